What follows belongs to an exercise in optimizing a design on an open flow for small area and a short achievable clock period; a production flow would make more cautious choices. RTL that was checked went through simulation tests only; none was proved equivalent to the original. Order is by start time. A run may have started before the one above it ended, and the first run may already hold edits. The series may have gaps, and a smaller design here may also do less where the tests do not look. Function not checked in runs 2, 3, 8, 12, 13, 15 to 17, 21 to 31, 33 and 34: the RTL went through the layout flow alone. No activity file was given, so power comes from the tool's default toggle rates.

--- run.sh ---
#!/bin/bash
# synth_recipe.tcl (not shown) runs the flow's synth.tcl, then flattens the netlist and writes it again
# the make line also repeats each setting of config.mk as NAME=value (left out here)
make -C /OpenROAD-flow-scripts/flow DESIGN_CONFIG=/design/flow/config.mk WORK_HOME=/design/flow/orfs CLKGATE_MAP_FILE= SYNTH_SCRIPT=/design/flow/synth_recipe.tcl finish
--- config.mk ---
export PLATFORM = sky130hd
export DESIGN_NAME = mult16_top
export DESIGN_NICKNAME = mult16_top
export VERILOG_FILES = /design/flow/design.v
export SDC_FILE = /design/flow/constraint.sdc
export NUM_CORES = 4
export LEC_CHECK = 0
export CAP_MARGIN = 20
export CORE_MARGIN = 2
export CORE_UTILIZATION = 40
export SLEW_MARGIN = 20
--- constraint.sdc ---
create_clock -name core_clock -period 15.0 [get_ports {clk}]
set_input_delay 3.0000 -clock core_clock [delete_from_list [all_inputs] [get_ports {clk}]]
set_output_delay 3.0000 -clock core_clock [all_outputs]
set_load 0.01 [all_outputs]
--- design.v ---
module mult16_top (
  input         clk,
  input  [15:0] a,
  input  [15:0] b,
  output [31:0] p
);
  reg  [15:0] a_r, b_r;
  reg  [31:0] p_r;
  wire [31:0] o;
  multiplier_16bit u_mul (.a(a_r), .b(b_r), .o(o));
  always @(posedge clk) begin
    a_r <= a;
    b_r <= b;
    p_r <= o;
  end
  assign p = p_r;
endmodule

module ha(input a, b, output sum, cout);
  assign {cout, sum} = a + b;
endmodule
module fa(input a, b, cin, output sum, cout);
  assign {cout, sum} = a + b + cin;
endmodule
module multiplier_16bit(input [15:0] a, b, output [31:0] o);
  wire [254:0] c;
  wire [209:0] s;
  assign o[0] = a[0] & b[0];
  ha ha1(.a(a[1]&b[0]), .b(a[0]&b[1]), .sum(o[1]), .cout(c[0]));
  ha ha2(.a(a[2]&b[0]), .b(a[1]&b[1]), .sum(s[0]), .cout(c[1]));
  ha ha3(.a(a[3]&b[0]), .b(a[2]&b[1]), .sum(s[1]), .cout(c[2]));
  ha ha4(.a(a[4]&b[0]), .b(a[3]&b[1]), .sum(s[2]), .cout(c[3]));
  ha ha5(.a(a[5]&b[0]), .b(a[4]&b[1]), .sum(s[3]), .cout(c[4]));
  ha ha6(.a(a[6]&b[0]), .b(a[5]&b[1]), .sum(s[4]), .cout(c[5]));
  ha ha7(.a(a[7]&b[0]), .b(a[6]&b[1]), .sum(s[5]), .cout(c[6]));
  ha ha8(.a(a[8]&b[0]), .b(a[7]&b[1]), .sum(s[6]), .cout(c[7]));
  ha ha9(.a(a[9]&b[0]), .b(a[8]&b[1]), .sum(s[7]), .cout(c[8]));
  ha ha10(.a(a[10]&b[0]), .b(a[9]&b[1]), .sum(s[8]), .cout(c[9]));
  ha ha11(.a(a[11]&b[0]), .b(a[10]&b[1]), .sum(s[9]), .cout(c[10]));
  ha ha12(.a(a[12]&b[0]), .b(a[11]&b[1]), .sum(s[10]), .cout(c[11]));
  ha ha13(.a(a[13]&b[0]), .b(a[12]&b[1]), .sum(s[11]), .cout(c[12]));
  ha ha14(.a(a[14]&b[0]), .b(a[13]&b[1]), .sum(s[12]), .cout(c[13]));
  ha ha15(.a(a[15]&b[0]), .b(a[14]&b[1]), .sum(s[13]), .cout(c[14]));
  fa fa1(.a(a[0]&b[2]), .b(s[0]), .cin(c[0]), .sum(o[2]), .cout(c[15]));
  fa fa2(.a(a[1]&b[2]), .b(s[1]), .cin(c[1]), .sum(s[14]), .cout(c[16]));
  fa fa3(.a(a[2]&b[2]), .b(s[2]), .cin(c[2]), .sum(s[15]), .cout(c[17]));
  fa fa4(.a(a[3]&b[2]), .b(s[3]), .cin(c[3]), .sum(s[16]), .cout(c[18]));
  fa fa5(.a(a[4]&b[2]), .b(s[4]), .cin(c[4]), .sum(s[17]), .cout(c[19]));
  fa fa6(.a(a[5]&b[2]), .b(s[5]), .cin(c[5]), .sum(s[18]), .cout(c[20]));
  fa fa7(.a(a[6]&b[2]), .b(s[6]), .cin(c[6]), .sum(s[19]), .cout(c[21]));
  fa fa8(.a(a[7]&b[2]), .b(s[7]), .cin(c[7]), .sum(s[20]), .cout(c[22]));
  fa fa9(.a(a[8]&b[2]), .b(s[8]), .cin(c[8]), .sum(s[21]), .cout(c[23]));
  fa fa10(.a(a[9]&b[2]), .b(s[9]), .cin(c[9]), .sum(s[22]), .cout(c[24]));
  fa fa11(.a(a[10]&b[2]), .b(s[10]), .cin(c[10]), .sum(s[23]), .cout(c[25]));
  fa fa12(.a(a[11]&b[2]), .b(s[11]), .cin(c[11]), .sum(s[24]), .cout(c[26]));
  fa fa13(.a(a[12]&b[2]), .b(s[12]), .cin(c[12]), .sum(s[25]), .cout(c[27]));
  fa fa14(.a(a[13]&b[2]), .b(s[13]), .cin(c[13]), .sum(s[26]), .cout(c[28]));
  fa fa15(.a(a[14]&b[2]), .b(a[15]&b[1]), .cin(c[14]), .sum(s[27]), .cout(c[29]));
  fa fa16(.a(a[0]&b[3]), .b(s[14]), .cin(c[15]), .sum(o[3]), .cout(c[30]));
  fa fa17(.a(a[1]&b[3]), .b(s[15]), .cin(c[16]), .sum(s[28]), .cout(c[31]));
  fa fa18(.a(a[2]&b[3]), .b(s[16]), .cin(c[17]), .sum(s[29]), .cout(c[32]));
  fa fa19(.a(a[3]&b[3]), .b(s[17]), .cin(c[18]), .sum(s[30]), .cout(c[33]));
  fa fa20(.a(a[4]&b[3]), .b(s[18]), .cin(c[19]), .sum(s[31]), .cout(c[34]));
  fa fa21(.a(a[5]&b[3]), .b(s[19]), .cin(c[20]), .sum(s[32]), .cout(c[35]));
  fa fa22(.a(a[6]&b[3]), .b(s[20]), .cin(c[21]), .sum(s[33]), .cout(c[36]));
  fa fa23(.a(a[7]&b[3]), .b(s[21]), .cin(c[22]), .sum(s[34]), .cout(c[37]));
  fa fa24(.a(a[8]&b[3]), .b(s[22]), .cin(c[23]), .sum(s[35]), .cout(c[38]));
  fa fa25(.a(a[9]&b[3]), .b(s[23]), .cin(c[24]), .sum(s[36]), .cout(c[39]));
  fa fa26(.a(a[10]&b[3]), .b(s[24]), .cin(c[25]), .sum(s[37]), .cout(c[40]));
  fa fa27(.a(a[11]&b[3]), .b(s[25]), .cin(c[26]), .sum(s[38]), .cout(c[41]));
  fa fa28(.a(a[12]&b[3]), .b(s[26]), .cin(c[27]), .sum(s[39]), .cout(c[42]));
  fa fa29(.a(a[13]&b[3]), .b(s[27]), .cin(c[28]), .sum(s[40]), .cout(c[43]));
  fa fa30(.a(a[14]&b[3]), .b(a[15]&b[2]), .cin(c[29]), .sum(s[41]), .cout(c[44]));
  fa fa31(.a(a[0]&b[4]), .b(s[28]), .cin(c[30]), .sum(o[4]), .cout(c[45]));
  fa fa32(.a(a[1]&b[4]), .b(s[29]), .cin(c[31]), .sum(s[42]), .cout(c[46]));
  fa fa33(.a(a[2]&b[4]), .b(s[30]), .cin(c[32]), .sum(s[43]), .cout(c[47]));
  fa fa34(.a(a[3]&b[4]), .b(s[31]), .cin(c[33]), .sum(s[44]), .cout(c[48]));
  fa fa35(.a(a[4]&b[4]), .b(s[32]), .cin(c[34]), .sum(s[45]), .cout(c[49]));
  fa fa36(.a(a[5]&b[4]), .b(s[33]), .cin(c[35]), .sum(s[46]), .cout(c[50]));
  fa fa37(.a(a[6]&b[4]), .b(s[34]), .cin(c[36]), .sum(s[47]), .cout(c[51]));
  fa fa38(.a(a[7]&b[4]), .b(s[35]), .cin(c[37]), .sum(s[48]), .cout(c[52]));
  fa fa39(.a(a[8]&b[4]), .b(s[36]), .cin(c[38]), .sum(s[49]), .cout(c[53]));
  fa fa40(.a(a[9]&b[4]), .b(s[37]), .cin(c[39]), .sum(s[50]), .cout(c[54]));
  fa fa41(.a(a[10]&b[4]), .b(s[38]), .cin(c[40]), .sum(s[51]), .cout(c[55]));
  fa fa42(.a(a[11]&b[4]), .b(s[39]), .cin(c[41]), .sum(s[52]), .cout(c[56]));
  fa fa43(.a(a[12]&b[4]), .b(s[40]), .cin(c[42]), .sum(s[53]), .cout(c[57]));
  fa fa44(.a(a[13]&b[4]), .b(s[41]), .cin(c[43]), .sum(s[54]), .cout(c[58]));
  fa fa45(.a(a[14]&b[4]), .b(a[15]&b[3]), .cin(c[44]), .sum(s[55]), .cout(c[59]));
  fa fa46(.a(a[0]&b[5]), .b(s[42]), .cin(c[45]), .sum(o[5]), .cout(c[60]));
  fa fa47(.a(a[1]&b[5]), .b(s[43]), .cin(c[46]), .sum(s[56]), .cout(c[61]));
  fa fa48(.a(a[2]&b[5]), .b(s[44]), .cin(c[47]), .sum(s[57]), .cout(c[62]));
  fa fa49(.a(a[3]&b[5]), .b(s[45]), .cin(c[48]), .sum(s[58]), .cout(c[63]));
  fa fa50(.a(a[4]&b[5]), .b(s[46]), .cin(c[49]), .sum(s[59]), .cout(c[64]));
  fa fa51(.a(a[5]&b[5]), .b(s[47]), .cin(c[50]), .sum(s[60]), .cout(c[65]));
  fa fa52(.a(a[6]&b[5]), .b(s[48]), .cin(c[51]), .sum(s[61]), .cout(c[66]));
  fa fa53(.a(a[7]&b[5]), .b(s[49]), .cin(c[52]), .sum(s[62]), .cout(c[67]));
  fa fa54(.a(a[8]&b[5]), .b(s[50]), .cin(c[53]), .sum(s[63]), .cout(c[68]));
  fa fa55(.a(a[9]&b[5]), .b(s[51]), .cin(c[54]), .sum(s[64]), .cout(c[69]));
  fa fa56(.a(a[10]&b[5]), .b(s[52]), .cin(c[55]), .sum(s[65]), .cout(c[70]));
  fa fa57(.a(a[11]&b[5]), .b(s[53]), .cin(c[56]), .sum(s[66]), .cout(c[71]));
  fa fa58(.a(a[12]&b[5]), .b(s[54]), .cin(c[57]), .sum(s[67]), .cout(c[72]));
  fa fa59(.a(a[13]&b[5]), .b(s[55]), .cin(c[58]), .sum(s[68]), .cout(c[73]));
  fa fa60(.a(a[14]&b[5]), .b(a[15]&b[4]), .cin(c[59]), .sum(s[69]), .cout(c[74]));
  fa fa61(.a(a[0]&b[6]), .b(s[56]), .cin(c[60]), .sum(o[6]), .cout(c[75]));
  fa fa62(.a(a[1]&b[6]), .b(s[57]), .cin(c[61]), .sum(s[70]), .cout(c[76]));
  fa fa63(.a(a[2]&b[6]), .b(s[58]), .cin(c[62]), .sum(s[71]), .cout(c[77]));
  fa fa64(.a(a[3]&b[6]), .b(s[59]), .cin(c[63]), .sum(s[72]), .cout(c[78]));
  fa fa65(.a(a[4]&b[6]), .b(s[60]), .cin(c[64]), .sum(s[73]), .cout(c[79]));
  fa fa66(.a(a[5]&b[6]), .b(s[61]), .cin(c[65]), .sum(s[74]), .cout(c[80]));
  fa fa67(.a(a[6]&b[6]), .b(s[62]), .cin(c[66]), .sum(s[75]), .cout(c[81]));
  fa fa68(.a(a[7]&b[6]), .b(s[63]), .cin(c[67]), .sum(s[76]), .cout(c[82]));
  fa fa69(.a(a[8]&b[6]), .b(s[64]), .cin(c[68]), .sum(s[77]), .cout(c[83]));
  fa fa70(.a(a[9]&b[6]), .b(s[65]), .cin(c[69]), .sum(s[78]), .cout(c[84]));
  fa fa71(.a(a[10]&b[6]), .b(s[66]), .cin(c[70]), .sum(s[79]), .cout(c[85]));
  fa fa72(.a(a[11]&b[6]), .b(s[67]), .cin(c[71]), .sum(s[80]), .cout(c[86]));
  fa fa73(.a(a[12]&b[6]), .b(s[68]), .cin(c[72]), .sum(s[81]), .cout(c[87]));
  fa fa74(.a(a[13]&b[6]), .b(s[69]), .cin(c[73]), .sum(s[82]), .cout(c[88]));
  fa fa75(.a(a[14]&b[6]), .b(a[15]&b[5]), .cin(c[74]), .sum(s[83]), .cout(c[89]));
  fa fa76(.a(a[0]&b[7]), .b(s[70]), .cin(c[75]), .sum(o[7]), .cout(c[90]));
  fa fa77(.a(a[1]&b[7]), .b(s[71]), .cin(c[76]), .sum(s[84]), .cout(c[91]));
  fa fa78(.a(a[2]&b[7]), .b(s[72]), .cin(c[77]), .sum(s[85]), .cout(c[92]));
  fa fa79(.a(a[3]&b[7]), .b(s[73]), .cin(c[78]), .sum(s[86]), .cout(c[93]));
  fa fa80(.a(a[4]&b[7]), .b(s[74]), .cin(c[79]), .sum(s[87]), .cout(c[94]));
  fa fa81(.a(a[5]&b[7]), .b(s[75]), .cin(c[80]), .sum(s[88]), .cout(c[95]));
  fa fa82(.a(a[6]&b[7]), .b(s[76]), .cin(c[81]), .sum(s[89]), .cout(c[96]));
  fa fa83(.a(a[7]&b[7]), .b(s[77]), .cin(c[82]), .sum(s[90]), .cout(c[97]));
  fa fa84(.a(a[8]&b[7]), .b(s[78]), .cin(c[83]), .sum(s[91]), .cout(c[98]));
  fa fa85(.a(a[9]&b[7]), .b(s[79]), .cin(c[84]), .sum(s[92]), .cout(c[99]));
  fa fa86(.a(a[10]&b[7]), .b(s[80]), .cin(c[85]), .sum(s[93]), .cout(c[100]));
  fa fa87(.a(a[11]&b[7]), .b(s[81]), .cin(c[86]), .sum(s[94]), .cout(c[101]));
  fa fa88(.a(a[12]&b[7]), .b(s[82]), .cin(c[87]), .sum(s[95]), .cout(c[102]));
  fa fa89(.a(a[13]&b[7]), .b(s[83]), .cin(c[88]), .sum(s[96]), .cout(c[103]));
  fa fa90(.a(a[14]&b[7]), .b(a[15]&b[6]), .cin(c[89]), .sum(s[97]), .cout(c[104]));
  fa fa91(.a(a[0]&b[8]), .b(s[84]), .cin(c[90]), .sum(o[8]), .cout(c[105]));
  fa fa92(.a(a[1]&b[8]), .b(s[85]), .cin(c[91]), .sum(s[98]), .cout(c[106]));
  fa fa93(.a(a[2]&b[8]), .b(s[86]), .cin(c[92]), .sum(s[99]), .cout(c[107]));
  fa fa94(.a(a[3]&b[8]), .b(s[87]), .cin(c[93]), .sum(s[100]), .cout(c[108]));
  fa fa95(.a(a[4]&b[8]), .b(s[88]), .cin(c[94]), .sum(s[101]), .cout(c[109]));
  fa fa96(.a(a[5]&b[8]), .b(s[89]), .cin(c[95]), .sum(s[102]), .cout(c[110]));
  fa fa97(.a(a[6]&b[8]), .b(s[90]), .cin(c[96]), .sum(s[103]), .cout(c[111]));
  fa fa98(.a(a[7]&b[8]), .b(s[91]), .cin(c[97]), .sum(s[104]), .cout(c[112]));
  fa fa99(.a(a[8]&b[8]), .b(s[92]), .cin(c[98]), .sum(s[105]), .cout(c[113]));
  fa fa100(.a(a[9]&b[8]), .b(s[93]), .cin(c[99]), .sum(s[106]), .cout(c[114]));
  fa fa101(.a(a[10]&b[8]), .b(s[94]), .cin(c[100]), .sum(s[107]), .cout(c[115]));
  fa fa102(.a(a[11]&b[8]), .b(s[95]), .cin(c[101]), .sum(s[108]), .cout(c[116]));
  fa fa103(.a(a[12]&b[8]), .b(s[96]), .cin(c[102]), .sum(s[109]), .cout(c[117]));
  fa fa104(.a(a[13]&b[8]), .b(s[97]), .cin(c[103]), .sum(s[110]), .cout(c[118]));
  fa fa105(.a(a[14]&b[8]), .b(a[15]&b[7]), .cin(c[104]), .sum(s[111]), .cout(c[119]));
  fa fa106(.a(a[0]&b[9]), .b(s[98]), .cin(c[105]), .sum(o[9]), .cout(c[120]));
  fa fa107(.a(a[1]&b[9]), .b(s[99]), .cin(c[106]), .sum(s[112]), .cout(c[121]));
  fa fa108(.a(a[2]&b[9]), .b(s[100]), .cin(c[107]), .sum(s[113]), .cout(c[122]));
  fa fa109(.a(a[3]&b[9]), .b(s[101]), .cin(c[108]), .sum(s[114]), .cout(c[123]));
  fa fa110(.a(a[4]&b[9]), .b(s[102]), .cin(c[109]), .sum(s[115]), .cout(c[124]));
  fa fa111(.a(a[5]&b[9]), .b(s[103]), .cin(c[110]), .sum(s[116]), .cout(c[125]));
  fa fa112(.a(a[6]&b[9]), .b(s[104]), .cin(c[111]), .sum(s[117]), .cout(c[126]));
  fa fa113(.a(a[7]&b[9]), .b(s[105]), .cin(c[112]), .sum(s[118]), .cout(c[127]));
  fa fa114(.a(a[8]&b[9]), .b(s[106]), .cin(c[113]), .sum(s[119]), .cout(c[128]));
  fa fa115(.a(a[9]&b[9]), .b(s[107]), .cin(c[114]), .sum(s[120]), .cout(c[129]));
  fa fa116(.a(a[10]&b[9]), .b(s[108]), .cin(c[115]), .sum(s[121]), .cout(c[130]));
  fa fa117(.a(a[11]&b[9]), .b(s[109]), .cin(c[116]), .sum(s[122]), .cout(c[131]));
  fa fa118(.a(a[12]&b[9]), .b(s[110]), .cin(c[117]), .sum(s[123]), .cout(c[132]));
  fa fa119(.a(a[13]&b[9]), .b(s[111]), .cin(c[118]), .sum(s[124]), .cout(c[133]));
  fa fa120(.a(a[14]&b[9]), .b(a[15]&b[8]), .cin(c[119]), .sum(s[125]), .cout(c[134]));
  fa fa121(.a(a[0]&b[10]), .b(s[112]), .cin(c[120]), .sum(o[10]), .cout(c[135]));
  fa fa122(.a(a[1]&b[10]), .b(s[113]), .cin(c[121]), .sum(s[126]), .cout(c[136]));
  fa fa123(.a(a[2]&b[10]), .b(s[114]), .cin(c[122]), .sum(s[127]), .cout(c[137]));
  fa fa124(.a(a[3]&b[10]), .b(s[115]), .cin(c[123]), .sum(s[128]), .cout(c[138]));
  fa fa125(.a(a[4]&b[10]), .b(s[116]), .cin(c[124]), .sum(s[129]), .cout(c[139]));
  fa fa126(.a(a[5]&b[10]), .b(s[117]), .cin(c[125]), .sum(s[130]), .cout(c[140]));
  fa fa127(.a(a[6]&b[10]), .b(s[118]), .cin(c[126]), .sum(s[131]), .cout(c[141]));
  fa fa128(.a(a[7]&b[10]), .b(s[119]), .cin(c[127]), .sum(s[132]), .cout(c[142]));
  fa fa129(.a(a[8]&b[10]), .b(s[120]), .cin(c[128]), .sum(s[133]), .cout(c[143]));
  fa fa130(.a(a[9]&b[10]), .b(s[121]), .cin(c[129]), .sum(s[134]), .cout(c[144]));
  fa fa131(.a(a[10]&b[10]), .b(s[122]), .cin(c[130]), .sum(s[135]), .cout(c[145]));
  fa fa132(.a(a[11]&b[10]), .b(s[123]), .cin(c[131]), .sum(s[136]), .cout(c[146]));
  fa fa133(.a(a[12]&b[10]), .b(s[124]), .cin(c[132]), .sum(s[137]), .cout(c[147]));
  fa fa134(.a(a[13]&b[10]), .b(s[125]), .cin(c[133]), .sum(s[138]), .cout(c[148]));
  fa fa135(.a(a[14]&b[10]), .b(a[15]&b[9]), .cin(c[134]), .sum(s[139]), .cout(c[149]));
  fa fa136(.a(a[0]&b[11]), .b(s[126]), .cin(c[135]), .sum(o[11]), .cout(c[150]));
  fa fa137(.a(a[1]&b[11]), .b(s[127]), .cin(c[136]), .sum(s[140]), .cout(c[151]));
  fa fa138(.a(a[2]&b[11]), .b(s[128]), .cin(c[137]), .sum(s[141]), .cout(c[152]));
  fa fa139(.a(a[3]&b[11]), .b(s[129]), .cin(c[138]), .sum(s[142]), .cout(c[153]));
  fa fa140(.a(a[4]&b[11]), .b(s[130]), .cin(c[139]), .sum(s[143]), .cout(c[154]));
  fa fa141(.a(a[5]&b[11]), .b(s[131]), .cin(c[140]), .sum(s[144]), .cout(c[155]));
  fa fa142(.a(a[6]&b[11]), .b(s[132]), .cin(c[141]), .sum(s[145]), .cout(c[156]));
  fa fa143(.a(a[7]&b[11]), .b(s[133]), .cin(c[142]), .sum(s[146]), .cout(c[157]));
  fa fa144(.a(a[8]&b[11]), .b(s[134]), .cin(c[143]), .sum(s[147]), .cout(c[158]));
  fa fa145(.a(a[9]&b[11]), .b(s[135]), .cin(c[144]), .sum(s[148]), .cout(c[159]));
  fa fa146(.a(a[10]&b[11]), .b(s[136]), .cin(c[145]), .sum(s[149]), .cout(c[160]));
  fa fa147(.a(a[11]&b[11]), .b(s[137]), .cin(c[146]), .sum(s[150]), .cout(c[161]));
  fa fa148(.a(a[12]&b[11]), .b(s[138]), .cin(c[147]), .sum(s[151]), .cout(c[162]));
  fa fa149(.a(a[13]&b[11]), .b(s[139]), .cin(c[148]), .sum(s[152]), .cout(c[163]));
  fa fa150(.a(a[14]&b[11]), .b(a[15]&b[10]), .cin(c[149]), .sum(s[153]), .cout(c[164]));
  fa fa151(.a(a[0]&b[12]), .b(s[140]), .cin(c[150]), .sum(o[12]), .cout(c[165]));
  fa fa152(.a(a[1]&b[12]), .b(s[141]), .cin(c[151]), .sum(s[154]), .cout(c[166]));
  fa fa153(.a(a[2]&b[12]), .b(s[142]), .cin(c[152]), .sum(s[155]), .cout(c[167]));
  fa fa154(.a(a[3]&b[12]), .b(s[143]), .cin(c[153]), .sum(s[156]), .cout(c[168]));
  fa fa155(.a(a[4]&b[12]), .b(s[144]), .cin(c[154]), .sum(s[157]), .cout(c[169]));
  fa fa156(.a(a[5]&b[12]), .b(s[145]), .cin(c[155]), .sum(s[158]), .cout(c[170]));
  fa fa157(.a(a[6]&b[12]), .b(s[146]), .cin(c[156]), .sum(s[159]), .cout(c[171]));
  fa fa158(.a(a[7]&b[12]), .b(s[147]), .cin(c[157]), .sum(s[160]), .cout(c[172]));
  fa fa159(.a(a[8]&b[12]), .b(s[148]), .cin(c[158]), .sum(s[161]), .cout(c[173]));
  fa fa160(.a(a[9]&b[12]), .b(s[149]), .cin(c[159]), .sum(s[162]), .cout(c[174]));
  fa fa161(.a(a[10]&b[12]), .b(s[150]), .cin(c[160]), .sum(s[163]), .cout(c[175]));
  fa fa162(.a(a[11]&b[12]), .b(s[151]), .cin(c[161]), .sum(s[164]), .cout(c[176]));
  fa fa163(.a(a[12]&b[12]), .b(s[152]), .cin(c[162]), .sum(s[165]), .cout(c[177]));
  fa fa164(.a(a[13]&b[12]), .b(s[153]), .cin(c[163]), .sum(s[166]), .cout(c[178]));
  fa fa165(.a(a[14]&b[12]), .b(a[15]&b[11]), .cin(c[164]), .sum(s[167]), .cout(c[179]));
  fa fa166(.a(a[0]&b[13]), .b(s[154]), .cin(c[165]), .sum(o[13]), .cout(c[180]));
  fa fa167(.a(a[1]&b[13]), .b(s[155]), .cin(c[166]), .sum(s[168]), .cout(c[181]));
  fa fa168(.a(a[2]&b[13]), .b(s[156]), .cin(c[167]), .sum(s[169]), .cout(c[182]));
  fa fa169(.a(a[3]&b[13]), .b(s[157]), .cin(c[168]), .sum(s[170]), .cout(c[183]));
  fa fa170(.a(a[4]&b[13]), .b(s[158]), .cin(c[169]), .sum(s[171]), .cout(c[184]));
  fa fa171(.a(a[5]&b[13]), .b(s[159]), .cin(c[170]), .sum(s[172]), .cout(c[185]));
  fa fa172(.a(a[6]&b[13]), .b(s[160]), .cin(c[171]), .sum(s[173]), .cout(c[186]));
  fa fa173(.a(a[7]&b[13]), .b(s[161]), .cin(c[172]), .sum(s[174]), .cout(c[187]));
  fa fa174(.a(a[8]&b[13]), .b(s[162]), .cin(c[173]), .sum(s[175]), .cout(c[188]));
  fa fa175(.a(a[9]&b[13]), .b(s[163]), .cin(c[174]), .sum(s[176]), .cout(c[189]));
  fa fa176(.a(a[10]&b[13]), .b(s[164]), .cin(c[175]), .sum(s[177]), .cout(c[190]));
  fa fa177(.a(a[11]&b[13]), .b(s[165]), .cin(c[176]), .sum(s[178]), .cout(c[191]));
  fa fa178(.a(a[12]&b[13]), .b(s[166]), .cin(c[177]), .sum(s[179]), .cout(c[192]));
  fa fa179(.a(a[13]&b[13]), .b(s[167]), .cin(c[178]), .sum(s[180]), .cout(c[193]));
  fa fa180(.a(a[14]&b[13]), .b(a[15]&b[12]), .cin(c[179]), .sum(s[181]), .cout(c[194]));
  fa fa181(.a(a[0]&b[14]), .b(s[168]), .cin(c[180]), .sum(o[14]), .cout(c[195]));
  fa fa182(.a(a[1]&b[14]), .b(s[169]), .cin(c[181]), .sum(s[182]), .cout(c[196]));
  fa fa183(.a(a[2]&b[14]), .b(s[170]), .cin(c[182]), .sum(s[183]), .cout(c[197]));
  fa fa184(.a(a[3]&b[14]), .b(s[171]), .cin(c[183]), .sum(s[184]), .cout(c[198]));
  fa fa185(.a(a[4]&b[14]), .b(s[172]), .cin(c[184]), .sum(s[185]), .cout(c[199]));
  fa fa186(.a(a[5]&b[14]), .b(s[173]), .cin(c[185]), .sum(s[186]), .cout(c[200]));
  fa fa187(.a(a[6]&b[14]), .b(s[174]), .cin(c[186]), .sum(s[187]), .cout(c[201]));
  fa fa188(.a(a[7]&b[14]), .b(s[175]), .cin(c[187]), .sum(s[188]), .cout(c[202]));
  fa fa189(.a(a[8]&b[14]), .b(s[176]), .cin(c[188]), .sum(s[189]), .cout(c[203]));
  fa fa190(.a(a[9]&b[14]), .b(s[177]), .cin(c[189]), .sum(s[190]), .cout(c[204]));
  fa fa191(.a(a[10]&b[14]), .b(s[178]), .cin(c[190]), .sum(s[191]), .cout(c[205]));
  fa fa192(.a(a[11]&b[14]), .b(s[179]), .cin(c[191]), .sum(s[192]), .cout(c[206]));
  fa fa193(.a(a[12]&b[14]), .b(s[180]), .cin(c[192]), .sum(s[193]), .cout(c[207]));
  fa fa194(.a(a[13]&b[14]), .b(s[181]), .cin(c[193]), .sum(s[194]), .cout(c[208]));
  fa fa195(.a(a[14]&b[14]), .b(a[15]&b[13]), .cin(c[194]), .sum(s[195]), .cout(c[209]));
  fa fa196(.a(a[0]&b[15]), .b(s[182]), .cin(c[195]), .sum(o[15]), .cout(c[210]));
  fa fa197(.a(a[1]&b[15]), .b(s[183]), .cin(c[196]), .sum(s[196]), .cout(c[211]));
  fa fa198(.a(a[2]&b[15]), .b(s[184]), .cin(c[197]), .sum(s[197]), .cout(c[212]));
  fa fa199(.a(a[3]&b[15]), .b(s[185]), .cin(c[198]), .sum(s[198]), .cout(c[213]));
  fa fa200(.a(a[4]&b[15]), .b(s[186]), .cin(c[199]), .sum(s[199]), .cout(c[214]));
  fa fa201(.a(a[5]&b[15]), .b(s[187]), .cin(c[200]), .sum(s[200]), .cout(c[215]));
  fa fa202(.a(a[6]&b[15]), .b(s[188]), .cin(c[201]), .sum(s[201]), .cout(c[216]));
  fa fa203(.a(a[7]&b[15]), .b(s[189]), .cin(c[202]), .sum(s[202]), .cout(c[217]));
  fa fa204(.a(a[8]&b[15]), .b(s[190]), .cin(c[203]), .sum(s[203]), .cout(c[218]));
  fa fa205(.a(a[9]&b[15]), .b(s[191]), .cin(c[204]), .sum(s[204]), .cout(c[219]));
  fa fa206(.a(a[10]&b[15]), .b(s[192]), .cin(c[205]), .sum(s[205]), .cout(c[220]));
  fa fa207(.a(a[11]&b[15]), .b(s[193]), .cin(c[206]), .sum(s[206]), .cout(c[221]));
  fa fa208(.a(a[12]&b[15]), .b(s[194]), .cin(c[207]), .sum(s[207]), .cout(c[222]));
  fa fa209(.a(a[13]&b[15]), .b(s[195]), .cin(c[208]), .sum(s[208]), .cout(c[223]));
  fa fa210(.a(a[14]&b[15]), .b(a[15]&b[14]), .cin(c[209]), .sum(s[209]), .cout(c[224]));
  ha ha16(.a(c[210]), .b(s[196]), .sum(o[16]), .cout(c[225]));
  fa fa211(.a(c[211]), .b(s[197]), .cin(c[225]), .sum(o[17]), .cout(c[226]));
  fa fa212(.a(c[212]), .b(s[198]), .cin(c[226]), .sum(o[18]), .cout(c[227]));
  fa fa213(.a(c[213]), .b(s[199]), .cin(c[227]), .sum(o[19]), .cout(c[228]));
  fa fa214(.a(c[214]), .b(s[200]), .cin(c[228]), .sum(o[20]), .cout(c[229]));
  fa fa215(.a(c[215]), .b(s[201]), .cin(c[229]), .sum(o[21]), .cout(c[230]));
  fa fa216(.a(c[216]), .b(s[202]), .cin(c[230]), .sum(o[22]), .cout(c[231]));
  fa fa217(.a(c[217]), .b(s[203]), .cin(c[231]), .sum(o[23]), .cout(c[232]));
  fa fa218(.a(c[218]), .b(s[204]), .cin(c[232]), .sum(o[24]), .cout(c[233]));
  fa fa219(.a(c[219]), .b(s[205]), .cin(c[233]), .sum(o[25]), .cout(c[234]));
  fa fa220(.a(c[220]), .b(s[206]), .cin(c[234]), .sum(o[26]), .cout(c[235]));
  fa fa221(.a(c[221]), .b(s[207]), .cin(c[235]), .sum(o[27]), .cout(c[236]));
  fa fa222(.a(c[222]), .b(s[208]), .cin(c[236]), .sum(o[28]), .cout(c[237]));
  fa fa223(.a(c[223]), .b(s[209]), .cin(c[237]), .sum(o[29]), .cout(c[238]));
  fa fa224(.a(c[224]), .b(a[15]&b[15]), .cin(c[238]), .sum(o[30]), .cout(o[31]));
endmodule
==> flow_summary.json, run 1 <==
{
  "outcome": "no timing/DRC/antenna violations",
  "nets": 979,
  "io_buffers": 64,
  "netlist_top_cells_area": "fa_1 58%, dfxtp_1 17%, nand2_1 11%, buf_6 4.2%, inv_1 3.5%",
  "post-cts-setup-buffer-count": 0,
  "syn_avg_cell_area_um2": 11.4,
  "critPathKind": "register to register",
  "rsz0062_at_grt": "false",
  "synth_top_area_share": 0.582,
  "grt_overflow": 0,
  "yosys.cell_types.count": 10,
  "required_ns": 15.22,
  "pin_count": 65,
  "finalCoreUtilization": 0.455,
  "grt_pass1_vias": 4992,
  "numCtsBuffers": 9,
  "crit_top_cell": "fa_1",
  "slew-limit-headroom": 0.581,
  "track_usage": 0.131,
  "cp_max_fo": 16,
  "dieArea_mm2": 0.0204,
  "drt-vias-per-instance": 4.58,
  "dr.pass1.iters": 4,
  "finalWorstSetupSlack_ns": 0.940,
  "cts_root_buffer": "clkbuf_16",
  "cts_tree": "yes",
  "routed_wl_um": 11700,
  "cp_slowest_cell": "dfxtp_1",
  "fin_crit_ns": 14.06,
  "synth_area_leader_cell": "fa_1",
  "hold_class": "register to register",
  "hpwl_um": 10100,
  "synth-seq-area-share": 0.166,
  "layout_common_cells": "224 x fa_1, 218 x nand2_1, 71 x inv_1",
  "setup.worst_path.end_class": "register",
  "maxCapViolations": 0,
  "drtAntennaViolNets": 0,
  "drt_iter0_markers": 135,
  "cts_resized": 0,
  "start_util": 0.409,
  "cts.path.max_buffers": 2,
  "max_freq_mhz": 71.1,
  "core_mm2": 0.0188,
  "grt_pass1_wl_um": 21600,
  "syn2layout_area_growth_pct": 11.2,
  "worst_path_largest_cell_delay_ns": 0.66,
  "tns_ns": 0,
  "avgRoutedWirePerCell_um": 12.1,
  "synth_cells": 674,
  "htree_levels": 3,
  "drv_slew": 0,
  "clk_latency_ns": 0.34,
  "antenna_found_initial": 0,
  "drive_gt1_frac": 0.0338,
  "num_antenna_cells": 0,
  "path_clk_slew_ns": 0.06,
  "netlist_area_mm2": 0.00771,
  "gp_congestion": 0.752,
  "cp.arrival_ns": 14.28,
  "cts_num_sinks": 64,
  "synth_seq_cells": 64,
  "layout_commonest_cell": "fa_1",
  "fp-row-count": 50,
  "setup_viol": 0,
  "startpoint_type": "register",
  "tightest_slew_ns": 0.628,
  "grt_start_max_net_pins": 17,
  "die_w_um": 143,
  "synth_warnings": 1,
  "post-place-ws_ns": 0.877,
  "timing.final.crit_share": 0.937,
  "holdBufCountCts": 0,
  "drcViolationCount": 0,
  "fin_skew_ns": 0.00788,
  "hold_viol_final": 0,
  "syn_nets": 947,
  "chipHeight_um": 143,
  "vias": 4445
}
[metrics by stage]
stage	std cells	hold slack, ns	area [µm²]
finish	970	0.709	8570
floorplan	674	0.521	7710
global route	970	0.748	8570
CTS	970	0.691	8570
detailed placement	955	0.684	8270
global placement	955	0.655	8270
[logic make-up after synthesis]
logic type | synth area share
simple gates | 0.139
fa+ha+maj | 0.608
buf+inv | 0.0870
flops | 0.166
[registers in the layout (all words and copies together), names as in the netlist]
name  cells
p_r      32
b_r      16
a_r      16
[worst max-delay path: cells and delay by family (launching register included)]
kind                     cells  cell delay, ns
buffers and inverters        4            0.28
flip-flops                   1            0.66
adder cells (fa/ha/maj)     30           12.78
AND/OR/NAND/NOR              1            0.25
[path summary, 6_finish.rpt]
path	from	end	slack, ns	depth (start not counted)
hold reg to reg	b_r[0]	p_r[0]	0.71	1
setup reg to reg	a_r[13]	p_r[30]	0.94	35
setup / recovery	a_r[13]	p_r[30]	0.94	35
hold / removal	b_r[0]	p_r[0]	0.71	1
[synthesized netlist by cell type]
cell,count
dfxtp_1,64
inv_1,71
ha_1,16
nand2_1,218
and2_1,27
and2_2,11
buf_2,11
buf_6,29
fa_1,224
buf_4,3
[metal layers]
| layer | GRT usage | vias to the layer above | share of wire |
|---|---|---|---|
| met4 | 0.0396 | 0 | 0.016 |
| met2 | 0.235 | 65 | 0.54 |
| met3 | 0.0298 | 15 | 0.031 |
| met1 | 0.158 | 2374 | 0.41 |
| li1 | - | 1991 | - |
| met5 | 0 | - | 0 |
[area by class of cell]
cell class	instances	area, µm²
tap	260	325
clock inverter	4	70.1
fill	1790	10300
inverter	71	267
sequential	64	1280
multi-input combinational	496	5750
timing repair buffer	64	641
clock buffer	11	233
Power of run 1 is left out: the tool's default activity adds up to more than one toggle a clock period on the data nets, which glitch-free logic cannot reach.
==> run 2, diff against run 1 <==
==> design.v (replaced) <==
module mult16_top (
  input         clk,
  input  [15:0] a,
  input  [15:0] b,
  output [31:0] p
);
  reg  [15:0] a_r, b_r;
  reg  [31:0] p_r;
  wire [31:0] o;
  multiplier_16bit u_mul (.a(a_r), .b(b_r), .o(o));
  always @(posedge clk) begin
    a_r <= a;
    b_r <= b;
    p_r <= o;
  end
  assign p = p_r;
endmodule

module ha(input a, b, output sum, cout);
  assign {cout, sum} = a + b;
endmodule
module fa(input a, b, cin, output sum, cout);
  assign {cout, sum} = a + b + cin;
endmodule
module multiplier_16bit(input [15:0] a, b, output [31:0] o);
  wire pp_0_0;
  wire pp_0_1;
  wire pp_0_2;
  wire pp_0_3;
  wire pp_0_4;
  wire pp_0_5;
  wire pp_0_6;
  wire pp_0_7;
  wire pp_0_8;
  wire pp_0_9;
  wire pp_0_10;
  wire pp_0_11;
  wire pp_0_12;
  wire pp_0_13;
  wire pp_0_14;
  wire pp_0_15;
  wire pp_1_0;
  wire pp_1_1;
  wire pp_1_2;
  wire pp_1_3;
  wire pp_1_4;
  wire pp_1_5;
  wire pp_1_6;
  wire pp_1_7;
  wire pp_1_8;
  wire pp_1_9;
  wire pp_1_10;
  wire pp_1_11;
  wire pp_1_12;
  wire pp_1_13;
  wire pp_1_14;
  wire pp_1_15;
  wire pp_2_0;
  wire pp_2_1;
  wire pp_2_2;
  wire pp_2_3;
  wire pp_2_4;
  wire pp_2_5;
  wire pp_2_6;
  wire pp_2_7;
  wire pp_2_8;
  wire pp_2_9;
  wire pp_2_10;
  wire pp_2_11;
  wire pp_2_12;
  wire pp_2_13;
  wire pp_2_14;
  wire pp_2_15;
  wire pp_3_0;
  wire pp_3_1;
  wire pp_3_2;
  wire pp_3_3;
  wire pp_3_4;
  wire pp_3_5;
  wire pp_3_6;
  wire pp_3_7;
  wire pp_3_8;
  wire pp_3_9;
  wire pp_3_10;
  wire pp_3_11;
  wire pp_3_12;
  wire pp_3_13;
  wire pp_3_14;
  wire pp_3_15;
  wire pp_4_0;
  wire pp_4_1;
  wire pp_4_2;
  wire pp_4_3;
  wire pp_4_4;
  wire pp_4_5;
  wire pp_4_6;
  wire pp_4_7;
  wire pp_4_8;
  wire pp_4_9;
  wire pp_4_10;
  wire pp_4_11;
  wire pp_4_12;
  wire pp_4_13;
  wire pp_4_14;
  wire pp_4_15;
  wire pp_5_0;
  wire pp_5_1;
  wire pp_5_2;
  wire pp_5_3;
  wire pp_5_4;
  wire pp_5_5;
  wire pp_5_6;
  wire pp_5_7;
  wire pp_5_8;
  wire pp_5_9;
  wire pp_5_10;
  wire pp_5_11;
  wire pp_5_12;
  wire pp_5_13;
  wire pp_5_14;
  wire pp_5_15;
  wire pp_6_0;
  wire pp_6_1;
  wire pp_6_2;
  wire pp_6_3;
  wire pp_6_4;
  wire pp_6_5;
  wire pp_6_6;
  wire pp_6_7;
  wire pp_6_8;
  wire pp_6_9;
  wire pp_6_10;
  wire pp_6_11;
  wire pp_6_12;
  wire pp_6_13;
  wire pp_6_14;
  wire pp_6_15;
  wire pp_7_0;
  wire pp_7_1;
  wire pp_7_2;
  wire pp_7_3;
  wire pp_7_4;
  wire pp_7_5;
  wire pp_7_6;
  wire pp_7_7;
  wire pp_7_8;
  wire pp_7_9;
  wire pp_7_10;
  wire pp_7_11;
  wire pp_7_12;
  wire pp_7_13;
  wire pp_7_14;
  wire pp_7_15;
  wire pp_8_0;
  wire pp_8_1;
  wire pp_8_2;
  wire pp_8_3;
  wire pp_8_4;
  wire pp_8_5;
  wire pp_8_6;
  wire pp_8_7;
  wire pp_8_8;
  wire pp_8_9;
  wire pp_8_10;
  wire pp_8_11;
  wire pp_8_12;
  wire pp_8_13;
  wire pp_8_14;
  wire pp_8_15;
  wire pp_9_0;
  wire pp_9_1;
  wire pp_9_2;
  wire pp_9_3;
  wire pp_9_4;
  wire pp_9_5;
  wire pp_9_6;
  wire pp_9_7;
  wire pp_9_8;
  wire pp_9_9;
  wire pp_9_10;
  wire pp_9_11;
  wire pp_9_12;
  wire pp_9_13;
  wire pp_9_14;
  wire pp_9_15;
  wire pp_10_0;
  wire pp_10_1;
  wire pp_10_2;
  wire pp_10_3;
  wire pp_10_4;
  wire pp_10_5;
  wire pp_10_6;
  wire pp_10_7;
  wire pp_10_8;
  wire pp_10_9;
  wire pp_10_10;
  wire pp_10_11;
  wire pp_10_12;
  wire pp_10_13;
  wire pp_10_14;
  wire pp_10_15;
  wire pp_11_0;
  wire pp_11_1;
  wire pp_11_2;
  wire pp_11_3;
  wire pp_11_4;
  wire pp_11_5;
  wire pp_11_6;
  wire pp_11_7;
  wire pp_11_8;
  wire pp_11_9;
  wire pp_11_10;
  wire pp_11_11;
  wire pp_11_12;
  wire pp_11_13;
  wire pp_11_14;
  wire pp_11_15;
  wire pp_12_0;
  wire pp_12_1;
  wire pp_12_2;
  wire pp_12_3;
  wire pp_12_4;
  wire pp_12_5;
  wire pp_12_6;
  wire pp_12_7;
  wire pp_12_8;
  wire pp_12_9;
  wire pp_12_10;
  wire pp_12_11;
  wire pp_12_12;
  wire pp_12_13;
  wire pp_12_14;
  wire pp_12_15;
  wire pp_13_0;
  wire pp_13_1;
  wire pp_13_2;
  wire pp_13_3;
  wire pp_13_4;
  wire pp_13_5;
  wire pp_13_6;
  wire pp_13_7;
  wire pp_13_8;
  wire pp_13_9;
  wire pp_13_10;
  wire pp_13_11;
  wire pp_13_12;
  wire pp_13_13;
  wire pp_13_14;
  wire pp_13_15;
  wire pp_14_0;
  wire pp_14_1;
  wire pp_14_2;
  wire pp_14_3;
  wire pp_14_4;
  wire pp_14_5;
  wire pp_14_6;
  wire pp_14_7;
  wire pp_14_8;
  wire pp_14_9;
  wire pp_14_10;
  wire pp_14_11;
  wire pp_14_12;
  wire pp_14_13;
  wire pp_14_14;
  wire pp_14_15;
  wire pp_15_0;
  wire pp_15_1;
  wire pp_15_2;
  wire pp_15_3;
  wire pp_15_4;
  wire pp_15_5;
  wire pp_15_6;
  wire pp_15_7;
  wire pp_15_8;
  wire pp_15_9;
  wire pp_15_10;
  wire pp_15_11;
  wire pp_15_12;
  wire pp_15_13;
  wire pp_15_14;
  wire pp_15_15;
  wire s1;
  wire c2;
  wire s3;
  wire c4;
  wire s5;
  wire c6;
  wire s7;
  wire c8;
  wire s9;
  wire c10;
  wire s11;
  wire c12;
  wire s13;
  wire c14;
  wire s15;
  wire c16;
  wire s17;
  wire c18;
  wire s19;
  wire c20;
  wire s21;
  wire c22;
  wire s23;
  wire c24;
  wire s25;
  wire c26;
  wire s27;
  wire c28;
  wire s29;
  wire c30;
  wire s31;
  wire c32;
  wire s33;
  wire c34;
  wire s35;
  wire c36;
  wire s37;
  wire c38;
  wire s39;
  wire c40;
  wire s41;
  wire c42;
  wire s43;
  wire c44;
  wire s45;
  wire c46;
  wire s47;
  wire c48;
  wire s49;
  wire c50;
  wire s51;
  wire c52;
  wire s53;
  wire c54;
  wire s55;
  wire c56;
  wire s57;
  wire c58;
  wire s59;
  wire c60;
  wire s61;
  wire c62;
  wire s63;
  wire c64;
  wire s65;
  wire c66;
  wire s67;
  wire c68;
  wire s69;
  wire c70;
  wire s71;
  wire c72;
  wire s73;
  wire c74;
  wire s75;
  wire c76;
  wire s77;
  wire c78;
  wire s79;
  wire c80;
  wire s81;
  wire c82;
  wire s83;
  wire c84;
  wire s85;
  wire c86;
  wire s87;
  wire c88;
  wire s89;
  wire c90;
  wire s91;
  wire c92;
  wire s93;
  wire c94;
  wire s95;
  wire c96;
  wire s97;
  wire c98;
  wire s99;
  wire c100;
  wire s101;
  wire c102;
  wire s103;
  wire c104;
  wire s105;
  wire c106;
  wire s107;
  wire c108;
  wire s109;
  wire c110;
  wire s111;
  wire c112;
  wire s113;
  wire c114;
  wire s115;
  wire c116;
  wire s117;
  wire c118;
  wire s119;
  wire c120;
  wire s121;
  wire c122;
  wire s123;
  wire c124;
  wire s125;
  wire c126;
  wire s127;
  wire c128;
  wire s129;
  wire c130;
  wire s131;
  wire c132;
  wire s133;
  wire c134;
  wire s135;
  wire c136;
  wire s137;
  wire c138;
  wire s139;
  wire c140;
  wire s141;
  wire c142;
  wire s143;
  wire c144;
  wire s145;
  wire c146;
  wire s147;
  wire c148;
  wire s149;
  wire c150;
  wire s151;
  wire c152;
  wire s153;
  wire c154;
  wire s155;
  wire c156;
  wire s157;
  wire c158;
  wire s159;
  wire c160;
  wire s161;
  wire c162;
  wire s163;
  wire c164;
  wire s165;
  wire c166;
  wire s167;
  wire c168;
  wire s169;
  wire c170;
  wire s171;
  wire c172;
  wire s173;
  wire c174;
  wire s175;
  wire c176;
  wire s177;
  wire c178;
  wire s179;
  wire c180;
  wire s181;
  wire c182;
  wire s183;
  wire c184;
  wire s185;
  wire c186;
  wire s187;
  wire c188;
  wire s189;
  wire c190;
  wire s191;
  wire c192;
  wire s193;
  wire c194;
  wire s195;
  wire c196;
  wire s197;
  wire c198;
  wire s199;
  wire c200;
  wire s201;
  wire c202;
  wire s203;
  wire c204;
  wire s205;
  wire c206;
  wire s207;
  wire c208;
  wire s209;
  wire c210;
  wire s211;
  wire c212;
  wire s213;
  wire c214;
  wire s215;
  wire c216;
  wire s217;
  wire c218;
  wire s219;
  wire c220;
  wire s221;
  wire c222;
  wire s223;
  wire c224;
  wire s225;
  wire c226;
  wire s227;
  wire c228;
  wire s229;
  wire c230;
  wire s231;
  wire c232;
  wire s233;
  wire c234;
  wire s235;
  wire c236;
  wire s237;
  wire c238;
  wire s239;
  wire c240;
  wire s241;
  wire c242;
  wire s243;
  wire c244;
  wire s245;
  wire c246;
  wire s247;
  wire c248;
  wire s249;
  wire c250;
  wire s251;
  wire c252;
  wire s253;
  wire c254;
  wire s255;
  wire c256;
  wire s257;
  wire c258;
  wire s259;
  wire c260;
  wire s261;
  wire c262;
  wire s263;
  wire c264;
  wire s265;
  wire c266;
  wire s267;
  wire c268;
  wire s269;
  wire c270;
  wire s271;
  wire c272;
  wire s273;
  wire c274;
  wire s275;
  wire c276;
  wire s277;
  wire c278;
  wire s279;
  wire c280;
  wire s281;
  wire c282;
  wire s283;
  wire c284;
  wire s285;
  wire c286;
  wire s287;
  wire c288;
  wire s289;
  wire c290;
  wire s291;
  wire c292;
  wire s293;
  wire c294;
  wire s295;
  wire c296;
  wire s297;
  wire c298;
  wire s299;
  wire c300;
  wire s301;
  wire c302;
  wire s303;
  wire c304;
  wire s305;
  wire c306;
  wire s307;
  wire c308;
  wire s309;
  wire c310;
  wire s311;
  wire c312;
  wire s313;
  wire c314;
  wire s315;
  wire c316;
  wire s317;
  wire c318;
  wire s319;
  wire c320;
  wire s321;
  wire c322;
  wire s323;
  wire c324;
  wire s325;
  wire c326;
  wire s327;
  wire c328;
  wire s329;
  wire c330;
  wire s331;
  wire c332;
  wire s333;
  wire c334;
  wire s335;
  wire c336;
  wire s337;
  wire c338;
  wire s339;
  wire c340;
  wire s341;
  wire c342;
  wire s343;
  wire c344;
  wire s345;
  wire c346;
  wire s347;
  wire c348;
  wire s349;
  wire c350;
  wire s351;
  wire c352;
  wire s353;
  wire c354;
  wire s355;
  wire c356;
  wire s357;
  wire c358;
  wire s359;
  wire c360;
  wire s361;
  wire c362;
  wire s363;
  wire c364;
  wire s365;
  wire c366;
  wire s367;
  wire c368;
  wire s369;
  wire c370;
  wire s371;
  wire c372;
  wire s373;
  wire c374;
  wire s375;
  wire c376;
  wire s377;
  wire c378;
  wire s379;
  wire c380;
  wire s381;
  wire c382;
  wire s383;
  wire c384;
  wire s385;
  wire c386;
  wire s387;
  wire c388;
  wire s389;
  wire c390;
  wire s391;
  wire c392;
  wire s393;
  wire c394;
  wire s395;
  wire c396;
  wire s397;
  wire c398;
  wire s399;
  wire c400;
  wire s401;
  wire c402;
  wire s403;
  wire c404;
  wire s405;
  wire c406;
  wire s407;
  wire c408;
  wire s409;
  wire c410;
  wire s411;
  wire c412;
  wire s413;
  wire c414;
  wire s415;
  wire c416;
  wire s417;
  wire c418;
  wire s419;
  wire c420;
  assign pp_0_0 = a[0] & b[0];
  assign pp_0_1 = a[0] & b[1];
  assign pp_0_2 = a[0] & b[2];
  assign pp_0_3 = a[0] & b[3];
  assign pp_0_4 = a[0] & b[4];
  assign pp_0_5 = a[0] & b[5];
  assign pp_0_6 = a[0] & b[6];
  assign pp_0_7 = a[0] & b[7];
  assign pp_0_8 = a[0] & b[8];
  assign pp_0_9 = a[0] & b[9];
  assign pp_0_10 = a[0] & b[10];
  assign pp_0_11 = a[0] & b[11];
  assign pp_0_12 = a[0] & b[12];
  assign pp_0_13 = a[0] & b[13];
  assign pp_0_14 = a[0] & b[14];
  assign pp_0_15 = a[0] & b[15];
  assign pp_1_0 = a[1] & b[0];
  assign pp_1_1 = a[1] & b[1];
  assign pp_1_2 = a[1] & b[2];
  assign pp_1_3 = a[1] & b[3];
  assign pp_1_4 = a[1] & b[4];
  assign pp_1_5 = a[1] & b[5];
  assign pp_1_6 = a[1] & b[6];
  assign pp_1_7 = a[1] & b[7];
  assign pp_1_8 = a[1] & b[8];
  assign pp_1_9 = a[1] & b[9];
  assign pp_1_10 = a[1] & b[10];
  assign pp_1_11 = a[1] & b[11];
  assign pp_1_12 = a[1] & b[12];
  assign pp_1_13 = a[1] & b[13];
  assign pp_1_14 = a[1] & b[14];
  assign pp_1_15 = a[1] & b[15];
  assign pp_2_0 = a[2] & b[0];
  assign pp_2_1 = a[2] & b[1];
  assign pp_2_2 = a[2] & b[2];
  assign pp_2_3 = a[2] & b[3];
  assign pp_2_4 = a[2] & b[4];
  assign pp_2_5 = a[2] & b[5];
  assign pp_2_6 = a[2] & b[6];
  assign pp_2_7 = a[2] & b[7];
  assign pp_2_8 = a[2] & b[8];
  assign pp_2_9 = a[2] & b[9];
  assign pp_2_10 = a[2] & b[10];
  assign pp_2_11 = a[2] & b[11];
  assign pp_2_12 = a[2] & b[12];
  assign pp_2_13 = a[2] & b[13];
  assign pp_2_14 = a[2] & b[14];
  assign pp_2_15 = a[2] & b[15];
  assign pp_3_0 = a[3] & b[0];
  assign pp_3_1 = a[3] & b[1];
  assign pp_3_2 = a[3] & b[2];
  assign pp_3_3 = a[3] & b[3];
  assign pp_3_4 = a[3] & b[4];
  assign pp_3_5 = a[3] & b[5];
  assign pp_3_6 = a[3] & b[6];
  assign pp_3_7 = a[3] & b[7];
  assign pp_3_8 = a[3] & b[8];
  assign pp_3_9 = a[3] & b[9];
  assign pp_3_10 = a[3] & b[10];
  assign pp_3_11 = a[3] & b[11];
  assign pp_3_12 = a[3] & b[12];
  assign pp_3_13 = a[3] & b[13];
  assign pp_3_14 = a[3] & b[14];
  assign pp_3_15 = a[3] & b[15];
  assign pp_4_0 = a[4] & b[0];
  assign pp_4_1 = a[4] & b[1];
  assign pp_4_2 = a[4] & b[2];
  assign pp_4_3 = a[4] & b[3];
  assign pp_4_4 = a[4] & b[4];
  assign pp_4_5 = a[4] & b[5];
  assign pp_4_6 = a[4] & b[6];
  assign pp_4_7 = a[4] & b[7];
  assign pp_4_8 = a[4] & b[8];
  assign pp_4_9 = a[4] & b[9];
  assign pp_4_10 = a[4] & b[10];
  assign pp_4_11 = a[4] & b[11];
  assign pp_4_12 = a[4] & b[12];
  assign pp_4_13 = a[4] & b[13];
  assign pp_4_14 = a[4] & b[14];
  assign pp_4_15 = a[4] & b[15];
  assign pp_5_0 = a[5] & b[0];
  assign pp_5_1 = a[5] & b[1];
  assign pp_5_2 = a[5] & b[2];
  assign pp_5_3 = a[5] & b[3];
  assign pp_5_4 = a[5] & b[4];
  assign pp_5_5 = a[5] & b[5];
  assign pp_5_6 = a[5] & b[6];
  assign pp_5_7 = a[5] & b[7];
  assign pp_5_8 = a[5] & b[8];
  assign pp_5_9 = a[5] & b[9];
  assign pp_5_10 = a[5] & b[10];
  assign pp_5_11 = a[5] & b[11];
  assign pp_5_12 = a[5] & b[12];
  assign pp_5_13 = a[5] & b[13];
  assign pp_5_14 = a[5] & b[14];
  assign pp_5_15 = a[5] & b[15];
  assign pp_6_0 = a[6] & b[0];
  assign pp_6_1 = a[6] & b[1];
  assign pp_6_2 = a[6] & b[2];
  assign pp_6_3 = a[6] & b[3];
  assign pp_6_4 = a[6] & b[4];
  assign pp_6_5 = a[6] & b[5];
  assign pp_6_6 = a[6] & b[6];
  assign pp_6_7 = a[6] & b[7];
  assign pp_6_8 = a[6] & b[8];
  assign pp_6_9 = a[6] & b[9];
  assign pp_6_10 = a[6] & b[10];
  assign pp_6_11 = a[6] & b[11];
  assign pp_6_12 = a[6] & b[12];
  assign pp_6_13 = a[6] & b[13];
  assign pp_6_14 = a[6] & b[14];
  assign pp_6_15 = a[6] & b[15];
  assign pp_7_0 = a[7] & b[0];
  assign pp_7_1 = a[7] & b[1];
  assign pp_7_2 = a[7] & b[2];
  assign pp_7_3 = a[7] & b[3];
  assign pp_7_4 = a[7] & b[4];
  assign pp_7_5 = a[7] & b[5];
  assign pp_7_6 = a[7] & b[6];
  assign pp_7_7 = a[7] & b[7];
  assign pp_7_8 = a[7] & b[8];
  assign pp_7_9 = a[7] & b[9];
  assign pp_7_10 = a[7] & b[10];
  assign pp_7_11 = a[7] & b[11];
  assign pp_7_12 = a[7] & b[12];
  assign pp_7_13 = a[7] & b[13];
  assign pp_7_14 = a[7] & b[14];
  assign pp_7_15 = a[7] & b[15];
  assign pp_8_0 = a[8] & b[0];
  assign pp_8_1 = a[8] & b[1];
  assign pp_8_2 = a[8] & b[2];
  assign pp_8_3 = a[8] & b[3];
  assign pp_8_4 = a[8] & b[4];
  assign pp_8_5 = a[8] & b[5];
  assign pp_8_6 = a[8] & b[6];
  assign pp_8_7 = a[8] & b[7];
  assign pp_8_8 = a[8] & b[8];
  assign pp_8_9 = a[8] & b[9];
  assign pp_8_10 = a[8] & b[10];
  assign pp_8_11 = a[8] & b[11];
  assign pp_8_12 = a[8] & b[12];
  assign pp_8_13 = a[8] & b[13];
  assign pp_8_14 = a[8] & b[14];
  assign pp_8_15 = a[8] & b[15];
  assign pp_9_0 = a[9] & b[0];
  assign pp_9_1 = a[9] & b[1];
  assign pp_9_2 = a[9] & b[2];
  assign pp_9_3 = a[9] & b[3];
  assign pp_9_4 = a[9] & b[4];
  assign pp_9_5 = a[9] & b[5];
  assign pp_9_6 = a[9] & b[6];
  assign pp_9_7 = a[9] & b[7];
  assign pp_9_8 = a[9] & b[8];
  assign pp_9_9 = a[9] & b[9];
  assign pp_9_10 = a[9] & b[10];
  assign pp_9_11 = a[9] & b[11];
  assign pp_9_12 = a[9] & b[12];
  assign pp_9_13 = a[9] & b[13];
  assign pp_9_14 = a[9] & b[14];
  assign pp_9_15 = a[9] & b[15];
  assign pp_10_0 = a[10] & b[0];
  assign pp_10_1 = a[10] & b[1];
  assign pp_10_2 = a[10] & b[2];
  assign pp_10_3 = a[10] & b[3];
  assign pp_10_4 = a[10] & b[4];
  assign pp_10_5 = a[10] & b[5];
  assign pp_10_6 = a[10] & b[6];
  assign pp_10_7 = a[10] & b[7];
  assign pp_10_8 = a[10] & b[8];
  assign pp_10_9 = a[10] & b[9];
  assign pp_10_10 = a[10] & b[10];
  assign pp_10_11 = a[10] & b[11];
  assign pp_10_12 = a[10] & b[12];
  assign pp_10_13 = a[10] & b[13];
  assign pp_10_14 = a[10] & b[14];
  assign pp_10_15 = a[10] & b[15];
  assign pp_11_0 = a[11] & b[0];
  assign pp_11_1 = a[11] & b[1];
  assign pp_11_2 = a[11] & b[2];
  assign pp_11_3 = a[11] & b[3];
  assign pp_11_4 = a[11] & b[4];
  assign pp_11_5 = a[11] & b[5];
  assign pp_11_6 = a[11] & b[6];
  assign pp_11_7 = a[11] & b[7];
  assign pp_11_8 = a[11] & b[8];
  assign pp_11_9 = a[11] & b[9];
  assign pp_11_10 = a[11] & b[10];
  assign pp_11_11 = a[11] & b[11];
  assign pp_11_12 = a[11] & b[12];
  assign pp_11_13 = a[11] & b[13];
  assign pp_11_14 = a[11] & b[14];
  assign pp_11_15 = a[11] & b[15];
  assign pp_12_0 = a[12] & b[0];
  assign pp_12_1 = a[12] & b[1];
  assign pp_12_2 = a[12] & b[2];
  assign pp_12_3 = a[12] & b[3];
  assign pp_12_4 = a[12] & b[4];
  assign pp_12_5 = a[12] & b[5];
  assign pp_12_6 = a[12] & b[6];
  assign pp_12_7 = a[12] & b[7];
  assign pp_12_8 = a[12] & b[8];
  assign pp_12_9 = a[12] & b[9];
  assign pp_12_10 = a[12] & b[10];
  assign pp_12_11 = a[12] & b[11];
  assign pp_12_12 = a[12] & b[12];
  assign pp_12_13 = a[12] & b[13];
  assign pp_12_14 = a[12] & b[14];
  assign pp_12_15 = a[12] & b[15];
  assign pp_13_0 = a[13] & b[0];
  assign pp_13_1 = a[13] & b[1];
  assign pp_13_2 = a[13] & b[2];
  assign pp_13_3 = a[13] & b[3];
  assign pp_13_4 = a[13] & b[4];
  assign pp_13_5 = a[13] & b[5];
  assign pp_13_6 = a[13] & b[6];
  assign pp_13_7 = a[13] & b[7];
  assign pp_13_8 = a[13] & b[8];
  assign pp_13_9 = a[13] & b[9];
  assign pp_13_10 = a[13] & b[10];
  assign pp_13_11 = a[13] & b[11];
  assign pp_13_12 = a[13] & b[12];
  assign pp_13_13 = a[13] & b[13];
  assign pp_13_14 = a[13] & b[14];
  assign pp_13_15 = a[13] & b[15];
  assign pp_14_0 = a[14] & b[0];
  assign pp_14_1 = a[14] & b[1];
  assign pp_14_2 = a[14] & b[2];
  assign pp_14_3 = a[14] & b[3];
  assign pp_14_4 = a[14] & b[4];
  assign pp_14_5 = a[14] & b[5];
  assign pp_14_6 = a[14] & b[6];
  assign pp_14_7 = a[14] & b[7];
  assign pp_14_8 = a[14] & b[8];
  assign pp_14_9 = a[14] & b[9];
  assign pp_14_10 = a[14] & b[10];
  assign pp_14_11 = a[14] & b[11];
  assign pp_14_12 = a[14] & b[12];
  assign pp_14_13 = a[14] & b[13];
  assign pp_14_14 = a[14] & b[14];
  assign pp_14_15 = a[14] & b[15];
  assign pp_15_0 = a[15] & b[0];
  assign pp_15_1 = a[15] & b[1];
  assign pp_15_2 = a[15] & b[2];
  assign pp_15_3 = a[15] & b[3];
  assign pp_15_4 = a[15] & b[4];
  assign pp_15_5 = a[15] & b[5];
  assign pp_15_6 = a[15] & b[6];
  assign pp_15_7 = a[15] & b[7];
  assign pp_15_8 = a[15] & b[8];
  assign pp_15_9 = a[15] & b[9];
  assign pp_15_10 = a[15] & b[10];
  assign pp_15_11 = a[15] & b[11];
  assign pp_15_12 = a[15] & b[12];
  assign pp_15_13 = a[15] & b[13];
  assign pp_15_14 = a[15] & b[14];
  assign pp_15_15 = a[15] & b[15];
  ha u_ha1 (.a(pp_0_13), .b(pp_10_3), .sum(s1), .cout(c2));
  fa u_fa1 (.a(pp_0_14), .b(pp_10_4), .cin(pp_11_3), .sum(s3), .cout(c4));
  ha u_ha2 (.a(pp_12_2), .b(pp_13_1), .sum(s5), .cout(c6));
  fa u_fa2 (.a(pp_0_15), .b(pp_10_5), .cin(pp_11_4), .sum(s7), .cout(c8));
  fa u_fa3 (.a(pp_12_3), .b(pp_13_2), .cin(pp_14_1), .sum(s9), .cout(c10));
  ha u_ha3 (.a(pp_15_0), .b(pp_1_14), .sum(s11), .cout(c12));
  fa u_fa4 (.a(pp_10_6), .b(pp_11_5), .cin(pp_12_4), .sum(s13), .cout(c14));
  fa u_fa5 (.a(pp_13_3), .b(pp_14_2), .cin(pp_15_1), .sum(s15), .cout(c16));
  ha u_ha4 (.a(pp_1_15), .b(pp_2_14), .sum(s17), .cout(c18));
  fa u_fa6 (.a(pp_10_7), .b(pp_11_6), .cin(pp_12_5), .sum(s19), .cout(c20));
  fa u_fa7 (.a(pp_13_4), .b(pp_14_3), .cin(pp_15_2), .sum(s21), .cout(c22));
  fa u_fa8 (.a(pp_10_8), .b(pp_11_7), .cin(pp_12_6), .sum(s23), .cout(c24));
  ha u_ha5 (.a(pp_0_9), .b(pp_1_8), .sum(s25), .cout(c26));
  fa u_fa9 (.a(pp_0_10), .b(pp_10_0), .cin(pp_1_9), .sum(s27), .cout(c28));
  ha u_ha6 (.a(pp_2_8), .b(pp_3_7), .sum(s29), .cout(c30));
  fa u_fa10 (.a(pp_0_11), .b(pp_10_1), .cin(pp_11_0), .sum(s31), .cout(c32));
  fa u_fa11 (.a(pp_1_10), .b(pp_2_9), .cin(pp_3_8), .sum(s33), .cout(c34));
  ha u_ha7 (.a(pp_4_7), .b(pp_5_6), .sum(s35), .cout(c36));
  fa u_fa12 (.a(pp_0_12), .b(pp_10_2), .cin(pp_11_1), .sum(s37), .cout(c38));
  fa u_fa13 (.a(pp_12_0), .b(pp_1_11), .cin(pp_2_10), .sum(s39), .cout(c40));
  fa u_fa14 (.a(pp_3_9), .b(pp_4_8), .cin(pp_5_7), .sum(s41), .cout(c42));
  ha u_ha8 (.a(pp_6_6), .b(pp_7_5), .sum(s43), .cout(c44));
  fa u_fa15 (.a(pp_11_2), .b(pp_12_1), .cin(pp_13_0), .sum(s45), .cout(c46));
  fa u_fa16 (.a(pp_1_12), .b(pp_2_11), .cin(pp_3_10), .sum(s47), .cout(c48));
  fa u_fa17 (.a(pp_4_9), .b(pp_5_8), .cin(pp_6_7), .sum(s49), .cout(c50));
  fa u_fa18 (.a(pp_7_6), .b(pp_8_5), .cin(pp_9_4), .sum(s51), .cout(c52));
  fa u_fa19 (.a(pp_14_0), .b(pp_1_13), .cin(pp_2_12), .sum(s53), .cout(c54));
  fa u_fa20 (.a(pp_3_11), .b(pp_4_10), .cin(pp_5_9), .sum(s55), .cout(c56));
  fa u_fa21 (.a(pp_6_8), .b(pp_7_7), .cin(pp_8_6), .sum(s57), .cout(c58));
  fa u_fa22 (.a(pp_9_5), .b(c2), .cin(s5), .sum(s59), .cout(c60));
  fa u_fa23 (.a(pp_2_13), .b(pp_3_12), .cin(pp_4_11), .sum(s61), .cout(c62));
  fa u_fa24 (.a(pp_5_10), .b(pp_6_9), .cin(pp_7_8), .sum(s63), .cout(c64));
  fa u_fa25 (.a(pp_8_7), .b(pp_9_6), .cin(c6), .sum(s65), .cout(c66));
  fa u_fa26 (.a(s11), .b(c4), .cin(s7), .sum(s67), .cout(c68));
  fa u_fa27 (.a(pp_3_13), .b(pp_4_12), .cin(pp_5_11), .sum(s69), .cout(c70));
  fa u_fa28 (.a(pp_6_10), .b(pp_7_9), .cin(pp_8_8), .sum(s71), .cout(c72));
  fa u_fa29 (.a(pp_9_7), .b(c12), .cin(s17), .sum(s73), .cout(c74));
  fa u_fa30 (.a(c10), .b(c8), .cin(s13), .sum(s75), .cout(c76));
  fa u_fa31 (.a(pp_2_15), .b(pp_3_14), .cin(pp_4_13), .sum(s77), .cout(c78));
  fa u_fa32 (.a(pp_5_12), .b(pp_6_11), .cin(pp_7_10), .sum(s79), .cout(c80));
  fa u_fa33 (.a(pp_8_9), .b(pp_9_8), .cin(c18), .sum(s81), .cout(c82));
  fa u_fa34 (.a(c14), .b(c16), .cin(s19), .sum(s83), .cout(c84));
  fa u_fa35 (.a(pp_13_5), .b(pp_14_4), .cin(pp_15_3), .sum(s85), .cout(c86));
  fa u_fa36 (.a(pp_3_15), .b(pp_4_14), .cin(pp_5_13), .sum(s87), .cout(c88));
  fa u_fa37 (.a(pp_6_12), .b(pp_7_11), .cin(pp_8_10), .sum(s89), .cout(c90));
  fa u_fa38 (.a(pp_9_9), .b(c20), .cin(c22), .sum(s91), .cout(c92));
  fa u_fa39 (.a(pp_10_9), .b(pp_11_8), .cin(pp_12_7), .sum(s93), .cout(c94));
  fa u_fa40 (.a(pp_13_6), .b(pp_14_5), .cin(pp_15_4), .sum(s95), .cout(c96));
  fa u_fa41 (.a(pp_4_15), .b(pp_5_14), .cin(pp_6_13), .sum(s97), .cout(c98));
  fa u_fa42 (.a(pp_7_12), .b(pp_8_11), .cin(pp_9_10), .sum(s99), .cout(c100));
  fa u_fa43 (.a(pp_10_10), .b(pp_11_9), .cin(pp_12_8), .sum(s101), .cout(c102));
  fa u_fa44 (.a(pp_13_7), .b(pp_14_6), .cin(pp_15_5), .sum(s103), .cout(c104));
  fa u_fa45 (.a(pp_5_15), .b(pp_6_14), .cin(pp_7_13), .sum(s105), .cout(c106));
  fa u_fa46 (.a(pp_10_11), .b(pp_11_10), .cin(pp_12_9), .sum(s107), .cout(c108));
  fa u_fa47 (.a(pp_13_8), .b(pp_14_7), .cin(pp_15_6), .sum(s109), .cout(c110));
  fa u_fa48 (.a(pp_10_12), .b(pp_11_11), .cin(pp_12_10), .sum(s111), .cout(c112));
  ha u_ha9 (.a(pp_0_6), .b(pp_1_5), .sum(s113), .cout(c114));
  fa u_fa49 (.a(pp_0_7), .b(pp_1_6), .cin(pp_2_5), .sum(s115), .cout(c116));
  ha u_ha10 (.a(pp_3_4), .b(pp_4_3), .sum(s117), .cout(c118));
  fa u_fa50 (.a(pp_0_8), .b(pp_1_7), .cin(pp_2_6), .sum(s119), .cout(c120));
  fa u_fa51 (.a(pp_3_5), .b(pp_4_4), .cin(pp_5_3), .sum(s121), .cout(c122));
  ha u_ha11 (.a(pp_6_2), .b(pp_7_1), .sum(s123), .cout(c124));
  fa u_fa52 (.a(pp_2_7), .b(pp_3_6), .cin(pp_4_5), .sum(s125), .cout(c126));
  fa u_fa53 (.a(pp_5_4), .b(pp_6_3), .cin(pp_7_2), .sum(s127), .cout(c128));
  fa u_fa54 (.a(pp_8_1), .b(pp_9_0), .cin(s25), .sum(s129), .cout(c130));
  fa u_fa55 (.a(pp_4_6), .b(pp_5_5), .cin(pp_6_4), .sum(s131), .cout(c132));
  fa u_fa56 (.a(pp_7_3), .b(pp_8_2), .cin(pp_9_1), .sum(s133), .cout(c134));
  fa u_fa57 (.a(c26), .b(s29), .cin(s27), .sum(s135), .cout(c136));
  fa u_fa58 (.a(pp_6_5), .b(pp_7_4), .cin(pp_8_3), .sum(s137), .cout(c138));
  fa u_fa59 (.a(pp_9_2), .b(c30), .cin(s35), .sum(s139), .cout(c140));
  fa u_fa60 (.a(c28), .b(s31), .cin(s33), .sum(s141), .cout(c142));
  fa u_fa61 (.a(pp_8_4), .b(pp_9_3), .cin(c36), .sum(s143), .cout(c144));
  fa u_fa62 (.a(s43), .b(c32), .cin(c34), .sum(s145), .cout(c146));
  fa u_fa63 (.a(s37), .b(s39), .cin(s41), .sum(s147), .cout(c148));
  fa u_fa64 (.a(c44), .b(s1), .cin(c38), .sum(s149), .cout(c150));
  fa u_fa65 (.a(c40), .b(c42), .cin(s45), .sum(s151), .cout(c152));
  fa u_fa66 (.a(s47), .b(s49), .cin(s51), .sum(s153), .cout(c154));
  fa u_fa67 (.a(c46), .b(c48), .cin(c50), .sum(s155), .cout(c156));
  fa u_fa68 (.a(c52), .b(s3), .cin(s53), .sum(s157), .cout(c158));
  fa u_fa69 (.a(s55), .b(s57), .cin(s59), .sum(s159), .cout(c160));
  fa u_fa70 (.a(c54), .b(c56), .cin(c58), .sum(s161), .cout(c162));
  fa u_fa71 (.a(s61), .b(s63), .cin(s9), .sum(s163), .cout(c164));
  fa u_fa72 (.a(s65), .b(c60), .cin(s67), .sum(s165), .cout(c166));
  fa u_fa73 (.a(c62), .b(c64), .cin(s15), .sum(s167), .cout(c168));
  fa u_fa74 (.a(s69), .b(s71), .cin(c66), .sum(s169), .cout(c170));
  fa u_fa75 (.a(s73), .b(c68), .cin(s75), .sum(s171), .cout(c172));
  fa u_fa76 (.a(c70), .b(c72), .cin(s21), .sum(s173), .cout(c174));
  fa u_fa77 (.a(s77), .b(s79), .cin(s81), .sum(s175), .cout(c176));
  fa u_fa78 (.a(c74), .b(c76), .cin(s83), .sum(s177), .cout(c178));
  fa u_fa79 (.a(c78), .b(c80), .cin(s23), .sum(s179), .cout(c180));
  fa u_fa80 (.a(s85), .b(s87), .cin(s89), .sum(s181), .cout(c182));
  fa u_fa81 (.a(c82), .b(c84), .cin(s91), .sum(s183), .cout(c184));
  fa u_fa82 (.a(c24), .b(c86), .cin(c88), .sum(s185), .cout(c186));
  fa u_fa83 (.a(c90), .b(s93), .cin(s95), .sum(s187), .cout(c188));
  fa u_fa84 (.a(s97), .b(s99), .cin(c92), .sum(s189), .cout(c190));
  fa u_fa85 (.a(pp_8_12), .b(pp_9_11), .cin(c100), .sum(s191), .cout(c192));
  fa u_fa86 (.a(c94), .b(c96), .cin(c98), .sum(s193), .cout(c194));
  fa u_fa87 (.a(s101), .b(s103), .cin(s105), .sum(s195), .cout(c196));
  fa u_fa88 (.a(pp_6_15), .b(pp_7_14), .cin(pp_8_13), .sum(s197), .cout(c198));
  fa u_fa89 (.a(pp_9_12), .b(c102), .cin(c104), .sum(s199), .cout(c200));
  fa u_fa90 (.a(c106), .b(s107), .cin(s109), .sum(s201), .cout(c202));
  fa u_fa91 (.a(pp_13_9), .b(pp_14_8), .cin(pp_15_7), .sum(s203), .cout(c204));
  fa u_fa92 (.a(pp_7_15), .b(pp_8_14), .cin(pp_9_13), .sum(s205), .cout(c206));
  fa u_fa93 (.a(c108), .b(c110), .cin(s111), .sum(s207), .cout(c208));
  fa u_fa94 (.a(pp_10_13), .b(pp_11_12), .cin(pp_12_11), .sum(s209), .cout(c210));
  fa u_fa95 (.a(pp_13_10), .b(pp_14_9), .cin(pp_15_8), .sum(s211), .cout(c212));
  fa u_fa96 (.a(pp_8_15), .b(pp_9_14), .cin(c112), .sum(s213), .cout(c214));
  fa u_fa97 (.a(pp_10_14), .b(pp_11_13), .cin(pp_12_12), .sum(s215), .cout(c216));
  fa u_fa98 (.a(pp_13_11), .b(pp_14_10), .cin(pp_15_9), .sum(s217), .cout(c218));
  fa u_fa99 (.a(pp_10_15), .b(pp_11_14), .cin(pp_12_13), .sum(s219), .cout(c220));
  ha u_ha12 (.a(pp_0_4), .b(pp_1_3), .sum(s221), .cout(c222));
  fa u_fa100 (.a(pp_0_5), .b(pp_1_4), .cin(pp_2_3), .sum(s223), .cout(c224));
  ha u_ha13 (.a(pp_3_2), .b(pp_4_1), .sum(s225), .cout(c226));
  fa u_fa101 (.a(pp_2_4), .b(pp_3_3), .cin(pp_4_2), .sum(s227), .cout(c228));
  fa u_fa102 (.a(pp_5_1), .b(pp_6_0), .cin(s113), .sum(s229), .cout(c230));
  fa u_fa103 (.a(pp_5_2), .b(pp_6_1), .cin(pp_7_0), .sum(s231), .cout(c232));
  fa u_fa104 (.a(c114), .b(s117), .cin(s115), .sum(s233), .cout(c234));
  fa u_fa105 (.a(pp_8_0), .b(c118), .cin(s123), .sum(s235), .cout(c236));
  fa u_fa106 (.a(c116), .b(s119), .cin(s121), .sum(s237), .cout(c238));
  fa u_fa107 (.a(c124), .b(c120), .cin(c122), .sum(s239), .cout(c240));
  fa u_fa108 (.a(s125), .b(s127), .cin(s129), .sum(s241), .cout(c242));
  fa u_fa109 (.a(c126), .b(c128), .cin(s131), .sum(s243), .cout(c244));
  fa u_fa110 (.a(s133), .b(c130), .cin(s135), .sum(s245), .cout(c246));
  fa u_fa111 (.a(c132), .b(c134), .cin(s137), .sum(s247), .cout(c248));
  fa u_fa112 (.a(s139), .b(c136), .cin(s141), .sum(s249), .cout(c250));
  fa u_fa113 (.a(c138), .b(s143), .cin(c140), .sum(s251), .cout(c252));
  fa u_fa114 (.a(c142), .b(s145), .cin(s147), .sum(s253), .cout(c254));
  fa u_fa115 (.a(c144), .b(s149), .cin(c146), .sum(s255), .cout(c256));
  fa u_fa116 (.a(c148), .b(s151), .cin(s153), .sum(s257), .cout(c258));
  fa u_fa117 (.a(c150), .b(c152), .cin(c154), .sum(s259), .cout(c260));
  fa u_fa118 (.a(s155), .b(s157), .cin(s159), .sum(s261), .cout(c262));
  fa u_fa119 (.a(c156), .b(c158), .cin(s161), .sum(s263), .cout(c264));
  fa u_fa120 (.a(s163), .b(c160), .cin(s165), .sum(s265), .cout(c266));
  fa u_fa121 (.a(c162), .b(c164), .cin(s167), .sum(s267), .cout(c268));
  fa u_fa122 (.a(s169), .b(c166), .cin(s171), .sum(s269), .cout(c270));
  fa u_fa123 (.a(c168), .b(s173), .cin(c170), .sum(s271), .cout(c272));
  fa u_fa124 (.a(s175), .b(c172), .cin(s177), .sum(s273), .cout(c274));
  fa u_fa125 (.a(c174), .b(s179), .cin(s181), .sum(s275), .cout(c276));
  fa u_fa126 (.a(c176), .b(c178), .cin(s183), .sum(s277), .cout(c278));
  fa u_fa127 (.a(c180), .b(c182), .cin(s185), .sum(s279), .cout(c280));
  fa u_fa128 (.a(s187), .b(s189), .cin(c184), .sum(s281), .cout(c282));
  fa u_fa129 (.a(s191), .b(c186), .cin(c188), .sum(s283), .cout(c284));
  fa u_fa130 (.a(s193), .b(s195), .cin(c190), .sum(s285), .cout(c286));
  fa u_fa131 (.a(s197), .b(c192), .cin(c194), .sum(s287), .cout(c288));
  fa u_fa132 (.a(c196), .b(s199), .cin(s201), .sum(s289), .cout(c290));
  fa u_fa133 (.a(c198), .b(s203), .cin(s205), .sum(s291), .cout(c292));
  fa u_fa134 (.a(c200), .b(c202), .cin(s207), .sum(s293), .cout(c294));
  fa u_fa135 (.a(c204), .b(c206), .cin(s209), .sum(s295), .cout(c296));
  fa u_fa136 (.a(s211), .b(s213), .cin(c208), .sum(s297), .cout(c298));
  fa u_fa137 (.a(pp_9_15), .b(c210), .cin(c212), .sum(s299), .cout(c300));
  fa u_fa138 (.a(s215), .b(s217), .cin(c214), .sum(s301), .cout(c302));
  fa u_fa139 (.a(pp_13_12), .b(pp_14_11), .cin(pp_15_10), .sum(s303), .cout(c304));
  fa u_fa140 (.a(c216), .b(c218), .cin(s219), .sum(s305), .cout(c306));
  fa u_fa141 (.a(pp_11_15), .b(pp_12_14), .cin(pp_13_13), .sum(s307), .cout(c308));
  fa u_fa142 (.a(pp_14_12), .b(pp_15_11), .cin(c220), .sum(s309), .cout(c310));
  fa u_fa143 (.a(pp_12_15), .b(pp_13_14), .cin(pp_14_13), .sum(s311), .cout(c312));
  ha u_ha14 (.a(pp_0_3), .b(pp_1_2), .sum(s313), .cout(c314));
  fa u_fa144 (.a(pp_2_2), .b(pp_3_1), .cin(pp_4_0), .sum(s315), .cout(c316));
  fa u_fa145 (.a(pp_5_0), .b(c222), .cin(s225), .sum(s317), .cout(c318));
  fa u_fa146 (.a(c226), .b(c224), .cin(s227), .sum(s319), .cout(c320));
  fa u_fa147 (.a(c228), .b(s231), .cin(c230), .sum(s321), .cout(c322));
  fa u_fa148 (.a(c232), .b(s235), .cin(c234), .sum(s323), .cout(c324));
  fa u_fa149 (.a(c236), .b(c238), .cin(s239), .sum(s325), .cout(c326));
  fa u_fa150 (.a(c240), .b(s243), .cin(c242), .sum(s327), .cout(c328));
  fa u_fa151 (.a(c244), .b(s247), .cin(c246), .sum(s329), .cout(c330));
  fa u_fa152 (.a(c248), .b(s251), .cin(c250), .sum(s331), .cout(c332));
  fa u_fa153 (.a(c252), .b(s255), .cin(c254), .sum(s333), .cout(c334));
  fa u_fa154 (.a(c256), .b(c258), .cin(s259), .sum(s335), .cout(c336));
  fa u_fa155 (.a(c260), .b(s263), .cin(c262), .sum(s337), .cout(c338));
  fa u_fa156 (.a(c264), .b(s267), .cin(c266), .sum(s339), .cout(c340));
  fa u_fa157 (.a(c268), .b(s271), .cin(c270), .sum(s341), .cout(c342));
  fa u_fa158 (.a(c272), .b(s275), .cin(c274), .sum(s343), .cout(c344));
  fa u_fa159 (.a(c276), .b(s279), .cin(c278), .sum(s345), .cout(c346));
  fa u_fa160 (.a(c280), .b(s283), .cin(s285), .sum(s347), .cout(c348));
  fa u_fa161 (.a(s287), .b(c284), .cin(s289), .sum(s349), .cout(c350));
  fa u_fa162 (.a(s291), .b(c288), .cin(c290), .sum(s351), .cout(c352));
  fa u_fa163 (.a(c292), .b(s295), .cin(s297), .sum(s353), .cout(c354));
  fa u_fa164 (.a(c296), .b(s299), .cin(s301), .sum(s355), .cout(c356));
  fa u_fa165 (.a(s303), .b(c300), .cin(s305), .sum(s357), .cout(c358));
  fa u_fa166 (.a(c304), .b(s307), .cin(s309), .sum(s359), .cout(c360));
  fa u_fa167 (.a(pp_15_12), .b(c308), .cin(s311), .sum(s361), .cout(c362));
  fa u_fa168 (.a(pp_13_15), .b(pp_14_14), .cin(pp_15_13), .sum(s363), .cout(c364));
  ha u_ha15 (.a(pp_0_2), .b(pp_1_1), .sum(s365), .cout(c366));
  fa u_fa169 (.a(pp_2_1), .b(pp_3_0), .cin(s313), .sum(s367), .cout(c368));
  fa u_fa170 (.a(c314), .b(s221), .cin(s315), .sum(s369), .cout(c370));
  fa u_fa171 (.a(c316), .b(s223), .cin(s317), .sum(s371), .cout(c372));
  fa u_fa172 (.a(c318), .b(s229), .cin(s319), .sum(s373), .cout(c374));
  fa u_fa173 (.a(c320), .b(s233), .cin(s321), .sum(s375), .cout(c376));
  fa u_fa174 (.a(s237), .b(c322), .cin(s323), .sum(s377), .cout(c378));
  fa u_fa175 (.a(s241), .b(c324), .cin(s325), .sum(s379), .cout(c380));
  fa u_fa176 (.a(s245), .b(c326), .cin(s327), .sum(s381), .cout(c382));
  fa u_fa177 (.a(s249), .b(c328), .cin(s329), .sum(s383), .cout(c384));
  fa u_fa178 (.a(s253), .b(c330), .cin(s331), .sum(s385), .cout(c386));
  fa u_fa179 (.a(s257), .b(c332), .cin(s333), .sum(s387), .cout(c388));
  fa u_fa180 (.a(s261), .b(c334), .cin(s335), .sum(s389), .cout(c390));
  fa u_fa181 (.a(s265), .b(c336), .cin(s337), .sum(s391), .cout(c392));
  fa u_fa182 (.a(s269), .b(c338), .cin(s339), .sum(s393), .cout(c394));
  fa u_fa183 (.a(s273), .b(c340), .cin(s341), .sum(s395), .cout(c396));
  fa u_fa184 (.a(s277), .b(c342), .cin(s343), .sum(s397), .cout(c398));
  fa u_fa185 (.a(s281), .b(c344), .cin(s345), .sum(s399), .cout(c400));
  fa u_fa186 (.a(c282), .b(s347), .cin(c346), .sum(s401), .cout(c402));
  fa u_fa187 (.a(c286), .b(s349), .cin(c348), .sum(s403), .cout(c404));
  fa u_fa188 (.a(s293), .b(c350), .cin(s351), .sum(s405), .cout(c406));
  fa u_fa189 (.a(c294), .b(c352), .cin(s353), .sum(s407), .cout(c408));
  fa u_fa190 (.a(c298), .b(s355), .cin(c354), .sum(s409), .cout(c410));
  fa u_fa191 (.a(c302), .b(s357), .cin(c356), .sum(s411), .cout(c412));
  fa u_fa192 (.a(c306), .b(s359), .cin(c358), .sum(s413), .cout(c414));
  fa u_fa193 (.a(c310), .b(s361), .cin(c360), .sum(s415), .cout(c416));
  fa u_fa194 (.a(c312), .b(s363), .cin(c362), .sum(s417), .cout(c418));
  fa u_fa195 (.a(pp_14_15), .b(pp_15_14), .cin(c364), .sum(s419), .cout(c420));
  assign o[0] = pp_0_0;
  wire [30:0] fx = {1'b0, pp_15_15, s419, s417, s415, s413, s411, s409, c406, s405, s403, s401, c398, c396, c394, c392, c390, c388, c386, c384, c382, c380, c378, c376, c374, c372, c370, c368, c366, pp_2_0, pp_0_1};
  wire [30:0] fy = {1'b0, c420, c418, c416, c414, c412, c410, c408, s407, c404, c402, c400, s399, s397, s395, s393, s391, s389, s387, s385, s383, s381, s379, s377, s375, s373, s371, s369, s367, s365, pp_1_0};
  wire [30:0] g0 = fx & fy;
  wire [30:0] p0 = fx ^ fy;
  wire G1_1 = g0[1] | (p0[1] & g0[0]);
  wire P1_1 = p0[1] & p0[0];
  wire G1_3 = g0[3] | (p0[3] & g0[2]);
  wire P1_3 = p0[3] & p0[2];
  wire G1_5 = g0[5] | (p0[5] & g0[4]);
  wire P1_5 = p0[5] & p0[4];
  wire G1_7 = g0[7] | (p0[7] & g0[6]);
  wire P1_7 = p0[7] & p0[6];
  wire G1_9 = g0[9] | (p0[9] & g0[8]);
  wire P1_9 = p0[9] & p0[8];
  wire G1_11 = g0[11] | (p0[11] & g0[10]);
  wire P1_11 = p0[11] & p0[10];
  wire G1_13 = g0[13] | (p0[13] & g0[12]);
  wire P1_13 = p0[13] & p0[12];
  wire G1_15 = g0[15] | (p0[15] & g0[14]);
  wire P1_15 = p0[15] & p0[14];
  wire G1_17 = g0[17] | (p0[17] & g0[16]);
  wire P1_17 = p0[17] & p0[16];
  wire G1_19 = g0[19] | (p0[19] & g0[18]);
  wire P1_19 = p0[19] & p0[18];
  wire G1_21 = g0[21] | (p0[21] & g0[20]);
  wire P1_21 = p0[21] & p0[20];
  wire G1_23 = g0[23] | (p0[23] & g0[22]);
  wire P1_23 = p0[23] & p0[22];
  wire G1_25 = g0[25] | (p0[25] & g0[24]);
  wire P1_25 = p0[25] & p0[24];
  wire G1_27 = g0[27] | (p0[27] & g0[26]);
  wire P1_27 = p0[27] & p0[26];
  wire G1_29 = g0[29] | (p0[29] & g0[28]);
  wire P1_29 = p0[29] & p0[28];
  wire G2_2 = g0[2] | (p0[2] & G1_1);
  wire P2_2 = p0[2] & P1_1;
  wire G2_3 = G1_3 | (P1_3 & G1_1);
  wire P2_3 = P1_3 & P1_1;
  wire G2_6 = g0[6] | (p0[6] & G1_5);
  wire P2_6 = p0[6] & P1_5;
  wire G2_7 = G1_7 | (P1_7 & G1_5);
  wire P2_7 = P1_7 & P1_5;
  wire G2_10 = g0[10] | (p0[10] & G1_9);
  wire P2_10 = p0[10] & P1_9;
  wire G2_11 = G1_11 | (P1_11 & G1_9);
  wire P2_11 = P1_11 & P1_9;
  wire G2_14 = g0[14] | (p0[14] & G1_13);
  wire P2_14 = p0[14] & P1_13;
  wire G2_15 = G1_15 | (P1_15 & G1_13);
  wire P2_15 = P1_15 & P1_13;
  wire G2_18 = g0[18] | (p0[18] & G1_17);
  wire P2_18 = p0[18] & P1_17;
  wire G2_19 = G1_19 | (P1_19 & G1_17);
  wire P2_19 = P1_19 & P1_17;
  wire G2_22 = g0[22] | (p0[22] & G1_21);
  wire P2_22 = p0[22] & P1_21;
  wire G2_23 = G1_23 | (P1_23 & G1_21);
  wire P2_23 = P1_23 & P1_21;
  wire G2_26 = g0[26] | (p0[26] & G1_25);
  wire P2_26 = p0[26] & P1_25;
  wire G2_27 = G1_27 | (P1_27 & G1_25);
  wire P2_27 = P1_27 & P1_25;
  wire G2_30 = g0[30] | (p0[30] & G1_29);
  wire P2_30 = p0[30] & P1_29;
  wire G3_4 = g0[4] | (p0[4] & G2_3);
  wire P3_4 = p0[4] & P2_3;
  wire G3_5 = G1_5 | (P1_5 & G2_3);
  wire P3_5 = P1_5 & P2_3;
  wire G3_6 = G2_6 | (P2_6 & G2_3);
  wire P3_6 = P2_6 & P2_3;
  wire G3_7 = G2_7 | (P2_7 & G2_3);
  wire P3_7 = P2_7 & P2_3;
  wire G3_12 = g0[12] | (p0[12] & G2_11);
  wire P3_12 = p0[12] & P2_11;
  wire G3_13 = G1_13 | (P1_13 & G2_11);
  wire P3_13 = P1_13 & P2_11;
  wire G3_14 = G2_14 | (P2_14 & G2_11);
  wire P3_14 = P2_14 & P2_11;
  wire G3_15 = G2_15 | (P2_15 & G2_11);
  wire P3_15 = P2_15 & P2_11;
  wire G3_20 = g0[20] | (p0[20] & G2_19);
  wire P3_20 = p0[20] & P2_19;
  wire G3_21 = G1_21 | (P1_21 & G2_19);
  wire P3_21 = P1_21 & P2_19;
  wire G3_22 = G2_22 | (P2_22 & G2_19);
  wire P3_22 = P2_22 & P2_19;
  wire G3_23 = G2_23 | (P2_23 & G2_19);
  wire P3_23 = P2_23 & P2_19;
  wire G3_28 = g0[28] | (p0[28] & G2_27);
  wire P3_28 = p0[28] & P2_27;
  wire G3_29 = G1_29 | (P1_29 & G2_27);
  wire P3_29 = P1_29 & P2_27;
  wire G3_30 = G2_30 | (P2_30 & G2_27);
  wire P3_30 = P2_30 & P2_27;
  wire G4_8 = g0[8] | (p0[8] & G3_7);
  wire P4_8 = p0[8] & P3_7;
  wire G4_9 = G1_9 | (P1_9 & G3_7);
  wire P4_9 = P1_9 & P3_7;
  wire G4_10 = G2_10 | (P2_10 & G3_7);
  wire P4_10 = P2_10 & P3_7;
  wire G4_11 = G2_11 | (P2_11 & G3_7);
  wire P4_11 = P2_11 & P3_7;
  wire G4_12 = G3_12 | (P3_12 & G3_7);
  wire P4_12 = P3_12 & P3_7;
  wire G4_13 = G3_13 | (P3_13 & G3_7);
  wire P4_13 = P3_13 & P3_7;
  wire G4_14 = G3_14 | (P3_14 & G3_7);
  wire P4_14 = P3_14 & P3_7;
  wire G4_15 = G3_15 | (P3_15 & G3_7);
  wire P4_15 = P3_15 & P3_7;
  wire G4_24 = g0[24] | (p0[24] & G3_23);
  wire P4_24 = p0[24] & P3_23;
  wire G4_25 = G1_25 | (P1_25 & G3_23);
  wire P4_25 = P1_25 & P3_23;
  wire G4_26 = G2_26 | (P2_26 & G3_23);
  wire P4_26 = P2_26 & P3_23;
  wire G4_27 = G2_27 | (P2_27 & G3_23);
  wire P4_27 = P2_27 & P3_23;
  wire G4_28 = G3_28 | (P3_28 & G3_23);
  wire P4_28 = P3_28 & P3_23;
  wire G4_29 = G3_29 | (P3_29 & G3_23);
  wire P4_29 = P3_29 & P3_23;
  wire G4_30 = G3_30 | (P3_30 & G3_23);
  wire P4_30 = P3_30 & P3_23;
  wire G5_16 = g0[16] | (p0[16] & G4_15);
  wire P5_16 = p0[16] & P4_15;
  wire G5_17 = G1_17 | (P1_17 & G4_15);
  wire P5_17 = P1_17 & P4_15;
  wire G5_18 = G2_18 | (P2_18 & G4_15);
  wire P5_18 = P2_18 & P4_15;
  wire G5_19 = G2_19 | (P2_19 & G4_15);
  wire P5_19 = P2_19 & P4_15;
  wire G5_20 = G3_20 | (P3_20 & G4_15);
  wire P5_20 = P3_20 & P4_15;
  wire G5_21 = G3_21 | (P3_21 & G4_15);
  wire P5_21 = P3_21 & P4_15;
  wire G5_22 = G3_22 | (P3_22 & G4_15);
  wire P5_22 = P3_22 & P4_15;
  wire G5_23 = G3_23 | (P3_23 & G4_15);
  wire P5_23 = P3_23 & P4_15;
  wire G5_24 = G4_24 | (P4_24 & G4_15);
  wire P5_24 = P4_24 & P4_15;
  wire G5_25 = G4_25 | (P4_25 & G4_15);
  wire P5_25 = P4_25 & P4_15;
  wire G5_26 = G4_26 | (P4_26 & G4_15);
  wire P5_26 = P4_26 & P4_15;
  wire G5_27 = G4_27 | (P4_27 & G4_15);
  wire P5_27 = P4_27 & P4_15;
  wire G5_28 = G4_28 | (P4_28 & G4_15);
  wire P5_28 = P4_28 & P4_15;
  wire G5_29 = G4_29 | (P4_29 & G4_15);
  wire P5_29 = P4_29 & P4_15;
  wire G5_30 = G4_30 | (P4_30 & G4_15);
  wire P5_30 = P4_30 & P4_15;
  assign o[1] = p0[0] ^ 1'b0;
  assign o[2] = p0[1] ^ g0[0];
  assign o[3] = p0[2] ^ G1_1;
  assign o[4] = p0[3] ^ G2_2;
  assign o[5] = p0[4] ^ G2_3;
  assign o[6] = p0[5] ^ G3_4;
  assign o[7] = p0[6] ^ G3_5;
  assign o[8] = p0[7] ^ G3_6;
  assign o[9] = p0[8] ^ G3_7;
  assign o[10] = p0[9] ^ G4_8;
  assign o[11] = p0[10] ^ G4_9;
  assign o[12] = p0[11] ^ G4_10;
  assign o[13] = p0[12] ^ G4_11;
  assign o[14] = p0[13] ^ G4_12;
  assign o[15] = p0[14] ^ G4_13;
  assign o[16] = p0[15] ^ G4_14;
  assign o[17] = p0[16] ^ G4_15;
  assign o[18] = p0[17] ^ G5_16;
  assign o[19] = p0[18] ^ G5_17;
  assign o[20] = p0[19] ^ G5_18;
  assign o[21] = p0[20] ^ G5_19;
  assign o[22] = p0[21] ^ G5_20;
  assign o[23] = p0[22] ^ G5_21;
  assign o[24] = p0[23] ^ G5_22;
  assign o[25] = p0[24] ^ G5_23;
  assign o[26] = p0[25] ^ G5_24;
  assign o[27] = p0[26] ^ G5_25;
  assign o[28] = p0[27] ^ G5_26;
  assign o[29] = p0[28] ^ G5_27;
  assign o[30] = p0[29] ^ G5_28;
  assign o[31] = p0[30] ^ G5_29;
endmodule
==> flow_summary.json, run 2 <==
{
  "grt_pass1_wl_um": 34800,
  "tightest_slew_ns": 0.795,
  "syn2layout_area_growth_pct": 13.9,
  "async_flop_share": 0,
  "syn_nets": 1163,
  "synth_area_leader_cell": "fa_1",
  "cp_slowest_cell": "dfxtp_1",
  "nets": 1209,
  "p_leak_uw": 0.00439,
  "max_freq_mhz": 169,
  "startpoint_type": "register",
  "fill_cells": 2104,
  "holdBufCountCts": 0,
  "power_density_mw_per_mm2": 203,
  "gp_congestion": 0.812,
  "synth_xor_area_frac": 0.0210,
  "grt_start_max_net_pins": 17,
  "netlist_area_mm2": 0.00875,
  "post-cts-setup-buffer-count": 0,
  "clk_latency_ns": 0.36,
  "synthSimpleGateAreaFrac": 0.179,
  "synth_cells": 886,
  "synth_most_common_cell": "fa_1",
  "setup.worst_path.end_class": "register",
  "rsz0062_at_grt": "false",
  "core_mm2": 0.0216,
  "layout_common_cells": "200 x fa_1, 189 x inv_1, 181 x and2_1",
  "synthAdderAreaFrac": 0.520,
  "synth_top_area_share": 0.457,
  "cts_num_sinks": 64,
  "dr.pass1.iters": 4,
  "outcome": "no timing/DRC/antenna violations",
  "fin_skew_ns": 0.0163,
  "ir_drop_v": 0.000137,
  "synth_compound_area_frac": 0.0389,
  "maxCapViolations": 0,
  "antenna_found_initial": 0,
  "netlist_top_cells_area": "fa_1 46%, dfxtp_1 15%, and2_1 13%, inv_1 8.1%, ha_1 6.3%",
  "cts_tree": "yes",
  "yosys-top-cells-count": "200 x fa_1, 189 x inv_1, 181 x and2_1",
  "setup_viol": 0,
  "synth-seq-area-share": 0.146,
  "hold_viol_final": 0,
  "required_ns": 15.28,
  "instances_no_fill": 1217,
  "critPathKind": "register to register",
  "drt-vias-per-instance": 4.79,
  "timing.final.crit_share": 0.394,
  "synth_seq_cells": 64,
  "slew-limit-headroom": 0.469,
  "path_clk_slew_ns": 0.07,
  "syn_avg_cell_area_um2": 9.88,
  "worst-path-buf-inv": 2,
  "synth_top_family_by_area": "adder cells",
  "hpwl_um": 15900,
  "drive_gt1_frac": 0.0288,
  "regMostFlops": "p_r",
  "drcViolationCount": 0,
  "synth_mux_area_frac": 0,
  "grt_overflow": 0,
  "track_usage": 0.194,
  "fin_crit_ns": 5.91,
  "fp-row-count": 54,
  "pin_count": 65,
  "yosys_most_used_dff": "dfxtp_1",
  "chipHeight_um": 152,
  "cp.arrival_ns": 6.19,
  "yosys.cell_types.count": 36,
  "io_buffers": 64,
  "crit_family": "adder cells",
  "placed_cells": 1201,
  "crit_chain": "and2_1 -> fa_1 -> inv_1 -> fa_1 -> fa_1 -> fa_1 -> fa_1 -> fa_1 -> inv_1 -> ha_1 -> nand3_1 -> a2111oi_2 -> o2111ai_1 -> o211a_2 -> o21ai_2 -> a221o_1 -> xor2_1",
  "worst_path_largest_cell_delay_ns": 0.66,
  "num_antenna_cells": 0,
  "drtAntennaViolNets": 0,
  "tns_ns": 0,
  "start_util": 0.405,
  "hold_class": "register to register",
  "reg_top3": "p_r: 32 flops, a_r: 16 flops, b_r: 16 flops",
  "htree_levels": 3,
  "cts.path.max_buffers": 2,
  "crit_top_cell": "fa_1",
  "die_w_um": 152,
  "drt_iter0_markers": 234,
  "cts_resized": 0,
  "drv_slew": 0,
  "cp_max_fo": 16,
  "numCtsBuffers": 9,
  "avgRoutedWirePerCell_um": 16.9,
  "layout_commonest_cell": "fa_1",
  "largest_reg_flops": 32,
  "synth-edff-count": 0,
  "routed_wl_um": 20600,
  "vias": 5826,
  "grt_pass1_vias": 6441,
  "synth_warnings": 1,
  "cts_root_buffer": "clkbuf_16",
  "dieArea_mm2": 0.0231
}
[run 2: cell type report]
cell class,count,area (µm²),area share
multi-input combinational,601,6640,0.666
clock inverter,7,101,0.0102
timing repair buffer,67,663,0.0665
tap,280,350,0.0351
inverter,189,709,0.0711
clock buffer,9,225,0.0226
sequential,64,1280,0.128
[run 2: worst paths after layout]
path	from	endpoint	slack (ns)	depth (start not counted)
hold / removal	a_r[0]	p_r[0]	0.77	1
setup / recovery	a_r[0]	p_r[30]	9.09	17
hold reg to reg	a_r[0]	p_r[0]	0.77	1
setup reg to reg	a_r[0]	p_r[30]	9.09	17
[run 2: report_power, final]
group	switching (µW)	total [µW]	internal, µW
clock network	93.8	241	147
registers	31.7	277	245
logic	808	1510	698
total	933	2020	1090
[run 2: per-stage QoR]
step	total power (µW)	hold slack, ns	setup WS, ns	util	instance area, µm²
floorplan	1440	0.495	9.58	-	8750
global placement	1800	0.750	9.19	0.446	9650
detailed placement	1820	0.758	9.03	0.446	9650
CTS	2070	0.768	9.02	0.461	9970
global route	2300	0.825	8.71	0.461	9970
finish	2020	0.769	9.09	0.461	9970
[run 2: cells by family after synthesis]
kind of cell,after synthesis
simple gates,287
compound gates,49
fa+ha+maj,244
flops,64
buf+inv,221
xor+xnor,21
[run 2: per-layer routing]
layer | global-route usage | share of wire
met1 | 0.257 | 0.44
met3 | 0.0337 | 0.059
met2 | 0.327 | 0.48
met5 | 0 | 0
met4 | 0.0619 | 0.020
==> run 3, diff against run 2 <==
--- a/design.v
+++ b/design.v
@@ -1170,185 +1170,3 @@
   wire [30:0] fy = {1'b0, c420, c418, c416, c414, c412, c410, c408, s407, c404, c402, c400, s399, s397, s395, s393, s391, s389, s387, s385, s383, s381, s379, s377, s375, s373, s371, s369, s367, s365, pp_1_0};
-  wire [30:0] g0 = fx & fy;
-  wire [30:0] p0 = fx ^ fy;
-  wire G1_1 = g0[1] | (p0[1] & g0[0]);
-  wire P1_1 = p0[1] & p0[0];
-  wire G1_3 = g0[3] | (p0[3] & g0[2]);
-  wire P1_3 = p0[3] & p0[2];
-  wire G1_5 = g0[5] | (p0[5] & g0[4]);
-  wire P1_5 = p0[5] & p0[4];
-  wire G1_7 = g0[7] | (p0[7] & g0[6]);
-  wire P1_7 = p0[7] & p0[6];
-  wire G1_9 = g0[9] | (p0[9] & g0[8]);
-  wire P1_9 = p0[9] & p0[8];
-  wire G1_11 = g0[11] | (p0[11] & g0[10]);
-  wire P1_11 = p0[11] & p0[10];
-  wire G1_13 = g0[13] | (p0[13] & g0[12]);
-  wire P1_13 = p0[13] & p0[12];
-  wire G1_15 = g0[15] | (p0[15] & g0[14]);
-  wire P1_15 = p0[15] & p0[14];
-  wire G1_17 = g0[17] | (p0[17] & g0[16]);
-  wire P1_17 = p0[17] & p0[16];
-  wire G1_19 = g0[19] | (p0[19] & g0[18]);
-  wire P1_19 = p0[19] & p0[18];
-  wire G1_21 = g0[21] | (p0[21] & g0[20]);
-  wire P1_21 = p0[21] & p0[20];
-  wire G1_23 = g0[23] | (p0[23] & g0[22]);
-  wire P1_23 = p0[23] & p0[22];
-  wire G1_25 = g0[25] | (p0[25] & g0[24]);
-  wire P1_25 = p0[25] & p0[24];
-  wire G1_27 = g0[27] | (p0[27] & g0[26]);
-  wire P1_27 = p0[27] & p0[26];
-  wire G1_29 = g0[29] | (p0[29] & g0[28]);
-  wire P1_29 = p0[29] & p0[28];
-  wire G2_2 = g0[2] | (p0[2] & G1_1);
-  wire P2_2 = p0[2] & P1_1;
-  wire G2_3 = G1_3 | (P1_3 & G1_1);
-  wire P2_3 = P1_3 & P1_1;
-  wire G2_6 = g0[6] | (p0[6] & G1_5);
-  wire P2_6 = p0[6] & P1_5;
-  wire G2_7 = G1_7 | (P1_7 & G1_5);
-  wire P2_7 = P1_7 & P1_5;
-  wire G2_10 = g0[10] | (p0[10] & G1_9);
-  wire P2_10 = p0[10] & P1_9;
-  wire G2_11 = G1_11 | (P1_11 & G1_9);
-  wire P2_11 = P1_11 & P1_9;
-  wire G2_14 = g0[14] | (p0[14] & G1_13);
-  wire P2_14 = p0[14] & P1_13;
-  wire G2_15 = G1_15 | (P1_15 & G1_13);
-  wire P2_15 = P1_15 & P1_13;
-  wire G2_18 = g0[18] | (p0[18] & G1_17);
-  wire P2_18 = p0[18] & P1_17;
-  wire G2_19 = G1_19 | (P1_19 & G1_17);
-  wire P2_19 = P1_19 & P1_17;
-  wire G2_22 = g0[22] | (p0[22] & G1_21);
-  wire P2_22 = p0[22] & P1_21;
-  wire G2_23 = G1_23 | (P1_23 & G1_21);
-  wire P2_23 = P1_23 & P1_21;
-  wire G2_26 = g0[26] | (p0[26] & G1_25);
-  wire P2_26 = p0[26] & P1_25;
-  wire G2_27 = G1_27 | (P1_27 & G1_25);
-  wire P2_27 = P1_27 & P1_25;
-  wire G2_30 = g0[30] | (p0[30] & G1_29);
-  wire P2_30 = p0[30] & P1_29;
-  wire G3_4 = g0[4] | (p0[4] & G2_3);
-  wire P3_4 = p0[4] & P2_3;
-  wire G3_5 = G1_5 | (P1_5 & G2_3);
-  wire P3_5 = P1_5 & P2_3;
-  wire G3_6 = G2_6 | (P2_6 & G2_3);
-  wire P3_6 = P2_6 & P2_3;
-  wire G3_7 = G2_7 | (P2_7 & G2_3);
-  wire P3_7 = P2_7 & P2_3;
-  wire G3_12 = g0[12] | (p0[12] & G2_11);
-  wire P3_12 = p0[12] & P2_11;
-  wire G3_13 = G1_13 | (P1_13 & G2_11);
-  wire P3_13 = P1_13 & P2_11;
-  wire G3_14 = G2_14 | (P2_14 & G2_11);
-  wire P3_14 = P2_14 & P2_11;
-  wire G3_15 = G2_15 | (P2_15 & G2_11);
-  wire P3_15 = P2_15 & P2_11;
-  wire G3_20 = g0[20] | (p0[20] & G2_19);
-  wire P3_20 = p0[20] & P2_19;
-  wire G3_21 = G1_21 | (P1_21 & G2_19);
-  wire P3_21 = P1_21 & P2_19;
-  wire G3_22 = G2_22 | (P2_22 & G2_19);
-  wire P3_22 = P2_22 & P2_19;
-  wire G3_23 = G2_23 | (P2_23 & G2_19);
-  wire P3_23 = P2_23 & P2_19;
-  wire G3_28 = g0[28] | (p0[28] & G2_27);
-  wire P3_28 = p0[28] & P2_27;
-  wire G3_29 = G1_29 | (P1_29 & G2_27);
-  wire P3_29 = P1_29 & P2_27;
-  wire G3_30 = G2_30 | (P2_30 & G2_27);
-  wire P3_30 = P2_30 & P2_27;
-  wire G4_8 = g0[8] | (p0[8] & G3_7);
-  wire P4_8 = p0[8] & P3_7;
-  wire G4_9 = G1_9 | (P1_9 & G3_7);
-  wire P4_9 = P1_9 & P3_7;
-  wire G4_10 = G2_10 | (P2_10 & G3_7);
-  wire P4_10 = P2_10 & P3_7;
-  wire G4_11 = G2_11 | (P2_11 & G3_7);
-  wire P4_11 = P2_11 & P3_7;
-  wire G4_12 = G3_12 | (P3_12 & G3_7);
-  wire P4_12 = P3_12 & P3_7;
-  wire G4_13 = G3_13 | (P3_13 & G3_7);
-  wire P4_13 = P3_13 & P3_7;
-  wire G4_14 = G3_14 | (P3_14 & G3_7);
-  wire P4_14 = P3_14 & P3_7;
-  wire G4_15 = G3_15 | (P3_15 & G3_7);
-  wire P4_15 = P3_15 & P3_7;
-  wire G4_24 = g0[24] | (p0[24] & G3_23);
-  wire P4_24 = p0[24] & P3_23;
-  wire G4_25 = G1_25 | (P1_25 & G3_23);
-  wire P4_25 = P1_25 & P3_23;
-  wire G4_26 = G2_26 | (P2_26 & G3_23);
-  wire P4_26 = P2_26 & P3_23;
-  wire G4_27 = G2_27 | (P2_27 & G3_23);
-  wire P4_27 = P2_27 & P3_23;
-  wire G4_28 = G3_28 | (P3_28 & G3_23);
-  wire P4_28 = P3_28 & P3_23;
-  wire G4_29 = G3_29 | (P3_29 & G3_23);
-  wire P4_29 = P3_29 & P3_23;
-  wire G4_30 = G3_30 | (P3_30 & G3_23);
-  wire P4_30 = P3_30 & P3_23;
-  wire G5_16 = g0[16] | (p0[16] & G4_15);
-  wire P5_16 = p0[16] & P4_15;
-  wire G5_17 = G1_17 | (P1_17 & G4_15);
-  wire P5_17 = P1_17 & P4_15;
-  wire G5_18 = G2_18 | (P2_18 & G4_15);
-  wire P5_18 = P2_18 & P4_15;
-  wire G5_19 = G2_19 | (P2_19 & G4_15);
-  wire P5_19 = P2_19 & P4_15;
-  wire G5_20 = G3_20 | (P3_20 & G4_15);
-  wire P5_20 = P3_20 & P4_15;
-  wire G5_21 = G3_21 | (P3_21 & G4_15);
-  wire P5_21 = P3_21 & P4_15;
-  wire G5_22 = G3_22 | (P3_22 & G4_15);
-  wire P5_22 = P3_22 & P4_15;
-  wire G5_23 = G3_23 | (P3_23 & G4_15);
-  wire P5_23 = P3_23 & P4_15;
-  wire G5_24 = G4_24 | (P4_24 & G4_15);
-  wire P5_24 = P4_24 & P4_15;
-  wire G5_25 = G4_25 | (P4_25 & G4_15);
-  wire P5_25 = P4_25 & P4_15;
-  wire G5_26 = G4_26 | (P4_26 & G4_15);
-  wire P5_26 = P4_26 & P4_15;
-  wire G5_27 = G4_27 | (P4_27 & G4_15);
-  wire P5_27 = P4_27 & P4_15;
-  wire G5_28 = G4_28 | (P4_28 & G4_15);
-  wire P5_28 = P4_28 & P4_15;
-  wire G5_29 = G4_29 | (P4_29 & G4_15);
-  wire P5_29 = P4_29 & P4_15;
-  wire G5_30 = G4_30 | (P4_30 & G4_15);
-  wire P5_30 = P4_30 & P4_15;
-  assign o[1] = p0[0] ^ 1'b0;
-  assign o[2] = p0[1] ^ g0[0];
-  assign o[3] = p0[2] ^ G1_1;
-  assign o[4] = p0[3] ^ G2_2;
-  assign o[5] = p0[4] ^ G2_3;
-  assign o[6] = p0[5] ^ G3_4;
-  assign o[7] = p0[6] ^ G3_5;
-  assign o[8] = p0[7] ^ G3_6;
-  assign o[9] = p0[8] ^ G3_7;
-  assign o[10] = p0[9] ^ G4_8;
-  assign o[11] = p0[10] ^ G4_9;
-  assign o[12] = p0[11] ^ G4_10;
-  assign o[13] = p0[12] ^ G4_11;
-  assign o[14] = p0[13] ^ G4_12;
-  assign o[15] = p0[14] ^ G4_13;
-  assign o[16] = p0[15] ^ G4_14;
-  assign o[17] = p0[16] ^ G4_15;
-  assign o[18] = p0[17] ^ G5_16;
-  assign o[19] = p0[18] ^ G5_17;
-  assign o[20] = p0[19] ^ G5_18;
-  assign o[21] = p0[20] ^ G5_19;
-  assign o[22] = p0[21] ^ G5_20;
-  assign o[23] = p0[22] ^ G5_21;
-  assign o[24] = p0[23] ^ G5_22;
-  assign o[25] = p0[24] ^ G5_23;
-  assign o[26] = p0[25] ^ G5_24;
-  assign o[27] = p0[26] ^ G5_25;
-  assign o[28] = p0[27] ^ G5_26;
-  assign o[29] = p0[28] ^ G5_27;
-  assign o[30] = p0[29] ^ G5_28;
-  assign o[31] = p0[30] ^ G5_29;
+  assign o[31:1] = fx + fy;
 endmodule
==> flow_summary.json, run 3 <==
{
  "syn2layout_area_growth_pct": 13.0,
  "core_mm2": 0.0224,
  "regMostFlops": "p_r",
  "dieArea_mm2": 0.0239,
  "outcome": "no timing/DRC/antenna violations",
  "chipHeight_um": 155,
  "cp_max_fo": 16,
  "cp.arrival_ns": 6.17,
  "layout_common_cells": "196 x fa_1, 167 x inv_1, 162 x and2_1",
  "antenna_found_initial": 0,
  "syn_nets": 1223,
  "slew-limit-headroom": 0.455,
  "clk_latency_ns": 0.36,
  "drv_slew": 0,
  "drt_iter0_markers": 280,
  "hold_viol_final": 0,
  "synth_warnings": 1,
  "hpwl_um": 17100,
  "holdBufCountCts": 0,
  "synth-edff-count": 0,
  "synth_cells": 949,
  "start_util": 0.405,
  "grt_overflow": 0,
  "yosys_most_used_dff": "dfxtp_1",
  "numCtsBuffers": 9,
  "cts_num_sinks": 64,
  "cts_tree": "yes",
  "synth_most_common_cell": "fa_1",
  "pin_count": 65,
  "drcViolationCount": 0,
  "reg_top3": "p_r: 32 flops, a_r: 16 flops, b_r: 16 flops",
  "required_ns": 15.22,
  "synth_top_area_share": 0.432,
  "place_area_mm2": 0.00995,
  "yosys.cell_types.count": 49,
  "drt-vias-per-instance": 5.03,
  "fill_cells": 2146,
  "tightest_slew_ns": 0.817,
  "path_clk_slew_ns": 0.06,
  "fin_skew_ns": 0.0155,
  "cts.path.max_buffers": 2,
  "largest_reg_flops": 32,
  "timing.final.crit_share": 0.396,
  "track_usage": 0.205,
  "routed_wl_um": 22500,
  "seq_area_mm2": 0.00128,
  "cts_root_buffer": "clkbuf_16",
  "grt_start_max_net_pins": 17,
  "setup_viol": 0,
  "synth_area_leader_cell": "fa_1",
  "instances_no_fill": 1279,
  "layout_commonest_cell": "fa_1",
  "yosys-top-cells-count": "196 x fa_1, 167 x inv_1, 162 x and2_1",
  "drive_gt1_frac": 0.0332,
  "hold_class": "register to register",
  "netlist_area_mm2": 0.00908,
  "synth_seq_cells": 64,
  "placed_cells": 1263,
  "max_freq_mhz": 168,
  "crit_chain": "and2_1 -> fa_1 -> inv_1 -> fa_1 -> fa_1 -> fa_1 -> fa_1 -> fa_1 -> inv_1 -> ha_1 -> a21oi_1 -> o21ai_0 -> a221oi_2 -> o31ai_2 -> and3_4 -> a221oi_4 -> o221ai_1",
  "design_area_mm2": 0.0103,
  "fin_hold_ws_ns": 0.781,
  "multi_input_area_mm2": 0.00702,
  "cts_resized": 0,
  "tns_ns": 0,
  "cp_slowest_cell": "dfxtp_1",
  "nets": 1263,
  "dr.pass1.iters": 4,
  "vias": 6439,
  "htree_levels": 3,
  "syn_avg_cell_area_um2": 9.57,
  "netlist_top_cells_area": "fa_1 43%, dfxtp_1 14%, and2_1 11%, inv_1 6.9%, ha_1 6.2%",
  "drtAntennaViolNets": 0,
  "maxCapViolations": 0,
  "worst_path_largest_cell_delay_ns": 0.73,
  "num_antenna_cells": 0,
  "crit_top_cell": "fa_1",
  "gp_congestion": 0.845,
  "grt_pass1_wl_um": 37200,
  "rsz0062_at_grt": "false",
  "fp-row-count": 55,
  "synth-seq-area-share": 0.141,
  "setup.worst_path.end_class": "register",
  "io_buffers": 64,
  "die_w_um": 155,
  "grt_pass1_vias": 7109,
  "async_flop_share": 0,
  "post-cts-setup-buffer-count": 0,
  "startpoint_type": "register",
  "fin_crit_ns": 5.95,
  "avgRoutedWirePerCell_um": 17.6,
  "critPathKind": "register to register"
}
[run 3: changes by cell type in the layout (fill, tap and decap cells not counted), sizes merged, moves of 4 or more]
cell,previous run,this run
nand2,86,116
inv,192,168
and2,182,162
a21oi,19,33
nor2,7,19
o21ai,7,17
nand4,1,9
fa,200,196
nand2b,5,1
o21a,1,5
[run 3: area by class of cell]
class | count | share of cell area
multi-input combinational | 680 | 0.685
inverter | 167 | 0.0611
tap | 285 | 0.0348
timing repair buffer | 67 | 0.0647
clock inverter | 6 | 0.00659
clock buffer | 10 | 0.0233
sequential | 64 | 0.125
[run 3: cell families after synthesis]
family | share of synthesized area
AND/OR/NAND/NOR | 0.190
adder cells (fa/ha/maj) | 0.494
XOR/XNOR | 0.0232
AO/OA/AOI/OAI | 0.0653
buffers and inverters | 0.0853
multiplexers | 0.00110
flip-flops | 0.141
[run 3: layer usage]
| metal | vias up | GRT usage | wire length (µm) |
|---|---|---|---|
| li1 | 2937 | - | - |
| met3 | 48 | 0.0434 | 1300 |
| met4 | 0 | 0.0935 | 826 |
| met2 | 182 | 0.352 | 11100 |
| met1 | 3272 | 0.249 | 9270 |
| met5 | - | 0 | 0 |
[run 3: critical path, delay by kind of cell (launching register included)]
family                     cells  cell delay, ns
adders and majority gates      7            3.32
buffers and inverters          2            0.12
and+or+nand+nor                2            0.48
DFF                            1            0.73
AOI/OAI and AO/OA              6            1.16
[run 3: path summary, 6_finish.rpt]
kind	startpoint	slack, ns	cells after the start	to
setup / recovery	b_r[7]	9.05	17	p_r[31]
hold / removal	a_r[0]	0.78	1	p_r[0]
setup reg to reg	b_r[7]	9.05	17	p_r[31]
hold reg to reg	a_r[0]	0.78	1	p_r[0]
[run 3: stage by stage]
step	utilization	worst slack, ns
finish	0.457	9.05
floorplan	-	9.63
CTS	0.457	9.03
detailed placement	0.444	9.04
global route	0.457	8.67
global placement	0.444	9.09
Power of run 3 is not shown: the default activity estimate is doubtful for this run.
==> run 4, diff against run 3 <==
--- a/design.v
+++ b/design.v
@@ -19,6 +19,8 @@
 module ha(input a, b, output sum, cout);
-  assign {cout, sum} = a + b;
+  assign sum = a ^ b;
+  assign cout = a & b;
 endmodule
 module fa(input a, b, cin, output sum, cout);
-  assign {cout, sum} = a + b + cin;
+  assign sum = a ^ b ^ cin;
+  assign cout = (a & b) | (a & cin) | (b & cin);
 endmodule
@@ -1170,3 +1172,283 @@
   wire [30:0] fy = {1'b0, c420, c418, c416, c414, c412, c410, c408, s407, c404, c402, c400, s399, s397, s395, s393, s391, s389, s387, s385, s383, s381, s379, s377, s375, s373, s371, s369, s367, s365, pp_1_0};
-  assign o[31:1] = fx + fy;
+  wire [30:0] g0 = fx & fy;
+  wire [30:0] p0 = fx ^ fy;
+  wire G1_1 = g0[1] | (p0[1] & g0[0]);
+  wire P1_1 = p0[1] & p0[0];
+  wire G1_2 = g0[2] | (p0[2] & g0[1]);
+  wire P1_2 = p0[2] & p0[1];
+  wire G1_3 = g0[3] | (p0[3] & g0[2]);
+  wire P1_3 = p0[3] & p0[2];
+  wire G1_4 = g0[4] | (p0[4] & g0[3]);
+  wire P1_4 = p0[4] & p0[3];
+  wire G1_5 = g0[5] | (p0[5] & g0[4]);
+  wire P1_5 = p0[5] & p0[4];
+  wire G1_6 = g0[6] | (p0[6] & g0[5]);
+  wire P1_6 = p0[6] & p0[5];
+  wire G1_7 = g0[7] | (p0[7] & g0[6]);
+  wire P1_7 = p0[7] & p0[6];
+  wire G1_8 = g0[8] | (p0[8] & g0[7]);
+  wire P1_8 = p0[8] & p0[7];
+  wire G1_9 = g0[9] | (p0[9] & g0[8]);
+  wire P1_9 = p0[9] & p0[8];
+  wire G1_10 = g0[10] | (p0[10] & g0[9]);
+  wire P1_10 = p0[10] & p0[9];
+  wire G1_11 = g0[11] | (p0[11] & g0[10]);
+  wire P1_11 = p0[11] & p0[10];
+  wire G1_12 = g0[12] | (p0[12] & g0[11]);
+  wire P1_12 = p0[12] & p0[11];
+  wire G1_13 = g0[13] | (p0[13] & g0[12]);
+  wire P1_13 = p0[13] & p0[12];
+  wire G1_14 = g0[14] | (p0[14] & g0[13]);
+  wire P1_14 = p0[14] & p0[13];
+  wire G1_15 = g0[15] | (p0[15] & g0[14]);
+  wire P1_15 = p0[15] & p0[14];
+  wire G1_16 = g0[16] | (p0[16] & g0[15]);
+  wire P1_16 = p0[16] & p0[15];
+  wire G1_17 = g0[17] | (p0[17] & g0[16]);
+  wire P1_17 = p0[17] & p0[16];
+  wire G1_18 = g0[18] | (p0[18] & g0[17]);
+  wire P1_18 = p0[18] & p0[17];
+  wire G1_19 = g0[19] | (p0[19] & g0[18]);
+  wire P1_19 = p0[19] & p0[18];
+  wire G1_20 = g0[20] | (p0[20] & g0[19]);
+  wire P1_20 = p0[20] & p0[19];
+  wire G1_21 = g0[21] | (p0[21] & g0[20]);
+  wire P1_21 = p0[21] & p0[20];
+  wire G1_22 = g0[22] | (p0[22] & g0[21]);
+  wire P1_22 = p0[22] & p0[21];
+  wire G1_23 = g0[23] | (p0[23] & g0[22]);
+  wire P1_23 = p0[23] & p0[22];
+  wire G1_24 = g0[24] | (p0[24] & g0[23]);
+  wire P1_24 = p0[24] & p0[23];
+  wire G1_25 = g0[25] | (p0[25] & g0[24]);
+  wire P1_25 = p0[25] & p0[24];
+  wire G1_26 = g0[26] | (p0[26] & g0[25]);
+  wire P1_26 = p0[26] & p0[25];
+  wire G1_27 = g0[27] | (p0[27] & g0[26]);
+  wire P1_27 = p0[27] & p0[26];
+  wire G1_28 = g0[28] | (p0[28] & g0[27]);
+  wire P1_28 = p0[28] & p0[27];
+  wire G1_29 = g0[29] | (p0[29] & g0[28]);
+  wire P1_29 = p0[29] & p0[28];
+  wire G1_30 = g0[30] | (p0[30] & g0[29]);
+  wire P1_30 = p0[30] & p0[29];
+  wire G2_2 = G1_2 | (P1_2 & g0[0]);
+  wire P2_2 = P1_2 & p0[0];
+  wire G2_3 = G1_3 | (P1_3 & G1_1);
+  wire P2_3 = P1_3 & P1_1;
+  wire G2_4 = G1_4 | (P1_4 & G1_2);
+  wire P2_4 = P1_4 & P1_2;
+  wire G2_5 = G1_5 | (P1_5 & G1_3);
+  wire P2_5 = P1_5 & P1_3;
+  wire G2_6 = G1_6 | (P1_6 & G1_4);
+  wire P2_6 = P1_6 & P1_4;
+  wire G2_7 = G1_7 | (P1_7 & G1_5);
+  wire P2_7 = P1_7 & P1_5;
+  wire G2_8 = G1_8 | (P1_8 & G1_6);
+  wire P2_8 = P1_8 & P1_6;
+  wire G2_9 = G1_9 | (P1_9 & G1_7);
+  wire P2_9 = P1_9 & P1_7;
+  wire G2_10 = G1_10 | (P1_10 & G1_8);
+  wire P2_10 = P1_10 & P1_8;
+  wire G2_11 = G1_11 | (P1_11 & G1_9);
+  wire P2_11 = P1_11 & P1_9;
+  wire G2_12 = G1_12 | (P1_12 & G1_10);
+  wire P2_12 = P1_12 & P1_10;
+  wire G2_13 = G1_13 | (P1_13 & G1_11);
+  wire P2_13 = P1_13 & P1_11;
+  wire G2_14 = G1_14 | (P1_14 & G1_12);
+  wire P2_14 = P1_14 & P1_12;
+  wire G2_15 = G1_15 | (P1_15 & G1_13);
+  wire P2_15 = P1_15 & P1_13;
+  wire G2_16 = G1_16 | (P1_16 & G1_14);
+  wire P2_16 = P1_16 & P1_14;
+  wire G2_17 = G1_17 | (P1_17 & G1_15);
+  wire P2_17 = P1_17 & P1_15;
+  wire G2_18 = G1_18 | (P1_18 & G1_16);
+  wire P2_18 = P1_18 & P1_16;
+  wire G2_19 = G1_19 | (P1_19 & G1_17);
+  wire P2_19 = P1_19 & P1_17;
+  wire G2_20 = G1_20 | (P1_20 & G1_18);
+  wire P2_20 = P1_20 & P1_18;
+  wire G2_21 = G1_21 | (P1_21 & G1_19);
+  wire P2_21 = P1_21 & P1_19;
+  wire G2_22 = G1_22 | (P1_22 & G1_20);
+  wire P2_22 = P1_22 & P1_20;
+  wire G2_23 = G1_23 | (P1_23 & G1_21);
+  wire P2_23 = P1_23 & P1_21;
+  wire G2_24 = G1_24 | (P1_24 & G1_22);
+  wire P2_24 = P1_24 & P1_22;
+  wire G2_25 = G1_25 | (P1_25 & G1_23);
+  wire P2_25 = P1_25 & P1_23;
+  wire G2_26 = G1_26 | (P1_26 & G1_24);
+  wire P2_26 = P1_26 & P1_24;
+  wire G2_27 = G1_27 | (P1_27 & G1_25);
+  wire P2_27 = P1_27 & P1_25;
+  wire G2_28 = G1_28 | (P1_28 & G1_26);
+  wire P2_28 = P1_28 & P1_26;
+  wire G2_29 = G1_29 | (P1_29 & G1_27);
+  wire P2_29 = P1_29 & P1_27;
+  wire G2_30 = G1_30 | (P1_30 & G1_28);
+  wire P2_30 = P1_30 & P1_28;
+  wire G3_4 = G2_4 | (P2_4 & g0[0]);
+  wire P3_4 = P2_4 & p0[0];
+  wire G3_5 = G2_5 | (P2_5 & G1_1);
+  wire P3_5 = P2_5 & P1_1;
+  wire G3_6 = G2_6 | (P2_6 & G2_2);
+  wire P3_6 = P2_6 & P2_2;
+  wire G3_7 = G2_7 | (P2_7 & G2_3);
+  wire P3_7 = P2_7 & P2_3;
+  wire G3_8 = G2_8 | (P2_8 & G2_4);
+  wire P3_8 = P2_8 & P2_4;
+  wire G3_9 = G2_9 | (P2_9 & G2_5);
+  wire P3_9 = P2_9 & P2_5;
+  wire G3_10 = G2_10 | (P2_10 & G2_6);
+  wire P3_10 = P2_10 & P2_6;
+  wire G3_11 = G2_11 | (P2_11 & G2_7);
+  wire P3_11 = P2_11 & P2_7;
+  wire G3_12 = G2_12 | (P2_12 & G2_8);
+  wire P3_12 = P2_12 & P2_8;
+  wire G3_13 = G2_13 | (P2_13 & G2_9);
+  wire P3_13 = P2_13 & P2_9;
+  wire G3_14 = G2_14 | (P2_14 & G2_10);
+  wire P3_14 = P2_14 & P2_10;
+  wire G3_15 = G2_15 | (P2_15 & G2_11);
+  wire P3_15 = P2_15 & P2_11;
+  wire G3_16 = G2_16 | (P2_16 & G2_12);
+  wire P3_16 = P2_16 & P2_12;
+  wire G3_17 = G2_17 | (P2_17 & G2_13);
+  wire P3_17 = P2_17 & P2_13;
+  wire G3_18 = G2_18 | (P2_18 & G2_14);
+  wire P3_18 = P2_18 & P2_14;
+  wire G3_19 = G2_19 | (P2_19 & G2_15);
+  wire P3_19 = P2_19 & P2_15;
+  wire G3_20 = G2_20 | (P2_20 & G2_16);
+  wire P3_20 = P2_20 & P2_16;
+  wire G3_21 = G2_21 | (P2_21 & G2_17);
+  wire P3_21 = P2_21 & P2_17;
+  wire G3_22 = G2_22 | (P2_22 & G2_18);
+  wire P3_22 = P2_22 & P2_18;
+  wire G3_23 = G2_23 | (P2_23 & G2_19);
+  wire P3_23 = P2_23 & P2_19;
+  wire G3_24 = G2_24 | (P2_24 & G2_20);
+  wire P3_24 = P2_24 & P2_20;
+  wire G3_25 = G2_25 | (P2_25 & G2_21);
+  wire P3_25 = P2_25 & P2_21;
+  wire G3_26 = G2_26 | (P2_26 & G2_22);
+  wire P3_26 = P2_26 & P2_22;
+  wire G3_27 = G2_27 | (P2_27 & G2_23);
+  wire P3_27 = P2_27 & P2_23;
+  wire G3_28 = G2_28 | (P2_28 & G2_24);
+  wire P3_28 = P2_28 & P2_24;
+  wire G3_29 = G2_29 | (P2_29 & G2_25);
+  wire P3_29 = P2_29 & P2_25;
+  wire G3_30 = G2_30 | (P2_30 & G2_26);
+  wire P3_30 = P2_30 & P2_26;
+  wire G4_8 = G3_8 | (P3_8 & g0[0]);
+  wire P4_8 = P3_8 & p0[0];
+  wire G4_9 = G3_9 | (P3_9 & G1_1);
+  wire P4_9 = P3_9 & P1_1;
+  wire G4_10 = G3_10 | (P3_10 & G2_2);
+  wire P4_10 = P3_10 & P2_2;
+  wire G4_11 = G3_11 | (P3_11 & G2_3);
+  wire P4_11 = P3_11 & P2_3;
+  wire G4_12 = G3_12 | (P3_12 & G3_4);
+  wire P4_12 = P3_12 & P3_4;
+  wire G4_13 = G3_13 | (P3_13 & G3_5);
+  wire P4_13 = P3_13 & P3_5;
+  wire G4_14 = G3_14 | (P3_14 & G3_6);
+  wire P4_14 = P3_14 & P3_6;
+  wire G4_15 = G3_15 | (P3_15 & G3_7);
+  wire P4_15 = P3_15 & P3_7;
+  wire G4_16 = G3_16 | (P3_16 & G3_8);
+  wire P4_16 = P3_16 & P3_8;
+  wire G4_17 = G3_17 | (P3_17 & G3_9);
+  wire P4_17 = P3_17 & P3_9;
+  wire G4_18 = G3_18 | (P3_18 & G3_10);
+  wire P4_18 = P3_18 & P3_10;
+  wire G4_19 = G3_19 | (P3_19 & G3_11);
+  wire P4_19 = P3_19 & P3_11;
+  wire G4_20 = G3_20 | (P3_20 & G3_12);
+  wire P4_20 = P3_20 & P3_12;
+  wire G4_21 = G3_21 | (P3_21 & G3_13);
+  wire P4_21 = P3_21 & P3_13;
+  wire G4_22 = G3_22 | (P3_22 & G3_14);
+  wire P4_22 = P3_22 & P3_14;
+  wire G4_23 = G3_23 | (P3_23 & G3_15);
+  wire P4_23 = P3_23 & P3_15;
+  wire G4_24 = G3_24 | (P3_24 & G3_16);
+  wire P4_24 = P3_24 & P3_16;
+  wire G4_25 = G3_25 | (P3_25 & G3_17);
+  wire P4_25 = P3_25 & P3_17;
+  wire G4_26 = G3_26 | (P3_26 & G3_18);
+  wire P4_26 = P3_26 & P3_18;
+  wire G4_27 = G3_27 | (P3_27 & G3_19);
+  wire P4_27 = P3_27 & P3_19;
+  wire G4_28 = G3_28 | (P3_28 & G3_20);
+  wire P4_28 = P3_28 & P3_20;
+  wire G4_29 = G3_29 | (P3_29 & G3_21);
+  wire P4_29 = P3_29 & P3_21;
+  wire G4_30 = G3_30 | (P3_30 & G3_22);
+  wire P4_30 = P3_30 & P3_22;
+  wire G5_16 = G4_16 | (P4_16 & g0[0]);
+  wire P5_16 = P4_16 & p0[0];
+  wire G5_17 = G4_17 | (P4_17 & G1_1);
+  wire P5_17 = P4_17 & P1_1;
+  wire G5_18 = G4_18 | (P4_18 & G2_2);
+  wire P5_18 = P4_18 & P2_2;
+  wire G5_19 = G4_19 | (P4_19 & G2_3);
+  wire P5_19 = P4_19 & P2_3;
+  wire G5_20 = G4_20 | (P4_20 & G3_4);
+  wire P5_20 = P4_20 & P3_4;
+  wire G5_21 = G4_21 | (P4_21 & G3_5);
+  wire P5_21 = P4_21 & P3_5;
+  wire G5_22 = G4_22 | (P4_22 & G3_6);
+  wire P5_22 = P4_22 & P3_6;
+  wire G5_23 = G4_23 | (P4_23 & G3_7);
+  wire P5_23 = P4_23 & P3_7;
+  wire G5_24 = G4_24 | (P4_24 & G4_8);
+  wire P5_24 = P4_24 & P4_8;
+  wire G5_25 = G4_25 | (P4_25 & G4_9);
+  wire P5_25 = P4_25 & P4_9;
+  wire G5_26 = G4_26 | (P4_26 & G4_10);
+  wire P5_26 = P4_26 & P4_10;
+  wire G5_27 = G4_27 | (P4_27 & G4_11);
+  wire P5_27 = P4_27 & P4_11;
+  wire G5_28 = G4_28 | (P4_28 & G4_12);
+  wire P5_28 = P4_28 & P4_12;
+  wire G5_29 = G4_29 | (P4_29 & G4_13);
+  wire P5_29 = P4_29 & P4_13;
+  wire G5_30 = G4_30 | (P4_30 & G4_14);
+  wire P5_30 = P4_30 & P4_14;
+  assign o[1] = p0[0] ^ 1'b0;
+  assign o[2] = p0[1] ^ g0[0];
+  assign o[3] = p0[2] ^ G1_1;
+  assign o[4] = p0[3] ^ G2_2;
+  assign o[5] = p0[4] ^ G2_3;
+  assign o[6] = p0[5] ^ G3_4;
+  assign o[7] = p0[6] ^ G3_5;
+  assign o[8] = p0[7] ^ G3_6;
+  assign o[9] = p0[8] ^ G3_7;
+  assign o[10] = p0[9] ^ G4_8;
+  assign o[11] = p0[10] ^ G4_9;
+  assign o[12] = p0[11] ^ G4_10;
+  assign o[13] = p0[12] ^ G4_11;
+  assign o[14] = p0[13] ^ G4_12;
+  assign o[15] = p0[14] ^ G4_13;
+  assign o[16] = p0[15] ^ G4_14;
+  assign o[17] = p0[16] ^ G4_15;
+  assign o[18] = p0[17] ^ G5_16;
+  assign o[19] = p0[18] ^ G5_17;
+  assign o[20] = p0[19] ^ G5_18;
+  assign o[21] = p0[20] ^ G5_19;
+  assign o[22] = p0[21] ^ G5_20;
+  assign o[23] = p0[22] ^ G5_21;
+  assign o[24] = p0[23] ^ G5_22;
+  assign o[25] = p0[24] ^ G5_23;
+  assign o[26] = p0[25] ^ G5_24;
+  assign o[27] = p0[26] ^ G5_25;
+  assign o[28] = p0[27] ^ G5_26;
+  assign o[29] = p0[28] ^ G5_27;
+  assign o[30] = p0[29] ^ G5_28;
+  assign o[31] = p0[30] ^ G5_29;
 endmodule
--- a/config.mk
+++ b/config.mk
@@ -9,3 +9,5 @@
 export CORE_MARGIN = 2
-export CORE_UTILIZATION = 40
+export CORE_UTILIZATION = 65
 export SLEW_MARGIN = 20
+export SYNTH_HIERARCHICAL = 1
+export SYNTH_MINIMUM_KEEP_SIZE = 0
==> flow_summary.json, run 4 <==
{
  "track_usage": 0.354,
  "layout_common_cells": "257 x and2_1, 196 x fa_1, 64 x dfxtp_1, 64 x clkdlybuf4s50_1, 45 x ha_1",
  "netlist_top_cells_area": "fa_1 44%, and2_1 18%, dfxtp_1 14%, ha_1 6.3%, a21oi_1 1.7%",
  "post-place-ws_ns": 9.51,
  "nets": 1120,
  "grt_overflow": 0,
  "rrSetupSlack_ns": 9.44,
  "synth_most_common_cell": "and2_1",
  "avgRoutedWirePerCell_um": 23.2,
  "drive_gt1_frac": 0.0270,
  "maxCapViolations": 0,
  "netlist_area_mm2": 0.00887,
  "grt_start_max_net_pins": 17,
  "chipHeight_um": 121,
  "outcome": "no timing/DRC/antenna violations",
  "synth_top_area_share": 0.442,
  "dr.pass1.iters": 5,
  "post-cts-setup-buffer-count": 0,
  "num_antenna_cells": 0,
  "holdBufCountCts": 0,
  "max_freq_mhz": 180,
  "cp_max_fo": 16,
  "fill_cells": 912,
  "synth_area_leader_cell": "fa_1",
  "path_clk_slew_ns": 0.06,
  "pin_count": 65,
  "regMostFlops": "p_r",
  "setup_viol": 0,
  "grt_pass1_vias": 7112,
  "required_ns": 15.24,
  "async_flop_share": 0,
  "core_mm2": 0.0133,
  "drt-vias-per-instance": 6.27,
  "grt_pass1_wl_um": 38100,
  "hold_class": "register to register",
  "gp_congestion": 0.927,
  "setup.worst_path.end_class": "register",
  "hpwl_um": 18200,
  "io_buffers": 64,
  "routed_wl_um": 23800,
  "yosys.cell_types.count": 53,
  "cts_num_sinks": 64,
  "layout_commonest_cell": "and2_1",
  "fin_skew_ns": 0.0102,
  "largest_reg_flops": 32,
  "synth-seq-area-share": 0.144,
  "htree_levels": 3,
  "tightest_slew_ns": 0.730,
  "rsz0062_at_grt": "false",
  "syn2layout_area_growth_pct": 10.9,
  "cts_root_buffer": "clkbuf_16",
  "antenna_found_initial": 0,
  "cts.path.max_buffers": 2,
  "synth_cells": 816,
  "reg_top3": "p_r: 32 flops, a_r: 16 flops, b_r: 16 flops",
  "syn_nets": 1090,
  "cts_resized": 0,
  "synth-edff-count": 0,
  "drcViolationCount": 0,
  "cp.arrival_ns": 5.79,
  "synth_warnings": 7,
  "fp-row-count": 42,
  "clk_latency_ns": 0.35,
  "tns_ns": 0,
  "finalWorstSetupSlack_ns": 9.44,
  "instances_no_fill": 1027,
  "cts_tree": "yes",
  "syn_avg_cell_area_um2": 10.9,
  "slew-limit-headroom": 0.512,
  "yosys_most_used_dff": "dfxtp_1",
  "drtAntennaViolNets": 0,
  "yosys-top-cells-count": "257 x and2_1, 196 x fa_1, 64 x dfxtp_1",
  "timing.final.crit_share": 0.371,
  "vias": 6437,
  "die_w_um": 121,
  "hold_viol_final": 0,
  "numCtsBuffers": 9,
  "synth_seq_cells": 64,
  "startpoint_type": "register",
  "dieArea_mm2": 0.0146,
  "placed_cells": 1011,
  "drv_slew": 0,
  "critPathKind": "register to register",
  "drt_iter0_markers": 539,
  "fin_crit_ns": 5.56,
  "start_util": 0.667
}
==> run 4: cell count changes after synthesis, sizes merged, moves of 3 or more <==
| cell | change |
|---|---|
| o41ai | +3 |
| nand4 | -5 |
| o211ai | +10 |
| and2 | +95 |
| buf | +6 |
| nand2 | -94 |
| inv | -156 |
==> run 4: path summary, 6_finish.rpt <==
check | startpoint | end | depth (start not counted)
worst max-delay path | b_r[15] | p_r[31] | 14
worst min-delay path | a_r[0] | p_r[0] | 1
worst max register to register | b_r[15] | p_r[31] | 14
worst min register to register | a_r[0] | p_r[0] | 1
==> run 4: per-module statistics from Yosys, one instance, submodules excluded <==
| module | cells inside | flops+latches | cell area (µm²) |
|---|---|---|---|
| multiplier_16bit | 542 | 0 | 3500 |
| mult16_top | 64 | 64 | 1280 |
| fa | 1 | 0 | 20.0 |
| ha | 1 | 0 | 12.5 |
==> run 4: layout make-up <==
cell class / instances / area (µm²) / share of cell area
clock inverter: 5 / 63.8 / 0.00649
multi-input combinational: 696 / 7350 / 0.747
clock buffer: 11 / 243 / 0.0247
timing repair buffer: 64 / 641 / 0.0651
sequential: 64 / 1280 / 0.130
tap: 176 / 220 / 0.0224
inverter: 11 / 41.3 / 0.00420
==> run 4: cell families after synthesis <==
kind of cell | Yosys count | share of synthesized area
compound gates | 102 | 0.0787
xor+xnor | 24 | 0.0237
fa+ha+maj | 241 | 0.506
buf+inv | 56 | 0.0272
flops | 64 | 0.144
simple gates | 329 | 0.220
==> run 4: per-stage QoR <==
step	hold WS, ns	area [µm²]	utilization
6_report	0.766	9840	0.740
2_1_floorplan	0.592	8870	-
5_1_grt	0.801	9840	0.740
3_5_place_dp	0.759	9530	0.717
3_3_place_gp	0.729	9530	0.717
4_1_cts	0.757	9840	0.740
==> run 4: layer usage <==
metal,up-vias,track usage,share of wire
met1,3278,0.451,0.39
met3,95,0.0590,0.061
met5,-,0,0
met4,0,0.211,0.063
li1,2710,-,-
met2,354,0.570,0.49
==> run 4: critical path: stages (launching register included) <==
cell       delay [ns]
dfxtp_1          0.70
and2_1           0.24
fa_1             0.41
fa_1             0.51
fa_1             0.45
fa_1             0.39
fa_1             0.52
fa_1             0.42
ha_1             0.37
a21oi_1          0.21
o21ai_0          0.18
or3_1            0.40
o21a_2           0.25
a2111oi_2        0.30
nor2_1           0.08
Power of run 4 is not shown: the default activity estimate is doubtful for this run.
==> run 5, diff against run 4 <==
--- a/config.mk
+++ b/config.mk
@@ -9,3 +9,3 @@
 export CORE_MARGIN = 2
-export CORE_UTILIZATION = 65
+export CORE_UTILIZATION = 40
 export SLEW_MARGIN = 20
==> flow_summary.json, run 5 <==
{
  "syn_avg_cell_area_um2": 10.9,
  "grt_start_max_net_pins": 17,
  "grt_overflow": 0,
  "grt_pass1_wl_um": 37800,
  "crit_start": "a_r[11]",
  "tightest_slew_ns": 0.762,
  "hold_depth": 1,
  "required_ns": 15.23,
  "routed_wl_um": 23800,
  "die_w_um": 153,
  "tns_ns": 0,
  "chipHeight_um": 153,
  "dieArea_mm2": 0.0234,
  "cp.arrival_ns": 5.85,
  "drive_gt1_frac": 0.0259,
  "fin_hold_ws_ns": 0.797,
  "critPathKind": "register to register",
  "yosys.cell_types.count": 53,
  "synth_seq_cells": 64,
  "netlist_top_cells_area": "fa_1 44%, and2_1 18%, dfxtp_1 14%, ha_1 6.3%, a21oi_1 1.7%",
  "track_usage": 0.210,
  "timing.final.crit_share": 0.375,
  "setup_viol": 0,
  "place_area_mm2": 0.00966,
  "rsz0062_at_grt": "false",
  "reg2reg_depth": 14,
  "post-cts-setup-buffer-count": 0,
  "synth_most_common_cell": "and2_1",
  "reg_top3": "p_r: 32 flops, a_r: 16 flops, b_r: 16 flops",
  "cp_max_fo": 16,
  "cts_num_sinks": 64,
  "cts.path.max_buffers": 2,
  "outcome": "no timing/DRC/antenna violations",
  "finalWorstSetupSlack_ns": 9.38,
  "io_buffers": 64,
  "synth_top_area_share": 0.442,
  "htree_levels": 3,
  "drv_slew": 0,
  "min_from": "a_r[0]",
  "drt-vias-per-instance": 5.34,
  "netlist_area_mm2": 0.00887,
  "yosys_most_used_dff": "dfxtp_1",
  "drtAntennaViolNets": 0,
  "core_mm2": 0.0218,
  "layout_common_cells": "257 x and2_1, 196 x fa_1, 64 x dfxtp_1, 64 x clkdlybuf4s50_1, 45 x ha_1",
  "setup.worst_path.end_class": "register",
  "syn_nets": 1090,
  "syn2layout_area_growth_pct": 11.9,
  "path_clk_slew_ns": 0.06,
  "fin_skew_ns": 0.0118,
  "cts_resized": 0,
  "yosys-top-cells-count": "257 x and2_1, 196 x fa_1, 64 x dfxtp_1",
  "dr.pass1.iters": 5,
  "fill_cells": 2060,
  "synth-edff-count": 0,
  "startpoint_type": "register",
  "max_freq_mhz": 178,
  "avgRoutedWirePerCell_um": 21.1,
  "largest_reg_flops": 32,
  "synth_area_leader_cell": "fa_1",
  "fin_crit_ns": 5.62,
  "async_flop_share": 0,
  "fp-row-count": 54,
  "start_util": 0.406,
  "clk_latency_ns": 0.35,
  "pin_count": 65,
  "cts_root_buffer": "clkbuf_16",
  "hold_viol_final": 0,
  "hpwl_um": 17800,
  "slew-limit-headroom": 0.491,
  "synth-seq-area-share": 0.144,
  "numCtsBuffers": 9,
  "vias": 6030,
  "layout_commonest_cell": "and2_1",
  "gp_congestion": 0.871,
  "antenna_found_initial": 0,
  "seq_area_mm2": 0.00128,
  "drt_iter0_markers": 275,
  "grt_pass1_vias": 6493,
  "hold_class": "register to register",
  "nets": 1120,
  "design_area_mm2": 0.00992,
  "num_antenna_cells": 0,
  "synth_warnings": 7,
  "holdBufCountCts": 0,
  "maxCapViolations": 0,
  "r2r-start": "a_r[11]",
  "drcViolationCount": 0,
  "regMostFlops": "p_r",
  "cts_tree": "yes",
  "multi_input_area_mm2": 0.00735,
  "post-place-ws_ns": 9.42,
  "synth_cells": 816
}
## run 5: cell counts after synthesis
No cell type changed its count.
## run 5: final timing paths
check	endpoint	slack [ns]
setup / recovery	p_r[31]	9.38
hold / removal	p_r[0]	0.80
setup reg to reg	p_r[31]	9.38
hold reg to reg	p_r[0]	0.80
## run 5: per-module statistics from Yosys, one instance, submodules excluded
module / cells inside / cell area [µm²]
fa: 1 / 20.0
ha: 1 / 12.5
mult16_top: 64 / 1280
multiplier_16bit: 542 / 3500
## run 5: per-layer routing
metal	share of wire	global-route usage	vias to the layer above
met4	0.011	0.0441	0
met3	0.072	0.0539	17
met1	0.47	0.305	3107
li1	-	-	2705
met5	0	0	-
met2	0.44	0.319	201
## run 5: cell families after synthesis
family	count (synthesis)	share of synthesized area
AO/OA/AOI/OAI	102	0.0787
flip-flops	64	0.144
adder cells (fa/ha/maj)	241	0.506
buffers and inverters	56	0.0272
AND/OR/NAND/NOR	329	0.220
XOR/XNOR	24	0.0237
## run 5: layout make-up
class | count | share of cell area
clock inverter | 4 | 0.00227
tap | 280 | 0.0353
inverter | 11 | 0.00416
clock buffer | 10 | 0.0241
multi-input combinational | 696 | 0.741
sequential | 64 | 0.129
timing repair buffer | 64 | 0.0646
## run 5: critical path, cell delays in order (launching register included)
cell,delay [ns]
dfxtp_1,0.76
and2_1,0.24
fa_1,0.43
fa_1,0.51
fa_1,0.43
fa_1,0.39
fa_1,0.53
fa_1,0.44
ha_1,0.39
a21oi_1,0.20
o21ai_0,0.17
or3_1,0.39
o21a_2,0.25
a2111oi_2,0.30
nor2_1,0.08
## run 5: stage by stage
| stage | cells | util |
|---|---|---|
| after floorplan | 816 | - |
| after global placement | 1115 | 0.443 |
| after detailed placement | 1115 | 0.443 |
| after CTS | 1129 | 0.455 |
| after global routing | 1129 | 0.455 |
| final | 1129 | 0.455 |
Power of run 5 is not shown: the default activity estimate is doubtful for this run.
==> run 6, diff against run 5 <==
==> flow/run.sh (new file) <==
#!/bin/bash
# Standard layout, with the port buffers made from buf_2 cells.
set -e
cp standard.sh standard_sh_copy.log
export BUFFER_PORTS_ARGS="-buffer_cell sky130_fd_sc_hd__buf_2"
bash standard.sh > standard.log 2>&1
==> standard.sh (new file) <==
#!/bin/bash
# synth_recipe.tcl (not shown) runs the flow's synth.tcl, then flattens the netlist and writes it again
# the make line also repeats each setting of config.mk as NAME=value (left out here)
make -C /OpenROAD-flow-scripts/flow DESIGN_CONFIG=/design/flow/config.mk WORK_HOME=/design/flow/orfs CLKGATE_MAP_FILE= SYNTH_SCRIPT=/design/flow/synth_recipe.tcl "${@:-finish}"
removed: run.sh
==> flow_summary.json, run 6 <==
{
  "outcome": "no timing/DRC/antenna violations",
  "cts_num_sinks": 64,
  "hpwl_um": 17800,
  "antenna_found_initial": 0,
  "yosys.cell_types.count": 53,
  "fp-row-count": 54,
  "cts.path.max_buffers": 2,
  "required_ns": 15.23,
  "grt_pass1_vias": 6451,
  "drive_gt1_frac": 0.101,
  "slew-limit-headroom": 0.461,
  "cp_max_fo": 16,
  "layout_common_cells": "257 x and2_1, 196 x fa_1, 64 x dfxtp_1, 64 x buf_2, 45 x ha_1",
  "io_buffers": 64,
  "setup_viol": 0,
  "dieArea_mm2": 0.0234,
  "gp_congestion": 0.859,
  "netlist_top_cells_area": "fa_1 44%, and2_1 18%, dfxtp_1 14%, ha_1 6.3%, a21oi_1 1.7%",
  "synth-seq-area-share": 0.144,
  "tns_ns": 0,
  "track_usage": 0.212,
  "timing.final.crit_share": 0.377,
  "synth_top_area_share": 0.442,
  "syn_nets": 1090,
  "critPathKind": "register to register",
  "synth-edff-count": 0,
  "path_clk_slew_ns": 0.06,
  "yosys_most_used_dff": "dfxtp_1",
  "avgRoutedWirePerCell_um": 21.4,
  "core_mm2": 0.0218,
  "largest_reg_flops": 32,
  "fin_skew_ns": 0.0153,
  "cp.arrival_ns": 5.88,
  "synthSimpleGateAreaFrac": 0.220,
  "synth_top_family_by_area": "adder cells",
  "grt_pass1_wl_um": 37900,
  "synth_most_common_cell": "and2_1",
  "reg_top3": "p_r: 32 flops, a_r: 16 flops, b_r: 16 flops",
  "syn_avg_cell_area_um2": 10.9,
  "cts_root_buffer": "clkbuf_16",
  "rrSetupSlack_ns": 9.35,
  "drv_slew": 0,
  "synthAdderAreaFrac": 0.506,
  "yosys-top-cells-count": "257 x and2_1, 196 x fa_1, 64 x dfxtp_1",
  "clk_latency_ns": 0.35,
  "tightest_slew_ns": 0.808,
  "drt-vias-per-instance": 5.42,
  "htree_levels": 3,
  "hold_viol_final": 0,
  "grt_start_max_net_pins": 17,
  "regMostFlops": "p_r",
  "num_antenna_cells": 0,
  "numCtsBuffers": 9,
  "max_freq_mhz": 177,
  "drt_iter0_markers": 308,
  "synth_compound_area_frac": 0.0787,
  "synth_mux_area_frac": 0,
  "vias": 6121,
  "synth_cells": 816,
  "maxCapViolations": 0,
  "synth_warnings": 7,
  "pin_count": 65,
  "start_util": 0.406,
  "layout_commonest_cell": "and2_1",
  "cts_resized": 0,
  "chipHeight_um": 153,
  "synth_area_leader_cell": "fa_1",
  "setup.worst_path.end_class": "register",
  "routed_wl_um": 24200,
  "synth_seq_cells": 64,
  "async_flop_share": 0,
  "dr.pass1.iters": 4,
  "drtAntennaViolNets": 0,
  "rsz0062_at_grt": "false",
  "syn2layout_area_growth_pct": 8.39,
  "die_w_um": 153,
  "post-cts-setup-buffer-count": 0,
  "nets": 1120,
  "grt_overflow": 0,
  "startpoint_type": "register",
  "netlist_area_mm2": 0.00887,
  "hold_class": "register to register",
  "fin_crit_ns": 5.65,
  "holdBufCountCts": 0,
  "cts_tree": "yes",
  "drcViolationCount": 0,
  "synth_xor_area_frac": 0.0237
}
==> run 6: logic make-up after synthesis <==
logic type | after synthesis
xor+xnor | 24
flops | 64
fa+ha+maj | 241
compound gates | 102
simple gates | 329
buf+inv | 56
==> run 6: final timing paths <==
check,from,to,cells after the start
worst max-delay path,b_r[7],p_r[31],14
worst min register to register,a_r[0],p_r[0],1
worst max register to register,b_r[7],p_r[31],14
worst min-delay path,a_r[0],p_r[0],1
==> run 6: layer usage <==
metal / global-route usage / routed length, µm / vias up
li1: - / - / 2705
met1: 0.315 / 11500 / 3193
met2: 0.328 / 10900 / 204
met3: 0.0397 / 1520 / 19
met4: 0.0414 / 247 / 0
met5: 0 / 0 / -
==> run 6: final cells by class <==
type	count	area [µm²]
fill	2101	12200
multi-input combinational	696	7350
sequential	64	1280
tap	280	350
timing repair buffer	64	320
clock buffer	12	256
inverter	11	41.3
clock inverter	3	17.5
==> run 6: Yosys stat by module (local to each module, per instance) <==
module            cell area, µm²  flip-flops and latches
ha                          12.5                       0
fa                          20.0                       0
mult16_top                  1280                      64
multiplier_16bit            3500                       0
==> run 6: through the flow <==
| step | instance area [µm²] | util | hold slack, ns | cells | worst slack (ns) |
|---|---|---|---|---|---|
| 6_report | 9620 | 0.441 | 0.809 | 1130 | 9.35 |
| 5_1_grt | 9620 | 0.441 | 0.851 | 1130 | 9.04 |
| 4_1_cts | 9620 | 0.441 | 0.809 | 1130 | 9.35 |
| 3_5_place_dp | 9340 | 0.428 | 0.800 | 1115 | 9.37 |
| 3_3_place_gp | 9340 | 0.428 | 0.819 | 1115 | 9.41 |
| 2_1_floorplan | 8870 | - | 0.592 | 816 | 9.77 |
==> run 6: critical path: stages (launching register included) <==
cell and delay, ns:
dfxtp_1 0.79, and2_1 0.26, fa_1 0.41, fa_1 0.52
fa_1 0.44, fa_1 0.39, fa_1 0.52, fa_1 0.44
ha_1 0.39, a21oi_1 0.20, o21ai_0 0.16, or3_1 0.39
o21a_2 0.25, a2111oi_2 0.30, nor2_1 0.08
Power of run 6 is not shown: the default activity estimate is doubtful for this run.
==> run 7, diff against run 6 <==
--- a/flow/run.sh
+++ b/flow/run.sh
@@ -5,2 +5,3 @@
 export BUFFER_PORTS_ARGS="-buffer_cell sky130_fd_sc_hd__buf_2"
+export SETUP_SLACK_MARGIN=11
 bash standard.sh > standard.log 2>&1
==> flow_summary.json, run 7 <==
{
  "antenna_found_initial": 0,
  "routed_wl_um": 26000,
  "gp_congestion": 0.857,
  "io_buffers": 64,
  "synth_seq_cells": 64,
  "track_usage": 0.225,
  "crit_top_cell": "fa_1",
  "crit_start": "a_r[0]",
  "rsz0062_at_grt": "true",
  "layout_commonest_cell": "and2_1",
  "worst_path_largest_cell_delay_ns": 0.62,
  "pin_count": 65,
  "critPathKind": "register to register",
  "required_ns": 15.23,
  "core_mm2": 0.0218,
  "r2r-start": "a_r[0]",
  "chipHeight_um": 153,
  "crit_cells": 14,
  "synth_area_leader_cell": "fa_1",
  "drcViolationCount": 0,
  "yosys-top-cells-count": "257 x and2_1, 196 x fa_1, 64 x dfxtp_1",
  "rrSetupSlack_ns": 10.03,
  "synth_warnings": 7,
  "crit_family": "adder cells",
  "cts.path.max_buffers": 2,
  "synth-edff-count": 0,
  "drive_gt1_frac": 0.326,
  "drt_iter0_markers": 327,
  "setup.worst_path.end_class": "register",
  "numCtsBuffers": 9,
  "dieArea_mm2": 0.0234,
  "fin_skew_ns": 0.0103,
  "fin_crit_ns": 4.97,
  "drtAntennaViolNets": 0,
  "netlist_area_mm2": 0.00887,
  "outcome": "no timing/DRC/antenna violations",
  "path_clk_slew_ns": 0.06,
  "timing.final.crit_share": 0.331,
  "dr.pass1.iters": 7,
  "start_util": 0.406,
  "startpoint_type": "register",
  "max_freq_mhz": 201,
  "grt_pass1_wl_um": 40300,
  "cp-endpoint": "p_r[31]",
  "async_flop_share": 0,
  "grt_overflow": 0,
  "cp.arrival_ns": 5.20,
  "largest_reg_flops": 32,
  "synth-seq-area-share": 0.144,
  "reg_top3": "p_r: 32 flops, a_r: 16 flops, b_r: 16 flops",
  "layout_common_cells": "246 x and2_1, 164 x fa_1, 66 x buf_2",
  "syn_nets": 1090,
  "cts_root_buffer": "clkbuf_16",
  "worst-path-buf-inv": 1,
  "syn_avg_cell_area_um2": 10.9,
  "syn2layout_area_growth_pct": 24.7,
  "tns_ns": 0,
  "regMostFlops": "p_r",
  "fp-row-count": 54,
  "cp_slowest_cell": "fa_1",
  "cts_tree": "yes",
  "design_area_mm2": 0.0111,
  "cts_num_sinks": 64,
  "hold_viol_final": 0,
  "tightest_slew_ns": 0.651,
  "crit_chain": "buf_4 -> and2_1 -> fa_1 -> fa_1 -> fa_1 -> fa_1 -> fa_1 -> ha_4 -> a21oi_1 -> o221ai_1 -> or3_1 -> o21a_4 -> a2111oi_4 -> nor2_1",
  "avgRoutedWirePerCell_um": 21.6,
  "yosys_most_used_dff": "dfxtp_1",
  "drt-vias-per-instance": 5.39,
  "synth_cells": 816,
  "synth_most_common_cell": "and2_1",
  "yosys.cell_types.count": 53,
  "maxCapViolations": 0,
  "die_w_um": 153,
  "synth_top_area_share": 0.442,
  "reg2reg_depth": 14,
  "nets": 1193,
  "netlist_top_cells_area": "fa_1 44%, and2_1 18%, dfxtp_1 14%, ha_1 6.3%, a21oi_1 1.7%",
  "htree_levels": 3,
  "place_area_mm2": 0.00949,
  "clk_latency_ns": 0.34,
  "grt_pass1_vias": 6932,
  "grt_util_met1": 0.317,
  "timing.rr.end": "p_r[31]",
  "grt_start_max_net_pins": 17,
  "cp_max_fo": 7,
  "hpwl_um": 18000,
  "vias": 6485,
  "top_usage_layer": "met2",
  "hold_class": "register to register",
  "setup_viol": 0,
  "use_met3": 0.0519,
  "slew-limit-headroom": 0.563,
  "use_met2": 0.359,
  "drv_slew": 0,
  "num_antenna_cells": 0
}
-- run 7: cells by family after synthesis --
group,synth area share
simple gates,0.220
fa+ha+maj,0.506
compound gates,0.0787
flops,0.144
buf+inv,0.0272
xor+xnor,0.0237
-- run 7: how the worst min path moves through the flow --
| stage | startpoint | to | slack, ns | cells past startpoint |
|---|---|---|---|---|
| after floorplan | b_r[0] | p_r[0] | 0.59 | 2 |
| after global placement | a_r[0] | p_r[0] | 0.82 | 1 |
| after detailed placement | b_r[0] | p_r[0] | 0.82 | 1 |
| after CTS | b_r[0] | p_r[0] | 0.63 | 1 |
| after global routing | b_r[0] | p_r[0] | 0.66 | 1 |
| final | b_r[0] | p_r[0] | 0.64 | 1 |
-- run 7: timing repair --
action                     CTS  global route
setup endpoints to repair   23            22
hold buffers                 0             0
resized for setup          144            38
pin swaps                   46            49
buffers inserted            49            24
-- run 7: layer usage --
layer | part of all wire | up-vias | wire length [µm]
li1 | - | 2856 | -
met1 | 0.44 | 3356 | 11500
met2 | 0.47 | 244 | 12300
met3 | 0.066 | 29 | 1710
met4 | 0.015 | 0 | 399
met5 | 0 | - | 0
-- run 7: worst register-to-register path: stages, from the launching register on --
cell	delay, ns
dfxtp_4	0.36
buf_4	0.16
and2_1	0.17
fa_1	0.57
fa_1	0.43
fa_1	0.41
fa_1	0.41
fa_1	0.62
ha_4	0.27
a21oi_1	0.27
o221ai_1	0.22
or3_1	0.36
o21a_4	0.23
a2111oi_4	0.28
nor2_1	0.08
-- run 7: stage by stage --
stage	cells	setup WS [ns]	util	hold WS, ns
after floorplan	816	9.91	-	0.593
after global placement	1115	9.46	0.435	0.822
after detailed placement	1115	9.45	0.435	0.817
after CTS	1180	10.06	0.492	0.628
after global routing	1204	9.92	0.507	0.661
final	1204	10.03	0.507	0.641
-- run 7: cell type report --
type                            instances  area, µm²
Clock buffer                           10        229
Clock inverter                          6       60.1
Fill cell                            1947      10800
Inverter                               11       41.3
Multi-Input combinational cell        696       8050
Sequential cell                        64       1400
Tap cell                              280        350
Timing Repair Buffer                  137        931
-- run 7: modules after synthesis, one instance, submodules excluded --
module            cells  cell area (µm²)  times used
multiplier_16bit    542             3500           1
mult16_top           64             1280           1
fa                    1             20.0         195
ha                    1             12.5          15
Power of run 7 is not shown: default switching activity piles up to over one toggle a cycle in this logic, so the estimate is an artifact.
--- run 8: outline of the changes from run 7 ---
design.v: 1454 -> 1297 lines; modules unchanged: 1
  mul_fa: new, 4 lines, not shown
  mul_inv: new, 3 lines
  mul_mux2i: new, 3 lines, not shown
  mul_nand2: new, 3 lines
  mul_nor2: new, 3 lines
  mul_o22ai: new, 3 lines, not shown
  mul_xnor2: new, 3 lines
  mul_xor2: new, 3 lines
  multiplier_16bit: edited, 1428 -> 1254 lines, shown in part
  removed: ha, fa
==> module mul_inv as of run 8 <==
module mul_inv(input a, output y);
  assign y = ~a;
endmodule
==> module mul_nand2 as of run 8 <==
module mul_nand2(input a, b, output y);
  assign y = ~(a & b);
endmodule
==> module mul_nor2 as of run 8 <==
module mul_nor2(input a, b, output y);
  assign y = ~(a | b);
endmodule
==> module mul_xnor2 as of run 8 <==
module mul_xnor2(input a, b, output y);
  assign y = ~(a ^ b);
endmodule
==> module mul_xor2 as of run 8 <==
module mul_xor2(input a, b, output y);
  assign y = a ^ b;
endmodule
==> module multiplier_16bit as of run 8, first 43 of 1254 lines <==
module multiplier_16bit(input [15:0] a, b, output [31:0] o);
  wire n1;
  wire n2;
  wire n3;
  wire n4;
  wire n5;
  wire n6;
  wire n7;
  wire n8;
  wire n9;
  wire n10;
  wire n11;
  wire n12;
  wire n13;
  wire n14;
  wire n15;
  wire n16;
  wire n17;
  wire n18;
  wire n19;
  wire n20;
  wire n21;
  wire n22;
  wire n23;
  wire n24;
  wire n25;
  wire n26;
  wire n27;
  wire n28;
  wire n29;
  wire n30;
  wire n31;
  wire n32;
  wire n33;
  wire n34;
  wire n35;
  wire n36;
  wire n37;
  wire n38;
  wire n39;
  wire n40;
  wire n41;
  wire n42;
--- a/flow/run.sh
+++ b/flow/run.sh
@@ -5,3 +5,2 @@
 export BUFFER_PORTS_ARGS="-buffer_cell sky130_fd_sc_hd__buf_2"
-export SETUP_SLACK_MARGIN=11
 bash standard.sh > standard.log 2>&1
==> flow_summary.json, run 8 <==
{
  "outcome": "no timing/DRC/antenna violations",
  "tightest_slew_ns": 0.956,
  "cts.path.max_buffers": 2,
  "setup.worst_path.end_class": "register",
  "grt_start_max_net_pins": 18,
  "required_ns": 15.26,
  "synth_most_common_cell": "xnor2_1",
  "crit_chain": "xnor2_1 -> nand2_1 -> o22ai_1 -> xnor2_1 -> fa_1 -> fa_1 -> fa_1 -> nand2_1 -> xnor2_1 -> mux2i_1 -> mux2i_1 -> ha_1 -> and3_1 -> nand3_1 -> nor3_2 -> nand3_2 -> and4b_1 -> a311oi_2",
  "multi_input_area_mm2": 0.00631,
  "nets": 1066,
  "hpwl_um": 16400,
  "fin_crit_ns": 5.99,
  "layout_common_cells": "194 x xnor2_1, 120 x o22ai_1, 113 x fa_1",
  "cp_max_fo": 10,
  "cts_root_buffer": "clkbuf_16",
  "cts_resized": 0,
  "chipHeight_um": 145,
  "synthAdderAreaFrac": 0.321,
  "synth_warnings": 7,
  "fin_skew_ns": 0.00859,
  "path_clk_slew_ns": 0.06,
  "drv_slew": 0,
  "tns_ns": 0,
  "grt_pass1_vias": 6083,
  "clk_latency_ns": 0.34,
  "synth_mux_area_frac": 0.0102,
  "cp_slowest_cell": "xnor2_1",
  "timing.final.crit_share": 0.400,
  "dieArea_mm2": 0.0210,
  "drcViolationCount": 0,
  "track_usage": 0.207,
  "start_util": 0.408,
  "core_mm2": 0.0195,
  "numCtsBuffers": 9,
  "holdBufCountCts": 0,
  "num_antenna_cells": 0,
  "drtAntennaViolNets": 0,
  "synthSimpleGateAreaFrac": 0.0743,
  "slew-limit-headroom": 0.358,
  "fp-row-count": 51,
  "startpoint_type": "register",
  "avgRoutedWirePerCell_um": 18.0,
  "netlist_top_cells_area": "fa_1 29%, xnor2_1 21%, dfxtp_1 16%, o22ai_1 9.5%, inv_1 4.1%",
  "io_buffers": 64,
  "max_freq_mhz": 167,
  "synth_top_family_by_area": "adder cells",
  "synth_seq_cells": 64,
  "async_flop_share": 0,
  "synth_compound_area_frac": 0.153,
  "cts_num_sinks": 64,
  "yosys.cell_types.count": 53,
  "maxCapViolations": 0,
  "synth-edff-count": 0,
  "die_w_um": 145,
  "layout_commonest_cell": "xnor2_1",
  "syn_nets": 993,
  "synth-seq-area-share": 0.161,
  "critPathKind": "register to register",
  "syn2layout_area_growth_pct": 12.1,
  "yosys-top-cells-count": "194 x xnor2_1, 120 x o22ai_1, 113 x fa_1",
  "drive_gt1_frac": 0.110,
  "grt_pass1_wl_um": 32700,
  "gp_congestion": 0.896,
  "drt_iter0_markers": 563,
  "largest_reg_flops": 32,
  "synth_cells": 824,
  "dr.pass1.iters": 5,
  "seq_area_mm2": 0.00128,
  "setup_viol": 0,
  "cp.arrival_ns": 6.26,
  "synth_xor_area_frac": 0.237,
  "regMostFlops": "p_r",
  "grt_overflow": 0,
  "synth_top_area_share": 0.285,
  "reg_top3": "p_r: 32 flops, a_r: 16 flops, b_r: 16 flops",
  "crit_family": "adder cells",
  "pin_count": 65,
  "worst_path_largest_cell_delay_ns": 0.82,
  "synth_area_leader_cell": "fa_1",
  "netlist_area_mm2": 0.00794,
  "antenna_found_initial": 0,
  "vias": 6233,
  "rsz0062_at_grt": "false",
  "cts_tree": "yes",
  "syn_avg_cell_area_um2": 9.63,
  "yosys_most_used_dff": "dfxtp_1",
  "routed_wl_um": 21000,
  "fill_cells": 1874,
  "worst-path-buf-inv": 0,
  "post-cts-setup-buffer-count": 0,
  "drt-vias-per-instance": 5.35,
  "htree_levels": 3,
  "hold_class": "register to register",
  "hold_viol_final": 0
}
run 8: cell types whose count changed after synthesis, moves of 13 or more:
cell      change
nor2_1       +29
xnor2_1     +178
ha_1         -22
xor2_1       +13
inv_1        +76
fa_1         -83
nand2_1      +17
clkbuf_1     -34
and2_1      -254
a21oi_1      -13
o22ai_1     +120
run 8: through the flow:
step	std cells	util	hold slack [ns]	setup WS, ns	cell area, µm²
2_1_floorplan	824	-	0.658	9.99	7940
3_3_place_gp	1151	0.441	0.782	9.18	8570
3_5_place_dp	1151	0.441	0.796	9.11	8570
4_1_cts	1166	0.457	0.810	9.10	8900
5_1_grt	1166	0.457	0.835	8.71	8900
6_report	1166	0.457	0.810	9.01	8900
run 8: final timing paths:
path              to  slack, ns    from  cells past startpoint
max          p_r[27]       9.01  b_r[7]                     18
min           p_r[0]       0.81  b_r[1]                      1
max reg2reg  p_r[27]       9.01  b_r[7]                     18
min reg2reg   p_r[0]       0.81  b_r[1]                      1
run 8: logic make-up after synthesis:
group / after synthesis
flip-flops: 64
AND/OR/NAND/NOR: 126
AO/OA/AOI/OAI: 186
XOR/XNOR: 215
multiplexers: 8
adder cells (fa/ha/maj): 136
buffers and inverters: 89
run 8: worst register-to-register path: stages (launching register included):
cell      delay [ns]
dfxtp_1         0.42
xnor2_1         0.82
nand2_1         0.46
o22ai_1         0.28
xnor2_1         0.17
fa_1            0.49
fa_1            0.46
fa_1            0.53
nand2_1         0.07
xnor2_1         0.26
mux2i_1         0.31
mux2i_1         0.11
ha_1            0.34
and3_1          0.22
nand3_1         0.16
nor3_2          0.17
nand3_2         0.16
and4b_1         0.25
a311oi_2        0.22
run 8: layout make-up:
| cell class | count | area share |
|---|---|---|
| clock buffers | 12 | 0.0288 |
| clock inverters | 3 | 0.00731 |
| inverters | 87 | 0.0367 |
| multi-input cells | 671 | 0.710 |
| flip-flops and latches | 64 | 0.144 |
| well taps | 265 | 0.0373 |
| repair buffers | 64 | 0.0360 |
run 8: metal layers:
layer  wire [µm]  vias to the layer above  global-route usage  share of wire
li1            -                     2965                   -              -
met1        9820                     2941               0.300           0.47
met2        9100                      294               0.314           0.43
met3        1470                       33              0.0240          0.070
met4         561                        0              0.0848          0.027
met5           0                        -                   0              0
run 8: Yosys stat by module, one instance, submodules excluded, a selection:
module            times used  flops+latches  cell area, µm²
multiplier_16bit           1              0            1440
mult16_top                 1             64            1280
mul_fa                   113              0            20.0
mul_xnor2                170              0            8.76
mul_xor2                  16              0            8.76
mul_o22ai                120              0            6.26
mul_inv                   81              0            3.75
mul_nand2                 21              0            3.75
mul_nor2                  33              0            3.75
Power of run 8 is left out for the same reason.
--- run 9: outline of the changes from run 8 ---
design.v: 1297 -> 1528 lines; modules unchanged: 7
  multiplier_16bit: edited, 1254 -> 1491 lines, shown in part
  removed: mul_o22ai, mul_xor2
==> module multiplier_16bit, changes in run 9, first 101 of 1384 lines <==
@@ -394,2 +394,10 @@
   wire n393;
+  wire n394;
+  wire n395;
+  wire n396;
+  wire n397;
+  wire n398;
+  wire n399;
+  wire n400;
+  wire n401;
   wire n402;
@@ -682,573 +690,802 @@
   wire n689;
+  wire n690;
+  wire n691;
+  wire n692;
+  wire n693;
+  wire n694;
+  wire n695;
+  wire n696;
+  wire n697;
+  wire n698;
+  wire n699;
+  wire n700;
+  wire n701;
+  wire n702;
+  wire n703;
+  wire n704;
+  wire n705;
+  wire n706;
+  wire n707;
+  wire n708;
+  wire n709;
+  wire n710;
+  wire n711;
+  wire n712;
+  wire n713;
+  wire n714;
+  wire n715;
+  wire n716;
+  wire n717;
+  wire n718;
+  wire n719;
+  wire n720;
+  wire n721;
+  wire n722;
+  wire n723;
+  wire n724;
+  wire n725;
+  wire n726;
+  wire n727;
+  wire n728;
+  wire n729;
+  wire n730;
+  wire n731;
+  wire n732;
+  wire n733;
+  wire n734;
+  wire n735;
+  wire n736;
+  wire n737;
+  wire n738;
+  wire n739;
+  wire n740;
+  wire n741;
+  wire n742;
+  wire n743;
+  wire n744;
+  wire n745;
+  wire n746;
+  wire n747;
+  wire n748;
+  wire n749;
+  wire n750;
+  wire n751;
+  wire n752;
+  wire n753;
+  wire n754;
+  wire n755;
+  wire n756;
+  wire n757;
+  wire n758;
+  wire n759;
+  wire n760;
+  wire n761;
+  wire n762;
+  wire n763;
+  wire n764;
+  wire n765;
+  wire n766;
+  wire n767;
+  wire n768;
+  wire n769;
+  wire n770;
+  wire n771;
+  wire n772;
+  wire n773;
+  wire n774;
+  wire n775;
+  wire n776;
+  wire n777;
==> flow_summary.json, run 9 <==
{
  "worst_path_largest_cell_delay_ns": 0.49,
  "fin_skew_ns": 0.0175,
  "path_clk_slew_ns": 0.07,
  "setup_viol": 0,
  "grt_overflow": 0,
  "syn_avg_cell_area_um2": 9.34,
  "layout_common_cells": "269 x nor2_1, 157 x fa_1, 115 x xnor2_1",
  "netlist_area_mm2": 0.00833,
  "finalCoreUtilization": 0.456,
  "async_flop_share": 0,
  "fin_crit_ns": 5.26,
  "cts_num_sinks": 64,
  "grt_start_max_net_pins": 14,
  "dr.pass1.iters": 5,
  "synth_warnings": 7,
  "drive_gt1_frac": 0.0960,
  "largest_reg_flops": 32,
  "maxCapViolations": 0,
  "io_buffers": 64,
  "tns_ns": 0,
  "netlist_top_cells_area": "fa_1 38%, dfxtp_1 15%, nor2_1 12%, xnor2_1 12%, mux2i_1 5.5%",
  "reg_top3": "p_r: 32 flops, a_r: 16 flops, b_r: 16 flops",
  "drtAntennaViolNets": 0,
  "htree_levels": 3,
  "outcome": "no timing/DRC/antenna violations",
  "fill_cells": 2004,
  "crit_chain": "inv_1 -> nor2_1 -> fa_1 -> fa_1 -> fa_1 -> mux2i_1 -> xnor2_1 -> xnor2_1 -> xnor2_1 -> xnor2_1 -> xnor2_1 -> mux2i_1 -> inv_1 -> ha_1 -> nand2_1 -> nor4_4 -> a22oi_1 -> o221ai_2 -> a31oi_1 -> xnor2_1",
  "synth-seq-area-share": 0.154,
  "syn_nets": 1105,
  "die_w_um": 148,
  "post-cts-setup-buffer-count": 0,
  "synth_area_leader_cell": "fa_1",
  "timing.final.crit_share": 0.351,
  "placed_cells": 1223,
  "core_mm2": 0.0204,
  "synth-edff-count": 0,
  "setup.worst_path.end_class": "register",
  "synth_cells": 892,
  "drcViolationCount": 0,
  "cts.path.max_buffers": 2,
  "synth_top_area_share": 0.377,
  "nets": 1177,
  "cts_resized": 0,
  "holdBufCountCts": 0,
  "seq_area_mm2": 0.00128,
  "hold_viol_final": 0,
  "drt_iter0_markers": 367,
  "max_freq_mhz": 190,
  "cts_tree": "yes",
  "cp_slowest_cell": "fa_1",
  "layout_commonest_cell": "nor2_1",
  "cp_max_fo": 8,
  "tightest_slew_ns": 0.582,
  "num_antenna_cells": 0,
  "yosys-top-cells-count": "269 x nor2_1, 157 x fa_1, 115 x xnor2_1",
  "drt-vias-per-instance": 5.04,
  "yosys.cell_types.count": 41,
  "dieArea_mm2": 0.0220,
  "rsz0062_at_grt": "false",
  "multi_input_area_mm2": 0.00665,
  "pin_count": 65,
  "required_ns": 15.23,
  "critPathKind": "register to register",
  "hpwl_um": 16600,
  "routed_wl_um": 19700,
  "syn2layout_area_growth_pct": 11.4,
  "grt_pass1_vias": 6683,
  "antenna_found_initial": 0,
  "synth_most_common_cell": "nor2_1",
  "numCtsBuffers": 9,
  "cts_root_buffer": "clkbuf_16",
  "vias": 6246,
  "hold_class": "register to register",
  "clk_latency_ns": 0.36,
  "gp_congestion": 0.895,
  "drv_slew": 0,
  "grt_pass1_wl_um": 33300,
  "instances_no_fill": 1239,
  "cp.arrival_ns": 5.49,
  "avgRoutedWirePerCell_um": 15.9,
  "slew-limit-headroom": 0.611,
  "regMostFlops": "p_r",
  "track_usage": 0.196,
  "startpoint_type": "register",
  "fp-row-count": 52,
  "crit_top_cell": "xnor2_1",
  "synth_seq_cells": 64,
  "yosys_most_used_dff": "dfxtp_1",
  "start_util": 0.409,
  "chipHeight_um": 148
}
==> run 9: per-module statistics from Yosys, one instance, submodules excluded <==
module | copies in the design | area, µm² | flops+latches
mult16_top | 1 | 1280 | 64
mul_mux2i | 46 | 10.0 | 0
mul_nor2 | 259 | 3.75 | 0
mul_xnor2 | 99 | 8.76 | 0
multiplier_16bit | 1 | 1220 | 0
mul_fa | 157 | 20.0 | 0
mul_inv | 99 | 3.75 | 0
mul_nand2 | 4 | 3.75 | 0
==> run 9: layer usage <==
layer  share of wire  track usage  routed length [µm]
met4           0.044        0.101                 864
met5               0            0                   0
met1            0.39        0.223                7600
met2            0.53        0.356               10400
met3           0.042       0.0301                 833
==> run 9: logic make-up after synthesis <==
group                    Yosys count  synth area share
AND/OR/NAND/NOR                  318             0.153
adder cells (fa/ha/maj)          180             0.412
XOR/XNOR                         127             0.134
buffers and inverters            106            0.0482
flip-flops                        64             0.154
AO/OA/AOI/OAI                     51            0.0445
multiplexers                      46            0.0553
==> run 9: path summary, 6_finish.rpt <==
path | slack [ns] | start | endpoint | cells past startpoint
worst max-delay path | 9.74 | b_r[10] | p_r[27] | 20
worst min register to register | 0.58 | a_r[0] | p_r[0] | 2
worst min-delay path | 0.58 | a_r[0] | p_r[0] | 2
worst max register to register | 9.74 | b_r[10] | p_r[27] | 20
==> run 9: area by class of cell <==
cell class,count,share of cell area
clock buffers,9,0.0243
clock inverters,7,0.00876
inverters,102,0.0412
multi-input cells,722,0.716
flip-flops and latches,64,0.138
well taps,270,0.0364
repair buffers,65,0.0353
==> run 9: per-stage QoR <==
| step | instance area [µm²] | hold WS [ns] | setup slack, ns |
|---|---|---|---|
| after detailed placement | 8980 | 0.579 | 9.76 |
| after floorplan | 8330 | 0.612 | 10.34 |
| after CTS | 9280 | 0.588 | 9.71 |
| after global routing | 9280 | 0.656 | 9.29 |
| after global placement | 8980 | 0.589 | 9.74 |
| final | 9280 | 0.577 | 9.74 |
==> run 9: worst max-delay path, delay by kind of cell (launching register included) <==
family / cells / cell delay (ns)
mux: 2 / 0.43
simple gates: 3 / 0.61
buf+inv: 2 / 0.29
xor+xnor: 6 / 1.17
compound gates: 3 / 0.63
flops: 1 / 0.32
fa+ha+maj: 4 / 1.69
Power of run 9 is left out for the same reason.
==> run 10, diff against run 9 <==
==> flow/run.sh (replaced) <==
#!/bin/bash
# The standard layout (standard.sh), except that the input and output
# port buffers are buf_2 cells. All of the flow's output goes to standard.log.
set -e
export BUFFER_PORTS_ARGS="-buffer_cell sky130_fd_sc_hd__buf_2"
bash standard.sh > standard.log 2>&1
==> flow_summary.json, run 10 <==
{
  "hold_class": "register to register",
  "synth-seq-area-share": 0.154,
  "fin_crit_ns": 5.26,
  "path_clk_slew_ns": 0.07,
  "maxCapViolations": 0,
  "fill_cells": 2004,
  "num_antenna_cells": 0,
  "post-cts-setup-buffer-count": 0,
  "async_flop_share": 0,
  "hpwl_um": 16600,
  "required_ns": 15.23,
  "drt-vias-per-instance": 5.04,
  "htree_levels": 3,
  "synth_area_leader_cell": "fa_1",
  "slew-limit-headroom": 0.611,
  "drcViolationCount": 0,
  "cp.arrival_ns": 5.49,
  "synth-edff-count": 0,
  "reg_top3": "p_r: 32 flops, a_r: 16 flops, b_r: 16 flops",
  "layout_commonest_cell": "nor2_1",
  "max_freq_mhz": 190,
  "cts_num_sinks": 64,
  "netlist_area_mm2": 0.00833,
  "dr.pass1.iters": 5,
  "core_mm2": 0.0204,
  "numCtsBuffers": 9,
  "multi_input_area_mm2": 0.00665,
  "rsz0062_at_grt": "false",
  "grt_pass1_vias": 6683,
  "start_util": 0.409,
  "worst_path_largest_cell_delay_ns": 0.49,
  "avgRoutedWirePerCell_um": 15.9,
  "syn_avg_cell_area_um2": 9.34,
  "clk_latency_ns": 0.36,
  "critPathKind": "register to register",
  "setup_viol": 0,
  "yosys_most_used_dff": "dfxtp_1",
  "nets": 1177,
  "netlist_top_cells_area": "fa_1 38%, dfxtp_1 15%, nor2_1 12%, xnor2_1 12%, mux2i_1 5.5%",
  "crit_top_cell": "xnor2_1",
  "tns_ns": 0,
  "hold_viol_final": 0,
  "outcome": "no timing/DRC/antenna violations",
  "reg2reg_depth": 20,
  "pin_count": 65,
  "crit_chain": "inv_1 -> nor2_1 -> fa_1 -> fa_1 -> fa_1 -> mux2i_1 -> xnor2_1 -> xnor2_1 -> xnor2_1 -> xnor2_1 -> xnor2_1 -> mux2i_1 -> inv_1 -> ha_1 -> nand2_1 -> nor4_4 -> a22oi_1 -> o221ai_2 -> a31oi_1 -> xnor2_1",
  "fin_hold_ws_ns": 0.577,
  "regMostFlops": "p_r",
  "fin_skew_ns": 0.0175,
  "vias": 6246,
  "cts_tree": "yes",
  "die_w_um": 148,
  "largest_reg_flops": 32,
  "startpoint_type": "register",
  "cts_resized": 0,
  "syn_nets": 1105,
  "cts_root_buffer": "clkbuf_16",
  "grt_overflow": 0,
  "drt_iter0_markers": 367,
  "drtAntennaViolNets": 0,
  "grt_pass1_wl_um": 33300,
  "grt_start_max_net_pins": 14,
  "antenna_found_initial": 0,
  "seq_area_mm2": 0.00128,
  "drv_slew": 0,
  "setup.worst_path.end_class": "register",
  "synth_cells": 892,
  "syn2layout_area_growth_pct": 11.4,
  "holdBufCountCts": 0,
  "cts.path.max_buffers": 2,
  "layout_common_cells": "269 x nor2_1, 157 x fa_1, 115 x xnor2_1",
  "gp_congestion": 0.895,
  "cp_max_fo": 8,
  "dieArea_mm2": 0.0220,
  "synth_most_common_cell": "nor2_1",
  "drive_gt1_frac": 0.0960,
  "timing.final.crit_share": 0.351,
  "tightest_slew_ns": 0.582,
  "yosys-top-cells-count": "269 x nor2_1, 157 x fa_1, 115 x xnor2_1",
  "io_buffers": 64,
  "yosys.cell_types.count": 41,
  "cp_slowest_cell": "fa_1",
  "track_usage": 0.196,
  "synth_top_area_share": 0.377,
  "chipHeight_um": 148,
  "synth_seq_cells": 64,
  "hold_depth": 2,
  "routed_wl_um": 19700,
  "synth_warnings": 7,
  "fp-row-count": 52
}
[run 10: path summary, 6_finish.rpt]
path,start,endpoint,slack (ns)
worst max-delay path,b_r[10],p_r[27],9.74
worst min-delay path,a_r[0],p_r[0],0.58
worst max register to register,b_r[10],p_r[27],9.74
worst min register to register,a_r[0],p_r[0],0.58
[run 10: critical path: cells and delay by family, from the launching register on]
kind | cells | cell delay, ns
adders and majority gates | 4 | 1.69
xor gates and xnor gates | 6 | 1.17
AOI/OAI and AO/OA | 3 | 0.63
and+or+nand+nor | 3 | 0.61
muxes | 2 | 0.43
DFF | 1 | 0.32
buffers and inverters | 2 | 0.29
[run 10: per-stage QoR]
step | cells | utilization | cell area [µm²] | worst slack (ns)
CTS | 1239 | 0.456 | 9280 | 9.71
global route | 1239 | 0.456 | 9280 | 9.29
detailed placement | 1223 | 0.441 | 8980 | 9.76
global placement | 1223 | 0.441 | 8980 | 9.74
floorplan | 892 | - | 8330 | 10.34
finish | 1239 | 0.456 | 9280 | 9.74
[run 10: final cells by class]
cell class,count,share of cell area
Multi-Input combinational cell,722,0.716
Sequential cell,64,0.138
Clock inverter,7,0.00876
Clock buffer,9,0.0243
Tap cell,270,0.0364
Inverter,102,0.0412
Timing Repair Buffer,65,0.0353
[run 10: per-layer routing]
layer | global-route usage | part of all wire
met5 | 0 | 0
met4 | 0.101 | 0.044
met3 | 0.0301 | 0.042
met2 | 0.356 | 0.53
met1 | 0.223 | 0.39
[run 10: modules after synthesis (local to each module, per instance)]
module	copies in the design	cell area [µm²]
mul_inv	99	3.75
mul_xnor2	99	8.76
mul_nor2	259	3.75
mul_fa	157	20.0
mul_nand2	4	3.75
mult16_top	1	1280
multiplier_16bit	1	1220
mul_mux2i	46	10.0
[run 10: cell families (layout without fill, tap and decap cells)]
logic type	after synthesis	in the layout	synth area share
flip-flops	64	64	0.154
buffers and inverters	106	183	0.0482
AND/OR/NAND/NOR	318	318	0.153
AO/OA/AOI/OAI	51	51	0.0445
adder cells (fa/ha/maj)	180	180	0.412
multiplexers	46	46	0.0553
XOR/XNOR	127	127	0.134
Power of run 10 is left out for the same reason.
==> run 11, diff against run 10 <==
--- a/flow/run.sh
+++ b/flow/run.sh
@@ -5,2 +5,3 @@
 export BUFFER_PORTS_ARGS="-buffer_cell sky130_fd_sc_hd__buf_2"
+export SETUP_SLACK_MARGIN=10.2
 bash standard.sh > standard.log 2>&1
==> flow_summary.json, run 11 <==
{
  "gp_congestion": 0.895,
  "startpoint_type": "register",
  "setup.worst_path.end_class": "register",
  "yosys-top-cells-count": "269 x nor2_1, 157 x fa_1, 115 x xnor2_1",
  "avgRoutedWirePerCell_um": 16.5,
  "pin_count": 65,
  "core_mm2": 0.0204,
  "io_buffers": 64,
  "routed_wl_um": 21100,
  "tns_ns": 0,
  "cts_tree": "yes",
  "yosys_most_used_dff": "dfxtp_1",
  "crit_family": "adder cells",
  "crit_top_cell": "mux2i_1",
  "hpwl_um": 16600,
  "instances_no_fill": 1278,
  "largest_reg_flops": 32,
  "setup_viol": 0,
  "drive_gt1_frac": 0.314,
  "synth_xor_area_frac": 0.134,
  "hold_viol_final": 0,
  "synth_most_common_cell": "nor2_1",
  "synth_warnings": 7,
  "vias": 6460,
  "synthSimpleGateAreaFrac": 0.153,
  "seq_area_mm2": 0.00132,
  "crit_start": "b_r[12]",
  "synth_top_family_by_area": "adder cells",
  "drt-vias-per-instance": 5.05,
  "required_ns": 15.26,
  "nets": 1216,
  "grt_pass1_vias": 6835,
  "worst_path_largest_cell_delay_ns": 0.52,
  "track_usage": 0.200,
  "syn_nets": 1105,
  "r2r-start": "b_r[12]",
  "slew-limit-headroom": 0.572,
  "synth_cells": 892,
  "start_util": 0.409,
  "grt_start_max_net_pins": 14,
  "num_antenna_cells": 0,
  "synth-edff-count": 0,
  "min_from": "a_r[0]",
  "grt_pass1_wl_um": 34000,
  "layout_common_cells": "235 x nor2_1, 134 x fa_1, 84 x xnor2_1",
  "synth_compound_area_frac": 0.0445,
  "numCtsBuffers": 9,
  "tightest_slew_ns": 0.641,
  "yosys.cell_types.count": 41,
  "syn_avg_cell_area_um2": 9.34,
  "post-place-ws_ns": 9.76,
  "regMostFlops": "p_r",
  "crit_chain": "clkinv_4 -> nor2_4 -> fa_2 -> fa_1 -> fa_2 -> xnor2_2 -> mux2i_1 -> xnor2_1 -> mux2i_1 -> xnor2_2 -> mux2i_1 -> inv_1 -> ha_4 -> nand2_4 -> nor4_4 -> buf_4 -> a41oi_4 -> o41ai_2 -> xor2_1",
  "synth-seq-area-share": 0.154,
  "fin_crit_ns": 4.86,
  "cts_num_sinks": 64,
  "fin_skew_ns": 0.0159,
  "grt_overflow": 0,
  "fin_hold_ws_ns": 0.614,
  "cp.arrival_ns": 5.12,
  "fill_cells": 1888,
  "cp_slowest_cell": "fa_1",
  "fp-row-count": 52,
  "antenna_found_initial": 0,
  "cts_root_buffer": "clkbuf_16",
  "maxCapViolations": 0,
  "synth_top_area_share": 0.377,
  "synth_mux_area_frac": 0.0553,
  "syn2layout_area_growth_pct": 24.6,
  "reg_top3": "p_r: 32 flops, a_r: 16 flops, b_r: 16 flops",
  "critPathKind": "register to register",
  "netlist_top_cells_area": "fa_1 38%, dfxtp_1 15%, nor2_1 12%, xnor2_1 12%, mux2i_1 5.5%",
  "drv_slew": 0,
  "synth_seq_cells": 64,
  "drtAntennaViolNets": 0,
  "multi_input_area_mm2": 0.00731,
  "hold_class": "register to register",
  "htree_levels": 3,
  "rsz0062_at_grt": "true",
  "layout_commonest_cell": "nor2_1",
  "dieArea_mm2": 0.0220,
  "path_clk_slew_ns": 0.07,
  "netlist_area_mm2": 0.00833,
  "cts.path.max_buffers": 2,
  "max_freq_mhz": 206,
  "async_flop_share": 0,
  "drt_iter0_markers": 312,
  "placed_cells": 1223,
  "die_w_um": 148,
  "clk_latency_ns": 0.36,
  "cp_max_fo": 8,
  "worst-path-buf-inv": 3,
  "synth_area_leader_cell": "fa_1",
  "synthAdderAreaFrac": 0.412,
  "outcome": "no timing/DRC/antenna violations",
  "drcViolationCount": 0,
  "dr.pass1.iters": 5,
  "chipHeight_um": 148,
  "finalWorstSetupSlack_ns": 10.14,
  "timing.final.crit_share": 0.324
}
==> run 11: final timing paths <==
| check | to | slack (ns) | cells after the start |
|---|---|---|---|
| max reg2reg | p_r[28] | 10.14 | 19 |
| min reg2reg | p_r[0] | 0.61 | 2 |
| max | p_r[28] | 10.14 | 19 |
| min | p_r[0] | 0.61 | 2 |
==> run 11: worst register-to-register path, cell delays in order (launching register included) <==
cell and delay (ns):
dfxtp_2 0.34, clkinv_4 0.10, nor2_4 0.05, fa_2 0.41, fa_1 0.52, fa_2 0.43
xnor2_2 0.20, mux2i_1 0.23, xnor2_1 0.19, mux2i_1 0.32, xnor2_2 0.17, mux2i_1 0.20
inv_1 0.09, ha_4 0.29, nand2_4 0.06, nor4_4 0.35, buf_4 0.18, a41oi_4 0.11
o41ai_2 0.29, xor2_1 0.22
==> run 11: area by class of cell <==
type,instances,share of cell area
inverter,102,0.0456
timing repair buffer,104,0.0614
tap,270,0.0325
sequential,64,0.127
clock buffer,9,0.0217
clock inverter,7,0.00784
multi-input combinational,722,0.704
==> run 11: logic make-up (layout without fill, tap and decap cells) <==
kind of cell             Yosys count  count (layout)
flip-flops                        64              64
buffers and inverters            106             222
multiplexers                      46              46
AND/OR/NAND/NOR                  318             318
XOR/XNOR                         127             127
AO/OA/AOI/OAI                     51              51
adder cells (fa/ha/maj)          180             180
==> run 11: stage by stage <==
| step | util | instance area, µm² |
|---|---|---|
| after floorplan | - | 8330 |
| after global placement | 0.441 | 8980 |
| after detailed placement | 0.441 | 8980 |
| after CTS | 0.474 | 9660 |
| after global routing | 0.510 | 10400 |
| final | 0.510 | 10400 |
==> run 11: Yosys stat by module, one instance, submodules excluded <==
| module | times used | cells | flops+latches | area, µm² |
|---|---|---|---|---|
| mult16_top | 1 | 64 | 64 | 1280 |
| mul_nor2 | 259 | 1 | 0 | 3.75 |
| mul_nand2 | 4 | 1 | 0 | 3.75 |
| mul_xnor2 | 99 | 1 | 0 | 8.76 |
| multiplier_16bit | 1 | 164 | 0 | 1220 |
| mul_inv | 99 | 1 | 0 | 3.75 |
| mul_mux2i | 46 | 1 | 0 | 10.0 |
| mul_fa | 157 | 1 | 0 | 20.0 |
==> run 11: layer usage <==
metal  GRT usage  routed length, µm  up-vias
li1            -                  -     2997
met1       0.226               8010     3236
met4      0.0990                931        0
met2       0.369              11400      172
met5           0                  0        -
met3      0.0298                737       55
==> run 11: timing repair <==
| item | 4_1_cts | 5_1_grt |
|---|---|---|
| gates resized for setup | 70 | 173 |
| setup endpoints to repair | 13 | 15 |
| pin swaps | 17 | 48 |
| buffers inserted | 21 | 18 |
| cloned | 0 | 0 |
| hold buffers | 0 | 0 |
| hold endpoints to repair | 0 | 0 |
Power of run 11 is left out for the same reason.
==> run 12: too many edits to list; what changed since run 11 <==
design.v: 1528 -> 2127 lines; modules unchanged: 7
  mul_aoi21: new, 3 lines
  mul_oai21: new, 3 lines
  mul_xor2: new, 3 lines
  multiplier_16bit: edited, 1491 -> 2081 lines, shown in part
==> module mul_aoi21 as of run 12 <==
module mul_aoi21(input a1, a2, b1, output y);
  assign y = ~((a1 & a2) | b1);
endmodule
==> module mul_oai21 as of run 12 <==
module mul_oai21(input a1, a2, b1, output y);
  assign y = ~((a1 | a2) & b1);
endmodule
==> module mul_xor2 as of run 12 <==
module mul_xor2(input a, b, output y);
  assign y = a ^ b;
endmodule
==> module multiplier_16bit, changes in run 12, first 60 of 774 lines <==
@@ -822,65 +822,346 @@
   wire n821;
+  wire n822;
+  wire n823;
+  wire n824;
+  wire n825;
+  wire n826;
+  wire n827;
+  wire n828;
+  wire n829;
+  wire n830;
+  wire n831;
+  wire n832;
+  wire n833;
+  wire n834;
+  wire n835;
+  wire n836;
+  wire n837;
+  wire n838;
+  wire n839;
+  wire n840;
+  wire n841;
+  wire n842;
+  wire n843;
+  wire n844;
+  wire n845;
+  wire n846;
+  wire n847;
+  wire n848;
+  wire n849;
+  wire n850;
+  wire n851;
+  wire n852;
+  wire n853;
+  wire n854;
+  wire n855;
+  wire n856;
+  wire n857;
+  wire n858;
+  wire n859;
+  wire n860;
+  wire n861;
+  wire n862;
+  wire n863;
+  wire n864;
+  wire n865;
+  wire n866;
+  wire n867;
+  wire n868;
+  wire n869;
+  wire n870;
+  wire n871;
+  wire n872;
+  wire n873;
+  wire n874;
+  wire n875;
+  wire n876;
+  wire n877;
+  wire n878;
+  wire n879;
--- a/flow/run.sh
+++ b/flow/run.sh
@@ -5,3 +5,2 @@
 export BUFFER_PORTS_ARGS="-buffer_cell sky130_fd_sc_hd__buf_2"
-export SETUP_SLACK_MARGIN=10.2
 bash standard.sh > standard.log 2>&1
==> flow_summary.json, run 12 <==
{
  "outcome": "no timing/DRC/antenna violations",
  "syn_avg_cell_area_um2": 8.55,
  "chipHeight_um": 153,
  "netlist_area_mm2": 0.00890,
  "yosys-top-cells-count": "299 x nor2_1, 171 x inv_1, 157 x fa_1",
  "drt-vias-per-instance": 4.79,
  "max_freq_mhz": 191,
  "synth_area_leader_cell": "fa_1",
  "drive_gt1_frac": 0.111,
  "clk_latency_ns": 0.35,
  "synth_seq_cells": 64,
  "synth_cells": 1041,
  "rsz0062_at_grt": "false",
  "fin_crit_ns": 5.22,
  "slew-limit-headroom": 0.473,
  "synth-edff-count": 0,
  "avgRoutedWirePerCell_um": 14.8,
  "grt_pass1_vias": 7127,
  "pin_count": 65,
  "seq_area_mm2": 0.00128,
  "cts_num_sinks": 64,
  "setup.worst_path.end_class": "register",
  "drcViolationCount": 0,
  "routed_wl_um": 20200,
  "grt_pass1_wl_um": 34400,
  "cp_max_fo": 8,
  "cp.arrival_ns": 5.44,
  "fp-row-count": 54,
  "reg_top3": "p_r: 32 flops, a_r: 16 flops, b_r: 16 flops",
  "cts_resized": 0,
  "num_antenna_cells": 0,
  "regMostFlops": "p_r",
  "critPathKind": "register to register",
  "gp_congestion": 0.867,
  "holdBufCountCts": 0,
  "cts_tree": "yes",
  "synth_warnings": 7,
  "dr.pass1.iters": 5,
  "hpwl_um": 16600,
  "hold_depth": 2,
  "hold_class": "register to register",
  "nets": 1275,
  "synth_most_common_cell": "nor2_1",
  "path_clk_slew_ns": 0.06,
  "drt_iter0_markers": 323,
  "track_usage": 0.185,
  "maxCapViolations": 0,
  "required_ns": 15.22,
  "fill_cells": 2180,
  "r2r-start": "a_r[3]",
  "reg2reg_depth": 16,
  "tns_ns": 0,
  "drtAntennaViolNets": 0,
  "core_mm2": 0.0218,
  "syn_nets": 1231,
  "grt_start_max_net_pins": 14,
  "largest_reg_flops": 32,
  "tightest_slew_ns": 0.786,
  "post-cts-setup-buffer-count": 0,
  "start_util": 0.408,
  "netlist_top_cells_area": "fa_1 35%, dfxtp_1 14%, nor2_1 13%, xnor2_1 12%, inv_1 7.2%",
  "layout_common_cells": "299 x nor2_1, 171 x inv_1, 157 x fa_1",
  "timing.final.crit_share": 0.348,
  "multi_input_area_mm2": 0.00674,
  "min_from": "a_r[0]",
  "antenna_found_initial": 0,
  "hold_viol_final": 0,
  "drv_slew": 0,
  "layout_commonest_cell": "nor2_1",
  "grt_overflow": 0,
  "yosys_most_used_dff": "dfxtp_1",
  "htree_levels": 3,
  "cts.path.max_buffers": 2,
  "yosys.cell_types.count": 11,
  "die_w_um": 153,
  "async_flop_share": 0,
  "cts_root_buffer": "clkbuf_16",
  "dieArea_mm2": 0.0235,
  "crit_start": "a_r[3]",
  "synth-seq-area-share": 0.144,
  "startpoint_type": "register",
  "io_buffers": 64,
  "numCtsBuffers": 9,
  "synth_top_area_share": 0.353,
  "setup_viol": 0,
  "vias": 6556,
  "fin_skew_ns": 0.00613,
  "syn2layout_area_growth_pct": 8.33
}
## run 12: cell count changes after synthesis, sizes merged, moves of 6 or more
cell / previous run / this run
nand4: 7 / 0
a21oi: 13 / 40
o21ai: 10 / 34
ha: 23 / 0
a31oi: 7 / 0
nand3: 6 / 0
nor2: 269 / 299
xnor2: 115 / 126
buf: 1 / 32
xor2: 12 / 24
inv: 102 / 171
nand2: 24 / 48
## run 12: layer usage
| metal | routed length [µm] | share of wire | up-vias | GRT usage |
|---|---|---|---|---|
| li1 | - | - | 3154 | - |
| met1 | 7760 | 0.38 | 3179 | 0.204 |
| met2 | 10800 | 0.53 | 177 | 0.349 |
| met3 | 967 | 0.048 | 46 | 0.0301 |
| met4 | 671 | 0.033 | 0 | 0.0772 |
| met5 | 0 | 0 | - | 0 |
## run 12: area by class of cell
cell class | count | area share
well taps | 280 | 0.0363
repair buffers | 65 | 0.0340
clock inverters | 7 | 0.00817
flip-flops and latches | 64 | 0.133
clock buffers | 9 | 0.0233
multi-input cells | 774 | 0.699
inverters | 171 | 0.0665
## run 12: worst max-delay path, stage by stage, from the launching register on
cell	delay, ns
dfxtp_1	0.31
inv_1	0.29
nor2_1	0.12
fa_1	0.48
fa_1	0.51
fa_1	0.43
xnor2_1	0.27
mux2i_1	0.26
xnor2_1	0.20
mux2i_1	0.28
xnor2_1	0.20
mux2i_1	0.29
xor2_1	0.40
nand2_1	0.10
o21ai_1	0.63
a21oi_2	0.14
xor2_1	0.18
## run 12: cell families after synthesis
group / Yosys count / share of synthesized area
flip-flops: 64 / 0.144
AO/OA/AOI/OAI: 74 / 0.0585
XOR/XNOR: 150 / 0.148
multiplexers: 46 / 0.0517
adder cells (fa/ha/maj): 157 / 0.353
AND/OR/NAND/NOR: 347 / 0.146
buffers and inverters: 203 / 0.0991
## run 12: path summary, 6_finish.rpt
path,endpoint,slack (ns)
setup / recovery,p_r[29],9.78
hold / removal,p_r[0],0.63
setup reg to reg,p_r[29],9.78
hold reg to reg,p_r[0],0.63
## run 12: modules after synthesis (local to each module, per instance), excerpt
module            times used  area (µm²)  cells
mult16_top                 1        1280     64
multiplier_16bit           1         240     32
mul_mux2i                 46        10.0      1
mul_aoi21                 40        8.76      1
mul_xnor2                126        8.76      1
mul_inv                  171        3.75      1
mul_nand2                 48        3.75      1
## run 12: metrics by stage
stage / setup WS [ns] / hold WS (ns) / instance area (µm²) / util / std cells
global placement: 9.83 / 0.617 / 9330 / 0.428 / 1353
CTS: 9.70 / 0.631 / 9640 / 0.442 / 1369
detailed placement: 9.74 / 0.610 / 9330 / 0.428 / 1353
finish: 9.78 / 0.635 / 9650 / 0.442 / 1370
floorplan: 10.33 / 0.612 / 8900 / - / 1041
global route: 9.40 / 0.678 / 9650 / 0.442 / 1370
Power of run 12 is left out for the same reason.
--- run 13: outline of the changes from run 12 ---
design.v: 2127 -> 2042 lines; modules unchanged: 10
  multiplier_16bit: edited, 2081 -> 1996 lines, shown in part
==> module multiplier_16bit as of run 13, first 115 of 1996 lines <==
module multiplier_16bit(input [15:0] a, b, output [31:0] o);
  wire n1;
  wire n2;
  wire n3;
  wire n4;
  wire n5;
  wire n6;
  wire n7;
  wire n8;
  wire n9;
  wire n10;
  wire n11;
  wire n12;
  wire n13;
  wire n14;
  wire n15;
  wire n16;
  wire n17;
  wire n18;
  wire n19;
  wire n20;
  wire n21;
  wire n22;
  wire n23;
  wire n24;
  wire n25;
  wire n26;
  wire n27;
  wire n28;
  wire n29;
  wire n30;
  wire n31;
  wire n32;
  wire n33;
  wire n34;
  wire n35;
  wire n36;
  wire n37;
  wire n38;
  wire n39;
  wire n40;
  wire n41;
  wire n42;
  wire n43;
  wire n44;
  wire n45;
  wire n46;
  wire n47;
  wire n48;
  wire n49;
  wire n50;
  wire n51;
  wire n52;
  wire n53;
  wire n54;
  wire n55;
  wire n56;
  wire n57;
  wire n58;
  wire n59;
  wire n60;
  wire n61;
  wire n62;
  wire n63;
  wire n64;
  wire n65;
  wire n66;
  wire n67;
  wire n68;
  wire n69;
  wire n70;
  wire n71;
  wire n72;
  wire n73;
  wire n74;
  wire n75;
  wire n76;
  wire n77;
  wire n78;
  wire n79;
  wire n80;
  wire n81;
  wire n82;
  wire n83;
  wire n84;
  wire n85;
  wire n86;
  wire n87;
  wire n88;
  wire n89;
  wire n90;
  wire n91;
  wire n92;
  wire n93;
  wire n94;
  wire n95;
  wire n96;
  wire n97;
  wire n98;
  wire n99;
  wire n100;
  wire n101;
  wire n102;
  wire n103;
  wire n104;
  wire n105;
  wire n106;
  wire n107;
  wire n108;
  wire n109;
  wire n110;
  wire n111;
  wire n112;
  wire n113;
  wire n114;
==> flow_summary.json, run 13 <==
{
  "outcome": "no timing/DRC/antenna violations",
  "required_ns": 15.22,
  "track_usage": 0.192,
  "wl_met3_um": 887,
  "post-place-ws_ns": 10.04,
  "netlist_top_cells_area": "fa_1 41%, dfxtp_1 15%, nor2_1 13%, xnor2_1 9.2%, inv_1 6.9%",
  "drv_slew": 0,
  "cp.arrival_ns": 5.16,
  "routed_wl_um": 19800,
  "synth_warnings": 7,
  "synth_area_leader_cell": "fa_1",
  "slew-limit-headroom": 0.596,
  "worst_path_largest_cell_delay_ns": 0.48,
  "rsz0062_at_grt": "false",
  "die_w_um": 151,
  "largest_reg_flops": 32,
  "nets": 1242,
  "async_flop_share": 0,
  "io_buffers": 64,
  "timing.final.crit_share": 0.330,
  "rrSetupSlack_ns": 10.06,
  "holdBufCountCts": 0,
  "crit_chain": "inv_1 -> nor2_1 -> fa_1 -> fa_1 -> fa_1 -> fa_1 -> xnor2_1 -> xnor2_1 -> nand2_1 -> xnor2_1 -> mux2i_1 -> xor2_1 -> nand2_1 -> o21ai_1 -> a21oi_2 -> o21ai_1 -> xnor2_1",
  "post-cts-setup-buffer-count": 0,
  "start_util": 0.410,
  "r2r-start": "b_r[8]",
  "cp_max_fo": 8,
  "setup_viol": 0,
  "grt_overflow": 0,
  "vias": 6354,
  "setup.worst_path.end_class": "register",
  "tightest_slew_ns": 0.604,
  "cts.path.max_buffers": 2,
  "fp-row-count": 53,
  "gp_congestion": 0.856,
  "drt_iter0_markers": 313,
  "yosys_most_used_dff": "dfxtp_1",
  "crit_cells": 17,
  "cts_tree": "yes",
  "cts_root_buffer": "clkbuf_16",
  "chipHeight_um": 151,
  "worst-path-buf-inv": 1,
  "hpwl_um": 16400,
  "crit_family": "adder cells",
  "grt_pass1_wl_um": 33500,
  "synth-edff-count": 0,
  "dr.pass1.iters": 4,
  "timing.rr.end": "p_r[27]",
  "reg2reg_depth": 17,
  "fin_skew_ns": 0.00978,
  "wl_met2_um": 10200,
  "regMostFlops": "p_r",
  "syn_avg_cell_area_um2": 8.78,
  "tns_ns": 0,
  "hold_viol_final": 0,
  "drtAntennaViolNets": 0,
  "hold_class": "register to register",
  "pin_count": 65,
  "synth_cells": 988,
  "drive_gt1_frac": 0.111,
  "grt_pass1_vias": 6864,
  "cp_slowest_cell": "fa_1",
  "max_freq_mhz": 202,
  "syn2layout_area_growth_pct": 8.31,
  "drt-met1-wl_um": 7870,
  "numCtsBuffers": 9,
  "drt-vias-per-instance": 4.85,
  "dieArea_mm2": 0.0229,
  "reg_top3": "p_r: 32 flops, a_r: 16 flops, b_r: 16 flops",
  "antenna_found_initial": 0,
  "layout_commonest_cell": "nor2_1",
  "clk_latency_ns": 0.35,
  "fin_crit_ns": 4.94,
  "path_clk_slew_ns": 0.06,
  "critPathKind": "register to register",
  "yosys.cell_types.count": 11,
  "drcViolationCount": 0,
  "synth_seq_cells": 64,
  "core_mm2": 0.0212,
  "min_from": "a_r[0]",
  "hold_depth": 2,
  "grt_start_max_net_pins": 13,
  "synth_top_area_share": 0.411,
  "yosys-top-cells-count": "296 x nor2_1, 178 x fa_1, 160 x inv_1",
  "avgRoutedWirePerCell_um": 15.1,
  "maxCapViolations": 0,
  "synth-seq-area-share": 0.148,
  "cts_resized": 0,
  "synth_most_common_cell": "nor2_1",
  "layout_common_cells": "296 x nor2_1, 178 x fa_1, 160 x inv_1",
  "startpoint_type": "register",
  "num_antenna_cells": 0,
  "htree_levels": 3,
  "cts_num_sinks": 64,
  "holdPathEnd": "p_r[0]",
  "highest_layer": "met4",
  "netlist_area_mm2": 0.00867,
  "finalWorstSetupSlack_ns": 10.06,
  "syn_nets": 1199
}
-- run 13: cells by family after synthesis --
kind of cell             share of synthesized area
adder cells (fa/ha/maj)                      0.411
flip-flops                                   0.148
AO/OA/AOI/OAI                               0.0584
multiplexers                                0.0265
AND/OR/NAND/NOR                              0.151
buffers and inverters                       0.0969
XOR/XNOR                                     0.109
-- run 13: Yosys stat by module (local to each module, per instance) --
| module | flops+latches | cells | copies in the design |
|---|---|---|---|
| mult16_top | 64 | 64 | 1 |
| multiplier_16bit | 0 | 32 | 1 |
| mul_fa | 0 | 1 | 178 |
| mul_mux2i | 0 | 1 | 23 |
| mul_aoi21 | 0 | 1 | 35 |
| mul_xnor2 | 0 | 1 | 91 |
| mul_xor2 | 0 | 1 | 17 |
| mul_oai21 | 0 | 1 | 40 |
| mul_inv | 0 | 1 | 160 |
| mul_nand2 | 0 | 1 | 52 |
| mul_nor2 | 0 | 1 | 296 |
-- run 13: routing by layer --
metal	global-route usage	vias up
li1	-	2979
met1	0.222	3139
met2	0.345	176
met3	0.0340	60
met4	0.0879	0
met5	0	-
-- run 13: cell type report --
class	instances	area (µm²)
Multi-Input combinational cell	732	6550
Clock buffer	9	225
Inverter	160	601
Timing Repair Buffer	64	320
Tap cell	275	344
Sequential cell	64	1280
Fill cell	2088	11800
Clock inverter	7	71.3
-- run 13: through the flow --
step / std cells / util / instance area (µm²) / hold WS, ns
2_1_floorplan: 988 / - / 8670 / 0.612
3_3_place_gp: 1295 / 0.430 / 9100 / 0.605
3_5_place_dp: 1295 / 0.430 / 9100 / 0.634
4_1_cts: 1311 / 0.444 / 9400 / 0.647
5_1_grt: 1311 / 0.444 / 9400 / 0.692
6_report: 1311 / 0.444 / 9400 / 0.634
-- run 13: how the worst max path moves through the flow --
stage,start,endpoint,slack (ns)
6_report,b_r[8],p_r[27],10.06
5_1_grt,a_r[0],p_r[29],9.66
4_1_cts,b_r[8],p_r[30],10.00
3_5_place_dp,a_r[0],p_r[30],10.04
3_3_place_gp,a_r[0],p_r[27],10.15
2_1_floorplan,b_r[8],p_r[27],10.48
-- run 13: worst register-to-register path: stages (launching register included) --
cell     delay (ns)
dfxtp_1        0.31
inv_1          0.20
nor2_1         0.12
fa_1           0.48
fa_1           0.46
fa_1           0.39
fa_1           0.40
xnor2_1        0.27
xnor2_1        0.20
nand2_1        0.10
xnor2_1        0.27
mux2i_1        0.30
xor2_1         0.35
nand2_1        0.09
o21ai_1        0.38
a21oi_2        0.21
o21ai_1        0.21
xnor2_1        0.08
Power of run 13 is left out for the same reason.
==> run 14, diff against run 13 <==
--- a/design.v
+++ b/design.v
@@ -1065,54 +1065,2 @@
   wire n1018;
-  wire n1019;
-  wire n1020;
-  wire n1021;
-  wire n1022;
-  wire n1023;
-  wire n1024;
-  wire n1025;
-  wire n1026;
-  wire n1027;
-  wire n1028;
-  wire n1029;
-  wire n1030;
-  wire n1031;
-  wire n1032;
-  wire n1033;
-  wire n1034;
-  wire n1035;
-  wire n1036;
-  wire n1037;
-  wire n1038;
-  wire n1039;
-  wire n1040;
-  wire n1041;
-  wire n1042;
-  wire n1043;
-  wire n1044;
-  wire n1045;
-  wire n1046;
-  wire n1047;
-  wire n1048;
-  wire n1049;
-  wire n1050;
-  wire n1051;
-  wire n1052;
-  wire n1053;
-  wire n1054;
-  wire n1055;
-  wire n1056;
-  wire n1057;
-  wire n1058;
-  wire n1059;
-  wire n1060;
-  wire n1061;
-  wire n1062;
-  wire n1063;
-  wire n1064;
-  wire n1065;
-  wire n1066;
-  wire n1067;
-  wire n1068;
-  wire n1069;
-  wire n1070;
   mul_inv u0 (.a(a[0]), .y(n1));
@@ -1794,249 +1742,197 @@
   mul_aoi21 u676 (.a1(n854), .a2(n852), .b1(n853), .y(n855));
-  mul_oai21 u677 (.a1(n794), .a2(n792), .b1(n795), .y(n856));
-  mul_nor2 u678 (.a(n794), .b(n791), .y(n857));
-  mul_aoi21 u679 (.a1(n857), .a2(n852), .b1(n856), .y(n858));
-  mul_nor2 u680 (.a(n435), .b(n795), .y(n859));
-  mul_nor2 u681 (.a(n435), .b(n794), .y(n860));
-  mul_inv u682 (.a(n859), .y(n861));
-  mul_inv u683 (.a(n860), .y(n862));
-  mul_oai21 u684 (.a1(n862), .a2(n855), .b1(n861), .y(n863));
-  mul_inv u685 (.a(n798), .y(n864));
-  mul_inv u686 (.a(n797), .y(n865));
-  mul_aoi21 u687 (.a1(n865), .a2(n863), .b1(n864), .y(n866));
+  mul_oai21 u677 (.a1(n794), .a2(n855), .b1(n795), .y(n856));
+  mul_nor2 u678 (.a(n435), .b(n795), .y(n857));
+  mul_nor2 u679 (.a(n435), .b(n794), .y(n858));
+  mul_inv u680 (.a(n857), .y(n859));
+  mul_inv u681 (.a(n858), .y(n860));
+  mul_oai21 u682 (.a1(n860), .a2(n855), .b1(n859), .y(n861));
+  mul_inv u683 (.a(n798), .y(n862));
+  mul_inv u684 (.a(n797), .y(n863));
+  mul_aoi21 u685 (.a1(n863), .a2(n861), .b1(n862), .y(n864));
+  mul_inv u686 (.a(n486), .y(n865));
+  mul_nor2 u687 (.a(n865), .b(n798), .y(n866));
   mul_inv u688 (.a(n486), .y(n867));
-  mul_nor2 u689 (.a(n867), .b(n798), .y(n868));
-  mul_inv u690 (.a(n486), .y(n869));
-  mul_nor2 u691 (.a(n869), .b(n797), .y(n870));
-  mul_aoi21 u692 (.a1(n870), .a2(n863), .b1(n868), .y(n871));
-  mul_aoi21 u693 (.a1(n799), .a2(n868), .b1(n800), .y(n872));
-  mul_nand2 u694 (.a(n799), .b(n870), .y(n873));
-  mul_inv u695 (.a(n863), .y(n874));
-  mul_oai21 u696 (.a1(n873), .a2(n874), .b1(n872), .y(n875));
-  mul_nand2 u697 (.a(n545), .b(n800), .y(n876));
-  mul_nand2 u698 (.a(n545), .b(n799), .y(n877));
-  mul_oai21 u699 (.a1(n877), .a2(n871), .b1(n876), .y(n878));
-  mul_inv u700 (.a(n545), .y(n879));
-  mul_nor2 u701 (.a(n802), .b(n879), .y(n880));
-  mul_inv u702 (.a(n803), .y(n881));
-  mul_aoi21 u703 (.a1(n880), .a2(n875), .b1(n881), .y(n882));
-  mul_oai21 u704 (.a1(n804), .a2(n803), .b1(n805), .y(n883));
-  mul_nor2 u705 (.a(n804), .b(n802), .y(n884));
-  mul_aoi21 u706 (.a1(n884), .a2(n878), .b1(n883), .y(n885));
-  mul_inv u707 (.a(n807), .y(n886));
-  mul_inv u708 (.a(n806), .y(n887));
-  mul_aoi21 u709 (.a1(n887), .a2(n883), .b1(n886), .y(n888));
-  mul_nand2 u710 (.a(n887), .b(n884), .y(n889));
-  mul_inv u711 (.a(n878), .y(n890));
-  mul_oai21 u712 (.a1(n889), .a2(n890), .b1(n888), .y(n891));
-  mul_inv u713 (.a(n807), .y(n892));
-  mul_aoi21 u714 (.a1(n808), .a2(n892), .b1(n809), .y(n893));
-  mul_inv u715 (.a(n808), .y(n894));
-  mul_nor2 u716 (.a(n894), .b(n806), .y(n895));
-  mul_inv u717 (.a(n895), .y(n896));
-  mul_inv u718 (.a(n883), .y(n897));
-  mul_oai21 u719 (.a1(n896), .a2(n897), .b1(n893), .y(n898));
-  mul_inv u720 (.a(n884), .y(n899));
-  mul_nor2 u721 (.a(n896), .b(n899), .y(n900));
-  mul_aoi21 u722 (.a1(n900), .a2(n878), .b1(n898), .y(n901));
-  mul_inv u723 (.a(n812), .y(n902));
-  mul_inv u724 (.a(n811), .y(n903));
-  mul_aoi21 u725 (.a1(n903), .a2(n809), .b1(n902), .y(n904));
-  mul_nand2 u726 (.a(n903), .b(n808), .y(n905));
-  mul_oai21 u727 (.a1(n806), .a2(n805), .b1(n807), .y(n906));
-  mul_nor2 u728 (.a(n806), .b(n804), .y(n907));
-  mul_inv u729 (.a(n904), .y(n908));
-  mul_inv u730 (.a(n905), .y(n909));
-  mul_aoi21 u731 (.a1(n909), .a2(n906), .b1(n908), .y(n910));
-  mul_nand2 u732 (.a(n909), .b(n907), .y(n911));
-  mul_oai21 u733 (.a1(n911), .a2(n882), .b1(n910), .y(n912));
-  mul_oai21 u734 (.a1(n814), .a2(n812), .b1(n815), .y(n913));
-  mul_nor2 u735 (.a(n814), .b(n811), .y(n914));
-  mul_aoi21 u736 (.a1(n914), .a2(n809), .b1(n913), .y(n915));
-  mul_nand2 u737 (.a(n914), .b(n808), .y(n916));
-  mul_inv u738 (.a(n906), .y(n917));
-  mul_oai21 u739 (.a1(n916), .a2(n917), .b1(n915), .y(n918));
-  mul_inv u740 (.a(n916), .y(n919));
-  mul_nand2 u741 (.a(n919), .b(n907), .y(n920));
-  mul_inv u742 (.a(n920), .y(n921));
-  mul_inv u743 (.a(n918), .y(n922));
-  mul_inv u744 (.a(n921), .y(n923));
-  mul_oai21 u745 (.a1(n923), .a2(n882), .b1(n922), .y(n924));
-  mul_oai21 u746 (.a1(n817), .a2(n815), .b1(n818), .y(n925));
-  mul_nor2 u747 (.a(n817), .b(n814), .y(n926));
-  mul_inv u748 (.a(n925), .y(n927));
-  mul_inv u749 (.a(n926), .y(n928));
-  mul_oai21 u750 (.a1(n928), .a2(n904), .b1(n927), .y(n929));
-  mul_nor2 u751 (.a(n928), .b(n905), .y(n930));
-  mul_aoi21 u752 (.a1(n930), .a2(n906), .b1(n929), .y(n931));
-  mul_nand2 u753 (.a(n930), .b(n907), .y(n932));
-  mul_oai21 u754 (.a1(n932), .a2(n882), .b1(n931), .y(n933));
-  mul_aoi21 u755 (.a1(n820), .a2(n925), .b1(n821), .y(n934));
-  mul_nand2 u756 (.a(n820), .b(n926), .y(n935));
-  mul_oai21 u757 (.a1(n935), .a2(n910), .b1(n934), .y(n936));
-  mul_nor2 u758 (.a(n935), .b(n911), .y(n937));
-  mul_inv u759 (.a(n882), .y(n938));
-  mul_aoi21 u760 (.a1(n937), .a2(n938), .b1(n936), .y(n939));
-  mul_aoi21 u761 (.a1(n823), .a2(n821), .b1(n824), .y(n940));
-  mul_nand2 u762 (.a(n823), .b(n820), .y(n941));
-  mul_inv u763 (.a(n940), .y(n942));
-  mul_inv u764 (.a(n941), .y(n943));
-  mul_aoi21 u765 (.a1(n943), .a2(n925), .b1(n942), .y(n944));
-  mul_nand2 u766 (.a(n943), .b(n926), .y(n945));
-  mul_oai21 u767 (.a1(n945), .a2(n910), .b1(n944), .y(n946));
-  mul_nor2 u768 (.a(n945), .b(n911), .y(n947));
-  mul_inv u769 (.a(n882), .y(n948));
-  mul_aoi21 u770 (.a1(n947), .a2(n948), .b1(n946), .y(n949));
-  mul_aoi21 u771 (.a1(n826), .a2(n824), .b1(n827), .y(n950));
-  mul_nand2 u772 (.a(n826), .b(n823), .y(n951));
-  mul_inv u773 (.a(n821), .y(n952));
-  mul_oai21 u774 (.a1(n951), .a2(n952), .b1(n950), .y(n953));
-  mul_inv u775 (.a(n951), .y(n954));
-  mul_nand2 u776 (.a(n954), .b(n820), .y(n955));
-  mul_inv u777 (.a(n955), .y(n956));
-  mul_aoi21 u778 (.a1(n956), .a2(n925), .b1(n953), .y(n957));
-  mul_nand2 u779 (.a(n956), .b(n926), .y(n958));
-  mul_oai21 u780 (.a1(n958), .a2(n910), .b1(n957), .y(n959));
-  mul_nor2 u781 (.a(n958), .b(n911), .y(n960));
-  mul_inv u782 (.a(n882), .y(n961));
+  mul_nor2 u689 (.a(n867), .b(n797), .y(n868));
+  mul_aoi21 u690 (.a1(n868), .a2(n861), .b1(n866), .y(n869));
+  mul_inv u691 (.a(n800), .y(n870));
+  mul_inv u692 (.a(n799), .y(n871));
+  mul_oai21 u693 (.a1(n871), .a2(n869), .b1(n870), .y(n872));
+  mul_nand2 u694 (.a(n545), .b(n800), .y(n873));
+  mul_nand2 u695 (.a(n545), .b(n799), .y(n874));
+  mul_oai21 u696 (.a1(n874), .a2(n869), .b1(n873), .y(n875));
+  mul_oai21 u697 (.a1(n802), .a2(n873), .b1(n803), .y(n876));
+  mul_nor2 u698 (.a(n802), .b(n874), .y(n877));
+  mul_inv u699 (.a(n869), .y(n878));
+  mul_aoi21 u700 (.a1(n877), .a2(n878), .b1(n876), .y(n879));
+  mul_oai21 u701 (.a1(n804), .a2(n879), .b1(n805), .y(n880));
+  mul_oai21 u702 (.a1(n806), .a2(n805), .b1(n807), .y(n881));
+  mul_nor2 u703 (.a(n806), .b(n804), .y(n882));
+  mul_inv u704 (.a(n881), .y(n883));
+  mul_inv u705 (.a(n882), .y(n884));
+  mul_oai21 u706 (.a1(n884), .a2(n879), .b1(n883), .y(n885));
+  mul_aoi21 u707 (.a1(n808), .a2(n881), .b1(n809), .y(n886));
+  mul_nand2 u708 (.a(n808), .b(n882), .y(n887));
+  mul_oai21 u709 (.a1(n887), .a2(n879), .b1(n886), .y(n888));
+  mul_inv u710 (.a(n812), .y(n889));
+  mul_inv u711 (.a(n811), .y(n890));
+  mul_aoi21 u712 (.a1(n890), .a2(n809), .b1(n889), .y(n891));
+  mul_nand2 u713 (.a(n890), .b(n808), .y(n892));
+  mul_inv u714 (.a(n891), .y(n893));
+  mul_inv u715 (.a(n892), .y(n894));
+  mul_aoi21 u716 (.a1(n894), .a2(n881), .b1(n893), .y(n895));
+  mul_nand2 u717 (.a(n894), .b(n882), .y(n896));
+  mul_oai21 u718 (.a1(n896), .a2(n879), .b1(n895), .y(n897));
+  mul_oai21 u719 (.a1(n814), .a2(n812), .b1(n815), .y(n898));
+  mul_nor2 u720 (.a(n814), .b(n811), .y(n899));
+  mul_inv u721 (.a(n898), .y(n900));
+  mul_inv u722 (.a(n899), .y(n901));
+  mul_oai21 u723 (.a1(n901), .a2(n886), .b1(n900), .y(n902));
+  mul_nor2 u724 (.a(n901), .b(n887), .y(n903));
+  mul_inv u725 (.a(n879), .y(n904));
+  mul_aoi21 u726 (.a1(n903), .a2(n904), .b1(n902), .y(n905));
+  mul_inv u727 (.a(n818), .y(n906));
+  mul_inv u728 (.a(n817), .y(n907));
+  mul_aoi21 u729 (.a1(n907), .a2(n898), .b1(n906), .y(n908));
+  mul_nand2 u730 (.a(n907), .b(n899), .y(n909));
+  mul_oai21 u731 (.a1(n909), .a2(n886), .b1(n908), .y(n910));
+  mul_nor2 u732 (.a(n909), .b(n887), .y(n911));
+  mul_inv u733 (.a(n879), .y(n912));
+  mul_aoi21 u734 (.a1(n911), .a2(n912), .b1(n910), .y(n913));
+  mul_oai21 u735 (.a1(n817), .a2(n815), .b1(n818), .y(n914));
+  mul_nor2 u736 (.a(n817), .b(n814), .y(n915));
+  mul_aoi21 u737 (.a1(n820), .a2(n914), .b1(n821), .y(n916));
+  mul_nand2 u738 (.a(n820), .b(n915), .y(n917));
+  mul_oai21 u739 (.a1(n917), .a2(n895), .b1(n916), .y(n918));
+  mul_nor2 u740 (.a(n917), .b(n896), .y(n919));
+  mul_inv u741 (.a(n879), .y(n920));
+  mul_aoi21 u742 (.a1(n919), .a2(n920), .b1(n918), .y(n921));
+  mul_aoi21 u743 (.a1(n823), .a2(n821), .b1(n824), .y(n922));
+  mul_nand2 u744 (.a(n823), .b(n820), .y(n923));
+  mul_inv u745 (.a(n922), .y(n924));
+  mul_inv u746 (.a(n923), .y(n925));
+  mul_aoi21 u747 (.a1(n925), .a2(n914), .b1(n924), .y(n926));
+  mul_nand2 u748 (.a(n925), .b(n915), .y(n927));
+  mul_oai21 u749 (.a1(n927), .a2(n895), .b1(n926), .y(n928));
+  mul_nor2 u750 (.a(n927), .b(n896), .y(n929));
+  mul_inv u751 (.a(n879), .y(n930));
+  mul_aoi21 u752 (.a1(n929), .a2(n930), .b1(n928), .y(n931));
+  mul_aoi21 u753 (.a1(n826), .a2(n824), .b1(n827), .y(n932));
+  mul_nand2 u754 (.a(n826), .b(n823), .y(n933));
+  mul_inv u755 (.a(n821), .y(n934));
+  mul_oai21 u756 (.a1(n933), .a2(n934), .b1(n932), .y(n935));
+  mul_inv u757 (.a(n933), .y(n936));
+  mul_nand2 u758 (.a(n936), .b(n820), .y(n937));
+  mul_inv u759 (.a(n937), .y(n938));
+  mul_aoi21 u760 (.a1(n938), .a2(n914), .b1(n935), .y(n939));
+  mul_nand2 u761 (.a(n938), .b(n915), .y(n940));
+  mul_oai21 u762 (.a1(n940), .a2(n895), .b1(n939), .y(n941));
+  mul_nor2 u763 (.a(n940), .b(n896), .y(n942));
+  mul_inv u764 (.a(n879), .y(n943));
+  mul_aoi21 u765 (.a1(n942), .a2(n943), .b1(n941), .y(n944));
+  mul_oai21 u766 (.a1(n829), .a2(n932), .b1(n830), .y(n945));
+  mul_nor2 u767 (.a(n829), .b(n933), .y(n946));
+  mul_inv u768 (.a(n945), .y(n947));
+  mul_inv u769 (.a(n946), .y(n948));
+  mul_oai21 u770 (.a1(n948), .a2(n916), .b1(n947), .y(n949));
+  mul_nor2 u771 (.a(n948), .b(n917), .y(n950));
+  mul_aoi21 u772 (.a1(n950), .a2(n897), .b1(n949), .y(n951));
+  mul_oai21 u773 (.a1(n831), .a2(n830), .b1(n832), .y(n952));
+  mul_nor2 u774 (.a(n831), .b(n829), .y(n953));
+  mul_aoi21 u775 (.a1(n953), .a2(n827), .b1(n952), .y(n954));
+  mul_nand2 u776 (.a(n953), .b(n826), .y(n955));
+  mul_oai21 u777 (.a1(n955), .a2(n926), .b1(n954), .y(n956));
+  mul_nor2 u778 (.a(n955), .b(n927), .y(n957));
+  mul_aoi21 u779 (.a1(n957), .a2(n897), .b1(n956), .y(n958));
+  mul_oai21 u780 (.a1(n833), .a2(n832), .b1(n834), .y(n959));
+  mul_nor2 u781 (.a(n833), .b(n831), .y(n960));
+  mul_inv u782 (.a(n830), .y(n961));
   mul_aoi21 u783 (.a1(n960), .a2(n961), .b1(n959), .y(n962));
-  mul_inv u784 (.a(n830), .y(n963));
-  mul_inv u785 (.a(n829), .y(n964));
-  mul_aoi21 u786 (.a1(n964), .a2(n827), .b1(n963), .y(n965));
-  mul_nand2 u787 (.a(n964), .b(n826), .y(n966));
-  mul_inv u788 (.a(n824), .y(n967));
-  mul_oai21 u789 (.a1(n966), .a2(n967), .b1(n965), .y(n968));
-  mul_inv u790 (.a(n823), .y(n969));
-  mul_nor2 u791 (.a(n966), .b(n969), .y(n970));
-  mul_inv u792 (.a(n818), .y(n971));
-  mul_aoi21 u793 (.a1(n820), .a2(n971), .b1(n821), .y(n972));
-  mul_inv u794 (.a(n817), .y(n973));
-  mul_nand2 u795 (.a(n820), .b(n973), .y(n974));
-  mul_inv u796 (.a(n913), .y(n975));
-  mul_oai21 u797 (.a1(n974), .a2(n975), .b1(n972), .y(n976));
-  mul_inv u798 (.a(n914), .y(n977));
-  mul_nor2 u799 (.a(n974), .b(n977), .y(n978));
-  mul_aoi21 u800 (.a1(n970), .a2(n976), .b1(n968), .y(n979));
-  mul_nand2 u801 (.a(n970), .b(n978), .y(n980));
-  mul_oai21 u802 (.a1(n980), .a2(n901), .b1(n979), .y(n981));
-  mul_oai21 u803 (.a1(n831), .a2(n830), .b1(n832), .y(n982));
-  mul_nor2 u804 (.a(n831), .b(n829), .y(n983));
-  mul_aoi21 u805 (.a1(n983), .a2(n827), .b1(n982), .y(n984));
-  mul_nand2 u806 (.a(n983), .b(n826), .y(n985));
-  mul_inv u807 (.a(n824), .y(n986));
-  mul_oai21 u808 (.a1(n985), .a2(n986), .b1(n984), .y(n987));
-  mul_inv u809 (.a(n823), .y(n988));
-  mul_nor2 u810 (.a(n985), .b(n988), .y(n989));
-  mul_aoi21 u811 (.a1(n989), .a2(n976), .b1(n987), .y(n990));
-  mul_nand2 u812 (.a(n989), .b(n978), .y(n991));
-  mul_oai21 u813 (.a1(n991), .a2(n901), .b1(n990), .y(n992));
-  mul_oai21 u814 (.a1(n833), .a2(n832), .b1(n834), .y(n993));
-  mul_nor2 u815 (.a(n833), .b(n831), .y(n994));
-  mul_inv u816 (.a(n830), .y(n995));
-  mul_aoi21 u817 (.a1(n994), .a2(n995), .b1(n993), .y(n996));
-  mul_inv u818 (.a(n994), .y(n997));
-  mul_nor2 u819 (.a(n997), .b(n829), .y(n998));
-  mul_inv u820 (.a(n998), .y(n999));
-  mul_oai21 u821 (.a1(n999), .a2(n950), .b1(n996), .y(n1000));
-  mul_nor2 u822 (.a(n999), .b(n951), .y(n1001));
-  mul_aoi21 u823 (.a1(n1001), .a2(n976), .b1(n1000), .y(n1002));
-  mul_nand2 u824 (.a(n1001), .b(n978), .y(n1003));
-  mul_oai21 u825 (.a1(n1003), .a2(n901), .b1(n1002), .y(n1004));
-  mul_oai21 u826 (.a1(n835), .a2(n834), .b1(n836), .y(n1005));
-  mul_nor2 u827 (.a(n835), .b(n833), .y(n1006));
-  mul_inv u828 (.a(n832), .y(n1007));
-  mul_aoi21 u829 (.a1(n1006), .a2(n1007), .b1(n1005), .y(n1008));
-  mul_inv u830 (.a(n1006), .y(n1009));
-  mul_nor2 u831 (.a(n1009), .b(n831), .y(n1010));
-  mul_inv u832 (.a(n1010), .y(n1011));
-  mul_oai21 u833 (.a1(n1011), .a2(n830), .b1(n1008), .y(n1012));
-  mul_nor2 u834 (.a(n1011), .b(n829), .y(n1013));
-  mul_inv u835 (.a(n1012), .y(n1014));
-  mul_inv u836 (.a(n1013), .y(n1015));
-  mul_oai21 u837 (.a1(n1015), .a2(n950), .b1(n1014), .y(n1016));
-  mul_nor2 u838 (.a(n1015), .b(n951), .y(n1017));
-  mul_aoi21 u839 (.a1(n1017), .a2(n976), .b1(n1016), .y(n1018));
-  mul_nand2 u840 (.a(n1017), .b(n978), .y(n1019));
-  mul_oai21 u841 (.a1(n1019), .a2(n901), .b1(n1018), .y(n1020));
-  mul_oai21 u842 (.a1(n837), .a2(n836), .b1(n838), .y(n1021));
-  mul_nor2 u843 (.a(n837), .b(n835), .y(n1022));
-  mul_inv u844 (.a(n1021), .y(n1023));
-  mul_inv u845 (.a(n1022), .y(n1024));
-  mul_oai21 u846 (.a1(n1024), .a2(n834), .b1(n1023), .y(n1025));
-  mul_nor2 u847 (.a(n1024), .b(n833), .y(n1026));
-  mul_inv u848 (.a(n832), .y(n1027));
-  mul_aoi21 u849 (.a1(n1026), .a2(n1027), .b1(n1025), .y(n1028));
-  mul_inv u850 (.a(n1026), .y(n1029));
-  mul_nor2 u851 (.a(n1029), .b(n831), .y(n1030));
-  mul_inv u852 (.a(n1030), .y(n1031));
-  mul_oai21 u853 (.a1(n1031), .a2(n830), .b1(n1028), .y(n1032));
-  mul_nor2 u854 (.a(n1031), .b(n829), .y(n1033));
-  mul_inv u855 (.a(n1032), .y(n1034));
-  mul_inv u856 (.a(n1033), .y(n1035));
-  mul_oai21 u857 (.a1(n1035), .a2(n950), .b1(n1034), .y(n1036));
-  mul_nor2 u858 (.a(n1035), .b(n951), .y(n1037));
-  mul_aoi21 u859 (.a1(n1037), .a2(n976), .b1(n1036), .y(n1038));
-  mul_nand2 u860 (.a(n1037), .b(n978), .y(n1039));
-  mul_oai21 u861 (.a1(n1039), .a2(n901), .b1(n1038), .y(n1040));
-  mul_inv u862 (.a(n776), .y(n1041));
-  mul_xnor2 u863 (.a(n777), .b(n321), .y(n1042));
-  mul_xnor2 u864 (.a(n840), .b(n325), .y(n1043));
-  mul_xnor2 u865 (.a(n842), .b(n331), .y(n1044));
-  mul_xor2 u866 (.a(n844), .b(n779), .y(n1045));
-  mul_xnor2 u867 (.a(n845), .b(n782), .y(n1046));
-  mul_xor2 u868 (.a(n848), .b(n785), .y(n1047));
-  mul_xor2 u869 (.a(n851), .b(n788), .y(n1048));
-  mul_xnor2 u870 (.a(n852), .b(n791), .y(n1049));
-  mul_xor2 u871 (.a(n855), .b(n794), .y(n1050));
-  mul_xor2 u872 (.a(n858), .b(n435), .y(n1051));
-  mul_xnor2 u873 (.a(n863), .b(n797), .y(n1052));
-  mul_xnor2 u874 (.a(n866), .b(n486), .y(n1053));
-  mul_xnor2 u875 (.a(n871), .b(n799), .y(n1054));
-  mul_xor2 u876 (.a(n875), .b(n545), .y(n1055));
-  mul_xnor2 u877 (.a(n878), .b(n802), .y(n1056));
-  mul_xor2 u878 (.a(n882), .b(n804), .y(n1057));
-  mul_xor2 u879 (.a(n885), .b(n806), .y(n1058));
-  mul_xor2 u880 (.a(n891), .b(n808), .y(n1059));
-  mul_xor2 u881 (.a(n901), .b(n811), .y(n1060));
-  mul_xnor2 u882 (.a(n912), .b(n814), .y(n1061));
-  mul_xnor2 u883 (.a(n924), .b(n817), .y(n1062));
-  mul_xor2 u884 (.a(n933), .b(n820), .y(n1063));
-  mul_xnor2 u885 (.a(n939), .b(n823), .y(n1064));
-  mul_xnor2 u886 (.a(n949), .b(n826), .y(n1065));
-  mul_xor2 u887 (.a(n962), .b(n829), .y(n1066));
-  mul_xnor2 u888 (.a(n981), .b(n831), .y(n1067));
-  mul_xnor2 u889 (.a(n992), .b(n833), .y(n1068));
-  mul_xnor2 u890 (.a(n1004), .b(n835), .y(n1069));
-  mul_xnor2 u891 (.a(n1020), .b(n837), .y(n1070));
+  mul_inv u784 (.a(n960), .y(n963));
+  mul_nor2 u785 (.a(n963), .b(n829), .y(n964));
+  mul_inv u786 (.a(n964), .y(n965));
+  mul_inv u787 (.a(n827), .y(n966));
+  mul_oai21 u788 (.a1(n965), .a2(n966), .b1(n962), .y(n967));
+  mul_inv u789 (.a(n826), .y(n968));
+  mul_nor2 u790 (.a(n965), .b(n968), .y(n969));
+  mul_inv u791 (.a(n967), .y(n970));
+  mul_inv u792 (.a(n969), .y(n971));
+  mul_oai21 u793 (.a1(n971), .a2(n926), .b1(n970), .y(n972));
+  mul_nor2 u794 (.a(n971), .b(n927), .y(n973));
+  mul_aoi21 u795 (.a1(n973), .a2(n897), .b1(n972), .y(n974));
+  mul_oai21 u796 (.a1(n835), .a2(n834), .b1(n836), .y(n975));
+  mul_nor2 u797 (.a(n835), .b(n833), .y(n976));
+  mul_aoi21 u798 (.a1(n976), .a2(n952), .b1(n975), .y(n977));
+  mul_nand2 u799 (.a(n976), .b(n953), .y(n978));
+  mul_oai21 u800 (.a1(n978), .a2(n944), .b1(n977), .y(n979));
+  mul_oai21 u801 (.a1(n837), .a2(n836), .b1(n838), .y(n980));
+  mul_nor2 u802 (.a(n837), .b(n835), .y(n981));
+  mul_inv u803 (.a(n980), .y(n982));
+  mul_inv u804 (.a(n981), .y(n983));
+  mul_oai21 u805 (.a1(n983), .a2(n834), .b1(n982), .y(n984));
+  mul_nor2 u806 (.a(n983), .b(n833), .y(n985));
+  mul_aoi21 u807 (.a1(n985), .a2(n952), .b1(n984), .y(n986));
+  mul_nand2 u808 (.a(n985), .b(n953), .y(n987));
+  mul_oai21 u809 (.a1(n987), .a2(n944), .b1(n986), .y(n988));
+  mul_inv u810 (.a(n776), .y(n989));
+  mul_xnor2 u811 (.a(n777), .b(n321), .y(n990));
+  mul_xnor2 u812 (.a(n840), .b(n325), .y(n991));
+  mul_xnor2 u813 (.a(n842), .b(n331), .y(n992));
+  mul_xor2 u814 (.a(n844), .b(n779), .y(n993));
+  mul_xnor2 u815 (.a(n845), .b(n782), .y(n994));
+  mul_xor2 u816 (.a(n848), .b(n785), .y(n995));
+  mul_xor2 u817 (.a(n851), .b(n788), .y(n996));
+  mul_xnor2 u818 (.a(n852), .b(n791), .y(n997));
+  mul_xor2 u819 (.a(n855), .b(n794), .y(n998));
+  mul_xnor2 u820 (.a(n856), .b(n435), .y(n999));
+  mul_xnor2 u821 (.a(n861), .b(n797), .y(n1000));
+  mul_xnor2 u822 (.a(n864), .b(n486), .y(n1001));
+  mul_xnor2 u823 (.a(n869), .b(n799), .y(n1002));
+  mul_xor2 u824 (.a(n872), .b(n545), .y(n1003));
+  mul_xnor2 u825 (.a(n875), .b(n802), .y(n1004));
+  mul_xor2 u826 (.a(n879), .b(n804), .y(n1005));
+  mul_xnor2 u827 (.a(n880), .b(n806), .y(n1006));
+  mul_xor2 u828 (.a(n885), .b(n808), .y(n1007));
+  mul_xnor2 u829 (.a(n888), .b(n811), .y(n1008));
+  mul_xnor2 u830 (.a(n897), .b(n814), .y(n1009));
+  mul_xor2 u831 (.a(n905), .b(n817), .y(n1010));
+  mul_xnor2 u832 (.a(n913), .b(n820), .y(n1011));
+  mul_xnor2 u833 (.a(n921), .b(n823), .y(n1012));
+  mul_xnor2 u834 (.a(n931), .b(n826), .y(n1013));
+  mul_xor2 u835 (.a(n944), .b(n829), .y(n1014));
+  mul_xor2 u836 (.a(n951), .b(n831), .y(n1015));
+  mul_xor2 u837 (.a(n958), .b(n833), .y(n1016));
+  mul_xor2 u838 (.a(n974), .b(n835), .y(n1017));
+  mul_xnor2 u839 (.a(n979), .b(n837), .y(n1018));
   assign o[0] = n65;
-  assign o[1] = n1041;
-  assign o[2] = n1042;
-  assign o[3] = n1043;
-  assign o[4] = n1044;
-  assign o[5] = n1045;
-  assign o[6] = n1046;
-  assign o[7] = n1047;
-  assign o[8] = n1048;
-  assign o[9] = n1049;
-  assign o[10] = n1050;
-  assign o[11] = n1051;
-  assign o[12] = n1052;
-  assign o[13] = n1053;
-  assign o[14] = n1054;
-  assign o[15] = n1055;
-  assign o[16] = n1056;
-  assign o[17] = n1057;
-  assign o[18] = n1058;
-  assign o[19] = n1059;
-  assign o[20] = n1060;
-  assign o[21] = n1061;
-  assign o[22] = n1062;
-  assign o[23] = n1063;
-  assign o[24] = n1064;
-  assign o[25] = n1065;
-  assign o[26] = n1066;
-  assign o[27] = n1067;
-  assign o[28] = n1068;
-  assign o[29] = n1069;
-  assign o[30] = n1070;
-  assign o[31] = n1040;
+  assign o[1] = n989;
+  assign o[2] = n990;
+  assign o[3] = n991;
+  assign o[4] = n992;
+  assign o[5] = n993;
+  assign o[6] = n994;
+  assign o[7] = n995;
+  assign o[8] = n996;
+  assign o[9] = n997;
+  assign o[10] = n998;
+  assign o[11] = n999;
+  assign o[12] = n1000;
+  assign o[13] = n1001;
+  assign o[14] = n1002;
+  assign o[15] = n1003;
+  assign o[16] = n1004;
+  assign o[17] = n1005;
+  assign o[18] = n1006;
+  assign o[19] = n1007;
+  assign o[20] = n1008;
+  assign o[21] = n1009;
+  assign o[22] = n1010;
+  assign o[23] = n1011;
+  assign o[24] = n1012;
+  assign o[25] = n1013;
+  assign o[26] = n1014;
+  assign o[27] = n1015;
+  assign o[28] = n1016;
+  assign o[29] = n1017;
+  assign o[30] = n1018;
+  assign o[31] = n988;
 endmodule
==> flow_summary.json, run 14 <==
{
  "grt_start_max_net_pins": 14,
  "drcViolationCount": 0,
  "chipHeight_um": 149,
  "layout_common_cells": "288 x nor2_1, 178 x fa_1, 139 x inv_1",
  "synth_warnings": 7,
  "synth_top_family_by_area": "adder cells",
  "regMostFlops": "p_r",
  "crit_chain": "inv_1 -> nor2_1 -> fa_1 -> fa_1 -> fa_1 -> fa_1 -> xnor2_1 -> xnor2_1 -> nand2_1 -> xnor2_1 -> mux2i_1 -> xor2_1 -> nand2_1 -> nor2_1 -> a21oi_2 -> o21ai_1 -> a21oi_2 -> xor2_1",
  "synthAdderAreaFrac": 0.423,
  "post-cts-setup-buffer-count": 0,
  "tightest_slew_ns": 0.495,
  "fin_skew_ns": 0.0185,
  "critPathKind": "register to register",
  "reg_top3": "p_r: 32 flops, a_r: 16 flops, b_r: 16 flops",
  "setup_viol": 0,
  "drt-vias-per-instance": 4.84,
  "grt_pass1_wl_um": 33800,
  "max_freq_mhz": 199,
  "drv_slew": 0,
  "outcome": "no timing/DRC/antenna violations",
  "htree_levels": 3,
  "holdBufCountCts": 0,
  "cts.path.max_buffers": 2,
  "yosys_most_used_dff": "dfxtp_1",
  "dieArea_mm2": 0.0223,
  "grt_pass1_vias": 6784,
  "synth_xor_area_frac": 0.112,
  "cp.arrival_ns": 5.23,
  "grt_overflow": 0,
  "core_mm2": 0.0208,
  "cts_root_buffer": "clkbuf_16",
  "yosys-top-cells-count": "288 x nor2_1, 178 x fa_1, 139 x inv_1",
  "tns_ns": 0,
  "cts_num_sinks": 64,
  "drt_iter0_markers": 284,
  "netlist_top_cells_area": "fa_1 42%, dfxtp_1 15%, nor2_1 13%, xnor2_1 9.5%, inv_1 6.2%",
  "path_clk_slew_ns": 0.06,
  "slew-limit-headroom": 0.670,
  "async_flop_share": 0,
  "hold_viol_final": 0,
  "drtAntennaViolNets": 0,
  "routed_wl_um": 19800,
  "hpwl_um": 16300,
  "nets": 1190,
  "synth_seq_cells": 64,
  "synth_cells": 936,
  "start_util": 0.405,
  "drive_gt1_frac": 0.109,
  "rrSetupSlack_ns": 9.98,
  "worst_path_largest_cell_delay_ns": 0.44,
  "numCtsBuffers": 9,
  "cts_tree": "yes",
  "synthSimpleGateAreaFrac": 0.148,
  "dr.pass1.iters": 5,
  "synth_mux_area_frac": 0.0273,
  "die_w_um": 149,
  "pin_count": 65,
  "timing.final.crit_share": 0.334,
  "cts_resized": 0,
  "layout_commonest_cell": "nor2_1",
  "setup.worst_path.end_class": "register",
  "fin_crit_ns": 5.02,
  "clk_latency_ns": 0.36,
  "synth_top_area_share": 0.423,
  "io_buffers": 64,
  "syn_avg_cell_area_um2": 9.01,
  "synth_most_common_cell": "nor2_1",
  "maxCapViolations": 0,
  "syn_nets": 1147,
  "netlist_area_mm2": 0.00843,
  "synth_compound_area_frac": 0.0476,
  "avgRoutedWirePerCell_um": 15.8,
  "startpoint_type": "register",
  "synth-seq-area-share": 0.152,
  "fp-row-count": 53,
  "cp_slowest_cell": "fa_1",
  "antenna_found_initial": 0,
  "fill_cells": 2115,
  "vias": 6098,
  "synth_area_leader_cell": "fa_1",
  "largest_reg_flops": 32,
  "crit_top_cell": "fa_1",
  "yosys.cell_types.count": 11,
  "hold_class": "register to register",
  "required_ns": 15.22,
  "syn2layout_area_growth_pct": 9.19,
  "gp_congestion": 0.849,
  "track_usage": 0.198,
  "num_antenna_cells": 0,
  "rsz0062_at_grt": "false",
  "synth-edff-count": 0,
  "cp_max_fo": 10
}
==> run 14: changes by cell type after synthesis, sizes merged <==
cell   before  now
nand2      52   44
inv       160  139
a21oi      35   27
nor2      296  288
o21ai      40   33
==> run 14: stage by stage <==
step                      cell area (µm²)   util  setup WS, ns  hold WS (ns)  instances
after floorplan                      8430      -         10.38         0.612        936
after global placement               8850  0.425         10.04         0.608       1243
after detailed placement             8850  0.425          9.91         0.615       1243
after CTS                            9210  0.442          9.90         0.630       1259
after global routing                 9210  0.442          9.51         0.672       1259
final                                9210  0.442          9.98         0.635       1259
==> run 14: cell type report <==
class,count,area (µm²),area share
clock inverter,7,125,0.0136
multi-input combinational,701,6390,0.694
timing repair buffer,64,320,0.0348
tap,275,344,0.0374
sequential,64,1280,0.139
inverter,139,522,0.0567
clock buffer,9,225,0.0245
==> run 14: Yosys stat by module, one instance, submodules excluded, excerpt <==
module	area, µm²	cells inside	flops+latches	times used
mult16_top	1280	64	64	1
mul_fa	20.0	1	0	178
mul_mux2i	10.0	1	0	23
mul_aoi21	8.76	1	0	27
mul_xor2	8.76	1	0	17
mul_xnor2	8.76	1	0	91
mul_oai21	5.00	1	0	33
mul_nor2	3.75	1	0	288
mul_inv	3.75	1	0	139
mul_nand2	3.75	1	0	44
==> run 14: worst paths after layout <==
kind,start,to,cells past startpoint
max reg2reg,b_r[7],p_r[29],18
min,a_r[0],p_r[0],2
min reg2reg,a_r[0],p_r[0],2
max,b_r[7],p_r[29],18
==> run 14: worst max-delay path: cells and delay by family, from the launching register on <==
| kind | cells | cell delay [ns] |
|---|---|---|
| adder cells (fa/ha/maj) | 4 | 1.66 |
| multiplexers | 1 | 0.29 |
| buffers and inverters | 1 | 0.27 |
| AO/OA/AOI/OAI | 3 | 0.70 |
| XOR/XNOR | 5 | 1.16 |
| AND/OR/NAND/NOR | 4 | 0.48 |
| flip-flops | 1 | 0.32 |
==> run 14: kinds of logic (layout without fill, tap and decap cells) <==
| family | count (synthesis) | count (layout) |
|---|---|---|
| simple gates | 332 | 332 |
| fa+ha+maj | 178 | 178 |
| xor+xnor | 108 | 108 |
| mux | 23 | 23 |
| compound gates | 60 | 60 |
| buf+inv | 171 | 219 |
| flops | 64 | 64 |
==> run 14: per-layer routing <==
metal,track usage,vias up,routed length (µm)
li1,-,2831,-
met1,0.236,3024,7640
met2,0.360,194,10600
met3,0.0278,49,916
met4,0.0810,0,728
met5,0,-,0
Power of run 14 is not shown: the default activity estimate is doubtful for this run.
==> run 15: too many edits to list; what changed since run 14 <==
design.v: 1938 -> 2088 lines; modules unchanged: 10
  multiplier_16bit: edited, 1892 -> 2042 lines, shown in part
==> module multiplier_16bit, changes in run 15, first 84 of 1133 lines <==
@@ -1019,2 +1019,79 @@
   wire n1018;
+  wire n1019;
+  wire n1020;
+  wire n1021;
+  wire n1022;
+  wire n1023;
+  wire n1024;
+  wire n1025;
+  wire n1026;
+  wire n1027;
+  wire n1028;
+  wire n1029;
+  wire n1030;
+  wire n1031;
+  wire n1032;
+  wire n1033;
+  wire n1034;
+  wire n1035;
+  wire n1036;
+  wire n1037;
+  wire n1038;
+  wire n1039;
+  wire n1040;
+  wire n1041;
+  wire n1042;
+  wire n1043;
+  wire n1044;
+  wire n1045;
+  wire n1046;
+  wire n1047;
+  wire n1048;
+  wire n1049;
+  wire n1050;
+  wire n1051;
+  wire n1052;
+  wire n1053;
+  wire n1054;
+  wire n1055;
+  wire n1056;
+  wire n1057;
+  wire n1058;
+  wire n1059;
+  wire n1060;
+  wire n1061;
+  wire n1062;
+  wire n1063;
+  wire n1064;
+  wire n1065;
+  wire n1066;
+  wire n1067;
+  wire n1068;
+  wire n1069;
+  wire n1070;
+  wire n1071;
+  wire n1072;
+  wire n1073;
+  wire n1074;
+  wire n1075;
+  wire n1076;
+  wire n1077;
+  wire n1078;
+  wire n1079;
+  wire n1080;
+  wire n1081;
+  wire n1082;
+  wire n1083;
+  wire n1084;
+  wire n1085;
+  wire n1086;
+  wire n1087;
+  wire n1088;
+  wire n1089;
+  wire n1090;
+  wire n1091;
+  wire n1092;
+  wire n1093;
+  wire n1094;
+  wire n1095;
   mul_inv u0 (.a(a[0]), .y(n1));
@@ -1402,491 +1479,564 @@
   mul_fa u382 (.a(n423), .b(n425), .cin(n407), .sum(n429), .cout(n430));
-  mul_xnor2 u383 (.a(n409), .b(n427), .y(n431));
-  mul_xnor2 u384 (.a(n431), .b(n429), .y(n432));
==> flow_summary.json, run 15 <==
{
  "fin_skew_ns": 0.00874,
  "largest_reg_flops": 32,
  "crit_top_cell": "fa_1",
  "hold_class": "register to register",
  "syn_avg_cell_area_um2": 8.66,
  "fp-row-count": 54,
  "pin_count": 65,
  "slew-limit-headroom": 0.457,
  "numCtsBuffers": 9,
  "clk_latency_ns": 0.35,
  "grt_overflow": 0,
  "nets": 1267,
  "avgRoutedWirePerCell_um": 15.6,
  "maxCapViolations": 0,
  "grt_pass1_vias": 6919,
  "layout_common_cells": "307 x nor2_1, 182 x inv_1, 182 x fa_1",
  "cts_tree": "yes",
  "grt_pass1_wl_um": 35100,
  "synth_top_area_share": 0.417,
  "vias": 6450,
  "netlist_area_mm2": 0.00874,
  "post-cts-setup-buffer-count": 0,
  "cts_resized": 0,
  "timing.final.crit_share": 0.340,
  "core_mm2": 0.0216,
  "syn2layout_area_growth_pct": 8.69,
  "synth-edff-count": 0,
  "track_usage": 0.192,
  "drt-vias-per-instance": 4.82,
  "synth_cells": 1009,
  "cp_slowest_cell": "fa_1",
  "dr.pass1.iters": 5,
  "drv_slew": 0,
  "crit_family": "adder cells",
  "outcome": "no timing/DRC/antenna violations",
  "timing.rr.end": "p_r[24]",
  "synth_most_common_cell": "nor2_1",
  "drt_iter0_markers": 338,
  "htree_levels": 3,
  "cts_num_sinks": 64,
  "yosys_most_used_dff": "dfxtp_1",
  "r2r-start": "b_r[10]",
  "tightest_slew_ns": 0.809,
  "worst-path-buf-inv": 1,
  "holdPathEnd": "p_r[0]",
  "hold_depth": 2,
  "die_w_um": 152,
  "grt_start_max_net_pins": 14,
  "reg2reg_depth": 16,
  "cts.path.max_buffers": 2,
  "synth_warnings": 7,
  "cts_root_buffer": "clkbuf_16",
  "yosys-top-cells-count": "307 x nor2_1, 182 x fa_1, 182 x inv_1",
  "setup_viol": 0,
  "max_freq_mhz": 196,
  "crit_chain": "inv_1 -> nor2_1 -> fa_1 -> fa_1 -> fa_1 -> fa_1 -> xnor2_1 -> mux2i_1 -> nor2_1 -> xnor2_1 -> mux2i_1 -> xnor2_1 -> nor2_1 -> a21oi_2 -> o21ai_1 -> xor2_1",
  "io_buffers": 64,
  "start_util": 0.404,
  "rrSetupSlack_ns": 9.90,
  "dieArea_mm2": 0.0230,
  "hpwl_um": 16900,
  "fin_crit_ns": 5.10,
  "drive_gt1_frac": 0.104,
  "startpoint_type": "register",
  "hold_viol_final": 0,
  "min_from": "a_r[0]",
  "antenna_found_initial": 0,
  "chipHeight_um": 152,
  "synth_seq_cells": 64,
  "tns_ns": 0,
  "netlist_top_cells_area": "fa_1 42%, dfxtp_1 15%, nor2_1 13%, xnor2_1 7.9%, inv_1 7.8%",
  "path_clk_slew_ns": 0.06,
  "rsz0062_at_grt": "false",
  "critPathKind": "register to register",
  "reg_top3": "p_r: 32 flops, a_r: 16 flops, b_r: 16 flops",
  "gp_congestion": 0.893,
  "cp_max_fo": 9,
  "holdBufCountCts": 0,
  "async_flop_share": 0,
  "layout_commonest_cell": "nor2_1",
  "setup.worst_path.end_class": "register",
  "routed_wl_um": 20800,
  "worst_path_largest_cell_delay_ns": 0.49,
  "cp.arrival_ns": 5.31,
  "yosys.cell_types.count": 11,
  "drcViolationCount": 0,
  "required_ns": 15.21,
  "synth-seq-area-share": 0.147,
  "num_antenna_cells": 0,
  "regMostFlops": "p_r",
  "synth_area_leader_cell": "fa_1",
  "syn_nets": 1224,
  "drtAntennaViolNets": 0
}
==> run 15: cell count changes after synthesis, moves of 12 or more <==
cell / change
inv_1: +43
nor2_1: +19
o21ai_1: +16
xnor2_1: -12
==> run 15: worst max path at each step <==
stage	from	endpoint	slack, ns	cells past startpoint
after CTS	b_r[11]	p_r[24]	9.90	16
final	b_r[10]	p_r[24]	9.90	16
after floorplan	b_r[10]	p_r[24]	10.44	17
after global routing	b_r[8]	p_r[24]	9.56	15
after detailed placement	b_r[11]	p_r[24]	9.92	16
after global placement	b_r[8]	p_r[20]	9.93	15
==> run 15: Yosys stat by module (local to each module, per instance), excerpt <==
| module | cell area, µm² | cells inside |
|---|---|---|
| mul_aoi21 | 8.76 | 1 |
| mul_fa | 20.0 | 1 |
| mul_inv | 3.75 | 1 |
| mul_mux2i | 10.0 | 1 |
| mul_nand2 | 3.75 | 1 |
| mul_nor2 | 3.75 | 1 |
| mul_oai21 | 5.00 | 1 |
| mul_xor2 | 8.76 | 1 |
| mult16_top | 1280 | 64 |
==> run 15: metal layers <==
layer  global-route usage  wire length (µm)
met5                    0                 0
met4               0.0708               615
met3               0.0299               925
met2                0.340             10800
met1                0.237              8500
==> run 15: tightest hold or removal path, delay by kind of cell, from the launching register on <==
kind,cells,cell delay [ns]
buffers and inverters,1,0.14
AND/OR/NAND/NOR,1,0.11
flip-flops,1,0.33
==> run 15: logic make-up after synthesis <==
kind of cell,Yosys count,synth area share
xor gates and xnor gates,100,0.100
adders and majority gates,182,0.417
DFF,64,0.147
muxes,19,0.0218
buffers and inverters,214,0.106
AOI/OAI and AO/OA,79,0.0581
and+or+nand+nor,351,0.151
==> run 15: cell type report <==
| cell class | instances | area (µm²) |
|---|---|---|
| Tap cell | 280 | 350 |
| Sequential cell | 64 | 1280 |
| Fill cell | 2189 | 12100 |
| Timing Repair Buffer | 64 | 320 |
| Clock buffer | 9 | 225 |
| Clock inverter | 7 | 104 |
| Multi-Input combinational cell | 731 | 6540 |
| Inverter | 182 | 683 |
==> run 15: metrics by stage <==
stage / area [µm²] / utilization / instances / hold slack [ns] / setup WS [ns]
2_1_floorplan: 8740 / - / 1009 / 0.612 / 10.44
3_3_place_gp: 9170 / 0.424 / 1321 / 0.604 / 9.93
3_5_place_dp: 9170 / 0.424 / 1321 / 0.604 / 9.92
4_1_cts: 9500 / 0.439 / 1337 / 0.620 / 9.90
5_1_grt: 9500 / 0.439 / 1337 / 0.662 / 9.56
6_report: 9500 / 0.439 / 1337 / 0.619 / 9.90
Power of run 15 is not shown: default switching activity piles up to over one toggle a cycle in this logic, so the estimate is an artifact.
==> run 16: too many edits to list; what changed since run 15 <==
design.v: 2088 -> 2066 lines; modules unchanged: 10
  multiplier_16bit: edited, 2042 -> 2020 lines, shown in part
==> module multiplier_16bit as of run 16, first 115 of 2020 lines <==
module multiplier_16bit(input [15:0] a, b, output [31:0] o);
  wire n1;
  wire n2;
  wire n3;
  wire n4;
  wire n5;
  wire n6;
  wire n7;
  wire n8;
  wire n9;
  wire n10;
  wire n11;
  wire n12;
  wire n13;
  wire n14;
  wire n15;
  wire n16;
  wire n17;
  wire n18;
  wire n19;
  wire n20;
  wire n21;
  wire n22;
  wire n23;
  wire n24;
  wire n25;
  wire n26;
  wire n27;
  wire n28;
  wire n29;
  wire n30;
  wire n31;
  wire n32;
  wire n33;
  wire n34;
  wire n35;
  wire n36;
  wire n37;
  wire n38;
  wire n39;
  wire n40;
  wire n41;
  wire n42;
  wire n43;
  wire n44;
  wire n45;
  wire n46;
  wire n47;
  wire n48;
  wire n49;
  wire n50;
  wire n51;
  wire n52;
  wire n53;
  wire n54;
  wire n55;
  wire n56;
  wire n57;
  wire n58;
  wire n59;
  wire n60;
  wire n61;
  wire n62;
  wire n63;
  wire n64;
  wire n65;
  wire n66;
  wire n67;
  wire n68;
  wire n69;
  wire n70;
  wire n71;
  wire n72;
  wire n73;
  wire n74;
  wire n75;
  wire n76;
  wire n77;
  wire n78;
  wire n79;
  wire n80;
  wire n81;
  wire n82;
  wire n83;
  wire n84;
  wire n85;
  wire n86;
  wire n87;
  wire n88;
  wire n89;
  wire n90;
  wire n91;
  wire n92;
  wire n93;
  wire n94;
  wire n95;
  wire n96;
  wire n97;
  wire n98;
  wire n99;
  wire n100;
  wire n101;
  wire n102;
  wire n103;
  wire n104;
  wire n105;
  wire n106;
  wire n107;
  wire n108;
  wire n109;
  wire n110;
  wire n111;
  wire n112;
  wire n113;
  wire n114;
==> flow_summary.json, run 16 <==
{
  "post-cts-setup-buffer-count": 0,
  "slew-limit-headroom": 0.543,
  "syn2layout_area_growth_pct": 8.38,
  "numCtsBuffers": 9,
  "yosys_most_used_dff": "dfxtp_1",
  "reg2reg_depth": 19,
  "grt_overflow": 0,
  "outcome": "no timing/DRC/antenna violations",
  "grt_pass1_vias": 7130,
  "track_usage": 0.193,
  "synth_most_common_cell": "nor2_1",
  "synth-edff-count": 0,
  "tightest_slew_ns": 0.683,
  "cp.arrival_ns": 5.31,
  "max_freq_mhz": 196,
  "holdPathEnd": "p_r[0]",
  "setup_viol": 0,
  "io_buffers": 64,
  "drtAntennaViolNets": 0,
  "grt_start_max_net_pins": 15,
  "layout_commonest_cell": "nor2_1",
  "htree_levels": 3,
  "largest_reg_flops": 32,
  "holdBufCountCts": 0,
  "hpwl_um": 16800,
  "yosys.cell_types.count": 11,
  "nets": 1250,
  "start_util": 0.405,
  "synth_area_leader_cell": "fa_1",
  "drcViolationCount": 0,
  "cts_root_buffer": "clkbuf_16",
  "chipHeight_um": 152,
  "path_clk_slew_ns": 0.06,
  "startpoint_type": "register",
  "setup.worst_path.end_class": "register",
  "tns_ns": 0,
  "fp-row-count": 54,
  "pin_count": 65,
  "grt_pass1_wl_um": 35600,
  "crit_chain": "inv_1 -> nor2_1 -> fa_1 -> fa_1 -> fa_1 -> xnor2_1 -> mux2i_1 -> mux2i_1 -> xnor2_1 -> mux2i_1 -> xor2_1 -> nand2_1 -> o21ai_1 -> inv_1 -> o21ai_1 -> buf_4 -> inv_1 -> o21ai_1 -> xor2_1",
  "cts_num_sinks": 64,
  "drv_slew": 0,
  "netlist_top_cells_area": "fa_1 38%, dfxtp_1 15%, nor2_1 13%, xnor2_1 10%, inv_1 7.2%",
  "num_antenna_cells": 0,
  "required_ns": 15.20,
  "synth_seq_cells": 64,
  "synth_warnings": 7,
  "synth_cells": 1005,
  "cts_tree": "yes",
  "syn_avg_cell_area_um2": 8.71,
  "routed_wl_um": 20800,
  "hold_depth": 2,
  "worst_path_largest_cell_delay_ns": 0.45,
  "async_flop_share": 0,
  "drt-vias-per-instance": 4.82,
  "regMostFlops": "p_r",
  "gp_congestion": 0.890,
  "clk_latency_ns": 0.35,
  "timing.final.crit_share": 0.341,
  "hold_class": "register to register",
  "r2r-start": "b_r[4]",
  "die_w_um": 152,
  "fin_crit_ns": 5.11,
  "fin_skew_ns": 0.0100,
  "reg_top3": "p_r: 32 flops, a_r: 16 flops, b_r: 16 flops",
  "vias": 6426,
  "synth-seq-area-share": 0.146,
  "hold_viol_final": 0,
  "dieArea_mm2": 0.0231,
  "syn_nets": 1206,
  "cp_max_fo": 14,
  "yosys-top-cells-count": "296 x nor2_1, 168 x fa_1, 168 x inv_1",
  "min_from": "a_r[0]",
  "worst-path-buf-inv": 4,
  "timing.rr.end": "p_r[26]",
  "netlist_area_mm2": 0.00875,
  "core_mm2": 0.0216,
  "drive_gt1_frac": 0.112,
  "layout_common_cells": "296 x nor2_1, 168 x inv_1, 168 x fa_1",
  "dr.pass1.iters": 4,
  "antenna_found_initial": 0,
  "synth_top_area_share": 0.384,
  "cts.path.max_buffers": 2,
  "cp_slowest_cell": "fa_1",
  "crit_start": "b_r[4]",
  "rsz0062_at_grt": "false",
  "cts_resized": 0,
  "drt_iter0_markers": 316,
  "critPathKind": "register to register",
  "maxCapViolations": 0,
  "rrSetupSlack_ns": 9.89,
  "avgRoutedWirePerCell_um": 15.6,
  "fill_cells": 2162,
  "crit_family": "adder cells"
}
## run 16: changes by cell type in the layout (fill, tap and decap cells not counted), moves of 11 or more
cell / previous run / this run
fa_1: 182 / 168
inv_1: 182 / 168
mux2i_1: 19 / 35
nor2_1: 307 / 296
o21ai_1: 49 / 31
xnor2_1: 79 / 104
## run 16: worst max-delay path by stage
stage	slack [ns]	end	cells after the start
CTS	9.86	p_r[26]	19
finish	9.89	p_r[26]	19
floorplan	9.80	p_r[26]	20
global placement	9.98	p_r[26]	20
global route	9.41	p_r[26]	20
detailed placement	9.90	p_r[26]	19
## run 16: per-stage QoR
stage | std cells | setup slack, ns | util | area (µm²) | hold WS (ns)
after floorplan | 1005 | 9.80 | - | 8750 | 0.612
after global placement | 1318 | 9.98 | 0.425 | 9190 | 0.631
after detailed placement | 1318 | 9.90 | 0.425 | 9190 | 0.653
after CTS | 1333 | 9.86 | 0.439 | 9490 | 0.668
after global routing | 1333 | 9.41 | 0.439 | 9490 | 0.714
final | 1333 | 9.89 | 0.439 | 9490 | 0.659
## run 16: worst reg2reg max path, delay by kind of cell (launching register included)
| kind | cells | cell delay, ns |
|---|---|---|
| mux | 3 | 0.82 |
| flops | 1 | 0.31 |
| fa+ha+maj | 3 | 1.34 |
| compound gates | 3 | 0.73 |
| buf+inv | 4 | 0.66 |
| simple gates | 2 | 0.21 |
| xor+xnor | 4 | 0.91 |
## run 16: cell type report
class                      count  area, µm²  share of cell area
clock buffer                   9        225              0.0237
clock inverter                 6       70.1             0.00738
inverter                     168        631              0.0665
multi-input combinational    741       6600               0.696
sequential                    64       1280               0.135
tap                          280        350              0.0369
timing repair buffer          65        328              0.0346
## run 16: kinds of logic after synthesis
group	share of synthesized area
AND/OR/NAND/NOR	0.146
buffers and inverters	0.0995
adder cells (fa/ha/maj)	0.384
XOR/XNOR	0.128
AO/OA/AOI/OAI	0.0557
flip-flops	0.146
multiplexers	0.0400
## run 16: per-layer routing
| metal | share of wire | global-route usage | vias to the layer above |
|---|---|---|---|
| met4 | 0.032 | 0.0748 | 0 |
| met3 | 0.046 | 0.0325 | 41 |
| li1 | - | - | 3028 |
| met5 | 0 | 0 | - |
| met1 | 0.40 | 0.229 | 3188 |
| met2 | 0.52 | 0.350 | 169 |
## run 16: per-module statistics from Yosys, one instance, submodules excluded, excerpt
module,cells inside,times used
mul_nor2,1,296
mul_xor2,1,24
mul_mux2i,1,35
multiplier_16bit,32,1
mul_aoi21,1,38
mul_inv,1,168
mul_fa,1,168
mul_xnor2,1,104
Power of run 16 is left out for the same reason.
==> run 17: too many edits to list; what changed since run 16 <==
design.v: 2066 -> 1997 lines; modules unchanged: 10
  multiplier_16bit: edited, 2020 -> 1951 lines, shown in part
==> module multiplier_16bit as of run 17, first 115 of 1951 lines <==
module multiplier_16bit(input [15:0] a, b, output [31:0] o);
  wire n1;
  wire n2;
  wire n3;
  wire n4;
  wire n5;
  wire n6;
  wire n7;
  wire n8;
  wire n9;
  wire n10;
  wire n11;
  wire n12;
  wire n13;
  wire n14;
  wire n15;
  wire n16;
  wire n17;
  wire n18;
  wire n19;
  wire n20;
  wire n21;
  wire n22;
  wire n23;
  wire n24;
  wire n25;
  wire n26;
  wire n27;
  wire n28;
  wire n29;
  wire n30;
  wire n31;
  wire n32;
  wire n33;
  wire n34;
  wire n35;
  wire n36;
  wire n37;
  wire n38;
  wire n39;
  wire n40;
  wire n41;
  wire n42;
  wire n43;
  wire n44;
  wire n45;
  wire n46;
  wire n47;
  wire n48;
  wire n49;
  wire n50;
  wire n51;
  wire n52;
  wire n53;
  wire n54;
  wire n55;
  wire n56;
  wire n57;
  wire n58;
  wire n59;
  wire n60;
  wire n61;
  wire n62;
  wire n63;
  wire n64;
  wire n65;
  wire n66;
  wire n67;
  wire n68;
  wire n69;
  wire n70;
  wire n71;
  wire n72;
  wire n73;
  wire n74;
  wire n75;
  wire n76;
  wire n77;
  wire n78;
  wire n79;
  wire n80;
  wire n81;
  wire n82;
  wire n83;
  wire n84;
  wire n85;
  wire n86;
  wire n87;
  wire n88;
  wire n89;
  wire n90;
  wire n91;
  wire n92;
  wire n93;
  wire n94;
  wire n95;
  wire n96;
  wire n97;
  wire n98;
  wire n99;
  wire n100;
  wire n101;
  wire n102;
  wire n103;
  wire n104;
  wire n105;
  wire n106;
  wire n107;
  wire n108;
  wire n109;
  wire n110;
  wire n111;
  wire n112;
  wire n113;
  wire n114;
==> flow_summary.json, run 17 <==
{
  "fill_cells": 2078,
  "synth_seq_cells": 64,
  "fin_crit_ns": 5.43,
  "nets": 1228,
  "hold_class": "register to register",
  "grt_util_met1": 0.245,
  "cts_num_sinks": 64,
  "synth_most_common_cell": "nor2_1",
  "dr.pass1.iters": 5,
  "track_usage": 0.203,
  "reg2reg_depth": 16,
  "syn_nets": 1184,
  "antenna_found_initial": 0,
  "fp-row-count": 53,
  "cts_resized": 0,
  "async_flop_share": 0,
  "synth_area_leader_cell": "fa_1",
  "required_ns": 15.21,
  "timing.final.crit_share": 0.362,
  "max_freq_mhz": 184,
  "die_w_um": 150,
  "tns_ns": 0,
  "crit_cells": 16,
  "path_clk_slew_ns": 0.06,
  "layout_common_cells": "289 x nor2_1, 193 x fa_1, 163 x inv_1",
  "rsz0062_at_grt": "false",
  "grt_pass1_wl_um": 34600,
  "largest_reg_flops": 32,
  "worst-path-buf-inv": 2,
  "drtAntennaViolNets": 0,
  "hold_depth": 2,
  "synth_xor_area_frac": 0.0797,
  "cts.path.max_buffers": 2,
  "netlist_top_cells_area": "fa_1 45%, dfxtp_1 15%, nor2_1 13%, inv_1 7.1%, xnor2_1 5.4%",
  "worst_path_largest_cell_delay_ns": 0.87,
  "start_util": 0.408,
  "drt_iter0_markers": 325,
  "holdBufCountCts": 0,
  "netlist_area_mm2": 0.00858,
  "cp_max_fo": 9,
  "htree_levels": 3,
  "synth-edff-count": 0,
  "fin_skew_ns": 0.00967,
  "drive_gt1_frac": 0.119,
  "multi_input_area_mm2": 0.00644,
  "critPathKind": "register to register",
  "synthAdderAreaFrac": 0.451,
  "use_met2": 0.367,
  "reg_top3": "p_r: 32 flops, a_r: 16 flops, b_r: 16 flops",
  "grt_start_max_net_pins": 14,
  "synth_top_area_share": 0.451,
  "dieArea_mm2": 0.0226,
  "core_mm2": 0.0210,
  "crit_chain": "inv_1 -> nor2_1 -> fa_1 -> fa_1 -> fa_1 -> fa_1 -> fa_1 -> xnor2_1 -> mux2i_1 -> xor2_1 -> nand2_1 -> o21ai_1 -> a21oi_2 -> inv_1 -> a21oi_2 -> xor2_1",
  "cts_tree": "yes",
  "pin_count": 65,
  "hpwl_um": 16900,
  "synth_warnings": 7,
  "crit_top_cell": "fa_1",
  "synth_top_family_by_area": "adder cells",
  "synth_compound_area_frac": 0.0603,
  "io_buffers": 64,
  "drt-vias-per-instance": 4.75,
  "slew-limit-headroom": 0.256,
  "drcViolationCount": 0,
  "layout_commonest_cell": "nor2_1",
  "cts_root_buffer": "clkbuf_16",
  "routed_wl_um": 20500,
  "avgRoutedWirePerCell_um": 16.0,
  "syn2layout_area_growth_pct": 8.58,
  "gp_congestion": 0.856,
  "synth-seq-area-share": 0.149,
  "outcome": "no timing/DRC/antenna violations",
  "seq_area_mm2": 0.00128,
  "vias": 6089,
  "crit_family": "adder cells",
  "grt_pass1_vias": 6774,
  "numCtsBuffers": 9,
  "synth_cells": 958,
  "setup.worst_path.end_class": "register",
  "setup_viol": 0,
  "synth_mux_area_frac": 0.00934,
  "use_met3": 0.0252,
  "yosys_most_used_dff": "dfxtp_1",
  "hold_viol_final": 0,
  "grt_overflow": 0,
  "post-cts-setup-buffer-count": 0,
  "drv_slew": 0,
  "startpoint_type": "register",
  "synthSimpleGateAreaFrac": 0.151,
  "num_antenna_cells": 0,
  "tightest_slew_ns": 1.11,
  "clk_latency_ns": 0.35,
  "regMostFlops": "p_r",
  "cp_slowest_cell": "o21ai_1",
  "cp.arrival_ns": 5.65,
  "syn_avg_cell_area_um2": 8.95,
  "yosys.cell_types.count": 11,
  "yosys-top-cells-count": "289 x nor2_1, 193 x fa_1, 163 x inv_1",
  "chipHeight_um": 150,
  "maxCapViolations": 0,
  "top_usage_layer": "met2"
}
==> run 17: worst paths after layout <==
path	endpoint	from	slack, ns
worst min-delay path	p_r[0]	a_r[0]	0.63
worst max register to register	p_r[25]	b_r[12]	9.57
worst max-delay path	p_r[25]	b_r[12]	9.57
worst min register to register	p_r[0]	a_r[0]	0.63
==> run 17: logic make-up after synthesis <==
| group | count (synthesis) |
|---|---|
| AO/OA/AOI/OAI | 74 |
| XOR/XNOR | 78 |
| adder cells (fa/ha/maj) | 193 |
| buffers and inverters | 195 |
| flip-flops | 64 |
| multiplexers | 8 |
| AND/OR/NAND/NOR | 346 |
==> run 17: per-stage QoR <==
| stage | cells | hold WS (ns) | setup slack (ns) | util | instance area [µm²] |
|---|---|---|---|---|---|
| final | 1282 | 0.632 | 9.57 | 0.443 | 9310 |
| after global routing | 1282 | 0.688 | 9.18 | 0.443 | 9310 |
| after CTS | 1282 | 0.620 | 9.55 | 0.443 | 9310 |
| after detailed placement | 1266 | 0.591 | 9.57 | 0.428 | 9010 |
| after global placement | 1266 | 0.601 | 9.65 | 0.428 | 9010 |
| after floorplan | 958 | 0.612 | 9.92 | - | 8580 |
==> run 17: worst min-delay path, stage by stage, from the launching register on <==
cell	delay, ns
dfxtp_1	0.32
inv_1	0.13
nor2_1	0.14
==> run 17: cell type report <==
class	instances	area share
flip-flops and latches	64	0.138
multi-input cells	699	0.692
repair buffers	65	0.0352
clock inverters	7	0.00847
inverters	163	0.0657
clock buffers	9	0.0242
well taps	275	0.0370
==> run 17: routing by layer <==
layer  part of all wire  routed length [µm]  vias to the layer above
met4              0.030                 606                        0
met3              0.035                 715                       33
met1               0.40                8280                     3055
li1                   -                   -                     2857
met2               0.53               10900                      144
met5                  0                   0                        -
==> run 17: per-module statistics from Yosys, one instance, submodules excluded <==
module	copies in the design	cells	cell area (µm²)	flops+latches
mult16_top	1	64	1280	64
multiplier_16bit	1	32	240	0
mul_fa	193	1	20.0	0
mul_mux2i	8	1	10.0	0
mul_aoi21	39	1	8.76	0
mul_xnor2	53	1	8.76	0
mul_xor2	25	1	8.76	0
mul_oai21	35	1	5.00	0
mul_inv	163	1	3.75	0
mul_nand2	57	1	3.75	0
mul_nor2	289	1	3.75	0
Power of run 17 is not shown: the default activity estimate is doubtful for this run.
==> run 18, diff against run 17 <==
==> design.v: back to that of run 14 <==
--- a/config.mk
+++ b/config.mk
@@ -10,2 +10,5 @@
 export CORE_UTILIZATION = 40
+export CTS_BUF_LIST = sky130_fd_sc_hd__clkbuf_8
+export CTS_CLUSTER_DIAMETER = 300
+export CTS_CLUSTER_SIZE = 64
 export SLEW_MARGIN = 20
==> flow_summary.json, run 18 <==
{
  "place_area_mm2": 0.00885,
  "yosys.cell_types.count": 11,
  "startpoint_type": "register",
  "critPathKind": "register to register",
  "antenna_found_initial": 0,
  "synth_warnings": 7,
  "htree_levels": 3,
  "layout_commonest_cell": "nor2_1",
  "cp.arrival_ns": 5.33,
  "track_usage": 0.199,
  "synth_cells": 936,
  "clk_latency_ns": 0.39,
  "syn2layout_area_growth_pct": 7.98,
  "gp_congestion": 0.849,
  "path_clk_slew_ns": 0.11,
  "synth-edff-count": 0,
  "post-cts-setup-buffer-count": 0,
  "cts_num_sinks": 64,
  "cts_root_buffer": "clkbuf_8",
  "cp_max_fo": 10,
  "drive_gt1_frac": 0.109,
  "hold_depth": 2,
  "yosys_most_used_dff": "dfxtp_1",
  "required_ns": 15.30,
  "pin_count": 65,
  "num_antenna_cells": 0,
  "largest_reg_flops": 32,
  "grt_overflow": 0,
  "async_flop_share": 0,
  "drt_iter0_markers": 278,
  "start_util": 0.405,
  "rsz0062_at_grt": "false",
  "cts.path.max_buffers": 2,
  "outcome": "no timing/DRC/antenna violations",
  "yosys-top-cells-count": "288 x nor2_1, 178 x fa_1, 139 x inv_1",
  "layout_common_cells": "288 x nor2_1, 178 x fa_1, 139 x inv_1",
  "hpwl_um": 16300,
  "vias": 6047,
  "holdBufCountCts": 0,
  "grt_pass1_vias": 6780,
  "drt-vias-per-instance": 4.80,
  "grt_pass1_wl_um": 33800,
  "fill_cells": 2129,
  "die_w_um": 149,
  "nets": 1190,
  "cts_resized": 0,
  "reg2reg_depth": 16,
  "regMostFlops": "p_r",
  "tightest_slew_ns": 0.496,
  "core_mm2": 0.0208,
  "fin_skew_ns": 0.0233,
  "io_buffers": 64,
  "fin_crit_ns": 5.03,
  "dieArea_mm2": 0.0223,
  "syn_nets": 1147,
  "drv_slew": 0,
  "drcViolationCount": 0,
  "grt_start_max_net_pins": 14,
  "hold_class": "register to register",
  "synth_seq_cells": 64,
  "fp-row-count": 53,
  "hold_viol_final": 0,
  "setup_viol": 0,
  "timing.final.crit_share": 0.335,
  "crit_start": "b_r[11]",
  "r2r-start": "b_r[11]",
  "netlist_top_cells_area": "fa_1 42%, dfxtp_1 15%, nor2_1 13%, xnor2_1 9.5%, inv_1 6.2%",
  "synth_top_area_share": 0.423,
  "max_freq_mhz": 199,
  "routed_wl_um": 19900,
  "reg_top3": "p_r: 32 flops, a_r: 16 flops, b_r: 16 flops",
  "tns_ns": 0,
  "dr.pass1.iters": 5,
  "netlist_area_mm2": 0.00843,
  "syn_avg_cell_area_um2": 9.01,
  "numCtsBuffers": 9,
  "synth_most_common_cell": "nor2_1",
  "setup.worst_path.end_class": "register",
  "holdPathEnd": "p_r[0]",
  "drtAntennaViolNets": 0,
  "maxCapViolations": 0,
  "chipHeight_um": 149,
  "synth_area_leader_cell": "fa_1",
  "avgRoutedWirePerCell_um": 15.8,
  "rrSetupSlack_ns": 9.97,
  "timing.rr.end": "p_r[29]",
  "cts_tree": "yes",
  "min_from": "a_r[0]",
  "synth-seq-area-share": 0.152,
  "slew-limit-headroom": 0.670,
  "design_area_mm2": 0.00910
}
-- run 18: cell count changes in the layout (fill, tap and decap cells not counted), sizes merged, moves of 8 or more --
| cell | change |
|---|---|
| fa | -15 |
| nand2 | -13 |
| a21oi | -12 |
| xnor2 | +38 |
| mux2i | +15 |
| inv | -23 |
| xor2 | -8 |
-- run 18: logic make-up after synthesis --
logic type	after synthesis	share of synthesized area
flip-flops	64	0.152
AO/OA/AOI/OAI	60	0.0476
multiplexers	23	0.0273
AND/OR/NAND/NOR	332	0.148
adder cells (fa/ha/maj)	178	0.423
buffers and inverters	171	0.0904
XOR/XNOR	108	0.112
-- run 18: metal layers --
| metal | global-route usage | wire length [µm] | vias to the layer above |
|---|---|---|---|
| met2 | 0.361 | 10600 | 164 |
| li1 | - | - | 2826 |
| met4 | 0.0757 | 682 | 0 |
| met3 | 0.0318 | 785 | 45 |
| met5 | 0 | 0 | - |
| met1 | 0.235 | 7810 | 3012 |
-- run 18: how the worst max path moves through the flow --
stage,to,cells past startpoint,slack [ns]
global route,p_r[29],18,9.51
global placement,p_r[28],16,10.04
detailed placement,p_r[29],18,9.91
finish,p_r[29],16,9.97
floorplan,p_r[28],19,10.38
CTS,p_r[29],18,9.90
-- run 18: final cells by class --
cell class | count | area (µm²) | share of cell area
Multi-Input combinational cell | 701 | 6390 | 0.702
Sequential cell | 64 | 1280 | 0.141
Inverter | 139 | 522 | 0.0573
Tap cell | 275 | 344 | 0.0378
Timing Repair Buffer | 64 | 320 | 0.0352
Clock inverter | 7 | 125 | 0.0137
Clock buffer | 9 | 124 | 0.0136
-- run 18: stage by stage --
step                      setup slack [ns]  utilization  hold slack [ns]  instances
after floorplan                      10.38            -            0.612        936
after detailed placement              9.91        0.425            0.615       1243
after global routing                  9.51        0.437            0.680       1259
after global placement               10.04        0.425            0.608       1243
final                                 9.97        0.437            0.643       1259
after CTS                             9.90        0.437            0.636       1259
-- run 18: critical path: stages (launching register included) --
cell and delay [ns]:
dfxtp_1 0.33, inv_1 0.24, nor2_1 0.12, fa_1 0.46
fa_1 0.51, fa_1 0.43, fa_1 0.42, xnor2_1 0.27
mux2i_1 0.29, xnor2_1 0.20, mux2i_1 0.29, xnor2_1 0.21
nor2_1 0.09, a21oi_2 0.42, o21ai_1 0.29, a21oi_2 0.21
xor2_1 0.15
-- run 18: modules after synthesis, one instance, submodules excluded --
module	cells inside	copies in the design	area, µm²
mult16_top	64	1	1280
multiplier_16bit	32	1	240
mul_fa	1	178	20.0
mul_mux2i	1	23	10.0
mul_aoi21	1	27	8.76
mul_xnor2	1	91	8.76
mul_xor2	1	17	8.76
mul_oai21	1	33	5.00
mul_inv	1	139	3.75
mul_nand2	1	44	3.75
mul_nor2	1	288	3.75
Power of run 18 is not shown: the default activity estimate is doubtful for this run.
==> run 19, diff against run 18 <==
--- a/config.mk
+++ b/config.mk
@@ -10,5 +10,5 @@
 export CORE_UTILIZATION = 40
-export CTS_BUF_LIST = sky130_fd_sc_hd__clkbuf_8
-export CTS_CLUSTER_DIAMETER = 300
-export CTS_CLUSTER_SIZE = 64
+export CTS_BUF_LIST = sky130_fd_sc_hd__clkbuf_4 sky130_fd_sc_hd__clkbuf_8
+export CTS_CLUSTER_DIAMETER = 200
+export CTS_CLUSTER_SIZE = 32
 export SLEW_MARGIN = 20
==> flow_summary.json, run 19 <==
{
  "antenna_found_initial": 0,
  "drcViolationCount": 0,
  "reg2reg_depth": 16,
  "grt_pass1_vias": 6780,
  "yosys-top-cells-count": "288 x nor2_1, 178 x fa_1, 139 x inv_1",
  "timing.rr.end": "p_r[29]",
  "avgRoutedWirePerCell_um": 15.8,
  "hpwl_um": 16300,
  "max_freq_mhz": 199,
  "synth_cells": 936,
  "synth-seq-area-share": 0.152,
  "hold_viol_final": 0,
  "holdBufCountCts": 0,
  "dr.pass1.iters": 5,
  "netlist_top_cells_area": "fa_1 42%, dfxtp_1 15%, nor2_1 13%, xnor2_1 9.5%, inv_1 6.2%",
  "cts_num_sinks": 64,
  "multi_input_area_mm2": 0.00639,
  "grt_overflow": 0,
  "cp_max_fo": 10,
  "slew-limit-headroom": 0.670,
  "seq_area_mm2": 0.00128,
  "post-cts-setup-buffer-count": 0,
  "cp.arrival_ns": 5.33,
  "synthAdderAreaFrac": 0.423,
  "netlist_area_mm2": 0.00843,
  "rrSetupSlack_ns": 9.97,
  "holdPathEnd": "p_r[0]",
  "pin_count": 65,
  "chipHeight_um": 149,
  "synth-edff-count": 0,
  "drv_slew": 0,
  "cts_root_buffer": "clkbuf_8",
  "hold_depth": 2,
  "synth_most_common_cell": "nor2_1",
  "cts_tree": "yes",
  "routed_wl_um": 19900,
  "dieArea_mm2": 0.0223,
  "synth_xor_area_frac": 0.112,
  "tightest_slew_ns": 0.496,
  "fill_cells": 2129,
  "fin_crit_ns": 5.03,
  "drt_iter0_markers": 278,
  "rsz0062_at_grt": "false",
  "yosys.cell_types.count": 11,
  "timing.final.crit_share": 0.335,
  "synth_warnings": 7,
  "nets": 1190,
  "outcome": "no timing/DRC/antenna violations",
  "synth_area_leader_cell": "fa_1",
  "synth_top_area_share": 0.423,
  "syn_avg_cell_area_um2": 9.01,
  "hold_class": "register to register",
  "synth_compound_area_frac": 0.0476,
  "numCtsBuffers": 9,
  "setup.worst_path.end_class": "register",
  "syn_nets": 1147,
  "largest_reg_flops": 32,
  "synth_top_family_by_area": "adder cells",
  "async_flop_share": 0,
  "reg_top3": "p_r: 32 flops, a_r: 16 flops, b_r: 16 flops",
  "clk_latency_ns": 0.39,
  "htree_levels": 3,
  "layout_commonest_cell": "nor2_1",
  "fp-row-count": 53,
  "synth_mux_area_frac": 0.0273,
  "synthSimpleGateAreaFrac": 0.148,
  "io_buffers": 64,
  "start_util": 0.405,
  "cts_resized": 0,
  "gp_congestion": 0.849,
  "drtAntennaViolNets": 0,
  "grt_start_max_net_pins": 14,
  "fin_skew_ns": 0.0233,
  "die_w_um": 149,
  "grt_pass1_wl_um": 33800,
  "startpoint_type": "register",
  "cts.path.max_buffers": 2,
  "r2r-start": "b_r[11]",
  "tns_ns": 0,
  "track_usage": 0.199,
  "synth_seq_cells": 64,
  "min_from": "a_r[0]",
  "drt-vias-per-instance": 4.80,
  "path_clk_slew_ns": 0.11,
  "syn2layout_area_growth_pct": 7.98,
  "num_antenna_cells": 0,
  "critPathKind": "register to register",
  "setup_viol": 0,
  "maxCapViolations": 0,
  "yosys_most_used_dff": "dfxtp_1",
  "drive_gt1_frac": 0.109,
  "layout_common_cells": "288 x nor2_1, 178 x fa_1, 139 x inv_1",
  "required_ns": 15.30,
  "vias": 6047,
  "regMostFlops": "p_r",
  "core_mm2": 0.0208
}
==> run 19: per-layer routing <==
layer  GRT usage  vias to the layer above  wire, µm
met1       0.235                     3012      7810
met5           0                        -         0
met4      0.0757                        0       682
met3      0.0318                       45       785
met2       0.361                      164     10600
li1            -                     2826         -
==> run 19: cell type report <==
type                    instances  area share
clock buffers                   9      0.0136
clock inverters                 7      0.0137
inverters                     139      0.0573
repair buffers                 64      0.0352
well taps                     275      0.0378
multi-input cells             701       0.702
flip-flops and latches         64       0.141
==> run 19: logic make-up after synthesis <==
logic type	count (synthesis)
AO/OA/AOI/OAI	60
XOR/XNOR	108
flip-flops	64
adder cells (fa/ha/maj)	178
multiplexers	23
buffers and inverters	171
AND/OR/NAND/NOR	332
==> run 19: worst max path at each step <==
stage | start | endpoint | slack, ns | cells past startpoint
detailed placement | b_r[7] | p_r[29] | 9.91 | 18
global placement | b_r[7] | p_r[28] | 10.04 | 16
global route | b_r[7] | p_r[29] | 9.51 | 18
CTS | b_r[7] | p_r[29] | 9.90 | 18
finish | b_r[11] | p_r[29] | 9.97 | 16
floorplan | b_r[8] | p_r[28] | 10.38 | 19
==> run 19: metrics by stage <==
stage          area, µm²  hold slack [ns]  worst slack [ns]  cells  utilization
2_1_floorplan       8430            0.612             10.38    936            -
3_3_place_gp        8850            0.608             10.04   1243        0.425
6_report            9100            0.643              9.97   1259        0.437
3_5_place_dp        8850            0.615              9.91   1243        0.425
5_1_grt             9100            0.680              9.51   1259        0.437
4_1_cts             9100            0.636              9.90   1259        0.437
==> run 19: critical path: stages (launching register included) <==
cell and delay [ns]:
dfxtp_1 0.33, inv_1 0.24, nor2_1 0.12, fa_1 0.46, fa_1 0.51, fa_1 0.43, fa_1 0.42, xnor2_1 0.27
mux2i_1 0.29, xnor2_1 0.20, mux2i_1 0.29, xnor2_1 0.21, nor2_1 0.09, a21oi_2 0.42, o21ai_1 0.29, a21oi_2 0.21
xor2_1 0.15
==> run 19: modules after synthesis, one instance, submodules excluded, excerpt <==
module / flip-flops and latches / cells / copies in the design
mul_nor2: 0 / 1 / 288
mul_oai21: 0 / 1 / 33
mul_nand2: 0 / 1 / 44
mul_aoi21: 0 / 1 / 27
mult16_top: 64 / 64 / 1
mul_xor2: 0 / 1 / 17
mul_fa: 0 / 1 / 178
Power of run 19 is not shown: the default activity estimate is doubtful for this run.
==> run 20, diff against run 19 <==
==> flow/run.sh (replaced) <==
#!/bin/bash
# The standard layout (standard.sh), except that the input and output
# port buffers are buf_2 cells and clock tree synthesis inserts no dummy loads.
# All of the flow's output goes to standard.log.
set -e
export BUFFER_PORTS_ARGS="-buffer_cell sky130_fd_sc_hd__buf_2"
export CTS_ARGS="-sink_clustering_enable -repair_clock_nets -dont_use_dummy_load -buf_list sky130_fd_sc_hd__clkbuf_8 -sink_clustering_size 64 -sink_clustering_max_diameter 300"
bash standard.sh > standard.log 2>&1
--- a/config.mk
+++ b/config.mk
@@ -10,5 +10,5 @@
 export CORE_UTILIZATION = 40
-export CTS_BUF_LIST = sky130_fd_sc_hd__clkbuf_4 sky130_fd_sc_hd__clkbuf_8
-export CTS_CLUSTER_DIAMETER = 200
-export CTS_CLUSTER_SIZE = 32
+export CTS_BUF_LIST = sky130_fd_sc_hd__clkbuf_8
+export CTS_CLUSTER_DIAMETER = 300
+export CTS_CLUSTER_SIZE = 64
 export SLEW_MARGIN = 20
==> flow_summary.json, run 20 <==
{
  "setup.worst_path.end_class": "register",
  "layout_commonest_cell": "nor2_1",
  "reg_top3": "p_r: 32 flops, a_r: 16 flops, b_r: 16 flops",
  "hold_depth": 2,
  "critPathKind": "register to register",
  "cts_num_sinks": 64,
  "largest_reg_flops": 32,
  "highest_layer": "met4",
  "fp-row-count": 53,
  "gp_congestion": 0.849,
  "wl_met3_um": 982,
  "start_util": 0.405,
  "max_freq_mhz": 200,
  "required_ns": 15.23,
  "routed_wl_um": 19800,
  "layout_common_cells": "288 x nor2_1, 178 x fa_1, 139 x inv_1",
  "slew-limit-headroom": 0.674,
  "clk_latency_ns": 0.37,
  "avgRoutedWirePerCell_um": 15.8,
  "htree_levels": 3,
  "rsz0062_at_grt": "false",
  "path_clk_slew_ns": 0.08,
  "grt_start_max_net_pins": 14,
  "yosys.cell_types.count": 11,
  "track_usage": 0.198,
  "post-cts-setup-buffer-count": 0,
  "tns_ns": 0,
  "holdPathEnd": "p_r[0]",
  "numCtsBuffers": 9,
  "cts_tree": "yes",
  "syn2layout_area_growth_pct": 6.50,
  "synth-seq-area-share": 0.152,
  "chipHeight_um": 149,
  "rrSetupSlack_ns": 9.99,
  "vias": 6040,
  "wl_met2_um": 10500,
  "nets": 1190,
  "hpwl_um": 16300,
  "cp.arrival_ns": 5.24,
  "tightest_slew_ns": 0.486,
  "setup_viol": 0,
  "cts.path.max_buffers": 2,
  "dieArea_mm2": 0.0223,
  "startpoint_type": "register",
  "timing.final.crit_share": 0.334,
  "netlist_top_cells_area": "fa_1 42%, dfxtp_1 15%, nor2_1 13%, xnor2_1 9.5%, inv_1 6.2%",
  "fin_hold_ws_ns": 0.640,
  "synth-edff-count": 0,
  "drtAntennaViolNets": 0,
  "yosys-top-cells-count": "288 x nor2_1, 178 x fa_1, 139 x inv_1",
  "fin_crit_ns": 5.01,
  "syn_nets": 1147,
  "synth_cells": 936,
  "r2r-start": "b_r[7]",
  "synth_top_area_share": 0.423,
  "drcViolationCount": 0,
  "holdBufCountCts": 0,
  "synth_most_common_cell": "nor2_1",
  "reg2reg_depth": 18,
  "synth_seq_cells": 64,
  "hold_viol_final": 0,
  "syn_avg_cell_area_um2": 9.01,
  "cts_root_buffer": "clkbuf_8",
  "num_antenna_cells": 0,
  "drt-vias-per-instance": 4.82,
  "drt-met1-wl_um": 7600,
  "core_mm2": 0.0208,
  "grt_pass1_wl_um": 33500,
  "cts_resized": 0,
  "antenna_found_initial": 0,
  "grt_overflow": 0,
  "hold_class": "register to register",
  "min_from": "a_r[0]",
  "netlist_area_mm2": 0.00843,
  "drive_gt1_frac": 0.102,
  "dr.pass1.iters": 5,
  "async_flop_share": 0,
  "synth_area_leader_cell": "fa_1",
  "pin_count": 65,
  "yosys_most_used_dff": "dfxtp_1",
  "outcome": "no timing/DRC/antenna violations",
  "grt_pass1_vias": 6759,
  "io_buffers": 64,
  "fin_skew_ns": 0.0240,
  "maxCapViolations": 0,
  "die_w_um": 149,
  "timing.rr.end": "p_r[29]",
  "cp_max_fo": 10,
  "drt_iter0_markers": 311,
  "post-place-ws_ns": 9.91,
  "synth_warnings": 7,
  "drv_slew": 0,
  "finalWorstSetupSlack_ns": 9.99,
  "regMostFlops": "p_r"
}
[run 20: cell count changes in the layout (fill, tap and decap cells not counted)]
cell,before,now
bufinv_16,3,0
clkinv_4,1,0
inv_6,3,0
[run 20: cell type report]
type,count,area (µm²)
Fill cell,2144,11800
Multi-Input combinational cell,701,6390
Sequential cell,64,1280
Inverter,139,522
Tap cell,275,344
Timing Repair Buffer,64,320
Clock buffer,9,124
[run 20: cells by family after synthesis]
family	count (synthesis)	synth area share
buffers and inverters	171	0.0904
XOR/XNOR	108	0.112
adder cells (fa/ha/maj)	178	0.423
AND/OR/NAND/NOR	332	0.148
AO/OA/AOI/OAI	60	0.0476
multiplexers	23	0.0273
flip-flops	64	0.152
[run 20: routing by layer]
layer	vias up	track usage
met1	2984	0.232
met3	46	0.0303
li1	2817	-
met2	193	0.360
met4	0	0.0800
met5	-	0
[run 20: modules after synthesis, one instance, submodules excluded]
module | flip-flops and latches | copies in the design
mult16_top | 64 | 1
multiplier_16bit | 0 | 1
mul_nand2 | 0 | 44
mul_xor2 | 0 | 17
mul_inv | 0 | 139
mul_oai21 | 0 | 33
mul_nor2 | 0 | 288
mul_fa | 0 | 178
mul_mux2i | 0 | 23
mul_xnor2 | 0 | 91
mul_aoi21 | 0 | 27
[run 20: worst max-delay path by stage]
stage	from	to	slack (ns)
final	b_r[7]	p_r[29]	9.99
after global routing	b_r[7]	p_r[29]	9.52
after CTS	b_r[7]	p_r[29]	9.90
after detailed placement	b_r[7]	p_r[29]	9.91
after global placement	b_r[7]	p_r[28]	10.04
after floorplan	b_r[8]	p_r[28]	10.38
[run 20: critical path, stage by stage (launching register included)]
cell and delay [ns]:
dfxtp_1 0.32, inv_1 0.26, nor2_1 0.12, fa_1 0.45, fa_1 0.43, fa_1 0.39
fa_1 0.39, xnor2_1 0.27, xnor2_1 0.19, nand2_1 0.10, xnor2_1 0.26, mux2i_1 0.29
xor2_1 0.28, nand2_1 0.11, nor2_1 0.15, a21oi_2 0.16, o21ai_1 0.43, a21oi_2 0.11
xor2_1 0.16
[run 20: stage by stage]
stage / instance area, µm² / utilization / std cells
after global routing: 8980 / 0.431 / 1252
after global placement: 8850 / 0.425 / 1243
after floorplan: 8430 / - / 936
final: 8980 / 0.431 / 1252
after CTS: 8980 / 0.431 / 1252
after detailed placement: 8850 / 0.425 / 1243
Power of run 20 is not shown: the default activity estimate is doubtful for this run.
--- run 21: outline of the changes from run 20 ---
design.v: 1938 -> 2152 lines; modules unchanged: 10
  multiplier_16bit: edited, 1892 -> 2106 lines, shown in part
==> module multiplier_16bit, changes in run 21, first 95 of 629 lines <==
@@ -1019,2 +1019,109 @@
   wire n1018;
+  wire n1019;
+  wire n1020;
+  wire n1021;
+  wire n1022;
+  wire n1023;
+  wire n1024;
+  wire n1025;
+  wire n1026;
+  wire n1027;
+  wire n1028;
+  wire n1029;
+  wire n1030;
+  wire n1031;
+  wire n1032;
+  wire n1033;
+  wire n1034;
+  wire n1035;
+  wire n1036;
+  wire n1037;
+  wire n1038;
+  wire n1039;
+  wire n1040;
+  wire n1041;
+  wire n1042;
+  wire n1043;
+  wire n1044;
+  wire n1045;
+  wire n1046;
+  wire n1047;
+  wire n1048;
+  wire n1049;
+  wire n1050;
+  wire n1051;
+  wire n1052;
+  wire n1053;
+  wire n1054;
+  wire n1055;
+  wire n1056;
+  wire n1057;
+  wire n1058;
+  wire n1059;
+  wire n1060;
+  wire n1061;
+  wire n1062;
+  wire n1063;
+  wire n1064;
+  wire n1065;
+  wire n1066;
+  wire n1067;
+  wire n1068;
+  wire n1069;
+  wire n1070;
+  wire n1071;
+  wire n1072;
+  wire n1073;
+  wire n1074;
+  wire n1075;
+  wire n1076;
+  wire n1077;
+  wire n1078;
+  wire n1079;
+  wire n1080;
+  wire n1081;
+  wire n1082;
+  wire n1083;
+  wire n1084;
+  wire n1085;
+  wire n1086;
+  wire n1087;
+  wire n1088;
+  wire n1089;
+  wire n1090;
+  wire n1091;
+  wire n1092;
+  wire n1093;
+  wire n1094;
+  wire n1095;
+  wire n1096;
+  wire n1097;
+  wire n1098;
+  wire n1099;
+  wire n1100;
+  wire n1101;
+  wire n1102;
+  wire n1103;
+  wire n1104;
+  wire n1105;
+  wire n1106;
+  wire n1107;
+  wire n1108;
+  wire n1109;
+  wire n1110;
+  wire n1111;
==> flow_summary.json, run 21 <==
{
  "nets": 1297,
  "max_freq_mhz": 196,
  "grt_pass1_wl_um": 34100,
  "slew-limit-headroom": 0.516,
  "fin_skew_ns": 0.0414,
  "grt_pass1_vias": 7065,
  "htree_levels": 3,
  "cp_max_fo": 8,
  "yosys.cell_types.count": 11,
  "netlist_top_cells_area": "fa_1 40%, dfxtp_1 14%, nor2_1 13%, xnor2_1 9.0%, inv_1 8.0%",
  "timing.final.crit_share": 0.341,
  "drcViolationCount": 0,
  "fp-row-count": 54,
  "fill_cells": 2194,
  "async_flop_share": 0,
  "seq_area_mm2": 0.00128,
  "reg_top3": "p_r: 32 flops, a_r: 16 flops, b_r: 16 flops",
  "die_w_um": 153,
  "path_clk_slew_ns": 0.09,
  "clk_latency_ns": 0.38,
  "layout_common_cells": "309 x nor2_1, 190 x inv_1, 178 x fa_1",
  "track_usage": 0.183,
  "synth_compound_area_frac": 0.0645,
  "cp_slowest_cell": "fa_1",
  "worst-path-buf-inv": 3,
  "holdBufCountCts": 0,
  "netlist_area_mm2": 0.00890,
  "cts.path.max_buffers": 2,
  "critPathKind": "register to register",
  "post-place-ws_ns": 9.92,
  "post-cts-setup-buffer-count": 0,
  "place_area_mm2": 0.00933,
  "syn2layout_area_growth_pct": 6.23,
  "drt_iter0_markers": 261,
  "setup_viol": 0,
  "dieArea_mm2": 0.0235,
  "cts_resized": 0,
  "core_mm2": 0.0218,
  "cts_tree": "yes",
  "outcome": "no timing/DRC/antenna violations",
  "maxCapViolations": 0,
  "regMostFlops": "p_r",
  "cts_num_sinks": 64,
  "synth_area_leader_cell": "fa_1",
  "synth_most_common_cell": "nor2_1",
  "routed_wl_um": 19700,
  "synth_top_family_by_area": "adder cells",
  "io_buffers": 64,
  "crit_family": "adder cells",
  "crit_chain": "inv_1 -> nor2_1 -> fa_1 -> fa_1 -> fa_1 -> fa_1 -> xnor2_1 -> xnor2_1 -> nand2_1 -> xnor2_1 -> mux2i_1 -> xor2_1 -> nand2_1 -> o21ai_1 -> inv_1 -> o21ai_1 -> inv_1 -> o21ai_1 -> xnor2_1",
  "tightest_slew_ns": 0.723,
  "rsz0062_at_grt": "false",
  "drtAntennaViolNets": 0,
  "synth-seq-area-share": 0.144,
  "largest_reg_flops": 32,
  "vias": 6543,
  "placed_cells": 1355,
  "tns_ns": 0,
  "yosys-top-cells-count": "309 x nor2_1, 190 x inv_1, 178 x fa_1",
  "avgRoutedWirePerCell_um": 14.4,
  "syn_avg_cell_area_um2": 8.54,
  "synth_mux_area_frac": 0.0259,
  "gp_congestion": 0.850,
  "cts_root_buffer": "clkbuf_8",
  "yosys_most_used_dff": "dfxtp_1",
  "hpwl_um": 16500,
  "synthSimpleGateAreaFrac": 0.152,
  "startpoint_type": "register",
  "numCtsBuffers": 9,
  "drive_gt1_frac": 0.101,
  "required_ns": 15.21,
  "instances_no_fill": 1364,
  "hold_viol_final": 0,
  "drv_slew": 0,
  "drt-vias-per-instance": 4.80,
  "antenna_found_initial": 0,
  "chipHeight_um": 153,
  "syn_nets": 1254,
  "cp.arrival_ns": 5.32,
  "start_util": 0.408,
  "synth_top_area_share": 0.400,
  "synth_xor_area_frac": 0.106,
  "synth_seq_cells": 64,
  "synth_cells": 1043,
  "finalWorstSetupSlack_ns": 9.89,
  "hold_class": "register to register",
  "setup.worst_path.end_class": "register",
  "synth-edff-count": 0,
  "dr.pass1.iters": 5,
  "grt_start_max_net_pins": 13,
  "worst_path_largest_cell_delay_ns": 0.45,
  "synthAdderAreaFrac": 0.400,
  "design_area_mm2": 0.00946,
  "fin_crit_ns": 5.11,
  "pin_count": 65,
  "multi_input_area_mm2": 0.00667,
  "synth_warnings": 7,
  "num_antenna_cells": 0,
  "layout_commonest_cell": "nor2_1",
  "grt_overflow": 0
}
==> run 21: cell count changes after synthesis, sizes merged <==
cell and delta:
a21oi +10, inv +51, nand2 +8, nor2 +21
o21ai +17
==> run 21: modules after synthesis, one instance, submodules excluded <==
module	times used	area [µm²]	flops+latches	cells inside
mul_aoi21	37	8.76	0	1
mul_fa	178	20.0	0	1
mul_inv	190	3.75	0	1
mul_mux2i	23	10.0	0	1
mul_nand2	52	3.75	0	1
mul_nor2	309	3.75	0	1
mul_oai21	50	5.00	0	1
mul_xnor2	91	8.76	0	1
mul_xor2	17	8.76	0	1
mult16_top	1	1280	64	64
multiplier_16bit	1	240	0	32
==> run 21: final cells by class <==
cell class                 instances  share of cell area
sequential                        64               0.135
timing repair buffer              64              0.0339
multi-input combinational        757               0.705
tap                              280              0.0370
clock buffer                       9              0.0131
inverter                         190              0.0754
==> run 21: worst register-to-register path: stages, from the launching register on <==
cell,delay [ns]
dfxtp_1,0.32
inv_1,0.20
nor2_1,0.11
fa_1,0.45
fa_1,0.43
fa_1,0.39
fa_1,0.40
xnor2_1,0.27
xnor2_1,0.19
nand2_1,0.09
xnor2_1,0.27
mux2i_1,0.29
xor2_1,0.37
nand2_1,0.10
o21ai_1,0.19
inv_1,0.08
o21ai_1,0.44
inv_1,0.09
o21ai_1,0.19
xnor2_1,0.08
==> run 21: metrics by stage <==
| stage | utilization | hold slack (ns) |
|---|---|---|
| 2_1_floorplan | - | 0.612 |
| 3_3_place_gp | 0.428 | 0.576 |
| 3_5_place_dp | 0.428 | 0.610 |
| 4_1_cts | 0.433 | 0.602 |
| 5_1_grt | 0.433 | 0.637 |
| 6_report | 0.433 | 0.588 |
==> run 21: cells by family after synthesis <==
kind of cell	count (synthesis)
DFF	64
muxes	23
xor gates and xnor gates	108
buffers and inverters	222
and+or+nand+nor	361
adders and majority gates	178
AOI/OAI and AO/OA	87
==> run 21: layer usage <==
layer,share of wire,GRT usage
met1,0.39,0.211
met5,0,0
met2,0.52,0.331
met3,0.041,0.0309
met4,0.045,0.0873
==> run 21: final timing paths <==
kind	depth (start not counted)	slack [ns]	from	end
hold reg to reg	2	0.59	a_r[0]	p_r[0]
setup reg to reg	19	9.89	b_r[8]	p_r[28]
hold / removal	2	0.59	a_r[0]	p_r[0]
setup / recovery	19	9.89	b_r[8]	p_r[28]
Power of run 21 is not shown: default switching activity piles up to over one toggle a cycle in this logic, so the estimate is an artifact.
--- run 22: outline of the changes from run 21 ---
design.v: 2152 -> 1886 lines; modules unchanged: 10
  multiplier_16bit: edited, 2106 -> 1840 lines, shown in part
==> module multiplier_16bit, changes in run 22, first 96 of 625 lines <==
@@ -993,135 +993,2 @@
   wire n992;
-  wire n993;
-  wire n994;
-  wire n995;
-  wire n996;
-  wire n997;
-  wire n998;
-  wire n999;
-  wire n1000;
-  wire n1001;
-  wire n1002;
-  wire n1003;
-  wire n1004;
-  wire n1005;
-  wire n1006;
-  wire n1007;
-  wire n1008;
-  wire n1009;
-  wire n1010;
-  wire n1011;
-  wire n1012;
-  wire n1013;
-  wire n1014;
-  wire n1015;
-  wire n1016;
-  wire n1017;
-  wire n1018;
-  wire n1019;
-  wire n1020;
-  wire n1021;
-  wire n1022;
-  wire n1023;
-  wire n1024;
-  wire n1025;
-  wire n1026;
-  wire n1027;
-  wire n1028;
-  wire n1029;
-  wire n1030;
-  wire n1031;
-  wire n1032;
-  wire n1033;
-  wire n1034;
-  wire n1035;
-  wire n1036;
-  wire n1037;
-  wire n1038;
-  wire n1039;
-  wire n1040;
-  wire n1041;
-  wire n1042;
-  wire n1043;
-  wire n1044;
-  wire n1045;
-  wire n1046;
-  wire n1047;
-  wire n1048;
-  wire n1049;
-  wire n1050;
-  wire n1051;
-  wire n1052;
-  wire n1053;
-  wire n1054;
-  wire n1055;
-  wire n1056;
-  wire n1057;
-  wire n1058;
-  wire n1059;
-  wire n1060;
-  wire n1061;
-  wire n1062;
-  wire n1063;
-  wire n1064;
-  wire n1065;
-  wire n1066;
-  wire n1067;
-  wire n1068;
-  wire n1069;
-  wire n1070;
-  wire n1071;
-  wire n1072;
-  wire n1073;
-  wire n1074;
-  wire n1075;
-  wire n1076;
-  wire n1077;
-  wire n1078;
-  wire n1079;
-  wire n1080;
-  wire n1081;
-  wire n1082;
-  wire n1083;
-  wire n1084;
-  wire n1085;
-  wire n1086;
==> flow_summary.json, run 22 <==
{
  "io_buffers": 64,
  "max_freq_mhz": 183,
  "numCtsBuffers": 9,
  "track_usage": 0.188,
  "antenna_found_initial": 1,
  "fin_skew_ns": 0.0266,
  "syn2layout_area_growth_pct": 6.54,
  "hold_viol_final": 0,
  "regMostFlops": "p_r",
  "gp_congestion": 0.897,
  "grt_pass1_wl_um": 31800,
  "setup.worst_path.end_class": "register",
  "holdBufCountCts": 0,
  "vias": 5799,
  "drcViolationCount": 0,
  "cp.arrival_ns": 5.70,
  "start_util": 0.408,
  "post-cts-setup-buffer-count": 0,
  "worst-path-buf-inv": 3,
  "synth_seq_cells": 64,
  "reg_top3": "p_r: 32 flops, a_r: 16 flops, b_r: 16 flops",
  "synth_warnings": 7,
  "drtAntennaViolNets": 0,
  "timing.final.crit_share": 0.364,
  "synth_top_area_share": 0.430,
  "tns_ns": 0,
  "cp_max_fo": 8,
  "required_ns": 15.25,
  "yosys-top-cells-count": "278 x nor2_1, 178 x fa_1, 146 x inv_1",
  "layout_commonest_cell": "nor2_1",
  "cts_resized": 0,
  "layout_common_cells": "278 x nor2_1, 178 x fa_1, 146 x inv_1",
  "use_met2": 0.327,
  "synth-seq-area-share": 0.155,
  "syn_avg_cell_area_um2": 9.10,
  "seq_area_mm2": 0.00128,
  "dieArea_mm2": 0.0219,
  "startpoint_type": "register",
  "worst_path_largest_cell_delay_ns": 0.73,
  "die_w_um": 148,
  "cts_num_sinks": 64,
  "avgRoutedWirePerCell_um": 15.4,
  "crit_family": "adder cells",
  "cts_tree": "yes",
  "cp_slowest_cell": "o21ai_1",
  "tightest_slew_ns": 0.881,
  "multi_input_area_mm2": 0.00621,
  "post-place-ws_ns": 9.56,
  "syn_nets": 1121,
  "rsz0062_at_grt": "false",
  "fill_cells": 2097,
  "htree_levels": 3,
  "crit_top_cell": "fa_1",
  "critPathKind": "register to register",
  "dr.pass1.iters": 5,
  "nets": 1164,
  "hold_class": "register to register",
  "grt_overflow": 0,
  "grt_start_max_net_pins": 12,
  "top_usage_layer": "met2",
  "largest_reg_flops": 32,
  "fp-row-count": 52,
  "crit_chain": "inv_1 -> nor2_1 -> fa_1 -> fa_1 -> fa_1 -> fa_1 -> xnor2_1 -> xnor2_1 -> nand2_1 -> xnor2_1 -> mux2i_1 -> xor2_1 -> nand2_1 -> inv_1 -> a21oi_2 -> inv_1 -> a21oi_2 -> o21ai_1 -> a21oi_2 -> xor2_1",
  "cts_root_buffer": "clkbuf_8",
  "chipHeight_um": 148,
  "netlist_area_mm2": 0.00828,
  "slew-limit-headroom": 0.408,
  "outcome": "no timing/DRC/antenna violations",
  "pin_count": 65,
  "synth_area_leader_cell": "fa_1",
  "grt_pass1_vias": 6424,
  "netlist_top_cells_area": "fa_1 43%, dfxtp_1 15%, nor2_1 13%, xnor2_1 9.3%, inv_1 6.6%",
  "synth_cells": 910,
  "routed_wl_um": 18800,
  "drt-vias-per-instance": 4.75,
  "finalWorstSetupSlack_ns": 9.55,
  "yosys.cell_types.count": 11,
  "setup_viol": 0,
  "synth_most_common_cell": "nor2_1",
  "yosys_most_used_dff": "dfxtp_1",
  "clk_latency_ns": 0.37,
  "cts.path.max_buffers": 2,
  "synth-edff-count": 0,
  "async_flop_share": 0,
  "drv_slew": 0,
  "maxCapViolations": 0,
  "path_clk_slew_ns": 0.08,
  "fin_hold_ws_ns": 0.623,
  "drt_iter0_markers": 273,
  "core_mm2": 0.0203,
  "hpwl_um": 15700,
  "use_met3": 0.0380,
  "drive_gt1_frac": 0.0967,
  "num_antenna_cells": 0,
  "grt_util_met1": 0.235,
  "fin_crit_ns": 5.45
}
==> run 22: changes by cell type after synthesis, sizes merged <==
cell	delta
inv	-44
a21oi	-18
xnor2	-3
o21ai	-26
nand2	-14
nor2	-31
xor2	+3
==> run 22: layout make-up <==
cell class	instances	area share
clock buffers	9	0.0140
multi-input cells	668	0.704
flip-flops and latches	64	0.145
well taps	270	0.0383
inverters	146	0.0621
repair buffers	64	0.0363
==> run 22: worst min-delay path: stages, from the launching register on <==
cell and delay (ns):
dfxtp_1 0.33, inv_1 0.13, nor2_1 0.13
==> run 22: routing by layer <==
metal  routed length, µm  vias to the layer above
li1                    -                     2710
met1                7930                     2865
met2                9370                      186
met3                 942                       38
met4                 592                        0
met5                   0                        -
==> run 22: path summary, 6_finish.rpt <==
check / startpoint / to / slack (ns) / cells after the start
worst min-delay path: a_r[0] / p_r[0] / 0.62 / 2
worst max-delay path: b_r[8] / p_r[27] / 9.55 / 20
worst min register to register: a_r[0] / p_r[0] / 0.62 / 2
worst max register to register: b_r[8] / p_r[27] / 9.55 / 20
==> run 22: metrics by stage <==
step / utilization / instances / cell area [µm²]
2_1_floorplan: - / 910 / 8280
3_3_place_gp: 0.429 / 1212 / 8700
3_5_place_dp: 0.429 / 1212 / 8700
4_1_cts: 0.435 / 1221 / 8820
5_1_grt: 0.435 / 1221 / 8820
6_report: 0.435 / 1221 / 8820
==> run 22: modules after synthesis (local to each module, per instance) <==
module,copies in the design,flops+latches,cells,cell area [µm²]
mul_nor2,278,0,1,3.75
mul_xnor2,88,0,1,8.76
mul_xor2,20,0,1,8.76
multiplier_16bit,1,0,32,240
mul_fa,178,0,1,20.0
mul_aoi21,19,0,1,8.76
mult16_top,1,64,64,1280
mul_oai21,24,0,1,5.00
mul_inv,146,0,1,3.75
mul_nand2,38,0,1,3.75
mul_mux2i,23,0,1,10.0
==> run 22: cells by family (layout without fill, tap and decap cells) <==
logic type / Yosys count / in the layout / synth area share
and+or+nand+nor: 316 / 316 / 0.143
adders and majority gates: 178 / 178 / 0.430
buffers and inverters: 178 / 219 / 0.0952
xor gates and xnor gates: 108 / 108 / 0.114
DFF: 64 / 64 / 0.155
AOI/OAI and AO/OA: 43 / 43 / 0.0346
muxes: 23 / 23 / 0.0278
Power of run 22 is not shown: the default activity estimate is doubtful for this run.
## Run 23: large edit since run 22, in outline
design.v: 1886 -> 1990 lines; modules unchanged: 10
  multiplier_16bit: edited, 1840 -> 1944 lines, shown in part
==> module multiplier_16bit, changes in run 23, first 61 of 1081 lines <==
@@ -993,2 +993,50 @@
   wire n992;
+  wire n993;
+  wire n994;
+  wire n995;
+  wire n996;
+  wire n997;
+  wire n998;
+  wire n999;
+  wire n1000;
+  wire n1001;
+  wire n1002;
+  wire n1003;
+  wire n1004;
+  wire n1005;
+  wire n1006;
+  wire n1007;
+  wire n1008;
+  wire n1009;
+  wire n1010;
+  wire n1011;
+  wire n1012;
+  wire n1013;
+  wire n1014;
+  wire n1015;
+  wire n1016;
+  wire n1017;
+  wire n1018;
+  wire n1019;
+  wire n1020;
+  wire n1021;
+  wire n1022;
+  wire n1023;
+  wire n1024;
+  wire n1025;
+  wire n1026;
+  wire n1027;
+  wire n1028;
+  wire n1029;
+  wire n1030;
+  wire n1031;
+  wire n1032;
+  wire n1033;
+  wire n1034;
+  wire n1035;
+  wire n1036;
+  wire n1037;
+  wire n1038;
+  wire n1039;
+  wire n1040;
   mul_inv u0 (.a(a[0]), .y(n1));
@@ -1353,488 +1401,544 @@
   mul_fa u359 (.a(n383), .b(n371), .cin(n385), .sum(n389), .cout(n390));
-  mul_fa u360 (.a(n387), .b(n373), .cin(n389), .sum(n391), .cout(n392));
-  mul_inv u361 (.a(n378), .y(n393));
-  mul_xnor2 u362 (.a(n393), .b(n375), .y(n394));
-  mul_nand2 u363 (.a(n393), .b(n375), .y(n395));
-  mul_fa u364 (.a(n75), .b(n90), .cin(n105), .sum(n396), .cout(n397));
-  mul_fa u365 (.a(n120), .b(n135), .cin(n150), .sum(n398), .cout(n399));
-  mul_fa u366 (.a(n165), .b(n180), .cin(n195), .sum(n400), .cout(n401));
-  mul_fa u367 (.a(n210), .b(n225), .cin(n380), .sum(n402), .cout(n403));
==> flow_summary.json, run 23 <==
{
  "antenna_found_initial": 0,
  "hpwl_um": 16900,
  "worst-path-buf-inv": 2,
  "crit_family": "adder cells",
  "chipHeight_um": 150,
  "crit_chain": "inv_1 -> nor2_1 -> fa_1 -> fa_1 -> fa_1 -> fa_1 -> xnor2_1 -> xnor2_1 -> xnor2_1 -> mux2i_1 -> mux2i_1 -> xnor2_1 -> nor2_1 -> a21oi_2 -> o21ai_1 -> buf_4 -> a21oi_2 -> xor2_1",
  "setup_viol": 0,
  "start_util": 0.408,
  "die_w_um": 150,
  "layout_commonest_cell": "nor2_1",
  "path_clk_slew_ns": 0.08,
  "rsz0062_at_grt": "false",
  "clk_latency_ns": 0.38,
  "synth_most_common_cell": "nor2_1",
  "hold_depth": 2,
  "grt_pass1_wl_um": 34300,
  "cp.arrival_ns": 5.14,
  "cts.path.max_buffers": 2,
  "track_usage": 0.200,
  "vias": 6210,
  "syn_nets": 1169,
  "core_mm2": 0.0210,
  "holdBufCountCts": 0,
  "synth_seq_cells": 64,
  "hold_viol_final": 0,
  "min_from": "a_r[0]",
  "grt_pass1_vias": 6869,
  "drt-vias-per-instance": 4.84,
  "hold_class": "register to register",
  "fp-row-count": 53,
  "drt_iter0_markers": 306,
  "fin_skew_ns": 0.0298,
  "synth_cells": 966,
  "routed_wl_um": 20500,
  "reg2reg_depth": 18,
  "cp_slowest_cell": "fa_1",
  "required_ns": 15.28,
  "synth_top_area_share": 0.397,
  "dieArea_mm2": 0.0226,
  "gp_congestion": 0.896,
  "grt_overflow": 0,
  "num_antenna_cells": 0,
  "numCtsBuffers": 9,
  "cts_resized": 0,
  "setup.worst_path.end_class": "register",
  "regMostFlops": "p_r",
  "syn2layout_area_growth_pct": 6.48,
  "drtAntennaViolNets": 0,
  "htree_levels": 3,
  "holdPathEnd": "p_r[0]",
  "critPathKind": "register to register",
  "layout_common_cells": "291 x nor2_1, 170 x fa_1, 147 x inv_1",
  "r2r-start": "b_r[8]",
  "cts_tree": "yes",
  "startpoint_type": "register",
  "outcome": "no timing/DRC/antenna violations",
  "slew-limit-headroom": 0.562,
  "nets": 1213,
  "netlist_area_mm2": 0.00858,
  "synth_warnings": 7,
  "syn_avg_cell_area_um2": 8.88,
  "netlist_top_cells_area": "fa_1 40%, dfxtp_1 15%, nor2_1 13%, xnor2_1 11%, inv_1 6.4%",
  "drcViolationCount": 0,
  "yosys-top-cells-count": "291 x nor2_1, 170 x fa_1, 147 x inv_1",
  "async_flop_share": 0,
  "dr.pass1.iters": 6,
  "synth_area_leader_cell": "fa_1",
  "io_buffers": 64,
  "tightest_slew_ns": 0.655,
  "drive_gt1_frac": 0.105,
  "cts_root_buffer": "clkbuf_8",
  "post-cts-setup-buffer-count": 0,
  "yosys_most_used_dff": "dfxtp_1",
  "worst_path_largest_cell_delay_ns": 0.47,
  "max_freq_mhz": 206,
  "tns_ns": 0,
  "drv_slew": 0,
  "largest_reg_flops": 32,
  "avgRoutedWirePerCell_um": 15.9,
  "synth-seq-area-share": 0.149,
  "cts_num_sinks": 64,
  "synth-edff-count": 0,
  "cp_max_fo": 13,
  "fin_crit_ns": 4.86,
  "reg_top3": "p_r: 32 flops, a_r: 16 flops, b_r: 16 flops",
  "fill_cells": 2102,
  "rrSetupSlack_ns": 10.14,
  "timing.rr.end": "p_r[20]",
  "yosys.cell_types.count": 11,
  "timing.final.crit_share": 0.324,
  "pin_count": 65,
  "maxCapViolations": 0,
  "grt_start_max_net_pins": 14
}
## run 23: cell types whose count changed in the layout (fill, tap and decap cells not counted), sizes merged
| cell | before | now |
|---|---|---|
| xnor2 | 88 | 104 |
| a21oi | 19 | 32 |
| nor2 | 278 | 291 |
| mux2i | 23 | 33 |
| fa | 178 | 170 |
| nand2 | 38 | 44 |
| o21ai | 24 | 29 |
| buf | 64 | 65 |
| inv | 146 | 147 |
## run 23: area by class of cell
cell class,instances,area [µm²],share of cell area
Timing Repair Buffer,65,328,0.0359
Tap cell,275,344,0.0377
Inverter,147,552,0.0604
Sequential cell,64,1280,0.140
Clock buffer,9,124,0.0136
Multi-Input combinational cell,723,6500,0.712
## run 23: worst min-delay path: stages, from the launching register on
cell     delay [ns]
dfxtp_1        0.31
inv_1          0.21
nor2_1         0.11
## run 23: worst max path at each step
stage / endpoint / slack (ns) / start / cells past startpoint
floorplan: p_r[28] / 10.01 / b_r[6] / 18
global placement: p_r[23] / 10.15 / b_r[8] / 18
detailed placement: p_r[20] / 10.15 / a_r[0] / 18
CTS: p_r[20] / 10.07 / b_r[8] / 18
global route: p_r[20] / 9.64 / b_r[3] / 21
finish: p_r[20] / 10.14 / b_r[8] / 18
## run 23: logic make-up (layout without fill, tap and decap cells)
group / Yosys count / in the layout / share of synthesized area
simple gates: 335 / 335 / 0.147
xor+xnor: 124 / 124 / 0.127
fa+ha+maj: 170 / 170 / 0.397
buf+inv: 179 / 221 / 0.0924
mux: 33 / 33 / 0.0385
flops: 64 / 64 / 0.149
compound gates: 61 / 61 / 0.0496
## run 23: per-stage QoR
| stage | hold WS, ns | utilization | cells | setup slack (ns) | cell area, µm² |
|---|---|---|---|---|---|
| CTS | 0.662 | 0.434 | 1283 | 10.07 | 9130 |
| global placement | 0.621 | 0.428 | 1274 | 10.15 | 9010 |
| detailed placement | 0.665 | 0.428 | 1274 | 10.15 | 9010 |
| floorplan | 0.612 | - | 966 | 10.01 | 8580 |
| global route | 0.703 | 0.434 | 1283 | 9.64 | 9130 |
| finish | 0.675 | 0.434 | 1283 | 10.14 | 9130 |
## run 23: Yosys stat by module (local to each module, per instance)
module / cells / times used / cell area, µm² / flip-flops and latches
mult16_top: 64 / 1 / 1280 / 64
mul_nand2: 1 / 44 / 3.75 / 0
mul_inv: 1 / 147 / 3.75 / 0
mul_oai21: 1 / 29 / 5.00 / 0
mul_xnor2: 1 / 104 / 8.76 / 0
multiplier_16bit: 32 / 1 / 240 / 0
mul_nor2: 1 / 291 / 3.75 / 0
mul_xor2: 1 / 20 / 8.76 / 0
mul_mux2i: 1 / 33 / 10.0 / 0
mul_fa: 1 / 170 / 20.0 / 0
mul_aoi21: 1 / 32 / 8.76 / 0
## run 23: per-layer routing
| layer | wire, µm | vias to the layer above | global-route usage |
|---|---|---|---|
| met5 | 0 | - | 0 |
| met4 | 590 | 0 | 0.0731 |
| met3 | 918 | 39 | 0.0306 |
| met2 | 10600 | 192 | 0.360 |
| met1 | 8360 | 3072 | 0.242 |
| li1 | - | 2907 | - |
Power of run 23 is not shown: the default activity estimate is doubtful for this run.
==> run 24: too many edits to list; what changed since run 23 <==
design.v: 1990 -> 2102 lines; modules unchanged: 10
  multiplier_16bit: edited, 1944 -> 2056 lines, shown in part
==> module multiplier_16bit, changes in run 24, first 69 of 562 lines <==
@@ -1041,2 +1041,58 @@
   wire n1040;
+  wire n1041;
+  wire n1042;
+  wire n1043;
+  wire n1044;
+  wire n1045;
+  wire n1046;
+  wire n1047;
+  wire n1048;
+  wire n1049;
+  wire n1050;
+  wire n1051;
+  wire n1052;
+  wire n1053;
+  wire n1054;
+  wire n1055;
+  wire n1056;
+  wire n1057;
+  wire n1058;
+  wire n1059;
+  wire n1060;
+  wire n1061;
+  wire n1062;
+  wire n1063;
+  wire n1064;
+  wire n1065;
+  wire n1066;
+  wire n1067;
+  wire n1068;
+  wire n1069;
+  wire n1070;
+  wire n1071;
+  wire n1072;
+  wire n1073;
+  wire n1074;
+  wire n1075;
+  wire n1076;
+  wire n1077;
+  wire n1078;
+  wire n1079;
+  wire n1080;
+  wire n1081;
+  wire n1082;
+  wire n1083;
+  wire n1084;
+  wire n1085;
+  wire n1086;
+  wire n1087;
+  wire n1088;
+  wire n1089;
+  wire n1090;
+  wire n1091;
+  wire n1092;
+  wire n1093;
+  wire n1094;
+  wire n1095;
+  wire n1096;
   mul_inv u0 (.a(a[0]), .y(n1));
@@ -1717,228 +1773,284 @@
   mul_oai21 u675 (.a1(n787), .a2(n845), .b1(n788), .y(n846));
-  mul_inv u676 (.a(n791), .y(n847));
-  mul_inv u677 (.a(n790), .y(n848));
-  mul_aoi21 u678 (.a1(n848), .a2(n846), .b1(n847), .y(n849));
-  mul_oai21 u679 (.a1(n793), .a2(n791), .b1(n794), .y(n850));
-  mul_nor2 u680 (.a(n793), .b(n790), .y(n851));
-  mul_aoi21 u681 (.a1(n851), .a2(n846), .b1(n850), .y(n852));
-  mul_oai21 u682 (.a1(n796), .a2(n852), .b1(n797), .y(n853));
-  mul_nor2 u683 (.a(n396), .b(n797), .y(n854));
==> flow_summary.json, run 24 <==
{
  "drt-met1-wl_um": 7910,
  "cts.path.max_buffers": 2,
  "hold_class": "register to register",
  "instances_no_fill": 1343,
  "holdBufCountCts": 0,
  "synth_most_common_cell": "nor2_1",
  "fin_skew_ns": 0.0329,
  "rrSetupSlack_ns": 10.00,
  "drv_slew": 0,
  "syn_nets": 1225,
  "tightest_slew_ns": 0.723,
  "routed_wl_um": 20200,
  "reg_top3": "p_r: 32 flops, a_r: 16 flops, b_r: 16 flops",
  "antenna_found_initial": 0,
  "cts_resized": 0,
  "synth_top_area_share": 0.386,
  "gp_congestion": 0.917,
  "netlist_area_mm2": 0.00882,
  "cts_root_buffer": "clkbuf_8",
  "drt-vias-per-instance": 4.83,
  "maxCapViolations": 0,
  "wl_met3_um": 993,
  "io_buffers": 64,
  "highest_layer": "met4",
  "dr.pass1.iters": 4,
  "vias": 6492,
  "die_w_um": 152,
  "layout_commonest_cell": "nor2_1",
  "syn_avg_cell_area_um2": 8.63,
  "cts_tree": "yes",
  "largest_reg_flops": 32,
  "regMostFlops": "p_r",
  "required_ns": 15.24,
  "path_clk_slew_ns": 0.09,
  "track_usage": 0.189,
  "placed_cells": 1334,
  "pin_count": 65,
  "chipHeight_um": 152,
  "rsz0062_at_grt": "false",
  "place_area_mm2": 0.00925,
  "fin_crit_ns": 5.00,
  "drive_gt1_frac": 0.103,
  "cp.arrival_ns": 5.24,
  "synth-edff-count": 0,
  "seq_area_mm2": 0.00128,
  "critPathKind": "register to register",
  "syn2layout_area_growth_pct": 6.29,
  "numCtsBuffers": 9,
  "cts_num_sinks": 64,
  "synth_area_leader_cell": "fa_1",
  "drt_iter0_markers": 325,
  "drtAntennaViolNets": 0,
  "multi_input_area_mm2": 0.00665,
  "cp_max_fo": 8,
  "timing.final.crit_share": 0.333,
  "grt_pass1_wl_um": 34800,
  "dieArea_mm2": 0.0233,
  "yosys-top-cells-count": "305 x nor2_1, 173 x inv_1, 170 x fa_1",
  "max_freq_mhz": 200,
  "setup_viol": 0,
  "hold_viol_final": 0,
  "synth-seq-area-share": 0.145,
  "drcViolationCount": 0,
  "synth_cells": 1022,
  "clk_latency_ns": 0.39,
  "setup.worst_path.end_class": "register",
  "startpoint_type": "register",
  "htree_levels": 3,
  "fill_cells": 2224,
  "num_antenna_cells": 0,
  "tns_ns": 0,
  "design_area_mm2": 0.00937,
  "fp-row-count": 54,
  "nets": 1268,
  "start_util": 0.405,
  "grt_pass1_vias": 7185,
  "grt_start_max_net_pins": 14,
  "post-place-ws_ns": 10.03,
  "outcome": "no timing/DRC/antenna violations",
  "wl_met2_um": 10400,
  "avgRoutedWirePerCell_um": 15.0,
  "slew-limit-headroom": 0.514,
  "async_flop_share": 0,
  "grt_overflow": 0,
  "netlist_top_cells_area": "fa_1 39%, dfxtp_1 15%, nor2_1 13%, xnor2_1 11%, inv_1 7.4%",
  "synth_seq_cells": 64,
  "layout_common_cells": "305 x nor2_1, 173 x inv_1, 170 x fa_1",
  "hpwl_um": 17000,
  "yosys.cell_types.count": 11,
  "core_mm2": 0.0218,
  "post-cts-setup-buffer-count": 0,
  "yosys_most_used_dff": "dfxtp_1",
  "synth_warnings": 7,
  "finalWorstSetupSlack_ns": 10.00
}
run 24: changes by cell type after synthesis:
| cell | before | now |
|---|---|---|
| xor2_1 | 20 | 17 |
| inv_1 | 147 | 173 |
| o21ai_1 | 29 | 39 |
| xnor2_1 | 104 | 107 |
| nor2_1 | 291 | 305 |
| a21oi_2 | 32 | 36 |
| nand2_1 | 44 | 46 |
run 24: stage by stage:
stage	hold slack, ns	utilization
floorplan	0.612	-
global placement	0.580	0.425
detailed placement	0.582	0.425
CTS	0.636	0.431
global route	0.705	0.431
finish	0.616	0.431
run 24: logic make-up after synthesis:
kind of cell,Yosys count,synth area share
adder cells (fa/ha/maj),170,0.386
AO/OA/AOI/OAI,75,0.0579
XOR/XNOR,124,0.123
AND/OR/NAND/NOR,351,0.149
multiplexers,33,0.0375
buffers and inverters,205,0.101
flip-flops,64,0.145
run 24: final timing paths:
| path | cells after the start | startpoint | endpoint |
|---|---|---|---|
| max reg2reg | 17 | b_r[8] | p_r[28] |
| min | 2 | a_r[0] | p_r[0] |
| min reg2reg | 2 | a_r[0] | p_r[0] |
| max | 17 | b_r[8] | p_r[28] |
run 24: per-layer routing:
layer  vias up  global-route usage
met5         -                   0
met4         0              0.0891
met3        49              0.0367
met2       189               0.341
met1      3179               0.215
li1       3075                   -
run 24: area by class of cell:
type / count / area share
Tap cell: 280 / 0.0374
Inverter: 173 / 0.0693
Timing Repair Buffer: 64 / 0.0342
Multi-Input combinational cell: 753 / 0.709
Sequential cell: 64 / 0.137
Clock buffer: 9 / 0.0132
run 24: per-module statistics from Yosys, one instance, submodules excluded:
module	cell area, µm²	copies in the design	flops+latches
mul_inv	3.75	173	0
mul_xor2	8.76	17	0
mul_fa	20.0	170	0
mult16_top	1280	1	64
multiplier_16bit	240	1	0
mul_oai21	5.00	39	0
mul_aoi21	8.76	36	0
mul_xnor2	8.76	107	0
mul_nor2	3.75	305	0
mul_nand2	3.75	46	0
mul_mux2i	10.0	33	0
run 24: critical path, stage by stage, from the launching register on:
cell and delay (ns):
dfxtp_1 0.32, inv_1 0.26, nor2_1 0.12, fa_1 0.45, fa_1 0.42, fa_1 0.39, fa_1 0.43, xnor2_1 0.25
xnor2_1 0.13, xnor2_1 0.27, mux2i_1 0.31, mux2i_1 0.15, xnor2_1 0.19, nor2_1 0.20, nand2_1 0.08, o21ai_1 0.57
a21oi_2 0.14, xor2_1 0.17
Power of run 24 is left out: the tool's default activity adds up to more than one toggle a clock period on the data nets, which glitch-free logic cannot reach.
--- run 25: outline of the changes from run 24 ---
design.v: 2102 -> 2074 lines; modules unchanged: 10
  multiplier_16bit: edited, 2056 -> 2028 lines, shown in part
==> module multiplier_16bit as of run 25, first 115 of 2028 lines <==
module multiplier_16bit(input [15:0] a, b, output [31:0] o);
  wire n1;
  wire n2;
  wire n3;
  wire n4;
  wire n5;
  wire n6;
  wire n7;
  wire n8;
  wire n9;
  wire n10;
  wire n11;
  wire n12;
  wire n13;
  wire n14;
  wire n15;
  wire n16;
  wire n17;
  wire n18;
  wire n19;
  wire n20;
  wire n21;
  wire n22;
  wire n23;
  wire n24;
  wire n25;
  wire n26;
  wire n27;
  wire n28;
  wire n29;
  wire n30;
  wire n31;
  wire n32;
  wire n33;
  wire n34;
  wire n35;
  wire n36;
  wire n37;
  wire n38;
  wire n39;
  wire n40;
  wire n41;
  wire n42;
  wire n43;
  wire n44;
  wire n45;
  wire n46;
  wire n47;
  wire n48;
  wire n49;
  wire n50;
  wire n51;
  wire n52;
  wire n53;
  wire n54;
  wire n55;
  wire n56;
  wire n57;
  wire n58;
  wire n59;
  wire n60;
  wire n61;
  wire n62;
  wire n63;
  wire n64;
  wire n65;
  wire n66;
  wire n67;
  wire n68;
  wire n69;
  wire n70;
  wire n71;
  wire n72;
  wire n73;
  wire n74;
  wire n75;
  wire n76;
  wire n77;
  wire n78;
  wire n79;
  wire n80;
  wire n81;
  wire n82;
  wire n83;
  wire n84;
  wire n85;
  wire n86;
  wire n87;
  wire n88;
  wire n89;
  wire n90;
  wire n91;
  wire n92;
  wire n93;
  wire n94;
  wire n95;
  wire n96;
  wire n97;
  wire n98;
  wire n99;
  wire n100;
  wire n101;
  wire n102;
  wire n103;
  wire n104;
  wire n105;
  wire n106;
  wire n107;
  wire n108;
  wire n109;
  wire n110;
  wire n111;
  wire n112;
  wire n113;
  wire n114;
==> flow_summary.json, run 25 <==
{
  "outcome": "no timing/DRC/antenna violations",
  "grt_start_max_net_pins": 13,
  "numCtsBuffers": 9,
  "htree_levels": 3,
  "cts_resized": 0,
  "min_from": "a_r[0]",
  "synth_warnings": 7,
  "fin_skew_ns": 0.0322,
  "antenna_found_initial": 0,
  "syn_nets": 1215,
  "async_flop_share": 0,
  "vias": 6353,
  "netlist_top_cells_area": "fa_1 41%, dfxtp_1 15%, nor2_1 13%, xnor2_1 8.8%, inv_1 7.1%",
  "yosys_most_used_dff": "dfxtp_1",
  "hold_depth": 2,
  "gp_congestion": 0.882,
  "synth_area_leader_cell": "fa_1",
  "cts.path.max_buffers": 2,
  "nets": 1258,
  "core_mm2": 0.0216,
  "routed_wl_um": 19500,
  "synth_seq_cells": 64,
  "reg_top3": "p_r: 32 flops, a_r: 16 flops, b_r: 16 flops",
  "io_buffers": 64,
  "cts_num_sinks": 64,
  "drtAntennaViolNets": 0,
  "setup.worst_path.end_class": "register",
  "hold_class": "register to register",
  "startpoint_type": "register",
  "num_antenna_cells": 0,
  "synth_cells": 1004,
  "dr.pass1.iters": 5,
  "regMostFlops": "p_r",
  "largest_reg_flops": 32,
  "synth_top_area_share": 0.407,
  "tns_ns": 0,
  "hold_viol_final": 0,
  "fin_crit_ns": 5.04,
  "holdBufCountCts": 0,
  "synth-seq-area-share": 0.146,
  "setup_viol": 0,
  "die_w_um": 152,
  "layout_commonest_cell": "nor2_1",
  "holdPathEnd": "p_r[0]",
  "layout_common_cells": "298 x nor2_1, 178 x fa_1, 165 x inv_1",
  "reg2reg_depth": 18,
  "tightest_slew_ns": 0.695,
  "syn2layout_area_growth_pct": 6.33,
  "fill_cells": 2231,
  "grt_pass1_vias": 7027,
  "netlist_area_mm2": 0.00875,
  "seq_area_mm2": 0.00128,
  "clk_latency_ns": 0.38,
  "synth_most_common_cell": "nor2_1",
  "grt_overflow": 0,
  "drt_iter0_markers": 313,
  "start_util": 0.405,
  "avgRoutedWirePerCell_um": 14.7,
  "syn_avg_cell_area_um2": 8.72,
  "yosys.cell_types.count": 11,
  "track_usage": 0.179,
  "maxCapViolations": 0,
  "timing.final.crit_share": 0.336,
  "pin_count": 65,
  "drv_slew": 0,
  "grt_pass1_wl_um": 33300,
  "cp_max_fo": 8,
  "hpwl_um": 16400,
  "slew-limit-headroom": 0.535,
  "critPathKind": "register to register",
  "r2r-start": "a_r[0]",
  "path_clk_slew_ns": 0.09,
  "timing.rr.end": "p_r[26]",
  "fp-row-count": 54,
  "multi_input_area_mm2": 0.00661,
  "drive_gt1_frac": 0.106,
  "synth-edff-count": 0,
  "yosys-top-cells-count": "298 x nor2_1, 178 x fa_1, 165 x inv_1",
  "dieArea_mm2": 0.0231,
  "rrSetupSlack_ns": 9.96,
  "cp.arrival_ns": 5.26,
  "post-cts-setup-buffer-count": 0,
  "chipHeight_um": 152,
  "drt-vias-per-instance": 4.79,
  "rsz0062_at_grt": "false",
  "max_freq_mhz": 198,
  "cts_tree": "yes",
  "cts_root_buffer": "clkbuf_8",
  "drcViolationCount": 0,
  "required_ns": 15.22
}
## run 25: worst max-delay path by stage
stage,start,to,cells past startpoint
after floorplan,b_r[8],p_r[26],19
after global routing,a_r[0],p_r[26],18
final,a_r[0],p_r[26],18
after detailed placement,b_r[7],p_r[26],18
after global placement,a_r[0],p_r[26],18
after CTS,b_r[7],p_r[26],18
## run 25: modules after synthesis, one instance, submodules excluded, a selection
module	cells	flip-flops and latches	times used	area, µm²
mult16_top	64	64	1	1280
multiplier_16bit	32	0	1	240
mul_fa	1	0	178	20.0
mul_mux2i	1	0	23	10.0
mul_xnor2	1	0	88	8.76
mul_inv	1	0	165	3.75
mul_nand2	1	0	56	3.75
## run 25: cell families after synthesis
logic type / Yosys count / share of synthesized area
compound gates: 80 / 0.0620
fa+ha+maj: 178 / 0.407
simple gates: 354 / 0.152
xor+xnor: 108 / 0.108
flops: 64 / 0.146
buf+inv: 197 / 0.0982
mux: 23 / 0.0263
## run 25: final cells by class
cell class | count | area share
inverter | 165 | 0.0666
clock buffer | 9 | 0.0133
tap | 280 | 0.0376
sequential | 64 | 0.138
multi-input combinational | 743 | 0.710
timing repair buffer | 64 | 0.0344
## run 25: through the flow
stage | cell area (µm²) | cells | utilization | setup WS, ns | hold WS, ns
2_1_floorplan | 8750 | 1004 | - | 10.37 | 0.612
3_3_place_gp | 9180 | 1316 | 0.425 | 10.08 | 0.582
3_5_place_dp | 9180 | 1316 | 0.425 | 10.02 | 0.590
4_1_cts | 9310 | 1325 | 0.430 | 9.98 | 0.591
5_1_grt | 9310 | 1325 | 0.430 | 9.54 | 0.617
6_report | 9310 | 1325 | 0.430 | 9.96 | 0.581
## run 25: worst max-delay path, stage by stage (launching register included)
cell     delay [ns]
dfxtp_1        0.31
inv_1          0.22
nor2_1         0.11
fa_1           0.47
fa_1           0.44
fa_1           0.39
fa_1           0.38
xnor2_1        0.27
xnor2_1        0.19
nand2_1        0.09
xnor2_1        0.27
mux2i_1        0.30
xor2_1         0.37
nand2_1        0.09
o21ai_1        0.40
inv_1          0.10
o21ai_1        0.25
a21oi_2        0.09
xor2_1         0.14
## run 25: routing by layer
metal | global-route usage | vias up | part of all wire
met5 | 0 | - | 0
met3 | 0.0277 | 49 | 0.041
met1 | 0.204 | 3130 | 0.40
met4 | 0.0739 | 0 | 0.034
met2 | 0.333 | 159 | 0.52
li1 | - | 3015 | -
Power of run 25 is left out for the same reason.
==> run 26, diff against run 25 <==
--- a/design.v
+++ b/design.v
@@ -1125,10 +1125,2 @@
   wire n1078;
-  wire n1079;
-  wire n1080;
-  wire n1081;
-  wire n1082;
-  wire n1083;
-  wire n1084;
-  wire n1085;
-  wire n1086;
   mul_inv u0 (.a(a[0]), .y(n1));
@@ -1841,234 +1833,226 @@
   mul_nor2 u707 (.a(n804), .b(n802), .y(n886));
-  mul_aoi21 u708 (.a1(n886), .a2(n880), .b1(n885), .y(n887));
-  mul_oai21 u709 (.a1(n806), .a2(n805), .b1(n807), .y(n888));
-  mul_nor2 u710 (.a(n806), .b(n804), .y(n889));
-  mul_inv u711 (.a(n545), .y(n890));
-  mul_nor2 u712 (.a(n802), .b(n890), .y(n891));
-  mul_inv u713 (.a(n803), .y(n892));
-  mul_aoi21 u714 (.a1(n889), .a2(n892), .b1(n888), .y(n893));
-  mul_nand2 u715 (.a(n889), .b(n891), .y(n894));
-  mul_inv u716 (.a(n877), .y(n895));
-  mul_oai21 u717 (.a1(n894), .a2(n895), .b1(n893), .y(n896));
-  mul_aoi21 u718 (.a1(n808), .a2(n888), .b1(n809), .y(n897));
-  mul_nand2 u719 (.a(n808), .b(n889), .y(n898));
-  mul_oai21 u720 (.a1(n898), .a2(n803), .b1(n897), .y(n899));
-  mul_inv u721 (.a(n898), .y(n900));
-  mul_nand2 u722 (.a(n900), .b(n891), .y(n901));
+  mul_inv u708 (.a(n878), .y(n887));
+  mul_aoi21 u709 (.a1(n886), .a2(n887), .b1(n885), .y(n888));
+  mul_inv u710 (.a(n879), .y(n889));
+  mul_nand2 u711 (.a(n886), .b(n889), .y(n890));
+  mul_oai21 u712 (.a1(n890), .a2(n873), .b1(n888), .y(n891));
+  mul_inv u713 (.a(n807), .y(n892));
+  mul_inv u714 (.a(n806), .y(n893));
+  mul_aoi21 u715 (.a1(n893), .a2(n885), .b1(n892), .y(n894));
+  mul_nand2 u716 (.a(n893), .b(n886), .y(n895));
+  mul_inv u717 (.a(n880), .y(n896));
+  mul_oai21 u718 (.a1(n895), .a2(n896), .b1(n894), .y(n897));
+  mul_inv u719 (.a(n807), .y(n898));
+  mul_aoi21 u720 (.a1(n808), .a2(n898), .b1(n809), .y(n899));
+  mul_inv u721 (.a(n808), .y(n900));
+  mul_nor2 u722 (.a(n900), .b(n806), .y(n901));
   mul_inv u723 (.a(n901), .y(n902));
-  mul_aoi21 u724 (.a1(n902), .a2(n877), .b1(n899), .y(n903));
-  mul_inv u725 (.a(n812), .y(n904));
-  mul_inv u726 (.a(n811), .y(n905));
-  mul_aoi21 u727 (.a1(n905), .a2(n809), .b1(n904), .y(n906));
-  mul_nand2 u728 (.a(n905), .b(n808), .y(n907));
-  mul_inv u729 (.a(n906), .y(n908));
-  mul_inv u730 (.a(n907), .y(n909));
-  mul_aoi21 u731 (.a1(n909), .a2(n888), .b1(n908), .y(n910));
-  mul_nand2 u732 (.a(n909), .b(n889), .y(n911));
-  mul_oai21 u733 (.a1(n911), .a2(n884), .b1(n910), .y(n912));
-  mul_oai21 u734 (.a1(n814), .a2(n906), .b1(n815), .y(n913));
-  mul_nor2 u735 (.a(n814), .b(n907), .y(n914));
-  mul_inv u736 (.a(n807), .y(n915));
-  mul_inv u737 (.a(n806), .y(n916));
-  mul_aoi21 u738 (.a1(n916), .a2(n885), .b1(n915), .y(n917));
-  mul_nand2 u739 (.a(n916), .b(n886), .y(n918));
-  mul_inv u740 (.a(n913), .y(n919));
-  mul_inv u741 (.a(n914), .y(n920));
-  mul_oai21 u742 (.a1(n920), .a2(n917), .b1(n919), .y(n921));
-  mul_nor2 u743 (.a(n920), .b(n918), .y(n922));
-  mul_aoi21 u744 (.a1(n922), .a2(n880), .b1(n921), .y(n923));
-  mul_oai21 u745 (.a1(n814), .a2(n812), .b1(n815), .y(n924));
-  mul_nor2 u746 (.a(n814), .b(n811), .y(n925));
-  mul_inv u747 (.a(n818), .y(n926));
-  mul_inv u748 (.a(n817), .y(n927));
-  mul_aoi21 u749 (.a1(n927), .a2(n924), .b1(n926), .y(n928));
-  mul_nand2 u750 (.a(n927), .b(n925), .y(n929));
-  mul_inv u751 (.a(n807), .y(n930));
-  mul_aoi21 u752 (.a1(n808), .a2(n930), .b1(n809), .y(n931));
-  mul_inv u753 (.a(n808), .y(n932));
-  mul_nor2 u754 (.a(n932), .b(n806), .y(n933));
-  mul_oai21 u755 (.a1(n929), .a2(n931), .b1(n928), .y(n934));
-  mul_inv u756 (.a(n929), .y(n935));
-  mul_nand2 u757 (.a(n935), .b(n933), .y(n936));
-  mul_inv u758 (.a(n936), .y(n937));
-  mul_inv u759 (.a(n934), .y(n938));
-  mul_inv u760 (.a(n937), .y(n939));
-  mul_oai21 u761 (.a1(n939), .a2(n887), .b1(n938), .y(n940));
-  mul_oai21 u762 (.a1(n817), .a2(n815), .b1(n818), .y(n941));
-  mul_nor2 u763 (.a(n817), .b(n814), .y(n942));
-  mul_aoi21 u764 (.a1(n820), .a2(n941), .b1(n821), .y(n943));
-  mul_nand2 u765 (.a(n820), .b(n942), .y(n944));
-  mul_oai21 u766 (.a1(n944), .a2(n910), .b1(n943), .y(n945));
-  mul_nor2 u767 (.a(n944), .b(n911), .y(n946));
-  mul_inv u768 (.a(n884), .y(n947));
-  mul_aoi21 u769 (.a1(n946), .a2(n947), .b1(n945), .y(n948));
-  mul_aoi21 u770 (.a1(n823), .a2(n821), .b1(n824), .y(n949));
-  mul_nand2 u771 (.a(n823), .b(n820), .y(n950));
-  mul_oai21 u772 (.a1(n950), .a2(n928), .b1(n949), .y(n951));
-  mul_nor2 u773 (.a(n950), .b(n929), .y(n952));
-  mul_inv u774 (.a(n933), .y(n953));
-  mul_inv u775 (.a(n885), .y(n954));
-  mul_oai21 u776 (.a1(n953), .a2(n954), .b1(n931), .y(n955));
-  mul_inv u777 (.a(n886), .y(n956));
-  mul_nor2 u778 (.a(n953), .b(n956), .y(n957));
-  mul_aoi21 u779 (.a1(n952), .a2(n955), .b1(n951), .y(n958));
-  mul_nand2 u780 (.a(n952), .b(n957), .y(n959));
-  mul_inv u781 (.a(n880), .y(n960));
+  mul_inv u724 (.a(n885), .y(n903));
+  mul_oai21 u725 (.a1(n902), .a2(n903), .b1(n899), .y(n904));
+  mul_inv u726 (.a(n886), .y(n905));
+  mul_nor2 u727 (.a(n902), .b(n905), .y(n906));
+  mul_aoi21 u728 (.a1(n906), .a2(n880), .b1(n904), .y(n907));
+  mul_inv u729 (.a(n812), .y(n908));
+  mul_inv u730 (.a(n811), .y(n909));
+  mul_aoi21 u731 (.a1(n909), .a2(n809), .b1(n908), .y(n910));
+  mul_nand2 u732 (.a(n909), .b(n808), .y(n911));
+  mul_oai21 u733 (.a1(n806), .a2(n805), .b1(n807), .y(n912));
+  mul_nor2 u734 (.a(n806), .b(n804), .y(n913));
+  mul_inv u735 (.a(n910), .y(n914));
+  mul_inv u736 (.a(n911), .y(n915));
+  mul_aoi21 u737 (.a1(n915), .a2(n912), .b1(n914), .y(n916));
+  mul_nand2 u738 (.a(n915), .b(n913), .y(n917));
+  mul_oai21 u739 (.a1(n917), .a2(n884), .b1(n916), .y(n918));
+  mul_oai21 u740 (.a1(n814), .a2(n812), .b1(n815), .y(n919));
+  mul_nor2 u741 (.a(n814), .b(n811), .y(n920));
+  mul_aoi21 u742 (.a1(n808), .a2(n912), .b1(n809), .y(n921));
+  mul_nand2 u743 (.a(n808), .b(n913), .y(n922));
+  mul_inv u744 (.a(n919), .y(n923));
+  mul_inv u745 (.a(n920), .y(n924));
+  mul_oai21 u746 (.a1(n924), .a2(n921), .b1(n923), .y(n925));
+  mul_nor2 u747 (.a(n924), .b(n922), .y(n926));
+  mul_inv u748 (.a(n884), .y(n927));
+  mul_aoi21 u749 (.a1(n926), .a2(n927), .b1(n925), .y(n928));
+  mul_inv u750 (.a(n818), .y(n929));
+  mul_inv u751 (.a(n817), .y(n930));
+  mul_aoi21 u752 (.a1(n930), .a2(n919), .b1(n929), .y(n931));
+  mul_nand2 u753 (.a(n930), .b(n920), .y(n932));
+  mul_oai21 u754 (.a1(n932), .a2(n899), .b1(n931), .y(n933));
+  mul_inv u755 (.a(n932), .y(n934));
+  mul_nand2 u756 (.a(n934), .b(n901), .y(n935));
+  mul_inv u757 (.a(n935), .y(n936));
+  mul_aoi21 u758 (.a1(n936), .a2(n891), .b1(n933), .y(n937));
+  mul_inv u759 (.a(n818), .y(n938));
+  mul_aoi21 u760 (.a1(n820), .a2(n938), .b1(n821), .y(n939));
+  mul_inv u761 (.a(n817), .y(n940));
+  mul_nand2 u762 (.a(n820), .b(n940), .y(n941));
+  mul_inv u763 (.a(n919), .y(n942));
+  mul_oai21 u764 (.a1(n941), .a2(n942), .b1(n939), .y(n943));
+  mul_inv u765 (.a(n920), .y(n944));
+  mul_nor2 u766 (.a(n941), .b(n944), .y(n945));
+  mul_aoi21 u767 (.a1(n945), .a2(n904), .b1(n943), .y(n946));
+  mul_nand2 u768 (.a(n945), .b(n906), .y(n947));
+  mul_inv u769 (.a(n880), .y(n948));
+  mul_oai21 u770 (.a1(n947), .a2(n948), .b1(n946), .y(n949));
+  mul_aoi21 u771 (.a1(n823), .a2(n821), .b1(n824), .y(n950));
+  mul_nand2 u772 (.a(n823), .b(n820), .y(n951));
+  mul_oai21 u773 (.a1(n951), .a2(n931), .b1(n950), .y(n952));
+  mul_nor2 u774 (.a(n951), .b(n932), .y(n953));
+  mul_aoi21 u775 (.a1(n953), .a2(n904), .b1(n952), .y(n954));
+  mul_nand2 u776 (.a(n953), .b(n906), .y(n955));
+  mul_inv u777 (.a(n880), .y(n956));
+  mul_oai21 u778 (.a1(n955), .a2(n956), .b1(n954), .y(n957));
+  mul_aoi21 u779 (.a1(n826), .a2(n824), .b1(n827), .y(n958));
+  mul_nand2 u780 (.a(n826), .b(n823), .y(n959));
+  mul_inv u781 (.a(n821), .y(n960));
   mul_oai21 u782 (.a1(n959), .a2(n960), .b1(n958), .y(n961));
-  mul_aoi21 u783 (.a1(n826), .a2(n824), .b1(n827), .y(n962));
-  mul_nand2 u784 (.a(n826), .b(n823), .y(n963));
-  mul_inv u785 (.a(n821), .y(n964));
-  mul_oai21 u786 (.a1(n963), .a2(n964), .b1(n962), .y(n965));
+  mul_inv u783 (.a(n959), .y(n962));
+  mul_nand2 u784 (.a(n962), .b(n820), .y(n963));
+  mul_oai21 u785 (.a1(n817), .a2(n815), .b1(n818), .y(n964));
+  mul_nor2 u786 (.a(n817), .b(n814), .y(n965));
   mul_inv u787 (.a(n963), .y(n966));
-  mul_nand2 u788 (.a(n966), .b(n820), .y(n967));
-  mul_inv u789 (.a(n941), .y(n968));
-  mul_inv u790 (.a(n942), .y(n969));
-  mul_oai21 u791 (.a1(n969), .a2(n906), .b1(n968), .y(n970));
-  mul_nor2 u792 (.a(n969), .b(n907), .y(n971));
-  mul_inv u793 (.a(n967), .y(n972));
-  mul_aoi21 u794 (.a1(n972), .a2(n970), .b1(n965), .y(n973));
-  mul_nand2 u795 (.a(n972), .b(n971), .y(n974));
-  mul_inv u796 (.a(n973), .y(n975));
-  mul_inv u797 (.a(n974), .y(n976));
-  mul_aoi21 u798 (.a1(n976), .a2(n896), .b1(n975), .y(n977));
-  mul_oai21 u799 (.a1(n829), .a2(n962), .b1(n830), .y(n978));
-  mul_nor2 u800 (.a(n829), .b(n963), .y(n979));
-  mul_inv u801 (.a(n818), .y(n980));
-  mul_aoi21 u802 (.a1(n820), .a2(n980), .b1(n821), .y(n981));
-  mul_inv u803 (.a(n817), .y(n982));
-  mul_nand2 u804 (.a(n820), .b(n982), .y(n983));
-  mul_inv u805 (.a(n924), .y(n984));
-  mul_oai21 u806 (.a1(n983), .a2(n984), .b1(n981), .y(n985));
-  mul_inv u807 (.a(n925), .y(n986));
-  mul_nor2 u808 (.a(n983), .b(n986), .y(n987));
-  mul_aoi21 u809 (.a1(n979), .a2(n985), .b1(n978), .y(n988));
-  mul_nand2 u810 (.a(n979), .b(n987), .y(n989));
-  mul_oai21 u811 (.a1(n989), .a2(n903), .b1(n988), .y(n990));
-  mul_oai21 u812 (.a1(n831), .a2(n830), .b1(n832), .y(n991));
-  mul_nor2 u813 (.a(n831), .b(n829), .y(n992));
-  mul_aoi21 u814 (.a1(n992), .a2(n827), .b1(n991), .y(n993));
-  mul_nand2 u815 (.a(n992), .b(n826), .y(n994));
-  mul_inv u816 (.a(n949), .y(n995));
-  mul_inv u817 (.a(n950), .y(n996));
-  mul_aoi21 u818 (.a1(n996), .a2(n941), .b1(n995), .y(n997));
-  mul_nand2 u819 (.a(n996), .b(n942), .y(n998));
-  mul_oai21 u820 (.a1(n994), .a2(n997), .b1(n993), .y(n999));
-  mul_nor2 u821 (.a(n994), .b(n998), .y(n1000));
-  mul_oai21 u822 (.a1(n911), .a2(n803), .b1(n910), .y(n1001));
-  mul_inv u823 (.a(n891), .y(n1002));
-  mul_nor2 u824 (.a(n911), .b(n1002), .y(n1003));
-  mul_aoi21 u825 (.a1(n1000), .a2(n1001), .b1(n999), .y(n1004));
-  mul_nand2 u826 (.a(n1000), .b(n1003), .y(n1005));
-  mul_inv u827 (.a(n877), .y(n1006));
-  mul_oai21 u828 (.a1(n1005), .a2(n1006), .b1(n1004), .y(n1007));
-  mul_oai21 u829 (.a1(n833), .a2(n832), .b1(n834), .y(n1008));
-  mul_nor2 u830 (.a(n833), .b(n831), .y(n1009));
-  mul_inv u831 (.a(n830), .y(n1010));
-  mul_aoi21 u832 (.a1(n1009), .a2(n1010), .b1(n1008), .y(n1011));
-  mul_inv u833 (.a(n1009), .y(n1012));
-  mul_nor2 u834 (.a(n1012), .b(n829), .y(n1013));
-  mul_inv u835 (.a(n1013), .y(n1014));
-  mul_inv u836 (.a(n827), .y(n1015));
-  mul_oai21 u837 (.a1(n1014), .a2(n1015), .b1(n1011), .y(n1016));
-  mul_inv u838 (.a(n826), .y(n1017));
-  mul_nor2 u839 (.a(n1014), .b(n1017), .y(n1018));
-  mul_inv u840 (.a(n1016), .y(n1019));
-  mul_inv u841 (.a(n1018), .y(n1020));
-  mul_oai21 u842 (.a1(n1020), .a2(n997), .b1(n1019), .y(n1021));
-  mul_nor2 u843 (.a(n1020), .b(n998), .y(n1022));
-  mul_aoi21 u844 (.a1(n1022), .a2(n1001), .b1(n1021), .y(n1023));
-  mul_nand2 u845 (.a(n1022), .b(n1003), .y(n1024));
-  mul_inv u846 (.a(n877), .y(n1025));
-  mul_oai21 u847 (.a1(n1024), .a2(n1025), .b1(n1023), .y(n1026));
-  mul_oai21 u848 (.a1(n835), .a2(n834), .b1(n836), .y(n1027));
-  mul_nor2 u849 (.a(n835), .b(n833), .y(n1028));
-  mul_aoi21 u850 (.a1(n1028), .a2(n991), .b1(n1027), .y(n1029));
-  mul_nand2 u851 (.a(n1028), .b(n992), .y(n1030));
-  mul_inv u852 (.a(n967), .y(n1031));
-  mul_aoi21 u853 (.a1(n1031), .a2(n941), .b1(n965), .y(n1032));
-  mul_nand2 u854 (.a(n1031), .b(n942), .y(n1033));
-  mul_oai21 u855 (.a1(n1030), .a2(n1032), .b1(n1029), .y(n1034));
-  mul_nor2 u856 (.a(n1030), .b(n1033), .y(n1035));
-  mul_aoi21 u857 (.a1(n1035), .a2(n912), .b1(n1034), .y(n1036));
-  mul_oai21 u858 (.a1(n837), .a2(n836), .b1(n838), .y(n1037));
-  mul_nor2 u859 (.a(n837), .b(n835), .y(n1038));
-  mul_inv u860 (.a(n1037), .y(n1039));
-  mul_inv u861 (.a(n1038), .y(n1040));
-  mul_oai21 u862 (.a1(n1040), .a2(n834), .b1(n1039), .y(n1041));
-  mul_nor2 u863 (.a(n1040), .b(n833), .y(n1042));
-  mul_aoi21 u864 (.a1(n1042), .a2(n991), .b1(n1041), .y(n1043));
-  mul_nand2 u865 (.a(n1042), .b(n992), .y(n1044));
+  mul_aoi21 u788 (.a1(n966), .a2(n964), .b1(n961), .y(n967));
+  mul_nand2 u789 (.a(n966), .b(n965), .y(n968));
+  mul_oai21 u790 (.a1(n968), .a2(n916), .b1(n967), .y(n969));
+  mul_nor2 u791 (.a(n968), .b(n917), .y(n970));
+  mul_inv u792 (.a(n884), .y(n971));
+  mul_aoi21 u793 (.a1(n970), .a2(n971), .b1(n969), .y(n972));
+  mul_inv u794 (.a(n830), .y(n973));
+  mul_inv u795 (.a(n829), .y(n974));
+  mul_aoi21 u796 (.a1(n974), .a2(n827), .b1(n973), .y(n975));
+  mul_nand2 u797 (.a(n974), .b(n826), .y(n976));
+  mul_oai21 u798 (.a1(n976), .a2(n950), .b1(n975), .y(n977));
+  mul_nor2 u799 (.a(n976), .b(n951), .y(n978));
+  mul_inv u800 (.a(n964), .y(n979));
+  mul_inv u801 (.a(n965), .y(n980));
+  mul_oai21 u802 (.a1(n980), .a2(n910), .b1(n979), .y(n981));
+  mul_nor2 u803 (.a(n980), .b(n911), .y(n982));
+  mul_aoi21 u804 (.a1(n978), .a2(n981), .b1(n977), .y(n983));
+  mul_nand2 u805 (.a(n978), .b(n982), .y(n984));
+  mul_inv u806 (.a(n983), .y(n985));
+  mul_inv u807 (.a(n984), .y(n986));
+  mul_aoi21 u808 (.a1(n986), .a2(n897), .b1(n985), .y(n987));
+  mul_oai21 u809 (.a1(n831), .a2(n830), .b1(n832), .y(n988));
+  mul_nor2 u810 (.a(n831), .b(n829), .y(n989));
+  mul_aoi21 u811 (.a1(n989), .a2(n961), .b1(n988), .y(n990));
+  mul_inv u812 (.a(n989), .y(n991));
+  mul_nor2 u813 (.a(n991), .b(n963), .y(n992));
+  mul_inv u814 (.a(n992), .y(n993));
+  mul_inv u815 (.a(n990), .y(n994));
+  mul_inv u816 (.a(n993), .y(n995));
+  mul_aoi21 u817 (.a1(n995), .a2(n933), .b1(n994), .y(n996));
+  mul_inv u818 (.a(n935), .y(n997));
+  mul_nand2 u819 (.a(n995), .b(n997), .y(n998));
+  mul_inv u820 (.a(n891), .y(n999));
+  mul_oai21 u821 (.a1(n998), .a2(n999), .b1(n996), .y(n1000));
+  mul_oai21 u822 (.a1(n833), .a2(n832), .b1(n834), .y(n1001));
+  mul_nor2 u823 (.a(n833), .b(n831), .y(n1002));
+  mul_inv u824 (.a(n830), .y(n1003));
+  mul_aoi21 u825 (.a1(n1002), .a2(n1003), .b1(n1001), .y(n1004));
+  mul_inv u826 (.a(n1002), .y(n1005));
+  mul_nor2 u827 (.a(n1005), .b(n829), .y(n1006));
+  mul_inv u828 (.a(n1006), .y(n1007));
+  mul_oai21 u829 (.a1(n1007), .a2(n958), .b1(n1004), .y(n1008));
+  mul_nor2 u830 (.a(n1007), .b(n959), .y(n1009));
+  mul_aoi21 u831 (.a1(n1009), .a2(n943), .b1(n1008), .y(n1010));
+  mul_nand2 u832 (.a(n1009), .b(n945), .y(n1011));
+  mul_inv u833 (.a(n904), .y(n1012));
+  mul_oai21 u834 (.a1(n1011), .a2(n1012), .b1(n1010), .y(n1013));
+  mul_inv u835 (.a(n1011), .y(n1014));
+  mul_nand2 u836 (.a(n1014), .b(n906), .y(n1015));
+  mul_inv u837 (.a(n1015), .y(n1016));
+  mul_aoi21 u838 (.a1(n1016), .a2(n880), .b1(n1013), .y(n1017));
+  mul_oai21 u839 (.a1(n835), .a2(n834), .b1(n836), .y(n1018));
+  mul_nor2 u840 (.a(n835), .b(n833), .y(n1019));
+  mul_aoi21 u841 (.a1(n1019), .a2(n988), .b1(n1018), .y(n1020));
+  mul_nand2 u842 (.a(n1019), .b(n989), .y(n1021));
+  mul_oai21 u843 (.a1(n1021), .a2(n958), .b1(n1020), .y(n1022));
+  mul_nor2 u844 (.a(n1021), .b(n959), .y(n1023));
+  mul_aoi21 u845 (.a1(n1023), .a2(n943), .b1(n1022), .y(n1024));
+  mul_nand2 u846 (.a(n1023), .b(n945), .y(n1025));
+  mul_oai21 u847 (.a1(n1025), .a2(n907), .b1(n1024), .y(n1026));
+  mul_oai21 u848 (.a1(n837), .a2(n836), .b1(n838), .y(n1027));
+  mul_nor2 u849 (.a(n837), .b(n835), .y(n1028));
+  mul_inv u850 (.a(n1027), .y(n1029));
+  mul_inv u851 (.a(n1028), .y(n1030));
+  mul_oai21 u852 (.a1(n1030), .a2(n834), .b1(n1029), .y(n1031));
+  mul_nor2 u853 (.a(n1030), .b(n833), .y(n1032));
+  mul_aoi21 u854 (.a1(n1032), .a2(n988), .b1(n1031), .y(n1033));
+  mul_nand2 u855 (.a(n1032), .b(n989), .y(n1034));
+  mul_inv u856 (.a(n1033), .y(n1035));
+  mul_inv u857 (.a(n1034), .y(n1036));
+  mul_aoi21 u858 (.a1(n1036), .a2(n961), .b1(n1035), .y(n1037));
+  mul_inv u859 (.a(n1036), .y(n1038));
+  mul_nor2 u860 (.a(n1038), .b(n963), .y(n1039));
+  mul_inv u861 (.a(n1039), .y(n1040));
+  mul_inv u862 (.a(n1037), .y(n1041));
+  mul_inv u863 (.a(n1040), .y(n1042));
+  mul_aoi21 u864 (.a1(n1042), .a2(n981), .b1(n1041), .y(n1043));
+  mul_nand2 u865 (.a(n1042), .b(n982), .y(n1044));
   mul_inv u866 (.a(n1043), .y(n1045));
   mul_inv u867 (.a(n1044), .y(n1046));
-  mul_aoi21 u868 (.a1(n1046), .a2(n965), .b1(n1045), .y(n1047));
-  mul_inv u869 (.a(n1046), .y(n1048));
-  mul_nor2 u870 (.a(n1048), .b(n967), .y(n1049));
-  mul_inv u871 (.a(n1049), .y(n1050));
-  mul_inv u872 (.a(n1047), .y(n1051));
-  mul_inv u873 (.a(n1050), .y(n1052));
-  mul_aoi21 u874 (.a1(n1052), .a2(n934), .b1(n1051), .y(n1053));
-  mul_inv u875 (.a(n936), .y(n1054));
-  mul_nand2 u876 (.a(n1052), .b(n1054), .y(n1055));
-  mul_oai21 u877 (.a1(n1055), .a2(n887), .b1(n1053), .y(n1056));
-  mul_inv u878 (.a(n776), .y(n1057));
-  mul_xnor2 u879 (.a(n777), .b(n321), .y(n1058));
-  mul_xnor2 u880 (.a(n840), .b(n325), .y(n1059));
-  mul_xnor2 u881 (.a(n842), .b(n331), .y(n1060));
-  mul_xor2 u882 (.a(n844), .b(n779), .y(n1061));
-  mul_xnor2 u883 (.a(n845), .b(n782), .y(n1062));
-  mul_xor2 u884 (.a(n849), .b(n785), .y(n1063));
-  mul_xor2 u885 (.a(n852), .b(n788), .y(n1064));
-  mul_xnor2 u886 (.a(n853), .b(n791), .y(n1065));
-  mul_xor2 u887 (.a(n856), .b(n794), .y(n1066));
-  mul_xor2 u888 (.a(n859), .b(n435), .y(n1067));
-  mul_xnor2 u889 (.a(n864), .b(n797), .y(n1068));
-  mul_xnor2 u890 (.a(n868), .b(n486), .y(n1069));
-  mul_xnor2 u891 (.a(n873), .b(n799), .y(n1070));
-  mul_xor2 u892 (.a(n877), .b(n545), .y(n1071));
-  mul_xnor2 u893 (.a(n880), .b(n802), .y(n1072));
-  mul_xor2 u894 (.a(n884), .b(n804), .y(n1073));
-  mul_xor2 u895 (.a(n887), .b(n806), .y(n1074));
-  mul_xor2 u896 (.a(n896), .b(n808), .y(n1075));
-  mul_xor2 u897 (.a(n903), .b(n811), .y(n1076));
-  mul_xnor2 u898 (.a(n912), .b(n814), .y(n1077));
-  mul_xor2 u899 (.a(n923), .b(n817), .y(n1078));
-  mul_xor2 u900 (.a(n940), .b(n820), .y(n1079));
-  mul_xnor2 u901 (.a(n948), .b(n823), .y(n1080));
-  mul_xor2 u902 (.a(n961), .b(n826), .y(n1081));
-  mul_xor2 u903 (.a(n977), .b(n829), .y(n1082));
-  mul_xnor2 u904 (.a(n990), .b(n831), .y(n1083));
-  mul_xnor2 u905 (.a(n1007), .b(n833), .y(n1084));
-  mul_xnor2 u906 (.a(n1026), .b(n835), .y(n1085));
-  mul_xor2 u907 (.a(n1036), .b(n837), .y(n1086));
+  mul_aoi21 u868 (.a1(n1046), .a2(n897), .b1(n1045), .y(n1047));
+  mul_inv u869 (.a(n776), .y(n1048));
+  mul_xnor2 u870 (.a(n777), .b(n321), .y(n1049));
+  mul_xnor2 u871 (.a(n840), .b(n325), .y(n1050));
+  mul_xnor2 u872 (.a(n842), .b(n331), .y(n1051));
+  mul_xor2 u873 (.a(n844), .b(n779), .y(n1052));
+  mul_xnor2 u874 (.a(n845), .b(n782), .y(n1053));
+  mul_xor2 u875 (.a(n849), .b(n785), .y(n1054));
+  mul_xor2 u876 (.a(n852), .b(n788), .y(n1055));
+  mul_xnor2 u877 (.a(n853), .b(n791), .y(n1056));
+  mul_xor2 u878 (.a(n856), .b(n794), .y(n1057));
+  mul_xor2 u879 (.a(n859), .b(n435), .y(n1058));
+  mul_xnor2 u880 (.a(n864), .b(n797), .y(n1059));
+  mul_xnor2 u881 (.a(n868), .b(n486), .y(n1060));
+  mul_xnor2 u882 (.a(n873), .b(n799), .y(n1061));
+  mul_xor2 u883 (.a(n877), .b(n545), .y(n1062));
+  mul_xnor2 u884 (.a(n880), .b(n802), .y(n1063));
+  mul_xor2 u885 (.a(n884), .b(n804), .y(n1064));
+  mul_xnor2 u886 (.a(n891), .b(n806), .y(n1065));
+  mul_xor2 u887 (.a(n897), .b(n808), .y(n1066));
+  mul_xor2 u888 (.a(n907), .b(n811), .y(n1067));
+  mul_xnor2 u889 (.a(n918), .b(n814), .y(n1068));
+  mul_xor2 u890 (.a(n928), .b(n817), .y(n1069));
+  mul_xnor2 u891 (.a(n937), .b(n820), .y(n1070));
+  mul_xor2 u892 (.a(n949), .b(n823), .y(n1071));
+  mul_xor2 u893 (.a(n957), .b(n826), .y(n1072));
+  mul_xor2 u894 (.a(n972), .b(n829), .y(n1073));
+  mul_xor2 u895 (.a(n987), .b(n831), .y(n1074));
+  mul_xnor2 u896 (.a(n1000), .b(n833), .y(n1075));
+  mul_xor2 u897 (.a(n1017), .b(n835), .y(n1076));
+  mul_xnor2 u898 (.a(n1026), .b(n837), .y(n1077));
+  mul_inv u899 (.a(n1047), .y(n1078));
   assign o[0] = n65;
-  assign o[1] = n1057;
-  assign o[2] = n1058;
-  assign o[3] = n1059;
-  assign o[4] = n1060;
-  assign o[5] = n1061;
-  assign o[6] = n1062;
-  assign o[7] = n1063;
-  assign o[8] = n1064;
-  assign o[9] = n1065;
-  assign o[10] = n1066;
-  assign o[11] = n1067;
-  assign o[12] = n1068;
-  assign o[13] = n1069;
-  assign o[14] = n1070;
-  assign o[15] = n1071;
-  assign o[16] = n1072;
-  assign o[17] = n1073;
-  assign o[18] = n1074;
-  assign o[19] = n1075;
-  assign o[20] = n1076;
-  assign o[21] = n1077;
-  assign o[22] = n1078;
-  assign o[23] = n1079;
-  assign o[24] = n1080;
-  assign o[25] = n1081;
-  assign o[26] = n1082;
-  assign o[27] = n1083;
-  assign o[28] = n1084;
-  assign o[29] = n1085;
-  assign o[30] = n1086;
-  assign o[31] = n1056;
+  assign o[1] = n1048;
+  assign o[2] = n1049;
+  assign o[3] = n1050;
+  assign o[4] = n1051;
+  assign o[5] = n1052;
+  assign o[6] = n1053;
+  assign o[7] = n1054;
+  assign o[8] = n1055;
+  assign o[9] = n1056;
+  assign o[10] = n1057;
+  assign o[11] = n1058;
+  assign o[12] = n1059;
+  assign o[13] = n1060;
+  assign o[14] = n1061;
+  assign o[15] = n1062;
+  assign o[16] = n1063;
+  assign o[17] = n1064;
+  assign o[18] = n1065;
+  assign o[19] = n1066;
+  assign o[20] = n1067;
+  assign o[21] = n1068;
+  assign o[22] = n1069;
+  assign o[23] = n1070;
+  assign o[24] = n1071;
+  assign o[25] = n1072;
+  assign o[26] = n1073;
+  assign o[27] = n1074;
+  assign o[28] = n1075;
+  assign o[29] = n1076;
+  assign o[30] = n1077;
+  assign o[31] = n1078;
 endmodule
==> flow_summary.json, run 26 <==
{
  "cts.path.max_buffers": 2,
  "crit_start": "b_r[7]",
  "nets": 1250,
  "synth_cells": 996,
  "reg_top3": "p_r: 32 flops, a_r: 16 flops, b_r: 16 flops",
  "rsz0062_at_grt": "false",
  "grt_overflow": 0,
  "gp_congestion": 0.873,
  "numCtsBuffers": 9,
  "cts_root_buffer": "clkbuf_8",
  "tns_ns": 0,
  "max_freq_mhz": 188,
  "design_area_mm2": 0.00928,
  "routed_wl_um": 19400,
  "timing.final.crit_share": 0.354,
  "critPathKind": "register to register",
  "cts_tree": "yes",
  "reg2reg_depth": 18,
  "synth_seq_cells": 64,
  "place_area_mm2": 0.00915,
  "regMostFlops": "p_r",
  "maxCapViolations": 0,
  "grt_pass1_wl_um": 33400,
  "synth_area_leader_cell": "fa_1",
  "track_usage": 0.189,
  "synth-seq-area-share": 0.147,
  "rrSetupSlack_ns": 9.69,
  "tightest_slew_ns": 0.601,
  "async_flop_share": 0,
  "io_buffers": 64,
  "hold_viol_final": 0,
  "yosys.cell_types.count": 11,
  "pin_count": 65,
  "startpoint_type": "register",
  "layout_commonest_cell": "nor2_1",
  "cts_num_sinks": 64,
  "avgRoutedWirePerCell_um": 14.7,
  "layout_common_cells": "294 x nor2_1, 178 x fa_1, 166 x inv_1",
  "hold_class": "register to register",
  "holdBufCountCts": 0,
  "hpwl_um": 16300,
  "chipHeight_um": 152,
  "cp-endpoint": "p_r[27]",
  "synth-edff-count": 0,
  "r2r-start": "b_r[7]",
  "min_from": "a_r[0]",
  "fp-row-count": 54,
  "netlist_top_cells_area": "fa_1 41%, dfxtp_1 15%, nor2_1 13%, xnor2_1 8.8%, inv_1 7.1%",
  "cp_max_fo": 8,
  "clk_latency_ns": 0.37,
  "drv_slew": 0,
  "htree_levels": 3,
  "timing.rr.end": "p_r[27]",
  "synth_warnings": 7,
  "largest_reg_flops": 32,
  "cts_resized": 0,
  "yosys_most_used_dff": "dfxtp_1",
  "yosys-top-cells-count": "294 x nor2_1, 178 x fa_1, 166 x inv_1",
  "post-cts-setup-buffer-count": 0,
  "drtAntennaViolNets": 0,
  "dieArea_mm2": 0.0230,
  "drive_gt1_frac": 0.108,
  "grt_pass1_vias": 7075,
  "fin_hold_ws_ns": 0.601,
  "start_util": 0.403,
  "num_antenna_cells": 0,
  "cp.arrival_ns": 5.52,
  "slew-limit-headroom": 0.598,
  "drcViolationCount": 0,
  "required_ns": 15.22,
  "synth_top_area_share": 0.409,
  "vias": 6272,
  "die_w_um": 152,
  "drt_iter0_markers": 276,
  "setup.worst_path.end_class": "register",
  "fin_skew_ns": 0.0206,
  "synth_most_common_cell": "nor2_1",
  "fin_crit_ns": 5.31,
  "outcome": "no timing/DRC/antenna violations",
  "drt-vias-per-instance": 4.76,
  "grt_start_max_net_pins": 13,
  "syn_avg_cell_area_um2": 8.76,
  "syn_nets": 1207,
  "finalCoreUtilization": 0.429,
  "core_mm2": 0.0216,
  "path_clk_slew_ns": 0.08,
  "dr.pass1.iters": 5,
  "setup_viol": 0,
  "antenna_found_initial": 0,
  "syn2layout_area_growth_pct": 6.36,
  "netlist_area_mm2": 0.00872
}
[run 26: cell types whose count changed after synthesis]
cell / delta
o21ai_1: -5
nand2_1: -1
nor2_1: -4
a21oi_2: +1
inv_1: +1
[run 26: per-stage QoR]
| stage | instances | setup WS [ns] |
|---|---|---|
| after global routing | 1317 | 9.21 |
| after global placement | 1308 | 9.82 |
| after CTS | 1317 | 9.70 |
| final | 1317 | 9.69 |
| after floorplan | 996 | 10.17 |
| after detailed placement | 1308 | 9.73 |
[run 26: cell type report]
class,count,area (µm²)
fill,2191,12300
multi-input combinational,734,6580
sequential,64,1280
inverter,166,623
tap,280,350
timing repair buffer,64,320
clock buffer,9,124
[run 26: worst max-delay path: stages, from the launching register on]
cell and delay (ns):
dfxtp_1 0.32, inv_1 0.23, nor2_1 0.11, fa_1 0.43
fa_1 0.42, fa_1 0.40, fa_1 0.40, xnor2_1 0.27
xnor2_1 0.19, nand2_1 0.09, xnor2_1 0.27, mux2i_1 0.30
xor2_1 0.36, nand2_1 0.17, o21ai_1 0.50, inv_1 0.09
o21ai_1 0.33, a21oi_2 0.10, xor2_1 0.15
[run 26: worst min-delay path by stage]
stage	endpoint	slack, ns	depth (start not counted)
after floorplan	p_r[0]	0.61	3
after global placement	p_r[0]	0.60	2
after detailed placement	p_r[0]	0.60	2
after CTS	p_r[0]	0.60	2
after global routing	p_r[0]	0.64	2
final	p_r[0]	0.60	2
[run 26: kinds of logic (layout without fill, tap and decap cells)]
kind of cell / Yosys count / count (layout) / share of synthesized area
simple gates: 349 / 349 / 0.150
flops: 64 / 64 / 0.147
buf+inv: 198 / 239 / 0.0990
compound gates: 76 / 76 / 0.0604
fa+ha+maj: 178 / 178 / 0.409
xor+xnor: 108 / 108 / 0.108
mux: 23 / 23 / 0.0264
[run 26: routing by layer]
layer | GRT usage | routed length [µm] | vias to the layer above
met5 | 0 | 0 | -
met2 | 0.348 | 10000 | 163
met1 | 0.219 | 7760 | 3067
met3 | 0.0257 | 747 | 55
met4 | 0.0852 | 810 | 0
li1 | - | - | 2987
[run 26: per-module statistics from Yosys (local to each module, per instance), excerpt]
module	area, µm²	flip-flops and latches	times used
mul_fa	20.0	0	178
mul_nand2	3.75	0	55
mul_xor2	8.76	0	20
mul_aoi21	8.76	0	39
mul_oai21	5.00	0	37
mul_nor2	3.75	0	294
mul_mux2i	10.0	0	23
Power of run 26 is left out for the same reason.
==> run 27, diff against run 26 <==
==> design.v: back to that of run 23 <==
--- a/config.mk
+++ b/config.mk
@@ -9,3 +9,3 @@
 export CORE_MARGIN = 2
-export CORE_UTILIZATION = 40
+export CORE_UTILIZATION = 70
 export CTS_BUF_LIST = sky130_fd_sc_hd__clkbuf_8
==> flow_summary.json, run 27 <==
{
  "crit_chain": "inv_1 -> nor2_1 -> fa_1 -> fa_1 -> fa_1 -> fa_1 -> xnor2_1 -> xnor2_1 -> xnor2_1 -> mux2i_1 -> mux2i_1 -> xnor2_1 -> nor2_1 -> a21oi_2 -> o21ai_1 -> buf_4 -> a21oi_2 -> xor2_1",
  "synth_seq_cells": 64,
  "drt_iter0_markers": 385,
  "regMostFlops": "p_r",
  "tightest_slew_ns": 0.678,
  "io_buffers": 64,
  "synth-edff-count": 0,
  "routed_wl_um": 20600,
  "tns_ns": 0,
  "setup_viol": 0,
  "fin_hold_ws_ns": 0.651,
  "vias": 6512,
  "reg_top3": "p_r: 32 flops, a_r: 16 flops, b_r: 16 flops",
  "dieArea_mm2": 0.0132,
  "slew-limit-headroom": 0.547,
  "outcome": "no timing/DRC/antenna violations",
  "critPathKind": "register to register",
  "htree_levels": 3,
  "yosys_most_used_dff": "dfxtp_1",
  "clk_latency_ns": 0.37,
  "worst_path_largest_cell_delay_ns": 0.48,
  "syn_avg_cell_area_um2": 8.88,
  "hpwl_um": 16900,
  "grt_pass1_wl_um": 34900,
  "crit_family": "adder cells",
  "max_freq_mhz": 199,
  "numCtsBuffers": 9,
  "hold_viol_final": 0,
  "yosys.cell_types.count": 11,
  "chipHeight_um": 115,
  "cts_tree": "yes",
  "hold_class": "register to register",
  "cp_max_fo": 13,
  "drive_gt1_frac": 0.105,
  "holdBufCountCts": 0,
  "drv_slew": 0,
  "num_antenna_cells": 0,
  "largest_reg_flops": 32,
  "drt-vias-per-instance": 5.64,
  "fill_cells": 921,
  "async_flop_share": 0,
  "yosys-top-cells-count": "291 x nor2_1, 170 x fa_1, 147 x inv_1",
  "gp_congestion": 0.975,
  "syn_nets": 1169,
  "design_area_mm2": 0.00897,
  "synth_cells": 966,
  "start_util": 0.717,
  "netlist_area_mm2": 0.00858,
  "cts_resized": 0,
  "worst-path-buf-inv": 2,
  "layout_common_cells": "291 x nor2_1, 170 x fa_1, 147 x inv_1",
  "synth_area_leader_cell": "fa_1",
  "startpoint_type": "register",
  "track_usage": 0.350,
  "fin_crit_ns": 5.04,
  "seq_area_mm2": 0.00128,
  "post-cts-setup-buffer-count": 0,
  "synth_most_common_cell": "nor2_1",
  "place_area_mm2": 0.00885,
  "fin_skew_ns": 0.0197,
  "grt_pass1_vias": 7399,
  "core_mm2": 0.0120,
  "syn2layout_area_growth_pct": 4.61,
  "grt_start_max_net_pins": 14,
  "timing.final.crit_share": 0.336,
  "avgRoutedWirePerCell_um": 17.8,
  "layout_commonest_cell": "nor2_1",
  "synth_top_area_share": 0.397,
  "dr.pass1.iters": 5,
  "drtAntennaViolNets": 0,
  "grt_overflow": 0,
  "cts_root_buffer": "clkbuf_8",
  "path_clk_slew_ns": 0.08,
  "multi_input_area_mm2": 0.00650,
  "pin_count": 65,
  "cts.path.max_buffers": 2,
  "die_w_um": 115,
  "setup.worst_path.end_class": "register",
  "cp_slowest_cell": "fa_1",
  "nets": 1213,
  "cp.arrival_ns": 5.32,
  "maxCapViolations": 0,
  "cts_num_sinks": 64,
  "fp-row-count": 40,
  "synth-seq-area-share": 0.149,
  "antenna_found_initial": 0,
  "netlist_top_cells_area": "fa_1 40%, dfxtp_1 15%, nor2_1 13%, xnor2_1 11%, inv_1 6.4%",
  "required_ns": 15.28,
  "synth_warnings": 7,
  "drcViolationCount": 0,
  "rsz0062_at_grt": "false"
}
[run 27: modules after synthesis (local to each module, per instance)]
module            cell area [µm²]  cells
mul_nand2                    3.75      1
mul_xnor2                    8.76      1
mul_aoi21                    8.76      1
mult16_top                   1280     64
mul_nor2                     3.75      1
mul_mux2i                    10.0      1
mul_xor2                     8.76      1
multiplier_16bit              240     32
mul_inv                      3.75      1
mul_oai21                    5.00      1
mul_fa                       20.0      1
[run 27: cells by family (layout without fill, tap and decap cells)]
family,count (synthesis),count (layout),share of synthesized area
AOI/OAI and AO/OA,61,61,0.0496
xor gates and xnor gates,124,124,0.127
and+or+nand+nor,335,335,0.147
buffers and inverters,179,221,0.0924
DFF,64,64,0.149
adders and majority gates,170,170,0.397
muxes,33,33,0.0385
[run 27: worst reg2reg max path, delay by kind of cell, from the launching register on]
family	cells	cell delay, ns
and+or+nand+nor	2	0.22
DFF	1	0.33
xor gates and xnor gates	5	1.11
buffers and inverters	2	0.49
adders and majority gates	4	1.76
muxes	2	0.46
AOI/OAI and AO/OA	3	0.55
[run 27: metal layers]
layer	vias to the layer above	GRT usage	share of wire
li1	2916	-	-
met1	3231	0.390	0.36
met2	287	0.643	0.55
met3	78	0.0630	0.052
met4	0	0.165	0.043
met5	-	0	0
[run 27: final timing paths]
path          start       to  slack, ns  cells after the start
max          b_r[8]  p_r[26]       9.96                     18
min          a_r[0]   p_r[0]       0.65                      2
max reg2reg  b_r[8]  p_r[26]       9.96                     18
min reg2reg  a_r[0]   p_r[0]       0.65                      2
[run 27: stage by stage]
stage	worst slack (ns)	utilization	instances
after floorplan	10.01	-	966
after global placement	10.22	0.740	1146
after detailed placement	10.02	0.740	1146
after CTS	9.97	0.750	1155
after global routing	9.65	0.750	1155
final	9.96	0.750	1155
[run 27: area by class of cell]
cell class | instances | area share
multi-input cells | 723 | 0.725
inverters | 147 | 0.0615
flip-flops and latches | 64 | 0.143
clock buffers | 9 | 0.0138
well taps | 147 | 0.0205
repair buffers | 65 | 0.0365
Power of run 27 is left out for the same reason.
==> run 28, diff against run 27 <==
--- a/config.mk
+++ b/config.mk
@@ -9,3 +9,3 @@
 export CORE_MARGIN = 2
-export CORE_UTILIZATION = 70
+export CORE_UTILIZATION = 55
 export CTS_BUF_LIST = sky130_fd_sc_hd__clkbuf_8
==> flow_summary.json, run 28 <==
{
  "worst-path-buf-inv": 2,
  "tns_ns": 0,
  "rrSetupSlack_ns": 10.08,
  "yosys-top-cells-count": "291 x nor2_1, 170 x fa_1, 147 x inv_1",
  "maxCapViolations": 0,
  "netlist_top_cells_area": "fa_1 40%, dfxtp_1 15%, nor2_1 13%, xnor2_1 11%, inv_1 6.4%",
  "htree_levels": 3,
  "layout_common_cells": "291 x nor2_1, 170 x fa_1, 147 x inv_1",
  "chipHeight_um": 129,
  "die_w_um": 129,
  "cts.path.max_buffers": 2,
  "synth_cells": 966,
  "dr.pass1.iters": 5,
  "grt_pass1_vias": 6832,
  "design_area_mm2": 0.00902,
  "synth_seq_cells": 64,
  "finalCoreUtilization": 0.593,
  "syn_nets": 1169,
  "regMostFlops": "p_r",
  "crit_family": "adder cells",
  "synth_area_leader_cell": "fa_1",
  "path_clk_slew_ns": 0.07,
  "crit_chain": "inv_1 -> nor2_1 -> fa_1 -> fa_1 -> fa_1 -> xnor2_1 -> mux2i_1 -> xnor2_1 -> xnor2_1 -> mux2i_1 -> xor2_1 -> nand2_1 -> o21ai_1 -> a21oi_2 -> o21ai_1 -> buf_4 -> a21oi_2 -> xor2_1",
  "hpwl_um": 16700,
  "synth_top_area_share": 0.397,
  "required_ns": 15.22,
  "synth_warnings": 7,
  "routed_wl_um": 19700,
  "layout_commonest_cell": "nor2_1",
  "timing.final.crit_share": 0.328,
  "yosys_most_used_dff": "dfxtp_1",
  "holdPathEnd": "p_r[0]",
  "drt_iter0_markers": 350,
  "drt-vias-per-instance": 5.17,
  "cts_tree": "yes",
  "cp_max_fo": 13,
  "post-cts-setup-buffer-count": 0,
  "fin_crit_ns": 4.92,
  "slew-limit-headroom": 0.559,
  "synth_most_common_cell": "nor2_1",
  "clk_latency_ns": 0.38,
  "timing.rr.end": "p_r[28]",
  "hold_class": "register to register",
  "max_freq_mhz": 203,
  "rsz0062_at_grt": "false",
  "multi_input_area_mm2": 0.00650,
  "drv_slew": 0,
  "cp_slowest_cell": "fa_1",
  "synth-seq-area-share": 0.149,
  "dieArea_mm2": 0.0166,
  "fp-row-count": 45,
  "seq_area_mm2": 0.00128,
  "antenna_found_initial": 0,
  "grt_start_max_net_pins": 14,
  "syn2layout_area_growth_pct": 5.21,
  "cts_num_sinks": 64,
  "grt_pass1_wl_um": 33500,
  "setup_viol": 0,
  "gp_congestion": 0.826,
  "core_mm2": 0.0152,
  "drcViolationCount": 0,
  "fill_cells": 1413,
  "r2r-start": "b_r[5]",
  "holdBufCountCts": 0,
  "hold_viol_final": 0,
  "critPathKind": "register to register",
  "drive_gt1_frac": 0.105,
  "hold_depth": 2,
  "io_buffers": 64,
  "outcome": "no timing/DRC/antenna violations",
  "reg_top3": "p_r: 32 flops, a_r: 16 flops, b_r: 16 flops",
  "nets": 1213,
  "netlist_area_mm2": 0.00858,
  "cp.arrival_ns": 5.14,
  "cts_resized": 0,
  "synth-edff-count": 0,
  "vias": 6186,
  "num_antenna_cells": 0,
  "tightest_slew_ns": 0.659,
  "yosys.cell_types.count": 11,
  "start_util": 0.564,
  "pin_count": 65,
  "track_usage": 0.266,
  "fin_skew_ns": 0.0277,
  "reg2reg_depth": 18,
  "startpoint_type": "register",
  "min_from": "a_r[0]",
  "numCtsBuffers": 9,
  "async_flop_share": 0,
  "setup.worst_path.end_class": "register",
  "place_area_mm2": 0.00890,
  "drtAntennaViolNets": 0,
  "avgRoutedWirePerCell_um": 16.5,
  "largest_reg_flops": 32,
  "cts_root_buffer": "clkbuf_8",
  "syn_avg_cell_area_um2": 8.88,
  "grt_overflow": 0,
  "worst_path_largest_cell_delay_ns": 0.45
}
run 28: cell counts after synthesis:
Identical to the previous run, type by type.
run 28: through the flow:
stage          cells  setup WS, ns  hold slack (ns)
4_1_cts         1196         10.05            0.580
2_1_floorplan    966         10.01            0.612
6_report        1196         10.08            0.584
3_5_place_dp    1187         10.06            0.584
5_1_grt         1196          9.73            0.613
3_3_place_gp    1187         10.11            0.583
run 28: kinds of logic (layout without fill, tap and decap cells):
group / count (synthesis) / in the layout / synth area share
adder cells (fa/ha/maj): 170 / 170 / 0.397
flip-flops: 64 / 64 / 0.149
multiplexers: 33 / 33 / 0.0385
AO/OA/AOI/OAI: 61 / 61 / 0.0496
AND/OR/NAND/NOR: 335 / 335 / 0.147
XOR/XNOR: 124 / 124 / 0.127
buffers and inverters: 179 / 221 / 0.0924
run 28: modules after synthesis (local to each module, per instance), excerpt:
| module | flip-flops and latches | times used | area (µm²) | cells inside |
|---|---|---|---|---|
| mult16_top | 64 | 1 | 1280 | 64 |
| mul_xor2 | 0 | 20 | 8.76 | 1 |
| mul_xnor2 | 0 | 104 | 8.76 | 1 |
| mul_oai21 | 0 | 29 | 5.00 | 1 |
| mul_mux2i | 0 | 33 | 10.0 | 1 |
| mul_inv | 0 | 147 | 3.75 | 1 |
| multiplier_16bit | 0 | 1 | 240 | 32 |
run 28: tightest hold or removal path: cells and delay by family, from the launching register on:
family,cells,cell delay [ns]
buffers and inverters,1,0.13
DFF,1,0.32
and+or+nand+nor,1,0.11
run 28: area by class of cell:
class | instances | share of cell area
clock buffer | 9 | 0.0137
sequential | 64 | 0.142
inverter | 147 | 0.0612
timing repair buffer | 65 | 0.0363
multi-input combinational | 723 | 0.721
tap | 188 | 0.0261
run 28: routing by layer:
metal,wire length [µm],GRT usage,part of all wire
met3,983,0.0432,0.050
met5,0,0,0
met2,10400,0.485,0.53
met1,7670,0.318,0.39
met4,618,0.0965,0.031
run 28: worst max path at each step:
stage               startpoint       to  depth (start not counted)
global placement        b_r[5]  p_r[20]                         21
CTS                     b_r[5]  p_r[28]                         21
floorplan               b_r[6]  p_r[28]                         18
global route            b_r[8]  p_r[27]                         18
finish                  b_r[5]  p_r[28]                         18
detailed placement      b_r[5]  p_r[28]                         21
Power of run 28 is not shown: the default activity estimate is doubtful for this run.
--- run 29: outline of the changes from run 28 ---
design.v: 1990 -> 1945 lines; modules unchanged: 10
  multiplier_16bit: edited, 1944 -> 1899 lines, shown in part
==> module multiplier_16bit as of run 29, first 101 of 1899 lines <==
module multiplier_16bit(input [15:0] a, b, output [31:0] o);
  wire n1;
  wire n2;
  wire n3;
  wire n4;
  wire n5;
  wire n6;
  wire n7;
  wire n8;
  wire n9;
  wire n10;
  wire n11;
  wire n12;
  wire n13;
  wire n14;
  wire n15;
  wire n16;
  wire n17;
  wire n18;
  wire n19;
  wire n20;
  wire n21;
  wire n22;
  wire n23;
  wire n24;
  wire n25;
  wire n26;
  wire n27;
  wire n28;
  wire n29;
  wire n30;
  wire n31;
  wire n32;
  wire n33;
  wire n34;
  wire n35;
  wire n36;
  wire n37;
  wire n38;
  wire n39;
  wire n40;
  wire n41;
  wire n42;
  wire n43;
  wire n44;
  wire n45;
  wire n46;
  wire n47;
  wire n48;
  wire n49;
  wire n50;
  wire n51;
  wire n52;
  wire n53;
  wire n54;
  wire n55;
  wire n56;
  wire n57;
  wire n58;
  wire n59;
  wire n60;
  wire n61;
  wire n62;
  wire n63;
  wire n64;
  wire n65;
  wire n66;
  wire n67;
  wire n68;
  wire n69;
  wire n70;
  wire n71;
  wire n72;
  wire n73;
  wire n74;
  wire n75;
  wire n76;
  wire n77;
  wire n78;
  wire n79;
  wire n80;
  wire n81;
  wire n82;
  wire n83;
  wire n84;
  wire n85;
  wire n86;
  wire n87;
  wire n88;
  wire n89;
  wire n90;
  wire n91;
  wire n92;
  wire n93;
  wire n94;
  wire n95;
  wire n96;
  wire n97;
  wire n98;
  wire n99;
  wire n100;
--- a/config.mk
+++ b/config.mk
@@ -9,3 +9,3 @@
 export CORE_MARGIN = 2
-export CORE_UTILIZATION = 55
+export CORE_UTILIZATION = 40
 export CTS_BUF_LIST = sky130_fd_sc_hd__clkbuf_8
==> flow_summary.json, run 29 <==
{
  "die_w_um": 150,
  "synth_warnings": 7,
  "rrSetupSlack_ns": 9.60,
  "yosys-top-cells-count": "289 x nor2_1, 155 x fa_1, 139 x xnor2_1",
  "hold_class": "register to register",
  "reg_top3": "p_r: 32 flops, a_r: 16 flops, b_r: 16 flops",
  "htree_levels": 3,
  "critPathKind": "register to register",
  "syn2layout_area_growth_pct": 6.46,
  "hold_viol_final": 0,
  "routed_wl_um": 19200,
  "cts_tree": "yes",
  "async_flop_share": 0,
  "drv_slew": 0,
  "dr.pass1.iters": 4,
  "slew-limit-headroom": 0.504,
  "netlist_top_cells_area": "fa_1 37%, dfxtp_1 15%, xnor2_1 14%, nor2_1 13%, mux2i_1 5.8%",
  "r2r-start": "b_r[8]",
  "holdPathEnd": "p_r[0]",
  "setup_viol": 0,
  "cts_root_buffer": "clkbuf_8",
  "worst-path-buf-inv": 2,
  "netlist_area_mm2": 0.00849,
  "synth_most_common_cell": "nor2_1",
  "min_from": "a_r[0]",
  "post-place-ws_ns": 9.48,
  "antenna_found_initial": 0,
  "multi_input_area_mm2": 0.00653,
  "maxCapViolations": 0,
  "fin_skew_ns": 0.0157,
  "tightest_slew_ns": 0.742,
  "nets": 1182,
  "drcViolationCount": 0,
  "syn_nets": 1139,
  "crit_start": "b_r[8]",
  "start_util": 0.405,
  "crit_chain": "inv_1 -> nor2_1 -> fa_1 -> fa_1 -> fa_1 -> xnor2_1 -> mux2i_1 -> xnor2_1 -> mux2i_1 -> mux2i_1 -> xor2_1 -> nand2_1 -> inv_1 -> nand2_1 -> o21ai_1 -> a21oi_2 -> o21ai_1 -> xor2_1",
  "hpwl_um": 14600,
  "path_clk_slew_ns": 0.08,
  "vias": 6180,
  "num_antenna_cells": 0,
  "synth-edff-count": 0,
  "crit_family": "adder cells",
  "yosys_most_used_dff": "dfxtp_1",
  "core_mm2": 0.0210,
  "grt_overflow": 0,
  "rsz0062_at_grt": "false",
  "drt-met1-wl_um": 7480,
  "avgRoutedWirePerCell_um": 15.2,
  "setup.worst_path.end_class": "register",
  "dieArea_mm2": 0.0224,
  "fill_cells": 2144,
  "max_freq_mhz": 185,
  "timing.rr.end": "p_r[26]",
  "layout_commonest_cell": "nor2_1",
  "cts_resized": 0,
  "seq_area_mm2": 0.00128,
  "reg2reg_depth": 18,
  "drt_iter0_markers": 269,
  "startpoint_type": "register",
  "syn_avg_cell_area_um2": 8.92,
  "drtAntennaViolNets": 0,
  "track_usage": 0.189,
  "regMostFlops": "p_r",
  "largest_reg_flops": 32,
  "timing.final.crit_share": 0.360,
  "pin_count": 65,
  "drive_gt1_frac": 0.0978,
  "wl_met3_um": 891,
  "cp.arrival_ns": 5.70,
  "highest_layer": "met4",
  "drt-vias-per-instance": 4.88,
  "synth_top_area_share": 0.366,
  "fin_crit_ns": 5.40,
  "fp-row-count": 53,
  "grt_pass1_vias": 6690,
  "cp_slowest_cell": "o21ai_1",
  "outcome": "no timing/DRC/antenna violations",
  "synth-seq-area-share": 0.151,
  "grt_start_max_net_pins": 17,
  "required_ns": 15.30,
  "chipHeight_um": 150,
  "clk_latency_ns": 0.37,
  "holdBufCountCts": 0,
  "hold_depth": 2,
  "finalWorstSetupSlack_ns": 9.60,
  "worst_path_largest_cell_delay_ns": 0.53,
  "tns_ns": 0,
  "post-cts-setup-buffer-count": 0,
  "grt_pass1_wl_um": 32700,
  "gp_congestion": 0.870,
  "cp_max_fo": 16,
  "cts.path.max_buffers": 2,
  "wl_met2_um": 10000,
  "synth_cells": 951,
  "synth_area_leader_cell": "fa_1",
  "synth_seq_cells": 64,
  "yosys.cell_types.count": 11,
  "numCtsBuffers": 9,
  "cts_num_sinks": 64,
  "io_buffers": 64,
  "layout_common_cells": "289 x nor2_1, 155 x fa_1, 139 x xnor2_1"
}
-- run 29: worst max path at each step --
stage,endpoint,depth (start not counted)
2_1_floorplan,p_r[26],19
3_3_place_gp,p_r[26],18
3_5_place_dp,p_r[26],18
4_1_cts,p_r[26],18
5_1_grt,p_r[26],18
6_report,p_r[26],18
-- run 29: layer usage --
metal	up-vias	global-route usage
met3	47	0.0302
li1	2896	-
met4	0	0.0863
met2	155	0.342
met1	3082	0.219
met5	-	0
-- run 29: final cells by class --
cell class | count | area share
clock buffer | 9 | 0.0137
inverter | 115 | 0.0478
multi-input combinational | 740 | 0.723
sequential | 64 | 0.142
tap | 275 | 0.0381
timing repair buffer | 64 | 0.0355
-- run 29: worst register-to-register path, cell delays in order, from the launching register on --
cell     delay [ns]
dfxtp_1        0.30
inv_1          0.46
nor2_1         0.16
fa_1           0.52
fa_1           0.43
fa_1           0.45
xnor2_1        0.26
mux2i_1        0.30
xnor2_1        0.21
mux2i_1        0.30
mux2i_1        0.15
xor2_1         0.33
nand2_1        0.12
inv_1          0.07
nand2_1        0.04
o21ai_1        0.53
a21oi_2        0.30
o21ai_1        0.23
xor2_1         0.17
-- run 29: Yosys stat by module (local to each module, per instance), a selection --
| module | copies in the design | area (µm²) | flip-flops and latches |
|---|---|---|---|
| mult16_top | 1 | 1280 | 64 |
| mul_fa | 155 | 20.0 | 0 |
| mul_mux2i | 49 | 10.0 | 0 |
| mul_xnor2 | 139 | 8.76 | 0 |
| mul_oai21 | 30 | 5.00 | 0 |
| mul_nand2 | 39 | 3.75 | 0 |
| mul_inv | 115 | 3.75 | 0 |
-- run 29: logic make-up (layout without fill, tap and decap cells) --
logic type	count (synthesis)	count (layout)	share of synthesized area
AND/OR/NAND/NOR	328	328	0.145
adder cells (fa/ha/maj)	155	155	0.366
XOR/XNOR	154	154	0.159
buffers and inverters	147	188	0.0792
flip-flops	64	64	0.151
AO/OA/AOI/OAI	54	54	0.0425
multiplexers	49	49	0.0578
-- run 29: stage by stage --
step	cell area (µm²)	hold slack (ns)	instances	util
final	9030	0.715	1267	0.431
after global routing	9030	0.785	1267	0.431
after CTS	9030	0.728	1267	0.431
after detailed placement	8910	0.705	1258	0.425
after global placement	8910	0.715	1258	0.425
after floorplan	8490	0.677	951	-
Power of run 29 is left out: the tool's default activity adds up to more than one toggle a clock period on the data nets, which glitch-free logic cannot reach.
--- run 30: outline of the changes from run 29 ---
design.v: 1945 -> 2112 lines; modules unchanged: 10
  multiplier_16bit: edited, 1899 -> 2066 lines, shown in part
==> module multiplier_16bit, changes in run 30, first 95 of 1943 lines <==
@@ -1011,889 +1011,1056 @@
   wire n1010;
+  wire n1011;
+  wire n1012;
+  wire n1013;
+  wire n1014;
+  wire n1015;
+  wire n1016;
+  wire n1017;
+  wire n1018;
+  wire n1019;
+  wire n1020;
+  wire n1021;
+  wire n1022;
+  wire n1023;
+  wire n1024;
+  wire n1025;
+  wire n1026;
+  wire n1027;
+  wire n1028;
+  wire n1029;
+  wire n1030;
+  wire n1031;
+  wire n1032;
+  wire n1033;
+  wire n1034;
+  wire n1035;
+  wire n1036;
+  wire n1037;
+  wire n1038;
+  wire n1039;
+  wire n1040;
+  wire n1041;
+  wire n1042;
+  wire n1043;
+  wire n1044;
+  wire n1045;
+  wire n1046;
+  wire n1047;
+  wire n1048;
+  wire n1049;
+  wire n1050;
+  wire n1051;
+  wire n1052;
+  wire n1053;
+  wire n1054;
+  wire n1055;
+  wire n1056;
+  wire n1057;
+  wire n1058;
+  wire n1059;
+  wire n1060;
+  wire n1061;
+  wire n1062;
+  wire n1063;
+  wire n1064;
+  wire n1065;
+  wire n1066;
+  wire n1067;
+  wire n1068;
+  wire n1069;
+  wire n1070;
+  wire n1071;
+  wire n1072;
+  wire n1073;
+  wire n1074;
+  wire n1075;
+  wire n1076;
+  wire n1077;
+  wire n1078;
+  wire n1079;
+  wire n1080;
+  wire n1081;
+  wire n1082;
+  wire n1083;
+  wire n1084;
+  wire n1085;
+  wire n1086;
+  wire n1087;
+  wire n1088;
+  wire n1089;
+  wire n1090;
+  wire n1091;
+  wire n1092;
+  wire n1093;
+  wire n1094;
+  wire n1095;
+  wire n1096;
+  wire n1097;
+  wire n1098;
+  wire n1099;
+  wire n1100;
+  wire n1101;
+  wire n1102;
+  wire n1103;
==> flow_summary.json, run 30 <==
{
  "instances_no_fill": 1345,
  "numCtsBuffers": 9,
  "syn2layout_area_growth_pct": 6.33,
  "cp-endpoint": "p_r[26]",
  "synth-edff-count": 0,
  "cp.arrival_ns": 5.21,
  "track_usage": 0.190,
  "pin_count": 65,
  "grt_pass1_wl_um": 34300,
  "gp_congestion": 0.930,
  "regMostFlops": "p_r",
  "worst_path_largest_cell_delay_ns": 0.49,
  "chipHeight_um": 152,
  "slew-limit-headroom": 0.524,
  "drt_iter0_markers": 344,
  "grt_pass1_vias": 6924,
  "cts.path.max_buffers": 2,
  "yosys_most_used_dff": "dfxtp_1",
  "dr.pass1.iters": 5,
  "hold_viol_final": 0,
  "yosys.cell_types.count": 11,
  "fp-row-count": 54,
  "setup.worst_path.end_class": "register",
  "routed_wl_um": 20300,
  "timing.final.crit_share": 0.331,
  "syn_nets": 1233,
  "crit_top_cell": "fa_1",
  "drcViolationCount": 0,
  "largest_reg_flops": 32,
  "die_w_um": 152,
  "htree_levels": 3,
  "netlist_area_mm2": 0.00875,
  "vias": 6246,
  "cts_tree": "yes",
  "crit_chain": "inv_1 -> nor2_1 -> fa_1 -> fa_1 -> fa_1 -> fa_1 -> xnor2_1 -> mux2i_1 -> xnor2_1 -> nor2_1 -> a21oi_2 -> o21ai_1 -> nand2_1 -> inv_1 -> a21oi_2 -> o21ai_1 -> xnor2_1",
  "synth_warnings": 7,
  "cp_slowest_cell": "fa_1",
  "layout_common_cells": "294 x nor2_1, 216 x inv_1, 176 x fa_1",
  "cts_resized": 0,
  "yosys-top-cells-count": "294 x nor2_1, 216 x inv_1, 176 x fa_1",
  "path_clk_slew_ns": 0.09,
  "drt-vias-per-instance": 4.64,
  "fill_cells": 2221,
  "reg2reg_depth": 17,
  "grt_start_max_net_pins": 14,
  "hold_class": "register to register",
  "crit_cells": 17,
  "start_util": 0.405,
  "synth_area_leader_cell": "fa_1",
  "cp_max_fo": 8,
  "rsz0062_at_grt": "false",
  "fin_skew_ns": 0.0371,
  "num_antenna_cells": 0,
  "placed_cells": 1336,
  "nets": 1276,
  "drtAntennaViolNets": 0,
  "setup_viol": 0,
  "avgRoutedWirePerCell_um": 15.1,
  "startpoint_type": "register",
  "layout_commonest_cell": "nor2_1",
  "io_buffers": 64,
  "syn_avg_cell_area_um2": 8.55,
  "grt_overflow": 0,
  "drv_slew": 0,
  "dieArea_mm2": 0.0231,
  "core_mm2": 0.0216,
  "async_flop_share": 0,
  "rrSetupSlack_ns": 10.03,
  "fin_crit_ns": 4.97,
  "synth_seq_cells": 64,
  "crit_family": "adder cells",
  "synth-seq-area-share": 0.146,
  "antenna_found_initial": 0,
  "required_ns": 15.23,
  "cts_root_buffer": "clkbuf_8",
  "timing.rr.end": "p_r[26]",
  "tns_ns": 0,
  "netlist_top_cells_area": "fa_1 40%, dfxtp_1 15%, nor2_1 13%, xnor2_1 9.7%, inv_1 9.3%",
  "drive_gt1_frac": 0.0892,
  "clk_latency_ns": 0.38,
  "critPathKind": "register to register",
  "hpwl_um": 17900,
  "synth_most_common_cell": "nor2_1",
  "outcome": "no timing/DRC/antenna violations",
  "post-cts-setup-buffer-count": 0,
  "synth_top_area_share": 0.403,
  "max_freq_mhz": 201,
  "r2r-start": "b_r[8]",
  "tightest_slew_ns": 0.709,
  "cts_num_sinks": 64,
  "holdBufCountCts": 0,
  "synth_cells": 1024,
  "maxCapViolations": 0,
  "reg_top3": "p_r: 32 flops, a_r: 16 flops, b_r: 16 flops",
  "crit_start": "b_r[8]",
  "worst-path-buf-inv": 2
}
## run 30: cell types whose count changed after synthesis
cell / previous run / this run
a21oi_2: 24 / 22
fa_1: 155 / 176
inv_1: 115 / 216
mux2i_1: 49 / 26
nand2_1: 39 / 41
nor2_1: 289 / 294
o21ai_1: 30 / 41
xnor2_1: 139 / 97
## run 30: layout make-up
cell class	count	area, µm²	area share
multi-input cells	712	6420	0.690
flip-flops and latches	64	1280	0.138
inverters	216	811	0.0871
well taps	280	350	0.0376
repair buffers	64	320	0.0344
clock buffers	9	124	0.0133
## run 30: logic make-up (layout without fill, tap and decap cells)
family | after synthesis | after routing | share of synthesized area
AOI/OAI and AO/OA | 63 | 63 | 0.0455
buffers and inverters | 248 | 289 | 0.120
and+or+nand+nor | 335 | 335 | 0.144
DFF | 64 | 64 | 0.146
adders and majority gates | 176 | 176 | 0.403
muxes | 26 | 26 | 0.0297
xor gates and xnor gates | 112 | 112 | 0.112
## run 30: worst min-delay path by stage
| stage | depth (start not counted) | slack (ns) | startpoint | end |
|---|---|---|---|---|
| 2_1_floorplan | 3 | 0.61 | a_r[0] | p_r[0] |
| 3_3_place_gp | 2 | 0.58 | a_r[0] | p_r[0] |
| 3_5_place_dp | 2 | 0.58 | a_r[0] | p_r[0] |
| 4_1_cts | 2 | 0.60 | a_r[0] | p_r[0] |
| 5_1_grt | 2 | 0.63 | a_r[0] | p_r[0] |
| 6_report | 2 | 0.60 | a_r[0] | p_r[0] |
## run 30: per-module statistics from Yosys (local to each module, per instance), excerpt
module,cells,copies in the design,flops+latches
mul_nor2,1,294,0
mul_fa,1,176,0
mul_aoi21,1,22,0
mult16_top,64,1,64
mul_inv,1,216,0
mul_xor2,1,15,0
mul_oai21,1,41,0
multiplier_16bit,32,1,0
## run 30: through the flow
stage | hold slack (ns) | setup WS (ns) | utilization | area (µm²)
after floorplan | 0.606 | 10.56 | - | 8750
after global placement | 0.578 | 10.07 | 0.425 | 9180
after detailed placement | 0.582 | 9.98 | 0.425 | 9180
after CTS | 0.599 | 9.97 | 0.430 | 9310
after global routing | 0.631 | 9.60 | 0.430 | 9310
final | 0.597 | 10.03 | 0.430 | 9310
## run 30: routing by layer
layer  GRT usage  part of all wire
met5           0                 0
met4      0.0863             0.041
met3      0.0282             0.038
met2       0.345              0.52
met1       0.222              0.40
## run 30: worst reg2reg max path: cells and delay by family, from the launching register on
kind	cells	cell delay, ns
compound gates	4	0.91
mux	1	0.30
xor+xnor	3	0.63
simple gates	3	0.56
buf+inv	2	0.23
flops	1	0.45
fa+ha+maj	4	1.75
Power of run 30 is not shown: the default activity estimate is doubtful for this run.
==> run 31: too many edits to list; what changed since run 30 <==
design.v: 2112 -> 2060 lines; modules unchanged: 10
  multiplier_16bit: edited, 2066 -> 2014 lines, shown in part
==> module multiplier_16bit as of run 31, first 115 of 2014 lines <==
module multiplier_16bit(input [15:0] a, b, output [31:0] o);
  wire n1;
  wire n2;
  wire n3;
  wire n4;
  wire n5;
  wire n6;
  wire n7;
  wire n8;
  wire n9;
  wire n10;
  wire n11;
  wire n12;
  wire n13;
  wire n14;
  wire n15;
  wire n16;
  wire n17;
  wire n18;
  wire n19;
  wire n20;
  wire n21;
  wire n22;
  wire n23;
  wire n24;
  wire n25;
  wire n26;
  wire n27;
  wire n28;
  wire n29;
  wire n30;
  wire n31;
  wire n32;
  wire n33;
  wire n34;
  wire n35;
  wire n36;
  wire n37;
  wire n38;
  wire n39;
  wire n40;
  wire n41;
  wire n42;
  wire n43;
  wire n44;
  wire n45;
  wire n46;
  wire n47;
  wire n48;
  wire n49;
  wire n50;
  wire n51;
  wire n52;
  wire n53;
  wire n54;
  wire n55;
  wire n56;
  wire n57;
  wire n58;
  wire n59;
  wire n60;
  wire n61;
  wire n62;
  wire n63;
  wire n64;
  wire n65;
  wire n66;
  wire n67;
  wire n68;
  wire n69;
  wire n70;
  wire n71;
  wire n72;
  wire n73;
  wire n74;
  wire n75;
  wire n76;
  wire n77;
  wire n78;
  wire n79;
  wire n80;
  wire n81;
  wire n82;
  wire n83;
  wire n84;
  wire n85;
  wire n86;
  wire n87;
  wire n88;
  wire n89;
  wire n90;
  wire n91;
  wire n92;
  wire n93;
  wire n94;
  wire n95;
  wire n96;
  wire n97;
  wire n98;
  wire n99;
  wire n100;
  wire n101;
  wire n102;
  wire n103;
  wire n104;
  wire n105;
  wire n106;
  wire n107;
  wire n108;
  wire n109;
  wire n110;
  wire n111;
  wire n112;
  wire n113;
  wire n114;
==> flow_summary.json, run 31 <==
{
  "outcome": "no timing/DRC/antenna violations",
  "place_area_mm2": 0.00915,
  "cts.path.max_buffers": 2,
  "netlist_top_cells_area": "fa_1 41%, dfxtp_1 15%, nor2_1 13%, xnor2_1 8.3%, inv_1 7.4%",
  "hold_viol_final": 0,
  "slew-limit-headroom": 0.453,
  "maxCapViolations": 0,
  "path_clk_slew_ns": 0.08,
  "layout_common_cells": "308 x nor2_1, 178 x fa_1, 171 x inv_1",
  "yosys.cell_types.count": 11,
  "grt_pass1_vias": 6938,
  "fill_cells": 2197,
  "dr.pass1.iters": 6,
  "yosys-top-cells-count": "308 x nor2_1, 178 x fa_1, 171 x inv_1",
  "drv_slew": 0,
  "drt-vias-per-instance": 4.76,
  "rsz0062_at_grt": "false",
  "largest_reg_flops": 32,
  "synth_most_common_cell": "nor2_1",
  "layout_commonest_cell": "nor2_1",
  "grt_pass1_wl_um": 34400,
  "chipHeight_um": 152,
  "setup.worst_path.end_class": "register",
  "drcViolationCount": 0,
  "hold_depth": 2,
  "numCtsBuffers": 9,
  "cts_num_sinks": 64,
  "hold_class": "register to register",
  "cts_tree": "yes",
  "reg2reg_depth": 17,
  "max_freq_mhz": 195,
  "fin_hold_ws_ns": 0.619,
  "cp_max_fo": 15,
  "cts_resized": 0,
  "tightest_slew_ns": 0.820,
  "pin_count": 65,
  "timing.rr.end": "p_r[22]",
  "holdBufCountCts": 0,
  "startpoint_type": "register",
  "drive_gt1_frac": 0.105,
  "core_mm2": 0.0216,
  "fp-row-count": 54,
  "synth_cells": 997,
  "required_ns": 15.21,
  "syn2layout_area_growth_pct": 6.36,
  "antenna_found_initial": 0,
  "cts_root_buffer": "clkbuf_8",
  "start_util": 0.403,
  "htree_levels": 3,
  "post-cts-setup-buffer-count": 0,
  "grt_start_max_net_pins": 16,
  "setup_viol": 0,
  "routed_wl_um": 20400,
  "grt_overflow": 0,
  "io_buffers": 64,
  "holdPathEnd": "p_r[0]",
  "timing.final.crit_share": 0.341,
  "yosys_most_used_dff": "dfxtp_1",
  "fin_crit_ns": 5.12,
  "tns_ns": 0,
  "synth_area_leader_cell": "fa_1",
  "vias": 6274,
  "dieArea_mm2": 0.0230,
  "synth_seq_cells": 64,
  "drtAntennaViolNets": 0,
  "avgRoutedWirePerCell_um": 15.4,
  "hpwl_um": 16600,
  "async_flop_share": 0,
  "drt_iter0_markers": 342,
  "reg_top3": "p_r: 32 flops, a_r: 16 flops, b_r: 16 flops",
  "r2r-start": "b_r[10]",
  "syn_avg_cell_area_um2": 8.74,
  "synth_top_area_share": 0.409,
  "synth-edff-count": 0,
  "clk_latency_ns": 0.37,
  "critPathKind": "register to register",
  "nets": 1251,
  "num_antenna_cells": 0,
  "die_w_um": 152,
  "fin_skew_ns": 0.0301,
  "netlist_area_mm2": 0.00872,
  "gp_congestion": 0.865,
  "design_area_mm2": 0.00927,
  "synth_warnings": 7,
  "regMostFlops": "p_r",
  "synth-seq-area-share": 0.147,
  "rrSetupSlack_ns": 9.88,
  "min_from": "a_r[0]",
  "track_usage": 0.197,
  "cp.arrival_ns": 5.33,
  "syn_nets": 1208
}
==> run 31: cell count changes in the layout (fill, tap and decap cells not counted), moves of 3 or more <==
cell     change
a21oi_2     +14
inv_1       -45
nor2_1      +14
nand2_1      -3
xnor2_1     -14
xor2_1      +10
o21ai_1      -3
==> run 31: Yosys stat by module, one instance, submodules excluded <==
module	cells inside	flops+latches
mult16_top	64	64
multiplier_16bit	32	0
mul_fa	1	0
mul_mux2i	1	0
mul_aoi21	1	0
mul_xnor2	1	0
mul_xor2	1	0
mul_oai21	1	0
mul_inv	1	0
mul_nand2	1	0
mul_nor2	1	0
==> run 31: layer usage <==
layer | up-vias | wire [µm] | GRT usage | share of wire
met4 | 0 | 477 | 0.0616 | 0.023
met1 | 3108 | 8350 | 0.231 | 0.41
met2 | 149 | 10900 | 0.371 | 0.53
met5 | - | 0 | 0 | 0
met3 | 36 | 643 | 0.0260 | 0.032
li1 | 2981 | - | - | -
==> run 31: worst max-delay path by stage <==
stage                 start      end  slack, ns  cells past startpoint
floorplan           b_r[10]  p_r[25]      10.46                     18
global placement    b_r[10]  p_r[26]       9.94                     17
detailed placement  b_r[10]  p_r[26]       9.86                     17
CTS                 b_r[10]  p_r[22]       9.86                     17
global route        b_r[10]  p_r[26]       9.48                     17
finish              b_r[10]  p_r[22]       9.88                     17
==> run 31: layout make-up <==
| type | instances | area, µm² | area share |
|---|---|---|---|
| multi-input combinational | 730 | 6550 | 0.707 |
| sequential | 64 | 1280 | 0.138 |
| inverter | 171 | 642 | 0.0692 |
| tap | 280 | 350 | 0.0378 |
| timing repair buffer | 64 | 320 | 0.0345 |
| clock buffer | 9 | 124 | 0.0134 |
==> run 31: critical path: stages (launching register included) <==
cell     delay [ns]
dfxtp_1        0.31
inv_1          0.26
nor2_1         0.12
fa_1           0.49
fa_1           0.47
fa_1           0.47
fa_1           0.44
xnor2_1        0.24
xnor2_1        0.19
nand2_1        0.10
xnor2_1        0.27
mux2i_1        0.29
xnor2_1        0.21
nor2_1         0.09
a21oi_2        0.64
inv_1          0.13
a21oi_2        0.17
xnor2_1        0.08
==> run 31: cells by family (layout without fill, tap and decap cells) <==
kind of cell,after synthesis,in the layout,synth area share
AO/OA/AOI/OAI,74,74,0.0580
XOR/XNOR,108,108,0.109
adder cells (fa/ha/maj),178,178,0.409
buffers and inverters,203,244,0.101
flip-flops,64,64,0.147
multiplexers,24,24,0.0276
AND/OR/NAND/NOR,346,346,0.149
==> run 31: through the flow <==
step                std cells  worst slack, ns  utilization
floorplan                 997            10.46            -
finish                   1318             9.88        0.429
CTS                      1318             9.86        0.429
global route             1318             9.48        0.429
detailed placement       1309             9.86        0.423
global placement         1309             9.94        0.423
Power of run 31 is not shown: the default activity estimate is doubtful for this run.
## Run 32: large edit since run 31, in outline
design.v: 2060 -> 2006 lines; modules unchanged: 10
  multiplier_16bit: edited, 2014 -> 1960 lines, shown in part
==> module multiplier_16bit as of run 32, first 115 of 1960 lines <==
module multiplier_16bit(input [15:0] a, b, output [31:0] o);
  wire n1;
  wire n2;
  wire n3;
  wire n4;
  wire n5;
  wire n6;
  wire n7;
  wire n8;
  wire n9;
  wire n10;
  wire n11;
  wire n12;
  wire n13;
  wire n14;
  wire n15;
  wire n16;
  wire n17;
  wire n18;
  wire n19;
  wire n20;
  wire n21;
  wire n22;
  wire n23;
  wire n24;
  wire n25;
  wire n26;
  wire n27;
  wire n28;
  wire n29;
  wire n30;
  wire n31;
  wire n32;
  wire n33;
  wire n34;
  wire n35;
  wire n36;
  wire n37;
  wire n38;
  wire n39;
  wire n40;
  wire n41;
  wire n42;
  wire n43;
  wire n44;
  wire n45;
  wire n46;
  wire n47;
  wire n48;
  wire n49;
  wire n50;
  wire n51;
  wire n52;
  wire n53;
  wire n54;
  wire n55;
  wire n56;
  wire n57;
  wire n58;
  wire n59;
  wire n60;
  wire n61;
  wire n62;
  wire n63;
  wire n64;
  wire n65;
  wire n66;
  wire n67;
  wire n68;
  wire n69;
  wire n70;
  wire n71;
  wire n72;
  wire n73;
  wire n74;
  wire n75;
  wire n76;
  wire n77;
  wire n78;
  wire n79;
  wire n80;
  wire n81;
  wire n82;
  wire n83;
  wire n84;
  wire n85;
  wire n86;
  wire n87;
  wire n88;
  wire n89;
  wire n90;
  wire n91;
  wire n92;
  wire n93;
  wire n94;
  wire n95;
  wire n96;
  wire n97;
  wire n98;
  wire n99;
  wire n100;
  wire n101;
  wire n102;
  wire n103;
  wire n104;
  wire n105;
  wire n106;
  wire n107;
  wire n108;
  wire n109;
  wire n110;
  wire n111;
  wire n112;
  wire n113;
  wire n114;
==> flow_summary.json, run 32 <==
{
  "core_mm2": 0.0210,
  "hpwl_um": 16600,
  "timing.final.crit_share": 0.321,
  "outcome": "no timing/DRC/antenna violations",
  "avgRoutedWirePerCell_um": 15.4,
  "drt-vias-per-instance": 4.83,
  "num_antenna_cells": 0,
  "fill_cells": 2054,
  "routed_wl_um": 20000,
  "synth_cells": 980,
  "cts_num_sinks": 64,
  "crit_family": "adder cells",
  "gp_congestion": 0.888,
  "hold_viol_final": 0,
  "synth_seq_cells": 64,
  "tightest_slew_ns": 0.563,
  "synth_warnings": 7,
  "netlist_area_mm2": 0.00859,
  "drt_iter0_markers": 410,
  "layout_commonest_cell": "nor2_1",
  "finalWorstSetupSlack_ns": 10.18,
  "largest_reg_flops": 32,
  "regMostFlops": "p_r",
  "hold_class": "register to register",
  "numCtsBuffers": 9,
  "worst_path_largest_cell_delay_ns": 0.46,
  "dieArea_mm2": 0.0227,
  "yosys.cell_types.count": 11,
  "synth-seq-area-share": 0.149,
  "drv_slew": 0,
  "post-cts-setup-buffer-count": 0,
  "cp_max_fo": 8,
  "drive_gt1_frac": 0.0949,
  "syn_avg_cell_area_um2": 8.77,
  "worst-path-buf-inv": 3,
  "track_usage": 0.194,
  "required_ns": 15.24,
  "setup.worst_path.end_class": "register",
  "fin_crit_ns": 4.82,
  "crit_chain": "inv_1 -> nor2_1 -> fa_1 -> fa_1 -> fa_1 -> xnor2_1 -> xnor2_1 -> xnor2_1 -> mux2i_1 -> xnor2_1 -> mux2i_1 -> xnor2_1 -> nor2_1 -> nand2_1 -> inv_1 -> nand2_1 -> inv_1 -> a21oi_2 -> o21ai_1 -> xor2_1",
  "path_clk_slew_ns": 0.08,
  "nets": 1215,
  "crit_top_cell": "xnor2_1",
  "synth_area_leader_cell": "fa_1",
  "start_util": 0.409,
  "max_freq_mhz": 208,
  "yosys_most_used_dff": "dfxtp_1",
  "pin_count": 65,
  "cts_tree": "yes",
  "startpoint_type": "register",
  "slew-limit-headroom": 0.623,
  "critPathKind": "register to register",
  "cp.arrival_ns": 5.05,
  "rsz0062_at_grt": "false",
  "synth_most_common_cell": "nor2_1",
  "dr.pass1.iters": 5,
  "grt_start_max_net_pins": 14,
  "vias": 6264,
  "grt_pass1_vias": 6897,
  "antenna_found_initial": 0,
  "yosys-top-cells-count": "286 x nor2_1, 158 x fa_1, 150 x inv_1",
  "synth_top_area_share": 0.368,
  "cts_root_buffer": "clkbuf_8",
  "drtAntennaViolNets": 0,
  "setup_viol": 0,
  "grt_pass1_wl_um": 33800,
  "syn_nets": 1171,
  "grt_overflow": 0,
  "clk_latency_ns": 0.37,
  "synth-edff-count": 0,
  "tns_ns": 0,
  "holdBufCountCts": 0,
  "reg_top3": "p_r: 32 flops, a_r: 16 flops, b_r: 16 flops",
  "chipHeight_um": 151,
  "fp-row-count": 53,
  "async_flop_share": 0,
  "htree_levels": 3,
  "post-place-ws_ns": 10.17,
  "layout_common_cells": "286 x nor2_1, 158 x fa_1, 150 x inv_1",
  "drcViolationCount": 0,
  "cts_resized": 0,
  "maxCapViolations": 0,
  "cts.path.max_buffers": 2,
  "fin_skew_ns": 0.0272,
  "syn2layout_area_growth_pct": 6.47,
  "io_buffers": 64,
  "die_w_um": 151,
  "cp_slowest_cell": "fa_1",
  "netlist_top_cells_area": "fa_1 37%, dfxtp_1 15%, xnor2_1 13%, nor2_1 12%, inv_1 6.6%"
}
-- run 32: cell types whose count changed in the layout (fill, tap and decap cells not counted) --
cell / delta
inv_1: -21
buf_4: +1
o21ai_1: -7
xnor2_1: +45
a21oi_2: -13
fa_1: -20
nand2_1: +4
xor2_1: -5
mux2i_1: +22
nor2_1: -22
-- run 32: cell type report --
class / count / area [µm²] / area share
clock buffers: 9 / 124 / 0.0135
flip-flops and latches: 64 / 1280 / 0.140
well taps: 275 / 344 / 0.0376
multi-input cells: 734 / 6510 / 0.711
inverters: 150 / 563 / 0.0616
repair buffers: 65 / 328 / 0.0358
-- run 32: per-layer routing --
metal  routed length, µm  global-route usage  up-vias
li1                    -                   -     2955
met1                8160               0.237     3060
met2               10200               0.342      205
met3                1040              0.0306       44
met4                 597              0.0764        0
met5                   0                   0        -
-- run 32: tightest hold or removal path, delay by kind of cell, from the launching register on --
family / cells / cell delay (ns)
AND/OR/NAND/NOR: 1 / 0.13
flip-flops: 1 / 0.33
buffers and inverters: 1 / 0.12
-- run 32: path summary, 6_finish.rpt --
kind,to,start,cells past startpoint,slack [ns]
worst max register to register,p_r[26],b_r[10],20,10.18
worst min-delay path,p_r[0],a_r[0],2,0.62
worst min register to register,p_r[0],a_r[0],2,0.62
worst max-delay path,p_r[26],b_r[10],20,10.18
-- run 32: Yosys stat by module, one instance, submodules excluded, a selection --
| module | cell area, µm² | flops+latches | times used |
|---|---|---|---|
| mult16_top | 1280 | 64 | 1 |
| mul_fa | 20.0 | 0 | 158 |
| mul_mux2i | 10.0 | 0 | 46 |
| mul_xnor2 | 8.76 | 0 | 128 |
| mul_aoi21 | 8.76 | 0 | 23 |
| mul_xor2 | 8.76 | 0 | 20 |
| mul_oai21 | 5.00 | 0 | 31 |
| mul_nand2 | 3.75 | 0 | 42 |
| mul_nor2 | 3.75 | 0 | 286 |
| mul_inv | 3.75 | 0 | 150 |
-- run 32: cell families after synthesis --
logic type,after synthesis,synth area share
flip-flops,64,0.149
AND/OR/NAND/NOR,328,0.143
multiplexers,46,0.0536
AO/OA/AOI/OAI,54,0.0415
buffers and inverters,182,0.0935
adder cells (fa/ha/maj),158,0.368
XOR/XNOR,148,0.151
-- run 32: stage by stage --
| step | cells | cell area [µm²] | hold WS, ns | utilization |
|---|---|---|---|---|
| after detailed placement | 1288 | 9020 | 0.589 | 0.429 |
| after CTS | 1297 | 9150 | 0.618 | 0.435 |
| after floorplan | 980 | 8590 | 0.612 | - |
| final | 1297 | 9150 | 0.625 | 0.435 |
| after global routing | 1297 | 9150 | 0.678 | 0.435 |
| after global placement | 1288 | 9020 | 0.590 | 0.429 |
Power of run 32 is not shown: default switching activity piles up to over one toggle a cycle in this logic, so the estimate is an artifact.
## Run 33: large edit since run 32, in outline
design.v: 2006 -> 2094 lines; modules unchanged: 10
  multiplier_16bit: edited, 1960 -> 2048 lines, not shown
==> flow_summary.json, run 33 <==
{
  "synth_cells": 1016,
  "place_area_mm2": 0.00921,
  "synthSimpleGateAreaFrac": 0.145,
  "largest_reg_flops": 32,
  "critPathKind": "register to register",
  "multi_input_area_mm2": 0.00651,
  "pin_count": 65,
  "maxCapViolations": 0,
  "gp_congestion": 0.916,
  "setup.worst_path.end_class": "register",
  "yosys.cell_types.count": 11,
  "hold_class": "register to register",
  "layout_common_cells": "297 x nor2_1, 197 x inv_1, 174 x fa_1",
  "finalWorstSetupSlack_ns": 9.75,
  "core_mm2": 0.0217,
  "cp.arrival_ns": 5.49,
  "startpoint_type": "register",
  "tightest_slew_ns": 1.03,
  "drcViolationCount": 0,
  "post-place-ws_ns": 9.75,
  "crit_chain": "inv_1 -> nor2_1 -> fa_1 -> fa_1 -> fa_1 -> fa_1 -> xnor2_1 -> xnor2_1 -> xnor2_1 -> mux2i_1 -> xor2_1 -> nand2_1 -> nor2_1 -> a21oi_2 -> o21ai_1 -> inv_1 -> o21ai_1 -> xnor2_1",
  "synth-seq-area-share": 0.146,
  "netlist_area_mm2": 0.00877,
  "layout_commonest_cell": "nor2_1",
  "dieArea_mm2": 0.0231,
  "cts_num_sinks": 64,
  "yosys-top-cells-count": "297 x nor2_1, 197 x inv_1, 174 x fa_1",
  "cp_max_fo": 10,
  "synth_most_common_cell": "nor2_1",
  "required_ns": 15.24,
  "nets": 1266,
  "yosys_most_used_dff": "dfxtp_1",
  "seq_area_mm2": 0.00128,
  "hold_viol_final": 0,
  "rrSetupSlack_ns": 9.75,
  "slew-limit-headroom": 0.311,
  "io_buffers": 64,
  "num_antenna_cells": 0,
  "synth_mux_area_frac": 0.0319,
  "syn_nets": 1223,
  "post-cts-setup-buffer-count": 0,
  "drive_gt1_frac": 0.102,
  "synth_area_leader_cell": "fa_1",
  "cts_resized": 0,
  "track_usage": 0.186,
  "synth_top_area_share": 0.397,
  "regMostFlops": "p_r",
  "drv_slew": 0,
  "grt_pass1_vias": 6787,
  "netlist_top_cells_area": "fa_1 40%, dfxtp_1 15%, nor2_1 13%, xnor2_1 9.8%, inv_1 8.4%",
  "syn_avg_cell_area_um2": 8.64,
  "setup_viol": 0,
  "path_clk_slew_ns": 0.08,
  "clk_latency_ns": 0.38,
  "synth_xor_area_frac": 0.116,
  "grt_overflow": 0,
  "rsz0062_at_grt": "false",
  "numCtsBuffers": 9,
  "fin_crit_ns": 5.25,
  "fin_skew_ns": 0.0283,
  "synth_warnings": 7,
  "tns_ns": 0,
  "drtAntennaViolNets": 0,
  "die_w_um": 152,
  "synth_compound_area_frac": 0.0526,
  "dr.pass1.iters": 5,
  "synth_top_family_by_area": "adder cells",
  "cts.path.max_buffers": 2,
  "hpwl_um": 17400,
  "grt_start_max_net_pins": 14,
  "chipHeight_um": 152,
  "cts_tree": "yes",
  "outcome": "no timing/DRC/antenna violations",
  "timing.final.crit_share": 0.350,
  "grt_pass1_wl_um": 33800,
  "antenna_found_initial": 0,
  "synthAdderAreaFrac": 0.397,
  "fill_cells": 2174,
  "start_util": 0.405,
  "routed_wl_um": 20100,
  "reg_top3": "p_r: 32 flops, a_r: 16 flops, b_r: 16 flops",
  "vias": 6250,
  "design_area_mm2": 0.00933,
  "cts_root_buffer": "clkbuf_8",
  "drt-vias-per-instance": 4.67,
  "max_freq_mhz": 190,
  "synth-edff-count": 0,
  "holdBufCountCts": 0,
  "async_flop_share": 0,
  "drt_iter0_markers": 238,
  "htree_levels": 3,
  "cp_slowest_cell": "o21ai_1",
  "worst_path_largest_cell_delay_ns": 0.81,
  "fp-row-count": 54,
  "synth_seq_cells": 64,
  "avgRoutedWirePerCell_um": 15.0,
  "syn2layout_area_growth_pct": 6.32
}
## run 33: changes by cell type after synthesis, sizes merged
cell	change
xnor2	-30
inv	+47
mux2i	-18
a21oi	+12
xor2	-2
fa	+16
nor2	+11
## run 33: routing by layer
layer / global-route usage / wire length (µm) / up-vias
li1: - / - / 3007
met1: 0.219 / 8100 / 3074
met2: 0.339 / 10600 / 130
met3: 0.0294 / 696 / 39
met4: 0.0721 / 723 / 0
met5: 0 / 0 / -
## run 33: final cells by class
cell class                      count  area share
Multi-Input combinational cell    723       0.698
Tap cell                          280      0.0376
Sequential cell                    64       0.137
Inverter                          197      0.0793
Timing Repair Buffer               64      0.0343
Clock buffer                        9      0.0133
## run 33: kinds of logic after synthesis
family | count (synthesis)
buffers and inverters | 229
AO/OA/AOI/OAI | 66
flip-flops | 64
adder cells (fa/ha/maj) | 174
AND/OR/NAND/NOR | 339
multiplexers | 28
XOR/XNOR | 116
## run 33: Yosys stat by module, one instance, submodules excluded, excerpt
module            cells inside  copies in the design  flip-flops and latches
mul_fa                       1                   174                       0
mul_inv                      1                   197                       0
mul_mux2i                    1                    28                       0
mul_nand2                    1                    42                       0
mul_nor2                     1                   297                       0
mul_oai21                    1                    31                       0
mul_xnor2                    1                    98                       0
mul_xor2                     1                    18                       0
mult16_top                  64                     1                      64
multiplier_16bit            32                     1                       0
## run 33: final timing paths
check | cells after the start | startpoint | to
min | 2 | a_r[0] | p_r[0]
min reg2reg | 2 | a_r[0] | p_r[0]
max | 18 | b_r[8] | p_r[28]
max reg2reg | 18 | b_r[8] | p_r[28]
## run 33: critical path: cells and delay by family, from the launching register on
| kind | cells | cell delay (ns) |
|---|---|---|
| multiplexers | 1 | 0.29 |
| buffers and inverters | 2 | 0.26 |
| AO/OA/AOI/OAI | 3 | 1.12 |
| adder cells (fa/ha/maj) | 4 | 1.69 |
| XOR/XNOR | 5 | 1.03 |
| AND/OR/NAND/NOR | 3 | 0.36 |
| flip-flops | 1 | 0.33 |
## run 33: per-stage QoR
| step | util | hold slack, ns | instances |
|---|---|---|---|
| 2_1_floorplan | - | 0.614 | 1016 |
| 3_3_place_gp | 0.424 | 0.587 | 1328 |
| 3_5_place_dp | 0.424 | 0.591 | 1328 |
| 4_1_cts | 0.430 | 0.623 | 1337 |
| 5_1_grt | 0.430 | 0.636 | 1337 |
| 6_report | 0.430 | 0.611 | 1337 |
Power of run 33 is left out for the same reason.
--- run 34: outline of the changes from run 33 ---
design.v: 2094 -> 2027 lines; modules unchanged: 10
  multiplier_16bit: edited, 2048 -> 1981 lines, shown in part
==> module multiplier_16bit as of run 34, first 115 of 1981 lines <==
module multiplier_16bit(input [15:0] a, b, output [31:0] o);
  wire n1;
  wire n2;
  wire n3;
  wire n4;
  wire n5;
  wire n6;
  wire n7;
  wire n8;
  wire n9;
  wire n10;
  wire n11;
  wire n12;
  wire n13;
  wire n14;
  wire n15;
  wire n16;
  wire n17;
  wire n18;
  wire n19;
  wire n20;
  wire n21;
  wire n22;
  wire n23;
  wire n24;
  wire n25;
  wire n26;
  wire n27;
  wire n28;
  wire n29;
  wire n30;
  wire n31;
  wire n32;
  wire n33;
  wire n34;
  wire n35;
  wire n36;
  wire n37;
  wire n38;
  wire n39;
  wire n40;
  wire n41;
  wire n42;
  wire n43;
  wire n44;
  wire n45;
  wire n46;
  wire n47;
  wire n48;
  wire n49;
  wire n50;
  wire n51;
  wire n52;
  wire n53;
  wire n54;
  wire n55;
  wire n56;
  wire n57;
  wire n58;
  wire n59;
  wire n60;
  wire n61;
  wire n62;
  wire n63;
  wire n64;
  wire n65;
  wire n66;
  wire n67;
  wire n68;
  wire n69;
  wire n70;
  wire n71;
  wire n72;
  wire n73;
  wire n74;
  wire n75;
  wire n76;
  wire n77;
  wire n78;
  wire n79;
  wire n80;
  wire n81;
  wire n82;
  wire n83;
  wire n84;
  wire n85;
  wire n86;
  wire n87;
  wire n88;
  wire n89;
  wire n90;
  wire n91;
  wire n92;
  wire n93;
  wire n94;
  wire n95;
  wire n96;
  wire n97;
  wire n98;
  wire n99;
  wire n100;
  wire n101;
  wire n102;
  wire n103;
  wire n104;
  wire n105;
  wire n106;
  wire n107;
  wire n108;
  wire n109;
  wire n110;
  wire n111;
  wire n112;
  wire n113;
  wire n114;
==> flow_summary.json, run 34 <==
{
  "fill_cells": 2100,
  "tightest_slew_ns": 0.621,
  "grt_pass1_wl_um": 33800,
  "rsz0062_at_grt": "false",
  "grt_start_max_net_pins": 13,
  "synth_area_leader_cell": "fa_1",
  "dieArea_mm2": 0.0229,
  "chipHeight_um": 151,
  "setup_viol": 0,
  "crit_start": "b_r[6]",
  "netlist_top_cells_area": "fa_1 39%, dfxtp_1 15%, nor2_1 13%, xnor2_1 10%, inv_1 6.8%",
  "cts_resized": 0,
  "yosys-top-cells-count": "296 x nor2_1, 171 x fa_1, 157 x inv_1",
  "cts.path.max_buffers": 2,
  "grt_pass1_vias": 6850,
  "synth-seq-area-share": 0.148,
  "reg_top3": "p_r: 32 flops, a_r: 16 flops, b_r: 16 flops",
  "path_clk_slew_ns": 0.08,
  "track_usage": 0.194,
  "yosys.cell_types.count": 11,
  "r2r-start": "b_r[6]",
  "die_w_um": 151,
  "multi_input_area_mm2": 0.00656,
  "start_util": 0.410,
  "outcome": "no timing/DRC/antenna violations",
  "synth_top_area_share": 0.395,
  "fp-row-count": 53,
  "synth_warnings": 7,
  "drive_gt1_frac": 0.108,
  "synth_cells": 984,
  "regMostFlops": "p_r",
  "syn_avg_cell_area_um2": 8.81,
  "vias": 6234,
  "max_freq_mhz": 206,
  "layout_common_cells": "296 x nor2_1, 171 x fa_1, 157 x inv_1",
  "cp_max_fo": 8,
  "cp.arrival_ns": 5.07,
  "cts_root_buffer": "clkbuf_8",
  "tns_ns": 0,
  "nets": 1232,
  "post-cts-setup-buffer-count": 0,
  "drtAntennaViolNets": 0,
  "min_from": "a_r[0]",
  "startpoint_type": "register",
  "fin_crit_ns": 4.85,
  "slew-limit-headroom": 0.585,
  "drt-vias-per-instance": 4.79,
  "yosys_most_used_dff": "dfxtp_1",
  "num_antenna_cells": 0,
  "cts_num_sinks": 64,
  "drt_iter0_markers": 294,
  "netlist_area_mm2": 0.00867,
  "fin_skew_ns": 0.0263,
  "syn2layout_area_growth_pct": 6.41,
  "dr.pass1.iters": 4,
  "gp_congestion": 0.889,
  "core_mm2": 0.0212,
  "synth-edff-count": 0,
  "syn_nets": 1188,
  "numCtsBuffers": 9,
  "largest_reg_flops": 32,
  "holdBufCountCts": 0,
  "htree_levels": 3,
  "synth_most_common_cell": "nor2_1",
  "pin_count": 65,
  "critPathKind": "register to register",
  "timing.final.crit_share": 0.323,
  "avgRoutedWirePerCell_um": 15.2,
  "hold_class": "register to register",
  "maxCapViolations": 0,
  "hold_viol_final": 0,
  "hpwl_um": 16600,
  "seq_area_mm2": 0.00128,
  "cts_tree": "yes",
  "drv_slew": 0,
  "setup.worst_path.end_class": "register",
  "antenna_found_initial": 0,
  "grt_overflow": 0,
  "drcViolationCount": 0,
  "synth_seq_cells": 64,
  "io_buffers": 64,
  "async_flop_share": 0,
  "routed_wl_um": 19700,
  "required_ns": 15.23,
  "layout_commonest_cell": "nor2_1",
  "clk_latency_ns": 0.37
}
==> run 34: cell types whose count changed in the layout (fill, tap and decap cells not counted), sizes merged, moves of 2 or more <==
cell and change:
fa -3, nand2 +2, inv -40, xnor2 +4, o21ai -2, a21oi +2
mux2i +4, xor2 +2
==> run 34: metrics by stage <==
step                      std cells  hold slack [ns]  cell area (µm²)  setup slack, ns  utilization
after CTS                      1301            0.642             9220            10.11        0.436
after detailed placement       1292            0.619             9100            10.13        0.430
after floorplan                 984            0.612             8670            10.13            -
final                          1301            0.648             9220            10.15        0.436
after global placement         1292            0.629             9100            10.13        0.430
after global routing           1301            0.684             9220             9.71        0.436
==> run 34: final cells by class <==
| type | instances | share of cell area |
|---|---|---|
| flip-flops and latches | 64 | 0.139 |
| multi-input cells | 731 | 0.711 |
| well taps | 275 | 0.0373 |
| inverters | 157 | 0.0639 |
| clock buffers | 9 | 0.0134 |
| repair buffers | 65 | 0.0355 |
==> run 34: worst paths after layout <==
kind / end / slack, ns / depth (start not counted)
worst max-delay path: p_r[19] / 10.15 / 17
worst min-delay path: p_r[0] / 0.65 / 2
worst max register to register: p_r[19] / 10.15 / 17
worst min register to register: p_r[0] / 0.65 / 2
==> run 34: per-layer routing <==
metal / track usage / share of wire
met1: 0.230 / 0.41
met4: 0.0701 / 0.028
met2: 0.350 / 0.52
met3: 0.0343 / 0.041
met5: 0 / 0
==> run 34: critical path, cell delays in order, from the launching register on <==
cell and delay (ns):
dfxtp_1 0.31, inv_1 0.21, nor2_1 0.11, fa_1 0.47, fa_1 0.42, fa_1 0.39, xnor2_1 0.28, mux2i_1 0.30
xnor2_1 0.12, xnor2_1 0.27, mux2i_1 0.29, xor2_1 0.31, nand2_1 0.09, o21ai_1 0.27, a21oi_2 0.16, o21ai_1 0.44
a21oi_2 0.10, xor2_1 0.17
==> run 34: kinds of logic (layout without fill, tap and decap cells) <==
kind of cell    after synthesis  after routing  synth area share
mux                          32             32            0.0370
xor+xnor                    122            122             0.123
fa+ha+maj                   171            171             0.395
simple gates                340            340             0.147
compound gates               66             66            0.0541
buf+inv                     189            231            0.0957
flops                        64             64             0.148
==> run 34: modules after synthesis, one instance, submodules excluded <==
module | area, µm² | cells
mul_inv | 3.75 | 1
mul_nor2 | 3.75 | 1
mul_aoi21 | 8.76 | 1
mul_fa | 20.0 | 1
mult16_top | 1280 | 64
mul_mux2i | 10.0 | 1
mul_xor2 | 8.76 | 1
mul_nand2 | 3.75 | 1
mul_xnor2 | 8.76 | 1
mul_oai21 | 5.00 | 1
multiplier_16bit | 240 | 32
Power of run 34 is left out for the same reason.

[port drivers added, routing unchanged]
Ports are ideal in the flow. The routed layouts listed here were re-timed in OpenROAD. Step 1 (the two cells are an assumption about what drives the block):
set clk [get_ports {clk}]
set_driving_cell -lib_cell sky130_fd_sc_hd__clkbuf_16 $clk
set_driving_cell -lib_cell sky130_fd_sc_hd__buf_2 [delete_from_list [all_inputs] $clk]
Step 2 also shifts input and output timing later by t, the mid clock arrival at the registers, as if the neighbouring blocks saw the same clock. Slacks: ideal / step 1 / step 2; pairs: ideal / step 1.
| run | t (ns) | slack for setup (ns) | worst setup path after step 2 | slew at the worst register clock pin (ns) | worst data-port slew with drivers (ns) |
|---|---|---|---|---|---|
| run 1 | 0.378 | 0.940 / 0.940 / 0.940 | register to register | 0.06 / 0.06 | 0.04 |
| run 2 | 0.398 | 9.092 / 9.092 / 9.092 | register to register | 0.07 / 0.07 | 0.05 |
| run 3 | 0.402 | 9.055 / 9.055 / 9.055 | register to register | 0.07 / 0.07 | 0.04 |
| run 4 | 0.390 | 9.442 / 9.442 / 9.442 | register to register | 0.06 / 0.06 | 0.04 |
| run 5 | 0.386 | 9.378 / 9.378 / 9.378 | register to register | 0.06 / 0.06 | 0.04 |
| run 6 | 0.391 | 9.351 / 9.351 / 9.351 | register to register | 0.06 / 0.06 | 0.05 |
| run 7 | 0.381 | 10.030 / 10.030 / 10.030 | register to register | 0.06 / 0.06 | 0.03 |
| run 8 | 0.380 | 9.006 / 9.006 / 9.006 | register to register | 0.06 / 0.06 | 0.03 |
| run 9 | 0.401 | 9.736 / 9.736 / 9.736 | register to register | 0.07 / 0.07 | 0.04 |
| run 10 | 0.401 | 9.736 / 9.736 / 9.736 | register to register | 0.07 / 0.07 | 0.04 |
| run 11 | 0.402 | 10.144 / 10.144 / 10.144 | register to register | 0.07 / 0.07 | 0.04 |
| run 12 | 0.392 | 9.778 / 9.778 / 9.778 | register to register | 0.06 / 0.06 | 0.04 |
| run 13 | 0.390 | 10.057 / 10.057 / 10.057 | register to register | 0.06 / 0.06 | 0.04 |
| run 14 | 0.394 | 9.983 / 9.983 / 9.983 | register to register | 0.08 / 0.08 | 0.05 |
| run 15 | 0.388 | 9.899 / 9.899 / 9.899 | register to register | 0.07 / 0.07 | 0.04 |
| run 16 | 0.391 | 9.891 / 9.891 / 9.891 | register to register | 0.07 / 0.07 | 0.04 |
| run 17 | 0.394 | 9.567 / 9.567 / 9.567 | register to register | 0.07 / 0.07 | 0.04 |
| run 18 | 0.414 | 9.968 / 9.968 / 9.968 | register to register | 0.11 / 0.11 | 0.05 |
| run 19 | 0.414 | 9.968 / 9.968 / 9.968 | register to register | 0.11 / 0.11 | 0.05 |
| run 20 | 0.399 | 9.995 / 9.995 / 9.995 | register to register | 0.09 / 0.09 | 0.05 |
| run 21 | 0.399 | 9.888 / 9.888 / 9.888 | register to register | 0.09 / 0.09 | 0.03 |
| run 22 | 0.396 | 9.547 / 9.547 / 9.547 | register to register | 0.08 / 0.08 | 0.04 |
| run 23 | 0.402 | 10.142 / 10.142 / 10.142 | register to register | 0.08 / 0.08 | 0.04 |
| run 24 | 0.415 | 10.003 / 10.003 / 10.003 | register to register | 0.09 / 0.09 | 0.04 |
| run 25 | 0.403 | 9.959 / 9.959 / 9.959 | register to register | 0.09 / 0.09 | 0.03 |
| run 26 | 0.396 | 9.691 / 9.691 / 9.691 | register to register | 0.08 / 0.08 | 0.03 |
| run 27 | 0.398 | 9.962 / 9.962 / 9.962 | register to register | 0.08 / 0.08 | 0.04 |
| run 28 | 0.403 | 10.084 / 10.084 / 10.084 | register to register | 0.08 / 0.08 | 0.04 |
| run 29 | 0.399 | 9.596 / 9.596 / 9.596 | register to register | 0.08 / 0.08 | 0.03 |
| run 30 | 0.404 | 10.028 / 10.028 / 10.028 | register to register | 0.09 / 0.09 | 0.04 |
| run 31 | 0.395 | 9.880 / 9.880 / 9.880 | register to register | 0.08 / 0.08 | 0.05 |
| run 32 | 0.391 | 10.185 / 10.185 / 10.185 | register to register | 0.08 / 0.08 | 0.05 |
| run 33 | 0.401 | 9.748 / 9.748 / 9.748 | register to register | 0.08 / 0.08 | 0.03 |
| run 34 | 0.398 | 10.152 / 10.152 / 10.152 | register to register | 0.09 / 0.09 | 0.04 |
After both steps setup and hold are still met in every run listed.
